What follows belongs to an exercise in optimizing a design on an open flow for small area, a short achievable clock period and few clock cycles per item; a production flow would make more cautious choices.
At most, simulation tests tie the RTL to the original design; equivalence was not proved.
The runs stand in the order in which they began. Some may have run side by side, so a run need not build on the results above it, and the first need not be the original design.
The series may have gaps, and a smaller design here may also do less where the tests do not look.
Function not checked in runs 2 to 4, 6 to 12, 14 to 17, 27, 35, 36 and 41 to 43: the RTL went through the layout flow alone.
No activity file was given, so power comes from the tool's default toggle rates.

==> design.v <==
module gcd( input [31:0] a_in,           
            input [31:0] b_in,           
            input start,                 
            input reset_n,               
            input clk,                   
            output reg [31:0] result,   
            output reg done);           
logic [31:0] reg_a;
logic [31:0] reg_b;
logic a_lt_b;
logic b_neq_zero;
  enum reg [1:0]{
	ALOAD_A = 2'b00,
	ASUB_B =  2'b01,
	ALOAD_B = 2'b10,
	AHOLD =   2'b11
  }mux_a;
  enum reg [1:0]{
	BLOAD_B = 2'b00,
	BLOAD_A = 2'b01,
	BHOLD =   2'b10
	} mux_b;
always_ff @(posedge clk, negedge reset_n) 
begin
  if (!reset_n)
	begin
		reg_a <= 0;
	end
	else
		begin	
			case (mux_a)
				ALOAD_A: 
					reg_a <= a_in;
				ASUB_B:
					reg_a <= reg_a - reg_b;
				ALOAD_B:
					reg_a <= reg_b;
				AHOLD:
					reg_a <= reg_a;
			endcase
		end
end
always_ff @(posedge clk, negedge reset_n) 
begin
  if (!reset_n)
	begin
		reg_b <= 0;
	end
  else
	begin
		case(mux_b)
			BLOAD_B: 
				reg_b <= b_in;
			BLOAD_A:
				reg_b <= reg_a;
			BHOLD:
				reg_b <= reg_b;
		endcase
	end
end
assign a_lt_b = (reg_a < reg_b); 
assign b_neq_zero = (reg_b != 0);
assign result = reg_a;
  enum reg [1:0]{
	IDLE = 2'b00,
	RUN =  2'b01,
	DONE = 2'b10,
	XX =    'x
}p_state,n_state;
always_ff @(posedge clk, negedge reset_n)
    if (!reset_n) 
		p_state <= IDLE;
	else
		p_state <= n_state;
always_comb 
begin
  n_state = XX;        
  case (p_state)  
	IDLE:
		begin
			if(start)
				n_state = RUN;
			else
				n_state = IDLE;
		end
	RUN:
		begin
			if(a_lt_b)
				n_state = RUN;
			else if (b_neq_zero)
				n_state = RUN;
			else
				n_state = DONE;
		end
	DONE:
		n_state = IDLE;
  endcase
end
always_comb 
begin
  mux_a = AHOLD;   
  mux_b = BHOLD;
  done = 1'b0;
    case (p_state)
		IDLE:
			if(start)
				begin
					mux_a = ALOAD_A;
					mux_b = BLOAD_B;
				end
			else
				begin
					mux_a = AHOLD;
					mux_b = BHOLD;
				end
		RUN:
			if(a_lt_b)
				begin
					mux_a = ALOAD_B;
					mux_b = BLOAD_A;
				end
			else if(b_neq_zero)
				begin
					mux_a = ASUB_B;
					mux_b = BHOLD;
				end
			else
				begin
					mux_a = AHOLD;
					mux_b = BHOLD;
				end
		DONE:
			begin
				mux_a = AHOLD;
				mux_b = BHOLD;
				done = 1;
			end
	endcase
end
endmodule
==> run.sh <==
#!/bin/bash
# synth_recipe.tcl (not shown) runs the flow's synth.tcl, then flattens the netlist and writes it again
# the make line also repeats each setting of config.mk as NAME=value (left out here)
make -C /OpenROAD-flow-scripts/flow DESIGN_CONFIG=/design/flow/config.mk WORK_HOME=/design/flow/orfs CLKGATE_MAP_FILE= SYNTH_SCRIPT=/design/flow/synth_recipe.tcl finish
==> config.mk <==
export PLATFORM = sky130hd
export DESIGN_NAME = gcd
export DESIGN_NICKNAME = gcd
export VERILOG_FILES = /design/flow/design.v
export SDC_FILE = /design/flow/constraint.sdc
export NUM_CORES = 4
export LEC_CHECK = 0
export CAP_MARGIN = 20
export CORE_MARGIN = 2
export CORE_UTILIZATION = 40
export PLACE_DENSITY = 0.6
export SLEW_MARGIN = 20
==> constraint.sdc <==
create_clock -name core_clock -period 4.0 [get_ports {clk}]
set_input_delay 0.8000 -clock core_clock [delete_from_list [all_inputs] [get_ports {clk}]]
set_output_delay 0.8000 -clock core_clock [all_outputs]
set_load 0.01 [all_outputs]
==> impl_metrics.csv, run 1 <==
group,metric,value,unit
yosys,muxShareOfSynthArea,7.549,%
sta,final.period_utilization,86.07,%
sta,post-route-min-period,3.443,ns
yosys,post-synth-top-count-cell,"nand2_1",
setup_path,crit_chain,"inv_1 > ha_1 > inv_1 > fa_1 > a21o_1 > a221oi_4 > a211oi_2 > o211a_4 > or2_1 > a31o_1 > buf_12 > a211o_1 > o211ai_1",
global_route,grt_overflow,0,
global_route,grt_use_total,22.59,%
setup_path,rr_startpoint,"reg_a[0]$_DFFE_PN0P_",
clocking,clk_latency,0.34,ns
drt,wl,15.72,mm
floorplan,fp.dieArea,14370,um^2
floorplan,io-pin-count,100,
yosys,yosys.area.top_type,"dfrtp_1",
clocking,cts_tree,"done",
finish,diodes,0,
clocking,cts-root-buf,"clkbuf_16",
yosys,seq_area_frac_synth,30.75,%
clocking,clock_path_buffers,2,
yosys,synth_area_leaders,"dfrtp_1 31%, ha_1 8.2%, nand2_1 7.1%",
floorplan,die_h,119.9,um
clocking,cts_setup_buffers,0,
setup_path,critical_path_required,4.26,ns
finish,area_growth,26.61,%
yosys,synth_top_cell_area_share,30.75,%
sta,rsz0062_at_grt,"false",
setup_path,worstSetupEndpointType,"flip-flop",
placed_design,dp_hpwl,11.75,mm
clocking,ctsHoldBuffers,0,
flow_run,cap_violations,0,
yosys,synth_edf_count,0,
yosys,synthCells,650,
sta,max_clock_freq,290.4,MHz
global_route,grt_pass1_vias,5095,
setup_path,path_class,"reg2reg",
setup_path,crit_path_max_incr_delay,0.41,ns
global_route,grt_max_degree,53,
drt,via_per_inst,5.656,
floorplan,core_area,13190,um^2
yosys,avgSynthCellArea,8.262,um^2
sta,setup_viol,0,
setup_path,path_buf_inv,3,
yosys,ys.flop_type,"dfrtp_1",
yosys,synth-compound-area-share,26.26,%
clocking,htreeDepth,3,
sta,hold_viol_final,0,
global_route,antenna_found_initial,0,
finish,fin_nets,837,
setup_path,arrival,3.70,ns
setup_path,worstPathMaxFanout,28,
setup_path,crit_end,"reg_a[30]$_DFFE_PN0P_",
yosys,ys_warn_count,2,
yosys,ys_ff_latch,66,
finish,fillers,1239,
setup_path,r2r_end,"reg_a[30]$_DFFE_PN0P_",
setup_path,cp-startpoint,"reg_a[0]$_DFFE_PN0P_",
sta,fin_skew,0.004008,ns
drt,ant_nets,0,
yosys,synthAdderAreaFrac,8.527,%
yosys,synthXorXnorAreaFrac,3.914,%
clocking,clk_pin_slew,0.05,ns
sta,slew_violations,0,
finish,seqCellArea,1652,um^2
floorplan,rows,42,
clocking,cts.sinks,66,
setup_path,rr_worst_depth,13,
clocking,ctsResizeCount,0,
finish,layout-drive-gt1-share,5.819,%
setup_path,path_delay_family,"compound AO/OA/AOI/OAI gates",
setup_path,critPathSlowestCell,"dfrtp_1",
drt,dr.pass1.iters,7,
sta,max_slew_margin,51.03,%
drt,drtIter0Drc,381,
placed_design,routabilityCongestion,0.9123,
global_route,grt_pass1_wl,25.57,mm
placed_design,port_buffers,99,
sta,worstMarginPinSlew,0.7268,ns
yosys,async_flop_share,100.0,%
clocking,cts-buffers-inserted,9,
drt,drc,0,
yosys,synthTopCellsByCount,"101 x nand2_1, 70 x o21ai_0, 66 x dfrtp_1",
drt,num_vias,5175,
outcome,outcome,"timing/DRC/antenna clean",
yosys,synthSimpleGateAreaFrac,16.29,%
hold_path,worstHoldPathType,"in2async",
yosys,synth_cell_types,63,
setup_path,cp.depth,13,
setup_path,r2r_slack,0.56,ns
setup_path,cp_common_cell,"inv_1",
floorplan,die_w,119.9,um
floorplan,initial_utilization,40.71,%
yosys,synth_top_family_by_area,"compound AO/OA/AOI/OAI gates",
drt,routedWlPerCell,17.17,um
yosys,syn-cell-area,5370,um^2
finish,multiInputGateArea,3358,um^2
sta,tns,0,ns
yosys,synth_fp_nets,753,
setup_path,cp-start-kind,"flip-flop",
per-layer routing:
metal | GRT usage (%) | share of wire (%) | vias up
li1 | - | - | 2525
met1 | 29.29 | 45 | 2459
met2 | 36.93 | 47 | 165
met3 | 5.181 | 5.8 | 26
met4 | 8.162 | 2.3 | 0
met5 | 0 | 0 | -
sequential cells by signal (all words and copies together) (netlist names):
register	count
p_state	2
reg_b	32
reg_a	32
area by class of cell:
type	instances	share of cell area [%]
multi-input combinational	504	49.39
tap	176	3.239
timing repair buffer	114	16.53
clock buffer	14	3.883
clock inverter	2	0.5153
inverter	39	2.153
sequential	66	24.29
placed cells by master (no fill, tap or decap), types with 9 or more instances in the layout:
cell               n
a21o_1            14
a21oi_1           44
a221oi_1          10
a222oi_1           9
buf_4             13
clkbuf_16          9
clkdlybuf4s50_1   98
dfrtp_1           66
ha_1              35
inv_1             39
mux2i_1           36
nand2_1          101
nand4_1            9
nor2_1            30
nor4_1            11
o21ai_0           70
xnor2_1           12
xor2_1            12
worst min-delay path by stage:
stage	from	to	slack, ns
5_1_grt	reg_b[30]$_DFFE_PN0P_	reg_b[30]$_DFFE_PN0P_	0.54
2_1_floorplan	reg_b[19]$_DFFE_PN0P_	reg_b[19]$_DFFE_PN0P_	0.47
3_3_place_gp	reg_b[27]$_DFFE_PN0P_	reg_b[27]$_DFFE_PN0P_	0.49
6_report	reset_n	reg_b[11]$_DFFE_PN0P_	0.50
3_5_place_dp	reg_b[27]$_DFFE_PN0P_	reg_b[27]$_DFFE_PN0P_	0.49
4_1_cts	reg_b[27]$_DFFE_PN0P_	reg_b[27]$_DFFE_PN0P_	0.51
worst reg2reg max path: stages, from the launching register on:
cell      delay (ns)
dfrtp_1         0.41
inv_1           0.07
ha_1            0.16
inv_1           0.06
fa_1            0.40
a21o_1          0.22
a221oi_4        0.39
a211oi_2        0.13
o211a_4         0.27
or2_1           0.28
a31o_1          0.37
buf_12          0.22
a211o_1         0.29
o211ai_1        0.08
stage by stage:
step / worst slack [ns] / util, % / cells / hold slack (ns) / instance area (um^2)
2_1_floorplan: 0.8731 / - / 650 / 0.4717 / 5370
3_3_place_gp: 0.6724 / 49.28 / 899 / 0.4925 / 6500
3_5_place_dp: 0.6051 / 49.28 / 899 / 0.4946 / 6500
4_1_cts: 0.5768 / 51.55 / 915 / 0.5058 / 6799
5_1_grt: 0.3898 / 51.55 / 915 / 0.5438 / 6799
6_report: 0.5571 / 51.55 / 915 / 0.5014 / 6799
cells by family (layout without fill, tap and decap cells):
family,after synthesis,in the layout
DFF,66,66
and+or+nand+nor,190,190
xor gates and xnor gates,24,24
adders and majority gates,36,36
AOI/OAI and AO/OA,214,214
buffers and inverters,80,169
muxes,40,40
Testbench counts, summed over its fixed seeds: cycles 388,241, items 2,400.
Power of run 1 is not shown: the default activity estimate is doubtful for this run.
==> inputs of run 2 (changes only) <==
==> design.v (replaced) <==
module gcd( input [31:0] a_in,
            input [31:0] b_in,
            input start,
            input reset_n,
            input clk,
            output [31:0] result,
            output done);
  localparam int M = 2;           
  logic [31:0] a, b;
  logic [4:0]  k;                 
  logic        h;                 
  logic        busy;
  logic        bz;                
  wire k_zero = (k == 5'd0);
  wire a_zero = (a == 32'd0);
  wire [32:0] d_ba = {1'b0, b} - {1'b0, a};
  wire [31:0] d_ab = a - b;
  wire        b_ge_a = ~d_ba[32];
  wire strip  = h || (!a[0] && !b[0]);      
  wire a_even = !a[0] && b[0];
  wire odd    = a[0] && b[0];
  logic [31:0] x;
  always_comb begin
    if (bz)                   x = b;
    else if (strip || a_even) x = a;
    else if (odd)             x = b_ge_a ? d_ba[31:0] : d_ab;
    else                      x = b;
  end
  wire x_zero = (x == 32'd0);
  logic [31:0] xs;
  always_comb begin
    xs = x >> 1;
    if (!bz && strip) xs = x >> 1;
    else if (M >= 4 && x[3:0] == 4'd0) xs = x >> 4;
    else if (M >= 3 && x[2:0] == 3'd0) xs = x >> 3;
    else if (M >= 2 && x[1:0] == 2'd0) xs = x >> 2;
  end
  assign done   = busy && bz && k_zero;
  assign result = a;
  always_ff @(posedge clk, negedge reset_n) begin
    if (!reset_n) begin
      a    <= '0;
      b    <= '0;
      k    <= '0;
      h    <= 1'b0;
      busy <= 1'b0;
      bz   <= 1'b0;
    end else if (!busy) begin
      if (start) begin
        a    <= a_in;
        b    <= b_in;
        k    <= '0;
        h    <= 1'b0;
        busy <= 1'b1;
        bz   <= (b_in == 32'd0);
      end else begin
        b    <= xs;
      end
    end else if (bz) begin
      if (!k_zero) begin
        a <= a << 1;
        k <= k - 5'd1;
      end else busy <= 1'b0;
    end else begin
      b  <= xs;
      bz <= x_zero;
      if (strip) begin
        a <= b;
        h <= !h;
        if (h) k <= k + 5'd1;
      end else if (a_even || (odd && !b_ge_a)) begin
        a <= b;
      end
    end
  end
endmodule
==> run 2 against run 1 <==
  * Highest routed layer unchanged
  * Cell area up 66%
  * Register-to-register slack worse by 0.39 ns
  * Via count up 89%
  * Critical endpoint is now bz$_DFFE_PN0N_
  * Wire length up 120%
  * Critical path depth up 2
  * Global-route usage up 7.4 points
  * Still clean
  * Count of clock-buffer cells in the layout down 5
  * Setup slack worse by 0.39 ns
==> impl_metrics.csv, run 2 <==
group,metric,value,unit
yosys,synth_cell_types,97,
setup_path,crit_chain,"inv_1 > ha_1 > a21o_1 > a21o_1 > a21oi_2 > o31ai_4 > buf_4 > buf_4 > nor3_1 > a211oi_1 > o221ai_1 > or4b_4 > nor4b_2 > o2111ai_1 > o31ai_2",
setup_path,rr_worst_depth,15,
global_route,grt_use_total,30.01,%
setup_path,path_class,"reg2reg",
setup_path,crit_path_max_incr_delay,0.53,ns
yosys,synth_fp_nets,1314,
finish,layout_commonest_cell,"buf_4",
drt,drtIter0Drc,692,
finish,reg_top3,"a: 32 flops, b: 32 flops, k: 5 flops",
sta,slew_violations,0,
yosys,synth_edf_count,0,
flow_run,cap_violations,0,
sta,tns,0,ns
drt,dr.pass1.iters,5,
finish,fin_nets,1495,
finish,diodes,0,
setup_path,worstPathMaxFanout,7,
yosys,synth_top_cell_area_share,20.61,%
floorplan,io-pin-count,100,
yosys,synth_area_leaders,"dfrtp_1 21%, ha_1 9.2%, a21oi_1 7.7%",
global_route,grt_max_degree,69,
clocking,cts-buffers-inserted,9,
hold_path,worstHoldPathType,"in2async",
clocking,clock_path_buffers,2,
clocking,cts-root-buf,"clkbuf_16",
placed_design,dp_worst_setup_slack,-0.05061,ns
sta,fin_skew,0.01773,ns
floorplan,fp.dieArea,23060,um^2
placed_design,dp_hpwl,27.19,mm
floorplan,die_w,151.8,um
clocking,htreeDepth,3,
setup_path,critical_path_required,4.26,ns
yosys,post-synth-top-count-cell,"a21oi_1",
clocking,cts_tree,"done",
drt,drc,0,
setup_path,r2r_slack,0.17,ns
sta,hold_viol_final,0,
clocking,clk_pin_slew,0.07,ns
drt,num_vias,9756,
outcome,outcome,"timing/DRC/antenna clean",
setup_path,path_buf_inv,3,
sta,max_slew_margin,44.27,%
yosys,ys_warn_count,1,
yosys,async_flop_share,100.0,%
sta,setup_viol,0,
global_route,grt_pass1_wl,55.16,mm
finish,layout-drive-gt1-share,18.01,%
sta,final.period_utilization,95.80,%
setup_path,path_delay_family,"compound AO/OA/AOI/OAI gates",
yosys,avgSynthCellArea,7.410,um^2
drt,via_per_inst,5.927,
setup_path,cp-start-kind,"flip-flop",
floorplan,initial_utilization,40.44,%
clocking,ctsHoldBuffers,0,
drt,ant_nets,0,
yosys,ys_ff_latch,72,
yosys,synthCells,1180,
finish,area_growth,29.02,%
drt,routedWlPerCell,21.47,um
sta,fin_ws,0.1679,ns
placed_design,routabilityCongestion,0.9843,
yosys,syn-cell-area,8743,um^2
sta,worstMarginPinSlew,0.8322,ns
setup_path,critPathSlowestCell,"or4b_4",
floorplan,rows,54,
floorplan,core_area,21620,um^2
drt,wl,35.35,mm
floorplan,die_h,151.8,um
sta,post-route-min-period,3.832,ns
finish,fillers,2159,
yosys,synthTopCellsByCount,"135 x a21oi_1, 112 x nand2_1, 110 x nor2_1",
clocking,cts.sinks,72,
yosys,ys.flop_type,"dfrtp_1",
sta,max_clock_freq,261.0,MHz
clocking,clk_latency,0.36,ns
finish,final_cell_mix,"152 x buf_4, 131 x a21oi_1, 111 x nand2_1, 108 x nor2_1, 98 x clkdlybuf4s50_1",
setup_path,rr_startpoint,"b[29]$_DFFE_PN0N_",
yosys,seq_area_frac_synth,20.61,%
global_route,grt_pass1_vias,9382,
placed_design,port_buffers,99,
setup_path,worstSetupEndpointType,"flip-flop",
global_route,antenna_found_initial,0,
setup_path,r2r_end,"bz$_DFFE_PN0N_",
yosys,yosys.area.top_type,"dfrtp_1",
setup_path,arrival,4.09,ns
global_route,grt_overflow,0,
[run 2: worst max-delay path by stage]
stage,startpoint,endpoint,slack (ns),cells after the start
final,b[29]$_DFFE_PN0N_,bz$_DFFE_PN0N_,0.17,15
after detailed placement,b[11]$_DFFE_PN0N_,bz$_DFFE_PN0N_,-0.05,14
after floorplan,a[0]$_DFFE_PN0P_,b[20]$_DFFE_PN0N_,0.72,17
after global routing,b[27]$_DFFE_PN0N_,bz$_DFFE_PN0N_,-0.007,16
after global placement,b[11]$_DFFE_PN0N_,bz$_DFFE_PN0N_,0.03,14
after CTS,b[16]$_DFFE_PN0N_,bz$_DFFE_PN0N_,0.01,14
[run 2: cell type report]
type / instances / area (um^2) / share of cell area (%)
Tap cell: 280 / 350.3 / 3.106
Sequential cell: 72 / 1808 / 16.03
Multi-Input combinational cell: 949 / 6409 / 56.81
Clock buffer: 9 / 225.2 / 1.996
Inverter: 78 / 292.8 / 2.595
Timing Repair Buffer: 251 / 2142 / 18.99
Clock inverter: 7 / 53.80 / 0.4769
[run 2: metrics by stage]
step | hold slack, ns | cells | cell area, um^2 | util [%]
floorplan | 0.4685 | 1180 | 8743 | -
global placement | 0.4919 | 1622 | 10800 | 49.94
detailed placement | 0.5027 | 1622 | 10800 | 49.94
CTS | 0.5153 | 1640 | 11090 | 51.30
global route | 0.5376 | 1646 | 11280 | 52.18
finish | 0.4605 | 1646 | 11280 | 52.18
[run 2: routing by layer]
layer | track usage, % | vias to the layer above | routed length (um)
met5 | 0 | - | 0
met4 | 8.456 | 0 | 927
met3 | 4.450 | 51 | 1948
met2 | 46.33 | 342 | 15650
met1 | 43.60 | 4681 | 16820
li1 | - | 4682 | -
[run 2: timing repair]
item	in CTS	in global routing
endpoints found under the setup margin	2	19
gates resized for setup	0	37
buffers inserted	2	5
gates cloned	0	1
pin swaps	1	6
endpoints found under the hold margin	0	0
[run 2: cells by family after synthesis]
family | after synthesis | share of synthesized area [%]
AOI/OAI and AO/OA | 465 | 35.09
and+or+nand+nor | 357 | 19.86
buffers and inverters | 160 | 8.028
DFF | 72 | 20.61
adders and majority gates | 67 | 9.845
muxes | 42 | 4.865
xor gates and xnor gates | 17 | 1.703
Power of run 2 is not shown: default switching activity piles up to over one toggle a cycle in this logic, so the estimate is an artifact.
==> inputs of run 3 (changes only) <==
==> design.v (replaced) <==
module gcd( input [31:0] a_in,
            input [31:0] b_in,
            input start,
            input reset_n,
            input clk,
            output [31:0] result,
            output done);
  localparam int M = 2;           
  logic signed [32:0] a, b;
  logic [4:0]  k;                 
  logic        h;                 
  logic        busy;
  logic        bz;                
  wire k_zero = (k == 5'd0);
  wire sub = (a[32] == b[32]);
  wire signed [32:0] e = b + (a ^ {33{sub}}) + {32'd0, sub};
  wire e_zero = (e == 33'd0);
  wire a_zero = (a == 33'd0);
  wire swap = e[32] ^ b[32] ^ e_zero;
  wire strip  = h || (!a[0] && !b[0]);      
  wire a_even = !a[0] && b[0];
  wire odd    = a[0] && b[0];
  logic signed [32:0] x;
  always_comb begin
    if (bz)                 x = b;
    else if (strip || a_even) x = a;
    else if (odd)           x = e;
    else                    x = b;
  end
  logic signed [32:0] xs;
  always_comb begin
    xs = x >>> 1;
    if (!bz && strip) xs = x >>> 1;
    else if (M >= 4 && x[3:0] == 4'd0) xs = x >>> 4;
    else if (M >= 3 && x[2:0] == 3'd0) xs = x >>> 3;
    else if (M >= 2 && x[1:0] == 2'd0) xs = x >>> 2;
  end
  assign done   = busy && bz && k_zero;
  assign result = a[31:0];
  always_ff @(posedge clk, negedge reset_n) begin
    if (!reset_n) begin
      a    <= '0;
      b    <= '0;
      k    <= '0;
      h    <= 1'b0;
      busy <= 1'b0;
      bz   <= 1'b0;
    end else if (!busy) begin
      if (start) begin
        a    <= {1'b0, a_in};
        b    <= {1'b0, b_in};
        k    <= '0;
        h    <= 1'b0;
        busy <= 1'b1;
        bz   <= (b_in == 32'd0);
      end else begin
        b    <= xs;
      end
    end else if (bz) begin
      if (!k_zero) begin
        a <= a <<< 1;
        k <= k - 5'd1;
      end else busy <= 1'b0;
    end else begin
      b  <= xs;
      bz <= odd ? e_zero : ((strip || a_even) && a_zero);
      if (strip) begin
        a <= b;
        h <= !h;
        if (h) k <= k + 5'd1;
      end else if (a_even || (odd && swap)) begin
        a <= b;
      end
    end
  end
endmodule
==> run 3 against run 2 <==
  * Now fails the layout checks on setup timing
  * Sequential share of layout area up 0.45 points
  * Cell count decreased by 10%
  * Register-to-register slack worse by 0.66 ns
  * Wire length decreased by 17%
  * Via count fell by 13%
  * Die area down 11%
  * Largest cell class unchanged
==> impl_metrics.csv, run 3 <==
group,metric,value,unit
outcome,outcome,"finished with violations",
outcome,violations,"setup timing",
drt,routedWlPerCell,19.77,um
floorplan,initial_utilization,40.96,%
clocking,clk_pin_slew,0.07,ns
sta,worstMarginPinSlew,0.8313,ns
finish,diodes,0,
clocking,cts-root-buf,"clkbuf_16",
drt,wl,29.30,mm
sta,fin_skew,0.01073,ns
setup_path,r2r_slack,-0.49,ns
placed_design,dp_hpwl,21.53,mm
finish,fin_nets,1326,
floorplan,die_h,142.9,um
finish,final_cell_mix,"202 x buf_4, 106 x nor2_1, 98 x clkdlybuf4s50_1, 93 x a21oi_1, 80 x nand2_1",
drt,drtIter0Drc,634,
finish,area_growth,46.16,%
yosys,synthTopCellsByCount,"109 x nor2_1, 103 x a21oi_1, 87 x nand2_1",
sta,rsz0062_at_grt,"true",
setup_path,worstPathMaxFanout,13,
finish,layout-drive-gt1-share,28.97,%
clocking,clock_path_buffers,2,
global_route,grt_max_degree,75,
sta,post-route-min-period,4.491,ns
drt,dr.pass1.iters,5,
floorplan,io-pin-count,100,
yosys,ys_ff_latch,74,
finish,fillers,1730,
setup_path,rr_startpoint,"a[32]$_DFFE_PN0P_",
floorplan,rows,50,
drt,ant_nets,0,
placed_design,dp_worst_setup_slack,-0.5330,ns
drt,drc,0,
sta,setup_viol,34,
floorplan,die_w,142.9,um
yosys,synth_fp_nets,1092,
sta,hold_viol_final,0,
finish,multiInputGateArea,5953,um^2
yosys,post-synth-top-count-cell,"nor2_1",
floorplan,fp.dieArea,20410,um^2
floorplan,core_area,18830,um^2
drt,via_per_inst,5.748,
drt,num_vias,8519,
global_route,grt_overflow,0,
yosys,seq_area_frac_synth,24.01,%
flow_run,cap_violations,0,
finish,layout_commonest_cell,"buf_4",
yosys,synth_top_cell_area_share,24.01,%
setup_path,arrival,4.74,ns
clocking,cts_tree,"done",
global_route,grt_pass1_wl,45.57,mm
setup_path,crit_end,"a[29]$_DFFE_PN0P_",
setup_path,worstSetupEndpointType,"flip-flop",
yosys,async_flop_share,100.0,%
finish,fin_cells,1482,
setup_path,rr_worst_depth,19,
setup_path,path_class,"reg2reg",
yosys,synth_edf_count,0,
yosys,avgSynthCellArea,7.846,um^2
clocking,cts.sinks,74,
global_route,grt_pass1_vias,8379,
setup_path,cp-start-kind,"flip-flop",
setup_path,cp-startpoint,"a[32]$_DFFE_PN0P_",
clocking,clk_latency,0.37,ns
placed_design,port_buffers,99,
hold_path,worstHoldPathType,"in2async",
finish,seqCellArea,1857,um^2
yosys,ys_warn_count,1,
clocking,htreeDepth,3,
yosys,synthCells,983,
yosys,syn-cell-area,7712,um^2
placed_design,post-place-cells,1443,
yosys,synth_cell_types,75,
clocking,cts-buffers-inserted,9,
yosys,ys.flop_type,"dfrtp_1",
setup_path,r2r_end,"a[29]$_DFFE_PN0P_",
global_route,grt_use_total,28.69,%
global_route,antenna_found_initial,0,
sta,slew_violations,0,
sta,max_clock_freq,222.7,MHz
sta,final.period_utilization,112.3,%
finish,reg_top3,"a: 33 flops, b: 33 flops, k: 5 flops",
placed_design,routabilityCongestion,0.9386,
sta,fin_ws,-0.4907,ns
clocking,ctsHoldBuffers,0,
yosys,synth_area_leaders,"dfrtp_1 24%, a21oi_1 6.7%, ha_1 6.5%",
setup_path,critical_path_required,4.25,ns
yosys,yosys.area.top_type,"dfrtp_1",
sta,max_slew_margin,44.58,%
-- run 3: cell types whose count changed after synthesis, moves of 18 or more --
cell     delta
a21oi_1    -32
buf_2      -18
buf_4      +28
ha_1       -24
inv_1      -66
mux2_1     +27
nand2_1    -25
o21ai_0    -40
xnor2_1    +33
-- run 3: timing repair --
| action | CTS | global route |
|---|---|---|
| resized for setup | 37 | 75 |
| endpoints found under the setup margin | 35 | 45 |
| cloned | 0 | 2 |
| pin swaps | 12 | 24 |
| setup buffers | 13 | 8 |
-- run 3: layout make-up --
| class | instances | share of cell area (%) |
|---|---|---|
| Clock buffer | 9 | 1.998 |
| Clock inverter | 7 | 0.8991 |
| Inverter | 11 | 0.3663 |
| Multi-Input combinational cell | 804 | 52.81 |
| Sequential cell | 74 | 16.47 |
| Tap cell | 260 | 2.886 |
| Timing Repair Buffer | 317 | 24.56 |
-- run 3: how the worst min path moves through the flow --
stage | startpoint | end | cells past startpoint
3_5_place_dp | k[2]$_DFFE_PN0P_ | k[2]$_DFFE_PN0P_ | 2
6_report | reset_n | a[2]$_DFFE_PN0P_ | 1
4_1_cts | k[2]$_DFFE_PN0P_ | k[2]$_DFFE_PN0P_ | 2
3_3_place_gp | k[2]$_DFFE_PN0P_ | k[2]$_DFFE_PN0P_ | 2
2_1_floorplan | k[2]$_DFFE_PN0P_ | k[2]$_DFFE_PN0P_ | 2
5_1_grt | reset_n | k[1]$_DFFE_PN0P_ | 1
-- run 3: critical path, cell delays in order, from the launching register on --
cell and delay, ns:
dfrtp_2 0.45, xor2_4 0.21, buf_12 0.14, buf_12 0.13, xnor2_1 0.13, ha_1 0.35, buf_6 0.16, nand3_2 0.05
o211ai_1 0.14, buf_4 0.16, o21ai_1 0.17, nand4_1 0.18, a41o_1 0.28, xnor2_1 0.31, o2111ai_2 0.20, nor4_4 0.36
mux2i_2 0.31, nor2_4 0.10, clkbuf_16 0.21, mux2_1 0.32
-- run 3: per-layer routing --
metal	GRT usage [%]	part of all wire (%)	wire length, um	up-vias
li1	-	-	-	4087
met5	0	0	0	-
met2	47.32	47	13680	287
met1	38.98	45	13230	4103
met4	8.911	2.3	678	0
met3	3.991	5.8	1703	42
-- run 3: through the flow --
stage | util, % | instance area [um^2] | hold slack [ns] | TNS [ns]
after detailed placement | 54.11 | 10190 | 0.5051 | -16.90
after floorplan | - | 7853 | 0.4693 | -0.8434
after global placement | 54.11 | 10190 | 0.4999 | -13.71
final | 59.86 | 11270 | 0.4773 | -14.95
after global routing | 59.86 | 11270 | 0.5453 | -21.84
after CTS | 57.47 | 10820 | 0.5195 | -14.42
-- run 3: cell families after synthesis --
| logic type | count (synthesis) | synth area share, % |
|---|---|---|
| buffers and inverters | 105 | 6.895 |
| and+or+nand+nor | 312 | 18.64 |
| DFF | 74 | 24.01 |
| adders and majority gates | 42 | 7.008 |
| AOI/OAI and AO/OA | 314 | 25.94 |
| xor gates and xnor gates | 52 | 6.003 |
| muxes | 84 | 11.50 |
Power of run 3 is left out for the same reason.
==> inputs of run 4 (changes only) <==
==> design.v (replaced) <==
module gcd( input [31:0] a_in,
            input [31:0] b_in,
            input start,
            input reset_n,
            input clk,
            output [31:0] result,
            output done);
  localparam int M = 2;           
  logic [32:0] a, b;              
  logic        fb;                
  logic [4:0]  k;                 
  logic        h;                 
  logic        busy;
  logic        bz;                
  wire k_zero = (k == 5'd0);
  wire a_zero = (a == 33'd0);
  wire a_odd = a[0] ^ a[32];
  wire b_odd = b[0] ^ fb;
  wire [32:0] ag0 = b & a;
  wire [32:0] ap  = b ^ a;
  wire [31:0] ag  = {ag0[31:1], ag0[0] | ap[0]};
  wire cy_g0_1 = ag[1] | (ap[1] & ag[0]);
  wire cy_p0_1 = ap[1] & ap[0];
  wire cy_g0_3 = ag[3] | (ap[3] & ag[2]);
  wire cy_p0_3 = ap[3] & ap[2];
  wire cy_g0_5 = ag[5] | (ap[5] & ag[4]);
  wire cy_p0_5 = ap[5] & ap[4];
  wire cy_g0_7 = ag[7] | (ap[7] & ag[6]);
  wire cy_p0_7 = ap[7] & ap[6];
  wire cy_g0_9 = ag[9] | (ap[9] & ag[8]);
  wire cy_p0_9 = ap[9] & ap[8];
  wire cy_g0_11 = ag[11] | (ap[11] & ag[10]);
  wire cy_p0_11 = ap[11] & ap[10];
  wire cy_g0_13 = ag[13] | (ap[13] & ag[12]);
  wire cy_p0_13 = ap[13] & ap[12];
  wire cy_g0_15 = ag[15] | (ap[15] & ag[14]);
  wire cy_p0_15 = ap[15] & ap[14];
  wire cy_g0_17 = ag[17] | (ap[17] & ag[16]);
  wire cy_p0_17 = ap[17] & ap[16];
  wire cy_g0_19 = ag[19] | (ap[19] & ag[18]);
  wire cy_p0_19 = ap[19] & ap[18];
  wire cy_g0_21 = ag[21] | (ap[21] & ag[20]);
  wire cy_p0_21 = ap[21] & ap[20];
  wire cy_g0_23 = ag[23] | (ap[23] & ag[22]);
  wire cy_p0_23 = ap[23] & ap[22];
  wire cy_g0_25 = ag[25] | (ap[25] & ag[24]);
  wire cy_p0_25 = ap[25] & ap[24];
  wire cy_g0_27 = ag[27] | (ap[27] & ag[26]);
  wire cy_p0_27 = ap[27] & ap[26];
  wire cy_g0_29 = ag[29] | (ap[29] & ag[28]);
  wire cy_p0_29 = ap[29] & ap[28];
  wire cy_g0_31 = ag[31] | (ap[31] & ag[30]);
  wire cy_p0_31 = ap[31] & ap[30];
  wire cy_g1_2 = ag[2] | (ap[2] & cy_g0_1);
  wire cy_p1_2 = ap[2] & cy_p0_1;
  wire cy_g1_3 = cy_g0_3 | (cy_p0_3 & cy_g0_1);
  wire cy_p1_3 = cy_p0_3 & cy_p0_1;
  wire cy_g1_6 = ag[6] | (ap[6] & cy_g0_5);
  wire cy_p1_6 = ap[6] & cy_p0_5;
  wire cy_g1_7 = cy_g0_7 | (cy_p0_7 & cy_g0_5);
  wire cy_p1_7 = cy_p0_7 & cy_p0_5;
  wire cy_g1_10 = ag[10] | (ap[10] & cy_g0_9);
  wire cy_p1_10 = ap[10] & cy_p0_9;
  wire cy_g1_11 = cy_g0_11 | (cy_p0_11 & cy_g0_9);
  wire cy_p1_11 = cy_p0_11 & cy_p0_9;
  wire cy_g1_14 = ag[14] | (ap[14] & cy_g0_13);
  wire cy_p1_14 = ap[14] & cy_p0_13;
  wire cy_g1_15 = cy_g0_15 | (cy_p0_15 & cy_g0_13);
  wire cy_p1_15 = cy_p0_15 & cy_p0_13;
  wire cy_g1_18 = ag[18] | (ap[18] & cy_g0_17);
  wire cy_p1_18 = ap[18] & cy_p0_17;
  wire cy_g1_19 = cy_g0_19 | (cy_p0_19 & cy_g0_17);
  wire cy_p1_19 = cy_p0_19 & cy_p0_17;
  wire cy_g1_22 = ag[22] | (ap[22] & cy_g0_21);
  wire cy_p1_22 = ap[22] & cy_p0_21;
  wire cy_g1_23 = cy_g0_23 | (cy_p0_23 & cy_g0_21);
  wire cy_p1_23 = cy_p0_23 & cy_p0_21;
  wire cy_g1_26 = ag[26] | (ap[26] & cy_g0_25);
  wire cy_p1_26 = ap[26] & cy_p0_25;
  wire cy_g1_27 = cy_g0_27 | (cy_p0_27 & cy_g0_25);
  wire cy_p1_27 = cy_p0_27 & cy_p0_25;
  wire cy_g1_30 = ag[30] | (ap[30] & cy_g0_29);
  wire cy_p1_30 = ap[30] & cy_p0_29;
  wire cy_g1_31 = cy_g0_31 | (cy_p0_31 & cy_g0_29);
  wire cy_p1_31 = cy_p0_31 & cy_p0_29;
  wire cy_g2_4 = ag[4] | (ap[4] & cy_g1_3);
  wire cy_p2_4 = ap[4] & cy_p1_3;
  wire cy_g2_5 = cy_g0_5 | (cy_p0_5 & cy_g1_3);
  wire cy_p2_5 = cy_p0_5 & cy_p1_3;
  wire cy_g2_6 = cy_g1_6 | (cy_p1_6 & cy_g1_3);
  wire cy_p2_6 = cy_p1_6 & cy_p1_3;
  wire cy_g2_7 = cy_g1_7 | (cy_p1_7 & cy_g1_3);
  wire cy_p2_7 = cy_p1_7 & cy_p1_3;
  wire cy_g2_12 = ag[12] | (ap[12] & cy_g1_11);
  wire cy_p2_12 = ap[12] & cy_p1_11;
  wire cy_g2_13 = cy_g0_13 | (cy_p0_13 & cy_g1_11);
  wire cy_p2_13 = cy_p0_13 & cy_p1_11;
  wire cy_g2_14 = cy_g1_14 | (cy_p1_14 & cy_g1_11);
  wire cy_p2_14 = cy_p1_14 & cy_p1_11;
  wire cy_g2_15 = cy_g1_15 | (cy_p1_15 & cy_g1_11);
  wire cy_p2_15 = cy_p1_15 & cy_p1_11;
  wire cy_g2_20 = ag[20] | (ap[20] & cy_g1_19);
  wire cy_p2_20 = ap[20] & cy_p1_19;
  wire cy_g2_21 = cy_g0_21 | (cy_p0_21 & cy_g1_19);
  wire cy_p2_21 = cy_p0_21 & cy_p1_19;
  wire cy_g2_22 = cy_g1_22 | (cy_p1_22 & cy_g1_19);
  wire cy_p2_22 = cy_p1_22 & cy_p1_19;
  wire cy_g2_23 = cy_g1_23 | (cy_p1_23 & cy_g1_19);
  wire cy_p2_23 = cy_p1_23 & cy_p1_19;
  wire cy_g2_28 = ag[28] | (ap[28] & cy_g1_27);
  wire cy_p2_28 = ap[28] & cy_p1_27;
  wire cy_g2_29 = cy_g0_29 | (cy_p0_29 & cy_g1_27);
  wire cy_p2_29 = cy_p0_29 & cy_p1_27;
  wire cy_g2_30 = cy_g1_30 | (cy_p1_30 & cy_g1_27);
  wire cy_p2_30 = cy_p1_30 & cy_p1_27;
  wire cy_g2_31 = cy_g1_31 | (cy_p1_31 & cy_g1_27);
  wire cy_p2_31 = cy_p1_31 & cy_p1_27;
  wire cy_g3_8 = ag[8] | (ap[8] & cy_g2_7);
  wire cy_p3_8 = ap[8] & cy_p2_7;
  wire cy_g3_9 = cy_g0_9 | (cy_p0_9 & cy_g2_7);
  wire cy_p3_9 = cy_p0_9 & cy_p2_7;
  wire cy_g3_10 = cy_g1_10 | (cy_p1_10 & cy_g2_7);
  wire cy_p3_10 = cy_p1_10 & cy_p2_7;
  wire cy_g3_11 = cy_g1_11 | (cy_p1_11 & cy_g2_7);
  wire cy_p3_11 = cy_p1_11 & cy_p2_7;
  wire cy_g3_12 = cy_g2_12 | (cy_p2_12 & cy_g2_7);
  wire cy_p3_12 = cy_p2_12 & cy_p2_7;
  wire cy_g3_13 = cy_g2_13 | (cy_p2_13 & cy_g2_7);
  wire cy_p3_13 = cy_p2_13 & cy_p2_7;
  wire cy_g3_14 = cy_g2_14 | (cy_p2_14 & cy_g2_7);
  wire cy_p3_14 = cy_p2_14 & cy_p2_7;
  wire cy_g3_15 = cy_g2_15 | (cy_p2_15 & cy_g2_7);
  wire cy_p3_15 = cy_p2_15 & cy_p2_7;
  wire cy_g3_24 = ag[24] | (ap[24] & cy_g2_23);
  wire cy_p3_24 = ap[24] & cy_p2_23;
  wire cy_g3_25 = cy_g0_25 | (cy_p0_25 & cy_g2_23);
  wire cy_p3_25 = cy_p0_25 & cy_p2_23;
  wire cy_g3_26 = cy_g1_26 | (cy_p1_26 & cy_g2_23);
  wire cy_p3_26 = cy_p1_26 & cy_p2_23;
  wire cy_g3_27 = cy_g1_27 | (cy_p1_27 & cy_g2_23);
  wire cy_p3_27 = cy_p1_27 & cy_p2_23;
  wire cy_g3_28 = cy_g2_28 | (cy_p2_28 & cy_g2_23);
  wire cy_p3_28 = cy_p2_28 & cy_p2_23;
  wire cy_g3_29 = cy_g2_29 | (cy_p2_29 & cy_g2_23);
  wire cy_p3_29 = cy_p2_29 & cy_p2_23;
  wire cy_g3_30 = cy_g2_30 | (cy_p2_30 & cy_g2_23);
  wire cy_p3_30 = cy_p2_30 & cy_p2_23;
  wire cy_g3_31 = cy_g2_31 | (cy_p2_31 & cy_g2_23);
  wire cy_p3_31 = cy_p2_31 & cy_p2_23;
  wire cy_g4_16 = ag[16] | (ap[16] & cy_g3_15);
  wire cy_p4_16 = ap[16] & cy_p3_15;
  wire cy_g4_17 = cy_g0_17 | (cy_p0_17 & cy_g3_15);
  wire cy_p4_17 = cy_p0_17 & cy_p3_15;
  wire cy_g4_18 = cy_g1_18 | (cy_p1_18 & cy_g3_15);
  wire cy_p4_18 = cy_p1_18 & cy_p3_15;
  wire cy_g4_19 = cy_g1_19 | (cy_p1_19 & cy_g3_15);
  wire cy_p4_19 = cy_p1_19 & cy_p3_15;
  wire cy_g4_20 = cy_g2_20 | (cy_p2_20 & cy_g3_15);
  wire cy_p4_20 = cy_p2_20 & cy_p3_15;
  wire cy_g4_21 = cy_g2_21 | (cy_p2_21 & cy_g3_15);
  wire cy_p4_21 = cy_p2_21 & cy_p3_15;
  wire cy_g4_22 = cy_g2_22 | (cy_p2_22 & cy_g3_15);
  wire cy_p4_22 = cy_p2_22 & cy_p3_15;
  wire cy_g4_23 = cy_g2_23 | (cy_p2_23 & cy_g3_15);
  wire cy_p4_23 = cy_p2_23 & cy_p3_15;
  wire cy_g4_24 = cy_g3_24 | (cy_p3_24 & cy_g3_15);
  wire cy_p4_24 = cy_p3_24 & cy_p3_15;
  wire cy_g4_25 = cy_g3_25 | (cy_p3_25 & cy_g3_15);
  wire cy_p4_25 = cy_p3_25 & cy_p3_15;
  wire cy_g4_26 = cy_g3_26 | (cy_p3_26 & cy_g3_15);
  wire cy_p4_26 = cy_p3_26 & cy_p3_15;
  wire cy_g4_27 = cy_g3_27 | (cy_p3_27 & cy_g3_15);
  wire cy_p4_27 = cy_p3_27 & cy_p3_15;
  wire cy_g4_28 = cy_g3_28 | (cy_p3_28 & cy_g3_15);
  wire cy_p4_28 = cy_p3_28 & cy_p3_15;
  wire cy_g4_29 = cy_g3_29 | (cy_p3_29 & cy_g3_15);
  wire cy_p4_29 = cy_p3_29 & cy_p3_15;
  wire cy_g4_30 = cy_g3_30 | (cy_p3_30 & cy_g3_15);
  wire cy_p4_30 = cy_p3_30 & cy_p3_15;
  wire cy_g4_31 = cy_g3_31 | (cy_p3_31 & cy_g3_15);
  wire cy_p4_31 = cy_p3_31 & cy_p3_15;
  wire [31:0] cy_G = {cy_g4_31, cy_g4_30, cy_g4_29, cy_g4_28, cy_g4_27, cy_g4_26, cy_g4_25, cy_g4_24, cy_g4_23, cy_g4_22, cy_g4_21, cy_g4_20, cy_g4_19, cy_g4_18, cy_g4_17, cy_g4_16, cy_g3_15, cy_g3_14, cy_g3_13, cy_g3_12, cy_g3_11, cy_g3_10, cy_g3_9, cy_g3_8, cy_g2_7, cy_g2_6, cy_g2_5, cy_g2_4, cy_g1_3, cy_g1_2, cy_g0_1, ag[0]};
  wire [32:0] e = ap ^ {cy_G, 1'b1};        
  wire e_zero = &(a ^ b);                   
  wire swap = e[32] ^ b[32];                
  wire strip  = h || (!a_odd && !b_odd);    
  wire a_even = !a_odd && b_odd;
  wire odd    = a_odd && b_odd;
  logic [32:0] x;
  logic        fx;
  always_comb begin
    if (strip || a_even) begin x = a; fx = a[32]; end
    else if (odd)        begin x = e; fx = 1'b0;  end
    else                 begin x = b; fx = fb;    end
  end
  wire [3:0] xl = x[3:0] ^ {4{fx}};
  logic [32:0] xs;
  always_comb begin
    xs = {x[32], x[32:1]};
    if (strip) xs = {x[32], x[32:1]};
    else if (M >= 4 && xl[3:0] == 4'd0) xs = {{4{x[32]}}, x[32:4]};
    else if (M >= 3 && xl[2:0] == 3'd0) xs = {{3{x[32]}}, x[32:3]};
    else if (M >= 2 && xl[1:0] == 2'd0) xs = {{2{x[32]}}, x[32:2]};
  end
  wire conv = !fx && x[32] && xs[0];
  assign done   = busy && bz && k_zero;
  assign result = a[31:0] ^ {32{a[32]}};
  always_ff @(posedge clk, negedge reset_n) begin
    if (!reset_n) begin
      a    <= '0;
      b    <= '0;
      fb   <= 1'b0;
      k    <= '0;
      h    <= 1'b0;
      busy <= 1'b0;
      bz   <= 1'b0;
    end else if (!busy) begin
      b  <= {xs[32:1], xs[0] & !conv};
      fb <= fx | conv;
      if (start) begin
        a    <= {1'b0, a_in};
        b    <= {1'b1, ~b_in};
        fb   <= 1'b1;
        k    <= '0;
        h    <= 1'b0;
        busy <= 1'b1;
        bz   <= (b_in == 32'd0);
      end
    end else if (bz) begin
      if (!k_zero) begin
        a <= {a[31:0], a[32]};
        k <= k - 5'd1;
      end else busy <= 1'b0;
    end else begin
      b  <= {xs[32:1], xs[0] & !conv};
      fb <= fx | conv;
      bz <= odd ? e_zero : a_zero;
      if (strip) begin
        a <= b;
        h <= !h;
        if (h) k <= k + 5'd1;
      end else if (a_even || (odd && swap)) begin
        a <= b;
      end
    end
  end
endmodule
==> run 4 against run 3 <==
  * Critical path type unchanged
  * Clock skew fell by 0.0031 ns
  * Die area decreased by 9.6%
  * Now clean on timing, DRC and antenna
  * Critical endpoint is now a[25]$_DFFE_PN0P_
  * Count of clock-buffer cells in the layout is 2 higher
  * Fmax grew 23%
  * Via count decreased by 23%
==> impl_metrics.csv, run 4 <==
group,metric,value,unit
outcome,outcome,"timing/DRC/antenna clean",
finish,layout-drive-gt1-share,10.56,%
setup_path,arrival,3.89,ns
floorplan,fp.dieArea,18460,um^2
placed_design,routabilityCongestion,0.8676,
yosys,synth_fp_nets,915,
clocking,cts_tree,"done",
drt,routedWlPerCell,20.12,um
power_and_ir_drop,total_power,7.815,mW
drt,routed.top_layer,"met5",
floorplan,initial_utilization,40.63,%
drt,drtIter0Drc,595,
drt,met2RoutedLength,10.45,mm
clocking,ctsHoldBuffers,0,
global_route,grt_max_degree,76,
power_and_ir_drop,irDropWorstVdd,0.3159,mV
sta,fin_ws,0.3481,ns
setup_path,worstSetupEndpointType,"flip-flop",
sta,fin_skew,0.007612,ns
global_route,grt_pass1_wl,34.92,mm
setup_path,cp-start-kind,"flip-flop",
global_route,grt_pass1_vias,6374,
clocking,clk_latency,0.35,ns
clocking,clock_path_buffers,2,
global_route,grt_overflow,0,
placed_design,dp_worst_setup_slack,0.3782,ns
floorplan,die_h,135.9,um
finish,reg_top3,"a: 33 flops, b: 33 flops, k: 5 flops",
sta,post-route-min-period,3.652,ns
yosys,ys_ff_latch,75,
yosys,seq_area_frac_synth,26.99,%
floorplan,rows,48,
clocking,cts-buffers-inserted,9,
yosys,synth_area_leaders,"dfrtp_1 27%, ha_1 6.3%, mux2i_1 6.0%",
finish,fillers,1699,
yosys,synthTopCellsByCount,"81 x nor2_1, 78 x nand2_1, 75 x dfrtp_1",
hold_path,worstHoldPathType,"in2async",
drt,dr.pass1.iters,5,
sta,max_slew_margin,50.85,%
setup_path,worstPathMaxFanout,24,
setup_path,path_class,"reg2reg",
floorplan,core_area,17120,um^2
setup_path,critical_path_required,4.24,ns
finish,fin_nets,994,
setup_path,cp-startpoint,"a[0]$_DFFE_PN0P_",
yosys,avgSynthCellArea,8.617,um^2
power_and_ir_drop,p_leak,3.506,nW
placed_design,dp_hpwl,15.61,mm
drt,via_per_inst,5.904,
finish,final_cell_mix,"98 x clkdlybuf4s50_1, 80 x nor2_1, 78 x nand2_1, 72 x dfrtp_1, 68 x a21oi_1",
flow_run,cap_violations,0,
global_route,grt_use_total,24.74,%
setup_path,rr_startpoint,"a[0]$_DFFE_PN0P_",
sta,hold_viol_final,0,
yosys,synth_top_cell_area_share,26.99,%
drt,dr_wl_met3,1.146,mm
sta,rsz0062_at_grt,"false",
drt,wl,22.44,mm
power_and_ir_drop,power_density,927.5,nW/um^2
finish,layout_commonest_cell,"clkdlybuf4s50_1",
finish,multiInputGateArea,4745,um^2
clocking,ctsResizeCount,0,
yosys,ys.flop_type,"dfrtp_1",
drt,drc,0,
sta,worstMarginPinSlew,0.7373,ns
yosys,synthCells,807,
floorplan,die_w,135.9,um
clocking,cts-root-buf,"clkbuf_16",
yosys,ys_warn_count,1,
clocking,htreeDepth,3,
clocking,cts_setup_buffers,0,
yosys,syn-cell-area,6954,um^2
sta,tns,0,ns
sta,final.period_utilization,91.30,%
yosys,yosys.area.top_type,"dfrtp_1",
floorplan,io-pin-count,100,
sta,setup_viol,0,
sta,max_clock_freq,273.8,MHz
yosys,post-synth-top-count-cell,"nor2_1",
sta,slew_violations,0,
global_route,antenna_found_initial,0,
finish,area_growth,21.18,%
drt,num_vias,6583,
yosys,synth_cell_types,69,
yosys,synth_edf_count,0,
clocking,clk_pin_slew,0.06,ns
finish,diodes,0,
drt,ant_nets,0,
finish,seqCellArea,1881,um^2
clocking,cts.sinks,75,
placed_design,port_buffers,99,
yosys,async_flop_share,100.0,%
drt,wl_met1,10.30,mm
[run 4: cell count changes after synthesis, sizes merged, moves of 22 or more]
cell	before	now
o22ai	25	3
buf	46	19
nor2	110	82
xor2	8	49
xnor2	44	11
a21oi	103	68
[run 4: path summary, 6_finish.rpt]
path	to	slack (ns)	cells past startpoint
min in group core_clock	k[2]$_DFFE_PN0P_	0.51	2
max in group asynchronous	bz$_DFFE_PN0P_	2.98	1
max	a[25]$_DFFE_PN0P_	0.35	13
min	a[3]$_DFFE_PN0P_	0.50	1
max reg2reg	a[25]$_DFFE_PN0P_	0.35	13
min reg2reg	k[2]$_DFFE_PN0P_	0.51	2
[run 4: power breakdown]
part	switching [mW]	internal [mW]
Combinational	2.68	2.55
Sequential	0.582	1.13
Clock	0.362	0.515
[run 4: cells by family (layout without fill, tap and decap cells)]
| family | count (synthesis) | count (layout) | share of synthesized area [%] |
|---|---|---|---|
| AO/OA/AOI/OAI | 236 | 236 | 22.40 |
| XOR/XNOR | 60 | 60 | 7.773 |
| adder cells (fa/ha/maj) | 41 | 41 | 8.025 |
| buffers and inverters | 67 | 150 | 4.822 |
| flip-flops | 75 | 75 | 26.99 |
| multiplexers | 80 | 80 | 13.60 |
| AND/OR/NAND/NOR | 248 | 248 | 16.39 |
[run 4: layout make-up]
cell class	instances	area share, %
multi-input cells	665	56.30
clock inverters	4	0.5791
clock buffers	11	2.999
inverters	15	0.6682
flip-flops and latches	75	22.32
repair buffers	120	13.79
well taps	225	3.341
[run 4: worst max-delay path, cell delays in order, from the launching register on]
cell	delay, ns
dfrtp_1	0.51
inv_1	0.15
ha_1	0.24
fa_1	0.39
nand3b_1	0.20
a21oi_1	0.19
nor2_1	0.13
o221ai_4	0.30
o221ai_4	0.21
a211o_1	0.32
o31a_1	0.12
o21ai_4	0.17
buf_12	0.24
mux2_2	0.36
[run 4: layer usage]
layer	GRT usage (%)	vias up
met1	33.15	3174
met5	1.667	-
li1	-	3132
met3	3.281	42
met4	9.317	2
met2	40.57	233
[run 4: through the flow]
| step | area (um^2) | cells | hold slack (ns) | utilization, % |
|---|---|---|---|---|
| 3_3_place_gp | 8122 | 1100 | 0.4956 | 47.45 |
| 3_5_place_dp | 8122 | 1100 | 0.5079 | 47.45 |
| 5_1_grt | 8427 | 1115 | 0.5540 | 49.23 |
| 6_report | 8427 | 1115 | 0.4953 | 49.23 |
| 2_1_floorplan | 6954 | 807 | 0.4693 | - |
| 4_1_cts | 8423 | 1115 | 0.5171 | 49.21 |
==> inputs of run 5 (changes only) <==
==> design.v (replaced) <==
module gcd( input [31:0] a_in,
            input [31:0] b_in,
            input start,
            input reset_n,
            input clk,
            output [31:0] result,
            output done);
  localparam int M = 2;           
  logic [32:0] a, b;              
  logic        fb;                
  logic [4:0]  k;                 
  logic        h;                 
  logic        busy;
  logic        bz;                
  wire k_zero = (k == 5'd0);
  wire a_zero = (a == 33'd0);
  wire a_odd = a[0] ^ a[32];
  wire b_odd = b[0] ^ fb;
  wire [32:0] e = b + a + 33'd1;            
  wire e_zero = (e == 33'd0);
  wire swap = e[32] ^ b[32];                
  wire strip  = h || (!a_odd && !b_odd);    
  wire a_even = !a_odd && b_odd;
  wire odd    = a_odd && b_odd;
  logic [32:0] x;
  logic        fx;
  always_comb begin
    if (strip || a_even) begin x = a; fx = a[32]; end
    else if (odd)        begin x = e; fx = 1'b0;  end
    else                 begin x = b; fx = fb;    end
  end
  wire [3:0] xl = x[3:0] ^ {4{fx}};
  logic [32:0] xs;
  always_comb begin
    xs = {x[32], x[32:1]};
    if (strip) xs = {x[32], x[32:1]};
    else if (M >= 4 && xl[3:0] == 4'd0) xs = {{4{x[32]}}, x[32:4]};
    else if (M >= 3 && xl[2:0] == 3'd0) xs = {{3{x[32]}}, x[32:3]};
    else if (M >= 2 && xl[1:0] == 2'd0) xs = {{2{x[32]}}, x[32:2]};
  end
  wire conv = !fx && x[32] && xs[0];
  assign done   = busy && bz && k_zero;
  assign result = a[31:0] ^ {32{a[32]}};
  always_ff @(posedge clk, negedge reset_n) begin
    if (!reset_n) begin
      a    <= '0;
      b    <= '0;
      fb   <= 1'b0;
      k    <= '0;
      h    <= 1'b0;
      busy <= 1'b0;
      bz   <= 1'b0;
    end else if (!busy) begin
      b  <= {xs[32:1], xs[0] & !conv};
      fb <= fx | conv;
      if (start) begin
        a    <= {1'b0, a_in};
        b    <= {1'b1, ~b_in};
        fb   <= 1'b1;
        k    <= '0;
        h    <= 1'b0;
        busy <= 1'b1;
        bz   <= (b_in == 32'd0);
      end
    end else if (bz) begin
      if (!k_zero) begin
        a <= {a[31:0], a[32]};
        k <= k - 5'd1;
      end else busy <= 1'b0;
    end else begin
      b  <= {xs[32:1], xs[0] & !conv};
      fb <= fx | conv;
      bz <= odd ? e_zero : a_zero;
      if (strip) begin
        a <= b;
        h <= !h;
        if (h) k <= k + 5'd1;
      end else if (a_even || (odd && swap)) begin
        a <= b;
      end
    end
  end
endmodule
==> run 5 against run 4 <==
  * Hold slack improved by 0.017 ns
  * Sequential cell count unchanged
  * Sequential share of layout area is 2.6 points lower
  * Critical endpoint is now a[12]$_DFFE_PN0P_
  * Largest cell class unchanged
  * Highest routed layer is now met4
==> impl_metrics.csv, run 5 <==
group,metric,value,unit
outcome,outcome,"timing/DRC/antenna clean",
setup_path,r2r_slack,0.51,ns
global_route,use_met1,37.93,%
drt,via_per_inst,6.111,
clocking,ctsResizeCount,0,
drt,wl,29.82,mm
hold_path,min_from,"k[2]$_DFFE_PN0P_",
setup_path,r2r_end,"a[12]$_DFFE_PN0P_",
sta,post-route-min-period,3.487,ns
yosys,seq_area_frac_synth,23.84,%
global_route,grt_pass1_vias,8191,
hold_path,worstHoldEndpoint,"k[2]$_DFFE_PN0P_",
placed_design,dp_worst_setup_slack,0.3199,ns
setup_path,cp-startpoint,"b[0]$_DFFE_PN0N_",
setup_path,critical_path_required,4.22,ns
clocking,cts.sinks,75,
drt,ant_nets,0,
floorplan,rows,51,
yosys,synth_edf_count,0,
global_route,use_met3,4.007,%
yosys,synth_cell_types,89,
sta,tns,0,ns
finish,final_util,49.04,%
setup_path,worstSetupEndpointType,"flip-flop",
floorplan,die_h,144.3,um
clocking,clk_pin_slew,0.06,ns
global_route,grt_max_degree,70,
sta,final.period_utilization,87.19,%
floorplan,initial_utilization,40.58,%
setup_path,rr_worst_depth,14,
finish,final_cell_mix,"134 x nand2_1, 115 x nor2_1, 103 x a21oi_1, 98 x clkdlybuf4s50_1, 73 x dfrtp_1",
drt,drc,0,
sta,worstMarginPinSlew,0.7760,ns
setup_path,worstPathMaxFanout,32,
sta,rsz0062_at_grt,"false",
drt,routedWlPerCell,21.47,um
clocking,cts_setup_buffers,0,
clocking,clock_path_buffers,2,
finish,fin_nets,1224,
yosys,ys_ff_latch,75,
finish,diodes,0,
global_route,grt_pass1_wl,46.42,mm
setup_path,path_class,"reg2reg",
setup_path,arrival,3.71,ns
drt,dr.pass1.iters,5,
hold_path,worstHoldPathType,"reg2reg",
finish,fin_cells,1389,
yosys,ys_warn_count,1,
clocking,htreeDepth,3,
yosys,syn-cell-area,7871,um^2
floorplan,fp.dieArea,20820,um^2
yosys,synth_area_leaders,"dfrtp_1 24%, a21oi_1 6.5%, nand2_1 6.4%",
flow_run,cap_violations,0,
clocking,cts_tree,"done",
yosys,yosys.area.top_type,"dfrtp_1",
sta,fin_ws,0.5125,ns
finish,layout-drive-gt1-share,8.363,%
sta,slew_violations,0,
sta,max_slew_margin,47.72,%
placed_design,routabilityCongestion,0.9590,
global_route,antenna_found_initial,0,
clocking,ctsHoldBuffers,0,
finish,fillers,1997,
global_route,busiest_layer,"met2",
sta,max_clock_freq,286.7,MHz
yosys,async_flop_share,100.0,%
clocking,cts-buffers-inserted,9,
yosys,ys.flop_type,"dfrtp_1",
setup_path,rr_startpoint,"b[0]$_DFFE_PN0N_",
clocking,clk_latency,0.36,ns
sta,setup_viol,0,
clocking,cts-root-buf,"clkbuf_16",
finish,area_growth,20.86,%
placed_design,port_buffers,99,
drt,drtIter0Drc,751,
yosys,synthCells,1041,
global_route,use_met2,48.34,%
global_route,grt_overflow,0,
floorplan,die_w,144.3,um
drt,num_vias,8488,
sta,hold_viol_final,0,
yosys,post-synth-top-count-cell,"nand2_1",
floorplan,io-pin-count,100,
placed_design,dp_hpwl,22.23,mm
floorplan,core_area,19400,um^2
yosys,synth_fp_nets,1146,
setup_path,cp-start-kind,"flip-flop",
placed_design,post-place-cells,1373,
sta,fin_skew,0.01355,ns
yosys,avgSynthCellArea,7.561,um^2
global_route,grt_use_total,29.01,%
finish,layout_commonest_cell,"nand2_1",
yosys,synth_top_cell_area_share,23.84,%
finish,reg_top3,"a: 33 flops, b: 33 flops, k: 5 flops",
hold_path,hold_depth,2,
yosys,synthTopCellsByCount,"134 x nand2_1, 116 x nor2_1, 103 x a21oi_1",
-- run 5: changes by cell type after synthesis, sizes merged, moves of 12 or more --
cell,previous run,this run
a21oi,68,106
buf,19,31
mux2,38,4
nand2,80,135
nor2,82,116
nor3,9,27
o21ai,63,88
-- run 5: area by class of cell --
class / count / area, um^2 / share of cell area [%]
clock buffer: 10 / 229.0 / 2.407
clock inverter: 6 / 112.6 / 1.184
inverter: 13 / 48.80 / 0.5130
multi-input combinational: 882 / 5630 / 59.19
sequential: 75 / 1879 / 19.76
tap: 265 / 331.6 / 3.485
timing repair buffer: 138 / 1281 / 13.47
-- run 5: logic make-up (layout without fill, tap and decap cells) --
kind of cell               Yosys count  in the layout  share of synthesized area (%)
and+or+nand+nor                    391            391                          23.26
AOI/OAI and AO/OA                  355            355                          29.96
buffers and inverters               84            167                          4.832
DFF                                 75             75                          23.84
xor gates and xnor gates            53             53                          6.088
muxes                               45             45                          5.786
adders and majority gates           38             38                          6.231
-- run 5: through the flow --
step / instance area [um^2] / hold WS [ns]
floorplan: 7871 / 0.4685
global placement: 9171 / 0.4948
detailed placement: 9171 / 0.5104
CTS: 9513 / 0.5184
global route: 9513 / 0.5406
finish: 9513 / 0.5121
-- run 5: routing by layer --
metal | part of all wire, % | vias to the layer above
met5 | 0 | -
met4 | 3.4 | 0
met3 | 5.9 | 64
met2 | 47 | 349
met1 | 44 | 4046
li1 | - | 4029
-- run 5: how the worst max path moves through the flow --
stage	slack, ns	to
floorplan	0.97	b[24]$_DFFE_PN0N_
global placement	0.40	bz$_DFFE_PN0N_
detailed placement	0.32	bz$_DFFE_PN0N_
CTS	0.57	a[12]$_DFFE_PN0P_
global route	0.27	a[12]$_DFFE_PN0P_
finish	0.51	a[12]$_DFFE_PN0P_
-- run 5: worst max-delay path: stages (launching register included) --
cell and delay (ns):
dfrtp_1 0.56, inv_1 0.15, ha_1 0.20, inv_1 0.06, fa_1 0.21, nand3_1 0.16
a211oi_1 0.47, o21ai_1 0.22, nand4_1 0.19, a21o_1 0.19, nand3_1 0.15, a211o_2 0.33
buf_4 0.23, nand2_1 0.10, o21ai_0 0.09
Testbench counts for the RTL of run 5, summed over its fixed seeds: cycles 62,691, items 2,400.
Power of run 5 is not shown: default switching activity piles up to over one toggle a cycle in this logic, so the estimate is an artifact.
==> inputs of run 6 (changes only) <==
--- a/design.v
+++ b/design.v
@@ -18,4 +18,168 @@
   wire b_odd = b[0] ^ fb;
-  wire [32:0] e = b + a + 33'd1;            
-  wire e_zero = (e == 33'd0);
+  wire [32:0] ag0 = b & a;
+  wire [32:0] ap  = b ^ a;
+  wire [31:0] ag  = {ag0[31:1], ag0[0] | ap[0]};
+  wire cy_g0_1 = ag[1] | (ap[1] & ag[0]);
+  wire cy_p0_1 = ap[1] & ap[0];
+  wire cy_g0_3 = ag[3] | (ap[3] & ag[2]);
+  wire cy_p0_3 = ap[3] & ap[2];
+  wire cy_g0_5 = ag[5] | (ap[5] & ag[4]);
+  wire cy_p0_5 = ap[5] & ap[4];
+  wire cy_g0_7 = ag[7] | (ap[7] & ag[6]);
+  wire cy_p0_7 = ap[7] & ap[6];
+  wire cy_g0_9 = ag[9] | (ap[9] & ag[8]);
+  wire cy_p0_9 = ap[9] & ap[8];
+  wire cy_g0_11 = ag[11] | (ap[11] & ag[10]);
+  wire cy_p0_11 = ap[11] & ap[10];
+  wire cy_g0_13 = ag[13] | (ap[13] & ag[12]);
+  wire cy_p0_13 = ap[13] & ap[12];
+  wire cy_g0_15 = ag[15] | (ap[15] & ag[14]);
+  wire cy_p0_15 = ap[15] & ap[14];
+  wire cy_g0_17 = ag[17] | (ap[17] & ag[16]);
+  wire cy_p0_17 = ap[17] & ap[16];
+  wire cy_g0_19 = ag[19] | (ap[19] & ag[18]);
+  wire cy_p0_19 = ap[19] & ap[18];
+  wire cy_g0_21 = ag[21] | (ap[21] & ag[20]);
+  wire cy_p0_21 = ap[21] & ap[20];
+  wire cy_g0_23 = ag[23] | (ap[23] & ag[22]);
+  wire cy_p0_23 = ap[23] & ap[22];
+  wire cy_g0_25 = ag[25] | (ap[25] & ag[24]);
+  wire cy_p0_25 = ap[25] & ap[24];
+  wire cy_g0_27 = ag[27] | (ap[27] & ag[26]);
+  wire cy_p0_27 = ap[27] & ap[26];
+  wire cy_g0_29 = ag[29] | (ap[29] & ag[28]);
+  wire cy_p0_29 = ap[29] & ap[28];
+  wire cy_g0_31 = ag[31] | (ap[31] & ag[30]);
+  wire cy_p0_31 = ap[31] & ap[30];
+  wire cy_g1_2 = ag[2] | (ap[2] & cy_g0_1);
+  wire cy_p1_2 = ap[2] & cy_p0_1;
+  wire cy_g1_3 = cy_g0_3 | (cy_p0_3 & cy_g0_1);
+  wire cy_p1_3 = cy_p0_3 & cy_p0_1;
+  wire cy_g1_6 = ag[6] | (ap[6] & cy_g0_5);
+  wire cy_p1_6 = ap[6] & cy_p0_5;
+  wire cy_g1_7 = cy_g0_7 | (cy_p0_7 & cy_g0_5);
+  wire cy_p1_7 = cy_p0_7 & cy_p0_5;
+  wire cy_g1_10 = ag[10] | (ap[10] & cy_g0_9);
+  wire cy_p1_10 = ap[10] & cy_p0_9;
+  wire cy_g1_11 = cy_g0_11 | (cy_p0_11 & cy_g0_9);
+  wire cy_p1_11 = cy_p0_11 & cy_p0_9;
+  wire cy_g1_14 = ag[14] | (ap[14] & cy_g0_13);
+  wire cy_p1_14 = ap[14] & cy_p0_13;
+  wire cy_g1_15 = cy_g0_15 | (cy_p0_15 & cy_g0_13);
+  wire cy_p1_15 = cy_p0_15 & cy_p0_13;
+  wire cy_g1_18 = ag[18] | (ap[18] & cy_g0_17);
+  wire cy_p1_18 = ap[18] & cy_p0_17;
+  wire cy_g1_19 = cy_g0_19 | (cy_p0_19 & cy_g0_17);
+  wire cy_p1_19 = cy_p0_19 & cy_p0_17;
+  wire cy_g1_22 = ag[22] | (ap[22] & cy_g0_21);
+  wire cy_p1_22 = ap[22] & cy_p0_21;
+  wire cy_g1_23 = cy_g0_23 | (cy_p0_23 & cy_g0_21);
+  wire cy_p1_23 = cy_p0_23 & cy_p0_21;
+  wire cy_g1_26 = ag[26] | (ap[26] & cy_g0_25);
+  wire cy_p1_26 = ap[26] & cy_p0_25;
+  wire cy_g1_27 = cy_g0_27 | (cy_p0_27 & cy_g0_25);
+  wire cy_p1_27 = cy_p0_27 & cy_p0_25;
+  wire cy_g1_30 = ag[30] | (ap[30] & cy_g0_29);
+  wire cy_p1_30 = ap[30] & cy_p0_29;
+  wire cy_g1_31 = cy_g0_31 | (cy_p0_31 & cy_g0_29);
+  wire cy_p1_31 = cy_p0_31 & cy_p0_29;
+  wire cy_g2_4 = ag[4] | (ap[4] & cy_g1_3);
+  wire cy_p2_4 = ap[4] & cy_p1_3;
+  wire cy_g2_5 = cy_g0_5 | (cy_p0_5 & cy_g1_3);
+  wire cy_p2_5 = cy_p0_5 & cy_p1_3;
+  wire cy_g2_6 = cy_g1_6 | (cy_p1_6 & cy_g1_3);
+  wire cy_p2_6 = cy_p1_6 & cy_p1_3;
+  wire cy_g2_7 = cy_g1_7 | (cy_p1_7 & cy_g1_3);
+  wire cy_p2_7 = cy_p1_7 & cy_p1_3;
+  wire cy_g2_12 = ag[12] | (ap[12] & cy_g1_11);
+  wire cy_p2_12 = ap[12] & cy_p1_11;
+  wire cy_g2_13 = cy_g0_13 | (cy_p0_13 & cy_g1_11);
+  wire cy_p2_13 = cy_p0_13 & cy_p1_11;
+  wire cy_g2_14 = cy_g1_14 | (cy_p1_14 & cy_g1_11);
+  wire cy_p2_14 = cy_p1_14 & cy_p1_11;
+  wire cy_g2_15 = cy_g1_15 | (cy_p1_15 & cy_g1_11);
+  wire cy_p2_15 = cy_p1_15 & cy_p1_11;
+  wire cy_g2_20 = ag[20] | (ap[20] & cy_g1_19);
+  wire cy_p2_20 = ap[20] & cy_p1_19;
+  wire cy_g2_21 = cy_g0_21 | (cy_p0_21 & cy_g1_19);
+  wire cy_p2_21 = cy_p0_21 & cy_p1_19;
+  wire cy_g2_22 = cy_g1_22 | (cy_p1_22 & cy_g1_19);
+  wire cy_p2_22 = cy_p1_22 & cy_p1_19;
+  wire cy_g2_23 = cy_g1_23 | (cy_p1_23 & cy_g1_19);
+  wire cy_p2_23 = cy_p1_23 & cy_p1_19;
+  wire cy_g2_28 = ag[28] | (ap[28] & cy_g1_27);
+  wire cy_p2_28 = ap[28] & cy_p1_27;
+  wire cy_g2_29 = cy_g0_29 | (cy_p0_29 & cy_g1_27);
+  wire cy_p2_29 = cy_p0_29 & cy_p1_27;
+  wire cy_g2_30 = cy_g1_30 | (cy_p1_30 & cy_g1_27);
+  wire cy_p2_30 = cy_p1_30 & cy_p1_27;
+  wire cy_g2_31 = cy_g1_31 | (cy_p1_31 & cy_g1_27);
+  wire cy_p2_31 = cy_p1_31 & cy_p1_27;
+  wire cy_g3_8 = ag[8] | (ap[8] & cy_g2_7);
+  wire cy_p3_8 = ap[8] & cy_p2_7;
+  wire cy_g3_9 = cy_g0_9 | (cy_p0_9 & cy_g2_7);
+  wire cy_p3_9 = cy_p0_9 & cy_p2_7;
+  wire cy_g3_10 = cy_g1_10 | (cy_p1_10 & cy_g2_7);
+  wire cy_p3_10 = cy_p1_10 & cy_p2_7;
+  wire cy_g3_11 = cy_g1_11 | (cy_p1_11 & cy_g2_7);
+  wire cy_p3_11 = cy_p1_11 & cy_p2_7;
+  wire cy_g3_12 = cy_g2_12 | (cy_p2_12 & cy_g2_7);
+  wire cy_p3_12 = cy_p2_12 & cy_p2_7;
+  wire cy_g3_13 = cy_g2_13 | (cy_p2_13 & cy_g2_7);
+  wire cy_p3_13 = cy_p2_13 & cy_p2_7;
+  wire cy_g3_14 = cy_g2_14 | (cy_p2_14 & cy_g2_7);
+  wire cy_p3_14 = cy_p2_14 & cy_p2_7;
+  wire cy_g3_15 = cy_g2_15 | (cy_p2_15 & cy_g2_7);
+  wire cy_p3_15 = cy_p2_15 & cy_p2_7;
+  wire cy_g3_24 = ag[24] | (ap[24] & cy_g2_23);
+  wire cy_p3_24 = ap[24] & cy_p2_23;
+  wire cy_g3_25 = cy_g0_25 | (cy_p0_25 & cy_g2_23);
+  wire cy_p3_25 = cy_p0_25 & cy_p2_23;
+  wire cy_g3_26 = cy_g1_26 | (cy_p1_26 & cy_g2_23);
+  wire cy_p3_26 = cy_p1_26 & cy_p2_23;
+  wire cy_g3_27 = cy_g1_27 | (cy_p1_27 & cy_g2_23);
+  wire cy_p3_27 = cy_p1_27 & cy_p2_23;
+  wire cy_g3_28 = cy_g2_28 | (cy_p2_28 & cy_g2_23);
+  wire cy_p3_28 = cy_p2_28 & cy_p2_23;
+  wire cy_g3_29 = cy_g2_29 | (cy_p2_29 & cy_g2_23);
+  wire cy_p3_29 = cy_p2_29 & cy_p2_23;
+  wire cy_g3_30 = cy_g2_30 | (cy_p2_30 & cy_g2_23);
+  wire cy_p3_30 = cy_p2_30 & cy_p2_23;
+  wire cy_g3_31 = cy_g2_31 | (cy_p2_31 & cy_g2_23);
+  wire cy_p3_31 = cy_p2_31 & cy_p2_23;
+  wire cy_g4_16 = ag[16] | (ap[16] & cy_g3_15);
+  wire cy_p4_16 = ap[16] & cy_p3_15;
+  wire cy_g4_17 = cy_g0_17 | (cy_p0_17 & cy_g3_15);
+  wire cy_p4_17 = cy_p0_17 & cy_p3_15;
+  wire cy_g4_18 = cy_g1_18 | (cy_p1_18 & cy_g3_15);
+  wire cy_p4_18 = cy_p1_18 & cy_p3_15;
+  wire cy_g4_19 = cy_g1_19 | (cy_p1_19 & cy_g3_15);
+  wire cy_p4_19 = cy_p1_19 & cy_p3_15;
+  wire cy_g4_20 = cy_g2_20 | (cy_p2_20 & cy_g3_15);
+  wire cy_p4_20 = cy_p2_20 & cy_p3_15;
+  wire cy_g4_21 = cy_g2_21 | (cy_p2_21 & cy_g3_15);
+  wire cy_p4_21 = cy_p2_21 & cy_p3_15;
+  wire cy_g4_22 = cy_g2_22 | (cy_p2_22 & cy_g3_15);
+  wire cy_p4_22 = cy_p2_22 & cy_p3_15;
+  wire cy_g4_23 = cy_g2_23 | (cy_p2_23 & cy_g3_15);
+  wire cy_p4_23 = cy_p2_23 & cy_p3_15;
+  wire cy_g4_24 = cy_g3_24 | (cy_p3_24 & cy_g3_15);
+  wire cy_p4_24 = cy_p3_24 & cy_p3_15;
+  wire cy_g4_25 = cy_g3_25 | (cy_p3_25 & cy_g3_15);
+  wire cy_p4_25 = cy_p3_25 & cy_p3_15;
+  wire cy_g4_26 = cy_g3_26 | (cy_p3_26 & cy_g3_15);
+  wire cy_p4_26 = cy_p3_26 & cy_p3_15;
+  wire cy_g4_27 = cy_g3_27 | (cy_p3_27 & cy_g3_15);
+  wire cy_p4_27 = cy_p3_27 & cy_p3_15;
+  wire cy_g4_28 = cy_g3_28 | (cy_p3_28 & cy_g3_15);
+  wire cy_p4_28 = cy_p3_28 & cy_p3_15;
+  wire cy_g4_29 = cy_g3_29 | (cy_p3_29 & cy_g3_15);
+  wire cy_p4_29 = cy_p3_29 & cy_p3_15;
+  wire cy_g4_30 = cy_g3_30 | (cy_p3_30 & cy_g3_15);
+  wire cy_p4_30 = cy_p3_30 & cy_p3_15;
+  wire cy_g4_31 = cy_g3_31 | (cy_p3_31 & cy_g3_15);
+  wire cy_p4_31 = cy_p3_31 & cy_p3_15;
+  wire [31:0] cy_G = {cy_g4_31, cy_g4_30, cy_g4_29, cy_g4_28, cy_g4_27, cy_g4_26, cy_g4_25, cy_g4_24, cy_g4_23, cy_g4_22, cy_g4_21, cy_g4_20, cy_g4_19, cy_g4_18, cy_g4_17, cy_g4_16, cy_g3_15, cy_g3_14, cy_g3_13, cy_g3_12, cy_g3_11, cy_g3_10, cy_g3_9, cy_g3_8, cy_g2_7, cy_g2_6, cy_g2_5, cy_g2_4, cy_g1_3, cy_g1_2, cy_g0_1, ag[0]};
+  wire [32:0] e = ap ^ {cy_G, 1'b1};        
+  wire e_zero = &(a ^ b);                   
   wire swap = e[32] ^ b[32];                
@@ -41,3 +205,4 @@
   wire conv = !fx && x[32] && xs[0];
-  assign done   = busy && bz && k_zero;
+  wire fin = bz || (odd && e_zero);
+  assign done   = busy && fin && k_zero;
   assign result = a[31:0] ^ {32{a[32]}};
@@ -64,2 +229,4 @@
       end
+    end else if (fin && k_zero) begin
+      busy <= 1'b0;
     end else if (bz) begin
@@ -68,3 +235,3 @@
         k <= k - 5'd1;
-      end else busy <= 1'b0;
+      end
     end else begin
==> run 6 against run 5 <==
  * Count of clock-buffer cells in the layout stayed put
  * Cell count is 13% lower
  * Die area is 8.2% lower
  * Sequential cell count stayed put
  * Hold slack worse by 0.013 ns
  * Critical path type is now reg2out
==> impl_metrics.csv, run 6 <==
group,metric,value,unit
outcome,outcome,"timing/DRC/antenna clean",
flow_run,cap_violations,0,
sta,setup_viol,0,
sta,fin_skew,0.01084,ns
yosys,async_flop_share,100.0,%
yosys,seq_area_frac_synth,26.05,%
setup_path,path_class,"reg2out",
yosys,ys.flop_type,"dfrtp_1",
drt,drtIter0Drc,753,
floorplan,io-pin-count,100,
clocking,cts_setup_buffers,0,
drt,ant_nets,0,
global_route,grt_use_total,26.49,%
clocking,cts-buffers-inserted,9,
finish,area_growth,24.41,%
yosys,avgSynthCellArea,8.254,um^2
placed_design,routabilityCongestion,0.9450,
finish,diodes,0,
floorplan,die_h,138.2,um
sta,max_slew_margin,37.19,%
yosys,synth_fp_nets,981,
hold_path,worstHoldPathType,"in2async",
setup_path,cp-start-kind,"flip-flop",
yosys,synth_cell_types,72,
yosys,synth_top_cell_area_share,26.05,%
drt,via_per_inst,5.956,
global_route,grt_max_degree,76,
clocking,clk_pin_slew,0.06,ns
yosys,syn-cell-area,7206,um^2
yosys,yosys.area.top_type,"dfrtp_1",
clocking,cts.sinks,75,
placed_design,dp_hpwl,18.02,mm
drt,dr.pass1.iters,5,
yosys,post-synth-top-count-cell,"nor2_1",
clocking,cts-root-buf,"clkbuf_16",
sta,post-route-min-period,3.841,ns
yosys,synth_area_leaders,"dfrtp_1 26%, a21oi_1 6.3%, mux2i_1 6.1%",
setup_path,critical_path_required,3.20,ns
sta,tns,0,ns
setup_path,worstPathMaxFanout,6,
drt,num_vias,7207,
sta,hold_viol_final,0,
drt,routedWlPerCell,20.80,um
sta,slew_violations,0,
finish,layout_commonest_cell,"clkdlybuf4s50_1",
clocking,htreeDepth,3,
sta,rsz0062_at_grt,"false",
yosys,synth_edf_count,0,
yosys,synthTopCellsByCount,"97 x nor2_1, 90 x a21oi_1, 85 x nand2_1",
placed_design,port_buffers,99,
floorplan,rows,49,
clocking,clk_latency,0.35,ns
finish,reg_top3,"a: 33 flops, b: 33 flops, k: 5 flops",
floorplan,die_w,138.2,um
sta,max_clock_freq,260.4,MHz
global_route,grt_pass1_wl,40.05,mm
clocking,clock_path_buffers,2,
finish,final_cell_mix,"98 x clkdlybuf4s50_1, 96 x nor2_1, 90 x a21oi_1, 85 x nand2_1, 72 x dfrtp_1",
sta,worstMarginPinSlew,0.9390,ns
setup_path,worstSetupEndpointType,"output pin",
finish,layout-drive-gt1-share,12.03,%
floorplan,fp.dieArea,19100,um^2
yosys,synthCells,873,
drt,drc,0,
global_route,antenna_found_initial,0,
floorplan,core_area,17840,um^2
global_route,grt_pass1_vias,7040,
drt,wl,25.17,mm
yosys,ys_ff_latch,75,
global_route,grt_overflow,0,
setup_path,arrival,3.04,ns
yosys,ys_warn_count,1,
floorplan,initial_utilization,40.39,%
clocking,cts_tree,"done",
sta,final.period_utilization,96.02,%
finish,fin_nets,1085,
run 6: changes by cell type after synthesis, sizes merged, moves of 6 or more:
cell and delta:
o22ai +6, nor2 -19, a21oi -14, nor3 -14
o21ai -22, a211oi -7, nand3 -11, buf -14
and2 -9, mux2 +27, nand2 -50, a22o +7
run 6: timing repair:
item                       CTS  global route
setup endpoints to repair    0             1
hold endpoints to repair     0             0
hold buffers                 0             0
gates resized for setup      0             1
run 6: area by class of cell:
| cell class | instances | area [um^2] |
|---|---|---|
| fill | 1711 | 8876 |
| multi-input combinational | 724 | 5034 |
| sequential | 75 | 1881 |
| timing repair buffer | 149 | 1380 |
| tap | 229 | 286.5 |
| clock buffer | 10 | 239.0 |
| clock inverter | 5 | 77.57 |
| inverter | 18 | 67.56 |
run 6: per-stage QoR:
| step | utilization, % | instances | cell area [um^2] | setup slack, ns | hold WS, ns |
|---|---|---|---|---|---|
| final | 50.25 | 1210 | 8965 | 0.1592 | 0.4994 |
| after floorplan | - | 873 | 7206 | 0.8833 | 0.4961 |
| after detailed placement | 48.41 | 1195 | 8637 | 0.2226 | 0.5438 |
| after CTS | 50.19 | 1210 | 8954 | 0.1570 | 0.5666 |
| after global placement | 48.41 | 1195 | 8637 | 0.3278 | 0.5333 |
| after global routing | 50.25 | 1210 | 8965 | 0.01675 | 0.5536 |
run 6: cell families after synthesis:
logic type               count (synthesis)  synth area share, %
buffers and inverters                   74                4.393
flip-flops                              75                26.05
AO/OA/AOI/OAI                          284                25.73
AND/OR/NAND/NOR                        269                17.03
multiplexers                            75                12.26
XOR/XNOR                                55                6.789
adder cells (fa/ha/maj)                 41                7.744
run 6: final timing paths:
path | endpoint | slack (ns) | cells after the start | startpoint
min reg2reg | k[4]$_DFFE_PN0P_ | 0.57 | 1 | k[4]$_DFFE_PN0P_
min | b[4]$_DFFE_PN0P_ | 0.50 | 1 | reset_n
min in group core_clock | k[4]$_DFFE_PN0P_ | 0.57 | 1 | k[4]$_DFFE_PN0P_
max in group asynchronous | a[32]$_DFFE_PN0P_ | 2.95 | 1 | reset_n
max | done | 0.16 | 7 | a[25]$_DFFE_PN0P_
max reg2reg | a[17]$_DFFE_PN0P_ | 0.21 | 10 | b[21]$_DFFE_PN0P_
run 6: metal layers:
metal | track usage, % | wire (um)
met5 | 0 | 0
met4 | 10.15 | 796
met3 | 4.157 | 1665
met2 | 41.95 | 11600
met1 | 36.59 | 11100
run 6: critical path, cell delays in order, from the launching register on:
cell,delay (ns)
dfrtp_1,0.46
ha_1,0.40
and3_1,0.22
nand2_1,0.13
nor4_1,0.34
nand3_1,0.29
a21oi_4,0.29
clkdlybuf4s50_1,0.57
Power of run 6 is not shown: the default activity estimate is doubtful for this run.
==> inputs of run 7 (changes only) <==
--- a/design.v
+++ b/design.v
@@ -7,3 +7,3 @@
             output done);
-  localparam int M = 2;           
+  localparam int M = 4;           
   logic [32:0] a, b;              
==> run 7 against run 6 <==
  * Sequential cell count stayed put
  * Setup slack better by 0.016 ns
  * Still clean on timing, DRC and antenna
  * Synthesized cell count is 11% higher
  * Cell area is 6.1% higher
  * Clock skew hardly changed
  * Die area is 7.6% higher
  * Sequential share of layout area is 1.2 points lower
  * Non-clock buffer count is 6 higher
  * First-iteration DRC count is 5.8% lower
  * Wire length is 9.7% higher
  * Critical path type is now reg2reg
==> impl_metrics.csv, run 7 <==
group,metric,value,unit
sta,rsz0062_at_grt,"false",
yosys,yosys.area.top_type,"dfrtp_1",
floorplan,rows,50,
finish,fin_cells,1333,
setup_path,path_buf_inv,2,
global_route,grt_overflow,0,
placed_design,port_buffers,99,
setup_path,path_class,"reg2reg",
sta,fin_skew,0.01099,ns
yosys,synthSimpleGateAreaFrac,18.50,%
finish,seqCellArea,1881,um^2
clocking,ctsHoldBuffers,0,
sta,slew_violations,0,
yosys,synth_top_cell_area_share,24.17,%
floorplan,die_w,143.3,um
drt,ant_nets,0,
clocking,cts.sinks,75,
placed_design,routabilityCongestion,0.9415,
global_route,grt_use_total,27.67,%
setup_path,critical_path_required,4.23,ns
clocking,ctsResizeCount,0,
finish,layout-drive-gt1-share,10.07,%
yosys,ys_warn_count,1,
yosys,ys.flop_type,"dfrtp_1",
outcome,outcome,"timing/DRC/antenna clean",
drt,routedWlPerCell,20.71,um
floorplan,initial_utilization,41.11,%
clocking,clk_pin_slew,0.07,ns
setup_path,worstPathMaxFanout,5,
floorplan,die_h,143.3,um
finish,fillers,1913,
finish,reg_top3,"a: 33 flops, b: 33 flops, k: 5 flops",
yosys,synthAdderAreaFrac,7.443,%
clocking,clk_latency,0.35,ns
sta,max_slew_margin,40.84,%
yosys,synth_edf_count,0,
yosys,syn-cell-area,7766,um^2
yosys,avgSynthCellArea,8.006,um^2
clocking,clock_path_buffers,2,
setup_path,cp-start-kind,"flip-flop",
setup_path,rr_startpoint,"b[0]$_DFFE_PN0P_",
finish,fin_nets,1176,
setup_path,r2r_slack,0.18,ns
yosys,seq_area_frac_synth,24.17,%
drt,wl,27.61,mm
yosys,synth-compound-area-share,28.16,%
yosys,synthCells,970,
drt,dr.pass1.iters,6,
drt,drtIter0Drc,709,
yosys,synthXorXnorAreaFrac,5.945,%
setup_path,critPathSlowestCell,"fa_1",
setup_path,rr_worst_depth,15,
global_route,grt_pass1_wl,43.83,mm
clocking,cts-root-buf,"clkbuf_16",
clocking,cts-buffers-inserted,9,
sta,post-route-min-period,3.825,ns
finish,area_growth,22.47,%
global_route,grt_max_degree,56,
placed_design,dp_hpwl,20.62,mm
yosys,ys_ff_latch,75,
drt,drc,0,
setup_path,r2r_end,"b[15]$_DFFE_PN0P_",
global_route,grt_pass1_vias,7558,
flow_run,cap_violations,0,
setup_path,crit_path_max_incr_delay,0.48,ns
clocking,cts_tree,"done",
yosys,async_flop_share,100.0,%
finish,multiInputGateArea,5550,um^2
yosys,synth_fp_nets,1078,
finish,diodes,0,
setup_path,worstSetupEndpointType,"flip-flop",
clocking,htreeDepth,3,
placed_design,post-place-cells,1317,
drt,num_vias,8044,
yosys,synth_area_leaders,"dfrtp_1 24%, a21oi_1 6.4%, ha_1 5.6%",
yosys,synth_cell_types,80,
yosys,muxShareOfSynthArea,11.18,%
sta,final.period_utilization,95.62,%
sta,tns,0,ns
global_route,antenna_found_initial,0,
sta,max_clock_freq,261.5,MHz
setup_path,crit_chain,"inv_1 > ha_1 > fa_1 > nand3b_1 > a21oi_1 > o21ai_1 > nand2_1 > inv_1 > fa_1 > o211ai_1 > o21ai_0 > o21ai_0 > a21oi_1 > o221ai_1 > a221o_1",
drt,via_per_inst,6.035,
sta,setup_viol,0,
hold_path,worstHoldPathType,"in2async",
floorplan,io-pin-count,100,
yosys,synthTopCellsByCount,"99 x a21oi_1, 99 x nor2_1, 79 x nand2_1",
setup_path,arrival,4.06,ns
floorplan,core_area,18890,um^2
clocking,cts_setup_buffers,0,
finish,final_cell_mix,"99 x a21oi_1, 99 x nor2_1, 98 x clkdlybuf4s50_1, 79 x nand2_1, 72 x dfrtp_1",
floorplan,fp.dieArea,20550,um^2
sta,hold_viol_final,0,
yosys,synth_top_family_by_area,"compound AO/OA/AOI/OAI gates",
setup_path,path_delay_family,"compound AO/OA/AOI/OAI gates",
sta,worstMarginPinSlew,0.8874,ns
## run 7: cell count changes in the layout (fill, tap and decap cells not counted), sizes merged, moves of 6 or more
cell,before,now
nand3,9,16
o221ai,7,16
buf,51,57
a221oi,4,10
mux2,31,37
a21oi,92,101
nand4,12,6
xor2,43,37
a21o,11,21
or3,5,11
## run 7: kinds of logic after synthesis
group | Yosys count
XOR/XNOR | 51
adder cells (fa/ha/maj) | 43
multiplexers | 81
buffers and inverters | 85
AND/OR/NAND/NOR | 300
flip-flops | 75
AO/OA/AOI/OAI | 335
## run 7: layout make-up
class                      instances  area share, %
multi-input combinational        810          58.35
timing repair buffer             155          15.08
sequential                        75          19.77
tap                              260          3.420
inverter                          17         0.6709
clock buffer                      13          2.526
clock inverter                     3         0.1842
## run 7: worst max-delay path by stage
stage                           start                 to  cells after the start
floorplan            a[0]$_DFFE_PN0P_  b[21]$_DFFE_PN0P_                     14
global placement     b[0]$_DFFE_PN0P_  b[16]$_DFFE_PN0P_                     17
detailed placement   b[0]$_DFFE_PN0P_  b[16]$_DFFE_PN0P_                     17
CTS                 b[17]$_DFFE_PN0P_               done                      7
global route         b[0]$_DFFE_PN0P_  b[13]$_DFFE_PN0P_                     16
finish               b[0]$_DFFE_PN0P_  b[15]$_DFFE_PN0P_                     15
## run 7: metrics by stage
| step | instance area [um^2] | util [%] | setup slack, ns | hold slack [ns] |
|---|---|---|---|---|
| floorplan | 7766 | - | 0.5770 | 0.4820 |
| global placement | 9238 | 48.89 | 0.2914 | 0.5187 |
| detailed placement | 9238 | 48.89 | 0.1780 | 0.5240 |
| CTS | 9495 | 50.26 | 0.02997 | 0.5384 |
| global route | 9512 | 50.34 | 0.01428 | 0.5899 |
| finish | 9512 | 50.34 | 0.1754 | 0.5273 |
## run 7: worst reg2reg max path: cells and delay by family, from the launching register on
kind | cells | cell delay [ns]
AOI/OAI and AO/OA | 8 | 1.62
adders and majority gates | 3 | 1.11
DFF | 1 | 0.46
and+or+nand+nor | 2 | 0.34
buffers and inverters | 2 | 0.20
## run 7: layer usage
metal / GRT usage [%] / share of wire [%] / up-vias
li1: - / - / 3844
met1: 39.76 / 45 / 3810
met2: 42.96 / 44 / 348
met3: 2.766 / 7.2 / 42
met4: 10.53 / 3.0 / 0
met5: 0 / 0 / -
Power of run 7 is not shown: default switching activity piles up to over one toggle a cycle in this logic, so the estimate is an artifact.
==> inputs of run 8 (changes only) <==
--- a/design.v
+++ b/design.v
@@ -7,3 +7,3 @@
             output done);
-  localparam int M = 4;           
+  localparam int M = 2;           
   logic [32:0] a, b;              
@@ -209,11 +209,8 @@
   always_ff @(posedge clk, negedge reset_n) begin
-    if (!reset_n) begin
-      a    <= '0;
-      b    <= '0;
-      fb   <= 1'b0;
-      k    <= '0;
-      h    <= 1'b0;
-      busy <= 1'b0;
-      bz   <= 1'b0;
-    end else if (!busy) begin
+    if (!reset_n)                  busy <= 1'b0;
+    else if (!busy)                busy <= start;
+    else if (fin && k_zero)        busy <= 1'b0;
+  end
+  always_ff @(posedge clk) begin
+    if (!busy) begin
       b  <= {xs[32:1], xs[0] & !conv};
@@ -226,7 +223,4 @@
         h    <= 1'b0;
-        busy <= 1'b1;
         bz   <= (b_in == 32'd0);
       end
-    end else if (fin && k_zero) begin
-      busy <= 1'b0;
     end else if (bz) begin
==> run 8 against run 7 <==
  * Die area shrank 13%
  * Still clean on timing, DRC and antenna
  * Hold slack improved by 0.050 ns
  * Utilization barely moved
  * Cell area is 13% lower
  * Critical path type is now reg2out
  * Synthesized area is 13% lower
  * Sequential cell count unchanged
  * Non-clock buffer count is 34 lower
  * Critical endpoint is now done
==> impl_metrics.csv, run 8 <==
group,metric,value,unit
finish,final_util,50.30,%
global_route,grt_max_degree,45,
yosys,ys.flop_type,"edfxtp_1",
flow_run,cap_violations,0,
sta,hold_viol_final,0,
finish,area_growth,23.61,%
clocking,clock_path_buffers,2,
finish,final_cell_mix,"99 x clkdlybuf4s50_1, 83 x a21oi_1, 81 x nor2_1, 74 x edfxtp_1, 59 x nand2_1",
clocking,cts.sinks,75,
outcome,outcome,"timing/DRC/antenna clean",
setup_path,cp-startpoint,"a[5]$_DFFE_PP_",
setup_path,worstSetupEndpointType,"output pin",
setup_path,path_class,"reg2out",
yosys,synth_edf_count,74,
global_route,grt_pass1_vias,6428,
yosys,synthTopCellsByCount,"83 x a21oi_1, 82 x nor2_1, 74 x edfxtp_1",
clocking,ctsResizeCount,0,
finish,reg_top3,"a: 33 flops, b: 33 flops, k: 5 flops",
clocking,cts-root-buf,"clkbuf_16",
drt,num_vias,6443,
floorplan,initial_utilization,40.69,%
yosys,avgSynthCellArea,8.824,um^2
setup_path,cp-start-kind,"flip-flop",
sta,tns,0,ns
floorplan,rows,47,
sta,slew_violations,0,
finish,diodes,0,
global_route,grt_pass1_wl,36.18,mm
floorplan,die_w,133.7,um
setup_path,worstPathMaxFanout,5,
floorplan,die_h,133.7,um
yosys,yosys.area.top_type,"edfxtp_1",
yosys,ys_ff_latch,75,
sta,max_slew_margin,25.19,%
sta,final.period_utilization,95.03,%
finish,layout_commonest_cell,"clkdlybuf4s50_1",
yosys,seq_area_frac_synth,33.42,%
yosys,synth_fp_nets,870,
finish,fin_nets,956,
floorplan,core_area,16520,um^2
yosys,synth_area_leaders,"edfxtp_1 33%, ha_1 6.5%, a21oi_1 6.2%",
drt,drc,0,
placed_design,routabilityCongestion,0.9441,
global_route,grt_use_total,26.20,%
drt,via_per_inst,6.010,
setup_path,arrival,3.00,ns
clocking,htreeDepth,3,
floorplan,fp.dieArea,17860,um^2
sta,fin_skew,0.007913,ns
drt,drtIter0Drc,572,
sta,post-route-min-period,3.801,ns
sta,rsz0062_at_grt,"false",
clocking,cts-buffers-inserted,9,
sta,setup_viol,0,
clocking,ctsHoldBuffers,0,
yosys,post-synth-top-count-cell,"a21oi_1",
setup_path,critical_path_required,3.20,ns
global_route,grt_overflow,0,
yosys,syn-cell-area,6724,um^2
global_route,antenna_found_initial,0,
sta,worstMarginPinSlew,1.121,ns
clocking,clk_pin_slew,0.06,ns
setup_path,rr_startpoint,"a[0]$_DFFE_PP_",
clocking,cts_setup_buffers,0,
clocking,clk_latency,0.36,ns
hold_path,worstHoldPathType,"in2async",
drt,wl,23.10,mm
drt,routedWlPerCell,21.55,um
placed_design,port_buffers,99,
clocking,cts_tree,"done",
finish,layout-drive-gt1-share,7.981,%
floorplan,io-pin-count,100,
yosys,synth_cell_types,75,
yosys,synth_top_cell_area_share,33.05,%
sta,max_clock_freq,263.1,MHz
yosys,async_flop_share,1.333,%
finish,fillers,1522,
yosys,ys_warn_count,1,
drt,dr.pass1.iters,5,
yosys,synthCells,762,
drt,ant_nets,0,
placed_design,dp_hpwl,16.64,mm
## run 8: cell types whose count changed after synthesis, sizes merged, moves of 20 or more
cell	delta
mux2	-36
edfxtp	+74
o21ai	-22
clkbuf	-20
nand2	-23
dfrtp	-74
## run 8: cell type report
type	instances	area (um^2)	share of cell area (%)
inverters	26	97.59	1.174
clock buffers	9	225.2	2.710
clock inverters	6	81.33	0.9785
well taps	220	275.3	3.312
multi-input cells	615	4228	50.87
flip-flops and latches	75	2248	27.05
repair buffers	121	1156	13.91
## run 8: logic make-up (layout without fill, tap and decap cells)
logic type | Yosys count | after routing | share of synthesized area [%]
simple gates | 240 | 240 | 17.14
compound gates | 233 | 233 | 22.65
flops | 75 | 75 | 33.42
buf+inv | 72 | 162 | 4.336
xor+xnor | 60 | 60 | 8.039
fa+ha+maj | 42 | 42 | 8.448
mux | 40 | 40 | 5.973
## run 8: final timing paths
kind                                      end  slack (ns)  depth (start not counted)
max                                      done        0.20                          7
min                            busy$_DFF_PN0_        0.58                          1
max reg2reg                   a[18]$_DFFE_PP_        0.43                         12
min reg2reg                k[0]$_SDFFCE_PN0P_        0.62                          1
max in group asynchronous      busy$_DFF_PN0_        3.31                          1
min in group core_clock    k[0]$_SDFFCE_PN0P_        0.62                          1
## run 8: layer usage
| layer | up-vias | track usage, % | routed length [um] |
|---|---|---|---|
| li1 | 3030 | - | - |
| met1 | 3095 | 35.50 | 10230 |
| met2 | 275 | 42.70 | 10960 |
| met3 | 43 | 3.196 | 1284 |
| met4 | 0 | 10.46 | 627 |
| met5 | - | 0 | 0 |
## run 8: worst max-delay path: stages (launching register included)
cell,delay [ns]
edfxtp_1,0.47
ha_1,0.44
nand4_1,0.20
nor4_2,0.34
nand3_1,0.19
o31ai_2,0.28
and2_1,0.19
clkdlybuf4s50_1,0.54
## run 8: through the flow
stage | hold WS [ns] | worst slack, ns | cell area (um^2) | cells
after floorplan | 0.5044 | 0.2626 | 6728 | 762
after global placement | 0.5986 | 0.5272 | 7994 | 1057
after detailed placement | 0.6161 | 0.4671 | 7994 | 1057
after CTS | 0.5797 | 0.1136 | 8300 | 1072
after global routing | 0.5837 | 0.05678 | 8312 | 1072
final | 0.5774 | 0.1988 | 8312 | 1072
Power of run 8 is not shown: the default activity estimate is doubtful for this run.
==> inputs of run 9 (changes only) <==
--- a/design.v
+++ b/design.v
@@ -205,12 +205,14 @@
   wire conv = !fx && x[32] && xs[0];
-  wire fin = bz || (odd && e_zero);
-  assign done   = busy && fin && k_zero;
+  assign done   = busy && bz && k_zero;
   assign result = a[31:0] ^ {32{a[32]}};
   always_ff @(posedge clk, negedge reset_n) begin
-    if (!reset_n)                  busy <= 1'b0;
-    else if (!busy)                busy <= start;
-    else if (fin && k_zero)        busy <= 1'b0;
-  end
-  always_ff @(posedge clk) begin
-    if (!busy) begin
+    if (!reset_n) begin
+      a    <= '0;
+      b    <= '0;
+      fb   <= 1'b0;
+      k    <= '0;
+      h    <= 1'b0;
+      busy <= 1'b0;
+      bz   <= 1'b0;
+    end else if (!busy) begin
       b  <= {xs[32:1], xs[0] & !conv};
@@ -223,2 +225,3 @@
         h    <= 1'b0;
+        busy <= 1'b1;
         bz   <= (b_in == 32'd0);
@@ -229,3 +232,3 @@
         k <= k - 5'd1;
-      end
+      end else busy <= 1'b0;
     end else begin
--- a/config.mk
+++ b/config.mk
@@ -11,2 +11,3 @@
 export PLACE_DENSITY = 0.6
+export SETUP_SLACK_MARGIN = 0.6
 export SLEW_MARGIN = 20
==> run 9 against run 8 <==
  * Still clean
  * Critical endpoint is now a[3]$_DFFE_PN0P_
  * Global-route usage decreased by 0.95 points
  * Highest routed layer is now met5
  * Fmax is 15% higher
  * Sequential cell count stayed put
==> impl_metrics.csv, run 9 <==
group,metric,value,unit
yosys,ys_warn_count,1,
setup_path,crit_path_max_incr_delay,0.46,ns
sta,rsz0062_at_grt,"true",
yosys,synthTopCellsByCount,"81 x nor2_1, 78 x nand2_1, 75 x dfrtp_1",
sta,worstMarginPinSlew,0.7942,ns
yosys,synth_fp_nets,915,
global_route,grt_overflow,0,
sta,fin_skew,0.008500,ns
drt,dr.pass1.iters,5,
setup_path,worstSetupEndpointType,"flip-flop",
floorplan,io-pin-count,100,
setup_path,critical_path_required,4.24,ns
clocking,clk_pin_slew,0.06,ns
setup_path,r2r_slack,0.70,ns
yosys,ys_ff_latch,75,
power_and_ir_drop,switching_share,45.97,%
placed_design,dp_hpwl,15.61,mm
clocking,ctsHoldBuffers,0,
global_route,grt_pass1_wl,35.48,mm
yosys,yosys.area.top_type,"dfrtp_1",
yosys,post-synth-top-count-cell,"nor2_1",
placed_design,port_buffers,99,
clocking,cts-buffers-inserted,9,
yosys,synth_top_cell_area_share,26.99,%
finish,fillers,1680,
drt,num_vias,6638,
setup_path,crit_chain,"ha_1 > a21oi_1 > o21ai_2 > a221oi_2 > buf_4 > nand3b_1 > o221ai_4 > nor2_2 > o31a_1 > o21ai_4 > bufbuf_16 > mux2_4",
global_route,antenna_found_initial,0,
sta,tns,0,ns
setup_path,cp-startpoint,"a[19]$_DFFE_PN0P_",
setup_path,worstPathMaxFanout,6,
floorplan,die_h,135.9,um
yosys,syn-cell-area,6954,um^2
yosys,synthCells,807,
drt,ant_nets,0,
power_and_ir_drop,irDropWorstVdd,0.3191,mV
setup_path,rr_worst_depth,12,
setup_path,path_class,"reg2reg",
sta,final.period_utilization,82.50,%
global_route,grt_max_degree,76,
finish,diodes,0,
drt,via_per_inst,5.911,
power_and_ir_drop,switching_power,3.736,mW
sta,setup_viol,0,
floorplan,rows,48,
outcome,outcome,"timing/DRC/antenna clean",
hold_path,worstHoldPathType,"in2async",
finish,layout_commonest_cell,"clkdlybuf4s50_1",
power_and_ir_drop,p_leak,3.570,nW
yosys,synth_cell_types,69,
power_and_ir_drop,clkPwrFrac,10.8,%
finish,reg_top3,"a: 33 flops, b: 33 flops, k: 5 flops",
setup_path,cp-start-kind,"flip-flop",
setup_path,rr_startpoint,"a[19]$_DFFE_PN0P_",
clocking,htreeDepth,3,
power_and_ir_drop,total_power,8.125,mW
yosys,seq_area_frac_synth,26.99,%
finish,fin_cells,1123,
yosys,ys.flop_type,"dfrtp_1",
finish,area_growth,24.09,%
global_route,grt_pass1_vias,6371,
drt,drtIter0Drc,618,
yosys,synth_edf_count,0,
clocking,clk_latency,0.36,ns
finish,fin_nets,1002,
drt,routedWlPerCell,20.44,um
flow_run,cap_violations,0,
sta,max_clock_freq,303.0,MHz
yosys,avgSynthCellArea,8.617,um^2
yosys,async_flop_share,100.0,%
setup_path,arrival,3.54,ns
floorplan,fp.dieArea,18460,um^2
sta,slew_violations,0,
floorplan,core_area,17120,um^2
clocking,clock_path_buffers,2,
setup_path,crit_end,"a[3]$_DFFE_PN0P_",
sta,hold_viol_final,0,
clocking,cts.sinks,75,
power_and_ir_drop,power_density,941.6,nW/um^2
placed_design,post-place-cells,1100,
power_and_ir_drop,combPwrFrac,68.1,%
setup_path,r2r_end,"a[3]$_DFFE_PN0P_",
power_and_ir_drop,power_frac_seq,21.1,%
clocking,cts-root-buf,"clkbuf_16",
sta,max_slew_margin,46.86,%
drt,drc,0,
global_route,grt_use_total,25.25,%
setup_path,critPathSlowestCell,"dfrtp_2",
placed_design,routabilityCongestion,0.8676,
power_and_ir_drop,p_int,4.390,mW
finish,final_cell_mix,"98 x clkdlybuf4s50_1, 80 x nor2_1, 78 x nand2_1, 67 x dfrtp_1, 65 x a21oi_1",
drt,wl,22.96,mm
clocking,cts_tree,"done",
finish,layout-drive-gt1-share,13.25,%
sta,post-route-min-period,3.300,ns
floorplan,initial_utilization,40.63,%
yosys,synth_area_leaders,"dfrtp_1 27%, ha_1 6.3%, mux2i_1 6.0%",
floorplan,die_w,135.9,um
==> run 9: final cells by class <==
| class | count | area (um^2) | share of cell area (%) |
|---|---|---|---|
| timing repair buffer | 128 | 1287 | 14.92 |
| multi-input combinational | 665 | 4816 | 55.81 |
| clock buffer | 11 | 252.7 | 2.929 |
| inverter | 15 | 56.30 | 0.6525 |
| clock inverter | 4 | 48.80 | 0.5655 |
| sequential | 75 | 1887 | 21.86 |
| tap | 225 | 281.5 | 3.262 |
==> run 9: how the worst min path moves through the flow <==
stage / depth (start not counted) / to / slack [ns]
final: 1 / a[3]$_DFFE_PN0P_ / 0.49
after global placement: 2 / k[2]$_DFFE_PN0P_ / 0.50
after global routing: 1 / b[3]$_DFFE_PN0N_ / 0.56
after CTS: 2 / k[2]$_DFFE_PN0P_ / 0.52
after detailed placement: 2 / k[2]$_DFFE_PN0P_ / 0.51
after floorplan: 2 / k[2]$_DFFE_PN0P_ / 0.47
==> run 9: cell families (layout without fill, tap and decap cells) <==
group                    Yosys count  count (layout)  synth area share (%)
adder cells (fa/ha/maj)           41              41                 8.025
buffers and inverters             67             158                 4.822
flip-flops                        75              75                 26.99
XOR/XNOR                          60              60                 7.773
AND/OR/NAND/NOR                  248             248                 16.39
multiplexers                      80              80                 13.60
AO/OA/AOI/OAI                    236             236                 22.40
==> run 9: worst max-delay path, delay by kind of cell (launching register included) <==
family,cells,cell delay (ns)
compound gates,6,1.32
fa+ha+maj,1,0.37
buf+inv,2,0.52
flops,1,0.46
mux,1,0.30
simple gates,2,0.20
==> run 9: repair_timing <==
item	in CTS	in global routing
hold endpoints to repair	0	0
gates cloned	2	0
buffers inserted	5	1
pin swaps	2	4
gates resized for setup	7	15
endpoints found under the setup margin	35	43
==> run 9: metal layers <==
| layer | vias to the layer above | GRT usage, % | routed length (um) | share of wire (%) |
|---|---|---|---|---|
| met2 | 232 | 40.85 | 10710 | 47 |
| met1 | 3222 | 34.22 | 10500 | 46 |
| met4 | 2 | 9.491 | 540 | 2.4 |
| li1 | 3142 | - | - | - |
| met3 | 40 | 3.468 | 1177 | 5.1 |
| met5 | - | 1.667 | 39 | 0.17 |
==> run 9: metrics by stage <==
stage / hold slack [ns] / cell area [um^2] / worst slack (ns) / util, %
finish: 0.4893 / 8630 / 0.6999 / 50.42
global route: 0.5553 / 8630 / 0.5891 / 50.42
CTS: 0.5171 / 8548 / 0.6068 / 49.94
detailed placement: 0.5079 / 8122 / 0.3782 / 47.45
global placement: 0.4956 / 8122 / 0.4591 / 47.45
floorplan: 0.4693 / 6954 / 0.7412 / -
==> run 9: power by group through the flow <==
| stage | clock (mW) | sequential (mW) | combinational, mW |
|---|---|---|---|
| after global placement | 0 | 1.73 | 5.14 |
| after global routing | 0.913 | 1.78 | 6.06 |
| after detailed placement | 0 | 1.73 | 5.17 |
| final | 0.875 | 1.72 | 5.53 |
| after floorplan | 0 | 1.50 | 4.01 |
| after CTS | 0.878 | 1.70 | 5.39 |
==> inputs of run 10 (changes only) <==
==> flow/run.sh (new file) <==
#!/bin/bash
# Standard ORFS layout, with the port buffers made of the smallest buffer cell.
set -euo pipefail
export BUFFER_PORTS_ARGS="-buffer_cell sky130_fd_sc_hd__buf_1"
bash standard.sh > standard_flow.log 2>&1
==> standard.sh (new file) <==
#!/bin/bash
# synth_recipe.tcl (not shown) runs the flow's synth.tcl, then flattens the netlist and writes it again
# the make line also repeats each setting of config.mk as NAME=value (left out here)
make -C /OpenROAD-flow-scripts/flow DESIGN_CONFIG=/design/flow/config.mk WORK_HOME=/design/flow/orfs CLKGATE_MAP_FILE= SYNTH_SCRIPT=/design/flow/synth_recipe.tcl "${@:-finish}"
--- a/config.mk
+++ b/config.mk
@@ -11,3 +11,2 @@
 export PLACE_DENSITY = 0.6
-export SETUP_SLACK_MARGIN = 0.6
 export SLEW_MARGIN = 20
removed: run.sh
==> run 10 against run 9 <==
  * Still clean
  * Hold slack improved by 0.037 ns
  * Wire length decreased by 1.5%
  * Clock power decreased by 11%
==> impl_metrics.csv, run 10 <==
group,metric,value,unit
power_and_ir_drop,irDropWorstVdd,0.4632,mV
drt,ant_nets,0,
clocking,cts.sinks,75,
setup_path,critPathSlowestCell,"dfrtp_1",
hold_path,min_from,"k[2]$_DFFE_PN0P_",
power_and_ir_drop,switching_share,48.27,%
setup_path,worstSetupEndpointType,"flip-flop",
floorplan,rows,48,
yosys,synth_top_cell_area_share,26.99,%
finish,layout-drive-gt1-share,10.66,%
setup_path,r2r_end,"a[25]$_DFFE_PN0P_",
placed_design,dp_hpwl,16.00,mm
power_and_ir_drop,combPwrFrac,66.8,%
placed_design,port_buffers,99,
floorplan,die_h,135.9,um
finish,area_growth,12.04,%
outcome,outcome,"timing/DRC/antenna clean",
hold_path,hold_depth,2,
sta,hold_viol_final,0,
sta,fin_skew,0.005748,ns
yosys,ys.flop_type,"dfrtp_1",
drt,drtIter0Drc,454,
yosys,syn-cell-area,6954,um^2
finish,layout_commonest_cell,"buf_1",
yosys,async_flop_share,100.0,%
setup_path,worstPathMaxFanout,14,
setup_path,critical_path_required,4.24,ns
yosys,synth_cell_types,69,
sta,slew_violations,0,
drt,wl,22.61,mm
global_route,antenna_found_initial,0,
finish,fin_nets,996,
sta,max_slew_margin,43.95,%
clocking,cts-root-buf,"clkbuf_16",
drt,via_per_inst,5.826,
setup_path,rr_worst_depth,13,
finish,reg_top3,"a: 33 flops, b: 33 flops, k: 5 flops",
yosys,synthTopCellsByCount,"81 x nor2_1, 78 x nand2_1, 75 x dfrtp_1",
clocking,ctsHoldBuffers,0,
global_route,grt_max_degree,55,
setup_path,crit_chain,"inv_1 > ha_1 > fa_1 > nand3b_1 > a21oi_1 > nor2_1 > o221ai_4 > o221ai_4 > a211o_1 > o31a_1 > o21ai_4 > buf_4 > mux2_2",
clocking,ctsResizeCount,0,
sta,post-route-min-period,3.682,ns
clocking,clock_path_buffers,2,
placed_design,routabilityCongestion,0.9050,
setup_path,path_class,"reg2reg",
drt,drc,0,
global_route,grt_overflow,0,
yosys,synthCells,807,
yosys,seq_area_frac_synth,26.99,%
sta,rsz0062_at_grt,"false",
setup_path,path_buf_inv,2,
setup_path,arrival,3.92,ns
setup_path,cp-start-kind,"flip-flop",
sta,setup_viol,0,
power_and_ir_drop,power_density,964.3,nW/um^2
finish,diodes,0,
finish,final_cell_mix,"98 x buf_1, 80 x nor2_1, 78 x nand2_1, 72 x dfrtp_1, 68 x a21oi_1",
yosys,avgSynthCellArea,8.617,um^2
global_route,grt_use_total,25.00,%
finish,design_area,7791,um^2
yosys,ys_warn_count,1,
yosys,ys_ff_latch,75,
flow_run,cap_violations,0,
placed_design,place_area,7523,um^2
clocking,cts_setup_buffers,0,
setup_path,r2r_slack,0.32,ns
global_route,grt_pass1_wl,35.27,mm
floorplan,fp.dieArea,18460,um^2
setup_path,rr_startpoint,"a[0]$_DFFE_PN0P_",
power_and_ir_drop,p_int,3.886,mW
yosys,synth_edf_count,0,
sta,max_clock_freq,271.6,MHz
sta,final.period_utilization,92.05,%
clocking,htreeDepth,3,
setup_path,crit_path_max_incr_delay,0.50,ns
yosys,post-synth-top-count-cell,"nor2_1",
yosys,yosys.area.top_type,"dfrtp_1",
clocking,clk_pin_slew,0.06,ns
clocking,cts-buffers-inserted,9,
floorplan,io-pin-count,100,
drt,num_vias,6502,
sta,worstMarginPinSlew,0.8407,ns
power_and_ir_drop,p_leak,3.234,nW
drt,dr.pass1.iters,5,
clocking,clk_latency,0.36,ns
setup_path,cp_common_cell,"o221ai_4",
power_and_ir_drop,clkPwrFrac,10.4,%
yosys,synth_area_leaders,"dfrtp_1 27%, ha_1 6.3%, mux2i_1 6.0%",
hold_path,worstHoldEndpoint,"k[2]$_DFFE_PN0P_",
power_and_ir_drop,power_frac_seq,22.9,%
global_route,grt_pass1_vias,6296,
hold_path,worstHoldPathType,"reg2reg",
clocking,cts_tree,"done",
floorplan,initial_utilization,40.63,%
yosys,synth_fp_nets,915,
floorplan,core_area,17120,um^2
sta,tns,0,ns
drt,routedWlPerCell,20.26,um
power_and_ir_drop,switching_power,3.627,mW
setup_path,path_delay_family,"compound AO/OA/AOI/OAI gates",
floorplan,die_w,135.9,um
==> run 10: cell counts after synthesis <==
No cell type changed its count.
==> run 10: cells by family after synthesis <==
| kind of cell | count (synthesis) | synth area share, % |
|---|---|---|
| buf+inv | 67 | 4.822 |
| fa+ha+maj | 41 | 8.025 |
| mux | 80 | 13.60 |
| flops | 75 | 26.99 |
| xor+xnor | 60 | 7.773 |
| simple gates | 248 | 16.39 |
| compound gates | 236 | 22.40 |
==> run 10: worst reg2reg max path, stage by stage, from the launching register on <==
cell,delay [ns]
dfrtp_1,0.50
inv_1,0.16
ha_1,0.24
fa_1,0.41
nand3b_1,0.19
a21oi_1,0.17
nor2_1,0.13
o221ai_4,0.29
o221ai_4,0.21
a211o_1,0.32
o31a_1,0.12
o21ai_4,0.17
buf_4,0.29
mux2_2,0.37
==> run 10: layout make-up <==
| class | count | area, um^2 |
|---|---|---|
| clock buffers | 11 | 252.7 |
| clock inverters | 3 | 15.01 |
| fillers | 1750 | 9325 |
| inverters | 15 | 56.30 |
| multi-input cells | 665 | 4745 |
| flip-flops and latches | 75 | 1881 |
| well taps | 225 | 281.5 |
| repair buffers | 122 | 560.5 |
==> run 10: how the worst max path moves through the flow <==
stage                     startpoint                end  depth (start not counted)
detailed placement  a[0]$_DFFE_PN0P_  a[25]$_DFFE_PN0P_                         13
global route        a[0]$_DFFE_PN0P_  a[25]$_DFFE_PN0P_                         13
floorplan           b[0]$_DFFE_PN0N_  a[10]$_DFFE_PN0P_                         14
CTS                 a[0]$_DFFE_PN0P_  a[25]$_DFFE_PN0P_                         13
global placement    a[0]$_DFFE_PN0P_  a[25]$_DFFE_PN0P_                         13
finish              a[0]$_DFFE_PN0P_  a[25]$_DFFE_PN0P_                         13
==> run 10: per-layer routing <==
metal	GRT usage [%]	up-vias	routed length, um
met3	4.512	48	1486
met1	34.02	3074	10180
met4	9.780	0	707
li1	-	3130	-
met5	0	-	0
met2	39.42	250	10240
==> run 10: power by group through the flow <==
stage                     logic [mW]  registers (mW)  clock network [mW]
final                           5.02            1.72               0.779
after global routing            5.59            1.78               0.817
after CTS                       4.99            1.71               0.790
after detailed placement        4.96            1.72                   0
after global placement          4.90            1.72                   0
after floorplan                 4.01            1.50                   0
==> run 10: stage by stage <==
step	hold WS (ns)	util [%]	setup slack, ns	power (mW)	std cells
global route	0.5536	45.52	0.1174	8.187	1116
floorplan	0.4693	-	0.7412	5.504	807
detailed placement	0.5135	43.95	0.3623	6.677	1102
CTS	0.5270	45.52	0.3556	7.485	1116
finish	0.5260	45.52	0.3180	7.513	1116
global placement	0.5063	43.95	0.4060	6.614	1102
==> inputs of run 11 (changes only) <==
==> run.sh (new file) <==
#!/bin/bash
# synth_recipe.tcl (not shown) runs the flow's synth.tcl, then flattens the netlist and writes it again
# the make line also repeats each setting of config.mk as NAME=value (left out here)
make -C /OpenROAD-flow-scripts/flow DESIGN_CONFIG=/design/flow/config.mk WORK_HOME=/design/flow/orfs CLKGATE_MAP_FILE= SYNTH_SCRIPT=/design/flow/synth_recipe.tcl finish
--- a/config.mk
+++ b/config.mk
@@ -11,2 +11,3 @@
 export PLACE_DENSITY = 0.6
+export SETUP_SLACK_MARGIN = 1.2
 export SLEW_MARGIN = 20
removed: flow/run.sh
removed: standard.sh
==> run 11 against run 10 <==
  * Hold slack got worse by 0.039 ns
  * Synthesized area did not move
  * Global-route usage rose by 1.5 points
  * Setup slack improved by 0.50 ns
  * Clock power barely moved
  * Register-to-register slack improved by 0.50 ns
  * Count of clock-buffer cells in the layout rose by 2
  * Fmax rose by 16%
  * Sequential share of layout area fell by 4.0 points
  * Power rose by 24%
  * Sequential cell count did not move
  * Critical path type unchanged
  * Largest cell class unchanged
  * Highest routed layer unchanged
==> impl_metrics.csv, run 11 <==
group,metric,value,unit
yosys,post-synth-top-count-cell,"nor2_1",
clocking,clk_pin_slew,0.06,ns
drt,wl,24.12,mm
hold_path,worstHoldPathType,"in2async",
finish,design_area,9492,um^2
clocking,ctsHoldBuffers,0,
sta,worstMarginPinSlew,0.7463,ns
setup_path,cp-startpoint,"a[15]$_DFFE_PN0P_",
yosys,async_flop_share,100.0,%
finish,final_cell_mix,"97 x clkdlybuf4s50_1, 76 x nand2_1, 75 x nor2_1, 60 x a21oi_1, 59 x buf_4",
floorplan,io-pin-count,100,
sta,setup_viol,0,
global_route,antenna_found_initial,0,
clocking,cts_tree,"done",
floorplan,rows,48,
finish,fin_nets,1048,
sta,fin_skew,0.01368,ns
yosys,synth_fp_nets,915,
drt,routedWlPerCell,20.63,um
finish,layout-drive-gt1-share,26.06,%
setup_path,path_class,"reg2reg",
yosys,synth_area_leaders,"dfrtp_1 27%, ha_1 6.3%, mux2i_1 6.0%",
yosys,syn-cell-area,6954,um^2
sta,slew_violations,0,
setup_path,critical_path_required,4.24,ns
drt,drtIter0Drc,505,
clocking,clk_latency,0.36,ns
drt,via_per_inst,5.940,
sta,final.period_utilization,79.43,%
yosys,ys_warn_count,1,
yosys,synthCells,807,
drt,dr.pass1.iters,5,
finish,reg_top3,"a: 33 flops, b: 33 flops, k: 5 flops",
floorplan,die_h,135.9,um
placed_design,dp_hpwl,15.51,mm
global_route,grt_overflow,0,
yosys,synth_edf_count,0,
floorplan,initial_utilization,40.63,%
floorplan,fp.dieArea,18460,um^2
floorplan,die_w,135.9,um
drt,ant_nets,0,
power_and_ir_drop,p_leak,3.851,nW
setup_path,worstPathMaxFanout,7,
sta,max_slew_margin,50.24,%
finish,final_util,55.45,%
sta,post-route-min-period,3.177,ns
flow_run,cap_violations,0,
sta,hold_viol_final,0,
outcome,outcome,"timing/DRC/antenna clean",
yosys,synth_top_cell_area_share,26.99,%
clocking,cts.sinks,75,
global_route,grt_use_total,26.52,%
yosys,seq_area_frac_synth,26.99,%
drt,num_vias,6944,
setup_path,cp-start-kind,"flip-flop",
yosys,ys_ff_latch,75,
global_route,grt_pass1_wl,37.57,mm
placed_design,port_buffers,99,
yosys,synthTopCellsByCount,"81 x nor2_1, 78 x nand2_1, 75 x dfrtp_1",
yosys,ys.flop_type,"dfrtp_1",
placed_design,routabilityCongestion,0.8997,
finish,fillers,1581,
setup_path,worstSetupEndpointType,"flip-flop",
yosys,synth_cell_types,69,
yosys,yosys.area.top_type,"dfrtp_1",
clocking,clock_path_buffers,2,
clocking,cts-root-buf,"clkbuf_16",
finish,layout_commonest_cell,"clkdlybuf4s50_1",
floorplan,core_area,17120,um^2
finish,diodes,0,
placed_design,place_area,8194,um^2
setup_path,rr_startpoint,"a[15]$_DFFE_PN0P_",
sta,tns,0,ns
clocking,cts-buffers-inserted,9,
setup_path,arrival,3.42,ns
clocking,htreeDepth,3,
finish,area_growth,36.49,%
power_and_ir_drop,total_power,9.339,mW
power_and_ir_drop,irDropWorstVdd,0.3729,mV
sta,max_clock_freq,314.7,MHz
sta,rsz0062_at_grt,"true",
power_and_ir_drop,power_density,983.9,nW/um^2
yosys,avgSynthCellArea,8.617,um^2
global_route,grt_max_degree,76,
global_route,grt_pass1_vias,6615,
drt,drc,0,
==> run 11: cell counts after synthesis <==
No cell type changed its count.
==> run 11: layout make-up <==
type                    count  area, um^2  share of cell area [%]
inverters                  15       65.06                  0.6855
repair buffers            174        1714                   18.06
flip-flops and latches     75        1911                   20.13
clock inverters             2       12.51                  0.1318
well taps                 225       281.5                   2.966
clock buffers              13       250.2                   2.636
multi-input cells         665        5258                   55.39
==> run 11: routing by layer <==
metal | part of all wire [%] | global-route usage (%) | vias to the layer above
met4 | 4.3 | 12.38 | 0
li1 | - | - | 3238
met3 | 7.1 | 3.617 | 70
met2 | 45 | 41.64 | 278
met1 | 43 | 36.21 | 3358
met5 | 0 | 0 | -
==> run 11: final timing paths <==
| check | slack (ns) | depth (start not counted) | to |
|---|---|---|---|
| worst min-delay path | 0.49 | 1 | k[2]$_DFFE_PN0P_ |
| worst max register to register | 0.82 | 12 | a[4]$_DFFE_PN0P_ |
| worst min register to register | 0.53 | 2 | k[2]$_DFFE_PN0P_ |
| worst max-delay path | 0.82 | 12 | a[4]$_DFFE_PN0P_ |
| min in group core_clock | 0.53 | 2 | k[2]$_DFFE_PN0P_ |
| max in group asynchronous | 2.96 | 1 | a[20]$_DFFE_PN0P_ |
==> run 11: worst max-delay path, cell delays in order (launching register included) <==
cell and delay (ns):
dfrtp_1 0.51, ha_4 0.36, and4_1 0.24, and2b_1 0.19, nand2_2 0.08, o221ai_4 0.23, o221ai_4 0.17, a211o_1 0.27
o31a_1 0.13, o21ai_4 0.24, buf_6 0.18, buf_16 0.16, mux2_4 0.30
==> run 11: report_power, final <==
group	switching [mW]	internal, mW
Clock	0.346	0.434
Sequential	0.573	1.16
Combinational	3.28	3.55
==> run 11: through the flow <==
step	hold WS [ns]	cells	setup WS [ns]
floorplan	0.4693	807	0.8460
global placement	0.5071	1105	0.5152
detailed placement	0.5175	1105	0.4704
CTS	0.5306	1153	0.8520
global route	0.5538	1169	0.7193
finish	0.4873	1169	0.8227
==> run 11: kinds of logic (layout without fill, tap and decap cells) <==
family	after synthesis	count (layout)	synth area share [%]
mux	80	80	13.60
compound gates	236	236	22.40
fa+ha+maj	41	41	8.025
xor+xnor	60	60	7.773
flops	75	75	26.99
simple gates	248	248	16.39
buf+inv	67	204	4.822
==> run 11: timing repair <==
action,4_1_cts,5_1_grt
gates resized for setup,69,75
pin swaps,15,22
buffers inserted,29,16
setup endpoints to repair,99,80
hold endpoints to repair,0,0
gates cloned,4,0
==> inputs of run 12 (changes only) <==
--- a/design.v
+++ b/design.v
@@ -7,3 +7,3 @@
             output done);
-  localparam int M = 2;           
+  localparam int M = 4;           
   logic [32:0] a, b;              
@@ -205,26 +205,22 @@
   wire conv = !fx && x[32] && xs[0];
-  assign done   = busy && bz && k_zero;
+  wire fin = bz || (odd && e_zero);
+  assign done   = busy && fin && k_zero;
   assign result = a[31:0] ^ {32{a[32]}};
   always_ff @(posedge clk, negedge reset_n) begin
-    if (!reset_n) begin
-      a    <= '0;
-      b    <= '0;
-      fb   <= 1'b0;
-      k    <= '0;
-      h    <= 1'b0;
-      busy <= 1'b0;
-      bz   <= 1'b0;
-    end else if (!busy) begin
-      b  <= {xs[32:1], xs[0] & !conv};
-      fb <= fx | conv;
-      if (start) begin
-        a    <= {1'b0, a_in};
-        b    <= {1'b1, ~b_in};
-        fb   <= 1'b1;
-        k    <= '0;
-        h    <= 1'b0;
-        busy <= 1'b1;
-        bz   <= (b_in == 32'd0);
-      end
-    end else if (bz) begin
+    if (!reset_n)                  busy <= 1'b0;
+    else if (!busy)                busy <= start;
+    else if (fin && k_zero)        busy <= 1'b0;
+  end
+  wire load = !busy && start;
+  always_ff @(posedge clk) begin
+    b  <= load ? {1'b1, ~b_in} : {xs[32:1], xs[0] & !conv};
+    fb <= load | fx | conv;
+  end
+  always_ff @(posedge clk) begin
+    if (load) begin
+      a  <= {1'b0, a_in};
+      k  <= '0;
+      h  <= 1'b0;
+      bz <= (b_in == 32'd0);
+    end else if (busy && bz) begin
       if (!k_zero) begin
@@ -232,6 +228,4 @@
         k <= k - 5'd1;
-      end else busy <= 1'b0;
-    end else begin
-      b  <= {xs[32:1], xs[0] & !conv};
-      fb <= fx | conv;
+      end
+    end else if (busy) begin
       bz <= odd ? e_zero : a_zero;
==> flow/run.sh (new file) <==
#!/bin/bash
# Standard ORFS layout, with the port buffers made of the smallest buffer cell.
set -euo pipefail
export BUFFER_PORTS_ARGS="-buffer_cell sky130_fd_sc_hd__buf_1"
bash standard.sh > standard_flow.log 2>&1
==> standard.sh (new file) <==
#!/bin/bash
# synth_recipe.tcl (not shown) runs the flow's synth.tcl, then flattens the netlist and writes it again
# the make line also repeats each setting of config.mk as NAME=value (left out here)
make -C /OpenROAD-flow-scripts/flow DESIGN_CONFIG=/design/flow/config.mk WORK_HOME=/design/flow/orfs CLKGATE_MAP_FILE= SYNTH_SCRIPT=/design/flow/synth_recipe.tcl "${@:-finish}"
--- a/config.mk
+++ b/config.mk
@@ -11,3 +11,3 @@
 export PLACE_DENSITY = 0.6
-export SETUP_SLACK_MARGIN = 1.2
+export SETUP_SLACK_MARGIN = 0.6
 export SLEW_MARGIN = 20
removed: run.sh
==> run 12 against run 11 <==
  * Still clean on timing, DRC and antenna
  * Die area grew 1.0%
  * Hold slack lost 0.28 ns
  * Utilization shrank 5.1 points
  * Cell count grew 7.5%
  * Highest routed layer unchanged
==> impl_metrics.csv, run 12 <==
group,metric,value,unit
outcome,outcome,"timing/DRC/antenna clean",
yosys,synth_fp_nets,988,
drt,dr.pass1.iters,5,
setup_path,r2r_end,"a[16]$_DFFE_PP_",
setup_path,r2r_slack,0.65,ns
setup_path,cp-start-kind,"flip-flop",
hold_path,worstHoldPathType,"in2async",
finish,reg_top3,"a: 33 flops, b: 33 flops, k: 5 flops",
sta,final.period_utilization,85.66,%
clocking,cts-buffers-inserted,9,
setup_path,rr_worst_depth,14,
setup_path,critical_path_required,3.20,ns
yosys,synth_area_leaders,"edfxtp_1 14%, dfxtp_1 12%, nand2_1 6.6%",
setup_path,worstSetupEndpointType,"output pin",
setup_path,arrival,2.63,ns
yosys,syn-cell-area,7029,um^2
sta,fin_skew,0.008827,ns
setup_path,worstPathMaxFanout,5,
clocking,clk_latency,0.35,ns
yosys,ys.flop_type,"dfxtp_1",
clocking,clk_pin_slew,0.05,ns
setup_path,crit_end,"done",
floorplan,die_w,136.6,um
yosys,ys_warn_count,1,
global_route,grt_overflow,0,
clocking,cts.sinks,75,
drt,drtIter0Drc,673,
drt,routedWlPerCell,20.26,um
drt,ant_nets,0,
clocking,cts-root-buf,"clkbuf_16",
setup_path,cp-startpoint,"a[6]$_DFFE_PP_",
finish,fin_cells,1257,
yosys,synth-compound-area-share,28.44,%
finish,fillers,1703,
setup_path,rr_startpoint,"a[0]$_DFFE_PP_",
clocking,htreeDepth,3,
global_route,grt_use_total,27.31,%
yosys,synthSimpleGateAreaFrac,20.40,%
setup_path,critPathSlowestCell,"edfxtp_1",
floorplan,rows,48,
yosys,yosys.area.top_type,"edfxtp_1",
finish,diodes,0,
yosys,avgSynthCellArea,7.988,um^2
floorplan,die_h,136.6,um
placed_design,place_area,7885,um^2
global_route,grt_pass1_wl,38.85,mm
floorplan,core_area,17240,um^2
yosys,synth_edf_count,33,
yosys,post-synth-top-count-cell,"nand2_1",
sta,tns,0,ns
setup_path,path_delay_family,"simple AND/OR/NAND/NOR gates",
finish,layout-drive-gt1-share,15.79,%
finish,fin_nets,1135,
setup_path,crit_chain,"ha_1 > nand4_1 > nor4_2 > nand4_1 > a21oi_2 > buf_1",
setup_path,cp.depth,6,
global_route,grt_pass1_vias,6940,
floorplan,io-pin-count,100,
finish,area_growth,23.41,%
setup_path,cp_common_cell,"nand4_1",
global_route,antenna_found_initial,0,
sta,setup_viol,0,
clocking,clock_path_buffers,2,
yosys,synth_top_family_by_area,"compound AO/OA/AOI/OAI gates",
yosys,synth_top_cell_area_share,14.10,%
setup_path,crit_path_max_incr_delay,0.47,ns
placed_design,routabilityCongestion,0.9001,
flow_run,cap_violations,0,
yosys,async_flop_share,1.333,%
yosys,synthAdderAreaFrac,8.224,%
placed_design,post-place-cells,1202,
yosys,synthCells,880,
placed_design,dp_hpwl,18.72,mm
sta,max_clock_freq,291.9,MHz
sta,worstMarginPinSlew,0.8086,ns
finish,final_cell_mix,"124 x nand2_1, 99 x buf_1, 77 x buf_4, 75 x nor2_1, 65 x a21oi_1",
sta,hold_ws,0.2026,ns
drt,via_per_inst,5.998,
setup_path,path_buf_inv,1,
clocking,cts_tree,"done",
yosys,synth_cell_types,86,
drt,wl,25.46,mm
sta,rsz0062_at_grt,"true",
sta,post-route-min-period,3.426,ns
drt,num_vias,7539,
yosys,muxShareOfSynthArea,4.005,%
sta,slew_violations,0,
placed_design,port_buffers,99,
yosys,synthTopCellsByCount,"124 x nand2_1, 78 x nor2_1, 72 x a21oi_1",
finish,design_area,8675,um^2
floorplan,initial_utilization,40.78,%
setup_path,path_class,"reg2out",
finish,layout_commonest_cell,"nand2_1",
sta,max_slew_margin,45.59,%
sta,hold_viol_final,0,
yosys,seq_area_frac_synth,26.13,%
clocking,ctsHoldBuffers,0,
floorplan,fp.dieArea,18650,um^2
drt,drc,0,
global_route,grt_max_degree,37,
yosys,synthXorXnorAreaFrac,8.206,%
yosys,ys_ff_latch,75,
-- run 12: changes by cell type after synthesis, sizes merged, moves of 10 or more --
cell and change:
dfxtp +41, nor3 +10, edfxtp +33, a22oi +33
dfrtp -74, mux2i -22, mux2 -34, inv +11
nand2 +46
-- run 12: stage by stage --
step | utilization [%] | setup slack [ns]
floorplan | - | 0.2274
global placement | 45.75 | 0.3876
detailed placement | 45.75 | 0.3583
CTS | 48.40 | 0.6032
global route | 50.33 | 0.4833
finish | 50.33 | 0.5737
-- run 12: worst min path at each step --
stage / end / slack [ns] / cells past startpoint
floorplan: k[4]$_SDFFE_PP0P_ / 0.48 / 2
global placement: k[4]$_SDFFE_PP0P_ / 0.51 / 2
detailed placement: k[4]$_SDFFE_PP0P_ / 0.52 / 2
CTS: busy$_DFF_PN0_ / 0.20 / 1
global route: busy$_DFF_PN0_ / 0.20 / 1
finish: busy$_DFF_PN0_ / 0.20 / 1
-- run 12: area by class of cell --
type,instances,area (um^2),area share [%]
sequential,75,1842,21.23
clock inverter,3,12.51,0.1442
tap,225,281.5,3.245
multi-input combinational,730,5086,58.63
clock buffer,13,261.5,3.015
timing repair buffer,184,1087,12.53
inverter,27,103.9,1.197
-- run 12: routing by layer --
layer	share of wire, %	GRT usage, %
met1	45	38.14
met2	44	42.44
met3	8.5	5.296
met4	2.6	8.623
met5	0	0
-- run 12: cell families (layout without fill, tap and decap cells) --
| family | Yosys count | in the layout |
|---|---|---|
| AOI/OAI and AO/OA | 292 | 292 |
| xor gates and xnor gates | 62 | 62 |
| adders and majority gates | 43 | 43 |
| buffers and inverters | 75 | 227 |
| DFF | 75 | 75 |
| muxes | 24 | 24 |
| and+or+nand+nor | 309 | 309 |
-- run 12: repair_timing --
item | CTS | global route
gates resized for setup | 16 | 28
setup buffers | 11 | 26
cloned | 1 | 1
setup endpoints to repair | 50 | 55
pin swaps | 7 | 13
hold endpoints to repair | 0 | 0
Power of run 12 is not shown: default switching activity piles up to over one toggle a cycle in this logic, so the estimate is an artifact.
==> inputs of run 13 (changes only) <==
--- a/design.v
+++ b/design.v
@@ -213,14 +213,15 @@
   end
-  wire load = !busy && start;
   always_ff @(posedge clk) begin
-    b  <= load ? {1'b1, ~b_in} : {xs[32:1], xs[0] & !conv};
-    fb <= load | fx | conv;
-  end
-  always_ff @(posedge clk) begin
-    if (load) begin
-      a  <= {1'b0, a_in};
-      k  <= '0;
-      h  <= 1'b0;
-      bz <= (b_in == 32'd0);
-    end else if (busy && bz) begin
+    if (!busy) begin
+      b  <= {xs[32:1], xs[0] & !conv};
+      fb <= fx | conv;
+      if (start) begin
+        a    <= {1'b0, a_in};
+        b    <= {1'b1, ~b_in};
+        fb   <= 1'b1;
+        k    <= '0;
+        h    <= 1'b0;
+        bz   <= (b_in == 32'd0);
+      end
+    end else if (bz) begin
       if (!k_zero) begin
@@ -229,3 +230,5 @@
       end
-    end else if (busy) begin
+    end else begin
+      b  <= {xs[32:1], xs[0] & !conv};
+      fb <= fx | conv;
       bz <= odd ? e_zero : a_zero;
==> run 13 against run 12 <==
  * First-iteration DRC count grew 22%
  * Via count about the same
  * Non-clock buffer count up 10
  * Still clean
  * Hold slack worse by 0.012 ns
  * Highest routed layer unchanged
  * Count of clock-buffer cells in the layout down 1
==> impl_metrics.csv, run 13 <==
group,metric,value,unit
yosys,synthSimpleGateAreaFrac,18.23,%
yosys,muxShareOfSynthArea,6.783,%
flow_run,cap_violations,0,
outcome,outcome,"timing/DRC/antenna clean",
yosys,yosys.area.top_type,"edfxtp_1",
setup_path,worstPathMaxFanout,11,
setup_path,crit_path_max_incr_delay,0.53,ns
yosys,synthTopCellsByCount,"98 x a21oi_1, 87 x nor2_1, 79 x nand2_1",
setup_path,r2r_slack,0.57,ns
finish,final_cell_mix,"99 x buf_1, 90 x buf_4, 86 x a21oi_1, 82 x nor2_1",
hold_path,worstHoldPathType,"in2async",
floorplan,initial_utilization,40.77,%
placed_design,dp_hpwl,19.90,mm
yosys,seq_area_frac_synth,30.69,%
yosys,synth_cell_types,83,
clocking,cts.sinks,75,
finish,fin_cells,1244,
sta,hold_viol_final,0,
drt,num_vias,7532,
yosys,synth-compound-area-share,24.11,%
global_route,grt_use_total,27.19,%
drt,wl,26.79,mm
sta,setup_viol,0,
yosys,synthAdderAreaFrac,7.757,%
yosys,synth_fp_nets,964,
drt,dr.pass1.iters,6,
yosys,synth_top_cell_area_share,30.34,%
global_route,grt_max_degree,56,
finish,layout-drive-gt1-share,19.41,%
setup_path,critPathSlowestCell,"fa_2",
drt,via_per_inst,6.055,
finish,layout_commonest_cell,"buf_1",
setup_path,rr_startpoint,"b[0]$_DFFE_PN_",
sta,post-route-min-period,3.431,ns
finish,diodes,0,
clocking,clk_pin_slew,0.07,ns
global_route,grt_pass1_vias,6980,
clocking,ctsHoldBuffers,0,
placed_design,post-place-cells,1211,
clocking,cts-buffers-inserted,9,
setup_path,r2r_end,"fb$_DFFE_PN_",
sta,worstMarginPinSlew,0.9815,ns
yosys,synth_area_leaders,"edfxtp_1 30%, a21oi_1 6.7%, mux2i_1 6.0%",
clocking,clk_latency,0.36,ns
setup_path,crit_chain,"inv_1 > ha_2 > fa_2 > fa_2 > a21oi_1 > mux2i_4 > xor2_2 > nand2_2 > nor2_4 > a31oi_1 > a211o_1",
yosys,ys_warn_count,1,
drt,drc,0,
yosys,syn-cell-area,7323,um^2
clocking,cts_tree,"done",
sta,fin_skew,0.01223,ns
sta,max_slew_margin,33.87,%
finish,area_growth,25.13,%
floorplan,die_w,139.3,um
yosys,synthXorXnorAreaFrac,8.098,%
setup_path,cp_common_cell,"fa_2",
setup_path,worstSetupEndpointType,"flip-flop",
global_route,grt_pass1_wl,41.15,mm
sta,tns,0,ns
setup_path,critical_path_required,4.11,ns
floorplan,io-pin-count,100,
floorplan,fp.dieArea,19410,um^2
yosys,synthCells,856,
sta,rsz0062_at_grt,"true",
setup_path,cp-start-kind,"flip-flop",
floorplan,rows,49,
yosys,synth_top_family_by_area,"compound AO/OA/AOI/OAI gates",
clocking,htreeDepth,3,
yosys,synth_edf_count,74,
placed_design,routabilityCongestion,0.9626,
floorplan,die_h,139.3,um
global_route,grt_overflow,0,
yosys,async_flop_share,1.333,%
setup_path,arrival,3.54,ns
yosys,avgSynthCellArea,8.555,um^2
floorplan,core_area,17960,um^2
finish,fin_nets,1118,
setup_path,path_class,"reg2reg",
clocking,cts-root-buf,"clkbuf_16",
sta,final.period_utilization,85.77,%
sta,slew_violations,0,
setup_path,rr_worst_depth,11,
yosys,ys.flop_type,"edfxtp_1",
yosys,ys_ff_latch,75,
yosys,post-synth-top-count-cell,"a21oi_1",
drt,routedWlPerCell,21.53,um
clocking,clock_path_buffers,2,
drt,drtIter0Drc,819,
finish,reg_top3,"a: 33 flops, b: 33 flops, k: 5 flops",
drt,ant_nets,0,
global_route,antenna_found_initial,0,
sta,max_clock_freq,291.5,MHz
placed_design,port_buffers,99,
[run 13: cell count changes in the layout (fill, tap and decap cells not counted), sizes merged, moves of 25 or more]
cell	delta
a22oi	-33
dfxtp	-41
mux2i	+25
edfxtp	+41
a21oi	+27
nand2	-45
[run 13: timing repair]
action | 4_1_cts | 5_1_grt
buffers inserted | 7 | 8
setup endpoints to repair | 51 | 65
resized for setup | 20 | 58
pin swaps | 9 | 16
gates cloned | 1 | 1
[run 13: kinds of logic (layout without fill, tap and decap cells)]
group | after synthesis | after routing
XOR/XNOR | 63 | 63
AO/OA/AOI/OAI | 274 | 275
AND/OR/NAND/NOR | 281 | 281
multiplexers | 48 | 48
flip-flops | 75 | 75
adder cells (fa/ha/maj) | 42 | 42
buffers and inverters | 73 | 231
[run 13: final cells by class]
cell class              count  area, um^2
inverters                  21       78.83
repair buffers            194        1106
well taps                 229       286.5
fillers                  1771        8800
flip-flops and latches     75        2248
clock buffers              12       256.5
clock inverters             4       97.59
multi-input cells         709        5090
[run 13: per-layer routing]
layer / vias to the layer above / global-route usage (%) / share of wire, %
met5: - / 0 / 0
met4: 0 / 9.463 / 2.8
li1: 3528 / - / -
met2: 403 / 37.36 / 41
met3: 51 / 5.609 / 9.2
met1: 3550 / 41.83 / 47
[run 13: critical path, delay by kind of cell, from the launching register on]
kind,cells,cell delay [ns]
compound gates,3,0.52
fa+ha+maj,3,1.07
simple gates,2,0.56
flops,1,0.35
xor+xnor,1,0.27
mux,1,0.33
buf+inv,1,0.07
[run 13: per-stage QoR]
stage / hold WS [ns] / cell area, um^2 / worst slack (ns) / util, %
after floorplan: 0.5044 / 7341 / 0.5853 / -
after global placement: 0.5645 / 8364 / 0.06049 / 46.56
after detailed placement: 0.5663 / 8364 / 0.09142 / 46.56
after CTS: 0.1829 / 8869 / 0.6038 / 49.37
after global routing: 0.1856 / 9164 / 0.4334 / 51.01
final: 0.1903 / 9164 / 0.5694 / 51.01
[run 13: how the worst max path moves through the flow]
| stage | startpoint | to | slack (ns) | cells after the start |
|---|---|---|---|---|
| after CTS | a[0]$_DFFE_PP_ | b[13]$_DFFE_PN_ | 0.60 | 15 |
| after global routing | a[0]$_DFFE_PP_ | b[13]$_DFFE_PN_ | 0.43 | 16 |
| final | b[0]$_DFFE_PN_ | fb$_DFFE_PN_ | 0.57 | 11 |
| after floorplan | a[9]$_DFFE_PP_ | a[0]$_DFFE_PP_ | 0.59 | 11 |
| after detailed placement | a[0]$_DFFE_PP_ | a[25]$_DFFE_PP_ | 0.09 | 14 |
| after global placement | a[0]$_DFFE_PP_ | b[14]$_DFFE_PN_ | 0.06 | 15 |
Testbench counts for the RTL of run 13, summed over its fixed seeds: cycles 51,004, items 2,400.
Power of run 13 is left out for the same reason.
==> inputs of run 14 (changes only) <==
--- a/design.v
+++ b/design.v
@@ -205,3 +205,3 @@
   wire conv = !fx && x[32] && xs[0];
-  wire fin = bz || (odd && e_zero);
+  wire fin = bz;
   assign done   = busy && fin && k_zero;
@@ -213,15 +213,14 @@
   end
+  wire load = !busy && start;
   always_ff @(posedge clk) begin
-    if (!busy) begin
-      b  <= {xs[32:1], xs[0] & !conv};
-      fb <= fx | conv;
-      if (start) begin
-        a    <= {1'b0, a_in};
-        b    <= {1'b1, ~b_in};
-        fb   <= 1'b1;
-        k    <= '0;
-        h    <= 1'b0;
-        bz   <= (b_in == 32'd0);
-      end
-    end else if (bz) begin
+    b  <= load ? {1'b1, ~b_in} : {xs[32:1], xs[0] & !conv};
+    fb <= load | fx | conv;
+  end
+  always_ff @(posedge clk) begin
+    if (load) begin
+      a  <= {1'b0, a_in};
+      k  <= '0;
+      h  <= 1'b0;
+      bz <= (b_in == 32'd0);
+    end else if (busy && bz) begin
       if (!k_zero) begin
@@ -230,5 +229,3 @@
       end
-    end else begin
-      b  <= {xs[32:1], xs[0] & !conv};
-      fb <= fx | conv;
+    end else if (busy) begin
       bz <= odd ? e_zero : a_zero;
==> run 14 against run 13 <==
  * Critical endpoint is now b[23]$_DFF_P_
  * First-iteration DRC count down 14%
  * Synthesized cell count up 4.8%
  * Synthesized area down 4.7%
  * Register-to-register slack better by 0.12 ns
  * Highest routed layer unchanged
==> impl_metrics.csv, run 14 <==
group,metric,value,unit
yosys,yosys.area.top_type,"edfxtp_1",
finish,layout_commonest_cell,"nand2_1",
finish,diodes,0,
yosys,synthCells,897,
floorplan,core_area,17180,um^2
placed_design,dp_hpwl,18.61,mm
drt,routedWlPerCell,20.23,um
setup_path,rr_worst_depth,11,
setup_path,path_buf_inv,1,
setup_path,cp_common_cell,"o211ai_1",
floorplan,die_h,136.1,um
sta,setup_viol,0,
global_route,grt_overflow,0,
clocking,cts.sinks,75,
setup_path,r2r_slack,0.69,ns
sta,max_slew_margin,45.64,%
global_route,grt_pass1_wl,38.73,mm
yosys,avgSynthCellArea,7.782,um^2
finish,area_growth,22.30,%
global_route,grt_max_degree,45,
finish,design_area,8537,um^2
placed_design,place_area,7724,um^2
placed_design,routabilityCongestion,0.9381,
finish,final_cell_mix,"134 x nand2_1, 99 x buf_1, 67 x nor2_1, 64 x a21oi_1, 64 x buf_4",
setup_path,path_delay_family,"compound AO/OA/AOI/OAI gates",
yosys,ys_warn_count,1,
setup_path,critPathSlowestCell,"edfxtp_1",
clocking,cts_tree,"done",
setup_path,r2r_end,"b[23]$_DFF_P_",
setup_path,critical_path_required,4.21,ns
finish,reg_top3,"a: 33 flops, b: 33 flops, k: 5 flops",
clocking,clock_path_buffers,2,
clocking,clk_latency,0.35,ns
outcome,outcome,"timing/DRC/antenna clean",
drt,ant_nets,0,
drt,drc,0,
drt,num_vias,7566,
hold_path,worstHoldPathType,"in2async",
floorplan,die_w,136.1,um
yosys,seq_area_frac_synth,26.31,%
drt,dr.pass1.iters,5,
sta,rsz0062_at_grt,"true",
yosys,post-synth-top-count-cell,"nand2_1",
yosys,syn-cell-area,6980,um^2
floorplan,rows,48,
sta,post-route-min-period,3.309,ns
setup_path,crit_end,"b[23]$_DFF_P_",
sta,max_clock_freq,302.2,MHz
global_route,grt_use_total,27.22,%
finish,fin_nets,1130,
yosys,ys.flop_type,"dfxtp_1",
sta,fin_skew,0.007794,ns
clocking,htreeDepth,3,
sta,slew_violations,0,
setup_path,worstPathMaxFanout,5,
setup_path,cp.depth,11,
finish,layout-drive-gt1-share,14.22,%
yosys,synth_top_cell_area_share,14.20,%
floorplan,fp.dieArea,18520,um^2
sta,hold_ws,0.2034,ns
yosys,synth_edf_count,33,
global_route,grt_pass1_vias,6849,
setup_path,arrival,3.51,ns
sta,hold_viol_final,0,
drt,wl,25.32,mm
setup_path,rr_startpoint,"a[10]$_DFFE_PP_",
yosys,synth_cell_types,85,
floorplan,initial_utilization,40.64,%
flow_run,cap_violations,0,
drt,drtIter0Drc,704,
yosys,synth_area_leaders,"edfxtp_1 14%, dfxtp_1 12%, nand2_1 7.3%",
clocking,clk_pin_slew,0.06,ns
global_route,antenna_found_initial,0,
sta,tns,0,ns
finish,fillers,1758,
floorplan,io-pin-count,100,
setup_path,crit_path_max_incr_delay,0.47,ns
yosys,synthTopCellsByCount,"136 x nand2_1, 72 x a21oi_1, 70 x nor2_1",
yosys,ys_ff_latch,75,
clocking,cts-root-buf,"clkbuf_16",
placed_design,port_buffers,99,
setup_path,crit_chain,"ha_1 > and4_1 > and3_2 > o211ai_1 > buf_4 > o211ai_1 > a211o_1 > a21oi_1 > nor2_1 > a211oi_1 > o221ai_1",
setup_path,worstSetupEndpointType,"flip-flop",
yosys,async_flop_share,1.333,%
finish,final_util,49.70,%
drt,via_per_inst,6.043,
sta,worstMarginPinSlew,0.8124,ns
setup_path,cp-startpoint,"a[10]$_DFFE_PP_",
clocking,cts-buffers-inserted,9,
sta,final.period_utilization,82.73,%
setup_path,path_class,"reg2reg",
setup_path,cp-start-kind,"flip-flop",
yosys,synth_fp_nets,1005,
-- run 14: cell types whose count changed in the layout (fill, tap and decap cells not counted), moves of 10 or more --
cell,change
a21oi_1,-22
o21ai_0,+10
nor2_1,-15
a22oi_1,+31
nand2_1,+60
edfxtp_1,-41
dfxtp_1,+39
mux2i_1,-39
buf_4,-26
-- run 14: repair_timing --
item	4_1_cts	5_1_grt
pin swaps	3	11
setup endpoints to repair	61	64
buffers inserted	6	25
gates resized for setup	13	53
hold buffers	0	0
-- run 14: worst reg2reg max path, stage by stage (launching register included) --
cell	delay [ns]
edfxtp_1	0.47
ha_1	0.40
and4_1	0.26
and3_2	0.26
o211ai_1	0.22
buf_4	0.19
o211ai_1	0.18
a211o_1	0.33
a21oi_1	0.35
nor2_1	0.08
a211oi_1	0.25
o221ai_1	0.17
-- run 14: worst min path at each step --
stage	from	to
2_1_floorplan	k[4]$_SDFFE_PP0P_	k[4]$_SDFFE_PP0P_
3_3_place_gp	k[4]$_SDFFE_PP0P_	k[4]$_SDFFE_PP0P_
3_5_place_dp	k[4]$_SDFFE_PP0P_	k[4]$_SDFFE_PP0P_
4_1_cts	reset_n	busy$_DFF_PN0_
5_1_grt	reset_n	busy$_DFF_PN0_
6_report	reset_n	busy$_DFF_PN0_
-- run 14: cells by family after synthesis --
group	count (synthesis)	share of synthesized area, %
muxes	7	1.147
xor gates and xnor gates	57	7.528
AOI/OAI and AO/OA	313	30.42
and+or+nand+nor	329	21.90
buffers and inverters	73	4.410
adders and majority gates	43	8.281
DFF	75	26.31
-- run 14: area by class of cell --
cell class	instances	area, um^2	area share, %
Clock buffer	12	236.5	2.770
Clock inverter	4	17.52	0.2052
Inverter	20	77.57	0.9087
Multi-Input combinational cell	749	5159	60.43
Sequential cell	75	1842	21.57
Tap cell	225	281.5	3.298
Timing Repair Buffer	167	923.4	10.82
-- run 14: routing by layer --
metal | global-route usage, % | up-vias | routed length, um
li1 | - | 3641 | -
met1 | 38.63 | 3508 | 11220
met2 | 42.69 | 369 | 11410
met3 | 3.468 | 48 | 2019
met4 | 9.028 | 0 | 681
met5 | 0 | - | 0
-- run 14: per-stage QoR --
stage	setup slack [ns]	instances
floorplan	0.6147	897
global placement	0.2245	1205
detailed placement	0.1498	1205
CTS	0.5086	1227
global route	0.5484	1252
finish	0.6909	1252
Power of run 14 is left out for the same reason.
==> inputs of run 15 (changes only) <==
--- a/design.v
+++ b/design.v
@@ -205,3 +205,3 @@
   wire conv = !fx && x[32] && xs[0];
-  wire fin = bz;
+  wire fin = bz || (odd && e_zero);
   assign done   = busy && fin && k_zero;
--- a/config.mk
+++ b/config.mk
@@ -9,4 +9,4 @@
 export CORE_MARGIN = 2
-export CORE_UTILIZATION = 40
-export PLACE_DENSITY = 0.6
+export CORE_UTILIZATION = 60
+export PLACE_DENSITY = 0.8
 export SETUP_SLACK_MARGIN = 0.6
==> run 15 against run 14 <==
  * Fmax shrank 4.0%
  * Critical path type unchanged
  * Synthesized cell count shrank 1.9%
  * Utilization grew 26 points
  * Critical endpoint is now a[0]$_DFFE_PP_
  * Register-to-register slack lost 0.14 ns
==> impl_metrics.csv, run 15 <==
group,metric,value,unit
sta,slew_violations,0,
sta,post-route-min-period,3.449,ns
floorplan,io-pin-count,100,
setup_path,worstPathMaxFanout,8,
flow_run,cap_violations,0,
yosys,synth_fp_nets,988,
placed_design,routabilityCongestion,1.006,
finish,fillers,856,
drt,wl,25.56,mm
finish,diodes,0,
sta,worstMarginPinSlew,0.7938,ns
drt,drtIter0Drc,982,
placed_design,dp_hpwl,17.52,mm
finish,final_util,76.00,%
finish,layout_commonest_cell,"nand2_1",
yosys,post-synth-top-count-cell,"nand2_1",
finish,layout-drive-gt1-share,17.50,%
yosys,ys_ff_latch,75,
global_route,grt_pass1_wl,38.09,mm
setup_path,arrival,3.52,ns
clocking,cts_tree,"done",
setup_path,worstSetupEndpointType,"flip-flop",
drt,num_vias,8067,
yosys,yosys.area.top_type,"edfxtp_1",
drt,routedWlPerCell,21.61,um
finish,multiInputGateArea,5146,um^2
finish,fin_nets,1143,
yosys,synth_area_leaders,"edfxtp_1 14%, dfxtp_1 12%, nand2_1 6.6%",
floorplan,initial_utilization,61.56,%
sta,max_slew_margin,46.59,%
floorplan,core_area,11420,um^2
floorplan,die_h,112.2,um
placed_design,port_buffers,99,
global_route,grt_max_degree,44,
sta,setup_viol,0,
outcome,outcome,"timing/DRC/antenna clean",
yosys,synth_cell_types,86,
clocking,clk_latency,0.36,ns
yosys,ys_warn_count,1,
setup_path,rr_startpoint,"a[0]$_DFFE_PP_",
finish,reg_top3,"a: 33 flops, b: 33 flops, k: 5 flops",
clocking,htreeDepth,3,
finish,area_growth,23.46,%
global_route,grt_pass1_vias,7246,
yosys,synthTopCellsByCount,"124 x nand2_1, 78 x nor2_1, 72 x a21oi_1",
setup_path,r2r_slack,0.55,ns
clocking,ctsHoldBuffers,0,
setup_path,cp-start-kind,"flip-flop",
yosys,async_flop_share,1.333,%
setup_path,critical_path_required,4.07,ns
yosys,synth_edf_count,33,
drt,via_per_inst,6.819,
clocking,cts.sinks,75,
sta,hold_viol_final,0,
yosys,ys.flop_type,"dfxtp_1",
global_route,antenna_found_initial,0,
yosys,seq_area_frac_synth,26.13,%
sta,final.period_utilization,86.22,%
placed_design,place_area,7715,um^2
sta,rsz0062_at_grt,"true",
yosys,avgSynthCellArea,7.988,um^2
yosys,synth_top_cell_area_share,14.10,%
sta,tns,0,ns
setup_path,r2r_end,"a[0]$_DFFE_PP_",
global_route,grt_overflow,0,
clocking,clock_path_buffers,2,
clocking,cts-buffers-inserted,9,
finish,design_area,8678,um^2
finish,final_cell_mix,"124 x nand2_1, 99 x buf_1, 86 x buf_4, 74 x nor2_1, 66 x a21oi_1",
hold_path,worstHoldPathType,"in2async",
finish,seqCellArea,1842,um^2
drt,dr.pass1.iters,6,
floorplan,die_w,112.2,um
yosys,syn-cell-area,7029,um^2
setup_path,path_class,"reg2reg",
drt,drc,0,
setup_path,rr_worst_depth,15,
clocking,clk_pin_slew,0.06,ns
global_route,grt_use_total,38.46,%
floorplan,rows,39,
sta,fin_skew,0.006055,ns
drt,ant_nets,0,
sta,max_clock_freq,290.0,MHz
clocking,cts-root-buf,"clkbuf_16",
floorplan,fp.dieArea,12600,um^2
yosys,synthCells,880,
==> run 15: metal layers <==
layer / part of all wire (%) / up-vias / global-route usage [%]
li1: - / 3610 / -
met1: 38 / 3733 / 50.94
met2: 45 / 591 / 59.84
met3: 12 / 133 / 8.045
met4: 5.3 / 0 / 18.94
met5: 0 / - / 1.569
==> run 15: cell type report <==
class	instances	share of cell area, %
multi-input combinational	730	59.30
sequential	75	21.22
timing repair buffer	192	12.82
clock buffer	11	2.797
tap	143	2.062
inverter	27	1.197
clock inverter	5	0.6055
==> run 15: kinds of logic (layout without fill, tap and decap cells) <==
kind of cell               Yosys count  after routing  synth area share [%]
AOI/OAI and AO/OA                  292            292                 28.44
and+or+nand+nor                    309            309                 20.40
muxes                               24             24                 4.005
DFF                                 75             75                 26.13
adders and majority gates           43             43                 8.224
xor gates and xnor gates            62             62                 8.206
buffers and inverters               75            235                 4.592
==> run 15: critical path, cell delays in order (launching register included) <==
cell,delay (ns)
edfxtp_1,0.39
inv_4,0.05
ha_4,0.15
fa_2,0.34
nand3b_1,0.23
a21oi_4,0.26
buf_6,0.14
o211ai_1,0.09
o211ai_1,0.09
buf_4,0.20
o221ai_4,0.13
mux2i_2,0.23
nand2_1,0.12
a311oi_4,0.38
buf_4,0.20
buf_8,0.15
==> run 15: how the worst max path moves through the flow <==
stage / startpoint / end / slack (ns) / cells past startpoint
after detailed placement: b[0]$_DFF_P_ / b[16]$_DFF_P_ / 0.20 / 16
final: a[0]$_DFFE_PP_ / a[0]$_DFFE_PP_ / 0.55 / 15
after global placement: b[0]$_DFF_P_ / b[5]$_DFF_P_ / 0.36 / 16
after global routing: a[7]$_DFFE_PP_ / a[0]$_DFFE_PP_ / 0.46 / 13
after floorplan: a[0]$_DFFE_PP_ / a[0]$_DFFE_PP_ / 0.23 / 13
after CTS: b[0]$_DFF_P_ / b[16]$_DFF_P_ / 0.61 / 16
==> run 15: through the flow <==
step	std cells	setup slack, ns	hold WS [ns]
after global placement	1111	0.3641	0.5037
final	1183	0.5512	0.1952
after floorplan	880	0.2274	0.4801
after CTS	1144	0.6098	0.2021
after detailed placement	1111	0.2043	0.5242
after global routing	1183	0.4629	0.2062
==> run 15: timing repair <==
item,in CTS,in global routing
buffers inserted,16,39
hold endpoints to repair,0,0
gates resized for setup,16,41
setup endpoints to repair,57,57
gates cloned,1,0
pin swaps,6,22
Power of run 15 is left out for the same reason.
==> inputs of run 16 (changes only) <==
--- a/config.mk
+++ b/config.mk
@@ -9,5 +9,5 @@
 export CORE_MARGIN = 2
-export CORE_UTILIZATION = 60
-export PLACE_DENSITY = 0.8
-export SETUP_SLACK_MARGIN = 0.6
+export CORE_UTILIZATION = 40
+export PLACE_DENSITY = 0.6
+export SETUP_SLACK_MARGIN = 0.9
 export SLEW_MARGIN = 20
==> run 16 against run 15 <==
  * Critical endpoint is now a[31]$_DFFE_PP_
  * Utilization shrank 20 points
  * Clock skew grew 0.0033 ns
  * Still clean
  * Synthesized cell count is the same
  * First-iteration DRC count shrank 23%
  * Non-clock buffer count grew 41
  * Die area grew 48%
  * Cell count grew 11%
==> impl_metrics.csv, run 16 <==
group,metric,value,unit
setup_path,worstSetupEndpointType,"flip-flop",
global_route,grt_overflow,0,
yosys,avgSynthCellArea,7.988,um^2
drt,num_vias,7976,
drt,drc,0,
placed_design,routabilityCongestion,0.9269,
finish,layout-drive-gt1-share,24.98,%
sta,max_clock_freq,308.9,MHz
clocking,clk_latency,0.36,ns
yosys,synth_edf_count,33,
finish,fillers,1625,
setup_path,crit_path_max_incr_delay,0.43,ns
setup_path,arrival,3.31,ns
clocking,clock_path_buffers,2,
floorplan,fp.dieArea,18650,um^2
yosys,ys_warn_count,1,
setup_path,crit_chain,"ha_4 > a21o_1 > a31o_4 > a311oi_4 > o211ai_1 > buf_4 > o221ai_4 > mux2i_1 > nand2_1 > a311oi_4 > buf_6 > buf_16",
yosys,synth_cell_types,86,
global_route,use_met2,43.78,%
clocking,htreeDepth,3,
clocking,clk_pin_slew,0.06,ns
setup_path,rr_worst_depth,12,
drt,via_per_inst,6.098,
setup_path,path_delay_family,"compound AO/OA/AOI/OAI gates",
yosys,synth_area_leaders,"edfxtp_1 14%, dfxtp_1 12%, nand2_1 6.6%",
sta,tns,0,ns
drt,routedWlPerCell,20.71,um
clocking,cts.sinks,75,
sta,worstMarginPinSlew,0.7280,ns
sta,fin_skew,0.009391,ns
global_route,use_met3,5.148,%
finish,final_cell_mix,"123 x nand2_1, 115 x buf_4, 98 x buf_1, 74 x nor2_1, 62 x a21oi_1",
yosys,post-synth-top-count-cell,"nand2_1",
setup_path,path_class,"reg2reg",
global_route,grt_pass1_vias,7322,
global_route,busiest_layer,"met2",
yosys,syn-cell-area,7029,um^2
floorplan,rows,48,
drt,drtIter0Drc,757,
placed_design,port_buffers,99,
placed_design,dp_hpwl,18.75,mm
clocking,cts_tree,"done",
finish,final_util,56.08,%
setup_path,cp_common_cell,"a311oi_4",
floorplan,io-pin-count,100,
setup_path,r2r_end,"a[31]$_DFFE_PP_",
yosys,synth_fp_nets,988,
clocking,cts-buffers-inserted,9,
yosys,seq_area_frac_synth,26.13,%
finish,area_growth,37.52,%
yosys,ys_ff_latch,75,
global_route,grt_pass1_wl,40.90,mm
sta,setup_viol,0,
finish,reg_top3,"a: 33 flops, b: 33 flops, k: 5 flops",
sta,hold_viol_final,0,
floorplan,initial_utilization,40.78,%
finish,multiInputGateArea,5602,um^2
yosys,synth_top_cell_area_share,14.10,%
setup_path,path_buf_inv,3,
global_route,grt_max_degree,46,
sta,slew_violations,0,
floorplan,die_w,136.6,um
yosys,yosys.area.top_type,"edfxtp_1",
setup_path,critical_path_required,4.07,ns
setup_path,rr_startpoint,"a[17]$_DFFE_PP_",
floorplan,die_h,136.6,um
sta,max_slew_margin,51.02,%
finish,fin_nets,1184,
global_route,antenna_found_initial,0,
yosys,async_flop_share,1.333,%
drt,dr.pass1.iters,5,
drt,wl,27.09,mm
outcome,outcome,"timing/DRC/antenna clean",
yosys,synthCells,880,
hold_path,worstHoldPathType,"in2async",
yosys,synthTopCellsByCount,"124 x nand2_1, 78 x nor2_1, 72 x a21oi_1",
sta,post-route-min-period,3.237,ns
setup_path,cp-start-kind,"flip-flop",
drt,ant_nets,0,
setup_path,worstPathMaxFanout,6,
flow_run,cap_violations,0,
global_route,grt_use_total,28.69,%
finish,layout_commonest_cell,"nand2_1",
setup_path,critPathSlowestCell,"edfxtp_1",
global_route,use_met1,40.11,%
sta,final.period_utilization,80.93,%
sta,rsz0062_at_grt,"true",
yosys,ys.flop_type,"dfxtp_1",
setup_path,r2r_slack,0.76,ns
clocking,cts-root-buf,"clkbuf_16",
finish,seqCellArea,1846,um^2
floorplan,core_area,17240,um^2
-- run 16: cell counts after synthesis --
Identical to the previous run, type by type.
-- run 16: cells by family (layout without fill, tap and decap cells) --
family	Yosys count	in the layout	share of synthesized area, %
AOI/OAI and AO/OA	292	292	28.44
xor gates and xnor gates	62	62	8.206
adders and majority gates	43	43	8.224
buffers and inverters	75	276	4.592
DFF	75	75	26.13
muxes	24	24	4.005
other	0	2	0
and+or+nand+nor	309	309	20.40
-- run 16: layer usage --
| metal | vias up | wire, um |
|---|---|---|
| li1 | 3704 | - |
| met1 | 3776 | 11680 |
| met2 | 422 | 12040 |
| met3 | 74 | 2404 |
| met4 | 0 | 958 |
| met5 | - | 0 |
-- run 16: worst max path at each step --
stage / startpoint / endpoint / slack (ns) / cells past startpoint
floorplan: a[0]$_DFFE_PP_ / a[0]$_DFFE_PP_ / 0.23 / 13
global placement: b[0]$_DFF_P_ / b[13]$_DFF_P_ / 0.36 / 17
detailed placement: b[0]$_DFF_P_ / b[20]$_DFF_P_ / 0.30 / 11
CTS: a[17]$_DFFE_PP_ / a[31]$_DFFE_PP_ / 0.80 / 12
global route: a[0]$_DFFE_PP_ / b[13]$_DFF_P_ / 0.67 / 17
finish: a[17]$_DFFE_PP_ / a[31]$_DFFE_PP_ / 0.76 / 12
-- run 16: what timing repair did --
action	in CTS	in global routing
cloned	2	0
hold buffers	0	0
resized for setup	82	55
setup endpoints to repair	66	63
pin swaps	37	33
setup buffers	55	32
-- run 16: layout make-up --
cell class	count	share of cell area [%]
clock buffers	10	2.369
multi-input cells	730	57.95
flip-flops and latches	75	19.09
well taps	225	2.912
clock inverters	6	0.5824
inverters	27	1.074
diodes	2	0.05177
repair buffers	233	15.97
-- run 16: through the flow --
stage	instances	cell area [um^2]	hold WS, ns	setup slack, ns
floorplan	880	7112	0.4801	0.2274
finish	1308	9667	0.1999	0.7628
CTS	1274	9085	0.1966	0.7969
global placement	1201	7903	0.5076	0.3568
global route	1306	9662	0.2017	0.6713
detailed placement	1201	7903	0.5165	0.3005
Power of run 16 is left out for the same reason.
==> inputs of run 17 (changes only) <==
==> design.v (replaced) <==
module gcd( input [31:0] a_in,
            input [31:0] b_in,
            input start,
            input reset_n,
            input clk,
            output [31:0] result,
            output done);
  localparam int M = 4;           
  logic [32:0] a, b;              
  logic        fb;                
  logic [4:0]  k;                 
  logic        h;                 
  logic        busy;
  logic        bz;                
  wire k_zero = (k == 5'd0);
  wire a_zero = (a == 33'd0);
  wire a_odd = a[0] ^ a[32];
  wire b_odd = b[0] ^ fb;
  wire [32:0] ag0 = b & a;
  wire [32:0] ap  = b ^ a;
  wire [31:0] ag  = {ag0[31:1], ag0[0] | ap[0]};
  wire cy_g0_1 = ag[1] | (ap[1] & ag[0]);
  wire cy_p0_1 = ap[1] & ap[0];
  wire cy_g0_3 = ag[3] | (ap[3] & ag[2]);
  wire cy_p0_3 = ap[3] & ap[2];
  wire cy_g0_5 = ag[5] | (ap[5] & ag[4]);
  wire cy_p0_5 = ap[5] & ap[4];
  wire cy_g0_7 = ag[7] | (ap[7] & ag[6]);
  wire cy_p0_7 = ap[7] & ap[6];
  wire cy_g0_9 = ag[9] | (ap[9] & ag[8]);
  wire cy_p0_9 = ap[9] & ap[8];
  wire cy_g0_11 = ag[11] | (ap[11] & ag[10]);
  wire cy_p0_11 = ap[11] & ap[10];
  wire cy_g0_13 = ag[13] | (ap[13] & ag[12]);
  wire cy_p0_13 = ap[13] & ap[12];
  wire cy_g0_15 = ag[15] | (ap[15] & ag[14]);
  wire cy_p0_15 = ap[15] & ap[14];
  wire cy_g0_17 = ag[17] | (ap[17] & ag[16]);
  wire cy_p0_17 = ap[17] & ap[16];
  wire cy_g0_19 = ag[19] | (ap[19] & ag[18]);
  wire cy_p0_19 = ap[19] & ap[18];
  wire cy_g0_21 = ag[21] | (ap[21] & ag[20]);
  wire cy_p0_21 = ap[21] & ap[20];
  wire cy_g0_23 = ag[23] | (ap[23] & ag[22]);
  wire cy_p0_23 = ap[23] & ap[22];
  wire cy_g0_25 = ag[25] | (ap[25] & ag[24]);
  wire cy_p0_25 = ap[25] & ap[24];
  wire cy_g0_27 = ag[27] | (ap[27] & ag[26]);
  wire cy_p0_27 = ap[27] & ap[26];
  wire cy_g0_29 = ag[29] | (ap[29] & ag[28]);
  wire cy_p0_29 = ap[29] & ap[28];
  wire cy_g0_31 = ag[31] | (ap[31] & ag[30]);
  wire cy_p0_31 = ap[31] & ap[30];
  wire cy_g1_3 = cy_g0_3 | (cy_p0_3 & cy_g0_1);
  wire cy_p1_3 = cy_p0_3 & cy_p0_1;
  wire cy_g1_7 = cy_g0_7 | (cy_p0_7 & cy_g0_5);
  wire cy_p1_7 = cy_p0_7 & cy_p0_5;
  wire cy_g1_11 = cy_g0_11 | (cy_p0_11 & cy_g0_9);
  wire cy_p1_11 = cy_p0_11 & cy_p0_9;
  wire cy_g1_15 = cy_g0_15 | (cy_p0_15 & cy_g0_13);
  wire cy_p1_15 = cy_p0_15 & cy_p0_13;
  wire cy_g1_19 = cy_g0_19 | (cy_p0_19 & cy_g0_17);
  wire cy_p1_19 = cy_p0_19 & cy_p0_17;
  wire cy_g1_23 = cy_g0_23 | (cy_p0_23 & cy_g0_21);
  wire cy_p1_23 = cy_p0_23 & cy_p0_21;
  wire cy_g1_27 = cy_g0_27 | (cy_p0_27 & cy_g0_25);
  wire cy_p1_27 = cy_p0_27 & cy_p0_25;
  wire cy_g1_31 = cy_g0_31 | (cy_p0_31 & cy_g0_29);
  wire cy_p1_31 = cy_p0_31 & cy_p0_29;
  wire cy_g2_7 = cy_g1_7 | (cy_p1_7 & cy_g1_3);
  wire cy_p2_7 = cy_p1_7 & cy_p1_3;
  wire cy_g2_15 = cy_g1_15 | (cy_p1_15 & cy_g1_11);
  wire cy_p2_15 = cy_p1_15 & cy_p1_11;
  wire cy_g2_23 = cy_g1_23 | (cy_p1_23 & cy_g1_19);
  wire cy_p2_23 = cy_p1_23 & cy_p1_19;
  wire cy_g2_31 = cy_g1_31 | (cy_p1_31 & cy_g1_27);
  wire cy_p2_31 = cy_p1_31 & cy_p1_27;
  wire cy_g3_15 = cy_g2_15 | (cy_p2_15 & cy_g2_7);
  wire cy_p3_15 = cy_p2_15 & cy_p2_7;
  wire cy_g3_31 = cy_g2_31 | (cy_p2_31 & cy_g2_23);
  wire cy_p3_31 = cy_p2_31 & cy_p2_23;
  wire cy_g4_31 = cy_g3_31 | (cy_p3_31 & cy_g3_15);
  wire cy_p4_31 = cy_p3_31 & cy_p3_15;
  wire cy_g5_23 = cy_g2_23 | (cy_p2_23 & cy_g3_15);
  wire cy_p5_23 = cy_p2_23 & cy_p3_15;
  wire cy_g6_11 = cy_g1_11 | (cy_p1_11 & cy_g2_7);
  wire cy_p6_11 = cy_p1_11 & cy_p2_7;
  wire cy_g6_19 = cy_g1_19 | (cy_p1_19 & cy_g3_15);
  wire cy_p6_19 = cy_p1_19 & cy_p3_15;
  wire cy_g6_27 = cy_g1_27 | (cy_p1_27 & cy_g5_23);
  wire cy_p6_27 = cy_p1_27 & cy_p5_23;
  wire cy_g7_5 = cy_g0_5 | (cy_p0_5 & cy_g1_3);
  wire cy_p7_5 = cy_p0_5 & cy_p1_3;
  wire cy_g7_9 = cy_g0_9 | (cy_p0_9 & cy_g2_7);
  wire cy_p7_9 = cy_p0_9 & cy_p2_7;
  wire cy_g7_13 = cy_g0_13 | (cy_p0_13 & cy_g6_11);
  wire cy_p7_13 = cy_p0_13 & cy_p6_11;
  wire cy_g7_17 = cy_g0_17 | (cy_p0_17 & cy_g3_15);
  wire cy_p7_17 = cy_p0_17 & cy_p3_15;
  wire cy_g7_21 = cy_g0_21 | (cy_p0_21 & cy_g6_19);
  wire cy_p7_21 = cy_p0_21 & cy_p6_19;
  wire cy_g7_25 = cy_g0_25 | (cy_p0_25 & cy_g5_23);
  wire cy_p7_25 = cy_p0_25 & cy_p5_23;
  wire cy_g7_29 = cy_g0_29 | (cy_p0_29 & cy_g6_27);
  wire cy_p7_29 = cy_p0_29 & cy_p6_27;
  wire cy_g8_2 = ag[2] | (ap[2] & cy_g0_1);
  wire cy_p8_2 = ap[2] & cy_p0_1;
  wire cy_g8_4 = ag[4] | (ap[4] & cy_g1_3);
  wire cy_p8_4 = ap[4] & cy_p1_3;
  wire cy_g8_6 = ag[6] | (ap[6] & cy_g7_5);
  wire cy_p8_6 = ap[6] & cy_p7_5;
  wire cy_g8_8 = ag[8] | (ap[8] & cy_g2_7);
  wire cy_p8_8 = ap[8] & cy_p2_7;
  wire cy_g8_10 = ag[10] | (ap[10] & cy_g7_9);
  wire cy_p8_10 = ap[10] & cy_p7_9;
  wire cy_g8_12 = ag[12] | (ap[12] & cy_g6_11);
  wire cy_p8_12 = ap[12] & cy_p6_11;
  wire cy_g8_14 = ag[14] | (ap[14] & cy_g7_13);
  wire cy_p8_14 = ap[14] & cy_p7_13;
  wire cy_g8_16 = ag[16] | (ap[16] & cy_g3_15);
  wire cy_p8_16 = ap[16] & cy_p3_15;
  wire cy_g8_18 = ag[18] | (ap[18] & cy_g7_17);
  wire cy_p8_18 = ap[18] & cy_p7_17;
  wire cy_g8_20 = ag[20] | (ap[20] & cy_g6_19);
  wire cy_p8_20 = ap[20] & cy_p6_19;
  wire cy_g8_22 = ag[22] | (ap[22] & cy_g7_21);
  wire cy_p8_22 = ap[22] & cy_p7_21;
  wire cy_g8_24 = ag[24] | (ap[24] & cy_g5_23);
  wire cy_p8_24 = ap[24] & cy_p5_23;
  wire cy_g8_26 = ag[26] | (ap[26] & cy_g7_25);
  wire cy_p8_26 = ap[26] & cy_p7_25;
  wire cy_g8_28 = ag[28] | (ap[28] & cy_g6_27);
  wire cy_p8_28 = ap[28] & cy_p6_27;
  wire cy_g8_30 = ag[30] | (ap[30] & cy_g7_29);
  wire cy_p8_30 = ap[30] & cy_p7_29;
  wire [31:0] cy_G = {cy_g4_31, cy_g8_30, cy_g7_29, cy_g8_28, cy_g6_27, cy_g8_26, cy_g7_25, cy_g8_24, cy_g5_23, cy_g8_22, cy_g7_21, cy_g8_20, cy_g6_19, cy_g8_18, cy_g7_17, cy_g8_16, cy_g3_15, cy_g8_14, cy_g7_13, cy_g8_12, cy_g6_11, cy_g8_10, cy_g7_9, cy_g8_8, cy_g2_7, cy_g8_6, cy_g7_5, cy_g8_4, cy_g1_3, cy_g8_2, cy_g0_1, ag[0]};
  wire [32:0] e = ap ^ {cy_G, 1'b1};        
  wire e_zero = &(a ^ b);                   
  wire swap = e[32] ^ b[32];                
  wire strip  = h || (!a_odd && !b_odd);    
  wire a_even = !a_odd && b_odd;
  wire odd    = a_odd && b_odd;
  logic [32:0] x;
  logic        fx;
  always_comb begin
    if (strip || a_even) begin x = a; fx = a[32]; end
    else if (odd)        begin x = e; fx = 1'b0;  end
    else                 begin x = b; fx = fb;    end
  end
  wire [3:0] xl = x[3:0] ^ {4{fx}};
  logic [32:0] xs;
  always_comb begin
    xs = {x[32], x[32:1]};
    if (strip) xs = {x[32], x[32:1]};
    else if (M >= 4 && xl[3:0] == 4'd0) xs = {{4{x[32]}}, x[32:4]};
    else if (M >= 3 && xl[2:0] == 3'd0) xs = {{3{x[32]}}, x[32:3]};
    else if (M >= 2 && xl[1:0] == 2'd0) xs = {{2{x[32]}}, x[32:2]};
  end
  wire conv = !fx && x[32] && xs[0];
  wire fin = bz || (odd && e_zero);
  assign done   = busy && fin && k_zero;
  assign result = a[31:0] ^ {32{a[32]}};
  always_ff @(posedge clk, negedge reset_n) begin
    if (!reset_n)                  busy <= 1'b0;
    else if (!busy)                busy <= start;
    else if (fin && k_zero)        busy <= 1'b0;
  end
  wire load = !busy && start;
  always_ff @(posedge clk) begin
    b  <= load ? {1'b1, ~b_in} : {xs[32:1], xs[0] & !conv};
    fb <= load | fx | conv;
  end
  always_ff @(posedge clk) begin
    if (load) begin
      a  <= {1'b0, a_in};
      k  <= '0;
      h  <= 1'b0;
      bz <= (b_in == 32'd0);
    end else if (busy && bz) begin
      if (!k_zero) begin
        a <= {a[31:0], a[32]};
        k <= k - 5'd1;
      end
    end else if (busy) begin
      bz <= odd ? e_zero : a_zero;
      if (strip) begin
        a <= b;
        h <= !h;
        if (h) k <= k + 5'd1;
      end else if (a_even || (odd && swap)) begin
        a <= b;
      end
    end
  end
endmodule
--- a/config.mk
+++ b/config.mk
@@ -11,3 +11,3 @@
 export PLACE_DENSITY = 0.6
-export SETUP_SLACK_MARGIN = 0.9
+export SETUP_SLACK_MARGIN = 0.6
 export SLEW_MARGIN = 20
==> run 17 against run 16 <==
  * Critical endpoint is now b[29]$_DFF_P_
  * Count of clock-buffer cells in the layout is 3 higher
  * Synthesized area is 3.6% lower
  * Hold slack hardly changed
  * Global-route usage is 3.1 points lower
  * Utilization is 5.9 points lower
  * Wire length is 14% lower
  * Cell count is 9.9% lower
  * Critical path depth is 7 higher
==> impl_metrics.csv, run 17 <==
group,metric,value,unit
outcome,outcome,"timing/DRC/antenna clean",
drt,via_per_inst,5.990,
clocking,cts-buffers-inserted,9,
yosys,synthTopCellsByCount,"99 x nand2_1, 59 x a21oi_1, 59 x nor2_1",
global_route,grt_pass1_wl,36.28,mm
sta,fin_skew,0.006806,ns
finish,diodes,0,
yosys,synthCells,829,
sta,worstMarginPinSlew,0.7812,ns
finish,final_util,50.21,%
yosys,synth_fp_nets,948,
drt,drtIter0Drc,586,
global_route,grt_overflow,0,
sta,rsz0062_at_grt,"true",
finish,fin_nets,1073,
sta,hold_viol_final,0,
floorplan,initial_utilization,40.86,%
yosys,syn-cell-area,6776,um^2
global_route,antenna_found_initial,0,
sta,setup_viol,0,
yosys,synth_top_family_by_area,"compound AO/OA/AOI/OAI gates",
sta,fin_ws,0.4908,ns
setup_path,path_class,"reg2reg",
global_route,grt_use_total,25.58,%
yosys,synth-compound-area-share,25.90,%
global_route,grt_max_degree,51,
yosys,ys_ff_latch,75,
setup_path,critical_path_required,4.22,ns
yosys,ys_warn_count,1,
sta,tns,0,ns
yosys,ys.flop_type,"dfxtp_1",
clocking,htreeDepth,3,
yosys,synth_edf_count,33,
yosys,avgSynthCellArea,8.174,um^2
clocking,clk_pin_slew,0.06,ns
sta,slew_violations,0,
yosys,synth_area_leaders,"edfxtp_1 15%, dfxtp_1 12%, ha_1 6.5%",
placed_design,routabilityCongestion,0.8723,
global_route,grt_pass1_vias,6463,
yosys,synth_cell_types,63,
finish,multiInputGateArea,4907,um^2
clocking,clk_latency,0.35,ns
sta,post-route-min-period,3.509,ns
drt,routedWlPerCell,19.86,um
yosys,seq_area_frac_synth,27.10,%
yosys,synth_top_cell_area_share,14.62,%
drt,num_vias,7062,
placed_design,dp_worst_setup_slack,0.1873,ns
clocking,clock_path_buffers,2,
finish,layout-drive-gt1-share,17.73,%
yosys,synthAdderAreaFrac,11.48,%
sta,max_slew_margin,47.80,%
floorplan,core_area,16580,um^2
yosys,yosys.area.top_type,"edfxtp_1",
hold_path,worstHoldPathType,"in2async",
drt,ant_nets,0,
yosys,async_flop_share,1.333,%
finish,area_growth,22.88,%
sta,max_clock_freq,285.0,MHz
placed_design,port_buffers,99,
sta,final.period_utilization,87.73,%
yosys,synthSimpleGateAreaFrac,19.66,%
placed_design,dp_hpwl,16.27,mm
floorplan,die_w,134.2,um
clocking,cts_tree,"done",
clocking,cts.sinks,75,
drt,dr.pass1.iters,5,
flow_run,cap_violations,0,
floorplan,die_h,134.2,um
setup_path,worstPathMaxFanout,5,
floorplan,io-pin-count,100,
finish,layout_commonest_cell,"buf_1",
setup_path,arrival,3.72,ns
drt,wl,23.41,mm
finish,seqCellArea,1842,um^2
floorplan,rows,47,
yosys,post-synth-top-count-cell,"nand2_1",
setup_path,cp-start-kind,"flip-flop",
setup_path,worstSetupEndpointType,"flip-flop",
finish,reg_top3,"a: 33 flops, b: 33 flops, k: 5 flops",
drt,drc,0,
yosys,synthXorXnorAreaFrac,7.792,%
finish,final_cell_mix,"99 x buf_1, 94 x nand2_1, 67 x buf_4, 56 x nor2_1, 39 x dfxtp_1",
finish,fillers,1664,
clocking,cts-root-buf,"clkbuf_16",
yosys,muxShareOfSynthArea,1.939,%
floorplan,fp.dieArea,18000,um^2
## run 17: cell count changes in the layout (fill, tap and decap cells not counted), moves of 10 or more
| cell | change |
|---|---|
| o221ai_1 | -10 |
| ha_1 | +12 |
| a21oi_1 | -27 |
| ha_4 | -11 |
| a221oi_1 | +11 |
| nand2_1 | -29 |
| nor2_1 | -18 |
| xor2_1 | -10 |
| nor3_1 | +21 |
| a21oi_2 | +15 |
| inv_1 | +13 |
| o22ai_1 | +27 |
| buf_4 | -48 |
## run 17: worst max-delay path, cell delays in order, from the launching register on
cell and delay (ns):
edfxtp_1 0.37, inv_2 0.07, ha_4 0.16, fa_2 0.33, nand3b_1 0.23, a21oi_4 0.24
o31ai_4 0.09, nand2_2 0.13, a21oi_4 0.10, o21bai_4 0.23, nand2b_4 0.07, a21oi_2 0.14
fa_2 0.45, nand2_2 0.07, a21oi_2 0.06, a21oi_2 0.25, buf_4 0.17, a21boi_2 0.05
o21ai_1 0.14, a31oi_1 0.05
## run 17: final timing paths
kind	start	to	slack, ns	cells after the start
max	a[0]$_DFFE_PP_	b[29]$_DFF_P_	0.49	19
max in group asynchronous	reset_n	busy$_DFF_PN0_	3.70	1
min reg2reg	k[1]$_SDFFE_PP0P_	k[1]$_SDFFE_PP0P_	0.53	2
min	reset_n	busy$_DFF_PN0_	0.20	1
min in group core_clock	k[1]$_SDFFE_PP0P_	k[1]$_SDFFE_PP0P_	0.53	2
max reg2reg	a[0]$_DFFE_PP_	b[29]$_DFF_P_	0.49	19
## run 17: metrics by stage
| step | hold WS, ns | cell area, um^2 | cells |
|---|---|---|---|
| after floorplan | 0.4707 | 6823 | 829 |
| after global placement | 0.4992 | 7507 | 1132 |
| after detailed placement | 0.5125 | 7507 | 1132 |
| after CTS | 0.1979 | 7921 | 1155 |
| after global routing | 0.2099 | 8327 | 1179 |
| final | 0.1995 | 8327 | 1179 |
## run 17: layout make-up
cell class | count | area share [%]
multi-input cells | 662 | 58.93
flip-flops and latches | 75 | 22.12
repair buffers | 169 | 10.91
well taps | 220 | 3.306
clock buffers | 13 | 2.885
inverters | 37 | 1.668
clock inverters | 3 | 0.1803
## run 17: logic make-up (layout without fill, tap and decap cells)
group                    Yosys count  after routing
XOR/XNOR                          56             56
multiplexers                      13             13
buffers and inverters             92            222
flip-flops                        75             75
AO/OA/AOI/OAI                    258            258
adder cells (fa/ha/maj)           52             52
AND/OR/NAND/NOR                  283            283
## run 17: per-layer routing
metal  GRT usage (%)  part of all wire (%)
met1           36.26                    44
met2           41.01                    46
met3           2.721                   6.7
met4           8.070                   2.8
met5               0                     0
## run 17: repair_timing
item / in CTS / in global routing
setup endpoints to repair: 52 / 62
hold buffers: 0 / 0
endpoints found under the hold margin: 0 / 0
setup buffers: 7 / 24
gates resized for setup: 27 / 54
pin swaps: 20 / 36
Power of run 17 is left out for the same reason.
==> inputs of run 18 (changes only) <==
--- a/design.v
+++ b/design.v
@@ -7,3 +7,3 @@
             output done);
-  localparam int M = 4;           
+  localparam int M = 3;           
   logic [32:0] a, b;              
@@ -53,85 +53,131 @@
   wire cy_p0_31 = ap[31] & ap[30];
+  wire cy_g1_2 = ag[2] | (ap[2] & cy_g0_1);
+  wire cy_p1_2 = ap[2] & cy_p0_1;
   wire cy_g1_3 = cy_g0_3 | (cy_p0_3 & cy_g0_1);
   wire cy_p1_3 = cy_p0_3 & cy_p0_1;
+  wire cy_g1_6 = ag[6] | (ap[6] & cy_g0_5);
+  wire cy_p1_6 = ap[6] & cy_p0_5;
   wire cy_g1_7 = cy_g0_7 | (cy_p0_7 & cy_g0_5);
   wire cy_p1_7 = cy_p0_7 & cy_p0_5;
+  wire cy_g1_10 = ag[10] | (ap[10] & cy_g0_9);
+  wire cy_p1_10 = ap[10] & cy_p0_9;
   wire cy_g1_11 = cy_g0_11 | (cy_p0_11 & cy_g0_9);
   wire cy_p1_11 = cy_p0_11 & cy_p0_9;
+  wire cy_g1_14 = ag[14] | (ap[14] & cy_g0_13);
+  wire cy_p1_14 = ap[14] & cy_p0_13;
   wire cy_g1_15 = cy_g0_15 | (cy_p0_15 & cy_g0_13);
   wire cy_p1_15 = cy_p0_15 & cy_p0_13;
+  wire cy_g1_18 = ag[18] | (ap[18] & cy_g0_17);
+  wire cy_p1_18 = ap[18] & cy_p0_17;
   wire cy_g1_19 = cy_g0_19 | (cy_p0_19 & cy_g0_17);
   wire cy_p1_19 = cy_p0_19 & cy_p0_17;
+  wire cy_g1_22 = ag[22] | (ap[22] & cy_g0_21);
+  wire cy_p1_22 = ap[22] & cy_p0_21;
   wire cy_g1_23 = cy_g0_23 | (cy_p0_23 & cy_g0_21);
   wire cy_p1_23 = cy_p0_23 & cy_p0_21;
+  wire cy_g1_26 = ag[26] | (ap[26] & cy_g0_25);
+  wire cy_p1_26 = ap[26] & cy_p0_25;
   wire cy_g1_27 = cy_g0_27 | (cy_p0_27 & cy_g0_25);
   wire cy_p1_27 = cy_p0_27 & cy_p0_25;
+  wire cy_g1_30 = ag[30] | (ap[30] & cy_g0_29);
+  wire cy_p1_30 = ap[30] & cy_p0_29;
   wire cy_g1_31 = cy_g0_31 | (cy_p0_31 & cy_g0_29);
   wire cy_p1_31 = cy_p0_31 & cy_p0_29;
+  wire cy_g2_4 = ag[4] | (ap[4] & cy_g1_3);
+  wire cy_p2_4 = ap[4] & cy_p1_3;
+  wire cy_g2_5 = cy_g0_5 | (cy_p0_5 & cy_g1_3);
+  wire cy_p2_5 = cy_p0_5 & cy_p1_3;
+  wire cy_g2_6 = cy_g1_6 | (cy_p1_6 & cy_g1_3);
+  wire cy_p2_6 = cy_p1_6 & cy_p1_3;
   wire cy_g2_7 = cy_g1_7 | (cy_p1_7 & cy_g1_3);
   wire cy_p2_7 = cy_p1_7 & cy_p1_3;
+  wire cy_g2_12 = ag[12] | (ap[12] & cy_g1_11);
+  wire cy_p2_12 = ap[12] & cy_p1_11;
+  wire cy_g2_13 = cy_g0_13 | (cy_p0_13 & cy_g1_11);
+  wire cy_p2_13 = cy_p0_13 & cy_p1_11;
+  wire cy_g2_14 = cy_g1_14 | (cy_p1_14 & cy_g1_11);
+  wire cy_p2_14 = cy_p1_14 & cy_p1_11;
   wire cy_g2_15 = cy_g1_15 | (cy_p1_15 & cy_g1_11);
   wire cy_p2_15 = cy_p1_15 & cy_p1_11;
+  wire cy_g2_20 = ag[20] | (ap[20] & cy_g1_19);
+  wire cy_p2_20 = ap[20] & cy_p1_19;
+  wire cy_g2_21 = cy_g0_21 | (cy_p0_21 & cy_g1_19);
+  wire cy_p2_21 = cy_p0_21 & cy_p1_19;
+  wire cy_g2_22 = cy_g1_22 | (cy_p1_22 & cy_g1_19);
+  wire cy_p2_22 = cy_p1_22 & cy_p1_19;
   wire cy_g2_23 = cy_g1_23 | (cy_p1_23 & cy_g1_19);
   wire cy_p2_23 = cy_p1_23 & cy_p1_19;
+  wire cy_g2_28 = ag[28] | (ap[28] & cy_g1_27);
+  wire cy_p2_28 = ap[28] & cy_p1_27;
+  wire cy_g2_29 = cy_g0_29 | (cy_p0_29 & cy_g1_27);
+  wire cy_p2_29 = cy_p0_29 & cy_p1_27;
+  wire cy_g2_30 = cy_g1_30 | (cy_p1_30 & cy_g1_27);
+  wire cy_p2_30 = cy_p1_30 & cy_p1_27;
   wire cy_g2_31 = cy_g1_31 | (cy_p1_31 & cy_g1_27);
   wire cy_p2_31 = cy_p1_31 & cy_p1_27;
+  wire cy_g3_8 = ag[8] | (ap[8] & cy_g2_7);
+  wire cy_p3_8 = ap[8] & cy_p2_7;
+  wire cy_g3_9 = cy_g0_9 | (cy_p0_9 & cy_g2_7);
+  wire cy_p3_9 = cy_p0_9 & cy_p2_7;
+  wire cy_g3_10 = cy_g1_10 | (cy_p1_10 & cy_g2_7);
+  wire cy_p3_10 = cy_p1_10 & cy_p2_7;
+  wire cy_g3_11 = cy_g1_11 | (cy_p1_11 & cy_g2_7);
+  wire cy_p3_11 = cy_p1_11 & cy_p2_7;
+  wire cy_g3_12 = cy_g2_12 | (cy_p2_12 & cy_g2_7);
+  wire cy_p3_12 = cy_p2_12 & cy_p2_7;
+  wire cy_g3_13 = cy_g2_13 | (cy_p2_13 & cy_g2_7);
+  wire cy_p3_13 = cy_p2_13 & cy_p2_7;
+  wire cy_g3_14 = cy_g2_14 | (cy_p2_14 & cy_g2_7);
+  wire cy_p3_14 = cy_p2_14 & cy_p2_7;
   wire cy_g3_15 = cy_g2_15 | (cy_p2_15 & cy_g2_7);
   wire cy_p3_15 = cy_p2_15 & cy_p2_7;
+  wire cy_g3_24 = ag[24] | (ap[24] & cy_g2_23);
+  wire cy_p3_24 = ap[24] & cy_p2_23;
+  wire cy_g3_25 = cy_g0_25 | (cy_p0_25 & cy_g2_23);
+  wire cy_p3_25 = cy_p0_25 & cy_p2_23;
+  wire cy_g3_26 = cy_g1_26 | (cy_p1_26 & cy_g2_23);
+  wire cy_p3_26 = cy_p1_26 & cy_p2_23;
+  wire cy_g3_27 = cy_g1_27 | (cy_p1_27 & cy_g2_23);
+  wire cy_p3_27 = cy_p1_27 & cy_p2_23;
+  wire cy_g3_28 = cy_g2_28 | (cy_p2_28 & cy_g2_23);
+  wire cy_p3_28 = cy_p2_28 & cy_p2_23;
+  wire cy_g3_29 = cy_g2_29 | (cy_p2_29 & cy_g2_23);
+  wire cy_p3_29 = cy_p2_29 & cy_p2_23;
+  wire cy_g3_30 = cy_g2_30 | (cy_p2_30 & cy_g2_23);
+  wire cy_p3_30 = cy_p2_30 & cy_p2_23;
   wire cy_g3_31 = cy_g2_31 | (cy_p2_31 & cy_g2_23);
   wire cy_p3_31 = cy_p2_31 & cy_p2_23;
+  wire cy_g4_16 = ag[16] | (ap[16] & cy_g3_15);
+  wire cy_p4_16 = ap[16] & cy_p3_15;
+  wire cy_g4_17 = cy_g0_17 | (cy_p0_17 & cy_g3_15);
+  wire cy_p4_17 = cy_p0_17 & cy_p3_15;
+  wire cy_g4_18 = cy_g1_18 | (cy_p1_18 & cy_g3_15);
+  wire cy_p4_18 = cy_p1_18 & cy_p3_15;
+  wire cy_g4_19 = cy_g1_19 | (cy_p1_19 & cy_g3_15);
+  wire cy_p4_19 = cy_p1_19 & cy_p3_15;
+  wire cy_g4_20 = cy_g2_20 | (cy_p2_20 & cy_g3_15);
+  wire cy_p4_20 = cy_p2_20 & cy_p3_15;
+  wire cy_g4_21 = cy_g2_21 | (cy_p2_21 & cy_g3_15);
+  wire cy_p4_21 = cy_p2_21 & cy_p3_15;
+  wire cy_g4_22 = cy_g2_22 | (cy_p2_22 & cy_g3_15);
+  wire cy_p4_22 = cy_p2_22 & cy_p3_15;
+  wire cy_g4_23 = cy_g2_23 | (cy_p2_23 & cy_g3_15);
+  wire cy_p4_23 = cy_p2_23 & cy_p3_15;
+  wire cy_g4_24 = cy_g3_24 | (cy_p3_24 & cy_g3_15);
+  wire cy_p4_24 = cy_p3_24 & cy_p3_15;
+  wire cy_g4_25 = cy_g3_25 | (cy_p3_25 & cy_g3_15);
+  wire cy_p4_25 = cy_p3_25 & cy_p3_15;
+  wire cy_g4_26 = cy_g3_26 | (cy_p3_26 & cy_g3_15);
+  wire cy_p4_26 = cy_p3_26 & cy_p3_15;
+  wire cy_g4_27 = cy_g3_27 | (cy_p3_27 & cy_g3_15);
+  wire cy_p4_27 = cy_p3_27 & cy_p3_15;
+  wire cy_g4_28 = cy_g3_28 | (cy_p3_28 & cy_g3_15);
+  wire cy_p4_28 = cy_p3_28 & cy_p3_15;
+  wire cy_g4_29 = cy_g3_29 | (cy_p3_29 & cy_g3_15);
+  wire cy_p4_29 = cy_p3_29 & cy_p3_15;
+  wire cy_g4_30 = cy_g3_30 | (cy_p3_30 & cy_g3_15);
+  wire cy_p4_30 = cy_p3_30 & cy_p3_15;
   wire cy_g4_31 = cy_g3_31 | (cy_p3_31 & cy_g3_15);
   wire cy_p4_31 = cy_p3_31 & cy_p3_15;
-  wire cy_g5_23 = cy_g2_23 | (cy_p2_23 & cy_g3_15);
-  wire cy_p5_23 = cy_p2_23 & cy_p3_15;
-  wire cy_g6_11 = cy_g1_11 | (cy_p1_11 & cy_g2_7);
-  wire cy_p6_11 = cy_p1_11 & cy_p2_7;
-  wire cy_g6_19 = cy_g1_19 | (cy_p1_19 & cy_g3_15);
-  wire cy_p6_19 = cy_p1_19 & cy_p3_15;
-  wire cy_g6_27 = cy_g1_27 | (cy_p1_27 & cy_g5_23);
-  wire cy_p6_27 = cy_p1_27 & cy_p5_23;
-  wire cy_g7_5 = cy_g0_5 | (cy_p0_5 & cy_g1_3);
-  wire cy_p7_5 = cy_p0_5 & cy_p1_3;
-  wire cy_g7_9 = cy_g0_9 | (cy_p0_9 & cy_g2_7);
-  wire cy_p7_9 = cy_p0_9 & cy_p2_7;
-  wire cy_g7_13 = cy_g0_13 | (cy_p0_13 & cy_g6_11);
-  wire cy_p7_13 = cy_p0_13 & cy_p6_11;
-  wire cy_g7_17 = cy_g0_17 | (cy_p0_17 & cy_g3_15);
-  wire cy_p7_17 = cy_p0_17 & cy_p3_15;
-  wire cy_g7_21 = cy_g0_21 | (cy_p0_21 & cy_g6_19);
-  wire cy_p7_21 = cy_p0_21 & cy_p6_19;
-  wire cy_g7_25 = cy_g0_25 | (cy_p0_25 & cy_g5_23);
-  wire cy_p7_25 = cy_p0_25 & cy_p5_23;
-  wire cy_g7_29 = cy_g0_29 | (cy_p0_29 & cy_g6_27);
-  wire cy_p7_29 = cy_p0_29 & cy_p6_27;
-  wire cy_g8_2 = ag[2] | (ap[2] & cy_g0_1);
-  wire cy_p8_2 = ap[2] & cy_p0_1;
-  wire cy_g8_4 = ag[4] | (ap[4] & cy_g1_3);
-  wire cy_p8_4 = ap[4] & cy_p1_3;
-  wire cy_g8_6 = ag[6] | (ap[6] & cy_g7_5);
-  wire cy_p8_6 = ap[6] & cy_p7_5;
-  wire cy_g8_8 = ag[8] | (ap[8] & cy_g2_7);
-  wire cy_p8_8 = ap[8] & cy_p2_7;
-  wire cy_g8_10 = ag[10] | (ap[10] & cy_g7_9);
-  wire cy_p8_10 = ap[10] & cy_p7_9;
-  wire cy_g8_12 = ag[12] | (ap[12] & cy_g6_11);
-  wire cy_p8_12 = ap[12] & cy_p6_11;
-  wire cy_g8_14 = ag[14] | (ap[14] & cy_g7_13);
-  wire cy_p8_14 = ap[14] & cy_p7_13;
-  wire cy_g8_16 = ag[16] | (ap[16] & cy_g3_15);
-  wire cy_p8_16 = ap[16] & cy_p3_15;
-  wire cy_g8_18 = ag[18] | (ap[18] & cy_g7_17);
-  wire cy_p8_18 = ap[18] & cy_p7_17;
-  wire cy_g8_20 = ag[20] | (ap[20] & cy_g6_19);
-  wire cy_p8_20 = ap[20] & cy_p6_19;
-  wire cy_g8_22 = ag[22] | (ap[22] & cy_g7_21);
-  wire cy_p8_22 = ap[22] & cy_p7_21;
-  wire cy_g8_24 = ag[24] | (ap[24] & cy_g5_23);
-  wire cy_p8_24 = ap[24] & cy_p5_23;
-  wire cy_g8_26 = ag[26] | (ap[26] & cy_g7_25);
-  wire cy_p8_26 = ap[26] & cy_p7_25;
-  wire cy_g8_28 = ag[28] | (ap[28] & cy_g6_27);
-  wire cy_p8_28 = ap[28] & cy_p6_27;
-  wire cy_g8_30 = ag[30] | (ap[30] & cy_g7_29);
-  wire cy_p8_30 = ap[30] & cy_p7_29;
-  wire [31:0] cy_G = {cy_g4_31, cy_g8_30, cy_g7_29, cy_g8_28, cy_g6_27, cy_g8_26, cy_g7_25, cy_g8_24, cy_g5_23, cy_g8_22, cy_g7_21, cy_g8_20, cy_g6_19, cy_g8_18, cy_g7_17, cy_g8_16, cy_g3_15, cy_g8_14, cy_g7_13, cy_g8_12, cy_g6_11, cy_g8_10, cy_g7_9, cy_g8_8, cy_g2_7, cy_g8_6, cy_g7_5, cy_g8_4, cy_g1_3, cy_g8_2, cy_g0_1, ag[0]};
+  wire [31:0] cy_G = {cy_g4_31, cy_g4_30, cy_g4_29, cy_g4_28, cy_g4_27, cy_g4_26, cy_g4_25, cy_g4_24, cy_g4_23, cy_g4_22, cy_g4_21, cy_g4_20, cy_g4_19, cy_g4_18, cy_g4_17, cy_g4_16, cy_g3_15, cy_g3_14, cy_g3_13, cy_g3_12, cy_g3_11, cy_g3_10, cy_g3_9, cy_g3_8, cy_g2_7, cy_g2_6, cy_g2_5, cy_g2_4, cy_g1_3, cy_g1_2, cy_g0_1, ag[0]};
   wire [32:0] e = ap ^ {cy_G, 1'b1};        
==> run 18 against run 17 <==
  * Hold slack worse by 0.0080 ns
  * Critical path type is now reg2out
  * Count of clock-buffer cells in the layout is 1 lower
  * Global-route usage is 0.89 points higher
  * Highest routed layer unchanged
  * Synthesized area is 3.3% lower
  * First-iteration DRC count is 7.2% lower
  * Sequential cell count stayed put
  * Wire length is 0.39% lower
  * Critical path depth is 10 lower
  * Sequential share of layout area is 1.1 points higher
  * Non-clock buffer count is 12 lower
==> impl_metrics.csv, run 18 <==
group,metric,value,unit
global_route,grt_use_total,26.47,%
finish,layout-drive-gt1-share,13.65,%
sta,max_clock_freq,301.2,MHz
hold_path,worstHoldPathType,"in2async",
floorplan,die_w,132.0,um
clocking,cts-buffers-inserted,9,
setup_path,rr_startpoint,"a[5]$_DFFE_PP_",
floorplan,fp.dieArea,17430,um^2
yosys,synthTopCellsByCount,"130 x nand2_1, 59 x a21oi_1, 57 x nor2_1",
yosys,synth_fp_nets,921,
floorplan,die_h,132.0,um
drt,drtIter0Drc,544,
finish,layout_commonest_cell,"nand2_1",
floorplan,io-pin-count,100,
placed_design,routabilityCongestion,0.9550,
drt,num_vias,6839,
clocking,clk_latency,0.36,ns
sta,post-route-min-period,3.320,ns
floorplan,initial_utilization,41.12,%
setup_path,critPathSlowestCell,"edfxtp_1",
yosys,ys.flop_type,"dfxtp_1",
floorplan,rows,46,
sta,setup_viol,0,
drt,routedWlPerCell,20.09,um
yosys,avgSynthCellArea,8.063,um^2
finish,diodes,0,
clocking,clk_pin_slew,0.06,ns
sta,max_slew_margin,33.66,%
drt,dr_wl_met3,1.641,mm
sta,hold_viol_final,0,
yosys,yosys.area.top_type,"edfxtp_1",
clocking,cts_tree,"done",
finish,fin_nets,1048,
flow_run,cap_violations,0,
clocking,clock_path_buffers,2,
placed_design,port_buffers,99,
yosys,seq_area_frac_synth,28.02,%
finish,fillers,1620,
global_route,grt_pass1_wl,36.04,mm
yosys,synth_edf_count,33,
yosys,ys_warn_count,1,
sta,slew_violations,0,
placed_design,place_area,7298,um^2
drt,routed.top_layer,"met4",
setup_path,crit_path_max_incr_delay,0.44,ns
clocking,ctsHoldBuffers,0,
clocking,htreeDepth,3,
sta,tns,0,ns
drt,met2RoutedLength,10.46,mm
floorplan,core_area,15940,um^2
finish,final_cell_mix,"128 x nand2_1, 98 x buf_1, 56 x buf_4, 55 x a21oi_1, 54 x nor2_1",
sta,rsz0062_at_grt,"true",
global_route,grt_overflow,0,
sta,worstMarginPinSlew,0.9915,ns
yosys,synth_top_cell_area_share,15.12,%
global_route,grt_pass1_vias,6543,
yosys,ys_ff_latch,75,
setup_path,cp-startpoint,"a[24]$_DFFE_PP_",
finish,final_util,49.76,%
yosys,synth_cell_types,77,
sta,hold_ws,0.1915,ns
yosys,post-synth-top-count-cell,"nand2_1",
setup_path,critical_path_required,3.20,ns
global_route,antenna_found_initial,0,
drt,ant_nets,0,
drt,wl_met1,10.14,mm
drt,dr.pass1.iters,5,
clocking,cts.sinks,75,
setup_path,worstPathMaxFanout,4,
drt,wl,23.32,mm
outcome,outcome,"timing/DRC/antenna clean",
drt,drc,0,
setup_path,worstSetupEndpointType,"output pin",
placed_design,dp_hpwl,16.93,mm
clocking,cts-root-buf,"clkbuf_16",
setup_path,crit_chain,"ha_4 > and2_4 > nand2_2 > nor2_4 > and3_4 > nand4_1 > nor3_4 > o211a_1 > clkbuf_2",
sta,fin_skew,0.01008,ns
setup_path,arrival,2.52,ns
drt,via_per_inst,5.891,
setup_path,path_class,"reg2out",
yosys,async_flop_share,1.333,%
finish,reg_top3,"a: 33 flops, b: 33 flops, k: 5 flops",
yosys,syn-cell-area,6555,um^2
sta,final.period_utilization,83.01,%
setup_path,cp-start-kind,"flip-flop",
finish,area_growth,21.03,%
yosys,synthCells,813,
yosys,synth_area_leaders,"edfxtp_1 15%, dfxtp_1 13%, nand2_1 7.4%",
global_route,grt_max_degree,45,
finish,design_area,7934,um^2
run 18: critical path: cells and delay by family, from the launching register on:
family,cells,cell delay (ns)
buf+inv,1,0.13
compound gates,1,0.19
fa+ha+maj,1,0.31
simple gates,6,1.07
flops,1,0.44
run 18: metrics by stage:
stage / setup WS, ns / instances
after floorplan: 0.7527 / 813
after global placement: 0.2332 / 1122
after detailed placement: 0.1937 / 1122
after CTS: 0.6186 / 1146
after global routing: 0.5814 / 1161
final: 0.6797 / 1161
run 18: logic make-up (layout without fill, tap and decap cells):
kind of cell / after synthesis / in the layout / synth area share (%)
DFF: 75 / 75 / 28.02
buffers and inverters: 62 / 192 / 4.104
and+or+nand+nor: 296 / 298 / 20.73
adders and majority gates: 41 / 41 / 8.513
AOI/OAI and AO/OA: 259 / 259 / 26.97
xor gates and xnor gates: 59 / 59 / 8.399
muxes: 21 / 21 / 3.264
run 18: worst paths after layout:
path,end,depth (start not counted),slack [ns]
setup / recovery,done,9,0.68
hold / removal,busy$_DFF_PN0_,1,0.19
setup reg to reg,a[28]$_DFFE_PP_,10,0.69
hold reg to reg,k[2]$_SDFFE_PP0P_,2,0.53
max in group asynchronous,busy$_DFF_PN0_,1,3.71
min in group core_clock,k[2]$_SDFFE_PP0P_,2,0.53
run 18: routing by layer:
metal | up-vias | GRT usage [%]
li1 | 3276 | -
met1 | 3237 | 34.84
met2 | 262 | 41.17
met3 | 64 | 5.690
met4 | 0 | 12.92
met5 | - | 0
run 18: layout make-up:
type | instances | area, um^2 | share of cell area, %
clock buffer | 12 | 279.0 | 3.517
inverter | 19 | 71.32 | 0.8989
tap | 216 | 270.3 | 3.406
multi-input combinational | 678 | 4627 | 58.32
clock inverter | 4 | 20.02 | 0.2523
timing repair buffer | 157 | 824.5 | 10.39
sequential | 75 | 1842 | 23.21
run 18: timing repair:
action                     4_1_cts  5_1_grt
setup endpoints to repair       34       52
gates resized for setup         10       24
setup buffers                    6       15
pin swaps                        4       10
cloned                           2        0
Testbench counts for the RTL of run 18, summed over its fixed seeds: cycles 53,893, items 2,400.
Power of run 18 is left out for the same reason.
==> inputs of run 19 (changes only) <==
--- a/config.mk
+++ b/config.mk
@@ -10,2 +10,3 @@
 export CORE_UTILIZATION = 40
+export CTS_BUF_LIST = sky130_fd_sc_hd__clkbuf_8
 export PLACE_DENSITY = 0.6
==> run 19 against run 18 <==
  * Critical path type unchanged
  * Global-route usage is 0.23 points lower
  * Count of clock-buffer cells in the layout shrank 3
  * Sequential cell count is the same
  * Highest routed layer unchanged
  * Synthesized cell count stayed put
  * Via count rose by 0.19%
  * Still clean
  * Critical endpoint unchanged
  * Utilization decreased by 0.22 points
  * Sequential share of layout area grew 0.10 points
  * Clock skew grew 0.0060 ns
  * Largest cell class unchanged
==> impl_metrics.csv, run 19 <==
group,metric,value,unit
setup_path,path_class,"reg2out",
yosys,synth_cell_types,77,
global_route,grt_overflow,0,
yosys,ys_warn_count,1,
global_route,grt_pass1_wl,35.80,mm
yosys,synth_edf_count,33,
sta,max_slew_margin,32.04,%
clocking,clk_pin_slew,0.08,ns
sta,setup_viol,0,
yosys,synthAdderAreaFrac,8.513,%
setup_path,cp-start-kind,"flip-flop",
setup_path,critPathSlowestCell,"edfxtp_1",
drt,wl,22.91,mm
setup_path,arrival,2.54,ns
clocking,clock_path_buffers,2,
placed_design,dp_hpwl,16.93,mm
outcome,outcome,"timing/DRC/antenna clean",
placed_design,routabilityCongestion,0.9550,
finish,reg_top3,"a: 33 flops, b: 33 flops, k: 5 flops",
yosys,synthCells,813,
placed_design,post-place-cells,1122,
finish,area_growth,20.50,%
placed_design,port_buffers,99,
sta,hold_viol_final,0,
yosys,avgSynthCellArea,8.063,um^2
setup_path,rr_startpoint,"a[6]$_DFFE_PP_",
yosys,synthXorXnorAreaFrac,8.399,%
yosys,post-synth-top-count-cell,"nand2_1",
setup_path,rr_worst_depth,11,
yosys,muxShareOfSynthArea,3.264,%
global_route,grt_pass1_vias,6503,
hold_path,worstHoldPathType,"in2async",
yosys,yosys.area.top_type,"edfxtp_1",
setup_path,path_buf_inv,1,
setup_path,cp-startpoint,"a[28]$_DFFE_PP_",
sta,tns,0,ns
drt,num_vias,6852,
yosys,ys_ff_latch,75,
yosys,ys.flop_type,"dfxtp_1",
floorplan,io-pin-count,100,
clocking,cts_tree,"done",
floorplan,rows,46,
sta,slew_violations,0,
yosys,synth_area_leaders,"edfxtp_1 15%, dfxtp_1 13%, nand2_1 7.4%",
sta,fin_skew,0.01603,ns
floorplan,fp.dieArea,17430,um^2
setup_path,r2r_end,"a[11]$_DFFE_PP_",
finish,fin_cells,1163,
setup_path,r2r_slack,0.72,ns
setup_path,worstPathMaxFanout,5,
finish,seqCellArea,1842,um^2
yosys,async_flop_share,1.333,%
sta,final.period_utilization,83.56,%
flow_run,cap_violations,0,
setup_path,crit_path_max_incr_delay,0.49,ns
clocking,ctsHoldBuffers,0,
clocking,cts.sinks,75,
clocking,htreeDepth,3,
floorplan,core_area,15940,um^2
drt,routedWlPerCell,19.70,um
yosys,synth-compound-area-share,26.97,%
setup_path,crit_end,"done",
clocking,cts-buffers-inserted,9,
drt,drtIter0Drc,608,
finish,fillers,1631,
yosys,synthSimpleGateAreaFrac,20.73,%
floorplan,die_h,132.0,um
yosys,synth_fp_nets,921,
finish,multiInputGateArea,4621,um^2
finish,layout-drive-gt1-share,13.83,%
sta,worstMarginPinSlew,1.016,ns
sta,rsz0062_at_grt,"true",
finish,final_cell_mix,"128 x nand2_1, 98 x buf_1, 56 x a21oi_1, 56 x buf_4, 54 x nor2_1",
floorplan,die_w,132.0,um
sta,max_clock_freq,299.2,MHz
finish,final_util,49.54,%
yosys,seq_area_frac_synth,28.02,%
setup_path,worstSetupEndpointType,"output pin",
sta,post-route-min-period,3.342,ns
drt,dr.pass1.iters,5,
drt,via_per_inst,5.892,
yosys,synthTopCellsByCount,"130 x nand2_1, 59 x a21oi_1, 57 x nor2_1",
yosys,synth_top_family_by_area,"compound AO/OA/AOI/OAI gates",
finish,diodes,0,
floorplan,initial_utilization,41.12,%
global_route,grt_use_total,26.23,%
setup_path,crit_chain,"ha_1 > nand2_1 > nor2_4 > and3_4 > nand4_1 > nor3_4 > o211a_1 > buf_2",
setup_path,cp.depth,8,
yosys,synth_top_cell_area_share,15.12,%
finish,fin_nets,1050,
drt,drc,0,
yosys,syn-cell-area,6555,um^2
drt,ant_nets,0,
setup_path,path_delay_family,"simple AND/OR/NAND/NOR gates",
global_route,grt_max_degree,45,
setup_path,critical_path_required,3.20,ns
clocking,clk_latency,0.39,ns
global_route,antenna_found_initial,0,
finish,layout_commonest_cell,"nand2_1",
clocking,cts-root-buf,"clkbuf_8",
-- run 19: worst min path at each step --
stage,depth (start not counted),endpoint,slack [ns]
6_report,1,busy$_DFF_PN0_,0.16
5_1_grt,1,busy$_DFF_PN0_,0.15
4_1_cts,1,busy$_DFF_PN0_,0.14
3_5_place_dp,2,k[4]$_SDFFE_PP0P_,0.52
3_3_place_gp,2,k[4]$_SDFFE_PP0P_,0.49
2_1_floorplan,2,k[4]$_SDFFE_PP0P_,0.48
-- run 19: layer usage --
layer	global-route usage, %	vias to the layer above	wire, um
li1	-	3278	-
met1	34.72	3253	9906
met2	41.58	273	10390
met3	4.960	48	1718
met4	11.84	0	893
met5	0	-	0
-- run 19: per-stage QoR --
step | hold slack, ns | cell area (um^2) | setup WS (ns)
CTS | 0.1403 | 7670 | 0.6102
global placement | 0.4950 | 7298 | 0.2332
detailed placement | 0.5192 | 7298 | 0.1937
floorplan | 0.4798 | 6555 | 0.7527
finish | 0.1618 | 7899 | 0.6577
global route | 0.1532 | 7899 | 0.5895
-- run 19: worst register-to-register path, stage by stage (launching register included) --
cell and delay, ns:
edfxtp_1 0.47, ha_1 0.39, o21a_1 0.23, a21o_1 0.25
o211ai_1 0.23, o211ai_2 0.20, a221oi_4 0.34, nand2_1 0.11
o221ai_1 0.24, a21oi_2 0.15, or2_4 0.28, buf_12 0.16
-- run 19: kinds of logic (layout without fill, tap and decap cells) --
family,after synthesis,count (layout)
mux,21,21
fa+ha+maj,41,41
compound gates,259,259
xor+xnor,59,59
flops,75,75
buf+inv,62,195
simple gates,296,297
-- run 19: what timing repair did --
item / in CTS / in global routing
setup buffers: 9 / 15
endpoints found under the setup margin: 34 / 54
resized for setup: 11 / 25
pin swaps: 4 / 10
cloned: 1 / 0
-- run 19: cell type report --
class,count,share of cell area (%)
tap,216,3.422
multi-input combinational,677,58.50
sequential,75,23.32
inverter,19,0.9346
clock buffer,9,1.568
clock inverter,7,1.061
timing repair buffer,160,11.20
Power of run 19 is left out for the same reason.
==> inputs of run 20 (changes only) <==
--- a/config.mk
+++ b/config.mk
@@ -10,5 +10,4 @@
 export CORE_UTILIZATION = 40
-export CTS_BUF_LIST = sky130_fd_sc_hd__clkbuf_8
 export PLACE_DENSITY = 0.6
-export SETUP_SLACK_MARGIN = 0.6
+export SETUP_SLACK_MARGIN = 0.8
 export SLEW_MARGIN = 20
==> run 20 against run 19 <==
  * Sequential share of layout area fell by 1.2 points
  * Clock skew fell by 0.0075 ns
  * Non-clock buffer count rose by 27
  * Count of clock-buffer cells in the layout rose by 2
  * Largest cell class unchanged
  * Utilization rose by 2.8 points
  * Die area did not move
  * Register-to-register slack improved by 0.11 ns
  * First-iteration DRC count rose by 42%
  * Cell count rose by 2.3%
  * Synthesized area did not move
  * Sequential cell count did not move
==> impl_metrics.csv, run 20 <==
group,metric,value,unit
yosys,synthTopCellsByCount,"130 x nand2_1, 59 x a21oi_1, 57 x nor2_1",
clocking,clk_latency,0.35,ns
yosys,synth_cell_types,77,
yosys,synth_fp_nets,921,
floorplan,io-pin-count,100,
finish,layout-drive-gt1-share,17.76,%
setup_path,cp-start-kind,"flip-flop",
setup_path,path_class,"reg2out",
finish,design_area,8343,um^2
sta,tns,0,ns
yosys,synthCells,813,
flow_run,cap_violations,0,
yosys,avgSynthCellArea,8.063,um^2
sta,final.period_utilization,80.22,%
finish,reg_top3,"a: 33 flops, b: 33 flops, k: 5 flops",
sta,post-route-min-period,3.209,ns
setup_path,worstSetupEndpointType,"output pin",
yosys,synth_area_leaders,"edfxtp_1 15%, dfxtp_1 13%, nand2_1 7.4%",
sta,rsz0062_at_grt,"true",
hold_path,worstHoldPathType,"in2async",
yosys,synth_edf_count,33,
finish,fin_nets,1077,
setup_path,worstPathMaxFanout,4,
drt,wl,23.48,mm
drt,routedWlPerCell,19.73,um
placed_design,port_buffers,99,
floorplan,die_w,132.0,um
global_route,grt_overflow,0,
clocking,clock_path_buffers,2,
clocking,cts.sinks,75,
global_route,grt_pass1_wl,35.91,mm
finish,diodes,0,
sta,slew_violations,0,
sta,hold_ws,0.1956,ns
global_route,grt_max_degree,46,
yosys,yosys.area.top_type,"edfxtp_1",
sta,worstMarginPinSlew,0.9811,ns
floorplan,core_area,15940,um^2
yosys,ys.flop_type,"dfxtp_1",
sta,setup_viol,0,
global_route,grt_pass1_vias,6457,
floorplan,rows,46,
clocking,cts_tree,"done",
yosys,syn-cell-area,6555,um^2
drt,via_per_inst,5.925,
placed_design,place_area,7211,um^2
drt,dr.pass1.iters,5,
drt,num_vias,7051,
sta,fin_skew,0.008573,ns
setup_path,critical_path_required,3.20,ns
drt,ant_nets,0,
clocking,cts-buffers-inserted,9,
drt,dr_wl_met3,1.644,mm
global_route,antenna_found_initial,0,
finish,layout_commonest_cell,"nand2_1",
placed_design,routabilityCongestion,0.9259,
yosys,seq_area_frac_synth,28.02,%
placed_design,dp_hpwl,16.40,mm
outcome,outcome,"timing/DRC/antenna clean",
sta,max_slew_margin,34.35,%
yosys,ys_warn_count,1,
finish,final_util,52.33,%
global_route,grt_use_total,26.21,%
drt,met2RoutedLength,10.66,mm
drt,drtIter0Drc,861,
drt,wl_met1,10.56,mm
clocking,htreeDepth,3,
drt,drc,0,
floorplan,die_h,132.0,um
yosys,ys_ff_latch,75,
yosys,synth_top_cell_area_share,15.12,%
finish,area_growth,27.28,%
drt,routed.top_layer,"met4",
clocking,clk_pin_slew,0.06,ns
floorplan,initial_utilization,41.12,%
clocking,cts-root-buf,"clkbuf_16",
sta,hold_viol_final,0,
finish,fillers,1596,
floorplan,fp.dieArea,17430,um^2
yosys,async_flop_share,1.333,%
clocking,ctsHoldBuffers,0,
setup_path,arrival,2.41,ns
sta,max_clock_freq,311.6,MHz
yosys,post-synth-top-count-cell,"nand2_1",
finish,final_cell_mix,"126 x nand2_1, 98 x buf_1, 80 x buf_4, 55 x a21oi_1, 52 x nor2_1",
[run 20: cell count changes in the layout (fill, tap and decap cells not counted), moves of 3 or more]
cell / delta
buf_4: +24
clkbuf_16: +9
clkbuf_8: -9
o21ai_1: +5
ha_4: +4
clkinv_2: -3
o21ai_0: -6
a211oi_1: -3
a211oi_2: +3
ha_1: -3
[run 20: final cells by class]
cell class                      instances  area [um^2]  share of cell area (%)
Sequential cell                        75         1843                   22.09
Multi-Input combinational cell        677         4753                   56.97
Timing Repair Buffer                  187         1116                   13.38
Clock inverter                          5        53.80                  0.6449
Tap cell                              216        270.3                   3.239
Inverter                               19        73.82                  0.8848
Clock buffer                           11        232.7                   2.789
[run 20: metrics by stage]
step / setup slack (ns) / std cells
after floorplan: 0.9124 / 813
after global placement: 0.4703 / 1110
after detailed placement: 0.3407 / 1110
after CTS: 0.7741 / 1161
after global routing: 0.7046 / 1190
final: 0.7911 / 1190
[run 20: path summary, 6_finish.rpt]
path / startpoint / endpoint / slack (ns) / depth (start not counted)
worst max-delay path: a[1]$_DFFE_PP_ / done / 0.79 / 7
worst min-delay path: reset_n / busy$_DFF_PN0_ / 0.20 / 1
max in group asynchronous: reset_n / busy$_DFF_PN0_ / 3.71 / 1
worst min register to register: k[2]$_SDFFE_PP0P_ / k[2]$_SDFFE_PP0P_ / 0.53 / 2
worst max register to register: a[17]$_DFFE_PP_ / a[16]$_DFFE_PP_ / 0.83 / 11
min in group core_clock: k[2]$_SDFFE_PP0P_ / k[2]$_SDFFE_PP0P_ / 0.53 / 2
[run 20: worst max-delay path, cell delays in order (launching register included)]
cell and delay, ns:
edfxtp_1 0.44, buf_4 0.16, ha_1 0.27, nand4_1 0.18, or4_4 0.48, nor3_4 0.20
o211a_1 0.21, buf_2 0.13
[run 20: per-layer routing]
layer	up-vias	GRT usage (%)
met5	-	0
met4	0	8.031
met3	37	4.460
met2	309	41.81
met1	3370	36.26
li1	3335	-
[run 20: timing repair]
item | CTS | global route
pin swaps | 10 | 17
setup buffers | 34 | 29
cloned | 1 | 0
gates resized for setup | 23 | 39
setup endpoints to repair | 53 | 62
[run 20: logic make-up after synthesis]
family                   count (synthesis)  synth area share, %
AND/OR/NAND/NOR                        296                20.73
AO/OA/AOI/OAI                          259                26.97
flip-flops                              75                28.02
buffers and inverters                   62                4.104
XOR/XNOR                                59                8.399
adder cells (fa/ha/maj)                 41                8.513
multiplexers                            21                3.264
Power of run 20 is left out for the same reason.
==> inputs of run 21 (changes only) <==
--- a/config.mk
+++ b/config.mk
@@ -10,4 +10,5 @@
 export CORE_UTILIZATION = 40
+export GPL_TIMING_DRIVEN = 0
 export PLACE_DENSITY = 0.6
-export SETUP_SLACK_MARGIN = 0.8
+export SETUP_SLACK_MARGIN = 0.6
 export SLEW_MARGIN = 20
==> run 21 against run 20 <==
  * Still clean on timing, DRC and antenna
  * Hold slack worse by 0.0011 ns
  * Die area did not move
  * Setup slack worse by 0.18 ns
  * Cell count rose by 0.50%
  * Largest cell class unchanged
==> impl_metrics.csv, run 21 <==
group,metric,value,unit
yosys,synth_cell_types,77,
setup_path,arrival,2.58,ns
global_route,grt_pass1_vias,6741,
finish,fin_cells,1196,
yosys,yosys.area.top_type,"edfxtp_1",
finish,fin_nets,1083,
clocking,ctsHoldBuffers,0,
setup_path,path_buf_inv,1,
yosys,ys_ff_latch,75,
drt,via_per_inst,6.097,
setup_path,path_class,"reg2out",
yosys,ys_warn_count,1,
drt,num_vias,7292,
setup_path,crit_chain,"ha_4 > and2_4 > nand2_2 > nor2_4 > and3_4 > nand4_1 > nor3_4 > o211a_1 > clkbuf_2",
finish,final_cell_mix,"127 x nand2_1, 107 x buf_1, 56 x nor2_1, 54 x a21oi_1, 48 x buf_4",
clocking,cts.sinks,75,
drt,drc,0,
sta,post-route-min-period,3.384,ns
clocking,cts_tree,"done",
clocking,cts-buffers-inserted,9,
sta,max_slew_margin,32.36,%
placed_design,port_buffers,99,
yosys,synth_fp_nets,921,
sta,slew_violations,0,
clocking,cts-root-buf,"clkbuf_16",
drt,ant_nets,0,
finish,diodes,0,
drt,wl,26.19,mm
yosys,seq_area_frac_synth,28.02,%
finish,final_util,51.69,%
floorplan,core_area,15940,um^2
clocking,htreeDepth,3,
floorplan,fp.dieArea,17430,um^2
floorplan,die_h,132.0,um
setup_path,worstSetupEndpointType,"output pin",
floorplan,initial_utilization,41.12,%
finish,seqCellArea,1838,um^2
setup_path,crit_path_max_incr_delay,0.45,ns
sta,fin_skew,0.008136,ns
finish,multiInputGateArea,4731,um^2
setup_path,path_delay_family,"simple AND/OR/NAND/NOR gates",
placed_design,post-place-cells,1128,
setup_path,worstPathMaxFanout,3,
global_route,grt_use_total,28.94,%
sta,final.period_utilization,84.60,%
yosys,post-synth-top-count-cell,"nand2_1",
setup_path,critPathSlowestCell,"edfxtp_1",
finish,reg_top3,"a: 33 flops, b: 33 flops, k: 5 flops",
sta,max_clock_freq,295.5,MHz
sta,setup_viol,0,
finish,area_growth,25.71,%
outcome,outcome,"timing/DRC/antenna clean",
clocking,clk_pin_slew,0.06,ns
flow_run,cap_violations,0,
floorplan,rows,46,
yosys,async_flop_share,1.333,%
yosys,synth_edf_count,33,
sta,rsz0062_at_grt,"true",
global_route,antenna_found_initial,0,
global_route,grt_max_degree,16,
finish,fillers,1597,
global_route,grt_overflow,0,
hold_path,worstHoldPathType,"in2async",
sta,worstMarginPinSlew,1.015,ns
global_route,grt_pass1_wl,39.08,mm
finish,layout-drive-gt1-share,14.49,%
floorplan,io-pin-count,100,
finish,layout_commonest_cell,"nand2_1",
yosys,syn-cell-area,6555,um^2
yosys,synth_top_cell_area_share,15.12,%
setup_path,critical_path_required,3.20,ns
yosys,synthCells,813,
yosys,ys.flop_type,"dfxtp_1",
setup_path,cp-start-kind,"flip-flop",
clocking,clk_latency,0.36,ns
yosys,synthTopCellsByCount,"130 x nand2_1, 59 x a21oi_1, 57 x nor2_1",
sta,hold_ws,0.1945,ns
drt,dr.pass1.iters,6,
floorplan,die_w,132.0,um
yosys,synth_area_leaders,"edfxtp_1 15%, dfxtp_1 13%, nand2_1 7.4%",
drt,routedWlPerCell,21.89,um
clocking,clock_path_buffers,2,
yosys,avgSynthCellArea,8.063,um^2
sta,hold_viol_final,0,
placed_design,dp_hpwl,18.57,mm
placed_design,routabilityCongestion,0.9838,
drt,drtIter0Drc,822,
sta,tns,0,ns
-- run 21: changes by cell type in the layout (fill, tap and decap cells not counted), sizes merged --
cell,before,now
clkbuf,11,40
buf,187,168
bufinv,1,0
clkinvlp,2,0
clkinv,2,1
-- run 21: what timing repair did --
action	in CTS	in global routing
pin swaps	7	23
cloned	1	1
setup buffers	20	30
gates resized for setup	24	40
setup endpoints to repair	61	57
-- run 21: path summary, 6_finish.rpt --
check	depth (start not counted)	startpoint	slack (ns)	end
worst max-delay path	9	a[24]$_DFFE_PP_	0.62	done
worst min-delay path	1	reset_n	0.19	busy$_DFF_PN0_
worst max register to register	15	a[0]$_DFFE_PP_	0.65	a[24]$_DFFE_PP_
worst min register to register	2	k[4]$_SDFFE_PP0P_	0.53	k[4]$_SDFFE_PP0P_
max in group asynchronous	1	reset_n	3.71	busy$_DFF_PN0_
min in group core_clock	2	k[4]$_SDFFE_PP0P_	0.53	k[4]$_SDFFE_PP0P_
-- run 21: kinds of logic (layout without fill, tap and decap cells) --
logic type	Yosys count	in the layout	share of synthesized area, %
fa+ha+maj	41	41	8.513
simple gates	296	297	20.73
mux	21	21	3.264
compound gates	259	259	26.97
xor+xnor	59	59	8.399
flops	75	75	28.02
buf+inv	62	228	4.104
-- run 21: area by class of cell --
cell class                 count  share of cell area [%]
timing repair buffer         150                   9.930
buffer                        43                   2.581
sequential                    75                   22.30
clock inverter                 1                 0.06073
tap                          216                   3.280
multi-input combinational    677                   57.41
clock buffer                  15                   3.507
inverter                      19                  0.9262
-- run 21: metrics by stage --
stage	cell area, um^2	setup slack [ns]
after global placement	7197	-0.1503
after CTS	7786	0.6027
after floorplan	6555	0.7527
after global routing	8240	0.5617
final	8240	0.6158
after detailed placement	7197	-0.1710
-- run 21: metal layers --
layer / share of wire [%] / track usage [%] / vias to the layer above / wire length (um)
met3: 10 / 5.267 / 98 / 2645
met5: 0 / 0 / - / 0
met4: 4.7 / 12.50 / 0 / 1219
met1: 41 / 38.53 / 3406 / 10680
li1: - / - / 3348 / -
met2: 44 / 45.98 / 440 / 11640
Power of run 21 is left out for the same reason.
==> inputs of run 22 (changes only) <==
--- a/config.mk
+++ b/config.mk
@@ -10,5 +10,4 @@
 export CORE_UTILIZATION = 40
-export GPL_TIMING_DRIVEN = 0
 export PLACE_DENSITY = 0.6
-export SETUP_SLACK_MARGIN = 0.6
+export SETUP_SLACK_MARGIN = 0.4
 export SLEW_MARGIN = 20
==> run 22 against run 21 <==
  * Still clean
  * Setup slack got worse by 0.11 ns
  * Fmax down 3.1%
  * Clock skew increased by 0.0061 ns
  * Count of clock-buffer cells in the layout fell by 3
  * Non-clock buffer count is 54 lower
  * Register-to-register slack worse by 0.12 ns
  * Synthesized area did not move
  * Hold slack improved by 0.0057 ns
  * Largest cell class unchanged
==> impl_metrics.csv, run 22 <==
group,metric,value,unit
yosys,seq_area_frac_synth,28.02,%
yosys,synth_fp_nets,921,
setup_path,path_class,"reg2out",
yosys,ys_warn_count,1,
clocking,cts_tree,"done",
drt,wl,22.12,mm
yosys,avgSynthCellArea,8.063,um^2
floorplan,io-pin-count,100,
global_route,grt_overflow,0,
sta,hold_viol_final,0,
setup_path,rr_startpoint,"a[5]$_DFFE_PP_",
yosys,synth_area_leaders,"edfxtp_1 15%, dfxtp_1 13%, nand2_1 7.4%",
placed_design,dp_hpwl,16.75,mm
placed_design,routabilityCongestion,0.9529,
floorplan,die_h,132.0,um
drt,drtIter0Drc,651,
sta,post-route-min-period,3.494,ns
floorplan,core_area,15940,um^2
clocking,ctsHoldBuffers,0,
setup_path,r2r_slack,0.53,ns
finish,final_util,47.86,%
clocking,clock_path_buffers,2,
global_route,antenna_found_initial,0,
drt,num_vias,6725,
finish,reg_top3,"a: 33 flops, b: 33 flops, k: 5 flops",
floorplan,die_w,132.0,um
yosys,synth_cell_types,77,
yosys,post-synth-top-count-cell,"nand2_1",
yosys,syn-cell-area,6555,um^2
drt,ant_nets,0,
setup_path,rr_worst_depth,11,
placed_design,port_buffers,99,
clocking,clk_pin_slew,0.06,ns
finish,fillers,1616,
setup_path,worstSetupEndpointType,"output pin",
yosys,yosys.area.top_type,"edfxtp_1",
finish,layout_commonest_cell,"nand2_1",
sta,tns,0,ns
sta,worstMarginPinSlew,0.9943,ns
setup_path,arrival,2.69,ns
clocking,htreeDepth,3,
sta,max_clock_freq,286.2,MHz
flow_run,cap_violations,0,
finish,diodes,0,
drt,drc,0,
yosys,ys.flop_type,"dfxtp_1",
setup_path,worstPathMaxFanout,6,
finish,fin_nets,1028,
floorplan,fp.dieArea,17430,um^2
sta,setup_viol,0,
finish,final_cell_mix,"130 x nand2_1, 99 x buf_1, 59 x a21oi_1, 54 x nor2_1, 50 x o21ai_0",
sta,fin_skew,0.01426,ns
setup_path,cp-start-kind,"flip-flop",
floorplan,rows,46,
setup_path,r2r_end,"a[9]$_DFFE_PP_",
yosys,synthCells,813,
drt,dr.pass1.iters,5,
outcome,outcome,"timing/DRC/antenna clean",
finish,area_growth,16.40,%
clocking,cts.sinks,75,
finish,layout-drive-gt1-share,9.514,%
global_route,grt_pass1_wl,34.38,mm
clocking,clk_latency,0.36,ns
floorplan,initial_utilization,41.12,%
clocking,cts-buffers-inserted,9,
sta,max_slew_margin,33.47,%
global_route,grt_use_total,24.97,%
sta,rsz0062_at_grt,"false",
global_route,grt_pass1_vias,6216,
drt,routedWlPerCell,19.39,um
setup_path,critical_path_required,3.20,ns
yosys,synth_top_cell_area_share,15.12,%
sta,slew_violations,0,
global_route,grt_max_degree,35,
hold_path,worstHoldPathType,"in2async",
yosys,synth_edf_count,33,
drt,via_per_inst,5.894,
sta,final.period_utilization,87.35,%
clocking,cts-root-buf,"clkbuf_16",
yosys,synthTopCellsByCount,"130 x nand2_1, 59 x a21oi_1, 57 x nor2_1",
yosys,ys_ff_latch,75,
yosys,async_flop_share,1.333,%
==> run 22: cell families after synthesis <==
| logic type | after synthesis | share of synthesized area [%] |
|---|---|---|
| simple gates | 296 | 20.73 |
| compound gates | 259 | 26.97 |
| flops | 75 | 28.02 |
| buf+inv | 62 | 4.104 |
| xor+xnor | 59 | 8.399 |
| fa+ha+maj | 41 | 8.513 |
| mux | 21 | 3.264 |
==> run 22: cell type report <==
type / count / area [um^2] / area share (%)
Clock buffer: 12 / 267.8 / 3.509
Clock inverter: 4 / 21.27 / 0.2788
Inverter: 19 / 71.32 / 0.9347
Multi-Input combinational cell: 676 / 4482 / 58.74
Sequential cell: 75 / 1839 / 24.11
Tap cell: 216 / 270.3 / 3.542
Timing Repair Buffer: 139 / 678.2 / 8.888
==> run 22: worst max-delay path by stage <==
stage	startpoint	to	cells after the start
2_1_floorplan	a[17]$_DFFE_PP_	a[0]$_DFFE_PP_	9
3_3_place_gp	a[17]$_DFFE_PP_	a[15]$_DFFE_PP_	10
3_5_place_dp	a[17]$_DFFE_PP_	a[17]$_DFFE_PP_	10
4_1_cts	a[17]$_DFFE_PP_	a[15]$_DFFE_PP_	10
5_1_grt	a[24]$_DFFE_PP_	done	9
6_report	a[20]$_DFFE_PP_	done	6
==> run 22: stage by stage <==
step	std cells	hold WS (ns)	setup slack [ns]	area [um^2]
final	1141	0.2002	0.5058	7630
after global routing	1141	0.1983	0.4070	7630
after CTS	1129	0.1965	0.4243	7528
after detailed placement	1113	0.5100	0.3441	7231
after global placement	1113	0.5001	0.4031	7231
after floorplan	813	0.4798	0.4447	6555
==> run 22: worst max-delay path, stage by stage (launching register included) <==
cell      delay [ns]
edfxtp_1        0.49
ha_1            0.44
nand4_1         0.24
or4_1           0.59
nor3_2          0.23
o211a_1         0.19
buf_1           0.15
==> run 22: timing repair <==
action | CTS | global route
setup endpoints to repair | 33 | 38
buffers inserted | 0 | 12
gates resized for setup | 2 | 6
pin swaps | 0 | 2
==> run 22: metal layers <==
layer	track usage, %	share of wire (%)
met5	0	0
met2	39.21	45
met4	8.514	2.8
met3	3.806	6.9
met1	34.98	45
Power of run 22 is left out for the same reason.
==> inputs of run 23 (changes only) <==
--- a/config.mk
+++ b/config.mk
@@ -9,5 +9,5 @@
 export CORE_MARGIN = 2
-export CORE_UTILIZATION = 40
-export PLACE_DENSITY = 0.6
-export SETUP_SLACK_MARGIN = 0.4
+export CORE_UTILIZATION = 50
+export PLACE_DENSITY = 0.7
+export SETUP_SLACK_MARGIN = 0.6
 export SLEW_MARGIN = 20
==> run 23 against run 22 <==
  * Still clean on timing, DRC and antenna
  * Critical path depth grew 3
  * First-iteration DRC count increased by 35%
  * Clock skew decreased by 0.0075 ns
  * Utilization grew 16 points
  * Sequential share of layout area fell by 1.4 points
  * Largest cell class unchanged
  * Highest routed layer unchanged
==> impl_metrics.csv, run 23 <==
group,metric,value,unit
setup_path,worstSetupEndpointType,"output pin",
setup_path,rr_startpoint,"a[24]$_DFFE_PP_",
sta,setup_viol,0,
flow_run,cap_violations,0,
clocking,cts_tree,"done",
yosys,synth_cell_types,77,
floorplan,io-pin-count,100,
outcome,outcome,"timing/DRC/antenna clean",
placed_design,dp_hpwl,16.87,mm
clocking,cts-root-buf,"clkbuf_16",
setup_path,cp-start-kind,"flip-flop",
floorplan,rows,41,
yosys,ys.flop_type,"dfxtp_1",
yosys,async_flop_share,1.333,%
sta,max_slew_margin,31.51,%
sta,rsz0062_at_grt,"true",
yosys,synthAdderAreaFrac,8.513,%
yosys,avgSynthCellArea,8.063,um^2
setup_path,critical_path_required,3.20,ns
floorplan,fp.dieArea,14040,um^2
yosys,synth_top_family_by_area,"compound AO/OA/AOI/OAI gates",
drt,ant_nets,0,
placed_design,port_buffers,99,
yosys,synth_top_cell_area_share,15.12,%
drt,drtIter0Drc,876,
setup_path,arrival,2.57,ns
setup_path,rr_worst_depth,18,
yosys,syn-cell-area,6555,um^2
global_route,grt_max_degree,42,
finish,layout-drive-gt1-share,15.58,%
yosys,synthCells,813,
sta,fin_skew,0.006776,ns
clocking,htreeDepth,3,
sta,final.period_utilization,84.37,%
setup_path,path_class,"reg2out",
floorplan,initial_utilization,51.52,%
drt,via_per_inst,6.339,
sta,hold_viol_final,0,
drt,wl,23.89,mm
yosys,post-synth-top-count-cell,"nand2_1",
clocking,ctsHoldBuffers,0,
clocking,cts-buffers-inserted,9,
global_route,grt_pass1_wl,36.92,mm
sta,max_clock_freq,296.3,MHz
setup_path,r2r_end,"bz$_DFFE_PP_",
setup_path,worstPathMaxFanout,4,
yosys,synth-compound-area-share,26.97,%
finish,final_cell_mix,"128 x nand2_1, 98 x buf_1, 74 x buf_4, 54 x nor2_1, 54 x a21oi_1",
floorplan,core_area,12720,um^2
global_route,grt_pass1_vias,6799,
floorplan,die_w,118.5,um
sta,post-route-min-period,3.375,ns
yosys,yosys.area.top_type,"edfxtp_1",
setup_path,crit_chain,"ha_4 > and2_4 > nand2_2 > nor2_4 > and3_4 > nand4_1 > nor3_2 > o211a_1 > clkbuf_2",
finish,fillers,1178,
drt,drc,0,
clocking,cts.sinks,75,
sta,tns,0,ns
setup_path,crit_end,"done",
finish,diodes,0,
finish,fin_nets,1067,
drt,num_vias,7195,
yosys,synth_area_leaders,"edfxtp_1 15%, dfxtp_1 13%, nand2_1 7.4%",
yosys,synth_fp_nets,921,
yosys,synthSimpleGateAreaFrac,20.73,%
clocking,clk_latency,0.35,ns
setup_path,cp-startpoint,"a[24]$_DFFE_PP_",
setup_path,critPathSlowestCell,"edfxtp_1",
finish,reg_top3,"a: 33 flops, b: 33 flops, k: 5 flops",
clocking,clk_pin_slew,0.06,ns
floorplan,die_h,118.5,um
sta,slew_violations,0,
sta,worstMarginPinSlew,1.026,ns
yosys,ys_warn_count,1,
yosys,synthXorXnorAreaFrac,8.399,%
global_route,grt_use_total,33.36,%
yosys,muxShareOfSynthArea,3.264,%
hold_path,worstHoldPathType,"in2async",
yosys,ys_ff_latch,75,
finish,layout_commonest_cell,"nand2_1",
yosys,synthTopCellsByCount,"130 x nand2_1, 59 x a21oi_1, 57 x nor2_1",
setup_path,r2r_slack,0.68,ns
yosys,synth_edf_count,33,
drt,dr.pass1.iters,8,
placed_design,routabilityCongestion,0.9414,
finish,area_growth,23.29,%
yosys,seq_area_frac_synth,28.02,%
global_route,grt_overflow,0,
setup_path,crit_path_max_incr_delay,0.45,ns
global_route,antenna_found_initial,0,
clocking,clock_path_buffers,2,
drt,routedWlPerCell,21.04,um
-- run 23: routing by layer --
metal | share of wire (%) | global-route usage [%]
met5 | 0 | 0
met4 | 3.7 | 15.18
met3 | 8.4 | 4.730
met2 | 47 | 54.37
met1 | 40 | 43.84
-- run 23: cell type report --
type | count | area [um^2] | share of cell area [%]
Clock buffer | 11 | 242.7 | 3.004
Inverter | 19 | 71.32 | 0.8825
Multi-Input combinational cell | 677 | 4654 | 57.59
Tap cell | 172 | 215.2 | 2.663
Sequential cell | 75 | 1838 | 22.74
Clock inverter | 4 | 51.30 | 0.6348
Timing Repair Buffer | 177 | 1008 | 12.48
-- run 23: what timing repair did --
item / 4_1_cts / 5_1_grt
endpoints found under the setup margin: 33 / 51
pin swaps: 4 / 14
cloned: 1 / 0
gates resized for setup: 6 / 30
buffers inserted: 17 / 31
-- run 23: how the worst min path moves through the flow --
| stage | start | endpoint | slack, ns |
|---|---|---|---|
| after floorplan | k[4]$_SDFFE_PP0P_ | k[4]$_SDFFE_PP0P_ | 0.48 |
| after global placement | k[4]$_SDFFE_PP0P_ | k[4]$_SDFFE_PP0P_ | 0.50 |
| after detailed placement | k[4]$_SDFFE_PP0P_ | k[4]$_SDFFE_PP0P_ | 0.51 |
| after CTS | reset_n | busy$_DFF_PN0_ | 0.21 |
| after global routing | reset_n | busy$_DFF_PN0_ | 0.21 |
| final | reset_n | busy$_DFF_PN0_ | 0.21 |
-- run 23: cells by family (layout without fill, tap and decap cells) --
group                    Yosys count  in the layout
multiplexers                      21             21
adder cells (fa/ha/maj)           41             41
buffers and inverters             62            211
AND/OR/NAND/NOR                  296            297
flip-flops                        75             75
XOR/XNOR                          59             59
AO/OA/AOI/OAI                    259            259
-- run 23: worst max-delay path, delay by kind of cell (launching register included) --
kind	cells	cell delay (ns)
adder cells (fa/ha/maj)	1	0.31
AND/OR/NAND/NOR	6	1.13
flip-flops	1	0.45
buffers and inverters	1	0.13
AO/OA/AOI/OAI	1	0.22
-- run 23: through the flow --
| stage | hold WS [ns] | area [um^2] | util [%] | setup WS (ns) | cells |
|---|---|---|---|---|---|
| floorplan | 0.4798 | 6555 | - | 0.7527 | 813 |
| global placement | 0.4955 | 7191 | 56.52 | 0.3257 | 1071 |
| detailed placement | 0.5140 | 7191 | 56.52 | 0.2037 | 1071 |
| CTS | 0.2081 | 7686 | 60.42 | 0.6011 | 1104 |
| global route | 0.2146 | 8082 | 63.52 | 0.5125 | 1135 |
| finish | 0.2097 | 8082 | 63.52 | 0.6251 | 1135 |
Power of run 23 is left out for the same reason.
==> inputs of run 24 (changes only) <==
==> flow/run.sh (replaced) <==
#!/bin/bash
# Standard ORFS layout, with the port buffers made of the smallest buffer
# cell and a clock tree of one level of large buffers without dummy loads.
set -euo pipefail
export BUFFER_PORTS_ARGS="-buffer_cell sky130_fd_sc_hd__buf_1"
export CTS_ARGS="-sink_clustering_enable -repair_clock_nets -dont_use_dummy_load -sink_clustering_size 80 -sink_clustering_max_diameter 400 -buf_list sky130_fd_sc_hd__clkbuf_16"
bash standard.sh > standard_flow.log 2>&1
--- a/config.mk
+++ b/config.mk
@@ -9,4 +9,4 @@
 export CORE_MARGIN = 2
-export CORE_UTILIZATION = 50
-export PLACE_DENSITY = 0.7
+export CORE_UTILIZATION = 40
+export PLACE_DENSITY = 0.6
 export SETUP_SLACK_MARGIN = 0.6
==> run 24 against run 23 <==
  * Critical endpoint unchanged
  * Cell count rose by 1.5%
  * Highest routed layer unchanged
  * Sequential cell count is the same
  * Sequential share of layout area is 0.78 points higher
  * Via count down 4.6%
  * Synthesized area did not move
==> impl_metrics.csv, run 24 <==
group,metric,value,unit
outcome,outcome,"timing/DRC/antenna clean",
clocking,htreeDepth,3,
yosys,synthXorXnorAreaFrac,8.399,%
setup_path,arrival,2.53,ns
global_route,use_met3,5.229,%
finish,layout-drive-gt1-share,12.71,%
yosys,muxShareOfSynthArea,3.264,%
drt,drc,0,
clocking,cts-root-buf,"clkbuf_16",
drt,ant_nets,0,
yosys,seq_area_frac_synth,28.02,%
clocking,clk_latency,0.35,ns
yosys,synth_fp_nets,921,
drt,dr.pass1.iters,5,
clocking,ctsHoldBuffers,0,
global_route,grt_pass1_wl,35.96,mm
hold_path,worstHoldPathType,"in2async",
drt,drtIter0Drc,553,
sta,max_clock_freq,300.2,MHz
clocking,cts-buffers-inserted,9,
sta,tns,0,ns
finish,fin_nets,1046,
finish,final_cell_mix,"128 x nand2_1, 98 x buf_1, 56 x a21oi_1, 54 x nor2_1, 54 x buf_4",
finish,final_util,49.11,%
floorplan,core_area,15940,um^2
floorplan,die_w,132.0,um
sta,post-route-min-period,3.331,ns
yosys,synth_edf_count,33,
setup_path,r2r_slack,0.73,ns
clocking,clk_pin_slew,0.06,ns
sta,hold_viol_final,0,
global_route,use_met1,34.73,%
yosys,avgSynthCellArea,8.063,um^2
floorplan,initial_utilization,41.12,%
yosys,synthSimpleGateAreaFrac,20.73,%
placed_design,port_buffers,99,
yosys,synth_area_leaders,"edfxtp_1 15%, dfxtp_1 13%, nand2_1 7.4%",
floorplan,io-pin-count,100,
placed_design,dp_hpwl,16.93,mm
flow_run,cap_violations,0,
yosys,synth_top_cell_area_share,15.12,%
global_route,busiest_layer,"met2",
global_route,grt_overflow,0,
drt,routedWlPerCell,20.08,um
finish,layout_commonest_cell,"nand2_1",
yosys,synthAdderAreaFrac,8.513,%
clocking,cts.sinks,75,
setup_path,worstPathMaxFanout,4,
global_route,grt_use_total,26.37,%
placed_design,place_area,7298,um^2
yosys,synth-compound-area-share,26.97,%
yosys,synth_top_family_by_area,"compound AO/OA/AOI/OAI gates",
global_route,grt_max_degree,45,
drt,wl,23.13,mm
setup_path,cp-start-kind,"flip-flop",
yosys,synth_cell_types,77,
placed_design,routabilityCongestion,0.9550,
sta,final.period_utilization,83.28,%
drt,via_per_inst,5.958,
yosys,synthCells,813,
yosys,ys_warn_count,1,
finish,reg_top3,"a: 33 flops, b: 33 flops, k: 5 flops",
drt,num_vias,6864,
floorplan,rows,46,
sta,fin_skew,0.01051,ns
sta,slew_violations,0,
clocking,clock_path_buffers,2,
yosys,ys_ff_latch,75,
floorplan,fp.dieArea,17430,um^2
global_route,antenna_found_initial,0,
clocking,cts_tree,"done",
sta,worstMarginPinSlew,0.9894,ns
finish,area_growth,19.43,%
yosys,synthTopCellsByCount,"130 x nand2_1, 59 x a21oi_1, 57 x nor2_1",
setup_path,critical_path_required,3.20,ns
sta,max_slew_margin,33.80,%
global_route,grt_pass1_vias,6530,
yosys,yosys.area.top_type,"edfxtp_1",
floorplan,die_h,132.0,um
yosys,ys.flop_type,"dfxtp_1",
yosys,syn-cell-area,6555,um^2
yosys,post-synth-top-count-cell,"nand2_1",
finish,design_area,7829,um^2
sta,setup_viol,0,
yosys,async_flop_share,1.333,%
global_route,use_met2,41.49,%
sta,rsz0062_at_grt,"true",
finish,diodes,0,
setup_path,path_class,"reg2out",
setup_path,worstSetupEndpointType,"output pin",
==> run 24: cell counts after synthesis <==
No cell type changed its count.
==> run 24: critical path, cell delays in order, from the launching register on <==
cell and delay (ns):
edfxtp_1 0.44, ha_4 0.31, and2_4 0.16, nand2_2 0.09, nor2_4 0.13, and3_4 0.24
nand4_1 0.21, nor3_4 0.29, o211a_1 0.19, clkbuf_2 0.13
==> run 24: cells by family after synthesis <==
kind of cell / Yosys count
AO/OA/AOI/OAI: 259
XOR/XNOR: 59
adder cells (fa/ha/maj): 41
buffers and inverters: 62
flip-flops: 75
multiplexers: 21
AND/OR/NAND/NOR: 296
==> run 24: worst paths after layout <==
| kind | start | to | cells past startpoint |
|---|---|---|---|
| max in group asynchronous | reset_n | busy$_DFF_PN0_ | 1 |
| max reg2reg | a[9]$_DFFE_PP_ | a[11]$_DFFE_PP_ | 12 |
| max | a[24]$_DFFE_PP_ | done | 9 |
| min in group core_clock | k[4]$_SDFFE_PP0P_ | k[4]$_SDFFE_PP0P_ | 2 |
| min | reset_n | busy$_DFF_PN0_ | 1 |
| min reg2reg | k[4]$_SDFFE_PP0P_ | k[4]$_SDFFE_PP0P_ | 2 |
==> run 24: area by class of cell <==
| class | count | area [um^2] |
|---|---|---|
| Clock buffer | 9 | 225.2 |
| Fill cell | 1620 | 8114 |
| Inverter | 19 | 71.32 |
| Multi-Input combinational cell | 678 | 4611 |
| Sequential cell | 75 | 1842 |
| Tap cell | 216 | 270.3 |
| Timing Repair Buffer | 155 | 809.5 |
==> run 24: through the flow <==
| stage | cells | hold WS, ns | setup WS [ns] |
|---|---|---|---|
| finish | 1152 | 0.1957 | 0.6687 |
| CTS | 1141 | 0.1874 | 0.6013 |
| global route | 1152 | 0.1976 | 0.5948 |
| floorplan | 813 | 0.4798 | 0.7527 |
| global placement | 1122 | 0.4950 | 0.2332 |
| detailed placement | 1122 | 0.5192 | 0.1937 |
==> run 24: what timing repair did <==
item                       CTS  global route
gates resized for setup     10            22
setup endpoints to repair   35            50
cloned                       2             0
pin swaps                    4             6
setup buffers                8            11
==> run 24: per-layer routing <==
metal | vias to the layer above | share of wire [%]
li1 | 3264 | -
met1 | 3269 | 44
met2 | 268 | 45
met3 | 63 | 7.0
met4 | 0 | 4.4
met5 | - | 0
Power of run 24 is left out for the same reason.
==> inputs of run 25 (changes only) <==
==> flow/run.sh (replaced) <==
#!/bin/bash
# Standard ORFS layout, with the port buffers made of the smallest buffer cell.
set -euo pipefail
export BUFFER_PORTS_ARGS="-buffer_cell sky130_fd_sc_hd__buf_1"
bash standard.sh > standard_flow.log 2>&1
--- a/config.mk
+++ b/config.mk
@@ -9,4 +9,4 @@
 export CORE_MARGIN = 2
-export CORE_UTILIZATION = 40
-export PLACE_DENSITY = 0.6
+export CORE_UTILIZATION = 30
+export PLACE_DENSITY = 0.5
 export SETUP_SLACK_MARGIN = 0.6
==> run 25 against run 24 <==
  * Still clean on timing, DRC and antenna
  * Register-to-register slack got worse by 0.08 ns
  * Utilization is 12 points lower
  * Synthesized area stayed put
  * Critical path type is now reg2reg
  * Critical endpoint is now a[0]$_DFFE_PP_
==> impl_metrics.csv, run 25 <==
group,metric,value,unit
yosys,post-synth-top-count-cell,"nand2_1",
sta,setup_viol,0,
setup_path,cp_common_cell,"buf_4",
setup_path,critPathSlowestCell,"edfxtp_1",
sta,hold_ws,0.1975,ns
finish,fin_nets,1060,
clocking,cts_tree,"done",
clocking,clk_pin_slew,0.07,ns
finish,fin_cells,1237,
yosys,avgSynthCellArea,8.063,um^2
finish,seqCellArea,1844,um^2
clocking,cts-root-buf,"clkbuf_16",
finish,diodes,0,
yosys,ys_ff_latch,75,
yosys,synthTopCellsByCount,"130 x nand2_1, 59 x a21oi_1, 57 x nor2_1",
sta,post-route-min-period,3.350,ns
drt,drc,0,
finish,multiInputGateArea,4619,um^2
drt,met2RoutedLength,12.04,mm
drt,num_vias,6893,
sta,fin_skew,0.01020,ns
global_route,grt_pass1_wl,38.74,mm
placed_design,post-place-cells,1191,
setup_path,r2r_slack,0.65,ns
yosys,syn-cell-area,6555,um^2
sta,hold_viol_final,0,
sta,tns,0,ns
finish,layout-drive-gt1-share,14.84,%
setup_path,rr_worst_depth,12,
clocking,clock_path_buffers,2,
floorplan,die_h,151.8,um
global_route,grt_use_total,21.43,%
drt,drtIter0Drc,615,
drt,ant_nets,0,
yosys,synth_top_cell_area_share,15.12,%
global_route,grt_overflow,0,
yosys,synth_edf_count,33,
global_route,grt_pass1_vias,6577,
floorplan,core_area,21620,um^2
setup_path,crit_path_max_incr_delay,0.45,ns
setup_path,r2r_end,"a[0]$_DFFE_PP_",
setup_path,arrival,3.47,ns
sta,slew_violations,0,
flow_run,cap_violations,0,
global_route,antenna_found_initial,0,
setup_path,critical_path_required,4.12,ns
yosys,synth_cell_types,77,
finish,layout_commonest_cell,"nand2_1",
floorplan,io-pin-count,100,
finish,final_cell_mix,"128 x nand2_1, 98 x buf_1, 69 x buf_4, 54 x nor2_1, 53 x a21oi_1",
drt,dr_wl_met3,1.338,mm
sta,max_slew_margin,38.69,%
yosys,async_flop_share,1.333,%
clocking,clk_latency,0.36,ns
drt,wl_met1,11.43,mm
drt,routed.top_layer,"met4",
clocking,cts-buffers-inserted,9,
placed_design,port_buffers,99,
drt,routedWlPerCell,20.63,um
yosys,synth_fp_nets,921,
setup_path,crit_chain,"ha_1 > o21a_1 > a21o_1 > o211ai_1 > o211ai_2 > a221oi_4 > nand2_1 > o221ai_2 > a21oi_2 > buf_4 > or2_4 > buf_4",
setup_path,path_buf_inv,2,
setup_path,path_class,"reg2reg",
yosys,ys.flop_type,"dfxtp_1",
global_route,grt_max_degree,45,
drt,via_per_inst,5.572,
floorplan,die_w,151.8,um
yosys,synthCells,813,
setup_path,worstPathMaxFanout,5,
floorplan,initial_utilization,30.32,%
sta,max_clock_freq,298.5,MHz
finish,fillers,2340,
clocking,htreeDepth,3,
placed_design,routabilityCongestion,0.8956,
yosys,seq_area_frac_synth,28.02,%
sta,final.period_utilization,83.75,%
sta,rsz0062_at_grt,"true",
drt,wl,25.52,mm
setup_path,path_delay_family,"compound AO/OA/AOI/OAI gates",
yosys,synth_area_leaders,"edfxtp_1 15%, dfxtp_1 13%, nand2_1 7.4%",
setup_path,rr_startpoint,"a[6]$_DFFE_PP_",
setup_path,cp-start-kind,"flip-flop",
yosys,ys_warn_count,1,
sta,worstMarginPinSlew,0.9186,ns
yosys,yosys.area.top_type,"edfxtp_1",
floorplan,rows,54,
clocking,cts.sinks,75,
hold_path,worstHoldPathType,"in2async",
drt,dr.pass1.iters,5,
finish,reg_top3,"a: 33 flops, b: 33 flops, k: 5 flops",
outcome,outcome,"timing/DRC/antenna clean",
floorplan,fp.dieArea,23050,um^2
placed_design,dp_hpwl,18.55,mm
setup_path,worstSetupEndpointType,"flip-flop",
finish,area_growth,23.46,%
-- run 25: cell families (layout without fill, tap and decap cells) --
| kind of cell | Yosys count | count (layout) | share of synthesized area (%) |
|---|---|---|---|
| AOI/OAI and AO/OA | 259 | 259 | 26.97 |
| DFF | 75 | 75 | 28.02 |
| buffers and inverters | 62 | 204 | 4.104 |
| and+or+nand+nor | 296 | 298 | 20.73 |
| adders and majority gates | 41 | 41 | 8.513 |
| xor gates and xnor gates | 59 | 59 | 8.399 |
| muxes | 21 | 21 | 3.264 |
-- run 25: stage by stage --
step                      setup WS, ns  instance area, um^2  utilization, %
after floorplan                 0.7527                 6555               -
after global placement          0.3015                 7416           34.30
after detailed placement        0.2364                 7416           34.30
after CTS                       0.6130                 7853           36.32
after global routing            0.5489                 8093           37.43
final                           0.6498                 8093           37.43
-- run 25: final cells by class --
cell class	count	area share, %
repair buffers	169	11.26
clock buffers	9	2.783
multi-input cells	678	57.08
inverters	19	0.9122
flip-flops and latches	75	22.79
clock inverters	7	0.8503
well taps	280	4.329
-- run 25: worst max path at each step --
stage                    startpoint               to  depth (start not counted)
floorplan           a[17]$_DFFE_PP_   a[0]$_DFFE_PP_                          9
global placement       b[0]$_DFF_P_  a[16]$_DFFE_PP_                         12
detailed placement     b[0]$_DFF_P_  a[15]$_DFFE_PP_                         12
CTS                 a[22]$_DFFE_PP_             done                          6
global route         a[5]$_DFFE_PP_   a[0]$_DFFE_PP_                         12
finish               a[6]$_DFFE_PP_   a[0]$_DFFE_PP_                         12
-- run 25: worst register-to-register path, stage by stage, from the launching register on --
cell	delay [ns]
edfxtp_1	0.45
ha_1	0.38
o21a_1	0.24
a21o_1	0.28
o211ai_1	0.22
o211ai_2	0.15
a221oi_4	0.36
nand2_1	0.14
o221ai_2	0.20
a21oi_2	0.08
buf_4	0.17
or2_4	0.28
buf_4	0.17
-- run 25: metal layers --
layer | up-vias | track usage [%]
li1 | 3307 | -
met5 | - | 0
met3 | 37 | 2.681
met4 | 0 | 7.165
met1 | 3337 | 29.01
met2 | 212 | 35.48
-- run 25: what timing repair did --
item / in CTS / in global routing
gates resized for setup: 16 / 23
pin swaps: 6 / 14
setup endpoints to repair: 38 / 47
gates cloned: 2 / 0
buffers inserted: 7 / 21
hold buffers: 0 / 0
Power of run 25 is left out for the same reason.
==> inputs of run 26 (changes only) <==
==> flow/run.sh (replaced) <==
#!/bin/bash
# Standard ORFS layout, with the port buffers made of the smallest buffer
# cell and a clock tree of one level of large buffers without dummy loads.
set -euo pipefail
export BUFFER_PORTS_ARGS="-buffer_cell sky130_fd_sc_hd__buf_1"
export CTS_ARGS="-sink_clustering_enable -repair_clock_nets -dont_use_dummy_load -sink_clustering_size 80 -sink_clustering_max_diameter 400 -buf_list sky130_fd_sc_hd__clkbuf_16"
bash standard.sh > standard_flow.log 2>&1
--- a/config.mk
+++ b/config.mk
@@ -7,6 +7,7 @@
 export LEC_CHECK = 0
+export ABC_AREA = 1
 export CAP_MARGIN = 20
 export CORE_MARGIN = 2
-export CORE_UTILIZATION = 30
-export PLACE_DENSITY = 0.5
+export CORE_UTILIZATION = 40
+export PLACE_DENSITY = 0.6
 export SETUP_SLACK_MARGIN = 0.6
==> run 26 against run 25 <==
  * Global-route usage rose by 3.1 points
  * Cell area rose by 0.49%
  * Hold slack improved by 0.0011 ns
  * Synthesized area rose by 9.5%
  * Non-clock buffer count fell by 41
  * Sequential share of layout area fell by 0.17 points
  * Critical path depth did not move
  * Sequential cell count did not move
  * Wire length fell by 10%
  * Critical path type is now reg2out
  * Largest cell class unchanged
  * Highest routed layer unchanged
==> impl_metrics.csv, run 26 <==
group,metric,value,unit
sta,final.period_utilization,80.56,%
drt,drtIter0Drc,697,
yosys,yosys.area.top_type,"nand2_1",
sta,max_clock_freq,310.3,MHz
finish,area_growth,13.32,%
drt,via_per_inst,5.400,
finish,layout-drive-gt1-share,8.423,%
clocking,cts_tree,"done",
yosys,synth_cell_types,49,
yosys,synthAdderAreaFrac,7.775,%
yosys,ys_warn_count,1,
sta,slew_violations,0,
drt,drc,0,
placed_design,dp_hpwl,15.96,mm
flow_run,cap_violations,0,
yosys,synthSimpleGateAreaFrac,37.62,%
sta,hold_viol_final,0,
yosys,synthCells,1123,
clocking,cts-buffers-inserted,9,
yosys,synth_top_family_by_area,"simple AND/OR/NAND/NOR gates",
placed_design,port_buffers,99,
global_route,grt_max_degree,86,
yosys,synthXorXnorAreaFrac,5.352,%
setup_path,worstSetupEndpointType,"output pin",
yosys,synth_edf_count,33,
finish,fin_nets,1321,
finish,final_cell_mix,"358 x nand2_1, 133 x nand3_1, 117 x inv_1, 99 x buf_1, 64 x a21oi_1",
yosys,post-synth-top-count-cell,"nand2_1",
drt,ant_nets,0,
yosys,synth-compound-area-share,13.41,%
outcome,outcome,"timing/DRC/antenna clean",
finish,diodes,0,
clocking,cts.sinks,75,
yosys,avgSynthCellArea,6.391,um^2
placed_design,routabilityCongestion,0.8902,
hold_path,worstHoldPathType,"in2async",
setup_path,critical_path_required,3.20,ns
yosys,synth_area_leaders,"nand2_1 19%, edfxtp_1 14%, dfxtp_1 11%",
sta,tns,0,ns
sta,fin_skew,0.01440,ns
drt,routedWlPerCell,15.95,um
floorplan,fp.dieArea,19030,um^2
drt,dr.pass1.iters,8,
floorplan,io-pin-count,100,
setup_path,cp-start-kind,"flip-flop",
setup_path,arrival,2.42,ns
floorplan,rows,48,
clocking,clk_latency,0.35,ns
drt,wl,22.91,mm
yosys,async_flop_share,1.333,%
clocking,cts-root-buf,"clkbuf_16",
sta,worstMarginPinSlew,1.047,ns
sta,rsz0062_at_grt,"true",
clocking,ctsHoldBuffers,0,
floorplan,die_w,138.0,um
yosys,ys_ff_latch,75,
yosys,synth_top_cell_area_share,18.83,%
finish,layout_commonest_cell,"nand2_1",
floorplan,die_h,138.0,um
sta,post-route-min-period,3.222,ns
setup_path,path_class,"reg2out",
yosys,muxShareOfSynthArea,0,%
global_route,grt_overflow,0,
global_route,grt_pass1_vias,6936,
sta,max_slew_margin,30.19,%
global_route,grt_pass1_wl,36.14,mm
yosys,ys.flop_type,"dfxtp_1",
clocking,clk_pin_slew,0.06,ns
drt,num_vias,7754,
finish,reg_top3,"a: 33 flops, b: 33 flops, k: 5 flops",
floorplan,initial_utilization,41.21,%
yosys,syn-cell-area,7177,um^2
floorplan,core_area,17420,um^2
yosys,seq_area_frac_synth,25.59,%
clocking,htreeDepth,3,
clocking,clock_path_buffers,2,
yosys,synthTopCellsByCount,"360 x nand2_1, 133 x nand3_1, 118 x inv_1",
yosys,synth_fp_nets,1231,
global_route,grt_use_total,24.49,%
sta,setup_viol,0,
setup_path,worstPathMaxFanout,5,
global_route,antenna_found_initial,0,
[run 26: changes by cell type after synthesis, moves of 12 or more]
| cell | delta |
|---|---|
| a22oi_1 | -28 |
| a211oi_1 | -13 |
| mux2i_1 | -18 |
| a21o_1 | -12 |
| or2_2 | +17 |
| inv_1 | +100 |
| nor3_1 | -16 |
| nand2_1 | +230 |
| nand3_1 | +119 |
[run 26: layout make-up]
cell class              count  area, um^2
inverters                 129       491.7
well taps                 225       281.5
multi-input cells         870        4698
repair buffers            128       596.8
flip-flops and latches     75        1839
fillers                  1914        9284
clock buffers               9       225.2
[run 26: through the flow]
stage / utilization [%] / instances / area, um^2 / hold WS [ns] / setup WS (ns)
floorplan: - / 1123 / 7177 / 0.4239 / 0.7121
global placement: 44.14 / 1411 / 7687 / 0.4430 / 0.7513
detailed placement: 44.14 / 1411 / 7687 / 0.4562 / 0.7017
CTS: 45.49 / 1420 / 7923 / 0.1933 / 0.6230
global route: 46.70 / 1436 / 8133 / 0.2006 / 0.5977
finish: 46.70 / 1436 / 8133 / 0.1987 / 0.7777
[run 26: cells by family (layout without fill, tap and decap cells)]
kind of cell / Yosys count / in the layout
DFF: 75 / 75
buffers and inverters: 178 / 266
AOI/OAI and AO/OA: 164 / 164
and+or+nand+nor: 622 / 622
xor gates and xnor gates: 43 / 43
adders and majority gates: 41 / 41
[run 26: final timing paths]
kind / start / end / slack [ns] / cells past startpoint
worst min-delay path: reset_n / busy$_DFF_PN0_ / 0.20 / 1
worst max register to register: b[0]$_DFF_P_ / a[27]$_DFFE_PP_ / 0.92 / 20
worst max-delay path: a[21]$_DFFE_PP_ / done / 0.78 / 12
max in group asynchronous: reset_n / busy$_DFF_PN0_ / 3.70 / 1
min in group core_clock: k[4]$_SDFFE_PP0P_ / k[4]$_SDFFE_PP0P_ / 0.47 / 1
worst min register to register: k[4]$_SDFFE_PP0P_ / k[4]$_SDFFE_PP0P_ / 0.47 / 1
[run 26: metal layers]
layer  vias to the layer above  GRT usage [%]  part of all wire, %
met5                         -              0                    0
met2                       308          38.97                   44
li1                       3880              -                    -
met3                        27          2.851                  7.4
met4                         0          6.406                  1.6
met1                      3539          35.17                   47
[run 26: worst max-delay path, cell delays in order (launching register included)]
cell	delay, ns
edfxtp_1	0.49
ha_4	0.33
nand2_1	0.09
nor2_2	0.13
inv_1	0.07
nor2_4	0.15
inv_1	0.11
nor2_2	0.11
nand4_1	0.18
nand2_1	0.10
nand2_1	0.07
nor2_1	0.09
buf_1	0.15
[run 26: timing repair]
item                                    in CTS  in global routing
endpoints found under the hold margin        0                  0
buffers inserted                             0                 16
pin swaps                                    0                  1
gates resized for setup                      3                 16
gates cloned                                 0                  0
endpoints found under the setup margin       1                 41
Power of run 26 is not shown: the default activity estimate is doubtful for this run.
==> inputs of run 27 (changes only) <==
--- a/design.v
+++ b/design.v
@@ -183,3 +183,3 @@
   wire [32:0] e = ap ^ {cy_G, 1'b1};        
-  wire e_zero = &(a ^ b);                   
+  wire e_zero = &(a | b) && !(|(a & b));  
   wire swap = e[32] ^ b[32];                
--- a/config.mk
+++ b/config.mk
@@ -7,3 +7,2 @@
 export LEC_CHECK = 0
-export ABC_AREA = 1
 export CAP_MARGIN = 20
==> run 27 against run 26 <==
  * Synthesized area fell by 2.9%
  * Setup slack worse by 0.33 ns
  * Register-to-register slack got worse by 0.47 ns
  * Critical path depth rose by 3
  * Non-clock buffer count up 34
  * Still clean on timing, DRC and antenna
  * Clock skew is 0.0012 ns lower
  * Fmax decreased by 9.2%
  * Wire length is 12% higher
  * First-iteration DRC count up 17%
==> impl_metrics.csv, run 27 <==
group,metric,value,unit
yosys,synth_top_cell_area_share,14.22,%
floorplan,core_area,17180,um^2
clocking,ctsHoldBuffers,0,
drt,drtIter0Drc,814,
sta,setup_viol,0,
clocking,htreeDepth,3,
finish,area_growth,21.40,%
setup_path,cp-start-kind,"flip-flop",
finish,reg_top3,"a: 33 flops, b: 33 flops, k: 5 flops",
yosys,muxShareOfSynthArea,2.028,%
finish,final_util,49.26,%
yosys,syn-cell-area,6970,um^2
global_route,grt_max_degree,90,
yosys,synth_cell_types,77,
global_route,grt_use_total,27.94,%
clocking,cts-root-buf,"clkbuf_16",
yosys,synthAdderAreaFrac,14.29,%
clocking,clk_latency,0.36,ns
sta,max_clock_freq,281.8,MHz
global_route,grt_overflow,0,
finish,final_cell_mix,"99 x buf_1, 73 x inv_1, 68 x ha_1, 56 x buf_4, 51 x a21oi_1",
drt,dr.pass1.iters,5,
clocking,cts-buffers-inserted,9,
setup_path,path_class,"reg2reg",
placed_design,dp_hpwl,18.42,mm
sta,fin_skew,0.01321,ns
sta,hold_viol_final,0,
yosys,synth-compound-area-share,25.02,%
yosys,seq_area_frac_synth,26.35,%
placed_design,place_area,7774,um^2
finish,layout-drive-gt1-share,13.84,%
placed_design,port_buffers,99,
yosys,ys.flop_type,"dfxtp_1",
yosys,avgSynthCellArea,8.439,um^2
finish,fillers,1741,
floorplan,io-pin-count,100,
yosys,ys_ff_latch,75,
yosys,ys_warn_count,1,
global_route,grt_pass1_wl,38.81,mm
drt,wl,25.76,mm
global_route,antenna_found_initial,0,
setup_path,worstSetupEndpointType,"flip-flop",
floorplan,initial_utilization,40.58,%
drt,num_vias,7168,
floorplan,fp.dieArea,18500,um^2
yosys,synthXorXnorAreaFrac,8.113,%
finish,design_area,8462,um^2
finish,layout_commonest_cell,"buf_1",
flow_run,cap_violations,0,
sta,post-route-min-period,3.549,ns
yosys,synthTopCellsByCount,"75 x inv_1, 70 x ha_1, 54 x a21oi_1",
sta,slew_violations,0,
setup_path,critical_path_required,4.11,ns
setup_path,arrival,3.66,ns
sta,final.period_utilization,88.72,%
clocking,clk_pin_slew,0.05,ns
drt,routedWlPerCell,21.84,um
sta,max_slew_margin,45.71,%
hold_path,worstHoldPathType,"in2async",
finish,diodes,0,
yosys,synth_area_leaders,"edfxtp_1 14%, ha_1 13%, dfxtp_1 12%",
yosys,synthSimpleGateAreaFrac,17.25,%
yosys,async_flop_share,1.333,%
placed_design,routabilityCongestion,0.9969,
sta,rsz0062_at_grt,"true",
clocking,clock_path_buffers,2,
yosys,post-synth-top-count-cell,"inv_1",
floorplan,die_h,136.0,um
yosys,synth_fp_nets,969,
drt,ant_nets,0,
sta,tns,0,ns
finish,fin_nets,1099,
floorplan,die_w,136.0,um
sta,worstMarginPinSlew,0.8114,ns
yosys,synth_edf_count,33,
setup_path,worstPathMaxFanout,8,
yosys,synth_top_family_by_area,"compound AO/OA/AOI/OAI gates",
yosys,yosys.area.top_type,"edfxtp_1",
clocking,cts_tree,"done",
outcome,outcome,"timing/DRC/antenna clean",
drt,drc,0,
floorplan,rows,48,
drt,via_per_inst,6.080,
yosys,synthCells,826,
global_route,grt_pass1_vias,6698,
clocking,cts.sinks,75,
run 27: final timing paths:
kind                              startpoint                end  slack, ns  cells after the start
max                           a[0]$_DFFE_PP_     a[3]$_DFFE_PP_       0.45                     15
min                                  reset_n     busy$_DFF_PN0_       0.20                      1
max reg2reg                   a[0]$_DFFE_PP_     a[3]$_DFFE_PP_       0.45                     15
min reg2reg                k[4]$_SDFFE_PP0P_  k[4]$_SDFFE_PP0P_       0.50                      2
max in group asynchronous            reset_n     busy$_DFF_PN0_       3.69                      1
min in group core_clock    k[4]$_SDFFE_PP0P_  k[4]$_SDFFE_PP0P_       0.50                      2
run 27: stage by stage:
stage | instances | setup slack (ns) | hold slack (ns)
global placement | 1141 | 0.1769 | 0.4796
finish | 1179 | 0.4510 | 0.2035
CTS | 1168 | 0.4885 | 0.2041
global route | 1179 | 0.2697 | 0.2122
detailed placement | 1141 | 0.07464 | 0.4856
floorplan | 826 | 0.4165 | 0.4583
run 27: worst max-delay path, cell delays in order, from the launching register on:
cell      delay (ns)
edfxtp_1        0.35
inv_2           0.06
ha_4            0.15
fa_2            0.35
nand2b_4        0.15
a21o_1          0.19
a211oi_4        0.26
o311ai_4        0.13
a211oi_2        0.29
mux2i_1         0.15
or3_4           0.44
xnor2_4         0.15
o31ai_4         0.21
buf_6           0.16
nand2_8         0.07
buf_12          0.18
run 27: cells by family after synthesis:
kind of cell	Yosys count
AOI/OAI and AO/OA	244
muxes	12
and+or+nand+nor	236
xor gates and xnor gates	62
adders and majority gates	76
DFF	75
buffers and inverters	121
run 27: repair_timing:
item / CTS / global route
setup buffers: 16 / 11
gates cloned: 2 / 0
endpoints found under the setup margin: 44 / 59
resized for setup: 19 / 22
pin swaps: 9 / 4
run 27: metal layers:
layer | part of all wire (%) | track usage [%] | vias to the layer above
met4 | 4.6 | 13.08 | 0
met2 | 43 | 42.66 | 365
li1 | - | - | 3326
met1 | 43 | 37.97 | 3400
met3 | 9.0 | 5.369 | 77
met5 | 0 | 0 | -
run 27: final cells by class:
type / count / area, um^2 / area share [%]
Tap cell: 225 / 281.5 / 3.327
Inverter: 77 / 289.0 / 3.416
Clock buffer: 9 / 225.2 / 2.662
Sequential cell: 75 / 1844 / 21.80
Multi-Input combinational cell: 631 / 4917 / 58.11
Timing Repair Buffer: 162 / 904.6 / 10.69
Power of run 27 is left out: the tool's default activity adds up to more than one toggle a clock period on the data nets, which glitch-free logic cannot reach.
==> inputs of run 28 (changes only) <==
==> design.v (replaced) <==
module gcd( input [31:0] a_in,
            input [31:0] b_in,
            input start,
            input reset_n,
            input clk,
            output [31:0] result,
            output done);
  localparam int M = 3;           
  logic [32:0] a, b;              
  logic        fb;                
  logic [4:0]  k;                 
  logic        h;                 
  logic        busy;
  logic        bz;                
  wire k_zero = (k == 5'd0);
  wire a_zero = (a == 33'd0);
  wire a_odd = a[0] ^ a[32];
  wire b_odd = b[0] ^ fb;
  wire [32:0] ag0 = b & a;
  wire [32:0] ap  = b ^ a;
  wire [31:0] ag  = {ag0[31:1], ag0[0] | ap[0]};
  wire cy_g0_1 = ag[1] | (ap[1] & ag[0]);
  wire cy_p0_1 = ap[1] & ap[0];
  wire cy_g0_3 = ag[3] | (ap[3] & ag[2]);
  wire cy_p0_3 = ap[3] & ap[2];
  wire cy_g0_5 = ag[5] | (ap[5] & ag[4]);
  wire cy_p0_5 = ap[5] & ap[4];
  wire cy_g0_7 = ag[7] | (ap[7] & ag[6]);
  wire cy_p0_7 = ap[7] & ap[6];
  wire cy_g0_9 = ag[9] | (ap[9] & ag[8]);
  wire cy_p0_9 = ap[9] & ap[8];
  wire cy_g0_11 = ag[11] | (ap[11] & ag[10]);
  wire cy_p0_11 = ap[11] & ap[10];
  wire cy_g0_13 = ag[13] | (ap[13] & ag[12]);
  wire cy_p0_13 = ap[13] & ap[12];
  wire cy_g0_15 = ag[15] | (ap[15] & ag[14]);
  wire cy_p0_15 = ap[15] & ap[14];
  wire cy_g0_17 = ag[17] | (ap[17] & ag[16]);
  wire cy_p0_17 = ap[17] & ap[16];
  wire cy_g0_19 = ag[19] | (ap[19] & ag[18]);
  wire cy_p0_19 = ap[19] & ap[18];
  wire cy_g0_21 = ag[21] | (ap[21] & ag[20]);
  wire cy_p0_21 = ap[21] & ap[20];
  wire cy_g0_23 = ag[23] | (ap[23] & ag[22]);
  wire cy_p0_23 = ap[23] & ap[22];
  wire cy_g0_25 = ag[25] | (ap[25] & ag[24]);
  wire cy_p0_25 = ap[25] & ap[24];
  wire cy_g0_27 = ag[27] | (ap[27] & ag[26]);
  wire cy_p0_27 = ap[27] & ap[26];
  wire cy_g0_29 = ag[29] | (ap[29] & ag[28]);
  wire cy_p0_29 = ap[29] & ap[28];
  wire cy_g0_31 = ag[31] | (ap[31] & ag[30]);
  wire cy_p0_31 = ap[31] & ap[30];
  wire cy_g1_3 = cy_g0_3 | (cy_p0_3 & cy_g0_1);
  wire cy_p1_3 = cy_p0_3 & cy_p0_1;
  wire cy_g1_7 = cy_g0_7 | (cy_p0_7 & cy_g0_5);
  wire cy_p1_7 = cy_p0_7 & cy_p0_5;
  wire cy_g1_11 = cy_g0_11 | (cy_p0_11 & cy_g0_9);
  wire cy_p1_11 = cy_p0_11 & cy_p0_9;
  wire cy_g1_15 = cy_g0_15 | (cy_p0_15 & cy_g0_13);
  wire cy_p1_15 = cy_p0_15 & cy_p0_13;
  wire cy_g1_19 = cy_g0_19 | (cy_p0_19 & cy_g0_17);
  wire cy_p1_19 = cy_p0_19 & cy_p0_17;
  wire cy_g1_23 = cy_g0_23 | (cy_p0_23 & cy_g0_21);
  wire cy_p1_23 = cy_p0_23 & cy_p0_21;
  wire cy_g1_27 = cy_g0_27 | (cy_p0_27 & cy_g0_25);
  wire cy_p1_27 = cy_p0_27 & cy_p0_25;
  wire cy_g1_31 = cy_g0_31 | (cy_p0_31 & cy_g0_29);
  wire cy_p1_31 = cy_p0_31 & cy_p0_29;
  wire cy_g2_7 = cy_g1_7 | (cy_p1_7 & cy_g1_3);
  wire cy_p2_7 = cy_p1_7 & cy_p1_3;
  wire cy_g2_15 = cy_g1_15 | (cy_p1_15 & cy_g1_11);
  wire cy_p2_15 = cy_p1_15 & cy_p1_11;
  wire cy_g2_23 = cy_g1_23 | (cy_p1_23 & cy_g1_19);
  wire cy_p2_23 = cy_p1_23 & cy_p1_19;
  wire cy_g2_31 = cy_g1_31 | (cy_p1_31 & cy_g1_27);
  wire cy_p2_31 = cy_p1_31 & cy_p1_27;
  wire cy_g3_15 = cy_g2_15 | (cy_p2_15 & cy_g2_7);
  wire cy_p3_15 = cy_p2_15 & cy_p2_7;
  wire cy_g3_31 = cy_g2_31 | (cy_p2_31 & cy_g2_23);
  wire cy_p3_31 = cy_p2_31 & cy_p2_23;
  wire cy_g4_31 = cy_g3_31 | (cy_p3_31 & cy_g3_15);
  wire cy_p4_31 = cy_p3_31 & cy_p3_15;
  wire cy_g5_23 = cy_g2_23 | (cy_p2_23 & cy_g3_15);
  wire cy_p5_23 = cy_p2_23 & cy_p3_15;
  wire cy_g6_11 = cy_g1_11 | (cy_p1_11 & cy_g2_7);
  wire cy_p6_11 = cy_p1_11 & cy_p2_7;
  wire cy_g6_19 = cy_g1_19 | (cy_p1_19 & cy_g3_15);
  wire cy_p6_19 = cy_p1_19 & cy_p3_15;
  wire cy_g6_27 = cy_g1_27 | (cy_p1_27 & cy_g5_23);
  wire cy_p6_27 = cy_p1_27 & cy_p5_23;
  wire cy_g7_5 = cy_g0_5 | (cy_p0_5 & cy_g1_3);
  wire cy_p7_5 = cy_p0_5 & cy_p1_3;
  wire cy_g7_9 = cy_g0_9 | (cy_p0_9 & cy_g2_7);
  wire cy_p7_9 = cy_p0_9 & cy_p2_7;
  wire cy_g7_13 = cy_g0_13 | (cy_p0_13 & cy_g6_11);
  wire cy_p7_13 = cy_p0_13 & cy_p6_11;
  wire cy_g7_17 = cy_g0_17 | (cy_p0_17 & cy_g3_15);
  wire cy_p7_17 = cy_p0_17 & cy_p3_15;
  wire cy_g7_21 = cy_g0_21 | (cy_p0_21 & cy_g6_19);
  wire cy_p7_21 = cy_p0_21 & cy_p6_19;
  wire cy_g7_25 = cy_g0_25 | (cy_p0_25 & cy_g5_23);
  wire cy_p7_25 = cy_p0_25 & cy_p5_23;
  wire cy_g7_29 = cy_g0_29 | (cy_p0_29 & cy_g6_27);
  wire cy_p7_29 = cy_p0_29 & cy_p6_27;
  wire cy_g8_2 = ag[2] | (ap[2] & cy_g0_1);
  wire cy_p8_2 = ap[2] & cy_p0_1;
  wire cy_g8_4 = ag[4] | (ap[4] & cy_g1_3);
  wire cy_p8_4 = ap[4] & cy_p1_3;
  wire cy_g8_6 = ag[6] | (ap[6] & cy_g7_5);
  wire cy_p8_6 = ap[6] & cy_p7_5;
  wire cy_g8_8 = ag[8] | (ap[8] & cy_g2_7);
  wire cy_p8_8 = ap[8] & cy_p2_7;
  wire cy_g8_10 = ag[10] | (ap[10] & cy_g7_9);
  wire cy_p8_10 = ap[10] & cy_p7_9;
  wire cy_g8_12 = ag[12] | (ap[12] & cy_g6_11);
  wire cy_p8_12 = ap[12] & cy_p6_11;
  wire cy_g8_14 = ag[14] | (ap[14] & cy_g7_13);
  wire cy_p8_14 = ap[14] & cy_p7_13;
  wire cy_g8_16 = ag[16] | (ap[16] & cy_g3_15);
  wire cy_p8_16 = ap[16] & cy_p3_15;
  wire cy_g8_18 = ag[18] | (ap[18] & cy_g7_17);
  wire cy_p8_18 = ap[18] & cy_p7_17;
  wire cy_g8_20 = ag[20] | (ap[20] & cy_g6_19);
  wire cy_p8_20 = ap[20] & cy_p6_19;
  wire cy_g8_22 = ag[22] | (ap[22] & cy_g7_21);
  wire cy_p8_22 = ap[22] & cy_p7_21;
  wire cy_g8_24 = ag[24] | (ap[24] & cy_g5_23);
  wire cy_p8_24 = ap[24] & cy_p5_23;
  wire cy_g8_26 = ag[26] | (ap[26] & cy_g7_25);
  wire cy_p8_26 = ap[26] & cy_p7_25;
  wire cy_g8_28 = ag[28] | (ap[28] & cy_g6_27);
  wire cy_p8_28 = ap[28] & cy_p6_27;
  wire cy_g8_30 = ag[30] | (ap[30] & cy_g7_29);
  wire cy_p8_30 = ap[30] & cy_p7_29;
  wire [31:0] cy_G = {cy_g4_31, cy_g8_30, cy_g7_29, cy_g8_28, cy_g6_27, cy_g8_26, cy_g7_25, cy_g8_24, cy_g5_23, cy_g8_22, cy_g7_21, cy_g8_20, cy_g6_19, cy_g8_18, cy_g7_17, cy_g8_16, cy_g3_15, cy_g8_14, cy_g7_13, cy_g8_12, cy_g6_11, cy_g8_10, cy_g7_9, cy_g8_8, cy_g2_7, cy_g8_6, cy_g7_5, cy_g8_4, cy_g1_3, cy_g8_2, cy_g0_1, ag[0]};
  wire [32:0] e = ap ^ {cy_G, 1'b1};        
  wire e_zero = &(a ^ b);                   
  wire swap = e[32] ^ b[32];                
  wire strip  = h || (!a_odd && !b_odd);    
  wire a_even = !a_odd && b_odd;
  wire odd    = a_odd && b_odd;
  logic [32:0] x;
  logic        fx;
  always_comb begin
    if (strip || a_even) begin x = a; fx = a[32]; end
    else if (odd)        begin x = e; fx = 1'b0;  end
    else                 begin x = b; fx = fb;    end
  end
  wire [3:0] xl = x[3:0] ^ {4{fx}};
  logic [32:0] xs;
  always_comb begin
    xs = {x[32], x[32:1]};
    if (strip) xs = {x[32], x[32:1]};
    else if (M >= 4 && xl[3:0] == 4'd0) xs = {{4{x[32]}}, x[32:4]};
    else if (M >= 3 && xl[2:0] == 3'd0) xs = {{3{x[32]}}, x[32:3]};
    else if (M >= 2 && xl[1:0] == 2'd0) xs = {{2{x[32]}}, x[32:2]};
  end
  wire conv = !fx && x[32] && xs[0];
  wire fin = bz || (odd && e_zero);
  assign done   = busy && fin && k_zero;
  assign result = a[31:0] ^ {32{a[32]}};
  always_ff @(posedge clk, negedge reset_n) begin
    if (!reset_n)                  busy <= 1'b0;
    else if (!busy)                busy <= start;
    else if (fin && k_zero)        busy <= 1'b0;
  end
  wire load = !busy && start;
  always_ff @(posedge clk) begin
    b  <= load ? {1'b1, ~b_in} : {xs[32:1], xs[0] & !conv};
    fb <= load | fx | conv;
  end
  always_ff @(posedge clk) begin
    if (load) begin
      a  <= {1'b0, a_in};
      k  <= '0;
      h  <= 1'b0;
      bz <= (b_in == 32'd0);
    end else if (busy && bz) begin
      if (!k_zero) begin
        a <= {a[31:0], a[32]};
        k <= k - 5'd1;
      end
    end else if (busy) begin
      bz <= odd ? e_zero : a_zero;
      if (strip) begin
        a <= b;
        h <= !h;
        if (h) k <= k + 5'd1;
      end else if (a_even || (odd && swap)) begin
        a <= b;
      end
    end
  end
endmodule
--- a/config.mk
+++ b/config.mk
@@ -7,2 +7,3 @@
 export LEC_CHECK = 0
+export ABC_AREA = 1
 export CAP_MARGIN = 20
==> run 28 against run 27 <==
  * Largest cell class unchanged
  * Die area down 5.5%
  * Utilization rose by 0.17 points
  * Critical path type is now reg2out
  * Fmax grew 7.1%
==> impl_metrics.csv, run 28 <==
group,metric,value,unit
outcome,outcome,"timing/DRC/antenna clean",
sta,worstMarginPinSlew,0.9171,ns
drt,routedWlPerCell,17.66,um
sta,slew_violations,0,
clocking,clk_pin_slew,0.06,ns
setup_path,cp-startpoint,"a[13]$_DFFE_PP_",
finish,layout_commonest_cell,"nand2_1",
finish,fin_nets,1130,
yosys,synth_area_leaders,"edfxtp_1 15%, dfxtp_1 12%, nand2_1 12%",
finish,final_util,49.44,%
setup_path,worstSetupEndpointType,"output pin",
yosys,ys_warn_count,1,
clocking,cts-root-buf,"clkbuf_16",
drt,drc,0,
yosys,post-synth-top-count-cell,"nand2_1",
setup_path,cp-start-kind,"flip-flop",
sta,final.period_utilization,82.82,%
sta,setup_viol,0,
yosys,async_flop_share,1.333,%
floorplan,fp.dieArea,17480,um^2
setup_path,worstPathMaxFanout,4,
placed_design,dp_hpwl,15.48,mm
yosys,ys.flop_type,"dfxtp_1",
drt,num_vias,6707,
setup_path,path_class,"reg2out",
clocking,cts_tree,"done",
placed_design,routabilityCongestion,0.9513,
clocking,cts.sinks,75,
sta,tns,0,ns
clocking,clk_latency,0.35,ns
finish,final_cell_mix,"193 x nand2_1, 102 x inv_1, 98 x buf_1, 66 x a21oi_1, 49 x o211ai_1",
floorplan,core_area,16000,um^2
sta,max_clock_freq,301.9,MHz
global_route,grt_use_total,24.45,%
clocking,clock_path_buffers,2,
finish,layout-drive-gt1-share,14.37,%
global_route,grt_pass1_wl,33.53,mm
yosys,synth_top_cell_area_share,15.07,%
sta,fin_skew,0.01254,ns
finish,area_growth,20.28,%
global_route,grt_overflow,0,
clocking,cts-buffers-inserted,9,
floorplan,io-pin-count,100,
sta,rsz0062_at_grt,"true",
setup_path,r2r_slack,0.80,ns
global_route,grt_pass1_vias,6008,
drt,routed.top_layer,"met4",
setup_path,arrival,2.51,ns
drt,met2RoutedLength,9.371,mm
floorplan,die_w,132.2,um
yosys,yosys.area.top_type,"edfxtp_1",
yosys,synth_cell_types,43,
floorplan,initial_utilization,41.10,%
setup_path,rr_startpoint,"a[13]$_DFFE_PP_",
sta,max_slew_margin,38.77,%
setup_path,critical_path_required,3.20,ns
finish,reg_top3,"a: 33 flops, b: 33 flops, k: 5 flops",
yosys,synthTopCellsByCount,"206 x nand2_1, 107 x inv_1, 70 x a21oi_1",
drt,dr.pass1.iters,6,
clocking,htreeDepth,3,
yosys,synthCells,902,
sta,hold_viol_final,0,
drt,ant_nets,0,
yosys,ys_ff_latch,75,
drt,drtIter0Drc,626,
yosys,avgSynthCellArea,7.291,um^2
yosys,synth_edf_count,33,
yosys,syn-cell-area,6576,um^2
floorplan,rows,46,
drt,via_per_inst,5.475,
global_route,antenna_found_initial,0,
finish,diodes,0,
floorplan,die_h,132.2,um
drt,dr_wl_met3,1.897,mm
yosys,synth_fp_nets,1021,
drt,wl_met1,9.890,mm
flow_run,cap_violations,0,
sta,post-route-min-period,3.313,ns
global_route,grt_max_degree,67,
placed_design,port_buffers,99,
drt,wl,21.63,mm
yosys,seq_area_frac_synth,27.93,%
hold_path,worstHoldPathType,"in2async",
run 28: stage by stage:
step / instance area, um^2 / cells / hold slack (ns) / setup slack, ns
2_1_floorplan: 6576 / 902 / 0.4235 / 0.6060
3_3_place_gp: 7122 / 1187 / 0.4442 / 0.2976
3_5_place_dp: 7122 / 1187 / 0.4472 / 0.2075
4_1_cts: 7438 / 1203 / 0.2070 / 0.5854
5_1_grt: 7910 / 1225 / 0.2087 / 0.5452
6_report: 7910 / 1225 / 0.2132 / 0.6872
run 28: cells by family (layout without fill, tap and decap cells):
logic type	Yosys count	after routing	share of synthesized area, %
simple gates	345	345	23.38
xor+xnor	50	50	6.659
flops	75	75	27.93
compound gates	219	219	20.13
fa+ha+maj	52	52	11.83
buf+inv	161	268	10.06
run 28: final cells by class:
cell class,instances,area [um^2]
clock buffers,9,225.2
inverters,113,424.2
repair buffers,146,729.5
multi-input cells,666,4422
fillers,1688,8090
well taps,216,270.3
flip-flops and latches,75,1839
run 28: path summary, 6_finish.rpt:
| kind | end | depth (start not counted) |
|---|---|---|
| hold reg to reg | k[4]$_SDFFE_PP0P_ | 1 |
| setup / recovery | done | 11 |
| min in group core_clock | k[4]$_SDFFE_PP0P_ | 1 |
| max in group asynchronous | busy$_DFF_PN0_ | 1 |
| setup reg to reg | b[28]$_DFF_P_ | 21 |
| hold / removal | busy$_DFF_PN0_ | 1 |
run 28: worst max-delay path: stages, from the launching register on:
cell and delay [ns]:
edfxtp_1 0.44, ha_4 0.32, nand2_1 0.06, nor2_2 0.18, inv_1 0.11, nor2_4 0.16
nand4_1 0.10, or3_4 0.43, nand2_2 0.07, nand2_2 0.06, nor2_2 0.10, buf_2 0.13
run 28: per-layer routing:
layer / vias up / global-route usage (%)
met5: - / 0
met2: 320 / 36.14
met3: 36 / 4.652
met1: 3085 / 35.95
li1: 3266 / -
met4: 0 / 7.587
run 28: timing repair:
| item | CTS | global route |
|---|---|---|
| pin swaps | 2 | 23 |
| setup endpoints to repair | 17 | 20 |
| resized for setup | 12 | 56 |
| setup buffers | 7 | 22 |
| endpoints found under the hold margin | 0 | 0 |
| hold buffers | 0 | 0 |
Testbench counts for the RTL of run 28, summed over its fixed seeds: cycles 53,893, items 2,400.
Power of run 28 is not shown: the default activity estimate is doubtful for this run.
==> inputs of run 29 (changes only) <==
--- a/config.mk
+++ b/config.mk
@@ -7,3 +7,2 @@
 export LEC_CHECK = 0
-export ABC_AREA = 1
 export CAP_MARGIN = 20
==> run 29 against run 28 <==
  * Still clean
  * Sequential share of layout area grew 0.43 points
  * Non-clock buffer count grew 13
  * Synthesized cell count shrank 13%
  * Fmax grew 0.74%
  * Die area shrank 3.5%
  * Utilization is essentially flat
  * Sequential cell count is the same
  * Wire length shrank 3.2%
  * First-iteration DRC count shrank 13%
  * Count of clock-buffer cells in the layout is the same
  * Hold slack lost 0.0040 ns
  * Via count shrank 4.8%
  * Critical path type is now reg2reg
  * Largest cell class unchanged
==> impl_metrics.csv, run 29 <==
group,metric,value,unit
outcome,outcome,"timing/DRC/antenna clean",
floorplan,rows,46,
finish,design_area,7771,um^2
placed_design,dp_hpwl,15.11,mm
global_route,antenna_found_initial,0,
sta,rsz0062_at_grt,"true",
finish,reg_top3,"a: 33 flops, b: 33 flops, k: 5 flops",
setup_path,crit_path_max_incr_delay,0.53,ns
clocking,clk_pin_slew,0.06,ns
finish,diodes,0,
drt,drtIter0Drc,545,
floorplan,die_h,129.9,um
yosys,synthCells,784,
finish,layout_commonest_cell,"nand2_1",
sta,tns,0,ns
floorplan,die_w,129.9,um
yosys,async_flop_share,1.333,%
drt,via_per_inst,5.713,
sta,worstMarginPinSlew,0.9445,ns
yosys,synth_edf_count,33,
yosys,avgSynthCellArea,8.085,um^2
yosys,synth_top_cell_area_share,15.63,%
yosys,synth_fp_nets,903,
placed_design,post-place-cells,1079,
yosys,yosys.area.top_type,"edfxtp_1",
sta,final.period_utilization,82.22,%
yosys,seq_area_frac_synth,28.98,%
finish,final_cell_mix,"108 x nand2_1, 99 x buf_1, 72 x a21oi_1, 67 x nor2_1, 59 x buf_4",
clocking,clk_latency,0.35,ns
clocking,cts-root-buf,"clkbuf_16",
sta,post-route-min-period,3.289,ns
global_route,grt_pass1_vias,5882,
drt,wl,20.95,mm
setup_path,crit_chain,"ha_4 > a21oi_2 > o21ai_2 > a221oi_4 > o21ai_4 > a21oi_4 > o21bai_4 > nand2_2 > nand2b_1 > fa_2 > nand2_1 > a21oi_1 > a21oi_2 > buf_4 > a211oi_2 > nor2_1 > a21oi_1",
placed_design,place_area,7038,um^2
sta,max_slew_margin,36.58,%
yosys,ys.flop_type,"dfxtp_1",
sta,fin_skew,0.01557,ns
yosys,ys_ff_latch,75,
global_route,grt_max_degree,66,
yosys,synth_area_leaders,"edfxtp_1 16%, dfxtp_1 13%, ha_1 6.9%",
setup_path,critical_path_required,4.27,ns
setup_path,critPathSlowestCell,"fa_2",
floorplan,fp.dieArea,16870,um^2
drt,dr.pass1.iters,5,
finish,fin_nets,1023,
floorplan,io-pin-count,100,
drt,routedWlPerCell,18.73,um
placed_design,routabilityCongestion,0.9020,
floorplan,initial_utilization,40.34,%
clocking,ctsHoldBuffers,0,
clocking,cts.sinks,75,
sta,slew_violations,0,
finish,fin_cells,1118,
drt,ant_nets,0,
clocking,clock_path_buffers,2,
yosys,post-synth-top-count-cell,"nand2_1",
finish,layout-drive-gt1-share,14.52,%
yosys,synth_cell_types,68,
setup_path,r2r_slack,0.71,ns
yosys,syn-cell-area,6339,um^2
global_route,grt_use_total,25.08,%
sta,setup_viol,0,
setup_path,path_delay_family,"compound AO/OA/AOI/OAI gates",
placed_design,port_buffers,99,
yosys,synthTopCellsByCount,"110 x nand2_1, 80 x a21oi_1, 69 x nor2_1",
global_route,grt_pass1_wl,32.37,mm
setup_path,worstSetupEndpointType,"flip-flop",
hold_path,worstHoldPathType,"in2async",
setup_path,cp-start-kind,"flip-flop",
drt,drc,0,
clocking,cts_tree,"done",
floorplan,core_area,15710,um^2
sta,max_clock_freq,304.1,MHz
clocking,cts-buffers-inserted,9,
setup_path,path_buf_inv,1,
setup_path,worstPathMaxFanout,3,
drt,num_vias,6387,
global_route,grt_overflow,0,
sta,hold_viol_final,0,
yosys,ys_warn_count,1,
finish,area_growth,22.60,%
setup_path,path_class,"reg2reg",
clocking,htreeDepth,3,
flow_run,cap_violations,0,
setup_path,arrival,3.56,ns
==> run 29: cell types whose count changed after synthesis, moves of 24 or more <==
cell      before  now
nand2_1      206  110
inv_1        107   30
o211ai_1      49    5
nand3_1       50    7
nor2_1        37   69
a211oi_1       0   24
==> run 29: timing repair <==
action / CTS / global route
endpoints found under the setup margin: 14 / 17
pin swaps: 14 / 28
buffers inserted: 18 / 12
gates resized for setup: 23 / 28
==> run 29: final timing paths <==
path	from	endpoint	cells after the start
min in group core_clock	k[4]$_SDFFE_PP0P_	k[4]$_SDFFE_PP0P_	2
max in group asynchronous	reset_n	busy$_DFF_PN0_	1
max	a[11]$_DFFE_PP_	b[25]$_DFF_P_	17
min	reset_n	busy$_DFF_PN0_	1
min reg2reg	k[4]$_SDFFE_PP0P_	k[4]$_SDFFE_PP0P_	2
max reg2reg	a[11]$_DFFE_PP_	b[25]$_DFF_P_	17
==> run 29: final cells by class <==
class	instances	area (um^2)
Tap cell	216	270.3
Multi-Input combinational cell	628	4482
Inverter	31	118.9
Timing Repair Buffer	159	834.6
Clock buffer	9	225.2
Sequential cell	75	1841
Fill cell	1610	7941
==> run 29: worst reg2reg max path, delay by kind of cell (launching register included) <==
kind,cells,cell delay [ns]
simple gates,4,0.27
fa+ha+maj,2,0.78
compound gates,10,1.57
buf+inv,1,0.16
flops,1,0.42
==> run 29: per-layer routing <==
metal | up-vias | wire length (um) | global-route usage [%]
li1 | 3079 | - | -
met1 | 3032 | 9379 | 34.08
met2 | 233 | 9443 | 39.30
met3 | 43 | 1588 | 6.109
met4 | 0 | 533 | 8.286
met5 | - | 0 | 0
==> run 29: kinds of logic (layout without fill, tap and decap cells) <==
kind of cell	Yosys count	in the layout	synth area share, %
AND/OR/NAND/NOR	259	259	18.50
buffers and inverters	81	199	5.192
XOR/XNOR	58	58	8.429
flip-flops	75	75	28.98
AO/OA/AOI/OAI	253	253	25.66
multiplexers	6	6	0.9673
adder cells (fa/ha/maj)	52	52	12.28
==> run 29: metrics by stage <==
| step | setup WS (ns) | hold WS [ns] | utilization (%) |
|---|---|---|---|
| global route | 0.5110 | 0.2099 | 49.46 |
| global placement | 0.2089 | 0.4853 | 44.79 |
| finish | 0.7114 | 0.2092 | 49.46 |
| floorplan | 0.5817 | 0.4707 | - |
| detailed placement | 0.2669 | 0.4972 | 44.79 |
| CTS | 0.6025 | 0.2080 | 47.91 |
Power of run 29 is not shown: default switching activity piles up to over one toggle a cycle in this logic, so the estimate is an artifact.
==> inputs of run 30 (changes only) <==
--- a/flow/run.sh
+++ b/flow/run.sh
@@ -2,3 +2,3 @@
 # Standard ORFS layout, with the port buffers made of the smallest buffer
-# cell and a clock tree of one level of large buffers without dummy loads.
+# cell and a clock tree without dummy loads.
 set -euo pipefail
--- a/config.mk
+++ b/config.mk
@@ -7,3 +7,3 @@
 export LEC_CHECK = 0
-export CAP_MARGIN = 20
+export CAP_MARGIN = 0
 export CORE_MARGIN = 2
@@ -12,2 +12,2 @@
 export SETUP_SLACK_MARGIN = 0.6
-export SLEW_MARGIN = 20
+export SLEW_MARGIN = 0
==> run 30 against run 29 <==
  * Synthesized cell count did not move
  * Critical path depth did not move
  * Setup slack did not move
  * Via count did not move
  * Non-clock buffer count did not move
  * Utilization did not move
  * Highest routed layer unchanged
==> impl_metrics.csv, run 30 <==
group,metric,value,unit
placed_design,routabilityCongestion,0.9020,
global_route,grt_overflow,0,
floorplan,die_h,129.9,um
yosys,synthXorXnorAreaFrac,8.429,%
finish,final_cell_mix,"108 x nand2_1, 99 x buf_1, 72 x a21oi_1, 67 x nor2_1, 59 x buf_4",
finish,layout-drive-gt1-share,14.52,%
setup_path,cp-start-kind,"flip-flop",
yosys,seq_area_frac_synth,28.98,%
sta,slew_violations,0,
global_route,grt_max_degree,66,
sta,final.period_utilization,82.22,%
finish,layout_commonest_cell,"nand2_1",
clocking,clock_path_buffers,2,
sta,tns,0,ns
hold_path,worstHoldPathType,"in2async",
drt,drc,0,
finish,diodes,0,
sta,hold_viol_final,0,
drt,drtIter0Drc,545,
yosys,muxShareOfSynthArea,0.9672,%
clocking,clk_pin_slew,0.06,ns
sta,post-route-min-period,3.289,ns
yosys,synthCells,784,
outcome,outcome,"timing/DRC/antenna clean",
setup_path,path_delay_family,"compound AO/OA/AOI/OAI gates",
setup_path,worstSetupEndpointType,"flip-flop",
setup_path,rr_worst_depth,17,
global_route,grt_pass1_vias,5882,
yosys,ys_warn_count,1,
drt,num_vias,6387,
placed_design,dp_hpwl,15.11,mm
sta,max_clock_freq,304.1,MHz
clocking,ctsHoldBuffers,0,
yosys,synth_fp_nets,903,
setup_path,path_buf_inv,1,
sta,worstMarginPinSlew,0.9445,ns
setup_path,critPathSlowestCell,"fa_2",
yosys,yosys.area.top_type,"edfxtp_1",
setup_path,crit_chain,"ha_4 > a21oi_2 > o21ai_2 > a221oi_4 > o21ai_4 > a21oi_4 > o21bai_4 > nand2_2 > nand2b_1 > fa_2 > nand2_1 > a21oi_1 > a21oi_2 > buf_4 > a211oi_2 > nor2_1 > a21oi_1",
finish,reg_top3,"a: 33 flops, b: 33 flops, k: 5 flops",
yosys,synthAdderAreaFrac,12.28,%
yosys,avgSynthCellArea,8.085,um^2
yosys,synth_top_family_by_area,"compound AO/OA/AOI/OAI gates",
yosys,ys.flop_type,"dfxtp_1",
sta,setup_viol,0,
sta,fin_skew,0.01557,ns
finish,fin_nets,1023,
floorplan,initial_utilization,40.34,%
flow_run,cap_violations,0,
clocking,cts_tree,"done",
floorplan,die_w,129.9,um
yosys,ys_ff_latch,75,
clocking,cts-buffers-inserted,9,
clocking,cts.sinks,75,
setup_path,crit_path_max_incr_delay,0.53,ns
setup_path,path_class,"reg2reg",
yosys,synth-compound-area-share,25.66,%
floorplan,rows,46,
yosys,synth_top_cell_area_share,15.63,%
sta,rsz0062_at_grt,"true",
finish,area_growth,22.60,%
drt,ant_nets,0,
floorplan,fp.dieArea,16870,um^2
setup_path,arrival,3.56,ns
drt,dr.pass1.iters,5,
yosys,async_flop_share,1.333,%
yosys,post-synth-top-count-cell,"nand2_1",
placed_design,dp_worst_setup_slack,0.2669,ns
yosys,synth_area_leaders,"edfxtp_1 16%, dfxtp_1 13%, ha_1 6.9%",
global_route,grt_use_total,25.08,%
global_route,grt_pass1_wl,32.37,mm
yosys,synth_cell_types,68,
placed_design,port_buffers,99,
sta,fin_ws,0.7114,ns
yosys,synth_edf_count,33,
yosys,synthTopCellsByCount,"110 x nand2_1, 80 x a21oi_1, 69 x nor2_1",
yosys,synthSimpleGateAreaFrac,18.50,%
drt,via_per_inst,5.713,
finish,final_util,49.46,%
drt,routedWlPerCell,18.73,um
sta,hold_ws,0.2092,ns
setup_path,cp.depth,17,
clocking,cts-root-buf,"clkbuf_16",
sta,max_slew_margin,36.58,%
floorplan,io-pin-count,100,
setup_path,critical_path_required,4.27,ns
clocking,clk_latency,0.35,ns
drt,wl,20.95,mm
setup_path,worstPathMaxFanout,3,
global_route,antenna_found_initial,0,
floorplan,core_area,15710,um^2
clocking,htreeDepth,3,
yosys,syn-cell-area,6339,um^2
run 30: cell counts in the layout (fill, tap and decap cells not counted):
No cell type changed its count.
run 30: metrics by stage:
| step | cells | instance area (um^2) |
|---|---|---|
| after floorplan | 784 | 6354 |
| after global placement | 1079 | 7038 |
| after detailed placement | 1079 | 7038 |
| after CTS | 1106 | 7528 |
| after global routing | 1118 | 7771 |
| final | 1118 | 7771 |
run 30: cell type report:
cell class / instances / area (um^2)
Tap cell: 216 / 270.3
Fill cell: 1610 / 7941
Multi-Input combinational cell: 628 / 4482
Inverter: 31 / 118.9
Timing Repair Buffer: 159 / 834.6
Sequential cell: 75 / 1841
Clock buffer: 9 / 225.2
run 30: cells by family (layout without fill, tap and decap cells):
| family | Yosys count | in the layout |
|---|---|---|
| buf+inv | 81 | 199 |
| simple gates | 259 | 259 |
| xor+xnor | 58 | 58 |
| flops | 75 | 75 |
| mux | 6 | 6 |
| fa+ha+maj | 52 | 52 |
| compound gates | 253 | 253 |
run 30: per-layer routing:
| layer | track usage, % | vias up | routed length [um] |
|---|---|---|---|
| met3 | 6.109 | 43 | 1588 |
| met4 | 8.286 | 0 | 533 |
| met2 | 39.30 | 233 | 9443 |
| li1 | - | 3079 | - |
| met1 | 34.08 | 3032 | 9379 |
| met5 | 0 | - | 0 |
run 30: final timing paths:
kind | start | to | slack (ns)
max | a[11]$_DFFE_PP_ | b[25]$_DFF_P_ | 0.71
min | reset_n | busy$_DFF_PN0_ | 0.21
max reg2reg | a[11]$_DFFE_PP_ | b[25]$_DFF_P_ | 0.71
min reg2reg | k[4]$_SDFFE_PP0P_ | k[4]$_SDFFE_PP0P_ | 0.51
max in group asynchronous | reset_n | busy$_DFF_PN0_ | 3.68
min in group core_clock | k[4]$_SDFFE_PP0P_ | k[4]$_SDFFE_PP0P_ | 0.51
run 30: what timing repair did:
item / in CTS / in global routing
setup buffers: 18 / 12
gates resized for setup: 23 / 28
endpoints found under the hold margin: 0 / 0
pin swaps: 14 / 28
endpoints found under the setup margin: 14 / 17
Power of run 30 is left out for the same reason.
==> inputs of run 31 (changes only) <==
--- a/config.mk
+++ b/config.mk
@@ -7,7 +7,7 @@
 export LEC_CHECK = 0
-export CAP_MARGIN = 0
+export CAP_MARGIN = 20
 export CORE_MARGIN = 2
 export CORE_UTILIZATION = 40
-export PLACE_DENSITY = 0.6
+export PLACE_DENSITY = 0.7
 export SETUP_SLACK_MARGIN = 0.6
-export SLEW_MARGIN = 0
+export SLEW_MARGIN = 20
==> run 31 against run 30 <==
  * Critical path type is now reg2out
  * Still clean on timing, DRC and antenna
  * Critical endpoint is now done
  * Sequential share of layout area is 0.15 points higher
  * Count of clock-buffer cells in the layout stayed put
  * Synthesized cell count stayed put
==> impl_metrics.csv, run 31 <==
group,metric,value,unit
yosys,async_flop_share,1.333,%
placed_design,routabilityCongestion,0.9243,
clocking,ctsHoldBuffers,0,
yosys,synth_cell_types,68,
sta,max_slew_margin,35.45,%
floorplan,initial_utilization,40.34,%
sta,worstMarginPinSlew,0.9681,ns
sta,hold_viol_final,0,
yosys,synth_area_leaders,"edfxtp_1 16%, dfxtp_1 13%, ha_1 6.9%",
sta,hold_ws,0.2021,ns
sta,fin_skew,0.01368,ns
global_route,grt_max_degree,83,
hold_path,worstHoldPathType,"in2async",
finish,layout_commonest_cell,"nand2_1",
sta,post-route-min-period,3.399,ns
drt,wl,21.03,mm
placed_design,port_buffers,99,
clocking,cts-root-buf,"clkbuf_16",
yosys,seq_area_frac_synth,28.98,%
clocking,htreeDepth,3,
global_route,grt_use_total,24.16,%
setup_path,worstSetupEndpointType,"output pin",
sta,max_clock_freq,294.2,MHz
finish,diodes,0,
yosys,synth_top_cell_area_share,15.63,%
yosys,ys.flop_type,"dfxtp_1",
setup_path,path_class,"reg2out",
yosys,synthCells,784,
clocking,clk_pin_slew,0.06,ns
sta,rsz0062_at_grt,"true",
drt,drc,0,
clocking,cts_tree,"done",
floorplan,rows,46,
drt,drtIter0Drc,693,
sta,slew_violations,0,
floorplan,fp.dieArea,16870,um^2
clocking,clock_path_buffers,2,
sta,final.period_utilization,84.97,%
setup_path,r2r_slack,0.60,ns
finish,layout-drive-gt1-share,13.97,%
drt,routedWlPerCell,18.81,um
global_route,antenna_found_initial,0,
setup_path,cp-start-kind,"flip-flop",
finish,reg_top3,"a: 33 flops, b: 33 flops, k: 5 flops",
setup_path,arrival,2.60,ns
global_route,grt_overflow,0,
setup_path,r2r_end,"b[21]$_DFF_P_",
yosys,post-synth-top-count-cell,"nand2_1",
finish,final_cell_mix,"107 x nand2_1, 99 x buf_1, 72 x a21oi_1, 68 x nor2_1, 57 x buf_4",
global_route,grt_pass1_vias,5972,
setup_path,worstPathMaxFanout,5,
floorplan,io-pin-count,100,
finish,fillers,1520,
yosys,synth_edf_count,33,
outcome,outcome,"timing/DRC/antenna clean",
yosys,synth_fp_nets,903,
yosys,ys_ff_latch,75,
finish,area_growth,22.09,%
clocking,clk_latency,0.35,ns
finish,fin_nets,1023,
setup_path,rr_worst_depth,18,
setup_path,critical_path_required,3.20,ns
yosys,avgSynthCellArea,8.085,um^2
clocking,cts.sinks,75,
sta,tns,0,ns
floorplan,die_h,129.9,um
sta,setup_viol,0,
placed_design,dp_hpwl,14.72,mm
drt,dr.pass1.iters,5,
yosys,yosys.area.top_type,"edfxtp_1",
floorplan,die_w,129.9,um
yosys,ys_warn_count,1,
yosys,syn-cell-area,6339,um^2
drt,via_per_inst,5.910,
flow_run,cap_violations,0,
setup_path,rr_startpoint,"a[10]$_DFFE_PP_",
floorplan,core_area,15710,um^2
yosys,synthTopCellsByCount,"110 x nand2_1, 80 x a21oi_1, 69 x nor2_1",
drt,ant_nets,0,
clocking,cts-buffers-inserted,9,
drt,num_vias,6607,
global_route,grt_pass1_wl,31.53,mm
[run 31: cell type report]
type | count | area [um^2] | share of cell area [%]
Multi-Input combinational cell | 629 | 4441 | 57.38
Sequential cell | 75 | 1844 | 23.83
Timing Repair Buffer | 158 | 839.6 | 10.85
Tap cell | 216 | 270.3 | 3.492
Clock buffer | 9 | 225.2 | 2.910
Inverter | 31 | 118.9 | 1.536
[run 31: worst max-delay path by stage]
stage / end / from / depth (start not counted) / slack (ns)
global route: b[21]$_DFF_P_ / a[8]$_DFFE_PP_ / 18 / 0.37
finish: done / a[31]$_DFFE_PP_ / 6 / 0.60
floorplan: b[29]$_DFF_P_ / a[0]$_DFFE_PP_ / 20 / 0.58
CTS: b[29]$_DFF_P_ / b[0]$_DFF_P_ / 18 / 0.61
global placement: b[29]$_DFF_P_ / b[0]$_DFF_P_ / 19 / 0.35
detailed placement: b[28]$_DFF_P_ / b[0]$_DFF_P_ / 18 / 0.23
[run 31: worst max-delay path: stages (launching register included)]
cell and delay [ns]:
edfxtp_1 0.53, ha_1 0.42, nand4_1 0.16, nor4_2 0.46, and4_1 0.34, o211a_1 0.19, buf_1 0.15
[run 31: layer usage]
layer	track usage [%]	routed length [um]	vias up
met4	8.918	624	0
met3	5.125	1791	55
met2	38.16	9597	337
li1	-	-	3081
met1	32.66	9017	3134
met5	0	0	-
[run 31: kinds of logic (layout without fill, tap and decap cells)]
logic type | Yosys count | count (layout) | synth area share, %
AO/OA/AOI/OAI | 253 | 254 | 25.66
buffers and inverters | 81 | 198 | 5.192
flip-flops | 75 | 75 | 28.98
AND/OR/NAND/NOR | 259 | 259 | 18.50
adder cells (fa/ha/maj) | 52 | 52 | 12.28
multiplexers | 6 | 6 | 0.9673
XOR/XNOR | 58 | 58 | 8.429
[run 31: per-stage QoR]
| stage | setup slack [ns] | instance area [um^2] | util [%] | std cells |
|---|---|---|---|---|
| 5_1_grt | 0.3681 | 7739 | 49.25 | 1118 |
| 2_1_floorplan | 0.5817 | 6354 | - | 784 |
| 6_report | 0.6014 | 7739 | 49.25 | 1118 |
| 3_3_place_gp | 0.3532 | 6988 | 44.47 | 1071 |
| 4_1_cts | 0.6074 | 7432 | 47.30 | 1098 |
| 3_5_place_dp | 0.2276 | 6988 | 44.47 | 1071 |
[run 31: repair_timing]
| action | in CTS | in global routing |
|---|---|---|
| endpoints found under the hold margin | 0 | 0 |
| endpoints found under the setup margin | 16 | 25 |
| cloned | 0 | 1 |
| setup buffers | 18 | 19 |
| resized for setup | 20 | 29 |
| pin swaps | 13 | 29 |
Power of run 31 is left out for the same reason.
==> inputs of run 32 (changes only) <==
--- a/config.mk
+++ b/config.mk
@@ -10,4 +10,5 @@
 export CORE_UTILIZATION = 40
-export PLACE_DENSITY = 0.7
+export PLACE_DENSITY = 0.6
 export SETUP_SLACK_MARGIN = 0.6
 export SLEW_MARGIN = 20
+export TNS_END_PERCENT = 10
==> run 32 against run 31 <==
  * Still clean on timing, DRC and antenna
  * Wire length shrank 0.43%
  * Utilization shrank 0.24 points
  * Via count shrank 4.2%
  * Sequential cell count is the same
  * Register-to-register slack gained 0.04 ns
  * Die area is the same
  * Critical path type unchanged
  * Largest cell class unchanged
==> impl_metrics.csv, run 32 <==
group,metric,value,unit
outcome,outcome,"timing/DRC/antenna clean",
placed_design,routabilityCongestion,0.9020,
clocking,ctsHoldBuffers,0,
drt,ant_nets,0,
yosys,synthCells,784,
yosys,synth_edf_count,33,
yosys,synth_area_leaders,"edfxtp_1 16%, dfxtp_1 13%, ha_1 6.9%",
floorplan,die_h,129.9,um
sta,rsz0062_at_grt,"true",
global_route,grt_pass1_vias,5844,
sta,max_slew_margin,39.41,%
flow_run,cap_violations,0,
clocking,clk_pin_slew,0.06,ns
setup_path,critical_path_required,3.20,ns
clocking,clk_latency,0.35,ns
setup_path,cp-start-kind,"flip-flop",
setup_path,path_buf_inv,1,
finish,reg_top3,"a: 33 flops, b: 33 flops, k: 5 flops",
yosys,synth_top_cell_area_share,15.63,%
sta,setup_viol,0,
global_route,grt_use_total,24.99,%
drt,routedWlPerCell,18.85,um
floorplan,rows,46,
drt,via_per_inst,5.698,
clocking,clock_path_buffers,2,
sta,hold_ws,0.2085,ns
clocking,cts-buffers-inserted,9,
finish,design_area,7701,um^2
setup_path,r2r_slack,0.64,ns
floorplan,io-pin-count,100,
yosys,seq_area_frac_synth,28.98,%
global_route,grt_max_degree,66,
floorplan,fp.dieArea,16870,um^2
sta,fin_skew,0.01461,ns
setup_path,worstSetupEndpointType,"output pin",
setup_path,critPathSlowestCell,"edfxtp_1",
sta,max_clock_freq,293.0,MHz
global_route,antenna_found_initial,0,
drt,num_vias,6331,
yosys,yosys.area.top_type,"edfxtp_1",
setup_path,path_delay_family,"simple AND/OR/NAND/NOR gates",
floorplan,core_area,15710,um^2
finish,fin_nets,1016,
setup_path,crit_chain,"ha_1 > nand4_1 > nor4_4 > and4_1 > o211a_1 > buf_1",
sta,slew_violations,0,
global_route,grt_overflow,0,
hold_path,worstHoldPathType,"in2async",
sta,hold_viol_final,0,
sta,post-route-min-period,3.414,ns
yosys,synthTopCellsByCount,"110 x nand2_1, 80 x a21oi_1, 69 x nor2_1",
setup_path,r2r_end,"b[29]$_DFF_P_",
yosys,avgSynthCellArea,8.085,um^2
setup_path,rr_startpoint,"a[0]$_DFFE_PP_",
yosys,synth_cell_types,68,
drt,wl,20.94,mm
floorplan,die_w,129.9,um
placed_design,place_area,7038,um^2
floorplan,initial_utilization,40.34,%
setup_path,worstPathMaxFanout,5,
global_route,grt_pass1_wl,32.19,mm
drt,dr.pass1.iters,6,
clocking,htreeDepth,3,
yosys,post-synth-top-count-cell,"nand2_1",
finish,diodes,0,
finish,final_util,49.01,%
finish,layout_commonest_cell,"nand2_1",
finish,area_growth,21.50,%
yosys,synth_fp_nets,903,
sta,tns,0,ns
placed_design,port_buffers,99,
finish,layout-drive-gt1-share,13.52,%
yosys,async_flop_share,1.333,%
sta,final.period_utilization,85.34,%
yosys,ys.flop_type,"dfxtp_1",
setup_path,path_class,"reg2out",
placed_design,dp_hpwl,15.11,mm
drt,drtIter0Drc,548,
setup_path,arrival,2.61,ns
finish,final_cell_mix,"107 x nand2_1, 99 x buf_1, 72 x a21oi_1, 67 x nor2_1, 52 x buf_4",
yosys,syn-cell-area,6339,um^2
clocking,cts-root-buf,"clkbuf_16",
clocking,cts_tree,"done",
sta,worstMarginPinSlew,0.9023,ns
setup_path,rr_worst_depth,19,
yosys,ys_warn_count,1,
setup_path,crit_path_max_incr_delay,0.51,ns
finish,fillers,1606,
yosys,ys_ff_latch,75,
drt,drc,0,
clocking,cts.sinks,75,
-- run 32: kinds of logic after synthesis --
kind of cell | after synthesis | share of synthesized area (%)
AOI/OAI and AO/OA | 253 | 25.66
xor gates and xnor gates | 58 | 8.429
muxes | 6 | 0.9673
DFF | 75 | 28.98
adders and majority gates | 52 | 12.28
and+or+nand+nor | 259 | 18.50
buffers and inverters | 81 | 5.192
-- run 32: how the worst max path moves through the flow --
stage / from / end / slack (ns) / cells past startpoint
3_5_place_dp: a[11]$_DFFE_PP_ / b[27]$_DFF_P_ / 0.27 / 18
4_1_cts: a[29]$_DFFE_PP_ / done / 0.57 / 6
3_3_place_gp: a[11]$_DFFE_PP_ / b[25]$_DFF_P_ / 0.21 / 18
5_1_grt: b[0]$_DFF_P_ / b[29]$_DFF_P_ / 0.46 / 19
6_report: a[29]$_DFFE_PP_ / done / 0.59 / 6
2_1_floorplan: a[0]$_DFFE_PP_ / b[29]$_DFF_P_ / 0.58 / 20
-- run 32: routing by layer --
| metal | vias up | track usage (%) | share of wire, % |
|---|---|---|---|
| met5 | - | 0 | 0 |
| met3 | 37 | 5.904 | 7.8 |
| met2 | 240 | 39.17 | 44 |
| met1 | 2992 | 34.13 | 45 |
| li1 | 3062 | - | - |
| met4 | 0 | 8.033 | 2.3 |
-- run 32: stage by stage --
stage,setup slack [ns],cells
2_1_floorplan,0.5817,784
3_3_place_gp,0.2089,1079
6_report,0.5865,1111
5_1_grt,0.4617,1111
3_5_place_dp,0.2669,1079
4_1_cts,0.5660,1101
-- run 32: worst reg2reg max path, delay by kind of cell (launching register included) --
kind / cells / cell delay [ns]
AO/OA/AOI/OAI: 8 / 1.05
XOR/XNOR: 1 / 0.12
adder cells (fa/ha/maj): 3 / 0.72
buffers and inverters: 1 / 0.06
flip-flops: 1 / 0.36
AND/OR/NAND/NOR: 6 / 0.96
-- run 32: cell type report --
class	instances	area [um^2]	share of cell area [%]
repair buffers	152	782.0	10.15
flip-flops and latches	75	1839	23.88
inverters	31	118.9	1.543
well taps	216	270.3	3.509
clock buffers	9	225.2	2.924
multi-input cells	628	4466	57.99
-- run 32: timing repair --
| action | CTS | global route |
|---|---|---|
| setup endpoints to repair | 14 | 21 |
| buffers inserted | 13 | 10 |
| pin swaps | 6 | 25 |
| gates resized for setup | 17 | 30 |
| hold endpoints to repair | 0 | 0 |
Power of run 32 is left out for the same reason.
==> inputs of run 33 (changes only) <==
--- a/config.mk
+++ b/config.mk
@@ -11,4 +11,3 @@
 export PLACE_DENSITY = 0.6
-export SETUP_SLACK_MARGIN = 0.6
+export SETUP_SLACK_MARGIN = 0.7
 export SLEW_MARGIN = 20
-export TNS_END_PERCENT = 10
==> run 33 against run 32 <==
  * Hold slack gained 0.014 ns
  * Clock skew is 0.0023 ns higher
  * Synthesized cell count is the same
  * Utilization rose by 1.3 points
  * Global-route usage grew 0.63 points
  * Non-clock buffer count grew 14
  * Count of clock-buffer cells in the layout is the same
  * Sequential cell count unchanged
  * Fmax grew 1.4%
  * Critical path depth is 11 higher
  * Sequential share of layout area shrank 0.55 points
  * Critical endpoint is now b[28]$_DFF_P_
==> impl_metrics.csv, run 33 <==
group,metric,value,unit
outcome,outcome,"timing/DRC/antenna clean",
global_route,grt_overflow,0,
global_route,grt_pass1_vias,5848,
global_route,antenna_found_initial,0,
sta,setup_viol,0,
finish,diodes,0,
placed_design,place_area,7049,um^2
yosys,async_flop_share,1.333,%
sta,fin_ws,0.6340,ns
floorplan,rows,46,
yosys,synth_fp_nets,903,
clocking,clock_path_buffers,2,
finish,fillers,1570,
floorplan,die_h,129.9,um
yosys,avgSynthCellArea,8.085,um^2
floorplan,fp.dieArea,16870,um^2
clocking,clk_latency,0.35,ns
sta,rsz0062_at_grt,"true",
yosys,synthTopCellsByCount,"110 x nand2_1, 80 x a21oi_1, 69 x nor2_1",
drt,drc,0,
yosys,synth_area_leaders,"edfxtp_1 16%, dfxtp_1 13%, ha_1 6.9%",
sta,worstMarginPinSlew,0.9687,ns
placed_design,port_buffers,99,
sta,post-route-min-period,3.366,ns
yosys,ys.flop_type,"dfxtp_1",
finish,layout_commonest_cell,"nand2_1",
clocking,cts-buffers-inserted,9,
sta,tns,0,ns
setup_path,critical_path_required,4.18,ns
drt,routedWlPerCell,19.46,um
floorplan,core_area,15710,um^2
clocking,htreeDepth,3,
finish,final_cell_mix,"109 x nand2_1, 99 x buf_1, 72 x a21oi_1, 67 x nor2_1, 66 x buf_4",
global_route,grt_pass1_wl,33.02,mm
yosys,seq_area_frac_synth,28.98,%
placed_design,dp_worst_setup_slack,0.2711,ns
yosys,ys_warn_count,1,
yosys,synthCells,784,
yosys,synth_top_cell_area_share,15.63,%
yosys,post-synth-top-count-cell,"nand2_1",
finish,fin_nets,1032,
clocking,cts-root-buf,"clkbuf_16",
finish,multiInputGateArea,4563,um^2
drt,via_per_inst,5.830,
global_route,grt_max_degree,43,
setup_path,path_class,"reg2reg",
sta,max_slew_margin,35.42,%
finish,seqCellArea,1843,um^2
placed_design,dp_hpwl,15.18,mm
global_route,grt_use_total,25.62,%
yosys,yosys.area.top_type,"edfxtp_1",
floorplan,die_w,129.9,um
sta,fin_skew,0.01694,ns
sta,max_clock_freq,297.1,MHz
flow_run,cap_violations,0,
setup_path,arrival,3.55,ns
drt,num_vias,6570,
yosys,synth_cell_types,68,
drt,ant_nets,0,
clocking,cts.sinks,75,
clocking,cts_tree,"done",
setup_path,cp-start-kind,"flip-flop",
sta,final.period_utilization,84.15,%
drt,drtIter0Drc,600,
setup_path,worstSetupEndpointType,"flip-flop",
sta,slew_violations,0,
yosys,syn-cell-area,6339,um^2
floorplan,io-pin-count,100,
placed_design,routabilityCongestion,0.8839,
clocking,ctsHoldBuffers,0,
finish,area_growth,24.62,%
finish,design_area,7899,um^2
yosys,ys_ff_latch,75,
setup_path,worstPathMaxFanout,3,
drt,dr.pass1.iters,5,
setup_path,rr_worst_depth,17,
yosys,synth_edf_count,33,
hold_path,worstHoldPathType,"in2async",
finish,reg_top3,"a: 33 flops, b: 33 flops, k: 5 flops",
placed_design,post-place-cells,1078,
floorplan,initial_utilization,40.34,%
clocking,clk_pin_slew,0.06,ns
sta,hold_viol_final,0,
finish,layout-drive-gt1-share,15.70,%
drt,wl,21.93,mm
finish,fin_cells,1127,
## run 33: area by class of cell
type | instances | share of cell area [%]
multi-input cells | 630 | 57.77
repair buffers | 166 | 11.12
clock buffers | 9 | 2.851
flip-flops and latches | 75 | 23.33
inverters | 31 | 1.505
well taps | 216 | 3.422
## run 33: timing repair
action / in CTS / in global routing
buffers inserted: 24 / 14
pin swaps: 20 / 11
cloned: 0 / 2
resized for setup: 19 / 32
setup endpoints to repair: 23 / 31
## run 33: path summary, 6_finish.rpt
path / startpoint / endpoint / slack (ns)
worst min-delay path: reset_n / busy$_DFF_PN0_ / 0.22
min in group core_clock: k[4]$_SDFFE_PP0P_ / k[4]$_SDFFE_PP0P_ / 0.51
worst max register to register: a[15]$_DFFE_PP_ / b[28]$_DFF_P_ / 0.63
max in group asynchronous: reset_n / busy$_DFF_PN0_ / 3.66
worst min register to register: k[4]$_SDFFE_PP0P_ / k[4]$_SDFFE_PP0P_ / 0.51
worst max-delay path: a[15]$_DFFE_PP_ / b[28]$_DFF_P_ / 0.63
## run 33: logic make-up after synthesis
kind of cell               synth area share (%)
xor gates and xnor gates                  8.429
AOI/OAI and AO/OA                         25.66
muxes                                    0.9673
buffers and inverters                     5.192
adders and majority gates                 12.28
and+or+nand+nor                           18.50
DFF                                       28.98
## run 33: metal layers
metal	GRT usage [%]	routed length [um]
met2	40.56	10020
met3	3.485	1708
met1	36.27	9759
met5	0	0
met4	8.286	440
## run 33: metrics by stage
step / utilization [%] / hold WS [ns]
after floorplan: - / 0.4707
after global placement: 44.86 / 0.4960
after detailed placement: 44.86 / 0.5109
after CTS: 48.18 / 0.2217
after global routing: 50.27 / 0.2343
final: 50.27 / 0.2222
## run 33: worst max-delay path: stages (launching register included)
cell and delay, ns:
edfxtp_1 0.46, ha_4 0.29, and4_1 0.18, a221oi_2 0.29
o21ai_2 0.11, a21oi_2 0.20, o21bai_2 0.09, nand2_1 0.11
a21oi_2 0.07, fa_2 0.38, xnor2_1 0.15, nor2_1 0.06
a21oi_1 0.12, o21ai_1 0.09, buf_4 0.16, buf_4 0.14
a211oi_1 0.20, o22ai_1 0.09
Power of run 33 is left out for the same reason.
==> inputs of run 34 (changes only) <==
--- a/config.mk
+++ b/config.mk
@@ -11,3 +11,3 @@
 export PLACE_DENSITY = 0.6
-export SETUP_SLACK_MARGIN = 0.7
+export SETUP_SLACK_MARGIN = 0.5
 export SLEW_MARGIN = 20
==> run 34 against run 33 <==
  * Still clean on timing, DRC and antenna
  * Global-route usage shrank 0.87 points
  * Count of clock-buffer cells in the layout is the same
  * Critical path depth shrank 9
  * Setup slack lost 0.046 ns
  * Die area is the same
  * First-iteration DRC count grew 12%
  * Largest cell class unchanged
==> impl_metrics.csv, run 34 <==
group,metric,value,unit
outcome,outcome,"timing/DRC/antenna clean",
sta,post-route-min-period,3.412,ns
drt,ant_nets,0,
sta,fin_skew,0.009174,ns
drt,wl,20.64,mm
clocking,cts.sinks,75,
clocking,clk_latency,0.35,ns
drt,drc,0,
drt,dr_wl_met3,1.509,mm
global_route,grt_max_degree,49,
yosys,ys_ff_latch,75,
setup_path,path_class,"reg2reg",
clocking,htreeDepth,3,
drt,via_per_inst,5.771,
yosys,avgSynthCellArea,8.085,um^2
global_route,grt_pass1_wl,31.89,mm
finish,final_cell_mix,"108 x nand2_1, 99 x buf_1, 70 x a21oi_1, 68 x nor2_1, 49 x buf_4",
drt,wl_met1,9.140,mm
sta,hold_viol_final,0,
floorplan,die_h,129.9,um
drt,dr.pass1.iters,7,
yosys,synth_area_leaders,"edfxtp_1 16%, dfxtp_1 13%, ha_1 6.9%",
yosys,synth_top_cell_area_share,15.63,%
finish,reg_top3,"a: 33 flops, b: 33 flops, k: 5 flops",
placed_design,routabilityCongestion,0.8949,
clocking,cts-buffers-inserted,9,
finish,fin_nets,1012,
clocking,cts_tree,"done",
finish,layout-drive-gt1-share,12.91,%
yosys,seq_area_frac_synth,28.98,%
floorplan,die_w,129.9,um
clocking,clock_path_buffers,2,
yosys,synth_edf_count,33,
drt,drtIter0Drc,672,
finish,diodes,0,
sta,rsz0062_at_grt,"true",
drt,num_vias,6389,
sta,slew_violations,0,
sta,tns,0,ns
yosys,post-synth-top-count-cell,"nand2_1",
setup_path,arrival,3.64,ns
setup_path,critical_path_required,4.23,ns
placed_design,post-place-cells,1085,
yosys,synthTopCellsByCount,"110 x nand2_1, 80 x a21oi_1, 69 x nor2_1",
finish,layout_commonest_cell,"nand2_1",
floorplan,initial_utilization,40.34,%
global_route,grt_pass1_vias,5923,
yosys,yosys.area.top_type,"edfxtp_1",
yosys,async_flop_share,1.333,%
global_route,antenna_found_initial,0,
floorplan,rows,46,
flow_run,cap_violations,0,
setup_path,worstPathMaxFanout,6,
sta,hold_ws,0.2028,ns
sta,worstMarginPinSlew,0.9857,ns
finish,fillers,1606,
sta,setup_viol,0,
finish,fin_cells,1107,
setup_path,worstSetupEndpointType,"flip-flop",
drt,met2RoutedLength,9.576,mm
floorplan,fp.dieArea,16870,um^2
hold_path,worstHoldPathType,"in2async",
floorplan,io-pin-count,100,
floorplan,core_area,15710,um^2
placed_design,port_buffers,99,
clocking,clk_pin_slew,0.06,ns
placed_design,dp_hpwl,15.20,mm
global_route,grt_use_total,24.75,%
yosys,syn-cell-area,6339,um^2
yosys,ys.flop_type,"dfxtp_1",
yosys,synth_cell_types,68,
yosys,synth_fp_nets,903,
drt,routed.top_layer,"met4",
clocking,cts-root-buf,"clkbuf_16",
global_route,grt_overflow,0,
setup_path,r2r_slack,0.59,ns
sta,max_slew_margin,34.04,%
yosys,synthCells,784,
sta,max_clock_freq,293.1,MHz
sta,final.period_utilization,85.31,%
yosys,ys_warn_count,1,
finish,area_growth,20.27,%
drt,routedWlPerCell,18.65,um
setup_path,cp-start-kind,"flip-flop",
## run 34: cell count changes in the layout (fill, tap and decap cells not counted), sizes merged
cell	previous run	this run
xnor2	25	24
o21ai	58	57
buf	166	148
## run 34: final cells by class
cell class | count | area [um^2] | share of cell area (%)
multi-input cells | 628 | 4432 | 58.13
flip-flops and latches | 75 | 1838 | 24.11
repair buffers | 148 | 739.5 | 9.700
well taps | 216 | 270.3 | 3.545
clock buffers | 9 | 225.2 | 2.954
inverters | 31 | 118.9 | 1.559
## run 34: path summary, 6_finish.rpt
| path | from | to | depth (start not counted) |
|---|---|---|---|
| hold / removal | reset_n | busy$_DFF_PN0_ | 1 |
| hold reg to reg | k[4]$_SDFFE_PP0P_ | k[4]$_SDFFE_PP0P_ | 2 |
| max in group asynchronous | reset_n | busy$_DFF_PN0_ | 1 |
| setup / recovery | a[23]$_DFFE_PP_ | b[0]$_DFF_P_ | 8 |
| setup reg to reg | a[23]$_DFFE_PP_ | b[0]$_DFF_P_ | 8 |
| min in group core_clock | k[4]$_SDFFE_PP0P_ | k[4]$_SDFFE_PP0P_ | 2 |
## run 34: repair_timing
action,4_1_cts,5_1_grt
endpoints found under the setup margin,11,18
pin swaps,3,21
resized for setup,9,42
hold buffers,0,0
setup buffers,6,7
## run 34: cells by family after synthesis
| family | count (synthesis) | synth area share, % |
|---|---|---|
| buffers and inverters | 81 | 5.192 |
| and+or+nand+nor | 259 | 18.50 |
| AOI/OAI and AO/OA | 253 | 25.66 |
| adders and majority gates | 52 | 12.28 |
| xor gates and xnor gates | 58 | 8.429 |
| muxes | 6 | 0.9673 |
| DFF | 75 | 28.98 |
## run 34: metal layers
metal | track usage [%] | vias up
met2 | 39.33 | 237
met5 | 0 | -
li1 | - | 3062
met3 | 5.945 | 38
met4 | 7.717 | 0
met1 | 33.38 | 3052
## run 34: worst max-delay path: stages, from the launching register on
cell      delay (ns)
edfxtp_1        0.52
ha_1            0.41
nand4_1         0.26
nor3_1          0.10
a221o_1         0.35
a211oi_4        0.36
mux2_1          0.36
or4_1           0.64
o31a_1          0.29
## run 34: stage by stage
stage	instance area (um^2)	worst slack (ns)	util [%]
detailed placement	7059	0.2368	44.93
CTS	7381	0.5037	46.97
finish	7624	0.5876	48.52
global route	7624	0.4267	48.52
global placement	7059	0.3615	44.93
floorplan	6339	0.5060	-
Power of run 34 is left out for the same reason.
==> inputs of run 35 (changes only) <==
--- a/design.v
+++ b/design.v
@@ -178,3 +178,4 @@
       bz <= (b_in == 32'd0);
-    end else if (busy && bz) begin
+    end else if (busy && fin) begin
+      bz <= 1'b1;
       if (!k_zero) begin
--- a/config.mk
+++ b/config.mk
@@ -11,3 +11,3 @@
 export PLACE_DENSITY = 0.6
-export SETUP_SLACK_MARGIN = 0.5
+export SETUP_SLACK_MARGIN = 0.6
 export SLEW_MARGIN = 20
==> run 35 against run 34 <==
  * Sequential cell count did not move
  * Cell count rose by 4.1%
  * Via count rose by 0.95%
  * Register-to-register slack got worse by 0.12 ns
  * Synthesized cell count rose by 5.1%
  * Synthesized area rose by 2.4%
  * Count of clock-buffer cells in the layout did not move
  * Non-clock buffer count rose by 11
  * Die area rose by 2.4%
  * Clock skew rose by 0.0027 ns
  * Cell area rose by 2.6%
==> impl_metrics.csv, run 35 <==
group,metric,value,unit
outcome,outcome,"timing/DRC/antenna clean",
yosys,ys.flop_type,"dfxtp_1",
drt,drc,0,
yosys,synth_cell_types,54,
clocking,cts_tree,"done",
drt,dr.pass1.iters,5,
global_route,grt_overflow,0,
yosys,yosys.area.top_type,"edfxtp_1",
sta,hold_viol_final,0,
finish,fillers,1615,
global_route,grt_pass1_vias,6194,
clocking,cts.sinks,75,
sta,final.period_utilization,88.28,%
finish,area_growth,20.52,%
placed_design,port_buffers,99,
sta,rsz0062_at_grt,"true",
yosys,syn-cell-area,6492,um^2
sta,post-route-min-period,3.531,ns
hold_path,worstHoldPathType,"in2async",
finish,multiInputGateArea,4506,um^2
sta,max_clock_freq,283.2,MHz
yosys,synthCells,824,
drt,via_per_inst,5.599,
floorplan,die_h,131.4,um
yosys,synthTopCellsByCount,"144 x nand2_1, 81 x nor2_1, 57 x a21oi_1",
floorplan,die_w,131.4,um
sta,worstMarginPinSlew,1.050,ns
yosys,synth_fp_nets,943,
floorplan,io-pin-count,100,
sta,slew_violations,0,
setup_path,cp-start-kind,"flip-flop",
global_route,antenna_found_initial,0,
clocking,cts-root-buf,"clkbuf_16",
drt,wl,20.65,mm
drt,ant_nets,0,
setup_path,path_class,"reg2reg",
finish,layout_commonest_cell,"nand2_1",
global_route,grt_use_total,24.19,%
yosys,synth_top_cell_area_share,15.26,%
yosys,synth_edf_count,33,
yosys,ys_ff_latch,75,
finish,diodes,0,
finish,seqCellArea,1842,um^2
finish,reg_top3,"a: 33 flops, b: 33 flops, k: 5 flops",
clocking,ctsHoldBuffers,0,
flow_run,cap_violations,0,
clocking,clk_latency,0.35,ns
yosys,async_flop_share,1.333,%
yosys,avgSynthCellArea,7.879,um^2
placed_design,dp_hpwl,14.69,mm
placed_design,routabilityCongestion,0.9129,
global_route,grt_pass1_wl,33.52,mm
yosys,seq_area_frac_synth,28.29,%
finish,fin_nets,1057,
setup_path,rr_worst_depth,16,
yosys,synth_area_leaders,"edfxtp_1 15%, dfxtp_1 13%, nand2_1 8.3%",
floorplan,rows,46,
drt,drtIter0Drc,658,
floorplan,core_area,15890,um^2
setup_path,worstPathMaxFanout,3,
drt,routedWlPerCell,17.93,um
floorplan,initial_utilization,40.87,%
setup_path,worstSetupEndpointType,"flip-flop",
sta,fin_skew,0.01184,ns
clocking,cts-buffers-inserted,9,
yosys,post-synth-top-count-cell,"nand2_1",
clocking,clk_pin_slew,0.06,ns
global_route,grt_max_degree,72,
setup_path,critical_path_required,4.28,ns
finish,final_util,49.26,%
drt,num_vias,6450,
clocking,htreeDepth,3,
clocking,clock_path_buffers,2,
sta,setup_viol,0,
yosys,ys_warn_count,1,
floorplan,fp.dieArea,17270,um^2
sta,max_slew_margin,30.00,%
finish,layout-drive-gt1-share,12.50,%
finish,final_cell_mix,"142 x nand2_1, 99 x buf_1, 80 x nor2_1, 56 x buf_4, 49 x a21oi_1",
setup_path,arrival,3.81,ns
[run 35: layout make-up]
| cell class | instances | share of cell area, % |
|---|---|---|
| multi-input combinational | 658 | 57.58 |
| inverter | 35 | 1.711 |
| timing repair buffer | 159 | 10.84 |
| clock buffer | 9 | 2.878 |
| tap | 216 | 3.454 |
| sequential | 75 | 23.54 |
[run 35: final timing paths]
check,startpoint,endpoint,slack [ns]
max in group asynchronous,reset_n,busy$_DFF_PN0_,3.70
worst min register to register,k[4]$_SDFFE_PP0P_,k[4]$_SDFFE_PP0P_,0.50
worst max-delay path,a[15]$_DFFE_PP_,b[21]$_DFF_P_,0.47
min in group core_clock,k[4]$_SDFFE_PP0P_,k[4]$_SDFFE_PP0P_,0.50
worst min-delay path,reset_n,busy$_DFF_PN0_,0.20
worst max register to register,a[15]$_DFFE_PP_,b[21]$_DFF_P_,0.47
[run 35: routing by layer]
metal | part of all wire, % | vias up | global-route usage, % | wire length, um
met5 | 0 | - | 0 | 0
met2 | 44 | 207 | 37.58 | 9089
li1 | - | 3156 | - | -
met4 | 2.8 | 0 | 8.273 | 581
met1 | 47 | 3052 | 34.69 | 9755
met3 | 5.9 | 35 | 3.009 | 1224
[run 35: stage by stage]
step / setup slack (ns) / cell area (um^2) / std cells / hold WS, ns / setup TNS, ns
after detailed placement: 0.1142 / 7224 / 1118 / 0.4892 / 0
after floorplan: -0.1273 / 6554 / 824 / 0.4578 / -4.075
after global placement: 0.1925 / 7224 / 1118 / 0.4834 / 0
after global routing: 0.2265 / 7825 / 1152 / 0.2075 / 0
after CTS: 0.4717 / 7747 / 1146 / 0.1945 / 0
final: 0.4689 / 7825 / 1152 / 0.1995 / 0
[run 35: repair_timing]
item | 4_1_cts | 5_1_grt
gates cloned | 0 | 1
setup endpoints to repair | 46 | 61
pin swaps | 24 | 14
setup buffers | 19 | 5
gates resized for setup | 34 | 12
[run 35: cells by family after synthesis]
logic type / Yosys count / synth area share, %
XOR/XNOR: 57 / 8.210
multiplexers: 24 / 3.816
flip-flops: 75 / 28.29
AND/OR/NAND/NOR: 298 / 19.71
AO/OA/AOI/OAI: 225 / 21.93
buffers and inverters: 91 / 5.743
adder cells (fa/ha/maj): 54 / 12.30
[run 35: critical path, stage by stage (launching register included)]
cell and delay, ns:
edfxtp_1 0.43, ha_1 0.39, nand4_1 0.20, inv_1 0.08, a221oi_2 0.33, o31ai_4 0.14, a21oi_2 0.18, o21bai_2 0.10
buf_4 0.15, buf_4 0.13, fa_2 0.51, nand2_1 0.05, a21oi_1 0.15, a21oi_1 0.09, a211oi_1 0.28, a211oi_1 0.07
a21oi_1 0.19
Power of run 35 is left out for the same reason.
==> inputs of run 36 (changes only) <==
--- a/design.v
+++ b/design.v
@@ -11,3 +11,2 @@
   logic [4:0]  k;                 
-  logic        h;                 
   logic        busy;
@@ -139,3 +138,3 @@
   wire swap = e[32] ^ b[32];                
-  wire strip  = h || (!a_odd && !b_odd);    
+  wire strip  = !a_odd && !b_odd;           
   wire a_even = !a_odd && b_odd;
@@ -145,3 +144,3 @@
   always_comb begin
-    if (strip || a_even) begin x = a; fx = a[32]; end
+    if (a_even)          begin x = a; fx = a[32]; end
     else if (odd)        begin x = e; fx = 1'b0;  end
@@ -176,6 +175,4 @@
       k  <= '0;
-      h  <= 1'b0;
       bz <= (b_in == 32'd0);
-    end else if (busy && fin) begin
-      bz <= 1'b1;
+    end else if (busy && bz) begin
       if (!k_zero) begin
@@ -185,7 +182,6 @@
     end else if (busy) begin
-      bz <= odd ? e_zero : a_zero;
+      bz <= odd ? e_zero : (a_even && a_zero);
       if (strip) begin
-        a <= b;
-        h <= !h;
-        if (h) k <= k + 5'd1;
+        a <= {a[32], a[32:1]};
+        k <= k + 5'd1;
       end else if (a_even || (odd && swap)) begin
==> run 36 against run 35 <==
  * Sequential share of layout area fell by 1.1 points
  * Die area rose by 1.2%
  * Hold slack got worse by 0.0022 ns
==> impl_metrics.csv, run 36 <==
group,metric,value,unit
yosys,avgSynthCellArea,7.607,um^2
setup_path,rr_startpoint,"a[0]$_DFFE_PP_",
sta,post-route-min-period,3.486,ns
yosys,synth_area_leaders,"edfxtp_1 15%, dfxtp_1 12%, a21oi_1 8.2%",
setup_path,crit_path_max_incr_delay,0.40,ns
sta,final.period_utilization,87.14,%
placed_design,port_buffers,99,
yosys,post-synth-top-count-cell,"nand2_1",
clocking,cts-buffers-inserted,9,
yosys,synthCells,864,
yosys,synth_fp_nets,983,
sta,tns,0,ns
setup_path,rr_worst_depth,20,
setup_path,critical_path_required,4.27,ns
finish,fin_cells,1193,
yosys,ys.flop_type,"dfxtp_1",
setup_path,worstSetupEndpointType,"flip-flop",
finish,layout-drive-gt1-share,14.74,%
drt,drtIter0Drc,580,
outcome,outcome,"timing/DRC/antenna clean",
floorplan,die_h,132.2,um
yosys,seq_area_frac_synth,27.64,%
clocking,clk_pin_slew,0.06,ns
finish,reg_top3,"a: 33 flops, b: 33 flops, k: 5 flops",
finish,area_growth,23.15,%
floorplan,io-pin-count,100,
setup_path,cp_common_cell,"o21ai_1",
clocking,cts.sinks,74,
finish,fin_nets,1098,
placed_design,dp_hpwl,15.52,mm
sta,hold_viol_final,0,
drt,routed.top_layer,"met4",
sta,max_slew_margin,35.98,%
finish,layout_commonest_cell,"nand2_1",
drt,via_per_inst,5.844,
finish,final_cell_mix,"129 x nand2_1, 98 x buf_1, 92 x a21oi_1, 84 x o21ai_0, 67 x buf_4",
drt,dr.pass1.iters,5,
setup_path,worstPathMaxFanout,2,
drt,ant_nets,0,
floorplan,rows,46,
yosys,yosys.area.top_type,"edfxtp_1",
floorplan,fp.dieArea,17470,um^2
sta,rsz0062_at_grt,"true",
placed_design,post-place-cells,1159,
setup_path,critPathSlowestCell,"edfxtp_1",
global_route,grt_pass1_vias,6422,
yosys,synth_edf_count,33,
sta,fin_ws,0.5144,ns
drt,wl,22.53,mm
setup_path,path_buf_inv,4,
setup_path,cp-start-kind,"flip-flop",
yosys,synth_top_cell_area_share,15.08,%
setup_path,path_class,"reg2reg",
yosys,synth_cell_types,55,
setup_path,r2r_slack,0.51,ns
floorplan,initial_utilization,41.08,%
floorplan,core_area,16000,um^2
clocking,clk_latency,0.35,ns
drt,met2RoutedLength,10.10,mm
setup_path,path_delay_family,"compound AO/OA/AOI/OAI gates",
clocking,htreeDepth,3,
yosys,ys_ff_latch,74,
drt,wl_met1,10.35,mm
global_route,antenna_found_initial,0,
setup_path,crit_chain,"clkinv_4 > ha_4 > fa_2 > nand3b_1 > a21oi_4 > buf_4 > buf_6 > nor2_2 > o21bai_2 > a21o_1 > a21oi_1 > fa_1 > xor2_1 > nand2_1 > o21ai_2 > a21oi_2 > inv_1 > a22oi_2 > o21ai_1 > o21ai_1",
clocking,cts_tree,"done",
drt,routedWlPerCell,18.88,um
drt,num_vias,6972,
setup_path,arrival,3.75,ns
yosys,syn-cell-area,6573,um^2
yosys,async_flop_share,1.351,%
global_route,grt_overflow,0,
sta,fin_skew,0.01460,ns
sta,worstMarginPinSlew,0.9603,ns
flow_run,cap_violations,0,
global_route,grt_use_total,25.21,%
global_route,grt_max_degree,64,
placed_design,dp_worst_setup_slack,0.2359,ns
global_route,grt_pass1_wl,35.01,mm
sta,slew_violations,0,
finish,diodes,0,
hold_path,worstHoldPathType,"in2async",
floorplan,die_w,132.2,um
clocking,clock_path_buffers,2,
sta,max_clock_freq,286.9,MHz
yosys,synthTopCellsByCount,"130 x nand2_1, 108 x a21oi_1, 100 x o21ai_0",
setup_path,r2r_end,"b[12]$_DFF_P_",
yosys,ys_warn_count,1,
clocking,cts-root-buf,"clkbuf_16",
sta,setup_viol,0,
drt,drc,0,
drt,dr_wl_met3,1.546,mm
placed_design,routabilityCongestion,0.8658,
-- run 36: cell types whose count changed in the layout (fill, tap and decap cells not counted), sizes merged, moves of 11 or more --
cell	previous run	this run
mux2i	21	5
nand3	13	2
o21ai	50	130
nor2	82	47
a22oi	1	28
a31oi	41	8
a21oi	57	108
nand2	144	130
-- run 36: final cells by class --
cell class	count	area [um^2]
sequential	74	1818
inverter	36	140.1
multi-input combinational	690	4742
tap	216	270.3
timing repair buffer	168	898.4
clock buffer	9	225.2
fill	1648	7906
-- run 36: worst max-delay path by stage --
stage | end | startpoint | slack, ns | cells past startpoint
after floorplan | b[27]$_DFF_P_ | b[0]$_DFF_P_ | 0.60 | 19
after global placement | b[29]$_DFF_P_ | a[0]$_DFFE_PP_ | 0.26 | 18
after detailed placement | b[29]$_DFF_P_ | a[5]$_DFFE_PP_ | 0.24 | 16
after CTS | b[29]$_DFF_P_ | a[0]$_DFFE_PP_ | 0.48 | 18
after global routing | b[13]$_DFF_P_ | a[0]$_DFFE_PP_ | 0.37 | 20
final | b[12]$_DFF_P_ | a[0]$_DFFE_PP_ | 0.51 | 20
-- run 36: per-stage QoR --
step	area [um^2]	hold WS, ns	util, %
2_1_floorplan	6624	0.4832	-
3_3_place_gp	7347	0.5072	45.92
3_5_place_dp	7347	0.5090	45.92
4_1_cts	7830	0.1923	48.94
5_1_grt	8094	0.1954	50.59
6_report	8094	0.1973	50.59
-- run 36: per-layer routing --
| metal | global-route usage (%) | vias up |
|---|---|---|
| li1 | - | 3350 |
| met1 | 35.65 | 3275 |
| met2 | 39.61 | 310 |
| met3 | 3.191 | 37 |
| met4 | 8.961 | 0 |
| met5 | 0 | - |
-- run 36: kinds of logic (layout without fill, tap and decap cells) --
logic type / count (synthesis) / in the layout / synth area share, %
AO/OA/AOI/OAI: 348 / 348 / 30.78
XOR/XNOR: 55 / 55 / 7.444
adder cells (fa/ha/maj): 53 / 53 / 11.99
buffers and inverters: 100 / 213 / 6.301
flip-flops: 74 / 74 / 27.64
multiplexers: 6 / 6 / 0.9328
AND/OR/NAND/NOR: 228 / 228 / 14.91
-- run 36: timing repair --
| item | in CTS | in global routing |
|---|---|---|
| hold buffers | 0 | 0 |
| buffers inserted | 18 | 7 |
| endpoints found under the setup margin | 15 | 53 |
| cloned | 0 | 0 |
| pin swaps | 14 | 33 |
| resized for setup | 22 | 52 |
Power of run 36 is left out for the same reason.
==> inputs of run 37 (changes only) <==
--- a/design.v
+++ b/design.v
@@ -11,2 +11,3 @@
   logic [4:0]  k;                 
+  logic        h;                 
   logic        busy;
@@ -138,3 +139,3 @@
   wire swap = e[32] ^ b[32];                
-  wire strip  = !a_odd && !b_odd;           
+  wire strip  = h || (!a_odd && !b_odd);    
   wire a_even = !a_odd && b_odd;
@@ -144,3 +145,3 @@
   always_comb begin
-    if (a_even)          begin x = a; fx = a[32]; end
+    if (strip || a_even) begin x = a; fx = a[32]; end
     else if (odd)        begin x = e; fx = 1'b0;  end
@@ -175,2 +176,3 @@
       k  <= '0;
+      h  <= 1'b0;
       bz <= (b_in == 32'd0);
@@ -182,6 +184,7 @@
     end else if (busy) begin
-      bz <= odd ? e_zero : (a_even && a_zero);
+      bz <= odd ? e_zero : a_zero;
       if (strip) begin
-        a <= {a[32], a[32:1]};
-        k <= k + 5'd1;
+        a <= b;
+        h <= !h;
+        if (h) k <= k + 5'd1;
       end else if (a_even || (odd && swap)) begin
--- a/config.mk
+++ b/config.mk
@@ -10,2 +10,3 @@
 export CORE_UTILIZATION = 40
+export GPL_ROUTABILITY_DRIVEN = 0
 export PLACE_DENSITY = 0.6
==> run 37 against run 36 <==
  * Still clean
  * Utilization shrank 1.1 points
  * Fmax is 6.0% higher
  * Non-clock buffer count fell by 9
  * Sequential cell count grew 1
  * Register-to-register slack better by 0.20 ns
  * Count of clock-buffer cells in the layout is the same
  * Largest cell class unchanged
  * Sequential share of layout area up 1.2 points
  * Synthesized area is 3.6% lower
  * Clock skew grew 0.00097 ns
  * Wire length fell by 7.0%
==> impl_metrics.csv, run 37 <==
group,metric,value,unit
clocking,cts_tree,"done",
setup_path,worstPathMaxFanout,3,
finish,layout-drive-gt1-share,14.52,%
clocking,ctsHoldBuffers,0,
global_route,grt_use_total,25.08,%
sta,setup_viol,0,
setup_path,path_delay_family,"compound AO/OA/AOI/OAI gates",
yosys,async_flop_share,1.333,%
finish,final_cell_mix,"108 x nand2_1, 99 x buf_1, 72 x a21oi_1, 67 x nor2_1, 59 x buf_4",
yosys,yosys.area.top_type,"edfxtp_1",
setup_path,cp-start-kind,"flip-flop",
setup_path,crit_path_max_incr_delay,0.53,ns
yosys,post-synth-top-count-cell,"nand2_1",
floorplan,initial_utilization,40.34,%
outcome,outcome,"timing/DRC/antenna clean",
clocking,cts-buffers-inserted,9,
setup_path,path_buf_inv,1,
drt,routedWlPerCell,18.73,um
sta,final.period_utilization,82.22,%
setup_path,crit_chain,"ha_4 > a21oi_2 > o21ai_2 > a221oi_4 > o21ai_4 > a21oi_4 > o21bai_4 > nand2_2 > nand2b_1 > fa_2 > nand2_1 > a21oi_1 > a21oi_2 > buf_4 > a211oi_2 > nor2_1 > a21oi_1",
global_route,use_met3,6.109,%
yosys,ys_ff_latch,75,
sta,worstMarginPinSlew,0.9445,ns
flow_run,cap_violations,0,
setup_path,path_class,"reg2reg",
floorplan,fp.dieArea,16870,um^2
setup_path,arrival,3.56,ns
sta,hold_viol_final,0,
drt,dr.pass1.iters,5,
floorplan,io-pin-count,100,
finish,reg_top3,"a: 33 flops, b: 33 flops, k: 5 flops",
finish,diodes,0,
setup_path,critical_path_required,4.27,ns
yosys,ys_warn_count,1,
yosys,ys.flop_type,"dfxtp_1",
sta,rsz0062_at_grt,"true",
yosys,avgSynthCellArea,8.085,um^2
global_route,grt_overflow,0,
global_route,grt_max_degree,66,
yosys,synth_top_cell_area_share,15.63,%
floorplan,die_h,129.9,um
clocking,cts-root-buf,"clkbuf_16",
floorplan,die_w,129.9,um
finish,layout_commonest_cell,"nand2_1",
global_route,use_met2,39.30,%
drt,num_vias,6387,
global_route,antenna_found_initial,0,
yosys,synthTopCellsByCount,"110 x nand2_1, 80 x a21oi_1, 69 x nor2_1",
sta,post-route-min-period,3.289,ns
setup_path,critPathSlowestCell,"fa_2",
drt,wl,20.95,mm
yosys,synth_cell_types,68,
yosys,synth_edf_count,33,
yosys,synth_area_leaders,"edfxtp_1 16%, dfxtp_1 13%, ha_1 6.9%",
sta,fin_skew,0.01557,ns
drt,via_per_inst,5.713,
global_route,use_met1,34.08,%
floorplan,core_area,15710,um^2
sta,slew_violations,0,
clocking,cts.sinks,75,
placed_design,dp_hpwl,15.11,mm
drt,drc,0,
floorplan,rows,46,
sta,tns,0,ns
placed_design,port_buffers,99,
clocking,clock_path_buffers,2,
sta,max_clock_freq,304.1,MHz
yosys,synthCells,784,
clocking,clk_pin_slew,0.06,ns
yosys,syn-cell-area,6339,um^2
yosys,seq_area_frac_synth,28.98,%
setup_path,cp.depth,17,
sta,max_slew_margin,36.58,%
yosys,synth_fp_nets,903,
clocking,htreeDepth,3,
drt,ant_nets,0,
global_route,grt_pass1_vias,5882,
drt,drtIter0Drc,545,
clocking,clk_latency,0.35,ns
finish,fin_nets,1023,
global_route,busiest_layer,"met2",
setup_path,rr_worst_depth,17,
finish,area_growth,22.60,%
global_route,grt_pass1_wl,32.37,mm
hold_path,worstHoldPathType,"in2async",
setup_path,worstSetupEndpointType,"flip-flop",
run 37: cell count changes after synthesis, sizes merged, moves of 7 or more:
cell,before,now
a221o,0,11
a21oi,108,82
clkbuf,43,36
o211ai,28,5
nand2,130,111
o22ai,1,9
nor3,7,22
o21ai,130,57
xnor2,14,24
buf,21,14
nor2,47,69
xor2,41,34
a211oi,15,25
run 37: area by class of cell:
cell class	count	area, um^2
Multi-Input combinational cell	628	4482
Sequential cell	75	1841
Inverter	31	118.9
Timing Repair Buffer	159	834.6
Fill cell	1610	7941
Tap cell	216	270.3
Clock buffer	9	225.2
run 37: final timing paths:
kind	start	endpoint	slack [ns]
max reg2reg	a[11]$_DFFE_PP_	b[25]$_DFF_P_	0.71
min in group core_clock	k[4]$_SDFFE_PP0P_	k[4]$_SDFFE_PP0P_	0.51
min	reset_n	busy$_DFF_PN0_	0.21
max	a[11]$_DFFE_PP_	b[25]$_DFF_P_	0.71
max in group asynchronous	reset_n	busy$_DFF_PN0_	3.68
min reg2reg	k[4]$_SDFFE_PP0P_	k[4]$_SDFFE_PP0P_	0.51
run 37: layer usage:
metal	up-vias	wire, um
met1	3032	9379
li1	3079	-
met2	233	9443
met3	43	1588
met4	0	533
met5	-	0
run 37: repair_timing:
action / 4_1_cts / 5_1_grt
endpoints found under the setup margin: 14 / 17
pin swaps: 14 / 28
setup buffers: 18 / 12
resized for setup: 23 / 28
run 37: kinds of logic (layout without fill, tap and decap cells):
| family | after synthesis | in the layout | share of synthesized area [%] |
|---|---|---|---|
| AO/OA/AOI/OAI | 253 | 253 | 25.66 |
| multiplexers | 6 | 6 | 0.9673 |
| buffers and inverters | 81 | 199 | 5.192 |
| XOR/XNOR | 58 | 58 | 8.429 |
| AND/OR/NAND/NOR | 259 | 259 | 18.50 |
| flip-flops | 75 | 75 | 28.98 |
| adder cells (fa/ha/maj) | 52 | 52 | 12.28 |
run 37: through the flow:
stage	utilization, %	instances	setup WS (ns)	hold slack [ns]	cell area [um^2]
2_1_floorplan	-	784	0.5817	0.4707	6354
3_3_place_gp	44.79	1079	0.2089	0.4853	7038
3_5_place_dp	44.79	1079	0.2669	0.4972	7038
4_1_cts	47.91	1106	0.6025	0.2080	7528
5_1_grt	49.46	1118	0.5110	0.2099	7771
6_report	49.46	1118	0.7114	0.2092	7771
run 37: worst reg2reg max path, cell delays in order (launching register included):
cell and delay [ns]:
edfxtp_1 0.42, ha_4 0.25, a21oi_2 0.14, o21ai_2 0.10
a221oi_4 0.30, o21ai_4 0.13, a21oi_4 0.19, o21bai_4 0.10
nand2_2 0.08, nand2b_1 0.08, fa_2 0.53, nand2_1 0.04
a21oi_1 0.19, a21oi_2 0.07, buf_4 0.16, a211oi_2 0.23
nor2_1 0.07, a21oi_1 0.12
Testbench counts for the RTL of run 37, summed over its fixed seeds: cycles 53,893, items 2,400.
Power of run 37 is left out for the same reason.
==> inputs of run 38 (changes only) <==
==> flow/run.sh (replaced) <==
#!/bin/bash
# Standard ORFS layout, with the port buffers made of the smallest buffer
# cell, a clock tree without dummy loads, and downsizing of gates off the
# critical paths after global routing.
set -euo pipefail
export BUFFER_PORTS_ARGS="-buffer_cell sky130_fd_sc_hd__buf_1"
export CTS_ARGS="-sink_clustering_enable -repair_clock_nets -dont_use_dummy_load -sink_clustering_size 80 -sink_clustering_max_diameter 400 -buf_list sky130_fd_sc_hd__clkbuf_16"
export RECOVER_POWER=100
bash standard.sh > standard_flow.log 2>&1
--- a/config.mk
+++ b/config.mk
@@ -10,3 +10,2 @@
 export CORE_UTILIZATION = 40
-export GPL_ROUTABILITY_DRIVEN = 0
 export PLACE_DENSITY = 0.6
==> run 38 against run 37 <==
  * Now fails the layout checks on capacitance limit, slew limit
  * Utilization decreased by 0.61 points
  * Register-to-register slack got worse by 0.27 ns
  * Wire length increased by 0.22%
  * Synthesized cell count unchanged
  * Synthesized area unchanged
  * Clock skew increased by 0.0014 ns
  * Critical endpoint is now a[13]$_DFFE_PP_
  * Largest cell class unchanged
==> impl_metrics.csv, run 38 <==
group,metric,value,unit
sta,max_slew_margin,-10.10,%
sta,hold_viol_final,0,
sta,post-route-min-period,3.554,ns
yosys,synth_edf_count,33,
setup_path,arrival,3.56,ns
sta,worstMarginPinSlew,1.648,ns
global_route,grt_pass1_vias,5882,
setup_path,rr_startpoint,"a[17]$_DFFE_PP_",
finish,diodes,0,
drt,ant_nets,0,
yosys,synth_area_leaders,"edfxtp_1 16%, dfxtp_1 13%, ha_1 6.9%",
yosys,avgSynthCellArea,8.085,um^2
sta,slew_violations,19,
floorplan,io-pin-count,100,
clocking,ctsHoldBuffers,0,
drt,dr.pass1.iters,8,
yosys,synth_cell_types,68,
floorplan,fp.dieArea,16870,um^2
clocking,clk_pin_slew,0.06,ns
setup_path,critPathSlowestCell,"edfxtp_1",
setup_path,r2r_slack,0.45,ns
finish,area_growth,21.08,%
clocking,clock_path_buffers,2,
clocking,cts_tree,"done",
floorplan,rows,46,
setup_path,path_class,"reg2reg",
drt,drc,0,
global_route,grt_overflow,0,
yosys,synthCells,784,
setup_path,critical_path_required,4.00,ns
setup_path,crit_path_max_incr_delay,0.50,ns
yosys,ys_warn_count,1,
setup_path,rr_worst_depth,10,
floorplan,initial_utilization,40.34,%
clocking,cts-buffers-inserted,9,
setup_path,worstSetupEndpointType,"flip-flop",
flow_run,cap_violations,1,
outcome,outcome,"finished with violations",
setup_path,worstPathMaxFanout,14,
global_route,grt_use_total,25.08,%
finish,layout-drive-gt1-share,13.19,%
floorplan,core_area,15710,um^2
yosys,syn-cell-area,6339,um^2
yosys,ys.flop_type,"dfxtp_1",
drt,routedWlPerCell,18.78,um
floorplan,die_h,129.9,um
sta,max_clock_freq,281.4,MHz
global_route,grt_pass1_wl,32.37,mm
clocking,cts-root-buf,"clkbuf_16",
yosys,seq_area_frac_synth,28.98,%
finish,fin_nets,1023,
setup_path,r2r_end,"a[13]$_DFFE_PP_",
sta,hold_ws,0.2134,ns
sta,rsz0062_at_grt,"true",
yosys,synth_top_cell_area_share,15.63,%
setup_path,path_buf_inv,2,
clocking,cts.sinks,75,
clocking,clk_latency,0.35,ns
yosys,synthTopCellsByCount,"110 x nand2_1, 80 x a21oi_1, 69 x nor2_1",
finish,layout_commonest_cell,"nand2_1",
global_route,antenna_found_initial,0,
drt,num_vias,6427,
yosys,post-synth-top-count-cell,"nand2_1",
yosys,synth_fp_nets,903,
drt,via_per_inst,5.749,
yosys,ys_ff_latch,75,
sta,tns,0,ns
floorplan,die_w,129.9,um
finish,reg_top3,"a: 33 flops, b: 33 flops, k: 5 flops",
hold_path,worstHoldPathType,"in2async",
sta,fin_skew,0.01692,ns
placed_design,port_buffers,99,
outcome,violations,"capacitance limit, slew limit",
drt,wl,20.99,mm
placed_design,dp_hpwl,15.11,mm
yosys,yosys.area.top_type,"edfxtp_1",
sta,final.period_utilization,88.85,%
setup_path,cp-start-kind,"flip-flop",
finish,final_cell_mix,"108 x nand2_1, 99 x buf_1, 73 x a21oi_1, 68 x nor2_1, 53 x buf_4",
clocking,htreeDepth,3,
yosys,async_flop_share,1.333,%
drt,drtIter0Drc,555,
setup_path,path_delay_family,"compound AO/OA/AOI/OAI gates",
global_route,grt_max_degree,66,
placed_design,routabilityCongestion,0.9020,
setup_path,crit_chain,"ha_1 > a21oi_1 > o21ai_0 > a221o_1 > a211oi_1 > buf_4 > mux2i_1 > a211o_1 > a21o_1 > clkbuf_2",
sta,setup_viol,0,
-- run 38: worst max-delay path by stage --
stage	start	endpoint	slack [ns]	depth (start not counted)
2_1_floorplan	a[0]$_DFFE_PP_	b[29]$_DFF_P_	0.58	20
3_3_place_gp	a[11]$_DFFE_PP_	b[25]$_DFF_P_	0.21	18
3_5_place_dp	a[11]$_DFFE_PP_	b[27]$_DFF_P_	0.27	18
4_1_cts	a[0]$_DFFE_PP_	b[29]$_DFF_P_	0.60	19
5_1_grt	a[0]$_DFFE_PP_	b[14]$_DFF_P_	0.26	12
6_report	a[17]$_DFFE_PP_	a[13]$_DFFE_PP_	0.45	10
-- run 38: timing repair --
action                     CTS  global route
setup endpoints to repair   14            17
resized for setup           23            28
setup buffers               18            12
pin swaps                   14            28
-- run 38: per-stage QoR --
step	cells	cell area, um^2	utilization (%)	worst slack, ns
floorplan	784	6354	-	0.5817
global placement	1079	7038	44.79	0.2089
detailed placement	1079	7038	44.79	0.2669
CTS	1106	7528	47.91	0.6025
global route	1118	7675	48.85	0.2602
finish	1118	7675	48.85	0.4461
-- run 38: worst register-to-register path: stages, from the launching register on --
cell and delay, ns:
edfxtp_1 0.50, ha_1 0.40, a21oi_1 0.14, o21ai_0 0.21, a221o_1 0.37, a211oi_1 0.45, buf_4 0.22, mux2i_1 0.22
a211o_1 0.17, a21o_1 0.14, clkbuf_2 0.38
-- run 38: cells by family after synthesis --
family / after synthesis / share of synthesized area [%]
and+or+nand+nor: 259 / 18.50
DFF: 75 / 28.98
muxes: 6 / 0.9673
AOI/OAI and AO/OA: 253 / 25.66
buffers and inverters: 81 / 5.192
adders and majority gates: 52 / 12.28
xor gates and xnor gates: 58 / 8.429
-- run 38: area by class of cell --
type                    instances  area (um^2)
fillers                      1625         8038
multi-input cells             628         4405
flip-flops and latches         75         1841
repair buffers                159        814.5
well taps                     216        270.3
clock buffers                   9        225.2
inverters                      31        118.9
-- run 38: layer usage --
metal  wire, um  global-route usage, %  up-vias
li1           -                      -     3084
met1       9316                  34.08     3046
met2       9464                  39.30      252
met3       1686                  6.109       45
met4        524                  8.286        0
met5          0                      0        -
Power of run 38 is left out for the same reason.
==> inputs of run 39 (changes only) <==
==> flow/run.sh (replaced) <==
#!/bin/bash
# Standard ORFS layout, with the port buffers made of the smallest buffer
# cell and a clock tree without dummy loads.
set -euo pipefail
export BUFFER_PORTS_ARGS="-buffer_cell sky130_fd_sc_hd__buf_1"
export CTS_ARGS="-sink_clustering_enable -repair_clock_nets -dont_use_dummy_load -sink_clustering_size 80 -sink_clustering_max_diameter 400 -buf_list sky130_fd_sc_hd__clkbuf_16"
bash standard.sh > standard_flow.log 2>&1
--- a/config.mk
+++ b/config.mk
@@ -9,3 +9,3 @@
 export CORE_MARGIN = 2
-export CORE_UTILIZATION = 40
+export CORE_UTILIZATION = 45
 export PLACE_DENSITY = 0.6
==> run 39 against run 38 <==
  * Fmax increased by 6.5%
  * Now clean on timing, DRC and antenna
  * Sequential cell count unchanged
  * Hold slack got worse by 0.011 ns
  * Die area decreased by 11%
  * Largest cell class unchanged
  * Utilization increased by 7.6 points
==> impl_metrics.csv, run 39 <==
group,metric,value,unit
global_route,use_met2,45.65,%
yosys,synth_top_cell_area_share,15.63,%
yosys,synth_area_leaders,"edfxtp_1 16%, dfxtp_1 13%, ha_1 6.9%",
drt,ant_nets,0,
yosys,seq_area_frac_synth,28.98,%
floorplan,core_area,13830,um^2
yosys,post-synth-top-count-cell,"nand2_1",
sta,hold_viol_final,0,
setup_path,critical_path_required,3.20,ns
sta,post-route-min-period,3.336,ns
setup_path,crit_path_max_incr_delay,0.52,ns
drt,wl,21.79,mm
setup_path,rr_startpoint,"a[0]$_DFFE_PP_",
yosys,synth_fp_nets,903,
setup_path,path_class,"reg2out",
sta,tns,0,ns
finish,fin_nets,1029,
clocking,clk_pin_slew,0.05,ns
setup_path,r2r_slack,0.68,ns
clocking,cts_tree,"done",
setup_path,r2r_end,"b[29]$_DFF_P_",
drt,num_vias,6542,
drt,via_per_inst,6.013,
floorplan,die_h,122.7,um
yosys,async_flop_share,1.333,%
yosys,ys_ff_latch,75,
drt,dr.pass1.iters,5,
floorplan,fp.dieArea,15050,um^2
clocking,cts.sinks,75,
clocking,clock_path_buffers,2,
setup_path,cp-startpoint,"a[31]$_DFFE_PP_",
drt,routedWlPerCell,20.03,um
hold_path,worstHoldPathType,"in2async",
yosys,avgSynthCellArea,8.085,um^2
sta,fin_skew,0.008690,ns
finish,area_growth,23.04,%
sta,rsz0062_at_grt,"true",
setup_path,rr_worst_depth,19,
outcome,outcome,"timing/DRC/antenna clean",
setup_path,path_buf_inv,1,
placed_design,port_buffers,99,
global_route,grt_pass1_vias,6214,
setup_path,worstSetupEndpointType,"output pin",
floorplan,io-pin-count,100,
yosys,ys_warn_count,1,
floorplan,rows,43,
clocking,clk_latency,0.35,ns
floorplan,initial_utilization,45.84,%
yosys,synthCells,784,
yosys,synth_edf_count,33,
setup_path,worstPathMaxFanout,5,
sta,max_clock_freq,299.8,MHz
clocking,ctsHoldBuffers,0,
setup_path,critPathSlowestCell,"edfxtp_1",
drt,drc,0,
setup_path,crit_end,"done",
global_route,antenna_found_initial,0,
placed_design,routabilityCongestion,0.9553,
global_route,use_met3,4.926,%
finish,final_util,56.40,%
yosys,synth_cell_types,68,
finish,layout-drive-gt1-share,15.53,%
drt,drtIter0Drc,529,
yosys,syn-cell-area,6339,um^2
finish,reg_top3,"a: 33 flops, b: 33 flops, k: 5 flops",
setup_path,cp-start-kind,"flip-flop",
finish,final_cell_mix,"107 x nand2_1, 99 x buf_1, 70 x a21oi_1, 68 x nor2_1, 65 x buf_4",
global_route,use_met1,37.28,%
setup_path,path_delay_family,"simple AND/OR/NAND/NOR gates",
global_route,grt_max_degree,45,
sta,max_slew_margin,17.80,%
flow_run,cap_violations,0,
finish,layout_commonest_cell,"nand2_1",
yosys,synthTopCellsByCount,"110 x nand2_1, 80 x a21oi_1, 69 x nor2_1",
clocking,htreeDepth,3,
global_route,busiest_layer,"met2",
setup_path,cp.depth,6,
setup_path,arrival,2.54,ns
yosys,yosys.area.top_type,"edfxtp_1",
global_route,grt_overflow,0,
clocking,cts-buffers-inserted,9,
clocking,cts-root-buf,"clkbuf_16",
setup_path,crit_chain,"ha_1 > nand4_1 > nor4_4 > and4_1 > o211a_1 > buf_1",
placed_design,dp_hpwl,15.24,mm
sta,final.period_utilization,83.40,%
floorplan,die_w,122.7,um
yosys,ys.flop_type,"dfxtp_1",
global_route,grt_pass1_wl,32.83,mm
sta,worstMarginPinSlew,1.233,ns
finish,diodes,0,
sta,slew_violations,0,
sta,setup_viol,0,
global_route,grt_use_total,28.45,%
## run 39: cell counts after synthesis
Identical to the previous run, type by type.
## run 39: worst min path at each step
stage | from | end | slack [ns]
floorplan | k[4]$_SDFFE_PP0P_ | k[4]$_SDFFE_PP0P_ | 0.47
global placement | k[4]$_SDFFE_PP0P_ | k[4]$_SDFFE_PP0P_ | 0.49
detailed placement | k[4]$_SDFFE_PP0P_ | k[4]$_SDFFE_PP0P_ | 0.50
CTS | reset_n | busy$_DFF_PN0_ | 0.20
global route | reset_n | busy$_DFF_PN0_ | 0.20
finish | reset_n | busy$_DFF_PN0_ | 0.20
## run 39: timing repair
action	in CTS	in global routing
cloned	0	1
pin swaps	9	43
setup buffers	17	20
setup endpoints to repair	15	48
resized for setup	17	43
## run 39: cell families after synthesis
kind of cell | Yosys count | share of synthesized area [%]
compound gates | 253 | 25.66
xor+xnor | 58 | 8.429
fa+ha+maj | 52 | 12.28
buf+inv | 81 | 5.192
flops | 75 | 28.98
mux | 6 | 0.9673
simple gates | 259 | 18.50
## run 39: layer usage
layer | routed length [um] | up-vias
met5 | 0 | -
met4 | 785 | 0
met3 | 1567 | 53
met2 | 10050 | 243
met1 | 9388 | 3159
li1 | - | 3087
## run 39: through the flow
step | worst slack [ns] | std cells | cell area (um^2) | hold slack [ns]
after detailed placement | 0.3690 | 1041 | 6963 | 0.5047
after floorplan | 0.5817 | 784 | 6354 | 0.4707
final | 0.6642 | 1088 | 7799 | 0.2026
after global placement | 0.4557 | 1041 | 6963 | 0.4901
after global routing | 0.4573 | 1088 | 7799 | 0.2032
after CTS | 0.6035 | 1067 | 7433 | 0.1958
## run 39: area by class of cell
cell class                      instances  area [um^2]
Tap cell                              180        225.2
Fill cell                            1321         6028
Clock buffer                            9        225.2
Inverter                               31        118.9
Multi-Input combinational cell        629         4532
Sequential cell                        75         1838
Timing Repair Buffer                  164        859.6
## run 39: worst reg2reg max path: stages, from the launching register on
cell,delay [ns]
edfxtp_1,0.36
inv_2,0.06
ha_4,0.15
fa_2,0.34
nand3b_1,0.21
nand2_2,0.13
a21oi_4,0.07
o21ai_2,0.17
a21oi_2,0.10
o21bai_2,0.23
nand2_2,0.11
a21oi_4,0.13
fa_2,0.20
xnor2_1,0.11
nor2_1,0.06
a21oi_1,0.13
o21ai_1,0.09
or4_1,0.41
nand3_1,0.09
a31oi_1,0.04
Power of run 39 is left out for the same reason.
==> inputs of run 40 (changes only) <==
--- a/config.mk
+++ b/config.mk
@@ -9,4 +9,4 @@
 export CORE_MARGIN = 2
-export CORE_UTILIZATION = 45
-export PLACE_DENSITY = 0.6
+export CORE_UTILIZATION = 40
+export PLACE_DENSITY = 0.55
 export SETUP_SLACK_MARGIN = 0.6
==> run 40 against run 39 <==
  * Global-route usage down 2.3 points
  * Cell count up 2.9%
  * Via count down 0.28%
  * Clock skew up 0.0039 ns
  * Critical path depth up 4
  * Non-clock buffer count down 4
  * Synthesized cell count unchanged
  * Synthesized area unchanged
  * First-iteration DRC count up 9.5%
  * Sequential cell count unchanged
  * Cell area up 0.42%
==> impl_metrics.csv, run 40 <==
group,metric,value,unit
outcome,outcome,"timing/DRC/antenna clean",
sta,final.period_utilization,85.12,%
sta,max_slew_margin,18.77,%
yosys,synth_area_leaders,"edfxtp_1 16%, dfxtp_1 13%, ha_1 6.9%",
finish,fin_nets,1025,
global_route,antenna_found_initial,0,
drt,dr.pass1.iters,5,
flow_run,cap_violations,0,
finish,fillers,1562,
floorplan,rows,46,
drt,ant_nets,0,
yosys,synthCells,784,
floorplan,die_h,129.9,um
sta,fin_skew,0.01255,ns
clocking,ctsHoldBuffers,0,
floorplan,initial_utilization,40.34,%
clocking,cts.sinks,75,
drt,wl,22.58,mm
clocking,clk_pin_slew,0.06,ns
global_route,grt_pass1_wl,33.98,mm
placed_design,routabilityCongestion,0.8801,
drt,drtIter0Drc,579,
global_route,grt_pass1_vias,6131,
yosys,seq_area_frac_synth,28.98,%
sta,slew_violations,0,
drt,routedWlPerCell,20.16,um
clocking,clock_path_buffers,2,
finish,final_cell_mix,"108 x nand2_1, 99 x buf_1, 69 x nor2_1, 68 x a21oi_1, 59 x buf_4",
drt,via_per_inst,5.825,
clocking,htreeDepth,3,
finish,layout-drive-gt1-share,15.93,%
setup_path,crit_chain,"ha_4 > a21oi_1 > o21ai_2 > a221oi_2 > o21ai_4 > buf_4 > a211oi_2 > mux2_1 > or4_1 > o31a_1",
floorplan,io-pin-count,100,
placed_design,port_buffers,99,
setup_path,cp-start-kind,"flip-flop",
yosys,avgSynthCellArea,8.085,um^2
setup_path,path_class,"reg2reg",
yosys,async_flop_share,1.333,%
sta,worstMarginPinSlew,1.218,ns
hold_path,worstHoldPathType,"in2async",
finish,diodes,0,
yosys,synth_fp_nets,903,
sta,max_clock_freq,293.7,MHz
clocking,clk_latency,0.35,ns
setup_path,worstPathMaxFanout,6,
clocking,cts-buffers-inserted,9,
floorplan,die_w,129.9,um
sta,post-route-min-period,3.405,ns
drt,num_vias,6524,
setup_path,crit_path_max_incr_delay,0.66,ns
placed_design,dp_hpwl,15.54,mm
yosys,ys.flop_type,"dfxtp_1",
setup_path,critPathSlowestCell,"or4_1",
sta,setup_viol,0,
yosys,yosys.area.top_type,"edfxtp_1",
finish,area_growth,23.55,%
finish,reg_top3,"a: 33 flops, b: 33 flops, k: 5 flops",
setup_path,worstSetupEndpointType,"flip-flop",
yosys,syn-cell-area,6339,um^2
setup_path,rr_worst_depth,10,
floorplan,fp.dieArea,16870,um^2
sta,hold_viol_final,0,
setup_path,arrival,3.63,ns
yosys,ys_warn_count,1,
yosys,synth_top_cell_area_share,15.63,%
yosys,ys_ff_latch,75,
floorplan,core_area,15710,um^2
yosys,post-synth-top-count-cell,"nand2_1",
yosys,synth_cell_types,68,
sta,tns,0,ns
global_route,grt_max_degree,83,
setup_path,critical_path_required,4.23,ns
sta,rsz0062_at_grt,"true",
global_route,grt_use_total,26.17,%
clocking,cts-root-buf,"clkbuf_16",
yosys,synth_edf_count,33,
global_route,grt_overflow,0,
finish,layout_commonest_cell,"nand2_1",
clocking,cts_tree,"done",
yosys,synthTopCellsByCount,"110 x nand2_1, 80 x a21oi_1, 69 x nor2_1",
drt,drc,0,
run 40: stage by stage:
| step | setup WS (ns) | hold slack (ns) | instance area (um^2) | util [%] | cells |
|---|---|---|---|---|---|
| finish | 0.5952 | 0.2045 | 7831 | 49.84 | 1120 |
| global route | 0.4048 | 0.1977 | 7831 | 49.84 | 1120 |
| floorplan | 0.5817 | 0.4707 | 6354 | - | 784 |
| global placement | 0.3369 | 0.4974 | 7041 | 44.81 | 1078 |
| detailed placement | 0.2785 | 0.5039 | 7041 | 44.81 | 1078 |
| CTS | 0.5512 | 0.1972 | 7440 | 47.35 | 1102 |
run 40: worst paths after layout:
kind | start | endpoint | slack, ns
max | a[11]$_DFFE_PP_ | b[0]$_DFF_P_ | 0.60
min | reset_n | busy$_DFF_PN0_ | 0.20
max reg2reg | a[11]$_DFFE_PP_ | b[0]$_DFF_P_ | 0.60
min reg2reg | k[4]$_SDFFE_PP0P_ | k[4]$_SDFFE_PP0P_ | 0.51
max in group asynchronous | reset_n | busy$_DFF_PN0_ | 3.70
min in group core_clock | k[4]$_SDFFE_PP0P_ | k[4]$_SDFFE_PP0P_ | 0.51
run 40: cells by family (layout without fill, tap and decap cells):
logic type	after synthesis	in the layout	share of synthesized area, %
adder cells (fa/ha/maj)	52	52	12.28
flip-flops	75	75	28.98
AND/OR/NAND/NOR	259	259	18.50
AO/OA/AOI/OAI	253	254	25.66
multiplexers	6	6	0.9673
XOR/XNOR	58	58	8.429
buffers and inverters	81	200	5.192
run 40: repair_timing:
action                                  CTS  global route
gates resized for setup                  16            49
gates cloned                              0             1
endpoints found under the setup margin   47            39
pin swaps                                10            24
buffers inserted                         15            17
run 40: final cells by class:
cell class / count / area (um^2) / share of cell area, %
inverter: 31 / 118.9 / 1.518
sequential: 75 / 1843 / 23.53
tap: 216 / 270.3 / 3.451
clock buffer: 9 / 225.2 / 2.876
timing repair buffer: 160 / 854.6 / 10.91
multi-input combinational: 629 / 4519 / 57.71
run 40: critical path, delay by kind of cell (launching register included):
| kind | cells | cell delay (ns) |
|---|---|---|
| mux | 1 | 0.38 |
| buf+inv | 1 | 0.16 |
| simple gates | 1 | 0.66 |
| flops | 1 | 0.43 |
| compound gates | 6 | 1.39 |
| fa+ha+maj | 1 | 0.28 |
run 40: per-layer routing:
metal | vias up | global-route usage (%) | routed length (um)
met2 | 251 | 43.02 | 10710
met3 | 33 | 3.977 | 1283
met1 | 3157 | 35.25 | 10150
met4 | 0 | 8.982 | 431
met5 | - | 0 | 0
li1 | 3083 | - | -
Power of run 40 is left out for the same reason.
==> inputs of run 41 (changes only) <==
--- a/design.v
+++ b/design.v
@@ -20,35 +20,36 @@
   wire [32:0] ap  = b ^ a;
-  wire [31:0] ag  = {ag0[31:1], ag0[0] | ap[0]};
-  wire cy_g0_1 = ag[1] | (ap[1] & ag[0]);
-  wire cy_p0_1 = ap[1] & ap[0];
-  wire cy_g0_3 = ag[3] | (ap[3] & ag[2]);
-  wire cy_p0_3 = ap[3] & ap[2];
-  wire cy_g0_5 = ag[5] | (ap[5] & ag[4]);
-  wire cy_p0_5 = ap[5] & ap[4];
-  wire cy_g0_7 = ag[7] | (ap[7] & ag[6]);
-  wire cy_p0_7 = ap[7] & ap[6];
-  wire cy_g0_9 = ag[9] | (ap[9] & ag[8]);
-  wire cy_p0_9 = ap[9] & ap[8];
-  wire cy_g0_11 = ag[11] | (ap[11] & ag[10]);
-  wire cy_p0_11 = ap[11] & ap[10];
-  wire cy_g0_13 = ag[13] | (ap[13] & ag[12]);
-  wire cy_p0_13 = ap[13] & ap[12];
-  wire cy_g0_15 = ag[15] | (ap[15] & ag[14]);
-  wire cy_p0_15 = ap[15] & ap[14];
-  wire cy_g0_17 = ag[17] | (ap[17] & ag[16]);
-  wire cy_p0_17 = ap[17] & ap[16];
-  wire cy_g0_19 = ag[19] | (ap[19] & ag[18]);
-  wire cy_p0_19 = ap[19] & ap[18];
-  wire cy_g0_21 = ag[21] | (ap[21] & ag[20]);
-  wire cy_p0_21 = ap[21] & ap[20];
-  wire cy_g0_23 = ag[23] | (ap[23] & ag[22]);
-  wire cy_p0_23 = ap[23] & ap[22];
-  wire cy_g0_25 = ag[25] | (ap[25] & ag[24]);
-  wire cy_p0_25 = ap[25] & ap[24];
-  wire cy_g0_27 = ag[27] | (ap[27] & ag[26]);
-  wire cy_p0_27 = ap[27] & ap[26];
-  wire cy_g0_29 = ag[29] | (ap[29] & ag[28]);
-  wire cy_p0_29 = ap[29] & ap[28];
-  wire cy_g0_31 = ag[31] | (ap[31] & ag[30]);
-  wire cy_p0_31 = ap[31] & ap[30];
+  wire [31:0] at  = b[31:0] | a[31:0];
+  wire [31:0] ag  = {ag0[31:1], at[0]};
+  wire cy_g0_1 = ag[1] | (at[1] & ag[0]);
+  wire cy_p0_1 = at[1] & at[0];
+  wire cy_g0_3 = ag[3] | (at[3] & ag[2]);
+  wire cy_p0_3 = at[3] & at[2];
+  wire cy_g0_5 = ag[5] | (at[5] & ag[4]);
+  wire cy_p0_5 = at[5] & at[4];
+  wire cy_g0_7 = ag[7] | (at[7] & ag[6]);
+  wire cy_p0_7 = at[7] & at[6];
+  wire cy_g0_9 = ag[9] | (at[9] & ag[8]);
+  wire cy_p0_9 = at[9] & at[8];
+  wire cy_g0_11 = ag[11] | (at[11] & ag[10]);
+  wire cy_p0_11 = at[11] & at[10];
+  wire cy_g0_13 = ag[13] | (at[13] & ag[12]);
+  wire cy_p0_13 = at[13] & at[12];
+  wire cy_g0_15 = ag[15] | (at[15] & ag[14]);
+  wire cy_p0_15 = at[15] & at[14];
+  wire cy_g0_17 = ag[17] | (at[17] & ag[16]);
+  wire cy_p0_17 = at[17] & at[16];
+  wire cy_g0_19 = ag[19] | (at[19] & ag[18]);
+  wire cy_p0_19 = at[19] & at[18];
+  wire cy_g0_21 = ag[21] | (at[21] & ag[20]);
+  wire cy_p0_21 = at[21] & at[20];
+  wire cy_g0_23 = ag[23] | (at[23] & ag[22]);
+  wire cy_p0_23 = at[23] & at[22];
+  wire cy_g0_25 = ag[25] | (at[25] & ag[24]);
+  wire cy_p0_25 = at[25] & at[24];
+  wire cy_g0_27 = ag[27] | (at[27] & ag[26]);
+  wire cy_p0_27 = at[27] & at[26];
+  wire cy_g0_29 = ag[29] | (at[29] & ag[28]);
+  wire cy_p0_29 = at[29] & at[28];
+  wire cy_g0_31 = ag[31] | (at[31] & ag[30]);
+  wire cy_p0_31 = at[31] & at[30];
   wire cy_g1_3 = cy_g0_3 | (cy_p0_3 & cy_g0_1);
@@ -105,32 +106,32 @@
   wire cy_p7_29 = cy_p0_29 & cy_p6_27;
-  wire cy_g8_2 = ag[2] | (ap[2] & cy_g0_1);
-  wire cy_p8_2 = ap[2] & cy_p0_1;
-  wire cy_g8_4 = ag[4] | (ap[4] & cy_g1_3);
-  wire cy_p8_4 = ap[4] & cy_p1_3;
-  wire cy_g8_6 = ag[6] | (ap[6] & cy_g7_5);
-  wire cy_p8_6 = ap[6] & cy_p7_5;
-  wire cy_g8_8 = ag[8] | (ap[8] & cy_g2_7);
-  wire cy_p8_8 = ap[8] & cy_p2_7;
-  wire cy_g8_10 = ag[10] | (ap[10] & cy_g7_9);
-  wire cy_p8_10 = ap[10] & cy_p7_9;
-  wire cy_g8_12 = ag[12] | (ap[12] & cy_g6_11);
-  wire cy_p8_12 = ap[12] & cy_p6_11;
-  wire cy_g8_14 = ag[14] | (ap[14] & cy_g7_13);
-  wire cy_p8_14 = ap[14] & cy_p7_13;
-  wire cy_g8_16 = ag[16] | (ap[16] & cy_g3_15);
-  wire cy_p8_16 = ap[16] & cy_p3_15;
-  wire cy_g8_18 = ag[18] | (ap[18] & cy_g7_17);
-  wire cy_p8_18 = ap[18] & cy_p7_17;
-  wire cy_g8_20 = ag[20] | (ap[20] & cy_g6_19);
-  wire cy_p8_20 = ap[20] & cy_p6_19;
-  wire cy_g8_22 = ag[22] | (ap[22] & cy_g7_21);
-  wire cy_p8_22 = ap[22] & cy_p7_21;
-  wire cy_g8_24 = ag[24] | (ap[24] & cy_g5_23);
-  wire cy_p8_24 = ap[24] & cy_p5_23;
-  wire cy_g8_26 = ag[26] | (ap[26] & cy_g7_25);
-  wire cy_p8_26 = ap[26] & cy_p7_25;
-  wire cy_g8_28 = ag[28] | (ap[28] & cy_g6_27);
-  wire cy_p8_28 = ap[28] & cy_p6_27;
-  wire cy_g8_30 = ag[30] | (ap[30] & cy_g7_29);
-  wire cy_p8_30 = ap[30] & cy_p7_29;
+  wire cy_g8_2 = ag[2] | (at[2] & cy_g0_1);
+  wire cy_p8_2 = at[2] & cy_p0_1;
+  wire cy_g8_4 = ag[4] | (at[4] & cy_g1_3);
+  wire cy_p8_4 = at[4] & cy_p1_3;
+  wire cy_g8_6 = ag[6] | (at[6] & cy_g7_5);
+  wire cy_p8_6 = at[6] & cy_p7_5;
+  wire cy_g8_8 = ag[8] | (at[8] & cy_g2_7);
+  wire cy_p8_8 = at[8] & cy_p2_7;
+  wire cy_g8_10 = ag[10] | (at[10] & cy_g7_9);
+  wire cy_p8_10 = at[10] & cy_p7_9;
+  wire cy_g8_12 = ag[12] | (at[12] & cy_g6_11);
+  wire cy_p8_12 = at[12] & cy_p6_11;
+  wire cy_g8_14 = ag[14] | (at[14] & cy_g7_13);
+  wire cy_p8_14 = at[14] & cy_p7_13;
+  wire cy_g8_16 = ag[16] | (at[16] & cy_g3_15);
+  wire cy_p8_16 = at[16] & cy_p3_15;
+  wire cy_g8_18 = ag[18] | (at[18] & cy_g7_17);
+  wire cy_p8_18 = at[18] & cy_p7_17;
+  wire cy_g8_20 = ag[20] | (at[20] & cy_g6_19);
+  wire cy_p8_20 = at[20] & cy_p6_19;
+  wire cy_g8_22 = ag[22] | (at[22] & cy_g7_21);
+  wire cy_p8_22 = at[22] & cy_p7_21;
+  wire cy_g8_24 = ag[24] | (at[24] & cy_g5_23);
+  wire cy_p8_24 = at[24] & cy_p5_23;
+  wire cy_g8_26 = ag[26] | (at[26] & cy_g7_25);
+  wire cy_p8_26 = at[26] & cy_p7_25;
+  wire cy_g8_28 = ag[28] | (at[28] & cy_g6_27);
+  wire cy_p8_28 = at[28] & cy_p6_27;
+  wire cy_g8_30 = ag[30] | (at[30] & cy_g7_29);
+  wire cy_p8_30 = at[30] & cy_p7_29;
   wire [31:0] cy_G = {cy_g4_31, cy_g8_30, cy_g7_29, cy_g8_28, cy_g6_27, cy_g8_26, cy_g7_25, cy_g8_24, cy_g5_23, cy_g8_22, cy_g7_21, cy_g8_20, cy_g6_19, cy_g8_18, cy_g7_17, cy_g8_16, cy_g3_15, cy_g8_14, cy_g7_13, cy_g8_12, cy_g6_11, cy_g8_10, cy_g7_9, cy_g8_8, cy_g2_7, cy_g8_6, cy_g7_5, cy_g8_4, cy_g1_3, cy_g8_2, cy_g0_1, ag[0]};
--- a/config.mk
+++ b/config.mk
@@ -10,3 +10,3 @@
 export CORE_UTILIZATION = 40
-export PLACE_DENSITY = 0.55
+export PLACE_DENSITY = 0.6
 export SETUP_SLACK_MARGIN = 0.6
==> run 41 against run 40 <==
  * Fmax shrank 4.4%
  * Still clean
  * Wire length is 1.3% higher
  * Register-to-register slack got worse by 0.16 ns
==> impl_metrics.csv, run 41 <==
group,metric,value,unit
sta,max_clock_freq,280.8,MHz
yosys,ys_warn_count,1,
setup_path,path_class,"reg2reg",
floorplan,die_w,136.8,um
yosys,ys_ff_latch,75,
finish,reg_top3,"a: 33 flops, b: 33 flops, k: 5 flops",
global_route,grt_overflow,0,
setup_path,r2r_slack,0.44,ns
setup_path,critical_path_required,4.22,ns
finish,fillers,1702,
drt,num_vias,6769,
setup_path,critPathSlowestCell,"fa_2",
sta,final.period_utilization,89.05,%
setup_path,path_buf_inv,4,
floorplan,rows,48,
finish,area_growth,20.26,%
drt,ant_nets,0,
yosys,avgSynthCellArea,8.337,um^2
sta,rsz0062_at_grt,"true",
yosys,synth_top_cell_area_share,14.05,%
placed_design,routabilityCongestion,0.8985,
sta,fin_ws,0.4382,ns
placed_design,dp_hpwl,16.98,mm
finish,layout_commonest_cell,"buf_1",
sta,worstMarginPinSlew,0.6967,ns
clocking,cts_tree,"done",
hold_path,worstHoldPathType,"in2async",
outcome,outcome,"timing/DRC/antenna clean",
yosys,synth_edf_count,33,
clocking,clk_latency,0.36,ns
yosys,synthTopCellsByCount,"87 x inv_1, 68 x nand2_1, 65 x ha_1",
drt,routedWlPerCell,19.30,um
yosys,post-synth-top-count-cell,"inv_1",
clocking,htreeDepth,3,
clocking,clk_pin_slew,0.06,ns
finish,layout-drive-gt1-share,16.04,%
setup_path,worstPathMaxFanout,3,
sta,slew_violations,0,
sta,hold_viol_final,0,
yosys,synth_fp_nets,995,
global_route,antenna_found_initial,0,
global_route,grt_pass1_wl,35.24,mm
clocking,cts-root-buf,"clkbuf_16",
finish,diodes,0,
setup_path,crit_path_max_incr_delay,0.41,ns
sta,max_slew_margin,53.13,%
sta,post-route-min-period,3.562,ns
yosys,seq_area_frac_synth,26.04,%
clocking,clock_path_buffers,2,
drt,drc,0,
yosys,yosys.area.top_type,"edfxtp_1",
yosys,synth_cell_types,63,
floorplan,fp.dieArea,18710,um^2
finish,fin_nets,1111,
sta,fin_skew,0.01987,ns
yosys,syn-cell-area,7053,um^2
clocking,cts.sinks,75,
yosys,synth_area_leaders,"edfxtp_1 14%, dfxtp_1 12%, ha_1 12%",
flow_run,cap_violations,0,
floorplan,io-pin-count,100,
placed_design,dp_worst_setup_slack,0.3306,ns
global_route,grt_max_degree,46,
sta,tns,0,ns
global_route,grt_pass1_vias,6263,
yosys,synthCells,846,
floorplan,die_h,136.8,um
setup_path,arrival,3.79,ns
drt,drtIter0Drc,499,
drt,wl,22.88,mm
setup_path,worstSetupEndpointType,"flip-flop",
setup_path,path_delay_family,"compound AO/OA/AOI/OAI gates",
drt,dr.pass1.iters,5,
floorplan,initial_utilization,40.78,%
clocking,cts-buffers-inserted,9,
setup_path,crit_chain,"inv_2 > ha_4 > fa_2 > nor2_4 > o311ai_4 > nand3_2 > a211oi_4 > buf_4 > buf_6 > inv_4 > a211o_1 > fa_2 > nand2_1 > a21oi_1 > a21oi_1 > nor2_1 > a211oi_2 > o22ai_1",
drt,via_per_inst,5.712,
yosys,async_flop_share,1.333,%
setup_path,cp-start-kind,"flip-flop",
placed_design,port_buffers,99,
yosys,ys.flop_type,"dfxtp_1",
sta,setup_viol,0,
floorplan,core_area,17300,um^2
global_route,grt_use_total,24.70,%
finish,final_cell_mix,"99 x buf_1, 84 x inv_1, 65 x nand2_1, 64 x ha_1",
-- run 41: changes by cell type after synthesis, moves of 9 or more --
cell / previous run / this run
a22oi_1: 27 / 1
a2bb2oi_1: 0 / 12
ha_1: 35 / 65
inv_1: 30 / 87
o211ai_1: 5 / 14
a21oi_1: 80 / 59
nor2_1: 69 / 60
a221o_1: 11 / 32
a211oi_2: 1 / 12
nor3_1: 21 / 38
nand2_1: 110 / 68
-- run 41: worst register-to-register path: stages, from the launching register on --
cell	delay [ns]
edfxtp_1	0.40
inv_2	0.09
ha_4	0.14
fa_2	0.24
nor2_4	0.06
o311ai_4	0.28
nand3_2	0.16
a211oi_4	0.30
buf_4	0.18
buf_6	0.10
inv_4	0.03
a211o_1	0.27
fa_2	0.41
nand2_1	0.06
a21oi_1	0.06
a21oi_1	0.26
nor2_1	0.09
a211oi_2	0.20
o22ai_1	0.10
-- run 41: stage by stage --
| step | hold slack [ns] | area [um^2] | instances | util, % |
|---|---|---|---|---|
| 3_3_place_gp | 0.4934 | 7777 | 1148 | 44.97 |
| 3_5_place_dp | 0.5064 | 7777 | 1148 | 44.97 |
| 2_1_floorplan | 0.4707 | 7106 | 846 | - |
| 5_1_grt | 0.2094 | 8482 | 1185 | 49.04 |
| 4_1_cts | 0.2062 | 8162 | 1162 | 47.19 |
| 6_report | 0.2092 | 8482 | 1185 | 49.04 |
-- run 41: layout make-up --
type                       count  area [um^2]  area share [%]
inverter                      88        332.8           3.924
multi-input combinational    629         4964           58.52
clock buffer                   9        225.2           2.655
sequential                    75         1841           21.70
timing repair buffer         159        838.3           9.883
tap                          225        281.5           3.319
-- run 41: path summary, 6_finish.rpt --
kind	from	endpoint	cells past startpoint
max	a[0]$_DFFE_PP_	b[16]$_DFF_P_	18
min in group core_clock	k[4]$_SDFFE_PP0P_	k[4]$_SDFFE_PP0P_	2
max in group asynchronous	reset_n	busy$_DFF_PN0_	1
min reg2reg	k[4]$_SDFFE_PP0P_	k[4]$_SDFFE_PP0P_	2
min	reset_n	busy$_DFF_PN0_	1
max reg2reg	a[0]$_DFFE_PP_	b[16]$_DFF_P_	18
-- run 41: repair_timing --
| action | CTS | global route |
|---|---|---|
| endpoints found under the setup margin | 39 | 56 |
| pin swaps | 12 | 41 |
| gates resized for setup | 32 | 37 |
| hold buffers | 0 | 0 |
| buffers inserted | 5 | 23 |
-- run 41: cell families after synthesis --
kind of cell | share of synthesized area, %
xor+xnor | 7.344
simple gates | 15.19
fa+ha+maj | 16.36
mux | 0.9935
flops | 26.04
buf+inv | 8.320
compound gates | 25.76
-- run 41: metal layers --
layer  track usage, %  routed length [um]
met5                0                   0
met4            6.300                 402
met3            4.148                1298
met2            38.75               10400
met1            35.26               10780
Power of run 41 is left out for the same reason.
==> inputs of run 42 (changes only) <==
==> design.v: back to that of run 17 <==
==> run 42 against run 41 <==
  * Fmax increased by 0.80%
  * Wire length is 4.9% higher
  * First-iteration DRC count increased by 34%
  * Largest cell class unchanged
==> impl_metrics.csv, run 42 <==
group,metric,value,unit
outcome,outcome,"timing/DRC/antenna clean",
floorplan,core_area,16580,um^2
sta,hold_ws,0.1994,ns
finish,final_cell_mix,"99 x buf_1, 96 x nand2_1, 73 x buf_4, 57 x nor2_1",
global_route,grt_pass1_wl,36.25,mm
yosys,avgSynthCellArea,8.174,um^2
placed_design,port_buffers,99,
floorplan,io-pin-count,100,
setup_path,r2r_slack,0.47,ns
finish,design_area,8374,um^2
clocking,clock_path_buffers,2,
sta,slew_violations,0,
setup_path,cp-start-kind,"flip-flop",
sta,post-route-min-period,3.533,ns
clocking,cts_tree,"done",
finish,fin_cells,1178,
setup_path,critical_path_required,4.22,ns
yosys,synth_cell_types,63,
floorplan,die_w,134.2,um
setup_path,worstPathMaxFanout,5,
yosys,synthCells,829,
sta,max_slew_margin,46.81,%
global_route,antenna_found_initial,0,
global_route,use_met1,36.65,%
placed_design,post-place-cells,1132,
yosys,synth_fp_nets,948,
sta,tns,0,ns
drt,ant_nets,0,
floorplan,fp.dieArea,18000,um^2
yosys,synthTopCellsByCount,"99 x nand2_1, 59 x a21oi_1, 59 x nor2_1",
clocking,clk_latency,0.35,ns
floorplan,die_h,134.2,um
placed_design,routabilityCongestion,0.8723,
yosys,ys.flop_type,"dfxtp_1",
yosys,synth_area_leaders,"edfxtp_1 15%, dfxtp_1 12%, ha_1 6.5%",
drt,drc,0,
clocking,clk_pin_slew,0.06,ns
flow_run,cap_violations,0,
yosys,seq_area_frac_synth,27.10,%
drt,via_per_inst,6.072,
sta,fin_skew,0.01210,ns
drt,drtIter0Drc,668,
clocking,cts.sinks,75,
finish,reg_top3,"a: 33 flops, b: 33 flops, k: 5 flops",
finish,multiInputGateArea,4951,um^2
setup_path,arrival,3.75,ns
placed_design,dp_hpwl,16.27,mm
global_route,use_met3,2.721,%
floorplan,initial_utilization,40.86,%
drt,wl,23.99,mm
clocking,cts-root-buf,"clkbuf_16",
global_route,use_met2,40.28,%
sta,hold_viol_final,0,
clocking,cts-buffers-inserted,9,
global_route,grt_use_total,25.59,%
global_route,grt_overflow,0,
yosys,ys_warn_count,1,
yosys,synth_top_cell_area_share,14.62,%
yosys,yosys.area.top_type,"edfxtp_1",
finish,seqCellArea,1842,um^2
setup_path,path_class,"reg2reg",
yosys,async_flop_share,1.333,%
global_route,grt_pass1_vias,6441,
sta,rsz0062_at_grt,"true",
finish,layout_commonest_cell,"buf_1",
finish,layout-drive-gt1-share,18.06,%
sta,final.period_utilization,88.34,%
finish,fillers,1651,
drt,num_vias,7153,
finish,diodes,0,
drt,routedWlPerCell,20.37,um
sta,max_clock_freq,283.0,MHz
yosys,post-synth-top-count-cell,"nand2_1",
setup_path,worstSetupEndpointType,"flip-flop",
finish,fin_nets,1079,
yosys,synth_edf_count,33,
global_route,grt_max_degree,51,
sta,setup_viol,0,
sta,worstMarginPinSlew,0.7959,ns
yosys,ys_ff_latch,75,
finish,area_growth,23.58,%
clocking,htreeDepth,3,
floorplan,rows,47,
placed_design,place_area,7507,um^2
hold_path,worstHoldPathType,"in2async",
drt,dr.pass1.iters,5,
yosys,syn-cell-area,6776,um^2
global_route,busiest_layer,"met2",
-- run 42: cell types whose count changed in the layout (fill, tap and decap cells not counted), moves of 11 or more --
cell,delta
a211oi_2,-12
a221o_1,-20
buf_4,+15
a22oi_1,+23
inv_1,-51
a221oi_1,+16
o21ai_0,-11
a2bb2oi_1,-12
o21ai_1,+11
ha_1,-38
o22ai_1,+16
nand2_1,+31
-- run 42: through the flow --
step | setup WS, ns | util [%]
final | 0.4666 | 50.50
after CTS | 0.5337 | 47.71
after global routing | 0.2863 | 50.50
after global placement | 0.2375 | 45.27
after floorplan | 0.5901 | -
after detailed placement | 0.1873 | 45.27
-- run 42: per-layer routing --
metal / vias to the layer above / part of all wire [%]
li1: 3335 / -
met1: 3452 / 44
met2: 324 / 46
met3: 42 / 7.1
met4: 0 / 2.6
met5: - / 0
-- run 42: logic make-up (layout without fill, tap and decap cells) --
group,after synthesis,in the layout,synth area share (%)
AND/OR/NAND/NOR,283,283,19.66
AO/OA/AOI/OAI,258,259,25.90
buffers and inverters,92,220,6.111
flip-flops,75,75,27.10
XOR/XNOR,56,56,7.792
adder cells (fa/ha/maj),52,52,11.48
multiplexers,13,13,1.939
-- run 42: what timing repair did --
action,CTS,global route
gates cloned,0,1
hold buffers,0,0
endpoints found under the hold margin,0,0
setup endpoints to repair,51,62
pin swaps,20,30
resized for setup,31,50
buffers inserted,8,28
-- run 42: worst max-delay path, stage by stage, from the launching register on --
cell	delay, ns
edfxtp_1	0.37
inv_2	0.07
ha_4	0.16
fa_2	0.36
nand3b_1	0.23
a21oi_4	0.24
o31ai_4	0.09
nand2_2	0.13
a21oi_4	0.09
o21bai_4	0.23
nand2b_4	0.09
a21oi_4	0.16
fa_2	0.44
nand2_2	0.07
a21oi_2	0.05
a21oi_2	0.25
buf_4	0.17
a21boi_2	0.04
o21ai_1	0.13
a31oi_1	0.05
-- run 42: layout make-up --
cell class              count  share of cell area (%)
well taps                 220                   3.287
clock buffers               9                   2.689
inverters                  37                   1.658
multi-input cells         663                   59.12
flip-flops and latches     75                   21.99
repair buffers            174                   11.25
-- run 42: worst paths after layout --
kind / cells after the start / startpoint / endpoint
max in group asynchronous: 1 / reset_n / busy$_DFF_PN0_
min reg2reg: 2 / k[1]$_SDFFE_PP0P_ / k[1]$_SDFFE_PP0P_
max reg2reg: 19 / a[0]$_DFFE_PP_ / b[29]$_DFF_P_
max: 19 / a[0]$_DFFE_PP_ / b[29]$_DFF_P_
min in group core_clock: 2 / k[1]$_SDFFE_PP0P_ / k[1]$_SDFFE_PP0P_
min: 1 / reset_n / busy$_DFF_PN0_
Power of run 42 is left out for the same reason.
==> inputs of run 43 (changes only) <==
--- a/design.v
+++ b/design.v
@@ -7,3 +7,3 @@
             output done);
-  localparam int M = 4;           
+  localparam int M = 2;           
   logic [32:0] a, b;              
==> run 43 against run 42 <==
  * Still clean on timing, DRC and antenna
  * Wire length shrank 20%
  * Synthesized area is 8.8% lower
  * Count of clock-buffer cells in the layout unchanged
==> impl_metrics.csv, run 43 <==
group,metric,value,unit
floorplan,initial_utilization,40.82,%
global_route,use_met3,4.341,%
finish,fin_nets,954,
hold_path,worstHoldPathType,"in2async",
global_route,use_met1,30.43,%
drt,routedWlPerCell,18.85,um
clocking,htreeDepth,3,
floorplan,io-pin-count,100,
setup_path,crit_path_max_incr_delay,0.54,ns
sta,max_slew_margin,36.24,%
placed_design,dp_worst_setup_slack,0.2031,ns
yosys,synth_top_cell_area_share,16.03,%
setup_path,worstPathMaxFanout,4,
drt,num_vias,5894,
setup_path,path_class,"reg2reg",
floorplan,fp.dieArea,16470,um^2
yosys,seq_area_frac_synth,29.71,%
sta,max_clock_freq,302.4,MHz
yosys,ys_warn_count,1,
yosys,synthAdderAreaFrac,12.75,%
setup_path,rr_startpoint,"b[0]$_DFF_P_",
drt,via_per_inst,5.773,
yosys,synth_edf_count,33,
setup_path,r2r_end,"b[17]$_DFF_P_",
sta,fin_skew,0.01199,ns
yosys,avgSynthCellArea,8.832,um^2
placed_design,port_buffers,99,
flow_run,cap_violations,0,
clocking,clk_latency,0.35,ns
outcome,outcome,"timing/DRC/antenna clean",
finish,layout-drive-gt1-share,15.61,%
global_route,use_met2,36.48,%
drt,dr.pass1.iters,5,
drt,wl,19.25,mm
sta,hold_viol_final,0,
yosys,synth_fp_nets,819,
yosys,yosys.area.top_type,"edfxtp_1",
finish,reg_top3,"a: 33 flops, b: 33 flops, k: 5 flops",
finish,final_util,50.18,%
sta,setup_viol,0,
sta,fin_ws,0.6933,ns
setup_path,worstSetupEndpointType,"flip-flop",
sta,final.period_utilization,82.67,%
yosys,syn-cell-area,6182,um^2
floorplan,die_w,128.3,um
setup_path,critical_path_required,4.22,ns
yosys,synthSimpleGateAreaFrac,16.03,%
yosys,async_flop_share,1.333,%
floorplan,core_area,15150,um^2
finish,diodes,0,
global_route,antenna_found_initial,0,
clocking,cts-root-buf,"clkbuf_16",
yosys,post-synth-top-count-cell,"nand2_1",
yosys,ys_ff_latch,75,
clocking,cts_tree,"done",
yosys,synthXorXnorAreaFrac,7.934,%
clocking,cts.sinks,75,
setup_path,arrival,3.52,ns
sta,worstMarginPinSlew,0.9495,ns
yosys,ys.flop_type,"dfxtp_1",
yosys,muxShareOfSynthArea,9.715,%
finish,area_growth,22.93,%
placed_design,dp_hpwl,13.79,mm
floorplan,rows,45,
global_route,grt_overflow,0,
placed_design,routabilityCongestion,0.8851,
finish,final_cell_mix,"99 x nand2_1, 99 x buf_1, 66 x buf_4, 60 x mux2i_1, 44 x nor2_1",
drt,drc,0,
sta,rsz0062_at_grt,"true",
clocking,cts-buffers-inserted,9,
clocking,clock_path_buffers,2,
yosys,synth_area_leaders,"edfxtp_1 16%, dfxtp_1 13%, mux2i_1 9.7%",
sta,tns,0,ns
setup_path,critPathSlowestCell,"fa_2",
global_route,grt_use_total,22.78,%
setup_path,r2r_slack,0.69,ns
global_route,grt_max_degree,38,
yosys,synth_cell_types,66,
sta,post-route-min-period,3.307,ns
floorplan,die_h,128.3,um
global_route,grt_pass1_wl,29.02,mm
yosys,synth_top_family_by_area,"compound AO/OA/AOI/OAI gates",
clocking,clk_pin_slew,0.06,ns
global_route,busiest_layer,"met2",
yosys,synth-compound-area-share,18.54,%
setup_path,rr_worst_depth,16,
setup_path,crit_chain,"inv_4 > ha_4 > fa_2 > nand3b_1 > a21oi_4 > nor3_4 > o21ai_2 > a21oi_2 > o21bai_1 > a21oi_2 > fa_2 > nand2_1 > o211ai_1 > o21ai_0 > mux2i_1 > mux2i_1",
global_route,grt_pass1_vias,5496,
sta,slew_violations,0,
drt,ant_nets,0,
yosys,synthCells,700,
setup_path,cp-start-kind,"flip-flop",
yosys,synthTopCellsByCount,"99 x nand2_1, 60 x mux2i_1, 45 x nor2_1",
drt,drtIter0Drc,375,
run 43: kinds of logic after synthesis:
kind of cell / count (synthesis)
buffers and inverters: 75
adder cells (fa/ha/maj): 53
multiplexers: 60
AO/OA/AOI/OAI: 168
XOR/XNOR: 53
AND/OR/NAND/NOR: 216
flip-flops: 75
run 43: worst max-delay path: cells and delay by family (launching register included):
kind | cells | cell delay, ns
adder cells (fa/ha/maj) | 3 | 1.04
multiplexers | 2 | 0.31
AO/OA/AOI/OAI | 7 | 1.05
flip-flops | 1 | 0.39
AND/OR/NAND/NOR | 3 | 0.35
buffers and inverters | 1 | 0.05
run 43: per-layer routing:
metal	wire [um]	vias up	share of wire (%)
met5	0	-	0
met4	557	0	2.9
met3	1268	41	6.6
met2	9041	236	47
met1	8382	2828	44
li1	-	2789	-
run 43: final cells by class:
| type | instances | area [um^2] |
|---|---|---|
| inverter | 34 | 130.1 |
| clock buffer | 9 | 225.2 |
| timing repair buffer | 165 | 867.1 |
| multi-input combinational | 550 | 4300 |
| fill | 1416 | 7546 |
| tap | 188 | 235.2 |
| sequential | 75 | 1842 |
run 43: worst max path at each step:
stage	cells past startpoint	from	to	slack, ns
3_3_place_gp	17	b[0]$_DFF_P_	b[18]$_DFF_P_	0.35
6_report	16	b[0]$_DFF_P_	b[17]$_DFF_P_	0.69
2_1_floorplan	18	a[0]$_DFFE_PP_	b[18]$_DFF_P_	0.60
3_5_place_dp	17	b[0]$_DFF_P_	b[17]$_DFF_P_	0.20
4_1_cts	16	a[7]$_DFFE_PP_	b[26]$_DFF_P_	0.60
5_1_grt	17	a[0]$_DFFE_PP_	b[17]$_DFF_P_	0.46
run 43: per-stage QoR:
| step | cell area (um^2) | instances | hold slack (ns) |
|---|---|---|---|
| 4_1_cts | 7054 | 978 | 0.2060 |
| 5_1_grt | 7600 | 1021 | 0.2214 |
| 2_1_floorplan | 6193 | 700 | 0.4526 |
| 3_3_place_gp | 6738 | 963 | 0.4728 |
| 3_5_place_dp | 6738 | 963 | 0.4718 |
| 6_report | 7600 | 1021 | 0.2211 |
run 43: repair_timing:
action,in CTS,in global routing
hold buffers,0,0
pin swaps,4,23
resized for setup,12,36
endpoints found under the setup margin,12,15
setup buffers,6,43
Power of run 43 is left out for the same reason.

[what the ideal ports hide]
In the flow no input, the clock included, has a driving cell. The finished layouts below were timed again as built, in two steps.
Step 1 assumes that a clkbuf_16 drives the clock port and a buf_2 every other input.
Step 2 also shifts input and output timing later by t, the mid clock arrival at the registers, as if the neighbouring blocks saw the same clock.
a / b / c = ideal ports / drivers / drivers and shift; a / b = the first two.
| run | t (ns) | setup WS [ns] | worst data-port slew with drivers (ns) |
|---|---|---|---|
| run 1 | 0.379 | 0.557 / 0.557 / 0.557 | 0.04 |
| run 2 | 0.403 | 0.168 / 0.168 / 0.168 | 0.04 |
| run 3 | 0.404 | -0.491 / -0.491 / -0.491 | 0.05 |
| run 4 | 0.393 | 0.348 / 0.348 / 0.348 | 0.04 |
| run 5 | 0.401 | 0.513 / 0.513 / 0.236 | 0.04 |
| run 6 | 0.395 | 0.159 / 0.111 / 0.211 | 0.04 |
| run 7 | 0.390 | 0.175 / 0.157 / 0.175 | 0.04 |
| run 8 | 0.399 | 0.199 / 0.153 / 0.431 | 0.04 |
| run 9 | 0.395 | 0.700 / 0.700 / 0.700 | 0.04 |
| run 10 | 0.396 | 0.318 / 0.318 / 0.318 | 0.04 |
| run 11 | 0.395 | 0.823 / 0.823 / 0.823 | 0.04 |
| run 12 | 0.394 | 0.574 / 0.530 / 0.648 | 0.04 |
| run 13 | 0.401 | 0.569 / 0.569 / 0.569 | 0.04 |
| run 14 | 0.391 | 0.691 / 0.691 / 0.691 | 0.04 |
| run 15 | 0.399 | 0.551 / 0.551 / 0.551 | 0.04 |
| run 16 | 0.396 | 0.763 / 0.763 / 0.763 | 0.04 |
| run 17 | 0.391 | 0.491 / 0.491 / 0.491 | 0.04 |
| run 18 | 0.396 | 0.680 / 0.639 / 0.685 | 0.04 |
| run 19 | 0.422 | 0.658 / 0.617 / 0.716 | 0.04 |
| run 20 | 0.391 | 0.791 / 0.747 / 0.833 | 0.03 |
| run 21 | 0.399 | 0.616 / 0.572 / 0.437 | 0.04 |
| run 22 | 0.392 | 0.506 / 0.464 / 0.526 | 0.04 |
| run 23 | 0.390 | 0.625 / 0.581 / 0.676 | 0.04 |
| run 24 | 0.390 | 0.669 / 0.627 / 0.728 | 0.03 |
| run 25 | 0.400 | 0.650 / 0.641 / 0.650 | 0.04 |
| run 26 | 0.387 | 0.778 / 0.734 / 0.924 | 0.04 |
| run 27 | 0.395 | 0.451 / 0.451 / 0.451 | 0.04 |
| run 28 | 0.383 | 0.687 / 0.647 / 0.796 | 0.04 |
| run 29 | 0.390 | 0.711 / 0.696 / 0.711 | 0.04 |
| run 30 | 0.390 | 0.711 / 0.696 / 0.711 | 0.04 |
| run 31 | 0.386 | 0.601 / 0.560 / 0.602 | 0.04 |
| run 32 | 0.391 | 0.586 / 0.543 / 0.639 | 0.04 |
| run 33 | 0.384 | 0.634 / 0.634 / 0.634 | 0.04 |
| run 34 | 0.383 | 0.588 / 0.571 / 0.588 | 0.04 |
| run 35 | 0.388 | 0.469 / 0.469 / 0.469 | 0.04 |
| run 36 | 0.388 | 0.514 / 0.514 / 0.514 | 0.04 |
| run 37 | 0.390 | 0.711 / 0.696 / 0.711 | 0.04 |
| run 38 | 0.389 | 0.446 / 0.413 / 0.446 | 0.04 |
| run 39 | 0.389 | 0.664 / 0.623 / 0.679 | 0.04 |
| run 40 | 0.379 | 0.595 / 0.595 / 0.595 | 0.04 |
| run 41 | 0.389 | 0.438 / 0.438 / 0.438 | 0.04 |
| run 42 | 0.389 | 0.467 / 0.467 / 0.467 | 0.04 |
| run 43 | 0.386 | 0.693 / 0.693 / 0.693 | 0.05 |
For run 5, which loses most, drivers alone change the setup slack by 0.000 ns; drivers and shift together by -0.277 ns.
